This design comes from an exercise in tuning for small area, a short achievable clock period and few clock cycles per item on the open sky130 flow, not from production work. At most, simulation tests tie the RTL to the original design; equivalence was not proved. Order is by start time. A run may have started before the one above it ended, and the first run may already hold edits. Not every run is shown, and edits may drop behaviour that the tests do not exercise. For runs 3 to 9, 11, 16 and 21, only the layout was checked, not whether the RTL still works.

File: flow/design.v
module iterative_karatsuba_32_16(clk, rst, enable, A, B, C, done);
    input clk;
    input rst;
    input enable;
    input [31:0] A;
    input [31:0] B;
    output [63:0] C;
    output done;
    reg        held;    
    reg [63:0] P_q;     
    wire [63:0] prod = {32'd0, A} * {32'd0, B};
    wire [63:0] C_n  = held ? P_q : prod;
    always @(posedge clk) begin
        if (rst)
            held <= 1'b0;
        else if (enable)
            held <= 1'b1;
        P_q <= C_n;
    end
    assign C    = C_n;
    assign done = held | enable;
endmodule
File: flow/run.sh
#!/bin/bash
# synth_recipe.tcl (not shown) runs the flow's synth.tcl, then flattens the netlist and writes it again
# the make line also repeats each setting of config.mk as NAME=value (left out here)
make -C /OpenROAD-flow-scripts/flow DESIGN_CONFIG=/design/flow/config.mk WORK_HOME=/design/flow/orfs CLKGATE_MAP_FILE= SYNTH_SCRIPT=/design/flow/synth_recipe.tcl finish
File: flow/config.mk
export PLATFORM = sky130hd
export DESIGN_NAME = iterative_karatsuba_32_16
export DESIGN_NICKNAME = iterative_karatsuba_32_16
export VERILOG_FILES = /design/flow/design.v
export SDC_FILE = /design/flow/constraint.sdc
export NUM_CORES = 4
export LEC_CHECK = 0
export CAP_MARGIN = 20
export CORE_MARGIN = 2
export CORE_UTILIZATION = 40
export SLEW_MARGIN = 20
File: flow/constraint.sdc
create_clock -name core_clock -period 42.0 [get_ports {clk}]
set_input_delay 8.4000 -clock core_clock [delete_from_list [all_inputs] [get_ports {clk}]]
set_output_delay 8.4000 -clock core_clock [all_outputs]
set_load 0.01 [all_outputs]
==> impl_metrics.json, run 1 <==
{
  "area_growth_pct": 7.240,
  "synth_seq_area_share_pct": 3.682,
  "post_cts_resized": 0,
  "clock_sinks": 65,
  "synthTopCellsByCount": "fa_1 (896), inv_1 (849), and2_1 (596)",
  "pin_count": 132,
  "design.die.area_um2": 90740,
  "slew_headroom_pct": 39.22,
  "dpl.hpwl_um": 78060,
  "rows": 109,
  "worstReg2RegStart": "held",
  "clkTransAtPathRegs_ps": 60,
  "drv_cap": 0,
  "initial_core_util_pct": 40.17,
  "synth_mux_area_share_pct": 0.2195,
  "num_vias": 25660,
  "htreeDepth": 3,
  "tns_ps": 0,
  "portBuffers": 131,
  "syn_nets": 5134,
  "r2r_cells": 2,
  "crit_arrival_ps": 17560,
  "synthArstFlopShare_pct": 0,
  "clock_latency_ps": 340,
  "avgRoutedWirePerCell_um": 19.83,
  "firstDrtPassIters": 6,
  "cts_tree": "done",
  "hold_path_class": "reg -> reg",
  "grt_usage_pct": 22.88,
  "end_kind": "output pin",
  "cts_made_buffers": 9,
  "critPathLaunch": "A[18]",
  "tightest_slew_ps": 911.8,
  "min_period_ps": 25960,
  "crit_path_end": "C[62]",
  "postCtsSetupBuffers": 0,
  "die_y_um": 301.2,
  "via_per_inst": 5.083,
  "synth-compound-area-share_pct": 4.847,
  "synth-main-ff-cell": "dfxtp_1",
  "die_width_um": 301.2,
  "grt_max_degree": 79,
  "hold_slack_ps": 469.2,
  "worstPathRequired_ps": 33600,
  "yosys.area_share.xor_xnor_pct": 1.363,
  "setup_viol": 0,
  "grt_overflow_total": 0,
  "clock_skew_ps": 8.783,
  "grt_pass1_wl_um": 158500,
  "coreArea_um2": 87970,
  "place_inst": 5028,
  "worst-path-max-fanout": 32,
  "dr.first_iter.drc_count": 1241,
  "synth_edf_count": 0,
  "outcome": "complete, no violations",
  "final_max_slew_viol_count": 0,
  "reg2reg_slack_ps": 40150,
  "drc": 0,
  "synth-seq-cells": 65,
  "yosysTopAreaCellShare_pct": 50.76,
  "syn_area_um2": 35340,
  "r2r-end": "P_q[4]",
  "cts_hold_buffers": 0,
  "crit_path_start_kind": "input port",
  "synthAdderAreaFrac_pct": 60.07,
  "gp_congestion": 0.8682,
  "synth_cells": 3908,
  "synth_most_common_cell": "fa_1",
  "fmax_ghz": 0.03852,
  "fill_cells": 8753,
  "synth_area_leader_cell": "fa_1",
  "instances_no_fill": 5049,
  "synth-simple-area-share_pct": 18.31,
  "synthDistinctLibCells": 62,
  "antenna_found_initial": 5,
  "fin_nets": 5100,
  "layout-drive-gt1-share_pct": 2.784,
  "clockBufferDepth": 2,
  "ys.warnings.count": 1,
  "critical_path_class": "in -> out",
  "avgSynthCellArea_um2": 9.043,
  "hold_violations": 0,
  "ant_nets": 0,
  "synth_top_family_by_area": "adder cells",
  "wirelength_um": 100100,
  "root_buffer": "clkbuf_16",
  "yosys-top-cells-area": "fa_1 (51%), and2_1 (11%), ha_1 (9.3%), inv_1 (9.0%), nand2_1 (5.8%)",
  "min_period_over_period_pct": 61.81,
  "rsz0062_at_grt": "false",
  "grt_pass1_vias": 27840
}
==> how the worst min path moves through the flow <==
| stage | from | to | slack (ps) | depth (start not counted) |
|---|---|---|---|---|
| finish | P_q[37] | P_q[37] | 470 | 2 |
| global route | P_q[52] | P_q[52] | 490 | 2 |
| CTS | P_q[55] | P_q[55] | 470 | 2 |
| detailed placement | P_q[55] | P_q[55] | 460 | 2 |
| global placement | P_q[52] | P_q[52] | 450 | 2 |
| floorplan | P_q[1] | P_q[1] | 490 | 1 |
==> final cells by class <==
class	count	area, µm²	area share (%)
multi-input combinational	2761	29970	79.08
inverter	849	3187	8.409
sequential	65	1305	3.443
clock inverter	7	77.57	0.2047
antenna	5	12.51	0.03301
clock buffer	9	225.2	0.5943
tap	1165	1458	3.846
timing repair buffer	188	1664	4.391
==> sequential cells by signal, summed over array words and instances, names as in the netlist <==
register  count
held          1
P_q          64
==> per-stage QoR <==
| step | worst slack, ps | instance area [µm²] | util (%) |
|---|---|---|---|
| 3_5_place_dp | 15860 | 37590 | 42.74 |
| 3_3_place_gp | 16000 | 37590 | 42.74 |
| 6_report | 16040 | 37900 | 43.08 |
| 5_1_grt | 15690 | 37890 | 43.08 |
| 2_1_floorplan | 18530 | 35340 | - |
| 4_1_cts | 15820 | 37900 | 43.08 |
==> worst max-delay path: stages <==
cell and delay, ps:
clkdlybuf4s50_1 450, buf_4 440, and2_1 230, fa_1 450
fa_1 550, inv_1 60, fa_1 440, fa_1 540
inv_1 60, fa_1 590, fa_1 450, fa_1 510
fa_1 410, ha_1 500, nand2_1 130, o21ai_0 470
o2111ai_1 320, nor3_1 250, o211ai_1 250, a211oi_1 710
o2111ai_1 210, mux2i_1 160, a311oi_1 310, clkdlybuf4s50_1 610
==> cell usage in the layout, fill, tap and decap left out, drive strengths merged, types with 15 or more instances in the layout <==
master	synthesis	routed
a21o	39	39
a21oi	72	72
and2	597	597
buf	6	72
clkdlybuf4s50	0	116
dfxtp	65	65
fa	896	896
ha	263	263
inv	849	851
nand2	547	547
nand3	18	18
nand4	17	17
nor2	37	37
nor3	15	15
o21ai	86	86
xnor2	32	32
xor2	23	23
==> layer usage <==
| layer | global-route usage [%] | vias to the layer above | part of all wire, % |
|---|---|---|---|
| met3 | 2.233 | 184 | 4.4 |
| met1 | 27.19 | 13390 | 38 |
| met2 | 41.61 | 736 | 53 |
| met5 | 0 | - | 0 |
| met4 | 10.44 | 0 | 5.4 |
| li1 | - | 11350 | - |
==> kinds of logic after synthesis <==
kind of cell	Yosys count
buffers and inverters	1082
XOR/XNOR	55
flip-flops	65
adder cells (fa/ha/maj)	1159
AND/OR/NAND/NOR	1267
AO/OA/AOI/OAI	273
multiplexers	7
Testbench counts, summed over its fixed seeds: cycles 3,208, items 3,200.
Power of run 1 is left out: the tool's default activity adds up to more than one toggle a clock period on the data nets, which glitch-free logic cannot reach.
--- run 2: outline of the changes from run 1 ---
flow/design.v: 22 -> 3408 lines; modules unchanged: 0
  iterative_karatsuba_32_16: edited, 22 -> 3408 lines, shown in part
==> module iterative_karatsuba_32_16, changes in run 2, first 107 of 3393 lines <==
@@ -10,4 +10,3390 @@
     reg [63:0] P_q;     
-    wire [63:0] prod = {32'd0, A} * {32'd0, B};
-    wire [63:0] C_n  = held ? P_q : prod;
+    wire bx1_0;
+    wire bx2_0;
+    wire bng_0;
+    wire pp1;
+    wire pp2;
+    wire pp3;
+    wire pp4;
+    wire pp5;
+    wire pp6;
+    wire pp7;
+    wire pp8;
+    wire pp9;
+    wire pp10;
+    wire pp11;
+    wire pp12;
+    wire pp13;
+    wire pp14;
+    wire pp15;
+    wire pp16;
+    wire pp17;
+    wire pp18;
+    wire pp19;
+    wire pp20;
+    wire pp21;
+    wire pp22;
+    wire pp23;
+    wire pp24;
+    wire pp25;
+    wire pp26;
+    wire pp27;
+    wire pp28;
+    wire pp29;
+    wire pp30;
+    wire pp31;
+    wire pp32;
+    wire pp33;
+    wire pn34;
+    wire ps35;
+    wire bx1_1;
+    wire bx2_1;
+    wire bng_1;
+    wire pp36;
+    wire pp37;
+    wire pp38;
+    wire pp39;
+    wire pp40;
+    wire pp41;
+    wire pp42;
+    wire pp43;
+    wire pp44;
+    wire pp45;
+    wire pp46;
+    wire pp47;
+    wire pp48;
+    wire pp49;
+    wire pp50;
+    wire pp51;
+    wire pp52;
+    wire pp53;
+    wire pp54;
+    wire pp55;
+    wire pp56;
+    wire pp57;
+    wire pp58;
+    wire pp59;
+    wire pp60;
+    wire pp61;
+    wire pp62;
+    wire pp63;
+    wire pp64;
+    wire pp65;
+    wire pp66;
+    wire pp67;
+    wire pp68;
+    wire pn69;
+    wire ps70;
+    wire bx1_2;
+    wire bx2_2;
+    wire bng_2;
+    wire pp71;
+    wire pp72;
+    wire pp73;
+    wire pp74;
+    wire pp75;
+    wire pp76;
+    wire pp77;
+    wire pp78;
+    wire pp79;
+    wire pp80;
+    wire pp81;
+    wire pp82;
+    wire pp83;
+    wire pp84;
+    wire pp85;
+    wire pp86;
+    wire pp87;
+    wire pp88;
+    wire pp89;
+    wire pp90;
+    wire pp91;
+    wire pp92;
+    wire pp93;
+    wire pp94;
removed: flow/run.sh
==> flow/flow/run.sh (new file) <==
#!/bin/bash
# Standard layout, except that Yosys's early "abc -fast" inside synth is
# skipped (SYNTH_ARGS=-noabc): the multiplier's full adders then reach
# extract_fa as written, so no inverters land between the adder cells.
# Everything else is standard.sh unchanged.
set -euo pipefail
bash standard.sh SYNTH_ARGS=-noabc synth > synth.log 2>&1
bash standard.sh > layout.log 2>&1
==> flow/standard.sh (new file) <==
#!/bin/bash
# synth_recipe.tcl (not shown) runs the flow's synth.tcl, then flattens the netlist and writes it again
# the make line also repeats each setting of config.mk as NAME=value (left out here)
make -C /OpenROAD-flow-scripts/flow DESIGN_CONFIG=/design/flow/config.mk WORK_HOME=/design/flow/orfs CLKGATE_MAP_FILE= SYNTH_SCRIPT=/design/flow/synth_recipe.tcl "${@:-finish}"
==> run 2 against run 1 <==
Critical path type unchanged. Clock skew shrank 0.65 ps. Non-clock buffer count increased by 22. Still clean on timing, DRC and antenna. Highest routed layer is now met5. Clock-buffer cell count up 2. Critical endpoint is now C[58]. Cell count shrank 29%. Global-route usage increased by 7.8 points. Area after synthesis down 26%.
==> impl_metrics.json, run 2 <==
{
  "outcome": "complete, no violations",
  "yosys-top-cells-area": "fa_1 (36%), xnor2_1 (17%), a22oi_1 (13%), ha_1 (6.3%), dfxtp_1 (5.0%)",
  "clockBufferDepth": 2,
  "grt_max_degree": 106,
  "final_max_slew_viol_count": 0,
  "synth_top_family_by_area": "adder cells",
  "tightest_slew_ps": 1094,
  "rsz0062_at_grt": "false",
  "cp_num_cells": 23,
  "gp_congestion": 0.9368,
  "layout_commonest_cell": "xnor2_1",
  "postCtsSetupBuffers": 0,
  "avgRoutedWirePerCell_um": 29.15,
  "crit_arrival_ps": 16900,
  "multi_input_comb_area_um2": 23480,
  "dpl.hpwl_um": 69860,
  "clock_latency_ps": 340,
  "num_vias": 23380,
  "synth_area_leader_cell": "fa_1",
  "dr.first_iter.drc_count": 3056,
  "clkTransAtPathRegs_ps": 50,
  "yosys.area_share.xor_xnor_pct": 18.56,
  "pin_count": 132,
  "synth-simple-area-share_pct": 6.423,
  "synth_seq_area_share_pct": 4.959,
  "post_cts_resized": 0,
  "critPathMaxStageDelay_ps": 710,
  "ys.warnings.count": 1,
  "synth-compound-area-share_pct": 21.29,
  "fin_nets": 3406,
  "worstHoldPathCells": 2,
  "coreArea_um2": 64700,
  "slew_headroom_pct": 27.04,
  "synth_most_common_cell": "xnor2_1",
  "synth_edf_count": 0,
  "drc": 0,
  "largestRegisters": "P_q x64, held x1",
  "worst-path-max-fanout": 32,
  "hold_slack_ps": 467.0,
  "worstPathRequired_ps": 33600,
  "cpMostUsedCell": "fa_1",
  "die_width_um": 260.1,
  "initial_core_util_pct": 40.55,
  "synth_cells": 2831,
  "cp_slowest_cell": "o311ai_0",
  "portBuffers": 131,
  "register_area_um2": 1305,
  "clock_skew_ps": 8.133,
  "largest_reg_flops": 64,
  "syn_area_um2": 26240,
  "synth-seq-cells": 65,
  "num_antenna_cells": 0,
  "setup_viol": 0,
  "layout-drive-gt1-share_pct": 5.284,
  "htreeDepth": 3,
  "synth-main-ff-cell": "dfxtp_1",
  "grt_pass1_wl_um": 156000,
  "area_growth_pct": 8.255,
  "worst_slack_ps": 16700,
  "crit_buf_inv": 4,
  "synthTopCellsByCount": "xnor2_1 (520), fa_1 (468), a22oi_1 (466)",
  "firstDrtPassIters": 7,
  "r2r_cells": 2,
  "avgSynthCellArea_um2": 9.268,
  "crit_path_start_kind": "input port",
  "fmax_ghz": 0.03953,
  "synthArstFlopShare_pct": 0,
  "critical_path.top_delay_family": "adder cells",
  "hold_violations": 0,
  "wirelength_um": 104900,
  "post-place-ws_ps": 16760,
  "ant_nets": 0,
  "yosysTopAreaCellShare_pct": 35.71,
  "rows": 93,
  "cts_made_buffers": 9,
  "die_y_um": 260.1,
  "syn_nets": 3498,
  "fill_cells": 6264,
  "tns_ps": 0,
  "grt_overflow_total": 0,
  "grt_usage_pct": 30.65,
  "drv_cap": 0,
  "min_period_over_period_pct": 60.23,
  "path_cells": "clkdlybuf4s50_1, ha_1, nand2b_1, clkinv_1, buf_4, xnor2_1, fa_1, fa_1, fa_1, fa_1, fa_1, ha_1, a21oi_1, o21ai_0, o311ai_0, nor2_1, a211oi_1, nor2_1, a21oi_1, o21ai_0, xnor2_1, o21ai_0, clkdlybuf4s50_1",
  "end_kind": "output pin",
  "clock_sinks": 65,
  "root_buffer": "clkbuf_16",
  "hold_path_class": "reg -> reg",
  "critical_path_class": "in -> out",
  "synthAdderAreaFrac_pct": 42.00,
  "grt_pass1_vias": 24580,
  "via_per_inst": 6.497,
  "synthDistinctLibCells": 70,
  "design.die.area_um2": 67660,
  "cts_tree": "done",
  "cts_hold_buffers": 0,
  "synth_mux_area_share_pct": 0.8965,
  "top_register": "P_q",
  "antenna_found_initial": 3,
  "min_period_ps": 25300,
  "layout_common_cells": "xnor2_1 (520), fa_1 (468), a22oi_1 (466)"
}
-- run 2: cells by family after synthesis --
kind of cell | after synthesis
AO/OA/AOI/OAI | 795
XOR/XNOR | 556
adder cells (fa/ha/maj) | 600
buffers and inverters | 408
flip-flops | 65
multiplexers | 23
AND/OR/NAND/NOR | 384
-- run 2: cell type report --
cell class | instances | area share (%)
well taps | 855 | 3.766
flip-flops and latches | 65 | 4.595
multi-input cells | 2358 | 82.67
inverters | 95 | 1.255
clock buffers | 11 | 0.8546
clock inverters | 5 | 0.1938
repair buffers | 210 | 6.669
-- run 2: worst reg2reg max path, stage by stage (launching register included) --
cell     delay (ps)
dfxtp_4         420
buf_4           670
mux2_2          520
-- run 2: stage by stage --
stage / util (%) / cells / area, µm²
finish: 43.90 / 3599 / 28400
detailed placement: 43.44 / 3583 / 28110
global placement: 43.44 / 3583 / 28110
CTS: 43.90 / 3599 / 28400
global route: 43.90 / 3599 / 28400
floorplan: - / 2831 / 26240
-- run 2: worst paths after layout --
path / startpoint / to / slack (ps)
worst max-delay path: B[3] / C[58] / 16700
worst min-delay path: P_q[30] / P_q[30] / 470
worst max register to register: held / P_q[0] / 40270
worst min register to register: P_q[30] / P_q[30] / 470
-- run 2: per-layer routing --
layer  wire [µm]  GRT usage [%]  up-vias
met4        4829          12.83        2
met1       40920          40.62    11680
met5          10              0        -
li1            -              -     9549
met3       13890          9.201      377
met2       45260          46.51     1778
Testbench counts for the RTL of run 2, summed over its fixed seeds: cycles 3,208, items 3,200.
Power of run 2 is left out for the same reason.
==> inputs of run 3 (changes only) <==
--- a/flow/design.v
+++ b/flow/design.v
@@ -1702,2 +1702,386 @@
     wire fc1644;
+    wire pg1645;
+    wire pp_1646;
+    wire pg1647;
+    wire pp_1648;
+    wire pg1649;
+    wire pp_1650;
+    wire pg1651;
+    wire pp_1652;
+    wire pg1653;
+    wire pp_1654;
+    wire pg1655;
+    wire pp_1656;
+    wire pg1657;
+    wire pp_1658;
+    wire pg1659;
+    wire pp_1660;
+    wire pg1661;
+    wire pp_1662;
+    wire pg1663;
+    wire pp_1664;
+    wire pg1665;
+    wire pp_1666;
+    wire pg1667;
+    wire pp_1668;
+    wire pg1669;
+    wire pp_1670;
+    wire pg1671;
+    wire pp_1672;
+    wire pg1673;
+    wire pp_1674;
+    wire pg1675;
+    wire pp_1676;
+    wire pg1677;
+    wire pp_1678;
+    wire pg1679;
+    wire pp_1680;
+    wire pg1681;
+    wire pp_1682;
+    wire pg1683;
+    wire pp_1684;
+    wire pg1685;
+    wire pp_1686;
+    wire pg1687;
+    wire pp_1688;
+    wire pg1689;
+    wire pp_1690;
+    wire pg1691;
+    wire pp_1692;
+    wire pg1693;
+    wire pp_1694;
+    wire pg1695;
+    wire pp_1696;
+    wire pg1697;
+    wire pp_1698;
+    wire pg1699;
+    wire pp_1700;
+    wire pg1701;
+    wire pp_1702;
+    wire pg1703;
+    wire pp_1704;
+    wire pg1705;
+    wire pp_1706;
+    wire pg1707;
+    wire pp_1708;
+    wire pg1709;
+    wire pp_1710;
+    wire pg1711;
+    wire pp_1712;
+    wire pg1713;
+    wire pp_1714;
+    wire pg1715;
+    wire pp_1716;
+    wire pg1717;
+    wire pp_1718;
+    wire pg1719;
+    wire pp_1720;
+    wire pg1721;
+    wire pp_1722;
+    wire pg1723;
+    wire pp_1724;
+    wire pg1725;
+    wire pp_1726;
+    wire pg1727;
+    wire pp_1728;
+    wire pg1729;
+    wire pp_1730;
+    wire pg1731;
+    wire pp_1732;
+    wire pg1733;
+    wire pp_1734;
+    wire pg1735;
+    wire pp_1736;
+    wire pg1737;
+    wire pp_1738;
+    wire pg1739;
+    wire pp_1740;
+    wire pg1741;
+    wire pp_1742;
+    wire pg1743;
+    wire pp_1744;
+    wire pg1745;
+    wire pp_1746;
+    wire pg1747;
+    wire pp_1748;
+    wire pg1749;
+    wire pp_1750;
+    wire pg1751;
+    wire pp_1752;
+    wire pg1753;
+    wire pp_1754;
+    wire pg1755;
+    wire pp_1756;
+    wire pg1757;
+    wire pp_1758;
+    wire pg1759;
+    wire pp_1760;
+    wire pg1761;
+    wire pp_1762;
+    wire pg1763;
+    wire pp_1764;
+    wire pg1765;
+    wire pp_1766;
+    wire pg1767;
+    wire pp_1768;
+    wire pg1769;
+    wire pp_1770;
+    wire pg1771;
+    wire pp_1772;
+    wire pg1773;
+    wire pp_1774;
+    wire pg1775;
+    wire pp_1776;
+    wire pg1777;
+    wire pp_1778;
+    wire pg1779;
+    wire pp_1780;
+    wire pg1781;
+    wire pp_1782;
+    wire pg1783;
+    wire pp_1784;
+    wire pg1785;
+    wire pp_1786;
+    wire pg1787;
+    wire pp_1788;
+    wire pg1789;
+    wire pp_1790;
+    wire pg1791;
+    wire pp_1792;
+    wire pg1793;
+    wire pp_1794;
+    wire pg1795;
+    wire pp_1796;
+    wire pg1797;
+    wire pp_1798;
+    wire pg1799;
+    wire pp_1800;
+    wire pg1801;
+    wire pp_1802;
+    wire pg1803;
+    wire pp_1804;
+    wire pg1805;
+    wire pp_1806;
+    wire pg1807;
+    wire pp_1808;
+    wire pg1809;
+    wire pp_1810;
+    wire pg1811;
+    wire pp_1812;
+    wire pg1813;
+    wire pp_1814;
+    wire pg1815;
+    wire pp_1816;
+    wire pg1817;
+    wire pp_1818;
+    wire pg1819;
+    wire pp_1820;
+    wire pg1821;
+    wire pp_1822;
+    wire pg1823;
+    wire pp_1824;
+    wire pg1825;
+    wire pp_1826;
+    wire pg1827;
+    wire pp_1828;
+    wire pg1829;
+    wire pp_1830;
+    wire pg1831;
+    wire pp_1832;
+    wire pg1833;
+    wire pp_1834;
+    wire pg1835;
+    wire pp_1836;
+    wire pg1837;
+    wire pp_1838;
+    wire pg1839;
+    wire pp_1840;
+    wire pg1841;
+    wire pp_1842;
+    wire pg1843;
+    wire pp_1844;
+    wire pg1845;
+    wire pp_1846;
+    wire pg1847;
+    wire pp_1848;
+    wire pg1849;
+    wire pp_1850;
+    wire pg1851;
+    wire pp_1852;
+    wire pg1853;
+    wire pp_1854;
+    wire pg1855;
+    wire pp_1856;
+    wire pg1857;
+    wire pp_1858;
+    wire pg1859;
+    wire pp_1860;
+    wire pg1861;
+    wire pp_1862;
+    wire pg1863;
+    wire pp_1864;
+    wire pg1865;
+    wire pp_1866;
+    wire pg1867;
+    wire pp_1868;
+    wire pg1869;
+    wire pp_1870;
+    wire pg1871;
+    wire pp_1872;
+    wire pg1873;
+    wire pp_1874;
+    wire pg1875;
+    wire pp_1876;
+    wire pg1877;
+    wire pp_1878;
+    wire pg1879;
+    wire pp_1880;
+    wire pg1881;
+    wire pp_1882;
+    wire pg1883;
+    wire pp_1884;
+    wire pg1885;
+    wire pp_1886;
+    wire pg1887;
+    wire pp_1888;
+    wire pg1889;
+    wire pp_1890;
+    wire pg1891;
+    wire pp_1892;
+    wire pg1893;
+    wire pp_1894;
+    wire pg1895;
+    wire pp_1896;
+    wire pg1897;
+    wire pp_1898;
+    wire pg1899;
+    wire pp_1900;
+    wire pg1901;
+    wire pp_1902;
+    wire pg1903;
+    wire pp_1904;
+    wire pg1905;
+    wire pp_1906;
+    wire pg1907;
+    wire pp_1908;
+    wire pg1909;
+    wire pp_1910;
+    wire pg1911;
+    wire pp_1912;
+    wire pg1913;
+    wire pp_1914;
+    wire pg1915;
+    wire pp_1916;
+    wire pg1917;
+    wire pp_1918;
+    wire pg1919;
+    wire pp_1920;
+    wire pg1921;
+    wire pp_1922;
+    wire pg1923;
+    wire pp_1924;
+    wire pg1925;
+    wire pp_1926;
+    wire pg1927;
+    wire pp_1928;
+    wire pg1929;
+    wire pp_1930;
+    wire pg1931;
+    wire pp_1932;
+    wire pg1933;
+    wire pp_1934;
+    wire pg1935;
+    wire pp_1936;
+    wire pg1937;
+    wire pp_1938;
+    wire pg1939;
+    wire pp_1940;
+    wire pg1941;
+    wire pp_1942;
+    wire pg1943;
+    wire pp_1944;
+    wire pg1945;
+    wire pp_1946;
+    wire pg1947;
+    wire pp_1948;
+    wire pg1949;
+    wire pp_1950;
+    wire pg1951;
+    wire pp_1952;
+    wire pg1953;
+    wire pp_1954;
+    wire pg1955;
+    wire pp_1956;
+    wire pg1957;
+    wire pp_1958;
+    wire pg1959;
+    wire pp_1960;
+    wire pg1961;
+    wire pp_1962;
+    wire pg1963;
+    wire pp_1964;
+    wire pg1965;
+    wire pp_1966;
+    wire pg1967;
+    wire pp_1968;
+    wire pg1969;
+    wire pp_1970;
+    wire pg1971;
+    wire pp_1972;
+    wire pg1973;
+    wire pp_1974;
+    wire pg1975;
+    wire pp_1976;
+    wire pg1977;
+    wire pp_1978;
+    wire pg1979;
+    wire pp_1980;
+    wire pg1981;
+    wire pp_1982;
+    wire pg1983;
+    wire pp_1984;
+    wire pg1985;
+    wire pp_1986;
+    wire pg1987;
+    wire pp_1988;
+    wire pg1989;
+    wire pp_1990;
+    wire pg1991;
+    wire pp_1992;
+    wire pg1993;
+    wire pp_1994;
+    wire pg1995;
+    wire pp_1996;
+    wire pg1997;
+    wire pp_1998;
+    wire pg1999;
+    wire pp_2000;
+    wire pg2001;
+    wire pp_2002;
+    wire pg2003;
+    wire pp_2004;
+    wire pg2005;
+    wire pp_2006;
+    wire pg2007;
+    wire pp_2008;
+    wire pg2009;
+    wire pp_2010;
+    wire pg2011;
+    wire pp_2012;
+    wire pg2013;
+    wire pp_2014;
+    wire pg2015;
+    wire pp_2016;
+    wire pg2017;
+    wire pp_2018;
+    wire pg2019;
+    wire pp_2020;
+    wire pg2021;
+    wire pp_2022;
+    wire pg2023;
+    wire pp_2024;
+    wire pg2025;
+    wire pp_2026;
+    wire pg2027;
+    wire pp_2028;
     assign bx1_0 = B[0] ^ 1'b0;
@@ -3396,3 +3780,391 @@
     wire [63:0] yn = {fs1643, fs1641, fs1639, fs1637, fs1635, fs1633, fs1631, fs1629, fs1627, fs1625, fs1623, fs1621, fs1619, fs1617, fs1615, fs1613, fs1611, fs1609, fs1607, fs1605, fs1603, fs1601, fs1599, fs1597, fs1595, fs1593, fs1591, fs1589, fs1587, fs1585, fs1583, fs1581, fs1579, fs1577, fs1575, fs1573, fs1571, fs1569, fs1567, fs1565, fs1563, fs1561, fs1559, fs1557, fs1555, fs1553, fs1551, fs1549, fs1547, fs1545, fs1543, fs1541, fs1539, fs1537, fs1535, fs1533, fs1531, fs1529, fs1527, fs1525, hs1523, pp36, 1'b0, pp1};
-    wire [63:0] prod = xn + yn;
+    wire [63:0] xa = xn;
+    wire [63:0] ya = yn;
+    wire [63:0] g0 = xa & ya;
+    wire [63:0] p0 = xa ^ ya;
+    assign pg1645 = g0[1] | (p0[1] & g0[0]);
+    assign pp_1646 = p0[1] & p0[0];
+    assign pg1647 = g0[3] | (p0[3] & g0[2]);
+    assign pp_1648 = p0[3] & p0[2];
+    assign pg1649 = g0[5] | (p0[5] & g0[4]);
+    assign pp_1650 = p0[5] & p0[4];
+    assign pg1651 = g0[7] | (p0[7] & g0[6]);
+    assign pp_1652 = p0[7] & p0[6];
+    assign pg1653 = g0[9] | (p0[9] & g0[8]);
+    assign pp_1654 = p0[9] & p0[8];
+    assign pg1655 = g0[11] | (p0[11] & g0[10]);
+    assign pp_1656 = p0[11] & p0[10];
+    assign pg1657 = g0[13] | (p0[13] & g0[12]);
+    assign pp_1658 = p0[13] & p0[12];
+    assign pg1659 = g0[15] | (p0[15] & g0[14]);
+    assign pp_1660 = p0[15] & p0[14];
+    assign pg1661 = g0[17] | (p0[17] & g0[16]);
+    assign pp_1662 = p0[17] & p0[16];
+    assign pg1663 = g0[19] | (p0[19] & g0[18]);
+    assign pp_1664 = p0[19] & p0[18];
+    assign pg1665 = g0[21] | (p0[21] & g0[20]);
+    assign pp_1666 = p0[21] & p0[20];
+    assign pg1667 = g0[23] | (p0[23] & g0[22]);
+    assign pp_1668 = p0[23] & p0[22];
+    assign pg1669 = g0[25] | (p0[25] & g0[24]);
+    assign pp_1670 = p0[25] & p0[24];
+    assign pg1671 = g0[27] | (p0[27] & g0[26]);
+    assign pp_1672 = p0[27] & p0[26];
+    assign pg1673 = g0[29] | (p0[29] & g0[28]);
+    assign pp_1674 = p0[29] & p0[28];
+    assign pg1675 = g0[31] | (p0[31] & g0[30]);
+    assign pp_1676 = p0[31] & p0[30];
+    assign pg1677 = g0[33] | (p0[33] & g0[32]);
+    assign pp_1678 = p0[33] & p0[32];
+    assign pg1679 = g0[35] | (p0[35] & g0[34]);
+    assign pp_1680 = p0[35] & p0[34];
+    assign pg1681 = g0[37] | (p0[37] & g0[36]);
+    assign pp_1682 = p0[37] & p0[36];
+    assign pg1683 = g0[39] | (p0[39] & g0[38]);
+    assign pp_1684 = p0[39] & p0[38];
+    assign pg1685 = g0[41] | (p0[41] & g0[40]);
+    assign pp_1686 = p0[41] & p0[40];
+    assign pg1687 = g0[43] | (p0[43] & g0[42]);
+    assign pp_1688 = p0[43] & p0[42];
+    assign pg1689 = g0[45] | (p0[45] & g0[44]);
+    assign pp_1690 = p0[45] & p0[44];
+    assign pg1691 = g0[47] | (p0[47] & g0[46]);
+    assign pp_1692 = p0[47] & p0[46];
+    assign pg1693 = g0[49] | (p0[49] & g0[48]);
+    assign pp_1694 = p0[49] & p0[48];
+    assign pg1695 = g0[51] | (p0[51] & g0[50]);
+    assign pp_1696 = p0[51] & p0[50];
+    assign pg1697 = g0[53] | (p0[53] & g0[52]);
+    assign pp_1698 = p0[53] & p0[52];
+    assign pg1699 = g0[55] | (p0[55] & g0[54]);
+    assign pp_1700 = p0[55] & p0[54];
+    assign pg1701 = g0[57] | (p0[57] & g0[56]);
+    assign pp_1702 = p0[57] & p0[56];
+    assign pg1703 = g0[59] | (p0[59] & g0[58]);
+    assign pp_1704 = p0[59] & p0[58];
+    assign pg1705 = g0[61] | (p0[61] & g0[60]);
+    assign pp_1706 = p0[61] & p0[60];
+    assign pg1707 = g0[63] | (p0[63] & g0[62]);
+    assign pp_1708 = p0[63] & p0[62];
+    assign pg1709 = g0[2] | (p0[2] & pg1645);
+    assign pp_1710 = p0[2] & pp_1646;
+    assign pg1711 = pg1647 | (pp_1648 & pg1645);
+    assign pp_1712 = pp_1648 & pp_1646;
+    assign pg1713 = g0[6] | (p0[6] & pg1649);
+    assign pp_1714 = p0[6] & pp_1650;
+    assign pg1715 = pg1651 | (pp_1652 & pg1649);
+    assign pp_1716 = pp_1652 & pp_1650;
+    assign pg1717 = g0[10] | (p0[10] & pg1653);
+    assign pp_1718 = p0[10] & pp_1654;
+    assign pg1719 = pg1655 | (pp_1656 & pg1653);
+    assign pp_1720 = pp_1656 & pp_1654;
+    assign pg1721 = g0[14] | (p0[14] & pg1657);
+    assign pp_1722 = p0[14] & pp_1658;
+    assign pg1723 = pg1659 | (pp_1660 & pg1657);
+    assign pp_1724 = pp_1660 & pp_1658;
+    assign pg1725 = g0[18] | (p0[18] & pg1661);
+    assign pp_1726 = p0[18] & pp_1662;
+    assign pg1727 = pg1663 | (pp_1664 & pg1661);
+    assign pp_1728 = pp_1664 & pp_1662;
+    assign pg1729 = g0[22] | (p0[22] & pg1665);
+    assign pp_1730 = p0[22] & pp_1666;
+    assign pg1731 = pg1667 | (pp_1668 & pg1665);
+    assign pp_1732 = pp_1668 & pp_1666;
+    assign pg1733 = g0[26] | (p0[26] & pg1669);
+    assign pp_1734 = p0[26] & pp_1670;
+    assign pg1735 = pg1671 | (pp_1672 & pg1669);
+    assign pp_1736 = pp_1672 & pp_1670;
+    assign pg1737 = g0[30] | (p0[30] & pg1673);
+    assign pp_1738 = p0[30] & pp_1674;
+    assign pg1739 = pg1675 | (pp_1676 & pg1673);
+    assign pp_1740 = pp_1676 & pp_1674;
+    assign pg1741 = g0[34] | (p0[34] & pg1677);
+    assign pp_1742 = p0[34] & pp_1678;
+    assign pg1743 = pg1679 | (pp_1680 & pg1677);
+    assign pp_1744 = pp_1680 & pp_1678;
+    assign pg1745 = g0[38] | (p0[38] & pg1681);
+    assign pp_1746 = p0[38] & pp_1682;
+    assign pg1747 = pg1683 | (pp_1684 & pg1681);
+    assign pp_1748 = pp_1684 & pp_1682;
+    assign pg1749 = g0[42] | (p0[42] & pg1685);
+    assign pp_1750 = p0[42] & pp_1686;
+    assign pg1751 = pg1687 | (pp_1688 & pg1685);
+    assign pp_1752 = pp_1688 & pp_1686;
+    assign pg1753 = g0[46] | (p0[46] & pg1689);
+    assign pp_1754 = p0[46] & pp_1690;
+    assign pg1755 = pg1691 | (pp_1692 & pg1689);
+    assign pp_1756 = pp_1692 & pp_1690;
+    assign pg1757 = g0[50] | (p0[50] & pg1693);
+    assign pp_1758 = p0[50] & pp_1694;
+    assign pg1759 = pg1695 | (pp_1696 & pg1693);
+    assign pp_1760 = pp_1696 & pp_1694;
+    assign pg1761 = g0[54] | (p0[54] & pg1697);
+    assign pp_1762 = p0[54] & pp_1698;
+    assign pg1763 = pg1699 | (pp_1700 & pg1697);
+    assign pp_1764 = pp_1700 & pp_1698;
+    assign pg1765 = g0[58] | (p0[58] & pg1701);
+    assign pp_1766 = p0[58] & pp_1702;
+    assign pg1767 = pg1703 | (pp_1704 & pg1701);
+    assign pp_1768 = pp_1704 & pp_1702;
+    assign pg1769 = g0[62] | (p0[62] & pg1705);
+    assign pp_1770 = p0[62] & pp_1706;
+    assign pg1771 = pg1707 | (pp_1708 & pg1705);
+    assign pp_1772 = pp_1708 & pp_1706;
+    assign pg1773 = g0[4] | (p0[4] & pg1711);
+    assign pp_1774 = p0[4] & pp_1712;
+    assign pg1775 = pg1649 | (pp_1650 & pg1711);
+    assign pp_1776 = pp_1650 & pp_1712;
+    assign pg1777 = pg1713 | (pp_1714 & pg1711);
+    assign pp_1778 = pp_1714 & pp_1712;
+    assign pg1779 = pg1715 | (pp_1716 & pg1711);
+    assign pp_1780 = pp_1716 & pp_1712;
+    assign pg1781 = g0[12] | (p0[12] & pg1719);
+    assign pp_1782 = p0[12] & pp_1720;
+    assign pg1783 = pg1657 | (pp_1658 & pg1719);
+    assign pp_1784 = pp_1658 & pp_1720;
+    assign pg1785 = pg1721 | (pp_1722 & pg1719);
+    assign pp_1786 = pp_1722 & pp_1720;
+    assign pg1787 = pg1723 | (pp_1724 & pg1719);
+    assign pp_1788 = pp_1724 & pp_1720;
+    assign pg1789 = g0[20] | (p0[20] & pg1727);
+    assign pp_1790 = p0[20] & pp_1728;
+    assign pg1791 = pg1665 | (pp_1666 & pg1727);
+    assign pp_1792 = pp_1666 & pp_1728;
+    assign pg1793 = pg1729 | (pp_1730 & pg1727);
+    assign pp_1794 = pp_1730 & pp_1728;
+    assign pg1795 = pg1731 | (pp_1732 & pg1727);
+    assign pp_1796 = pp_1732 & pp_1728;
+    assign pg1797 = g0[28] | (p0[28] & pg1735);
+    assign pp_1798 = p0[28] & pp_1736;
+    assign pg1799 = pg1673 | (pp_1674 & pg1735);
+    assign pp_1800 = pp_1674 & pp_1736;
+    assign pg1801 = pg1737 | (pp_1738 & pg1735);
+    assign pp_1802 = pp_1738 & pp_1736;
+    assign pg1803 = pg1739 | (pp_1740 & pg1735);
+    assign pp_1804 = pp_1740 & pp_1736;
+    assign pg1805 = g0[36] | (p0[36] & pg1743);
+    assign pp_1806 = p0[36] & pp_1744;
+    assign pg1807 = pg1681 | (pp_1682 & pg1743);
+    assign pp_1808 = pp_1682 & pp_1744;
+    assign pg1809 = pg1745 | (pp_1746 & pg1743);
+    assign pp_1810 = pp_1746 & pp_1744;
+    assign pg1811 = pg1747 | (pp_1748 & pg1743);
+    assign pp_1812 = pp_1748 & pp_1744;
+    assign pg1813 = g0[44] | (p0[44] & pg1751);
+    assign pp_1814 = p0[44] & pp_1752;
+    assign pg1815 = pg1689 | (pp_1690 & pg1751);
+    assign pp_1816 = pp_1690 & pp_1752;
+    assign pg1817 = pg1753 | (pp_1754 & pg1751);
+    assign pp_1818 = pp_1754 & pp_1752;
+    assign pg1819 = pg1755 | (pp_1756 & pg1751);
+    assign pp_1820 = pp_1756 & pp_1752;
+    assign pg1821 = g0[52] | (p0[52] & pg1759);
+    assign pp_1822 = p0[52] & pp_1760;
+    assign pg1823 = pg1697 | (pp_1698 & pg1759);
+    assign pp_1824 = pp_1698 & pp_1760;
+    assign pg1825 = pg1761 | (pp_1762 & pg1759);
+    assign pp_1826 = pp_1762 & pp_1760;
+    assign pg1827 = pg1763 | (pp_1764 & pg1759);
+    assign pp_1828 = pp_1764 & pp_1760;
+    assign pg1829 = g0[60] | (p0[60] & pg1767);
+    assign pp_1830 = p0[60] & pp_1768;
+    assign pg1831 = pg1705 | (pp_1706 & pg1767);
+    assign pp_1832 = pp_1706 & pp_1768;
+    assign pg1833 = pg1769 | (pp_1770 & pg1767);
+    assign pp_1834 = pp_1770 & pp_1768;
+    assign pg1835 = pg1771 | (pp_1772 & pg1767);
+    assign pp_1836 = pp_1772 & pp_1768;
+    assign pg1837 = g0[8] | (p0[8] & pg1779);
+    assign pp_1838 = p0[8] & pp_1780;
+    assign pg1839 = pg1653 | (pp_1654 & pg1779);
+    assign pp_1840 = pp_1654 & pp_1780;
+    assign pg1841 = pg1717 | (pp_1718 & pg1779);
+    assign pp_1842 = pp_1718 & pp_1780;
+    assign pg1843 = pg1719 | (pp_1720 & pg1779);
+    assign pp_1844 = pp_1720 & pp_1780;
+    assign pg1845 = pg1781 | (pp_1782 & pg1779);
+    assign pp_1846 = pp_1782 & pp_1780;
+    assign pg1847 = pg1783 | (pp_1784 & pg1779);
+    assign pp_1848 = pp_1784 & pp_1780;
+    assign pg1849 = pg1785 | (pp_1786 & pg1779);
+    assign pp_1850 = pp_1786 & pp_1780;
+    assign pg1851 = pg1787 | (pp_1788 & pg1779);
+    assign pp_1852 = pp_1788 & pp_1780;
+    assign pg1853 = g0[24] | (p0[24] & pg1795);
+    assign pp_1854 = p0[24] & pp_1796;
+    assign pg1855 = pg1669 | (pp_1670 & pg1795);
+    assign pp_1856 = pp_1670 & pp_1796;
+    assign pg1857 = pg1733 | (pp_1734 & pg1795);
+    assign pp_1858 = pp_1734 & pp_1796;
+    assign pg1859 = pg1735 | (pp_1736 & pg1795);
+    assign pp_1860 = pp_1736 & pp_1796;
+    assign pg1861 = pg1797 | (pp_1798 & pg1795);
+    assign pp_1862 = pp_1798 & pp_1796;
+    assign pg1863 = pg1799 | (pp_1800 & pg1795);
+    assign pp_1864 = pp_1800 & pp_1796;
+    assign pg1865 = pg1801 | (pp_1802 & pg1795);
+    assign pp_1866 = pp_1802 & pp_1796;
+    assign pg1867 = pg1803 | (pp_1804 & pg1795);
+    assign pp_1868 = pp_1804 & pp_1796;
+    assign pg1869 = g0[40] | (p0[40] & pg1811);
+    assign pp_1870 = p0[40] & pp_1812;
+    assign pg1871 = pg1685 | (pp_1686 & pg1811);
+    assign pp_1872 = pp_1686 & pp_1812;
+    assign pg1873 = pg1749 | (pp_1750 & pg1811);
+    assign pp_1874 = pp_1750 & pp_1812;
+    assign pg1875 = pg1751 | (pp_1752 & pg1811);
+    assign pp_1876 = pp_1752 & pp_1812;
+    assign pg1877 = pg1813 | (pp_1814 & pg1811);
+    assign pp_1878 = pp_1814 & pp_1812;
+    assign pg1879 = pg1815 | (pp_1816 & pg1811);
+    assign pp_1880 = pp_1816 & pp_1812;
+    assign pg1881 = pg1817 | (pp_1818 & pg1811);
+    assign pp_1882 = pp_1818 & pp_1812;
+    assign pg1883 = pg1819 | (pp_1820 & pg1811);
+    assign pp_1884 = pp_1820 & pp_1812;
+    assign pg1885 = g0[56] | (p0[56] & pg1827);
+    assign pp_1886 = p0[56] & pp_1828;
+    assign pg1887 = pg1701 | (pp_1702 & pg1827);
+    assign pp_1888 = pp_1702 & pp_1828;
+    assign pg1889 = pg1765 | (pp_1766 & pg1827);
+    assign pp_1890 = pp_1766 & pp_1828;
+    assign pg1891 = pg1767 | (pp_1768 & pg1827);
+    assign pp_1892 = pp_1768 & pp_1828;
+    assign pg1893 = pg1829 | (pp_1830 & pg1827);
+    assign pp_1894 = pp_1830 & pp_1828;
+    assign pg1895 = pg1831 | (pp_1832 & pg1827);
+    assign pp_1896 = pp_1832 & pp_1828;
+    assign pg1897 = pg1833 | (pp_1834 & pg1827);
+    assign pp_1898 = pp_1834 & pp_1828;
+    assign pg1899 = pg1835 | (pp_1836 & pg1827);
+    assign pp_1900 = pp_1836 & pp_1828;
+    assign pg1901 = g0[16] | (p0[16] & pg1851);
+    assign pp_1902 = p0[16] & pp_1852;
+    assign pg1903 = pg1661 | (pp_1662 & pg1851);
+    assign pp_1904 = pp_1662 & pp_1852;
+    assign pg1905 = pg1725 | (pp_1726 & pg1851);
+    assign pp_1906 = pp_1726 & pp_1852;
+    assign pg1907 = pg1727 | (pp_1728 & pg1851);
+    assign pp_1908 = pp_1728 & pp_1852;
+    assign pg1909 = pg1789 | (pp_1790 & pg1851);
+    assign pp_1910 = pp_1790 & pp_1852;
+    assign pg1911 = pg1791 | (pp_1792 & pg1851);
+    assign pp_1912 = pp_1792 & pp_1852;
+    assign pg1913 = pg1793 | (pp_1794 & pg1851);
+    assign pp_1914 = pp_1794 & pp_1852;
+    assign pg1915 = pg1795 | (pp_1796 & pg1851);
+    assign pp_1916 = pp_1796 & pp_1852;
+    assign pg1917 = pg1853 | (pp_1854 & pg1851);
+    assign pp_1918 = pp_1854 & pp_1852;
+    assign pg1919 = pg1855 | (pp_1856 & pg1851);
+    assign pp_1920 = pp_1856 & pp_1852;
+    assign pg1921 = pg1857 | (pp_1858 & pg1851);
+    assign pp_1922 = pp_1858 & pp_1852;
+    assign pg1923 = pg1859 | (pp_1860 & pg1851);
+    assign pp_1924 = pp_1860 & pp_1852;
+    assign pg1925 = pg1861 | (pp_1862 & pg1851);
+    assign pp_1926 = pp_1862 & pp_1852;
+    assign pg1927 = pg1863 | (pp_1864 & pg1851);
+    assign pp_1928 = pp_1864 & pp_1852;
+    assign pg1929 = pg1865 | (pp_1866 & pg1851);
+    assign pp_1930 = pp_1866 & pp_1852;
+    assign pg1931 = pg1867 | (pp_1868 & pg1851);
+    assign pp_1932 = pp_1868 & pp_1852;
+    assign pg1933 = g0[48] | (p0[48] & pg1883);
+    assign pp_1934 = p0[48] & pp_1884;
+    assign pg1935 = pg1693 | (pp_1694 & pg1883);
+    assign pp_1936 = pp_1694 & pp_1884;
+    assign pg1937 = pg1757 | (pp_1758 & pg1883);
+    assign pp_1938 = pp_1758 & pp_1884;
+    assign pg1939 = pg1759 | (pp_1760 & pg1883);
+    assign pp_1940 = pp_1760 & pp_1884;
+    assign pg1941 = pg1821 | (pp_1822 & pg1883);
+    assign pp_1942 = pp_1822 & pp_1884;
+    assign pg1943 = pg1823 | (pp_1824 & pg1883);
+    assign pp_1944 = pp_1824 & pp_1884;
+    assign pg1945 = pg1825 | (pp_1826 & pg1883);
+    assign pp_1946 = pp_1826 & pp_1884;
+    assign pg1947 = pg1827 | (pp_1828 & pg1883);
+    assign pp_1948 = pp_1828 & pp_1884;
+    assign pg1949 = pg1885 | (pp_1886 & pg1883);
+    assign pp_1950 = pp_1886 & pp_1884;
+    assign pg1951 = pg1887 | (pp_1888 & pg1883);
+    assign pp_1952 = pp_1888 & pp_1884;
+    assign pg1953 = pg1889 | (pp_1890 & pg1883);
+    assign pp_1954 = pp_1890 & pp_1884;
+    assign pg1955 = pg1891 | (pp_1892 & pg1883);
+    assign pp_1956 = pp_1892 & pp_1884;
+    assign pg1957 = pg1893 | (pp_1894 & pg1883);
+    assign pp_1958 = pp_1894 & pp_1884;
+    assign pg1959 = pg1895 | (pp_1896 & pg1883);
+    assign pp_1960 = pp_1896 & pp_1884;
+    assign pg1961 = pg1897 | (pp_1898 & pg1883);
+    assign pp_1962 = pp_1898 & pp_1884;
+    assign pg1963 = pg1899 | (pp_1900 & pg1883);
+    assign pp_1964 = pp_1900 & pp_1884;
+    assign pg1965 = g0[32] | (p0[32] & pg1931);
+    assign pp_1966 = p0[32] & pp_1932;
+    assign pg1967 = pg1677 | (pp_1678 & pg1931);
+    assign pp_1968 = pp_1678 & pp_1932;
+    assign pg1969 = pg1741 | (pp_1742 & pg1931);
+    assign pp_1970 = pp_1742 & pp_1932;
+    assign pg1971 = pg1743 | (pp_1744 & pg1931);
+    assign pp_1972 = pp_1744 & pp_1932;
+    assign pg1973 = pg1805 | (pp_1806 & pg1931);
+    assign pp_1974 = pp_1806 & pp_1932;
+    assign pg1975 = pg1807 | (pp_1808 & pg1931);
+    assign pp_1976 = pp_1808 & pp_1932;
+    assign pg1977 = pg1809 | (pp_1810 & pg1931);
+    assign pp_1978 = pp_1810 & pp_1932;
+    assign pg1979 = pg1811 | (pp_1812 & pg1931);
+    assign pp_1980 = pp_1812 & pp_1932;
+    assign pg1981 = pg1869 | (pp_1870 & pg1931);
+    assign pp_1982 = pp_1870 & pp_1932;
+    assign pg1983 = pg1871 | (pp_1872 & pg1931);
+    assign pp_1984 = pp_1872 & pp_1932;
+    assign pg1985 = pg1873 | (pp_1874 & pg1931);
+    assign pp_1986 = pp_1874 & pp_1932;
+    assign pg1987 = pg1875 | (pp_1876 & pg1931);
+    assign pp_1988 = pp_1876 & pp_1932;
+    assign pg1989 = pg1877 | (pp_1878 & pg1931);
+    assign pp_1990 = pp_1878 & pp_1932;
+    assign pg1991 = pg1879 | (pp_1880 & pg1931);
+    assign pp_1992 = pp_1880 & pp_1932;
+    assign pg1993 = pg1881 | (pp_1882 & pg1931);
+    assign pp_1994 = pp_1882 & pp_1932;
+    assign pg1995 = pg1883 | (pp_1884 & pg1931);
+    assign pp_1996 = pp_1884 & pp_1932;
+    assign pg1997 = pg1933 | (pp_1934 & pg1931);
+    assign pp_1998 = pp_1934 & pp_1932;
+    assign pg1999 = pg1935 | (pp_1936 & pg1931);
+    assign pp_2000 = pp_1936 & pp_1932;
+    assign pg2001 = pg1937 | (pp_1938 & pg1931);
+    assign pp_2002 = pp_1938 & pp_1932;
+    assign pg2003 = pg1939 | (pp_1940 & pg1931);
+    assign pp_2004 = pp_1940 & pp_1932;
+    assign pg2005 = pg1941 | (pp_1942 & pg1931);
+    assign pp_2006 = pp_1942 & pp_1932;
+    assign pg2007 = pg1943 | (pp_1944 & pg1931);
+    assign pp_2008 = pp_1944 & pp_1932;
+    assign pg2009 = pg1945 | (pp_1946 & pg1931);
+    assign pp_2010 = pp_1946 & pp_1932;
+    assign pg2011 = pg1947 | (pp_1948 & pg1931);
+    assign pp_2012 = pp_1948 & pp_1932;
+    assign pg2013 = pg1949 | (pp_1950 & pg1931);
+    assign pp_2014 = pp_1950 & pp_1932;
+    assign pg2015 = pg1951 | (pp_1952 & pg1931);
+    assign pp_2016 = pp_1952 & pp_1932;
+    assign pg2017 = pg1953 | (pp_1954 & pg1931);
+    assign pp_2018 = pp_1954 & pp_1932;
+    assign pg2019 = pg1955 | (pp_1956 & pg1931);
+    assign pp_2020 = pp_1956 & pp_1932;
+    assign pg2021 = pg1957 | (pp_1958 & pg1931);
+    assign pp_2022 = pp_1958 & pp_1932;
+    assign pg2023 = pg1959 | (pp_1960 & pg1931);
+    assign pp_2024 = pp_1960 & pp_1932;
+    assign pg2025 = pg1961 | (pp_1962 & pg1931);
+    assign pp_2026 = pp_1962 & pp_1932;
+    assign pg2027 = pg1963 | (pp_1964 & pg1931);
+    assign pp_2028 = pp_1964 & pp_1932;
+    wire [63:0] prod = {p0[63] ^ pg2025, p0[62] ^ pg2023, p0[61] ^ pg2021, p0[60] ^ pg2019, p0[59] ^ pg2017, p0[58] ^ pg2015, p0[57] ^ pg2013, p0[56] ^ pg2011, p0[55] ^ pg2009, p0[54] ^ pg2007, p0[53] ^ pg2005, p0[52] ^ pg2003, p0[51] ^ pg2001, p0[50] ^ pg1999, p0[49] ^ pg1997, p0[48] ^ pg1995, p0[47] ^ pg1993, p0[46] ^ pg1991, p0[45] ^ pg1989, p0[44] ^ pg1987, p0[43] ^ pg1985, p0[42] ^ pg1983, p0[41] ^ pg1981, p0[40] ^ pg1979, p0[39] ^ pg1977, p0[38] ^ pg1975, p0[37] ^ pg1973, p0[36] ^ pg1971, p0[35] ^ pg1969, p0[34] ^ pg1967, p0[33] ^ pg1965, p0[32] ^ pg1931, p0[31] ^ pg1929, p0[30] ^ pg1927, p0[29] ^ pg1925, p0[28] ^ pg1923, p0[27] ^ pg1921, p0[26] ^ pg1919, p0[25] ^ pg1917, p0[24] ^ pg1915, p0[23] ^ pg1913, p0[22] ^ pg1911, p0[21] ^ pg1909, p0[20] ^ pg1907, p0[19] ^ pg1905, p0[18] ^ pg1903, p0[17] ^ pg1901, p0[16] ^ pg1851, p0[15] ^ pg1849, p0[14] ^ pg1847, p0[13] ^ pg1845, p0[12] ^ pg1843, p0[11] ^ pg1841, p0[10] ^ pg1839, p0[9] ^ pg1837, p0[8] ^ pg1779, p0[7] ^ pg1777, p0[6] ^ pg1775, p0[5] ^ pg1773, p0[4] ^ pg1711, p0[3] ^ pg1709, p0[2] ^ pg1645, p0[1] ^ g0[0], p0[0]};
     wire [63:0] C_n = held ? P_q : prod;
==> flow/flow/run.sh (replaced) <==
#!/bin/bash
# The standard layout with two changes:
#  - synthesis skips Yosys's early "abc -fast" (SYNTH_ARGS=-noabc), so the
#    multiplier's full adders reach extract_fa as written and no inverters
#    land between the adder cells;
#  - every port still gets its buffer, but a plain buf_2 rather than the
#    delay cell buffer_ports picks by default.
set -euo pipefail
export BUFFER_PORTS_ARGS="-buffer_cell sky130_fd_sc_hd__buf_2"
bash standard.sh SYNTH_ARGS=-noabc synth > synth.log 2>&1
bash standard.sh > layout.log 2>&1
--- a/flow/config.mk
+++ b/flow/config.mk
@@ -9,3 +9,4 @@
 export CORE_MARGIN = 2
-export CORE_UTILIZATION = 40
+export CORE_UTILIZATION = 65
+export PLACE_DENSITY = 0.75
 export SLEW_MARGIN = 20
==> run 3 against run 2 <==
Cell count fell by 16%. Still clean on timing, DRC and antenna. First-iteration DRC count rose by 13%. Area after synthesis fell by 4.3%. Routed wire length fell by 16%. Clock-buffer cell count fell by 1. Design area fell by 7.9%. Critical path depth rose by 2. Core utilization rose by 25 points. Largest cell class unchanged.
==> impl_metrics.json, run 3 <==
{
  "avgRoutedWirePerCell_um": 29.06,
  "wirelength_um": 87630,
  "grt_pass1_wl_um": 134600,
  "fmax_ghz": 0.03958,
  "min_period_ps": 25270,
  "synth_most_common_cell": "xnor2_1",
  "layout_common_cells": "xnor2_1 (518), fa_1 (473), a22oi_1 (467)",
  "hold_violations": 0,
  "tns_ps": 0,
  "min_to": "P_q[29]",
  "cts_tree": "done",
  "ant_nets": 0,
  "root_buffer": "clkbuf_16",
  "hold_path_class": "reg -> reg",
  "synthArstFlopShare_pct": 0,
  "grt_max_degree": 76,
  "worstPathRequired_ps": 33600,
  "die_width_um": 200.5,
  "htreeDepth": 3,
  "synth_edf_count": 0,
  "dr.first_iter.drc_count": 3440,
  "reg2reg_slack_ps": 39700,
  "layout-drive-gt1-share_pct": 10.14,
  "design.die.area_um2": 40210,
  "synth_cells": 2594,
  "firstDrtPassIters": 7,
  "worstHoldPathCells": 2,
  "postCtsSetupBuffers": 0,
  "yosysTopAreaCellShare_pct": 37.72,
  "r2r_cells": 5,
  "syn_area_um2": 25100,
  "r2r-end": "P_q[35]",
  "synthDistinctLibCells": 61,
  "cts_made_buffers": 9,
  "initial_core_util_pct": 66.34,
  "num_antenna_cells": 0,
  "rsz0062_at_grt": "false",
  "num_vias": 21750,
  "clock_skew_ps": 6.549,
  "fin_nets": 3171,
  "die_y_um": 200.5,
  "drv_cap": 0,
  "dpl.hpwl_um": 58210,
  "portBuffers": 131,
  "critical_path_class": "in -> out",
  "setup_viol": 0,
  "synth_area_leader_cell": "fa_1",
  "layout_commonest_cell": "xnor2_1",
  "top_register": "P_q",
  "antenna_found_initial": 0,
  "coreArea_um2": 37840,
  "clkTransAtPathRegs_ps": 50,
  "final_util_pct": 69.15,
  "post-place-ws_ps": 16790,
  "final_max_slew_viol_count": 0,
  "tightest_slew_ps": 1167,
  "worstReg2RegStart": "held",
  "clock_sinks": 65,
  "clock_latency_ps": 370,
  "worst_slack_ps": 16730,
  "area_growth_pct": 4.246,
  "yosys-top-cells-area": "fa_1 (38%), xnor2_1 (18%), a22oi_1 (14%), ha_1 (6.6%), dfxtp_1 (5.2%)",
  "pin_count": 132,
  "end_kind": "output pin",
  "ys.warnings.count": 1,
  "grt_pass1_vias": 22930,
  "avgSynthCellArea_um2": 9.678,
  "grt_usage_pct": 43.76,
  "gp_congestion": 0.9831,
  "rows": 71,
  "clockBufferDepth": 2,
  "largest_reg_flops": 64,
  "synthTopCellsByCount": "xnor2_1 (518), fa_1 (473), a22oi_1 (467)",
  "outcome": "complete, no violations",
  "slew_headroom_pct": 22.13,
  "min_period_over_period_pct": 60.16,
  "crit_path_start_kind": "input port",
  "hold_slack_ps": 455.7,
  "worst-path-max-fanout": 38,
  "largestRegisters": "P_q x64, held x1",
  "synth_seq_area_share_pct": 5.183,
  "synth-seq-cells": 65,
  "via_per_inst": 7.213,
  "cts_hold_buffers": 0,
  "drc": 0,
  "post_cts_resized": 0,
  "syn_nets": 3266,
  "grt_overflow_total": 0,
  "crit_arrival_ps": 16870,
  "synth-main-ff-cell": "dfxtp_1",
  "hold_start": "P_q[29]"
}
run 3: kinds of logic after synthesis:
| family | synth area share, % |
|---|---|
| xor+xnor | 19.61 |
| simple gates | 4.949 |
| fa+ha+maj | 44.30 |
| flops | 5.183 |
| mux | 0.4037 |
| buf+inv | 5.732 |
| compound gates | 19.83 |
run 3: per-stage QoR:
| stage | instance area [µm²] | instances |
|---|---|---|
| after floorplan | 25100 | 2594 |
| after global placement | 25820 | 2999 |
| after detailed placement | 25820 | 2999 |
| after CTS | 26170 | 3015 |
| after global routing | 26170 | 3015 |
| final | 26170 | 3015 |
run 3: worst max-delay path by stage:
stage          start    end  slack (ps)  cells past startpoint
6_report        B[1]  C[62]       16730                     25
5_1_grt         B[1]  C[62]       16140                     25
4_1_cts         B[1]  C[62]       16770                     25
2_1_floorplan  B[29]  C[62]       18770                     23
3_3_place_gp    B[1]  C[62]       17080                     25
3_5_place_dp    B[1]  C[62]       16790                     25
run 3: worst max-delay path: stages:
cell and delay (ps):
buf_2 410, inv_1 730, nand2_1 140, o21ai_2 590, buf_4 350, a22oi_1 110
xnor2_1 190, fa_1 530, fa_1 530, fa_1 420, fa_1 460, fa_1 530
fa_1 410, ha_1 370, a21oi_1 160, o21ai_0 160, a221oi_1 600, or3_1 200
o211ai_1 100, nor3_1 290, a211oi_2 160, o31a_1 330, o21a_1 180, o31ai_1 280
buf_2 190
run 3: cell type report:
| cell class | count | area, µm² |
|---|---|---|
| multi-input cells | 2146 | 22450 |
| fillers | 2979 | 11670 |
| flip-flops and latches | 65 | 1305 |
| repair buffers | 189 | 1091 |
| well taps | 511 | 639.4 |
| inverters | 88 | 330.3 |
| clock buffers | 10 | 239.0 |
| clock inverters | 6 | 115.1 |
run 3: layer usage:
layer	up-vias	wire [µm]	track usage (%)
met2	1943	36470	62.66
li1	8694	-	-
met5	-	0	0
met4	0	4935	21.96
met3	450	15120	19.87
met1	10660	31100	56.01
Power of run 3 is left out for the same reason.
==> inputs of run 4 (changes only) <==
--- a/flow/config.mk
+++ b/flow/config.mk
@@ -9,4 +9,3 @@
 export CORE_MARGIN = 2
-export CORE_UTILIZATION = 65
-export PLACE_DENSITY = 0.75
+export CORE_UTILIZATION = 40
 export SLEW_MARGIN = 20
==> run 4 against run 3 <==
Still clean. Sequential share of layout area is 0.074 points lower. Clock-buffer cell count is 1 lower. First-iteration DRC count is 22% lower. Worst setup slack better by 21 ps. Via count is 2.4% lower. Design area is 1.5% higher. Critical path type unchanged. Highest routed layer is now met5.
==> impl_metrics.json, run 4 <==
{
  "outcome": "complete, no violations",
  "postCtsSetupBuffers": 0,
  "cts_hold_buffers": 0,
  "coreArea_um2": 61830,
  "syn_nets": 3266,
  "synthTopCellsByCount": "xnor2_1 (518), fa_1 (473), a22oi_1 (467)",
  "reg2reg_slack_ps": 39810,
  "hold_path_class": "reg -> reg",
  "grt_pass1_wl_um": 140000,
  "pin_count": 132,
  "antenna_found_initial": 3,
  "design.die.area_um2": 64780,
  "avgSynthCellArea_um2": 9.678,
  "clock_sinks": 65,
  "layout_common_cells": "xnor2_1 (518), fa_1 (473), a22oi_1 (467)",
  "synth_area_leader_cell": "fa_1",
  "cts_made_buffers": 9,
  "via_per_inst": 6.334,
  "grt_usage_pct": 28.97,
  "tightest_slew_ps": 1091,
  "gp_congestion": 0.9028,
  "synth_edf_count": 0,
  "critical_path_class": "in -> out",
  "synth_seq_area_share_pct": 5.183,
  "synth_cells": 2594,
  "htreeDepth": 3,
  "top_register": "P_q",
  "syn_area_um2": 25100,
  "synth-seq-cells": 65,
  "hold_violations": 0,
  "num_vias": 21220,
  "rsz0062_at_grt": "false",
  "layout_commonest_cell": "xnor2_1",
  "clockBufferDepth": 2,
  "wirelength_um": 92750,
  "die_y_um": 254.5,
  "synthArstFlopShare_pct": 0,
  "worstPathRequired_ps": 33600,
  "largest_reg_flops": 64,
  "yosys-top-cells-area": "fa_1 (38%), xnor2_1 (18%), a22oi_1 (14%), ha_1 (6.6%), dfxtp_1 (5.2%)",
  "post_cts_resized": 0,
  "tns_ps": 0,
  "worst-path-max-fanout": 38,
  "synthDistinctLibCells": 61,
  "ys.warnings.count": 1,
  "grt_overflow_total": 0,
  "clock_skew_ps": 10.94,
  "firstDrtPassIters": 7,
  "layout-drive-gt1-share_pct": 10.55,
  "largestRegisters": "P_q x64, held x1",
  "root_buffer": "clkbuf_16",
  "initial_core_util_pct": 40.60,
  "crit_path_start_kind": "input port",
  "slew_headroom_pct": 27.29,
  "die_width_um": 254.5,
  "yosysTopAreaCellShare_pct": 37.72,
  "clkTransAtPathRegs_ps": 60,
  "end_kind": "output pin",
  "portBuffers": 131,
  "final_max_slew_viol_count": 0,
  "avgRoutedWirePerCell_um": 27.69,
  "area_growth_pct": 5.826,
  "rows": 91,
  "min_period_over_period_pct": 60.11,
  "drv_cap": 0,
  "synth-main-ff-cell": "dfxtp_1",
  "ant_nets": 0,
  "cts_tree": "done",
  "setup_viol": 0,
  "crit_arrival_ps": 16850,
  "grt_max_degree": 71,
  "dpl.hpwl_um": 60810,
  "min_period_ps": 25250,
  "fin_nets": 3180,
  "drc": 0,
  "fmax_ghz": 0.03961,
  "synth_most_common_cell": "xnor2_1",
  "grt_pass1_vias": 22700,
  "clock_latency_ps": 390,
  "dr.first_iter.drc_count": 2689
}
==> run 4: kinds of logic (layout without fill, tap and decap cells) <==
kind of cell,Yosys count,in the layout,share of synthesized area [%]
flip-flops,65,65,5.183
AO/OA/AOI/OAI,686,686,19.83
AND/OR/NAND/NOR,284,284,4.949
XOR/XNOR,562,562,19.61
buffers and inverters,383,301,5.732
adder cells (fa/ha/maj),605,605,44.30
other,0,1,0
multiplexers,9,9,0.4037
==> run 4: critical path, cell delays in order <==
cell and delay, ps:
buf_2 90, buf_4 290, ha_1 290, nand2b_1 200, inv_2 770, xnor2_1 210
fa_1 540, fa_1 580, fa_1 430, fa_1 410, fa_1 540, fa_1 410
ha_1 350, a21oi_1 170, o21ai_0 230, a221oi_1 830, or3_1 220, o211ai_1 260
nor3_1 430, a211oi_2 170, o31a_1 360, o21a_1 180, o31ai_1 240, buf_2 190
==> run 4: metal layers <==
metal / vias to the layer above / GRT usage, % / part of all wire [%]
li1: 8702 / - / -
met1: 10720 / 37.17 / 38
met2: 1500 / 46.40 / 46
met3: 288 / 6.603 / 11
met4: 4 / 13.53 / 4.7
met5: - / 0 / 0.029
==> run 4: worst paths after layout <==
path | endpoint | cells past startpoint | start
worst max-delay path | C[62] | 24 | B[1]
worst min register to register | P_q[61] | 2 | P_q[61]
worst min-delay path | P_q[61] | 2 | P_q[61]
worst max register to register | P_q[35] | 3 | held
==> run 4: metrics by stage <==
step / cells / setup WS (ps) / hold slack, ps / area, µm² / utilization [%]
2_1_floorplan: 2594 / 18770 / 487.5 / 25100 / -
4_1_cts: 3349 / 16870 / 456.0 / 26560 / 42.97
3_5_place_dp: 3334 / 16880 / 442.9 / 26280 / 42.50
5_1_grt: 3349 / 16320 / 482.8 / 26560 / 42.97
6_report: 3350 / 16750 / 454.8 / 26570 / 42.97
3_3_place_gp: 3334 / 16980 / 435.5 / 26280 / 42.50
==> run 4: area by class of cell <==
class                   instances  area, µm²
inverters                      88      330.3
clock inverters                 6      60.06
fillers                      5963      35260
clock buffers                   9      225.2
multi-input cells            2146      22440
repair buffers                198       1159
well taps                     837       1047
diodes                          1      2.502
flip-flops and latches         65       1305
Power of run 4 is left out for the same reason.
==> inputs of run 5 (changes only) <==
--- a/flow/flow/run.sh
+++ b/flow/flow/run.sh
@@ -9,2 +9,3 @@
 export BUFFER_PORTS_ARGS="-buffer_cell sky130_fd_sc_hd__buf_2"
+export SETUP_SLACK_MARGIN=18
 bash standard.sh SYNTH_ARGS=-noabc synth > synth.log 2>&1
==> run 5 against run 4 <==
Flip-flop and latch count is the same. Die area did not move. Synthesized cell count unchanged. Sequential share of layout area decreased by 0.12 points. Critical endpoint is now C[39]. Highest routed layer unchanged.
==> impl_metrics.json, run 5 <==
{
  "place_inst": 3334,
  "ys.warnings.count": 1,
  "coreArea_um2": 61830,
  "crit_buf_inv": 4,
  "rows": 91,
  "num_antenna_cells": 0,
  "synthTopCellsByCount": "xnor2_1 (518), fa_1 (473), a22oi_1 (467)",
  "synth_most_common_cell": "xnor2_1",
  "synthDistinctLibCells": 61,
  "antenna_found_initial": 2,
  "num_vias": 21480,
  "gp_congestion": 0.9028,
  "wirelength_um": 93940,
  "layout_common_cells": "xnor2_1 (514), fa_1 (473), a22oi_1 (467)",
  "cts_tree": "done",
  "final_util_pct": 44.04,
  "synth_seq_area_share_pct": 5.183,
  "largest_reg_flops": 64,
  "clkTransAtPathRegs_ps": 60,
  "syn_area_um2": 25100,
  "min_period_over_period_pct": 56.72,
  "via_per_inst": 6.376,
  "tightest_slew_ps": 1104,
  "critical_path.top_delay_family": "adder cells",
  "tns_ps": 0,
  "fin_nets": 3200,
  "synthArstFlopShare_pct": 0,
  "dpl.hpwl_um": 60810,
  "path_cells": "buf_2, buf_12, ha_4, buf_6, a22oi_1, xnor2_1, fa_1, fa_1, fa_1, fa_1, fa_1, ha_1, a21oi_1, o21bai_1, a221o_2, o2111a_2, o31a_1, o21a_1, or2_4, a2111o_1, o221a_2, buf_2",
  "grt_pass1_vias": 22800,
  "synth_area_leader_cell": "fa_1",
  "area_growth_pct": 8.468,
  "cpMostUsedCell": "fa_1",
  "cp_slowest_cell": "fa_1",
  "worstReg2RegStart": "held",
  "clock_sinks": 65,
  "synth_edf_count": 0,
  "min_period_ps": 23820,
  "clockBufferDepth": 2,
  "reg2reg_slack_ps": 39810,
  "dr_wl_met3_um": 10760,
  "syn_nets": 3266,
  "rsz0062_at_grt": "true",
  "grt_usage_pct": 29.09,
  "grt_pass1_wl_um": 140600,
  "grt_max_degree": 71,
  "portBuffers": 131,
  "design.die.area_um2": 64780,
  "grt_overflow_total": 0,
  "hold_violations": 0,
  "route.met2.wl_um": 43340,
  "critical_path_class": "in -> out",
  "layout-drive-gt1-share_pct": 12.56,
  "layout_commonest_cell": "xnor2_1",
  "r2r-end": "P_q[35]",
  "critPathLaunch": "B[1]",
  "hold_path_class": "reg -> reg",
  "crit_arrival_ps": 15420,
  "crit_path_start_kind": "input port",
  "die_width_um": 254.5,
  "largestRegisters": "P_q x64, held x1",
  "instances_no_fill": 3369,
  "critPathMaxStageDelay_ps": 520,
  "yosys-top-cells-area": "fa_1 (38%), xnor2_1 (18%), a22oi_1 (14%), ha_1 (6.6%), dfxtp_1 (5.2%)",
  "avgSynthCellArea_um2": 9.678,
  "synth-main-ff-cell": "dfxtp_1",
  "cts_made_buffers": 9,
  "crit_path_end": "C[39]",
  "root_buffer": "clkbuf_16",
  "cts_hold_buffers": 0,
  "end_kind": "output pin",
  "htreeDepth": 3,
  "setup_viol": 0,
  "synth_cells": 2594,
  "slew_headroom_pct": 26.41,
  "synth-seq-cells": 65,
  "dr.first_iter.drc_count": 2757,
  "clock_latency_ps": 400,
  "r2r_cells": 3,
  "firstDrtPassIters": 7,
  "ant_nets": 0,
  "drv_cap": 0,
  "worst-path-max-fanout": 38,
  "clock_skew_ps": 9.553,
  "outcome": "complete, no violations",
  "cp_num_cells": 22,
  "pin_count": 132,
  "met1_length_um": 35360,
  "die_y_um": 254.5,
  "routed.top_layer": "met5",
  "worstPathRequired_ps": 33600,
  "yosysTopAreaCellShare_pct": 37.72,
  "initial_core_util_pct": 40.60,
  "top_register": "P_q",
  "fmax_ghz": 0.04197,
  "avgRoutedWirePerCell_um": 27.88,
  "drc": 0,
  "final_max_slew_viol_count": 0
}
[run 5: metal layers]
layer | up-vias | global-route usage [%]
li1 | 8750 | -
met1 | 10890 | 37.50
met2 | 1512 | 46.77
met3 | 327 | 6.246
met4 | 4 | 13.41
met5 | - | 0
[run 5: metrics by stage]
stage               hold WS (ps)  area, µm²  setup WS (ps)
global route               482.8      27230          17880
CTS                        456.0      26810          18010
floorplan                  487.5      25100          18770
finish                     454.8      27230          18180
global placement           435.5      26280          16980
detailed placement         442.9      26280          16880
[run 5: worst min path at each step]
stage | start | endpoint | slack [ps] | cells after the start
after floorplan | P_q[60] | P_q[60] | 490 | 2
after global placement | P_q[54] | P_q[54] | 440 | 2
after detailed placement | P_q[61] | P_q[61] | 440 | 2
after CTS | P_q[61] | P_q[61] | 460 | 2
after global routing | P_q[4] | P_q[4] | 480 | 1
final | P_q[61] | P_q[61] | 450 | 2
[run 5: cell type report]
cell class,instances,area [µm²]
Clock buffer,9,225.2
Clock inverter,6,60.06
Fill cell,5930,34600
Inverter,88,389.1
Multi-Input combinational cell,2146,22620
Sequential cell,65,1305
Tap cell,837,1047
Timing Repair Buffer,218,1587
[run 5: logic make-up (layout without fill, tap and decap cells)]
| kind of cell | count (synthesis) | after routing | share of synthesized area [%] |
|---|---|---|---|
| multiplexers | 9 | 9 | 0.4037 |
| buffers and inverters | 383 | 321 | 5.732 |
| XOR/XNOR | 562 | 562 | 19.61 |
| adder cells (fa/ha/maj) | 605 | 605 | 44.30 |
| AO/OA/AOI/OAI | 686 | 686 | 19.83 |
| AND/OR/NAND/NOR | 284 | 284 | 4.949 |
| flip-flops | 65 | 65 | 5.183 |
[run 5: what timing repair did]
item                                    in CTS  in global routing
setup buffers                                7                  8
gates resized for setup                     46                 58
endpoints found under the setup margin      29                 22
pin swaps                                    2                  6
gates cloned                                 0                  5
[run 5: tightest hold or removal path: cells and delay by family, from the launching register on]
kind             cells  cell delay, ps
AND/OR/NAND/NOR      1              50
AO/OA/AOI/OAI        1              70
flip-flops           1             300
Power of run 5 is left out for the same reason.
==> inputs of run 6 (changes only) <==
--- a/flow/flow/run.sh
+++ b/flow/flow/run.sh
@@ -9,3 +9,2 @@
 export BUFFER_PORTS_ARGS="-buffer_cell sky130_fd_sc_hd__buf_2"
-export SETUP_SLACK_MARGIN=18
 bash standard.sh SYNTH_ARGS=-noabc synth > synth.log 2>&1
--- a/flow/config.mk
+++ b/flow/config.mk
@@ -7,5 +7,5 @@
 export LEC_CHECK = 0
-export CAP_MARGIN = 20
+export CAP_MARGIN = 50
 export CORE_MARGIN = 2
 export CORE_UTILIZATION = 40
-export SLEW_MARGIN = 20
+export SLEW_MARGIN = 70
==> run 6 against run 5 <==
Flip-flop and latch count stayed put. Cell count down 0.24%. Synthesized cell count stayed put. Routed wire length down 1.2%. Worst setup slack got worse by 600 ps. Non-clock buffer count down 8. Sequential share of layout area about the same. Critical path depth grew 3. Critical endpoint is now C[63]. Global-route usage is 0.089 points lower. Clock-buffer cell count stayed put.
==> impl_metrics.json, run 6 <==
{
  "synthTopCellsByCount": "xnor2_1 (518), fa_1 (473), a22oi_1 (467)",
  "syn_nets": 3266,
  "synth_edf_count": 0,
  "largest_reg_flops": 64,
  "slew_headroom_pct": 68.77,
  "hold_path_class": "reg -> reg",
  "use_met2_pct": 46.31,
  "clock_sinks": 65,
  "avgRoutedWirePerCell_um": 27.61,
  "synth_area_leader_cell": "fa_1",
  "area_growth_pct": 9.171,
  "end_kind": "output pin",
  "grt_busiest_layer": "met2",
  "drc": 0,
  "setup_viol": 0,
  "cts_made_buffers": 9,
  "die_y_um": 254.5,
  "pin_count": 132,
  "wirelength_um": 92810,
  "critical_path_class": "in -> out",
  "clock_skew_ps": 13.11,
  "layout-drive-gt1-share_pct": 12.44,
  "synthArstFlopShare_pct": 0,
  "grt_util_met3_pct": 7.206,
  "clock_latency_ps": 390,
  "synthDistinctLibCells": 61,
  "final_max_slew_viol_count": 0,
  "synth_most_common_cell": "xnor2_1",
  "syn_area_um2": 25100,
  "grt_max_degree": 71,
  "portBuffers": 131,
  "min_period_ps": 24420,
  "fin_nets": 3192,
  "dr.first_iter.drc_count": 2608,
  "hold_start": "P_q[54]",
  "gp_congestion": 0.9028,
  "r2r_cells": 5,
  "synth-main-ff-cell": "dfxtp_1",
  "grt_use_met1_pct": 36.70,
  "rsz0062_at_grt": "false",
  "initial_core_util_pct": 40.60,
  "synth-seq-cells": 65,
  "tns_ps": 0,
  "worst-path-max-fanout": 18,
  "drv_cap": 0,
  "htreeDepth": 3,
  "ys.warnings.count": 1,
  "worstPathRequired_ps": 33600,
  "layout_commonest_cell": "xnor2_1",
  "grt_usage_pct": 29.01,
  "min_period_over_period_pct": 58.15,
  "root_buffer": "clkbuf_16",
  "layout_common_cells": "xnor2_1 (514), fa_1 (473), a22oi_1 (467)",
  "synth_seq_area_share_pct": 5.183,
  "num_vias": 21430,
  "cts_hold_buffers": 0,
  "design.die.area_um2": 64780,
  "worstReg2RegStart": "held",
  "die_width_um": 254.5,
  "yosysTopAreaCellShare_pct": 37.72,
  "grt_pass1_wl_um": 140500,
  "cts_tree": "done",
  "via_per_inst": 6.377,
  "yosys-top-cells-area": "fa_1 (38%), xnor2_1 (18%), a22oi_1 (14%), ha_1 (6.6%), dfxtp_1 (5.2%)",
  "outcome": "complete, no violations",
  "firstDrtPassIters": 7,
  "crit_arrival_ps": 16020,
  "fmax_ghz": 0.04095,
  "postCtsSetupBuffers": 0,
  "grt_pass1_vias": 22900,
  "antenna_found_initial": 0,
  "critPathLaunch": "B[15]",
  "dpl.hpwl_um": 61760,
  "avgSynthCellArea_um2": 9.678,
  "num_antenna_cells": 0,
  "synth_cells": 2594,
  "top_register": "P_q",
  "rows": 91,
  "hold_violations": 0,
  "crit_path_start_kind": "input port",
  "grt_overflow_total": 0,
  "largestRegisters": "P_q x64, held x1",
  "ant_nets": 0,
  "post_cts_resized": 0,
  "clkTransAtPathRegs_ps": 60,
  "tightest_slew_ps": 468.5,
  "coreArea_um2": 61830,
  "worstHoldPathCells": 2,
  "clockBufferDepth": 2
}
[run 6: routing by layer]
layer  up-vias  part of all wire, %
met1     10790                   37
met5         -                    0
li1       8733                    -
met4         0                  5.4
met2      1568                   46
met3       344                   12
[run 6: worst paths after layout]
check,slack [ps],endpoint
max,17580,C[63]
max reg2reg,40270,P_q[35]
min reg2reg,460,P_q[54]
min,460,P_q[54]
[run 6: layout make-up]
type | instances | area (µm²)
Timing Repair Buffer | 210 | 1745
Inverter | 88 | 342.8
Fill cell | 5888 | 34420
Tap cell | 837 | 1047
Clock inverter | 6 | 60.06
Clock buffer | 9 | 225.2
Sequential cell | 65 | 1305
Multi-Input combinational cell | 2146 | 22680
[run 6: cells by family after synthesis]
family	after synthesis	synth area share (%)
xor+xnor	562	19.61
flops	65	5.183
fa+ha+maj	605	44.30
buf+inv	383	5.732
mux	9	0.4037
simple gates	284	4.949
compound gates	686	19.83
[run 6: metrics by stage]
stage | worst slack [ps] | hold WS, ps | instance area, µm² | cells | utilization (%)
floorplan | 18770 | 487.5 | 25100 | 2594 | -
global placement | 16980 | 435.5 | 26280 | 3334 | 42.50
detailed placement | 17520 | 439.0 | 26960 | 3342 | 43.61
CTS | 17510 | 460.5 | 27250 | 3357 | 44.07
global route | 17210 | 480.3 | 27410 | 3361 | 44.33
finish | 17580 | 455.2 | 27410 | 3361 | 44.33
[run 6: critical path, stage by stage]
cell	delay, ps
buf_2	240
ha_2	210
nand2b_1	250
clkinv_2	400
buf_4	400
xnor2_1	250
fa_1	460
fa_1	400
fa_1	460
fa_1	450
fa_1	530
fa_1	430
ha_1	410
nand3_1	120
a21oi_1	260
a221oi_4	160
or3_1	390
o211ai_1	160
clkdlybuf4s15_2	310
nor3_2	70
a211oi_2	370
nor3_1	130
o21a_1	200
o31ai_1	320
buf_2	200
Power of run 6 is left out for the same reason.
==> inputs of run 7 (changes only) <==
--- a/flow/flow/run.sh
+++ b/flow/flow/run.sh
@@ -9,2 +9,3 @@
 export BUFFER_PORTS_ARGS="-buffer_cell sky130_fd_sc_hd__buf_2"
+export SETUP_SLACK_MARGIN=21
 bash standard.sh SYNTH_ARGS=-noabc synth > synth.log 2>&1
--- a/flow/config.mk
+++ b/flow/config.mk
@@ -7,5 +7,5 @@
 export LEC_CHECK = 0
-export CAP_MARGIN = 50
+export CAP_MARGIN = 20
 export CORE_MARGIN = 2
 export CORE_UTILIZATION = 40
-export SLEW_MARGIN = 70
+export SLEW_MARGIN = 20
==> run 7 against run 6 <==
Die area did not move. First-iteration DRC count is 17% higher. Critical path depth is 1 lower. Worst hold slack got worse by 9.9 ps. Critical path type unchanged. Highest routed layer is now met5.
==> impl_metrics.json, run 7 <==
{
  "wirelength_um": 103600,
  "slew_headroom_pct": 42.27,
  "path_cells": "buf_4, ha_4, buf_6, buf_4, buf_4, buf_8, a22oi_1, xnor2_1, ha_1, fa_2, fa_2, fa_1, fa_1, ha_1, inv_2, o21bai_1, a221o_2, o2111a_2, o31a_1, o21a_1, or2_4, a2111o_1, o221a_4, buf_6",
  "avgSynthCellArea_um2": 9.678,
  "gp_congestion": 0.8801,
  "design.die.area_um2": 64780,
  "synth_seq_area_share_pct": 5.183,
  "top_register": "P_q",
  "fin_nets": 3417,
  "synth-main-ff-cell": "dfxtp_1",
  "dpl.hpwl_um": 60540,
  "cp_slowest_cell": "fa_1",
  "layout_commonest_cell": "xnor2_1",
  "critPathMaxStageDelay_ps": 600,
  "clock_latency_ps": 410,
  "synth-seq-cells": 65,
  "worst-path-max-fanout": 16,
  "die_width_um": 254.5,
  "clockBufferDepth": 2,
  "die_y_um": 254.5,
  "root_buffer": "clkbuf_16",
  "outcome": "complete, no violations",
  "clock_skew_ps": 9.273,
  "largestRegisters": "P_q x64, held x1",
  "syn_nets": 3266,
  "setup_viol": 0,
  "synth_area_leader_cell": "fa_1",
  "grt_max_degree": 62,
  "avgRoutedWirePerCell_um": 28.85,
  "portBuffers": 131,
  "synthTopCellsByCount": "xnor2_1 (518), fa_1 (473), a22oi_1 (467)",
  "firstDrtPassIters": 8,
  "clock_sinks": 65,
  "via_per_inst": 6.415,
  "crit_arrival_ps": 14890,
  "critPathLaunch": "B[10]",
  "initial_core_util_pct": 40.60,
  "crit_path_start_kind": "input port",
  "htreeDepth": 3,
  "reg2reg_slack_ps": 40270,
  "grt_pass1_wl_um": 154400,
  "layout-drive-gt1-share_pct": 31.78,
  "ant_nets": 0,
  "ys.warnings.count": 1,
  "final_max_slew_viol_count": 0,
  "hold_path_class": "reg -> reg",
  "syn_area_um2": 25100,
  "rows": 91,
  "coreArea_um2": 61830,
  "cts_tree": "done",
  "synthArstFlopShare_pct": 0,
  "rsz0062_at_grt": "true",
  "grt_usage_pct": 32.13,
  "synthDistinctLibCells": 61,
  "fmax_ghz": 0.04293,
  "critical_path_class": "in -> out",
  "pin_count": 132,
  "min_period_ps": 23290,
  "r2r_cells": 4,
  "grt_pass1_vias": 24970,
  "end_kind": "output pin",
  "fill_cells": 5391,
  "largest_reg_flops": 64,
  "area_growth_pct": 29.11,
  "drv_cap": 0,
  "worstReg2RegStart": "held",
  "antenna_found_initial": 2,
  "tightest_slew_ps": 865.9,
  "num_vias": 23030,
  "min_period_over_period_pct": 55.46,
  "yosys-top-cells-area": "fa_1 (38%), xnor2_1 (18%), a22oi_1 (14%), ha_1 (6.6%), dfxtp_1 (5.2%)",
  "dr.first_iter.drc_count": 3042,
  "hold_violations": 0,
  "cts_hold_buffers": 0,
  "worstPathRequired_ps": 33600,
  "layout_common_cells": "xnor2_1 (477), a22oi_1 (411), fa_1 (392)",
  "r2r-end": "P_q[43]",
  "tns_ps": 0,
  "clkTransAtPathRegs_ps": 60,
  "synth_most_common_cell": "xnor2_1",
  "drc": 0,
  "yosysTopAreaCellShare_pct": 37.72,
  "synth_cells": 2594,
  "crit_path_end": "C[39]",
  "cts_made_buffers": 9,
  "grt_overflow_total": 0,
  "synth_edf_count": 0,
  "cpMostUsedCell": "buf_4"
}
[run 7: final cells by class]
| class | instances | area, µm² | share of cell area, % |
|---|---|---|---|
| tap | 837 | 1047 | 3.231 |
| inverter | 88 | 470.5 | 1.451 |
| timing repair buffer | 434 | 4523 | 13.95 |
| clock inverter | 5 | 85.08 | 0.2625 |
| antenna | 3 | 7.507 | 0.02316 |
| timing repair inverter | 1 | 8.758 | 0.02702 |
| multi-input combinational | 2146 | 24710 | 76.24 |
| clock buffer | 11 | 254.0 | 0.7836 |
| sequential | 65 | 1305 | 4.026 |
[run 7: logic make-up after synthesis]
group,synth area share (%)
AOI/OAI and AO/OA,19.83
adders and majority gates,44.30
xor gates and xnor gates,19.61
buffers and inverters,5.732
and+or+nand+nor,4.949
DFF,5.183
muxes,0.4037
[run 7: worst max-delay path, delay by kind of cell]
| family | cells | cell delay, ps |
|---|---|---|
| buf+inv | 7 | 910 |
| compound gates | 8 | 2210 |
| fa+ha+maj | 7 | 2900 |
| simple gates | 1 | 260 |
| xor+xnor | 1 | 190 |
[run 7: how the worst min path moves through the flow]
| stage | start | endpoint | cells past startpoint |
|---|---|---|---|
| after global routing | P_q[51] | P_q[51] | 2 |
| after floorplan | P_q[60] | P_q[60] | 2 |
| final | P_q[38] | P_q[38] | 2 |
| after detailed placement | P_q[51] | P_q[51] | 2 |
| after CTS | P_q[51] | P_q[51] | 2 |
| after global placement | P_q[44] | P_q[44] | 2 |
[run 7: timing repair]
item                                   CTS  global route
pin swaps                              184            81
setup endpoints to repair               57            55
endpoints found under the hold margin    0             0
cloned                                  23             3
buffers inserted                       188            33
gates resized for setup                429           126
[run 7: through the flow]
stage               hold slack [ps]  utilization, %  instances  worst slack [ps]  cell area (µm²)
detailed placement            430.8           43.59       3324             17380            26950
floorplan                     450.0               -       2594             19450            26260
global placement              428.1           43.59       3324             17410            26950
CTS                           447.2           50.88       3551             18770            31460
finish                        445.3           52.43       3590             18710            32410
global route                  453.7           52.41       3587             18560            32400
[run 7: metal layers]
layer	vias to the layer above	share of wire [%]	global-route usage (%)
li1	9220	-	-
met2	1737	45	50.14
met4	2	6.9	20.03
met3	499	12	11.07
met5	-	0.0087	0
met1	11570	35	37.98
Power of run 7 is left out for the same reason.
==> inputs of run 8 (changes only) <==
--- a/flow/flow/run.sh
+++ b/flow/flow/run.sh
@@ -9,3 +9,3 @@
 export BUFFER_PORTS_ARGS="-buffer_cell sky130_fd_sc_hd__buf_2"
-export SETUP_SLACK_MARGIN=21
+export SETUP_SLACK_MARGIN=19.5
 bash standard.sh SYNTH_ARGS=-noabc synth > synth.log 2>&1
==> run 8 against run 7 <==
Still clean. Non-clock buffer count increased by 17. Core utilization increased by 0.28 points. Design area increased by 0.53%. Clock skew increased by 15 ps. Register-to-register slack got worse by 390 ps. First-iteration DRC count increased by 5.8%. Global-route usage increased by 1.4 points. Synthesized cell count unchanged. Clock-buffer cell count decreased by 2. Worst setup slack got worse by 89 ps. Area after synthesis unchanged. Critical path depth decreased by 2. Critical endpoint is now C[62].
==> impl_metrics.json, run 8 <==
{
  "ys.warnings.count": 1,
  "worst-path-max-fanout": 33,
  "clockBufferDepth": 2,
  "synth_seq_area_share_pct": 5.183,
  "min_period_over_period_pct": 55.67,
  "synth_cells": 2594,
  "ant_nets": 0,
  "htreeDepth": 3,
  "tns_ps": 0,
  "area_growth_pct": 29.79,
  "final_util_pct": 52.70,
  "syn_nets": 3266,
  "die_y_um": 254.5,
  "synth-seq-cells": 65,
  "grt_usage_pct": 33.57,
  "grt_busiest_layer": "met2",
  "gp_congestion": 0.8850,
  "rows": 91,
  "end_kind": "output pin",
  "top_register": "P_q",
  "min_period_ps": 23380,
  "initial_core_util_pct": 40.60,
  "wirelength_um": 109800,
  "hold_path_class": "reg -> reg",
  "dpl.hpwl_um": 60620,
  "fmax_ghz": 0.04277,
  "hold_violations": 0,
  "synthTopCellsByCount": "xnor2_1 (518), fa_1 (473), a22oi_1 (467)",
  "grt_pass1_vias": 25170,
  "path_cells": "buf_2, buf_4, a22oi_1, xnor2_1, fa_2, fa_2, fa_2, fa_2, fa_1, fa_2, ha_4, a21oi_2, o21ai_2, or4_4, a31oi_4, o211ai_1, nor3_2, a211oi_2, o31a_1, o21a_1, o31ai_4, buf_2",
  "portBuffers": 131,
  "largest_reg_flops": 64,
  "slew_headroom_pct": 37.32,
  "synth_most_common_cell": "xnor2_1",
  "design.die.area_um2": 64780,
  "crit_arrival_ps": 14980,
  "cp_slowest_cell": "fa_1",
  "grt_use_met1_pct": 39.74,
  "rsz0062_at_grt": "true",
  "layout_common_cells": "xnor2_1 (475), a22oi_1 (424), fa_1 (389)",
  "worstPathRequired_ps": 33600,
  "die_width_um": 254.5,
  "grt_max_degree": 67,
  "fin_nets": 3436,
  "syn_area_um2": 25100,
  "crit_buf_inv": 3,
  "synth_edf_count": 0,
  "drc": 0,
  "layout_commonest_cell": "xnor2_1",
  "via_per_inst": 6.600,
  "avgSynthCellArea_um2": 9.678,
  "clock_skew_ps": 24.11,
  "synth-main-ff-cell": "dfxtp_1",
  "outcome": "complete, no violations",
  "critical_path.top_delay_family": "adder cells",
  "synth_area_leader_cell": "fa_1",
  "dr.first_iter.drc_count": 3219,
  "synthArstFlopShare_pct": 0,
  "use_met2_pct": 51.19,
  "cpMostUsedCell": "fa_2",
  "cts_made_buffers": 9,
  "tightest_slew_ps": 940.2,
  "layout-drive-gt1-share_pct": 30.66,
  "antenna_found_initial": 0,
  "critical_path_class": "in -> out",
  "coreArea_um2": 61830,
  "synthDistinctLibCells": 61,
  "critPathMaxStageDelay_ps": 530,
  "yosysTopAreaCellShare_pct": 37.72,
  "clock_latency_ps": 410,
  "grt_util_met3_pct": 12.17,
  "clkTransAtPathRegs_ps": 80,
  "grt_pass1_wl_um": 159600,
  "pin_count": 132,
  "clock_sinks": 65,
  "root_buffer": "clkbuf_16",
  "final_max_slew_viol_count": 0,
  "num_vias": 23810,
  "largestRegisters": "P_q x64, held x1",
  "grt_overflow_total": 0,
  "drv_cap": 0,
  "firstDrtPassIters": 7,
  "avgRoutedWirePerCell_um": 30.44,
  "crit_path_start_kind": "input port",
  "yosys-top-cells-area": "fa_1 (38%), xnor2_1 (18%), a22oi_1 (14%), ha_1 (6.6%), dfxtp_1 (5.2%)",
  "cts_tree": "done",
  "setup_viol": 0
}
## run 8: final timing paths
check,start,end,slack (ps),cells after the start
max,A[28],C[62],18620,22
min,P_q[58],P_q[58],450,2
max reg2reg,held,P_q[16],39880,2
min reg2reg,P_q[58],P_q[58],450,2
## run 8: final cells by class
type	instances	area, µm²
clock buffers	9	225.2
well taps	837	1047
clock inverters	7	102.6
diodes	2	5.005
repair inverters	2	17.52
fillers	5295	29240
repair buffers	451	5016
flip-flops and latches	65	1305
inverters	88	454.2
multi-input cells	2147	24410
## run 8: kinds of logic (layout without fill, tap and decap cells)
| kind of cell | count (synthesis) | count (layout) | synth area share [%] |
|---|---|---|---|
| AO/OA/AOI/OAI | 686 | 687 | 19.83 |
| adder cells (fa/ha/maj) | 605 | 605 | 44.30 |
| XOR/XNOR | 562 | 562 | 19.61 |
| buffers and inverters | 383 | 557 | 5.732 |
| AND/OR/NAND/NOR | 284 | 284 | 4.949 |
| flip-flops | 65 | 65 | 5.183 |
| multiplexers | 9 | 9 | 0.4037 |
| other | 0 | 2 | 0 |
## run 8: worst reg2reg max path, cell delays in order (launching register included)
cell     delay (ps)
dfxtp_4         800
buf_4           660
mux2_2          530
## run 8: per-layer routing
| layer | vias up | part of all wire, % | routed length [µm] |
|---|---|---|---|
| met2 | 2017 | 44 | 48330 |
| met3 | 646 | 13 | 14670 |
| li1 | 9249 | - | - |
| met1 | 11900 | 35 | 38070 |
| met4 | 0 | 8.0 | 8752 |
| met5 | - | 0 | 0 |
## run 8: repair_timing
action / CTS / global route
endpoints found under the hold margin: 0 / 0
hold buffers: 0 / 0
pin swaps: 145 / 145
cloned: 32 / 1
gates resized for setup: 444 / 163
setup endpoints to repair: 48 / 42
setup buffers: 169 / 62
## run 8: through the flow
| stage | area, µm² | cells | hold slack [ps] | worst slack [ps] |
|---|---|---|---|---|
| 2_1_floorplan | 25780 | 2594 | 450.0 | 19450 |
| 3_3_place_gp | 26600 | 3326 | 432.2 | 17410 |
| 3_5_place_dp | 26600 | 3326 | 441.6 | 17310 |
| 4_1_cts | 31360 | 3543 | 462.5 | 18760 |
| 5_1_grt | 32580 | 3606 | 482.2 | 18560 |
| 6_report | 32580 | 3608 | 453.5 | 18620 |
Power of run 8 is left out for the same reason.
==> inputs of run 9 (changes only) <==
--- a/flow/flow/run.sh
+++ b/flow/flow/run.sh
@@ -9,3 +9,3 @@
 export BUFFER_PORTS_ARGS="-buffer_cell sky130_fd_sc_hd__buf_2"
-export SETUP_SLACK_MARGIN=19.5
+export SETUP_SLACK_MARGIN=18
 bash standard.sh SYNTH_ARGS=-noabc synth > synth.log 2>&1
--- a/flow/config.mk
+++ b/flow/config.mk
@@ -7,2 +7,3 @@
 export LEC_CHECK = 0
+export ABC_AREA = 1
 export CAP_MARGIN = 20
==> run 9 against run 8 <==
Worst hold slack got worse by 8.9 ps. Design area decreased by 16%. Routed wire length decreased by 15%. Via count decreased by 4.4%. Critical path type unchanged. Critical endpoint is now C[33]. Largest cell class unchanged.
==> impl_metrics.json, run 9 <==
{
  "grt_overflow_total": 0,
  "synth_edf_count": 0,
  "synth-main-ff-cell": "dfxtp_1",
  "portBuffers": 131,
  "num_antenna_cells": 0,
  "final_max_slew_viol_count": 0,
  "pin_count": 132,
  "synthTopCellsByCount": "xor2_1 (507), o22ai_1 (496), fa_1 (473)",
  "crit_path_start_kind": "input port",
  "use_met2_pct": 42.05,
  "clkTransAtPathRegs_ps": 60,
  "fmax_ghz": 0.04284,
  "initial_core_util_pct": 40.27,
  "synth_seq_area_share_pct": 5.039,
  "hold_slack_ps": 444.5,
  "synth_most_common_cell": "xor2_1",
  "synthArstFlopShare_pct": 0,
  "reg2reg_slack_ps": 39810,
  "worstPathRequired_ps": 33600,
  "dpl.hpwl_um": 63390,
  "worst-path-max-fanout": 38,
  "rsz0062_at_grt": "false",
  "fin_nets": 3662,
  "top_register": "P_q",
  "slew_headroom_pct": 38.25,
  "cpMostUsedCell": "fa_1",
  "die_width_um": 258.1,
  "synth_cells": 3029,
  "yosysTopAreaCellShare_pct": 36.67,
  "drc": 0,
  "end_kind": "output pin",
  "tightest_slew_ps": 925.2,
  "cts_tree": "done",
  "area_growth_pct": 6.347,
  "critPathMaxStageDelay_ps": 540,
  "grt_max_degree": 77,
  "synthDistinctLibCells": 42,
  "hold_path_class": "reg -> reg",
  "outcome": "complete, no violations",
  "dr.first_iter.drc_count": 2416,
  "syn_nets": 3701,
  "ant_nets": 0,
  "avgSynthCellArea_um2": 8.525,
  "largestRegisters": "P_q x64, held x1",
  "yosys-top-cells-area": "fa_1 (37%), xor2_1 (17%), o22ai_1 (12%), nand2_1 (6.7%), ha_1 (6.4%)",
  "clock_sinks": 65,
  "num_vias": 22760,
  "layout_common_cells": "xor2_1 (507), o22ai_1 (496), fa_1 (473)",
  "tns_ps": 0,
  "syn_area_um2": 25820,
  "hold_violations": 0,
  "grt_util_met3_pct": 9.158,
  "design.die.area_um2": 66610,
  "layout-drive-gt1-share_pct": 9.583,
  "via_per_inst": 5.912,
  "synth-seq-cells": 65,
  "rows": 93,
  "min_period_ps": 23340,
  "cp_slowest_cell": "fa_1",
  "clockBufferDepth": 2,
  "htreeDepth": 3,
  "grt_use_met1_pct": 37.14,
  "drv_cap": 0,
  "ys.warnings.count": 1,
  "path_cells": "buf_2, buf_6, ha_1, inv_1, buf_4, o22ai_1, xor2_1, fa_1, fa_1, fa_1, fa_1, fa_1, ha_1, nand2_1, nand2_1, a21oi_2, nand2_2, a21oi_2, nand2_4, fa_1, xnor2_1, o21ai_0, buf_2",
  "firstDrtPassIters": 6,
  "synth_area_leader_cell": "fa_1",
  "grt_pass1_wl_um": 142400,
  "clock_latency_ps": 380,
  "grt_pass1_vias": 23180,
  "layout_commonest_cell": "xor2_1",
  "setup_viol": 0,
  "wirelength_um": 93180,
  "critical_path_class": "in -> out",
  "largest_reg_flops": 64,
  "grt_usage_pct": 28.04,
  "grt_busiest_layer": "met2",
  "min_period_over_period_pct": 55.57,
  "gp_congestion": 0.9569,
  "antenna_found_initial": 7,
  "clock_skew_ps": 7.124,
  "die_y_um": 258.1,
  "avgRoutedWirePerCell_um": 24.20,
  "root_buffer": "clkbuf_16",
  "cts_made_buffers": 9,
  "crit_arrival_ps": 14940,
  "coreArea_um2": 64120
}
run 9: cell count changes after synthesis, sizes merged, moves of 49 or more:
cell | before | now
a22oi | 467 | 0
xnor2 | 518 | 29
buf | 13 | 62
clkbuf | 282 | 201
inv | 79 | 263
xor2 | 44 | 507
nor2 | 30 | 99
nand2 | 179 | 480
o22ai | 11 | 496
nand3 | 10 | 104
run 9: kinds of logic (layout without fill, tap and decap cells):
group | after synthesis | after routing | share of synthesized area [%]
DFF | 65 | 65 | 5.039
adders and majority gates | 605 | 605 | 43.07
buffers and inverters | 528 | 494 | 8.106
and+or+nand+nor | 701 | 701 | 11.35
xor gates and xnor gates | 536 | 536 | 18.18
AOI/OAI and AO/OA | 594 | 594 | 14.26
run 9: per-stage QoR:
stage / instance area (µm²) / utilization, % / std cells / setup WS (ps)
2_1_floorplan: 25820 / - / 3029 / 19540
3_3_place_gp: 27180 / 42.39 / 3834 / 18360
3_5_place_dp: 27180 / 42.39 / 3834 / 18290
4_1_cts: 27450 / 42.82 / 3850 / 18280
5_1_grt: 27460 / 42.83 / 3850 / 18240
6_report: 27460 / 42.83 / 3850 / 18660
run 9: area by class of cell:
type | count | area, µm²
Tap cell | 855 | 1070
Fill cell | 6294 | 36650
Timing Repair Buffer | 213 | 1275
Clock buffer | 11 | 242.7
Inverter | 265 | 999.7
Multi-Input combinational cell | 2436 | 22540
Clock inverter | 5 | 31.28
Sequential cell | 65 | 1305
run 9: worst max-delay path: cells and delay by family:
| family | cells | cell delay (ps) |
|---|---|---|
| xor gates and xnor gates | 2 | 330 |
| adders and majority gates | 8 | 3540 |
| buffers and inverters | 5 | 1020 |
| and+or+nand+nor | 4 | 670 |
| AOI/OAI and AO/OA | 4 | 930 |
run 9: path summary, 6_finish.rpt:
kind,endpoint,cells after the start,start
min reg2reg,P_q[45],2,P_q[45]
max,C[33],23,B[1]
min,P_q[45],2,P_q[45]
max reg2reg,P_q[13],4,held
run 9: metal layers:
layer | share of wire [%] | vias to the layer above
li1 | - | 9911
met1 | 39 | 11050
met2 | 43 | 1491
met3 | 13 | 297
met4 | 4.3 | 14
met5 | 0.079 | -
run 9: timing repair:
item                       in CTS  in global routing
setup endpoints to repair       0                  2
buffers inserted                0                  0
gates resized for setup         0                  2
hold buffers                    0                  0
Power of run 9 is left out for the same reason.
==> inputs of run 10 (changes only) <==
--- a/flow/design.v
+++ b/flow/design.v
@@ -1942,146 +1942,2 @@
     wire pp_1884;
-    wire pg1885;
-    wire pp_1886;
-    wire pg1887;
-    wire pp_1888;
-    wire pg1889;
-    wire pp_1890;
-    wire pg1891;
-    wire pp_1892;
-    wire pg1893;
-    wire pp_1894;
-    wire pg1895;
-    wire pp_1896;
-    wire pg1897;
-    wire pp_1898;
-    wire pg1899;
-    wire pp_1900;
-    wire pg1901;
-    wire pp_1902;
-    wire pg1903;
-    wire pp_1904;
-    wire pg1905;
-    wire pp_1906;
-    wire pg1907;
-    wire pp_1908;
-    wire pg1909;
-    wire pp_1910;
-    wire pg1911;
-    wire pp_1912;
-    wire pg1913;
-    wire pp_1914;
-    wire pg1915;
-    wire pp_1916;
-    wire pg1917;
-    wire pp_1918;
-    wire pg1919;
-    wire pp_1920;
-    wire pg1921;
-    wire pp_1922;
-    wire pg1923;
-    wire pp_1924;
-    wire pg1925;
-    wire pp_1926;
-    wire pg1927;
-    wire pp_1928;
-    wire pg1929;
-    wire pp_1930;
-    wire pg1931;
-    wire pp_1932;
-    wire pg1933;
-    wire pp_1934;
-    wire pg1935;
-    wire pp_1936;
-    wire pg1937;
-    wire pp_1938;
-    wire pg1939;
-    wire pp_1940;
-    wire pg1941;
-    wire pp_1942;
-    wire pg1943;
-    wire pp_1944;
-    wire pg1945;
-    wire pp_1946;
-    wire pg1947;
-    wire pp_1948;
-    wire pg1949;
-    wire pp_1950;
-    wire pg1951;
-    wire pp_1952;
-    wire pg1953;
-    wire pp_1954;
-    wire pg1955;
-    wire pp_1956;
-    wire pg1957;
-    wire pp_1958;
-    wire pg1959;
-    wire pp_1960;
-    wire pg1961;
-    wire pp_1962;
-    wire pg1963;
-    wire pp_1964;
-    wire pg1965;
-    wire pp_1966;
-    wire pg1967;
-    wire pp_1968;
-    wire pg1969;
-    wire pp_1970;
-    wire pg1971;
-    wire pp_1972;
-    wire pg1973;
-    wire pp_1974;
-    wire pg1975;
-    wire pp_1976;
-    wire pg1977;
-    wire pp_1978;
-    wire pg1979;
-    wire pp_1980;
-    wire pg1981;
-    wire pp_1982;
-    wire pg1983;
-    wire pp_1984;
-    wire pg1985;
-    wire pp_1986;
-    wire pg1987;
-    wire pp_1988;
-    wire pg1989;
-    wire pp_1990;
-    wire pg1991;
-    wire pp_1992;
-    wire pg1993;
-    wire pp_1994;
-    wire pg1995;
-    wire pp_1996;
-    wire pg1997;
-    wire pp_1998;
-    wire pg1999;
-    wire pp_2000;
-    wire pg2001;
-    wire pp_2002;
-    wire pg2003;
-    wire pp_2004;
-    wire pg2005;
-    wire pp_2006;
-    wire pg2007;
-    wire pp_2008;
-    wire pg2009;
-    wire pp_2010;
-    wire pg2011;
-    wire pp_2012;
-    wire pg2013;
-    wire pp_2014;
-    wire pg2015;
-    wire pp_2016;
-    wire pg2017;
-    wire pp_2018;
-    wire pg2019;
-    wire pp_2020;
-    wire pg2021;
-    wire pp_2022;
-    wire pg2023;
-    wire pp_2024;
-    wire pg2025;
-    wire pp_2026;
-    wire pg2027;
-    wire pp_2028;
     assign bx1_0 = B[0] ^ 1'b0;
@@ -3848,323 +3704,179 @@
     assign pp_1708 = p0[63] & p0[62];
-    assign pg1709 = g0[2] | (p0[2] & pg1645);
-    assign pp_1710 = p0[2] & pp_1646;
-    assign pg1711 = pg1647 | (pp_1648 & pg1645);
-    assign pp_1712 = pp_1648 & pp_1646;
-    assign pg1713 = g0[6] | (p0[6] & pg1649);
-    assign pp_1714 = p0[6] & pp_1650;
-    assign pg1715 = pg1651 | (pp_1652 & pg1649);
-    assign pp_1716 = pp_1652 & pp_1650;
-    assign pg1717 = g0[10] | (p0[10] & pg1653);
-    assign pp_1718 = p0[10] & pp_1654;
-    assign pg1719 = pg1655 | (pp_1656 & pg1653);
-    assign pp_1720 = pp_1656 & pp_1654;
-    assign pg1721 = g0[14] | (p0[14] & pg1657);
-    assign pp_1722 = p0[14] & pp_1658;
-    assign pg1723 = pg1659 | (pp_1660 & pg1657);
-    assign pp_1724 = pp_1660 & pp_1658;
-    assign pg1725 = g0[18] | (p0[18] & pg1661);
-    assign pp_1726 = p0[18] & pp_1662;
-    assign pg1727 = pg1663 | (pp_1664 & pg1661);
-    assign pp_1728 = pp_1664 & pp_1662;
-    assign pg1729 = g0[22] | (p0[22] & pg1665);
-    assign pp_1730 = p0[22] & pp_1666;
-    assign pg1731 = pg1667 | (pp_1668 & pg1665);
-    assign pp_1732 = pp_1668 & pp_1666;
-    assign pg1733 = g0[26] | (p0[26] & pg1669);
-    assign pp_1734 = p0[26] & pp_1670;
-    assign pg1735 = pg1671 | (pp_1672 & pg1669);
-    assign pp_1736 = pp_1672 & pp_1670;
-    assign pg1737 = g0[30] | (p0[30] & pg1673);
-    assign pp_1738 = p0[30] & pp_1674;
-    assign pg1739 = pg1675 | (pp_1676 & pg1673);
-    assign pp_1740 = pp_1676 & pp_1674;
-    assign pg1741 = g0[34] | (p0[34] & pg1677);
-    assign pp_1742 = p0[34] & pp_1678;
-    assign pg1743 = pg1679 | (pp_1680 & pg1677);
-    assign pp_1744 = pp_1680 & pp_1678;
-    assign pg1745 = g0[38] | (p0[38] & pg1681);
-    assign pp_1746 = p0[38] & pp_1682;
-    assign pg1747 = pg1683 | (pp_1684 & pg1681);
-    assign pp_1748 = pp_1684 & pp_1682;
-    assign pg1749 = g0[42] | (p0[42] & pg1685);
-    assign pp_1750 = p0[42] & pp_1686;
-    assign pg1751 = pg1687 | (pp_1688 & pg1685);
-    assign pp_1752 = pp_1688 & pp_1686;
-    assign pg1753 = g0[46] | (p0[46] & pg1689);
-    assign pp_1754 = p0[46] & pp_1690;
-    assign pg1755 = pg1691 | (pp_1692 & pg1689);
-    assign pp_1756 = pp_1692 & pp_1690;
-    assign pg1757 = g0[50] | (p0[50] & pg1693);
-    assign pp_1758 = p0[50] & pp_1694;
-    assign pg1759 = pg1695 | (pp_1696 & pg1693);
-    assign pp_1760 = pp_1696 & pp_1694;
-    assign pg1761 = g0[54] | (p0[54] & pg1697);
-    assign pp_1762 = p0[54] & pp_1698;
-    assign pg1763 = pg1699 | (pp_1700 & pg1697);
-    assign pp_1764 = pp_1700 & pp_1698;
-    assign pg1765 = g0[58] | (p0[58] & pg1701);
-    assign pp_1766 = p0[58] & pp_1702;
-    assign pg1767 = pg1703 | (pp_1704 & pg1701);
-    assign pp_1768 = pp_1704 & pp_1702;
-    assign pg1769 = g0[62] | (p0[62] & pg1705);
-    assign pp_1770 = p0[62] & pp_1706;
-    assign pg1771 = pg1707 | (pp_1708 & pg1705);
-    assign pp_1772 = pp_1708 & pp_1706;
-    assign pg1773 = g0[4] | (p0[4] & pg1711);
-    assign pp_1774 = p0[4] & pp_1712;
-    assign pg1775 = pg1649 | (pp_1650 & pg1711);
-    assign pp_1776 = pp_1650 & pp_1712;
-    assign pg1777 = pg1713 | (pp_1714 & pg1711);
-    assign pp_1778 = pp_1714 & pp_1712;
-    assign pg1779 = pg1715 | (pp_1716 & pg1711);
-    assign pp_1780 = pp_1716 & pp_1712;
-    assign pg1781 = g0[12] | (p0[12] & pg1719);
-    assign pp_1782 = p0[12] & pp_1720;
-    assign pg1783 = pg1657 | (pp_1658 & pg1719);
-    assign pp_1784 = pp_1658 & pp_1720;
-    assign pg1785 = pg1721 | (pp_1722 & pg1719);
-    assign pp_1786 = pp_1722 & pp_1720;
-    assign pg1787 = pg1723 | (pp_1724 & pg1719);
-    assign pp_1788 = pp_1724 & pp_1720;
-    assign pg1789 = g0[20] | (p0[20] & pg1727);
-    assign pp_1790 = p0[20] & pp_1728;
-    assign pg1791 = pg1665 | (pp_1666 & pg1727);
-    assign pp_1792 = pp_1666 & pp_1728;
-    assign pg1793 = pg1729 | (pp_1730 & pg1727);
-    assign pp_1794 = pp_1730 & pp_1728;
-    assign pg1795 = pg1731 | (pp_1732 & pg1727);
-    assign pp_1796 = pp_1732 & pp_1728;
-    assign pg1797 = g0[28] | (p0[28] & pg1735);
-    assign pp_1798 = p0[28] & pp_1736;
-    assign pg1799 = pg1673 | (pp_1674 & pg1735);
-    assign pp_1800 = pp_1674 & pp_1736;
-    assign pg1801 = pg1737 | (pp_1738 & pg1735);
-    assign pp_1802 = pp_1738 & pp_1736;
-    assign pg1803 = pg1739 | (pp_1740 & pg1735);
-    assign pp_1804 = pp_1740 & pp_1736;
-    assign pg1805 = g0[36] | (p0[36] & pg1743);
-    assign pp_1806 = p0[36] & pp_1744;
-    assign pg1807 = pg1681 | (pp_1682 & pg1743);
-    assign pp_1808 = pp_1682 & pp_1744;
-    assign pg1809 = pg1745 | (pp_1746 & pg1743);
-    assign pp_1810 = pp_1746 & pp_1744;
-    assign pg1811 = pg1747 | (pp_1748 & pg1743);
-    assign pp_1812 = pp_1748 & pp_1744;
-    assign pg1813 = g0[44] | (p0[44] & pg1751);
-    assign pp_1814 = p0[44] & pp_1752;
-    assign pg1815 = pg1689 | (pp_1690 & pg1751);
-    assign pp_1816 = pp_1690 & pp_1752;
-    assign pg1817 = pg1753 | (pp_1754 & pg1751);
-    assign pp_1818 = pp_1754 & pp_1752;
-    assign pg1819 = pg1755 | (pp_1756 & pg1751);
-    assign pp_1820 = pp_1756 & pp_1752;
-    assign pg1821 = g0[52] | (p0[52] & pg1759);
-    assign pp_1822 = p0[52] & pp_1760;
-    assign pg1823 = pg1697 | (pp_1698 & pg1759);
-    assign pp_1824 = pp_1698 & pp_1760;
-    assign pg1825 = pg1761 | (pp_1762 & pg1759);
-    assign pp_1826 = pp_1762 & pp_1760;
-    assign pg1827 = pg1763 | (pp_1764 & pg1759);
-    assign pp_1828 = pp_1764 & pp_1760;
-    assign pg1829 = g0[60] | (p0[60] & pg1767);
-    assign pp_1830 = p0[60] & pp_1768;
-    assign pg1831 = pg1705 | (pp_1706 & pg1767);
-    assign pp_1832 = pp_1706 & pp_1768;
-    assign pg1833 = pg1769 | (pp_1770 & pg1767);
-    assign pp_1834 = pp_1770 & pp_1768;
-    assign pg1835 = pg1771 | (pp_1772 & pg1767);
-    assign pp_1836 = pp_1772 & pp_1768;
-    assign pg1837 = g0[8] | (p0[8] & pg1779);
-    assign pp_1838 = p0[8] & pp_1780;
-    assign pg1839 = pg1653 | (pp_1654 & pg1779);
-    assign pp_1840 = pp_1654 & pp_1780;
-    assign pg1841 = pg1717 | (pp_1718 & pg1779);
-    assign pp_1842 = pp_1718 & pp_1780;
-    assign pg1843 = pg1719 | (pp_1720 & pg1779);
-    assign pp_1844 = pp_1720 & pp_1780;
-    assign pg1845 = pg1781 | (pp_1782 & pg1779);
-    assign pp_1846 = pp_1782 & pp_1780;
-    assign pg1847 = pg1783 | (pp_1784 & pg1779);
-    assign pp_1848 = pp_1784 & pp_1780;
-    assign pg1849 = pg1785 | (pp_1786 & pg1779);
-    assign pp_1850 = pp_1786 & pp_1780;
-    assign pg1851 = pg1787 | (pp_1788 & pg1779);
-    assign pp_1852 = pp_1788 & pp_1780;
-    assign pg1853 = g0[24] | (p0[24] & pg1795);
-    assign pp_1854 = p0[24] & pp_1796;
-    assign pg1855 = pg1669 | (pp_1670 & pg1795);
-    assign pp_1856 = pp_1670 & pp_1796;
-    assign pg1857 = pg1733 | (pp_1734 & pg1795);
-    assign pp_1858 = pp_1734 & pp_1796;
-    assign pg1859 = pg1735 | (pp_1736 & pg1795);
-    assign pp_1860 = pp_1736 & pp_1796;
-    assign pg1861 = pg1797 | (pp_1798 & pg1795);
-    assign pp_1862 = pp_1798 & pp_1796;
-    assign pg1863 = pg1799 | (pp_1800 & pg1795);
-    assign pp_1864 = pp_1800 & pp_1796;
-    assign pg1865 = pg1801 | (pp_1802 & pg1795);
-    assign pp_1866 = pp_1802 & pp_1796;
-    assign pg1867 = pg1803 | (pp_1804 & pg1795);
-    assign pp_1868 = pp_1804 & pp_1796;
-    assign pg1869 = g0[40] | (p0[40] & pg1811);
-    assign pp_1870 = p0[40] & pp_1812;
-    assign pg1871 = pg1685 | (pp_1686 & pg1811);
-    assign pp_1872 = pp_1686 & pp_1812;
-    assign pg1873 = pg1749 | (pp_1750 & pg1811);
-    assign pp_1874 = pp_1750 & pp_1812;
-    assign pg1875 = pg1751 | (pp_1752 & pg1811);
-    assign pp_1876 = pp_1752 & pp_1812;
-    assign pg1877 = pg1813 | (pp_1814 & pg1811);
-    assign pp_1878 = pp_1814 & pp_1812;
-    assign pg1879 = pg1815 | (pp_1816 & pg1811);
-    assign pp_1880 = pp_1816 & pp_1812;
-    assign pg1881 = pg1817 | (pp_1818 & pg1811);
-    assign pp_1882 = pp_1818 & pp_1812;
-    assign pg1883 = pg1819 | (pp_1820 & pg1811);
-    assign pp_1884 = pp_1820 & pp_1812;
-    assign pg1885 = g0[56] | (p0[56] & pg1827);
-    assign pp_1886 = p0[56] & pp_1828;
-    assign pg1887 = pg1701 | (pp_1702 & pg1827);
-    assign pp_1888 = pp_1702 & pp_1828;
-    assign pg1889 = pg1765 | (pp_1766 & pg1827);
-    assign pp_1890 = pp_1766 & pp_1828;
-    assign pg1891 = pg1767 | (pp_1768 & pg1827);
-    assign pp_1892 = pp_1768 & pp_1828;
-    assign pg1893 = pg1829 | (pp_1830 & pg1827);
-    assign pp_1894 = pp_1830 & pp_1828;
-    assign pg1895 = pg1831 | (pp_1832 & pg1827);
-    assign pp_1896 = pp_1832 & pp_1828;
-    assign pg1897 = pg1833 | (pp_1834 & pg1827);
-    assign pp_1898 = pp_1834 & pp_1828;
-    assign pg1899 = pg1835 | (pp_1836 & pg1827);
-    assign pp_1900 = pp_1836 & pp_1828;
-    assign pg1901 = g0[16] | (p0[16] & pg1851);
-    assign pp_1902 = p0[16] & pp_1852;
-    assign pg1903 = pg1661 | (pp_1662 & pg1851);
-    assign pp_1904 = pp_1662 & pp_1852;
-    assign pg1905 = pg1725 | (pp_1726 & pg1851);
-    assign pp_1906 = pp_1726 & pp_1852;
-    assign pg1907 = pg1727 | (pp_1728 & pg1851);
-    assign pp_1908 = pp_1728 & pp_1852;
-    assign pg1909 = pg1789 | (pp_1790 & pg1851);
-    assign pp_1910 = pp_1790 & pp_1852;
-    assign pg1911 = pg1791 | (pp_1792 & pg1851);
-    assign pp_1912 = pp_1792 & pp_1852;
-    assign pg1913 = pg1793 | (pp_1794 & pg1851);
-    assign pp_1914 = pp_1794 & pp_1852;
-    assign pg1915 = pg1795 | (pp_1796 & pg1851);
-    assign pp_1916 = pp_1796 & pp_1852;
-    assign pg1917 = pg1853 | (pp_1854 & pg1851);
-    assign pp_1918 = pp_1854 & pp_1852;
-    assign pg1919 = pg1855 | (pp_1856 & pg1851);
-    assign pp_1920 = pp_1856 & pp_1852;
-    assign pg1921 = pg1857 | (pp_1858 & pg1851);
-    assign pp_1922 = pp_1858 & pp_1852;
-    assign pg1923 = pg1859 | (pp_1860 & pg1851);
-    assign pp_1924 = pp_1860 & pp_1852;
-    assign pg1925 = pg1861 | (pp_1862 & pg1851);
-    assign pp_1926 = pp_1862 & pp_1852;
-    assign pg1927 = pg1863 | (pp_1864 & pg1851);
-    assign pp_1928 = pp_1864 & pp_1852;
-    assign pg1929 = pg1865 | (pp_1866 & pg1851);
-    assign pp_1930 = pp_1866 & pp_1852;
-    assign pg1931 = pg1867 | (pp_1868 & pg1851);
-    assign pp_1932 = pp_1868 & pp_1852;
-    assign pg1933 = g0[48] | (p0[48] & pg1883);
-    assign pp_1934 = p0[48] & pp_1884;
-    assign pg1935 = pg1693 | (pp_1694 & pg1883);
-    assign pp_1936 = pp_1694 & pp_1884;
-    assign pg1937 = pg1757 | (pp_1758 & pg1883);
-    assign pp_1938 = pp_1758 & pp_1884;
-    assign pg1939 = pg1759 | (pp_1760 & pg1883);
-    assign pp_1940 = pp_1760 & pp_1884;
-    assign pg1941 = pg1821 | (pp_1822 & pg1883);
-    assign pp_1942 = pp_1822 & pp_1884;
-    assign pg1943 = pg1823 | (pp_1824 & pg1883);
-    assign pp_1944 = pp_1824 & pp_1884;
-    assign pg1945 = pg1825 | (pp_1826 & pg1883);
-    assign pp_1946 = pp_1826 & pp_1884;
-    assign pg1947 = pg1827 | (pp_1828 & pg1883);
-    assign pp_1948 = pp_1828 & pp_1884;
-    assign pg1949 = pg1885 | (pp_1886 & pg1883);
-    assign pp_1950 = pp_1886 & pp_1884;
-    assign pg1951 = pg1887 | (pp_1888 & pg1883);
-    assign pp_1952 = pp_1888 & pp_1884;
-    assign pg1953 = pg1889 | (pp_1890 & pg1883);
-    assign pp_1954 = pp_1890 & pp_1884;
-    assign pg1955 = pg1891 | (pp_1892 & pg1883);
-    assign pp_1956 = pp_1892 & pp_1884;
-    assign pg1957 = pg1893 | (pp_1894 & pg1883);
-    assign pp_1958 = pp_1894 & pp_1884;
-    assign pg1959 = pg1895 | (pp_1896 & pg1883);
-    assign pp_1960 = pp_1896 & pp_1884;
-    assign pg1961 = pg1897 | (pp_1898 & pg1883);
-    assign pp_1962 = pp_1898 & pp_1884;
-    assign pg1963 = pg1899 | (pp_1900 & pg1883);
-    assign pp_1964 = pp_1900 & pp_1884;
-    assign pg1965 = g0[32] | (p0[32] & pg1931);
-    assign pp_1966 = p0[32] & pp_1932;
-    assign pg1967 = pg1677 | (pp_1678 & pg1931);
-    assign pp_1968 = pp_1678 & pp_1932;
-    assign pg1969 = pg1741 | (pp_1742 & pg1931);
-    assign pp_1970 = pp_1742 & pp_1932;
-    assign pg1971 = pg1743 | (pp_1744 & pg1931);
-    assign pp_1972 = pp_1744 & pp_1932;
-    assign pg1973 = pg1805 | (pp_1806 & pg1931);
-    assign pp_1974 = pp_1806 & pp_1932;
-    assign pg1975 = pg1807 | (pp_1808 & pg1931);
-    assign pp_1976 = pp_1808 & pp_1932;
-    assign pg1977 = pg1809 | (pp_1810 & pg1931);
-    assign pp_1978 = pp_1810 & pp_1932;
-    assign pg1979 = pg1811 | (pp_1812 & pg1931);
-    assign pp_1980 = pp_1812 & pp_1932;
-    assign pg1981 = pg1869 | (pp_1870 & pg1931);
-    assign pp_1982 = pp_1870 & pp_1932;
-    assign pg1983 = pg1871 | (pp_1872 & pg1931);
-    assign pp_1984 = pp_1872 & pp_1932;
-    assign pg1985 = pg1873 | (pp_1874 & pg1931);
-    assign pp_1986 = pp_1874 & pp_1932;
-    assign pg1987 = pg1875 | (pp_1876 & pg1931);
-    assign pp_1988 = pp_1876 & pp_1932;
-    assign pg1989 = pg1877 | (pp_1878 & pg1931);
-    assign pp_1990 = pp_1878 & pp_1932;
-    assign pg1991 = pg1879 | (pp_1880 & pg1931);
-    assign pp_1992 = pp_1880 & pp_1932;
-    assign pg1993 = pg1881 | (pp_1882 & pg1931);
-    assign pp_1994 = pp_1882 & pp_1932;
-    assign pg1995 = pg1883 | (pp_1884 & pg1931);
-    assign pp_1996 = pp_1884 & pp_1932;
-    assign pg1997 = pg1933 | (pp_1934 & pg1931);
-    assign pp_1998 = pp_1934 & pp_1932;
-    assign pg1999 = pg1935 | (pp_1936 & pg1931);
-    assign pp_2000 = pp_1936 & pp_1932;
-    assign pg2001 = pg1937 | (pp_1938 & pg1931);
-    assign pp_2002 = pp_1938 & pp_1932;
-    assign pg2003 = pg1939 | (pp_1940 & pg1931);
-    assign pp_2004 = pp_1940 & pp_1932;
-    assign pg2005 = pg1941 | (pp_1942 & pg1931);
-    assign pp_2006 = pp_1942 & pp_1932;
-    assign pg2007 = pg1943 | (pp_1944 & pg1931);
-    assign pp_2008 = pp_1944 & pp_1932;
-    assign pg2009 = pg1945 | (pp_1946 & pg1931);
-    assign pp_2010 = pp_1946 & pp_1932;
-    assign pg2011 = pg1947 | (pp_1948 & pg1931);
-    assign pp_2012 = pp_1948 & pp_1932;
-    assign pg2013 = pg1949 | (pp_1950 & pg1931);
-    assign pp_2014 = pp_1950 & pp_1932;
-    assign pg2015 = pg1951 | (pp_1952 & pg1931);
-    assign pp_2016 = pp_1952 & pp_1932;
-    assign pg2017 = pg1953 | (pp_1954 & pg1931);
-    assign pp_2018 = pp_1954 & pp_1932;
-    assign pg2019 = pg1955 | (pp_1956 & pg1931);
-    assign pp_2020 = pp_1956 & pp_1932;
-    assign pg2021 = pg1957 | (pp_1958 & pg1931);
-    assign pp_2022 = pp_1958 & pp_1932;
-    assign pg2023 = pg1959 | (pp_1960 & pg1931);
-    assign pp_2024 = pp_1960 & pp_1932;
-    assign pg2025 = pg1961 | (pp_1962 & pg1931);
-    assign pp_2026 = pp_1962 & pp_1932;
-    assign pg2027 = pg1963 | (pp_1964 & pg1931);
-    assign pp_2028 = pp_1964 & pp_1932;
-    wire [63:0] prod = {p0[63] ^ pg2025, p0[62] ^ pg2023, p0[61] ^ pg2021, p0[60] ^ pg2019, p0[59] ^ pg2017, p0[58] ^ pg2015, p0[57] ^ pg2013, p0[56] ^ pg2011, p0[55] ^ pg2009, p0[54] ^ pg2007, p0[53] ^ pg2005, p0[52] ^ pg2003, p0[51] ^ pg2001, p0[50] ^ pg1999, p0[49] ^ pg1997, p0[48] ^ pg1995, p0[47] ^ pg1993, p0[46] ^ pg1991, p0[45] ^ pg1989, p0[44] ^ pg1987, p0[43] ^ pg1985, p0[42] ^ pg1983, p0[41] ^ pg1981, p0[40] ^ pg1979, p0[39] ^ pg1977, p0[38] ^ pg1975, p0[37] ^ pg1973, p0[36] ^ pg1971, p0[35] ^ pg1969, p0[34] ^ pg1967, p0[33] ^ pg1965, p0[32] ^ pg1931, p0[31] ^ pg1929, p0[30] ^ pg1927, p0[29] ^ pg1925, p0[28] ^ pg1923, p0[27] ^ pg1921, p0[26] ^ pg1919, p0[25] ^ pg1917, p0[24] ^ pg1915, p0[23] ^ pg1913, p0[22] ^ pg1911, p0[21] ^ pg1909, p0[20] ^ pg1907, p0[19] ^ pg1905, p0[18] ^ pg1903, p0[17] ^ pg1901, p0[16] ^ pg1851, p0[15] ^ pg1849, p0[14] ^ pg1847, p0[13] ^ pg1845, p0[12] ^ pg1843, p0[11] ^ pg1841, p0[10] ^ pg1839, p0[9] ^ pg1837, p0[8] ^ pg1779, p0[7] ^ pg1777, p0[6] ^ pg1775, p0[5] ^ pg1773, p0[4] ^ pg1711, p0[3] ^ pg1709, p0[2] ^ pg1645, p0[1] ^ g0[0], p0[0]};
+    assign pg1709 = pg1647 | (pp_1648 & pg1645);
+    assign pp_1710 = pp_1648 & pp_1646;
+    assign pg1711 = pg1651 | (pp_1652 & pg1649);
+    assign pp_1712 = pp_1652 & pp_1650;
+    assign pg1713 = pg1655 | (pp_1656 & pg1653);
+    assign pp_1714 = pp_1656 & pp_1654;
+    assign pg1715 = pg1659 | (pp_1660 & pg1657);
+    assign pp_1716 = pp_1660 & pp_1658;
+    assign pg1717 = pg1663 | (pp_1664 & pg1661);
+    assign pp_1718 = pp_1664 & pp_1662;
+    assign pg1719 = pg1667 | (pp_1668 & pg1665);
+    assign pp_1720 = pp_1668 & pp_1666;
+    assign pg1721 = pg1671 | (pp_1672 & pg1669);
+    assign pp_1722 = pp_1672 & pp_1670;
+    assign pg1723 = pg1675 | (pp_1676 & pg1673);
+    assign pp_1724 = pp_1676 & pp_1674;
+    assign pg1725 = pg1679 | (pp_1680 & pg1677);
+    assign pp_1726 = pp_1680 & pp_1678;
+    assign pg1727 = pg1683 | (pp_1684 & pg1681);
+    assign pp_1728 = pp_1684 & pp_1682;
+    assign pg1729 = pg1687 | (pp_1688 & pg1685);
+    assign pp_1730 = pp_1688 & pp_1686;
+    assign pg1731 = pg1691 | (pp_1692 & pg1689);
+    assign pp_1732 = pp_1692 & pp_1690;
+    assign pg1733 = pg1695 | (pp_1696 & pg1693);
+    assign pp_1734 = pp_1696 & pp_1694;
+    assign pg1735 = pg1699 | (pp_1700 & pg1697);
+    assign pp_1736 = pp_1700 & pp_1698;
+    assign pg1737 = pg1703 | (pp_1704 & pg1701);
+    assign pp_1738 = pp_1704 & pp_1702;
+    assign pg1739 = pg1707 | (pp_1708 & pg1705);
+    assign pp_1740 = pp_1708 & pp_1706;
+    assign pg1741 = pg1711 | (pp_1712 & pg1709);
+    assign pp_1742 = pp_1712 & pp_1710;
+    assign pg1743 = pg1715 | (pp_1716 & pg1713);
+    assign pp_1744 = pp_1716 & pp_1714;
+    assign pg1745 = pg1719 | (pp_1720 & pg1717);
+    assign pp_1746 = pp_1720 & pp_1718;
+    assign pg1747 = pg1723 | (pp_1724 & pg1721);
+    assign pp_1748 = pp_1724 & pp_1722;
+    assign pg1749 = pg1727 | (pp_1728 & pg1725);
+    assign pp_1750 = pp_1728 & pp_1726;
+    assign pg1751 = pg1731 | (pp_1732 & pg1729);
+    assign pp_1752 = pp_1732 & pp_1730;
+    assign pg1753 = pg1735 | (pp_1736 & pg1733);
+    assign pp_1754 = pp_1736 & pp_1734;
+    assign pg1755 = pg1739 | (pp_1740 & pg1737);
+    assign pp_1756 = pp_1740 & pp_1738;
+    assign pg1757 = pg1743 | (pp_1744 & pg1741);
+    assign pp_1758 = pp_1744 & pp_1742;
+    assign pg1759 = pg1747 | (pp_1748 & pg1745);
+    assign pp_1760 = pp_1748 & pp_1746;
+    assign pg1761 = pg1751 | (pp_1752 & pg1749);
+    assign pp_1762 = pp_1752 & pp_1750;
+    assign pg1763 = pg1755 | (pp_1756 & pg1753);
+    assign pp_1764 = pp_1756 & pp_1754;
+    assign pg1765 = pg1759 | (pp_1760 & pg1757);
+    assign pp_1766 = pp_1760 & pp_1758;
+    assign pg1767 = pg1763 | (pp_1764 & pg1761);
+    assign pp_1768 = pp_1764 & pp_1762;
+    assign pg1769 = pg1767 | (pp_1768 & pg1765);
+    assign pp_1770 = pp_1768 & pp_1766;
+    assign pg1771 = pg1761 | (pp_1762 & pg1765);
+    assign pp_1772 = pp_1762 & pp_1766;
+    assign pg1773 = pg1745 | (pp_1746 & pg1757);
+    assign pp_1774 = pp_1746 & pp_1758;
+    assign pg1775 = pg1749 | (pp_1750 & pg1765);
+    assign pp_1776 = pp_1750 & pp_1766;
+    assign pg1777 = pg1753 | (pp_1754 & pg1771);
+    assign pp_1778 = pp_1754 & pp_1772;
+    assign pg1779 = pg1713 | (pp_1714 & pg1741);
+    assign pp_1780 = pp_1714 & pp_1742;
+    assign pg1781 = pg1717 | (pp_1718 & pg1757);
+    assign pp_1782 = pp_1718 & pp_1758;
+    assign pg1783 = pg1721 | (pp_1722 & pg1773);
+    assign pp_1784 = pp_1722 & pp_1774;
+    assign pg1785 = pg1725 | (pp_1726 & pg1765);
+    assign pp_1786 = pp_1726 & pp_1766;
+    assign pg1787 = pg1729 | (pp_1730 & pg1775);
+    assign pp_1788 = pp_1730 & pp_1776;
+    assign pg1789 = pg1733 | (pp_1734 & pg1771);
+    assign pp_1790 = pp_1734 & pp_1772;
+    assign pg1791 = pg1737 | (pp_1738 & pg1777);
+    assign pp_1792 = pp_1738 & pp_1778;
+    assign pg1793 = pg1649 | (pp_1650 & pg1709);
+    assign pp_1794 = pp_1650 & pp_1710;
+    assign pg1795 = pg1653 | (pp_1654 & pg1741);
+    assign pp_1796 = pp_1654 & pp_1742;
+    assign pg1797 = pg1657 | (pp_1658 & pg1779);
+    assign pp_1798 = pp_1658 & pp_1780;
+    assign pg1799 = pg1661 | (pp_1662 & pg1757);
+    assign pp_1800 = pp_1662 & pp_1758;
+    assign pg1801 = pg1665 | (pp_1666 & pg1781);
+    assign pp_1802 = pp_1666 & pp_1782;
+    assign pg1803 = pg1669 | (pp_1670 & pg1773);
+    assign pp_1804 = pp_1670 & pp_1774;
+    assign pg1805 = pg1673 | (pp_1674 & pg1783);
+    assign pp_1806 = pp_1674 & pp_1784;
+    assign pg1807 = pg1677 | (pp_1678 & pg1765);
+    assign pp_1808 = pp_1678 & pp_1766;
+    assign pg1809 = pg1681 | (pp_1682 & pg1785);
+    assign pp_1810 = pp_1682 & pp_1786;
+    assign pg1811 = pg1685 | (pp_1686 & pg1775);
+    assign pp_1812 = pp_1686 & pp_1776;
+    assign pg1813 = pg1689 | (pp_1690 & pg1787);
+    assign pp_1814 = pp_1690 & pp_1788;
+    assign pg1815 = pg1693 | (pp_1694 & pg1771);
+    assign pp_1816 = pp_1694 & pp_1772;
+    assign pg1817 = pg1697 | (pp_1698 & pg1789);
+    assign pp_1818 = pp_1698 & pp_1790;
+    assign pg1819 = pg1701 | (pp_1702 & pg1777);
+    assign pp_1820 = pp_1702 & pp_1778;
+    assign pg1821 = pg1705 | (pp_1706 & pg1791);
+    assign pp_1822 = pp_1706 & pp_1792;
+    assign pg1823 = g0[2] | (p0[2] & pg1645);
+    assign pp_1824 = p0[2] & pp_1646;
+    assign pg1825 = g0[4] | (p0[4] & pg1709);
+    assign pp_1826 = p0[4] & pp_1710;
+    assign pg1827 = g0[6] | (p0[6] & pg1793);
+    assign pp_1828 = p0[6] & pp_1794;
+    assign pg1829 = g0[8] | (p0[8] & pg1741);
+    assign pp_1830 = p0[8] & pp_1742;
+    assign pg1831 = g0[10] | (p0[10] & pg1795);
+    assign pp_1832 = p0[10] & pp_1796;
+    assign pg1833 = g0[12] | (p0[12] & pg1779);
+    assign pp_1834 = p0[12] & pp_1780;
+    assign pg1835 = g0[14] | (p0[14] & pg1797);
+    assign pp_1836 = p0[14] & pp_1798;
+    assign pg1837 = g0[16] | (p0[16] & pg1757);
+    assign pp_1838 = p0[16] & pp_1758;
+    assign pg1839 = g0[18] | (p0[18] & pg1799);
+    assign pp_1840 = p0[18] & pp_1800;
+    assign pg1841 = g0[20] | (p0[20] & pg1781);
+    assign pp_1842 = p0[20] & pp_1782;
+    assign pg1843 = g0[22] | (p0[22] & pg1801);
+    assign pp_1844 = p0[22] & pp_1802;
+    assign pg1845 = g0[24] | (p0[24] & pg1773);
+    assign pp_1846 = p0[24] & pp_1774;
+    assign pg1847 = g0[26] | (p0[26] & pg1803);
+    assign pp_1848 = p0[26] & pp_1804;
+    assign pg1849 = g0[28] | (p0[28] & pg1783);
+    assign pp_1850 = p0[28] & pp_1784;
+    assign pg1851 = g0[30] | (p0[30] & pg1805);
+    assign pp_1852 = p0[30] & pp_1806;
+    assign pg1853 = g0[32] | (p0[32] & pg1765);
+    assign pp_1854 = p0[32] & pp_1766;
+    assign pg1855 = g0[34] | (p0[34] & pg1807);
+    assign pp_1856 = p0[34] & pp_1808;
+    assign pg1857 = g0[36] | (p0[36] & pg1785);
+    assign pp_1858 = p0[36] & pp_1786;
+    assign pg1859 = g0[38] | (p0[38] & pg1809);
+    assign pp_1860 = p0[38] & pp_1810;
+    assign pg1861 = g0[40] | (p0[40] & pg1775);
+    assign pp_1862 = p0[40] & pp_1776;
+    assign pg1863 = g0[42] | (p0[42] & pg1811);
+    assign pp_1864 = p0[42] & pp_1812;
+    assign pg1865 = g0[44] | (p0[44] & pg1787);
+    assign pp_1866 = p0[44] & pp_1788;
+    assign pg1867 = g0[46] | (p0[46] & pg1813);
+    assign pp_1868 = p0[46] & pp_1814;
+    assign pg1869 = g0[48] | (p0[48] & pg1771);
+    assign pp_1870 = p0[48] & pp_1772;
+    assign pg1871 = g0[50] | (p0[50] & pg1815);
+    assign pp_1872 = p0[50] & pp_1816;
+    assign pg1873 = g0[52] | (p0[52] & pg1789);
+    assign pp_1874 = p0[52] & pp_1790;
+    assign pg1875 = g0[54] | (p0[54] & pg1817);
+    assign pp_1876 = p0[54] & pp_1818;
+    assign pg1877 = g0[56] | (p0[56] & pg1777);
+    assign pp_1878 = p0[56] & pp_1778;
+    assign pg1879 = g0[58] | (p0[58] & pg1819);
+    assign pp_1880 = p0[58] & pp_1820;
+    assign pg1881 = g0[60] | (p0[60] & pg1791);
+    assign pp_1882 = p0[60] & pp_1792;
+    assign pg1883 = g0[62] | (p0[62] & pg1821);
+    assign pp_1884 = p0[62] & pp_1822;
+    wire [63:0] prod = {p0[63] ^ pg1883, p0[62] ^ pg1821, p0[61] ^ pg1881, p0[60] ^ pg1791, p0[59] ^ pg1879, p0[58] ^ pg1819, p0[57] ^ pg1877, p0[56] ^ pg1777, p0[55] ^ pg1875, p0[54] ^ pg1817, p0[53] ^ pg1873, p0[52] ^ pg1789, p0[51] ^ pg1871, p0[50] ^ pg1815, p0[49] ^ pg1869, p0[48] ^ pg1771, p0[47] ^ pg1867, p0[46] ^ pg1813, p0[45] ^ pg1865, p0[44] ^ pg1787, p0[43] ^ pg1863, p0[42] ^ pg1811, p0[41] ^ pg1861, p0[40] ^ pg1775, p0[39] ^ pg1859, p0[38] ^ pg1809, p0[37] ^ pg1857, p0[36] ^ pg1785, p0[35] ^ pg1855, p0[34] ^ pg1807, p0[33] ^ pg1853, p0[32] ^ pg1765, p0[31] ^ pg1851, p0[30] ^ pg1805, p0[29] ^ pg1849, p0[28] ^ pg1783, p0[27] ^ pg1847, p0[26] ^ pg1803, p0[25] ^ pg1845, p0[24] ^ pg1773, p0[23] ^ pg1843, p0[22] ^ pg1801, p0[21] ^ pg1841, p0[20] ^ pg1781, p0[19] ^ pg1839, p0[18] ^ pg1799, p0[17] ^ pg1837, p0[16] ^ pg1757, p0[15] ^ pg1835, p0[14] ^ pg1797, p0[13] ^ pg1833, p0[12] ^ pg1779, p0[11] ^ pg1831, p0[10] ^ pg1795, p0[9] ^ pg1829, p0[8] ^ pg1741, p0[7] ^ pg1827, p0[6] ^ pg1793, p0[5] ^ pg1825, p0[4] ^ pg1709, p0[3] ^ pg1823, p0[2] ^ pg1645, p0[1] ^ g0[0], p0[0]};
     wire [63:0] C_n = held ? P_q : prod;
==> run 10 against run 9 <==
Still clean on timing, DRC and antenna. Routed wire length down 0.95%. Fmax is 1.6% lower. Worst setup slack got worse by 380 ps. Via count is 5.9% lower. Clock-buffer cell count down 1. Sequential share of layout area rose by 0.14 points. Highest routed layer is now met4.
==> impl_metrics.json, run 10 <==
{
  "grt_overflow_total": 0,
  "synthDistinctLibCells": 29,
  "min_period_over_period_pct": 56.47,
  "design.die.area_um2": 63730,
  "layout-drive-gt1-share_pct": 11.91,
  "worst_slack_ps": 18280,
  "syn_area_um2": 24690,
  "synth_most_common_cell": "xor2_1",
  "dpl.hpwl_um": 60930,
  "synth_cells": 2649,
  "htreeDepth": 3,
  "post-place-ws_ps": 17170,
  "tightest_slew_ps": 848.3,
  "synth-seq-cells": 65,
  "wirelength_um": 92300,
  "avgRoutedWirePerCell_um": 26.93,
  "syn_nets": 3346,
  "synthTopCellsByCount": "xor2_1 (506), fa_1 (499), o22ai_1 (496)",
  "end_kind": "output pin",
  "cp_slowest_cell": "fa_1",
  "outcome": "complete, no violations",
  "clock_latency_ps": 390,
  "cts_tree": "done",
  "grt_max_degree": 54,
  "die_width_um": 252.5,
  "drc": 0,
  "fmax_ghz": 0.04216,
  "synth_seq_area_share_pct": 5.270,
  "final_util_pct": 43.49,
  "root_buffer": "clkbuf_16",
  "setup_viol": 0,
  "yosys-top-cells-area": "fa_1 (40%), xor2_1 (18%), o22ai_1 (13%), ha_1 (6.6%), dfxtp_1 (5.3%)",
  "hold_path_class": "reg -> reg",
  "clock_skew_ps": 8.623,
  "hold_violations": 0,
  "clock_sinks": 65,
  "num_vias": 21410,
  "via_per_inst": 6.248,
  "place_inst": 3393,
  "ys.warnings.count": 1,
  "ant_nets": 0,
  "clockBufferDepth": 2,
  "clkTransAtPathRegs_ps": 70,
  "cts_made_buffers": 9,
  "top_register": "P_q",
  "rsz0062_at_grt": "false",
  "tns_ps": 0,
  "worst-path-max-fanout": 38,
  "largestRegisters": "P_q x64, held x1",
  "area_growth_pct": 8.082,
  "die_y_um": 252.5,
  "crit_path_start_kind": "input port",
  "pin_count": 132,
  "grt_pass1_vias": 23650,
  "grt_pass1_wl_um": 141300,
  "dr.first_iter.drc_count": 2743,
  "min_period_ps": 23720,
  "synth_edf_count": 0,
  "gp_congestion": 0.9083,
  "synth-main-ff-cell": "dfxtp_1",
  "avgSynthCellArea_um2": 9.321,
  "worstPathRequired_ps": 33600,
  "instances_no_fill": 3427,
  "final_max_slew_viol_count": 0,
  "drv_cap": 0,
  "synthArstFlopShare_pct": 0,
  "rows": 91,
  "critPathMaxStageDelay_ps": 530,
  "fin_nets": 3329,
  "layout_commonest_cell": "xor2_1",
  "coreArea_um2": 61370,
  "grt_usage_pct": 29.37,
  "critical_path_class": "in -> out",
  "layout_common_cells": "xor2_1 (506), fa_1 (499), o22ai_1 (495)",
  "largest_reg_flops": 64,
  "antenna_found_initial": 1,
  "crit_arrival_ps": 15320,
  "yosysTopAreaCellShare_pct": 40.46,
  "portBuffers": 131,
  "slew_headroom_pct": 43.04,
  "initial_core_util_pct": 40.23,
  "synth_area_leader_cell": "fa_1",
  "num_antenna_cells": 0,
  "fill_cells": 5923,
  "reg2reg_slack_ps": 40320,
  "cpMostUsedCell": "fa_1",
  "firstDrtPassIters": 8
}
## run 10: worst max-delay path: cells and delay by family
family          cells  cell delay [ps]
fa+ha+maj           8             3530
simple gates       12             1290
compound gates      4              640
buf+inv             5              910
xor+xnor            2              500
## run 10: what timing repair did
| item | 4_1_cts | 5_1_grt |
|---|---|---|
| setup buffers | 11 | 4 |
| cloned | 1 | 2 |
| setup endpoints to repair | 28 | 12 |
| resized for setup | 12 | 52 |
| hold buffers | 0 | 0 |
| pin swaps | 0 | 1 |
## run 10: final cells by class
class	count	area [µm²]	share of cell area (%)
multi-input combinational	2146	21840	81.84
timing repair buffer	229	1549	5.804
sequential	65	1305	4.890
tap	790	988.4	3.704
inverter	179	709.4	2.658
clock buffer	10	239.0	0.8955
clock inverter	6	42.54	0.1594
timing repair inverter	2	12.51	0.04688
## run 10: worst paths after layout
path         startpoint       to  cells after the start
max reg2reg        held  P_q[39]                      2
min reg2reg     P_q[56]  P_q[56]                      2
max                B[1]    C[47]                     31
min             P_q[56]  P_q[56]                      2
## run 10: logic make-up (layout without fill, tap and decap cells)
kind of cell               Yosys count  after routing  synth area share, %
AOI/OAI and AO/OA                  571            571                14.39
xor gates and xnor gates           560            560                19.86
adders and majority gates          630            630                47.10
buffers and inverters              438            426                6.902
DFF                                 65             65                5.270
and+or+nand+nor                    385            385                6.481
## run 10: metrics by stage
step,cell area (µm²),hold WS [ps]
floorplan,24690,483.6
global placement,26030,429.9
detailed placement,26030,433.7
CTS,26440,452.9
global route,26690,459.3
finish,26690,447.2
## run 10: routing by layer
layer | wire length, µm | GRT usage, % | part of all wire, % | vias to the layer above
met3 | 10930 | 8.074 | 12 | 449
li1 | - | - | - | 8797
met2 | 41620 | 46.38 | 45 | 1601
met1 | 33740 | 36.07 | 37 | 10570
met4 | 6003 | 16.96 | 6.5 | 0
met5 | 0 | 0.2317 | 0 | -
Testbench counts for the RTL of run 10, summed over its fixed seeds: cycles 3,208, items 3,200.
Power of run 10 is left out for the same reason.
==> inputs of run 11 (changes only) <==
--- a/flow/design.v
+++ b/flow/design.v
@@ -1943,4 +1943,4 @@
     assign bx1_0 = B[0] ^ 1'b0;
-    assign bx2_0 = (B[1] & ~B[0] & ~1'b0) | (~B[1] & B[0] & 1'b0);
-    assign bng_0 = B[1] & ~(B[0] & 1'b0);
+    assign bx2_0 = (B[1] ^ B[0]) & ~(B[0] ^ 1'b0);
+    assign bng_0 = B[1];
     assign pp1 = ((A[0] & bx1_0) | (1'b0 & bx2_0)) ^ bng_0;
@@ -1981,4 +1981,4 @@
     assign bx1_1 = B[2] ^ B[1];
-    assign bx2_1 = (B[3] & ~B[2] & ~B[1]) | (~B[3] & B[2] & B[1]);
-    assign bng_1 = B[3] & ~(B[2] & B[1]);
+    assign bx2_1 = (B[3] ^ B[2]) & ~(B[2] ^ B[1]);
+    assign bng_1 = B[3];
     assign pp36 = ((A[0] & bx1_1) | (1'b0 & bx2_1)) ^ bng_1;
@@ -2019,4 +2019,4 @@
     assign bx1_2 = B[4] ^ B[3];
-    assign bx2_2 = (B[5] & ~B[4] & ~B[3]) | (~B[5] & B[4] & B[3]);
-    assign bng_2 = B[5] & ~(B[4] & B[3]);
+    assign bx2_2 = (B[5] ^ B[4]) & ~(B[4] ^ B[3]);
+    assign bng_2 = B[5];
     assign pp71 = ((A[0] & bx1_2) | (1'b0 & bx2_2)) ^ bng_2;
@@ -2057,4 +2057,4 @@
     assign bx1_3 = B[6] ^ B[5];
-    assign bx2_3 = (B[7] & ~B[6] & ~B[5]) | (~B[7] & B[6] & B[5]);
-    assign bng_3 = B[7] & ~(B[6] & B[5]);
+    assign bx2_3 = (B[7] ^ B[6]) & ~(B[6] ^ B[5]);
+    assign bng_3 = B[7];
     assign pp106 = ((A[0] & bx1_3) | (1'b0 & bx2_3)) ^ bng_3;
@@ -2095,4 +2095,4 @@
     assign bx1_4 = B[8] ^ B[7];
-    assign bx2_4 = (B[9] & ~B[8] & ~B[7]) | (~B[9] & B[8] & B[7]);
-    assign bng_4 = B[9] & ~(B[8] & B[7]);
+    assign bx2_4 = (B[9] ^ B[8]) & ~(B[8] ^ B[7]);
+    assign bng_4 = B[9];
     assign pp141 = ((A[0] & bx1_4) | (1'b0 & bx2_4)) ^ bng_4;
@@ -2133,4 +2133,4 @@
     assign bx1_5 = B[10] ^ B[9];
-    assign bx2_5 = (B[11] & ~B[10] & ~B[9]) | (~B[11] & B[10] & B[9]);
-    assign bng_5 = B[11] & ~(B[10] & B[9]);
+    assign bx2_5 = (B[11] ^ B[10]) & ~(B[10] ^ B[9]);
+    assign bng_5 = B[11];
     assign pp176 = ((A[0] & bx1_5) | (1'b0 & bx2_5)) ^ bng_5;
@@ -2171,4 +2171,4 @@
     assign bx1_6 = B[12] ^ B[11];
-    assign bx2_6 = (B[13] & ~B[12] & ~B[11]) | (~B[13] & B[12] & B[11]);
-    assign bng_6 = B[13] & ~(B[12] & B[11]);
+    assign bx2_6 = (B[13] ^ B[12]) & ~(B[12] ^ B[11]);
+    assign bng_6 = B[13];
     assign pp211 = ((A[0] & bx1_6) | (1'b0 & bx2_6)) ^ bng_6;
@@ -2209,4 +2209,4 @@
     assign bx1_7 = B[14] ^ B[13];
-    assign bx2_7 = (B[15] & ~B[14] & ~B[13]) | (~B[15] & B[14] & B[13]);
-    assign bng_7 = B[15] & ~(B[14] & B[13]);
+    assign bx2_7 = (B[15] ^ B[14]) & ~(B[14] ^ B[13]);
+    assign bng_7 = B[15];
     assign pp246 = ((A[0] & bx1_7) | (1'b0 & bx2_7)) ^ bng_7;
@@ -2247,4 +2247,4 @@
     assign bx1_8 = B[16] ^ B[15];
-    assign bx2_8 = (B[17] & ~B[16] & ~B[15]) | (~B[17] & B[16] & B[15]);
-    assign bng_8 = B[17] & ~(B[16] & B[15]);
+    assign bx2_8 = (B[17] ^ B[16]) & ~(B[16] ^ B[15]);
+    assign bng_8 = B[17];
     assign pp281 = ((A[0] & bx1_8) | (1'b0 & bx2_8)) ^ bng_8;
@@ -2285,4 +2285,4 @@
     assign bx1_9 = B[18] ^ B[17];
-    assign bx2_9 = (B[19] & ~B[18] & ~B[17]) | (~B[19] & B[18] & B[17]);
-    assign bng_9 = B[19] & ~(B[18] & B[17]);
+    assign bx2_9 = (B[19] ^ B[18]) & ~(B[18] ^ B[17]);
+    assign bng_9 = B[19];
     assign pp316 = ((A[0] & bx1_9) | (1'b0 & bx2_9)) ^ bng_9;
@@ -2323,4 +2323,4 @@
     assign bx1_10 = B[20] ^ B[19];
-    assign bx2_10 = (B[21] & ~B[20] & ~B[19]) | (~B[21] & B[20] & B[19]);
-    assign bng_10 = B[21] & ~(B[20] & B[19]);
+    assign bx2_10 = (B[21] ^ B[20]) & ~(B[20] ^ B[19]);
+    assign bng_10 = B[21];
     assign pp351 = ((A[0] & bx1_10) | (1'b0 & bx2_10)) ^ bng_10;
@@ -2361,4 +2361,4 @@
     assign bx1_11 = B[22] ^ B[21];
-    assign bx2_11 = (B[23] & ~B[22] & ~B[21]) | (~B[23] & B[22] & B[21]);
-    assign bng_11 = B[23] & ~(B[22] & B[21]);
+    assign bx2_11 = (B[23] ^ B[22]) & ~(B[22] ^ B[21]);
+    assign bng_11 = B[23];
     assign pp386 = ((A[0] & bx1_11) | (1'b0 & bx2_11)) ^ bng_11;
@@ -2399,4 +2399,4 @@
     assign bx1_12 = B[24] ^ B[23];
-    assign bx2_12 = (B[25] & ~B[24] & ~B[23]) | (~B[25] & B[24] & B[23]);
-    assign bng_12 = B[25] & ~(B[24] & B[23]);
+    assign bx2_12 = (B[25] ^ B[24]) & ~(B[24] ^ B[23]);
+    assign bng_12 = B[25];
     assign pp421 = ((A[0] & bx1_12) | (1'b0 & bx2_12)) ^ bng_12;
@@ -2437,4 +2437,4 @@
     assign bx1_13 = B[26] ^ B[25];
-    assign bx2_13 = (B[27] & ~B[26] & ~B[25]) | (~B[27] & B[26] & B[25]);
-    assign bng_13 = B[27] & ~(B[26] & B[25]);
+    assign bx2_13 = (B[27] ^ B[26]) & ~(B[26] ^ B[25]);
+    assign bng_13 = B[27];
     assign pp456 = ((A[0] & bx1_13) | (1'b0 & bx2_13)) ^ bng_13;
@@ -2475,4 +2475,4 @@
     assign bx1_14 = B[28] ^ B[27];
-    assign bx2_14 = (B[29] & ~B[28] & ~B[27]) | (~B[29] & B[28] & B[27]);
-    assign bng_14 = B[29] & ~(B[28] & B[27]);
+    assign bx2_14 = (B[29] ^ B[28]) & ~(B[28] ^ B[27]);
+    assign bng_14 = B[29];
     assign pp491 = ((A[0] & bx1_14) | (1'b0 & bx2_14)) ^ bng_14;
@@ -2513,4 +2513,4 @@
     assign bx1_15 = B[30] ^ B[29];
-    assign bx2_15 = (B[31] & ~B[30] & ~B[29]) | (~B[31] & B[30] & B[29]);
-    assign bng_15 = B[31] & ~(B[30] & B[29]);
+    assign bx2_15 = (B[31] ^ B[30]) & ~(B[30] ^ B[29]);
+    assign bng_15 = B[31];
     assign pp526 = ((A[0] & bx1_15) | (1'b0 & bx2_15)) ^ bng_15;
==> run 11 against run 10 <==
Still clean on timing, DRC and antenna. Via count rose by 0.15%. Design area rose by 0.40%. Clock skew rose by 4.9 ps. First-iteration DRC count fell by 7.4%. Worst hold slack improved by 3.9 ps. Routed wire length fell by 1.3%. Largest cell class unchanged. Highest routed layer is now met5.
==> impl_metrics.json, run 11 <==
{
  "outcome": "complete, no violations",
  "area_growth_pct": 9.545,
  "clockBufferDepth": 2,
  "crit_path_end": "C[63]",
  "coreArea_um2": 60360,
  "pin_count": 132,
  "crit_arrival_ps": 15380,
  "rsz0062_at_grt": "false",
  "cpMostUsedCell": "fa_1",
  "drc": 0,
  "grt_max_degree": 97,
  "fin_nets": 3290,
  "syn_area_um2": 24460,
  "clock_sinks": 65,
  "critical_path_class": "in -> out",
  "critPathMaxStageDelay_ps": 600,
  "syn_nets": 3312,
  "yosys-top-cells-area": "fa_1 (41%), xor2_1 (18%), o22ai_1 (13%), ha_1 (6.0%), dfxtp_1 (5.3%)",
  "synth_most_common_cell": "xor2_1",
  "end_kind": "output pin",
  "layout-drive-gt1-share_pct": 12.63,
  "avgSynthCellArea_um2": 9.304,
  "cts_made_buffers": 9,
  "dpl.hpwl_um": 58880,
  "num_vias": 21450,
  "cts_tree": "done",
  "hold_path_class": "reg -> reg",
  "antenna_found_initial": 10,
  "min_period_ps": 23780,
  "yosysTopAreaCellShare_pct": 40.84,
  "synth-seq-cells": 65,
  "worstReg2RegStart": "held",
  "synth-main-ff-cell": "dfxtp_1",
  "r2r-end": "P_q[18]",
  "synthDistinctLibCells": 31,
  "die_y_um": 251.3,
  "largestRegisters": "P_q x64, held x1",
  "initial_core_util_pct": 40.52,
  "largest_reg_flops": 64,
  "crit_path_start_kind": "input port",
  "synthArstFlopShare_pct": 0,
  "htreeDepth": 3,
  "fmax_ghz": 0.04206,
  "clkTransAtPathRegs_ps": 60,
  "hold_violations": 0,
  "reg2reg_slack_ps": 40120,
  "via_per_inst": 6.315,
  "layout_commonest_cell": "xor2_1",
  "clock_latency_ps": 400,
  "critPathLaunch": "B[7]",
  "top_register": "P_q",
  "root_buffer": "clkbuf_16",
  "portBuffers": 131,
  "tightest_slew_ps": 961.5,
  "final_max_slew_viol_count": 0,
  "synth_edf_count": 0,
  "synthTopCellsByCount": "xor2_1 (514), fa_1 (499), o22ai_1 (496)",
  "worstPathRequired_ps": 33600,
  "r2r_cells": 4,
  "slew_headroom_pct": 35.90,
  "clock_skew_ps": 13.48,
  "grt_overflow_total": 0,
  "layout_common_cells": "xor2_1 (513), fa_1 (499), o22ai_1 (495)",
  "dr.first_iter.drc_count": 2541,
  "drv_cap": 0,
  "ys.warnings.count": 1,
  "design.die.area_um2": 63140,
  "rows": 90,
  "wirelength_um": 91060,
  "cp_slowest_cell": "fa_1",
  "grt_pass1_wl_um": 136900,
  "tns_ps": 0,
  "worst-path-max-fanout": 32,
  "avgRoutedWirePerCell_um": 26.81,
  "synth_seq_area_share_pct": 5.320,
  "die_width_um": 251.3,
  "gp_congestion": 0.8975,
  "grt_pass1_vias": 22880,
  "ant_nets": 0,
  "min_period_over_period_pct": 56.61,
  "setup_viol": 0,
  "synth_area_leader_cell": "fa_1",
  "firstDrtPassIters": 5,
  "grt_usage_pct": 28.61,
  "synth_cells": 2629
}
[run 11: cell types whose count changed in the layout (fill, tap and decap cells not counted), moves of 13 or more]
cell     delta
o21ai_0    +28
nor2_1     +13
inv_1      -14
xnor2_1    -25
nand2_1    -23
nand3_1    -14
[run 11: worst min-delay path by stage]
stage	from	endpoint	slack, ps	depth (start not counted)
after floorplan	P_q[10]	P_q[10]	480	2
after global placement	P_q[0]	P_q[0]	430	2
after detailed placement	P_q[58]	P_q[58]	440	2
after CTS	P_q[32]	P_q[32]	450	2
after global routing	P_q[32]	P_q[32]	470	2
final	P_q[10]	P_q[10]	450	2
[run 11: per-stage QoR]
step	std cells	instance area [µm²]	utilization (%)	hold WS, ps	setup slack, ps
2_1_floorplan	2629	24460	-	483.6	18910
3_3_place_gp	3348	25690	42.56	430.8	17480
3_5_place_dp	3348	25690	42.56	435.8	17410
4_1_cts	3369	26200	43.40	452.5	18000
5_1_grt	3395	26790	44.39	467.2	17980
6_report	3396	26790	44.39	451.1	18220
[run 11: critical path, delay by kind of cell]
kind / cells / cell delay [ps]
AND/OR/NAND/NOR: 11 / 950
XOR/XNOR: 3 / 550
buffers and inverters: 5 / 940
AO/OA/AOI/OAI: 5 / 810
adder cells (fa/ha/maj): 8 / 3700
[run 11: repair_timing]
action                                  CTS  global route
endpoints found under the setup margin   25            18
setup buffers                             2            20
pin swaps                                 4             6
hold buffers                              0             0
resized for setup                        38            72
cloned                                    3             5
[run 11: final cells by class]
| type | count | area [µm²] |
|---|---|---|
| Clock inverter | 6 | 67.56 |
| Fill cell | 5794 | 33560 |
| Inverter | 158 | 609.3 |
| Clock buffer | 10 | 239.0 |
| Sequential cell | 65 | 1305 |
| Antenna cell | 2 | 5.005 |
| Tap cell | 782 | 978.4 |
| Multi-Input combinational cell | 2136 | 21740 |
| Timing Repair Buffer | 237 | 1853 |
[run 11: layer usage]
metal,vias up,share of wire [%],track usage [%]
li1,8760,-,-
met1,10810,39,36.88
met3,335,12,8.615
met2,1523,45,44.37
met4,18,4.4,12.77
met5,-,0.12,0
[run 11: kinds of logic (layout without fill, tap and decap cells)]
group	Yosys count	count (layout)	synth area share, %
buffers and inverters	431	411	6.926
AOI/OAI and AO/OA	616	619	15.40
other	0	2	0
adders and majority gates	616	616	46.83
xor gates and xnor gates	544	544	19.48
DFF	65	65	5.320
and+or+nand+nor	357	357	6.052
Power of run 11 is left out for the same reason.
==> inputs of run 12 (changes only) <==
==> flow/design.v: back to that of run 10 <==
--- a/flow/flow/run.sh
+++ b/flow/flow/run.sh
@@ -9,3 +9,3 @@
 export BUFFER_PORTS_ARGS="-buffer_cell sky130_fd_sc_hd__buf_2"
-export SETUP_SLACK_MARGIN=18
+export SETUP_SLACK_MARGIN=17.5
 bash standard.sh SYNTH_ARGS=-noabc synth > synth.log 2>&1
==> run 12 against run 11 <==
Flip-flop and latch count unchanged. Fmax is 1.8% lower. Via count increased by 0.33%. Register-to-register slack better by 200 ps. Clock-buffer cell count unchanged. Synthesized cell count is 0.76% higher. Clock skew down 4.8 ps. Die area grew 0.93%. Sequential share of layout area increased by 0.068 points. Highest routed layer is now met4. Global-route usage is 0.77 points higher. Core utilization is 1.3 points lower.
==> impl_metrics.json, run 12 <==
{
  "ant_nets": 0,
  "avgSynthCellArea_um2": 9.321,
  "cpMostUsedCell": "nand2_1",
  "largestRegisters": "P_q x64, held x1",
  "synth-seq-cells": 65,
  "setup_viol": 0,
  "root_buffer": "clkbuf_16",
  "layout_commonest_cell": "xor2_1",
  "hold_path_class": "reg -> reg",
  "initial_core_util_pct": 40.23,
  "place_inst": 3393,
  "rsz0062_at_grt": "false",
  "final_max_slew_viol_count": 0,
  "final_area_um2": 26430,
  "crit_path_start_kind": "input port",
  "clkTransAtPathRegs_ps": 70,
  "pin_count": 132,
  "ys.warnings.count": 1,
  "synth_edf_count": 0,
  "area_growth_pct": 7.028,
  "critPathMaxStageDelay_ps": 560,
  "clock_skew_ps": 8.691,
  "final_util_pct": 43.06,
  "num_vias": 21520,
  "portBuffers": 131,
  "syn_nets": 3346,
  "htreeDepth": 3,
  "design.die.area_um2": 63730,
  "cts_hold_buffers": 0,
  "die_y_um": 252.5,
  "grt_max_degree": 54,
  "gp_congestion": 0.9083,
  "largest_reg_flops": 64,
  "cts_tree": "done",
  "synthDistinctLibCells": 29,
  "hold_start": "P_q[56]",
  "layout-drive-gt1-share_pct": 11.03,
  "die_width_um": 252.5,
  "synthArstFlopShare_pct": 0,
  "clock_sinks": 65,
  "outcome": "complete, no violations",
  "yosysTopAreaCellShare_pct": 40.46,
  "min_period_ps": 24200,
  "tightest_slew_ps": 842.2,
  "critPathLaunch": "B[1]",
  "synth_area_leader_cell": "fa_1",
  "grt_usage_pct": 29.39,
  "rows": 91,
  "top_register": "P_q",
  "grt_pass1_wl_um": 141200,
  "dpl_cell_area_um2": 26030,
  "synthTopCellsByCount": "xor2_1 (506), fa_1 (499), o22ai_1 (496)",
  "antenna_found_initial": 1,
  "wirelength_um": 92290,
  "grt_pass1_vias": 23550,
  "hold_violations": 0,
  "layout_common_cells": "xor2_1 (506), fa_1 (499), o22ai_1 (496)",
  "coreArea_um2": 61370,
  "synth_most_common_cell": "xor2_1",
  "slew_headroom_pct": 43.85,
  "syn_area_um2": 24690,
  "cp_slowest_cell": "fa_1",
  "drc": 0,
  "dpl.hpwl_um": 60930,
  "worstReg2RegStart": "held",
  "yosys-top-cells-area": "fa_1 (40%), xor2_1 (18%), o22ai_1 (13%), ha_1 (6.6%), dfxtp_1 (5.3%)",
  "end_kind": "output pin",
  "synth_cells": 2649,
  "tns_ps": 0,
  "instances_no_fill": 3421,
  "fin_nets": 3322,
  "firstDrtPassIters": 9,
  "synth-main-ff-cell": "dfxtp_1",
  "crit_arrival_ps": 15800,
  "drv_cap": 0,
  "avgRoutedWirePerCell_um": 26.98,
  "dr.first_iter.drc_count": 2852,
  "synth_seq_area_share_pct": 5.270,
  "grt_overflow_total": 0,
  "clockBufferDepth": 2,
  "fmax_ghz": 0.04132,
  "critical_path_class": "in -> out",
  "cts_made_buffers": 9,
  "clock_latency_ps": 390,
  "worstPathRequired_ps": 33600,
  "via_per_inst": 6.289,
  "worst-path-max-fanout": 38,
  "min_period_over_period_pct": 57.63
}
-- run 12: repair_timing --
action | CTS | global route
setup endpoints to repair | 2 | 8
gates cloned | 1 | 0
resized for setup | 2 | 5
pin swaps | 0 | 0
buffers inserted | 0 | 10
-- run 12: through the flow --
step	hold WS, ps	setup slack [ps]
after floorplan	483.6	19060
after global routing	459.3	17530
final	447.3	17800
after detailed placement	433.7	17170
after global placement	429.9	17280
after CTS	452.9	17610
-- run 12: path summary, 6_finish.rpt --
kind	end	slack [ps]	depth (start not counted)
min reg2reg	P_q[56]	450	2
min	P_q[56]	450	2
max	C[47]	17800	30
max reg2reg	P_q[39]	40320	2
-- run 12: metal layers --
metal	share of wire (%)	routed length [µm]	global-route usage, %
met5	0	0	0
met4	6.2	5734	16.38
met3	11	10600	8.043
met2	45	41770	46.62
met1	37	34180	36.19
-- run 12: layout make-up --
type	instances	area, µm²
Fill cell	5954	34940
Multi-Input combinational cell	2146	21810
Timing Repair Buffer	223	1350
Sequential cell	65	1305
Tap cell	790	988.4
Inverter	179	686.9
Clock buffer	10	239.0
Clock inverter	6	42.54
Timing Repair inverter	1	5.005
Antenna cell	1	2.502
-- run 12: critical path: cells and delay by family --
family                   cells  cell delay (ps)
AO/OA/AOI/OAI                4              700
XOR/XNOR                     2              520
buffers and inverters        5             1330
AND/OR/NAND/NOR             12             1500
adder cells (fa/ha/maj)      7             3250
-- run 12: logic make-up (layout without fill, tap and decap cells) --
kind of cell,after synthesis,after routing,synth area share [%]
AOI/OAI and AO/OA,571,571,14.39
and+or+nand+nor,385,385,6.481
adders and majority gates,630,630,47.10
buffers and inverters,438,419,6.902
DFF,65,65,5.270
other,0,1,0
xor gates and xnor gates,560,560,19.86
Testbench counts for the RTL of run 12, summed over its fixed seeds: cycles 3,208, items 3,200.
Power of run 12 is left out for the same reason.
==> inputs of run 13 (changes only) <==
--- a/flow/flow/run.sh
+++ b/flow/flow/run.sh
@@ -9,3 +9,3 @@
 export BUFFER_PORTS_ARGS="-buffer_cell sky130_fd_sc_hd__buf_2"
-export SETUP_SLACK_MARGIN=17.5
+export SETUP_SLACK_MARGIN=18.5
 bash standard.sh SYNTH_ARGS=-noabc synth > synth.log 2>&1
==> run 13 against run 12 <==
Via count up 0.52%. Clock skew hardly changed. Worst setup slack improved by 730 ps. Register-to-register slack barely moved. Routed wire length rose by 1.3%. Global-route usage up 0.29 points. Core utilization rose by 1.4 points. Synthesized cell count stayed put. Area after synthesis stayed put. Clock-buffer cell count did not move. Largest cell class unchanged.
==> impl_metrics.json, run 13 <==
{
  "grt_pass1_wl_um": 142700,
  "htreeDepth": 3,
  "grt_pass1_vias": 23690,
  "multi_input_comb_area_um2": 22110,
  "layout_common_cells": "xor2_1 (505), o22ai_1 (486), fa_1 (480)",
  "clock_latency_ps": 390,
  "design.die.area_um2": 63730,
  "fill_cells": 5864,
  "fmax_ghz": 0.04261,
  "initial_core_util_pct": 40.23,
  "crit_path_start_kind": "input port",
  "worst-path-max-fanout": 5,
  "cts_tree": "done",
  "cts_hold_buffers": 0,
  "routed.top_layer": "met4",
  "min_period_ps": 23470,
  "register_area_um2": 1305,
  "hold_slack_ps": 447.3,
  "synthArstFlopShare_pct": 0,
  "tightest_slew_ps": 797.8,
  "grt_overflow_total": 0,
  "firstDrtPassIters": 8,
  "route.met2.wl_um": 42380,
  "layout_commonest_cell": "xor2_1",
  "syn_nets": 3346,
  "area_growth_pct": 10.62,
  "tns_ps": 0,
  "dr_wl_met3_um": 10710,
  "critical_path_class": "in -> out",
  "avgSynthCellArea_um2": 9.321,
  "synth_edf_count": 0,
  "met1_length_um": 34480,
  "hold_path_class": "reg -> reg",
  "syn_area_um2": 24690,
  "clockBufferDepth": 2,
  "wirelength_um": 93520,
  "min_period_over_period_pct": 55.88,
  "coreArea_um2": 61370,
  "drc": 0,
  "synth_seq_area_share_pct": 5.270,
  "dpl_cell_area_um2": 26030,
  "portBuffers": 131,
  "root_buffer": "clkbuf_16",
  "dpl.hpwl_um": 60930,
  "rows": 91,
  "clock_sinks": 65,
  "cpMostUsedCell": "nand2_1",
  "via_per_inst": 6.270,
  "slew_headroom_pct": 46.43,
  "crit_arrival_ps": 15070,
  "final_area_um2": 27310,
  "synthTopCellsByCount": "xor2_1 (506), fa_1 (499), o22ai_1 (496)",
  "final_util_pct": 44.50,
  "synth-main-ff-cell": "dfxtp_1",
  "largestRegisters": "P_q x64, held x1",
  "num_vias": 21630,
  "worstPathRequired_ps": 33600,
  "synth_area_leader_cell": "fa_1",
  "dr.first_iter.drc_count": 2712,
  "yosysTopAreaCellShare_pct": 40.46,
  "synthDistinctLibCells": 29,
  "ant_nets": 0,
  "synth_cells": 2649,
  "die_width_um": 252.5,
  "die_y_um": 252.5,
  "fin_nets": 3350,
  "final_max_slew_viol_count": 0,
  "hold_violations": 0,
  "avgRoutedWirePerCell_um": 27.11,
  "yosys-top-cells-area": "fa_1 (40%), xor2_1 (18%), o22ai_1 (13%), ha_1 (6.6%), dfxtp_1 (5.3%)",
  "ys.warnings.count": 1,
  "antenna_found_initial": 1,
  "end_kind": "output pin",
  "clkTransAtPathRegs_ps": 70,
  "grt_max_degree": 54,
  "clock_skew_ps": 8.605,
  "rsz0062_at_grt": "true",
  "synth-seq-cells": 65,
  "worstHoldPathCells": 2,
  "r2r_cells": 2,
  "setup_viol": 0,
  "largest_reg_flops": 64,
  "outcome": "complete, no violations",
  "drv_cap": 0,
  "top_register": "P_q",
  "critPathMaxStageDelay_ps": 530,
  "cts_made_buffers": 9,
  "synth_most_common_cell": "xor2_1",
  "gp_congestion": 0.9083,
  "layout-drive-gt1-share_pct": 14.37,
  "cp_slowest_cell": "fa_1",
  "grt_usage_pct": 29.68,
  "pin_count": 132
}
==> run 13: metal layers <==
layer,up-vias,track usage [%]
met5,-,0.2317
li1,8837,-
met1,10730,36.51
met3,418,8.208
met2,1642,46.92
met4,0,16.82
==> run 13: timing repair <==
action	in CTS	in global routing
pin swaps	5	35
buffers inserted	16	15
endpoints found under the hold margin	0	0
setup endpoints to repair	40	30
gates resized for setup	79	51
cloned	7	1
==> run 13: worst paths after layout <==
kind           start       to  slack (ps)
max             B[3]    C[47]       18530
min          P_q[56]  P_q[56]         450
max reg2reg     held  P_q[39]       40320
min reg2reg  P_q[56]  P_q[56]         450
==> run 13: final cells by class <==
type / count / area share [%]
Clock inverter: 6 / 0.1558
Timing Repair inverter: 2 / 0.04581
Clock buffer: 10 / 0.8750
Sequential cell: 65 / 4.778
Timing Repair Buffer: 250 / 6.954
Multi-Input combinational cell: 2146 / 80.97
Antenna cell: 1 / 0.009162
Inverter: 179 / 2.597
Tap cell: 790 / 3.619
==> run 13: cells by family (layout without fill, tap and decap cells) <==
family	after synthesis	count (layout)	synth area share (%)
adders and majority gates	630	630	47.10
DFF	65	65	5.270
AOI/OAI and AO/OA	571	571	14.39
other	0	1	0
buffers and inverters	438	447	6.902
and+or+nand+nor	385	385	6.481
xor gates and xnor gates	560	560	19.86
==> run 13: worst max-delay path: cells and delay by family <==
family | cells | cell delay (ps)
adders and majority gates | 8 | 3460
and+or+nand+nor | 13 | 1340
buffers and inverters | 4 | 680
xor gates and xnor gates | 2 | 510
AOI/OAI and AO/OA | 4 | 660
==> run 13: stage by stage <==
stage / std cells / worst slack (ps)
3_3_place_gp: 3393 / 17280
4_1_cts: 3432 / 18500
6_report: 3449 / 18530
5_1_grt: 3448 / 18240
2_1_floorplan: 2649 / 19060
3_5_place_dp: 3393 / 17170
Power of run 13 is left out for the same reason.
==> inputs of run 14 (changes only) <==
--- a/flow/flow/run.sh
+++ b/flow/flow/run.sh
@@ -9,3 +9,3 @@
 export BUFFER_PORTS_ARGS="-buffer_cell sky130_fd_sc_hd__buf_2"
-export SETUP_SLACK_MARGIN=18.5
+export SETUP_SLACK_MARGIN=18
 bash standard.sh SYNTH_ARGS=-noabc synth > synth.log 2>&1
--- a/flow/config.mk
+++ b/flow/config.mk
@@ -10,3 +10,4 @@
 export CORE_MARGIN = 2
-export CORE_UTILIZATION = 40
+export CORE_UTILIZATION = 60
+export PLACE_DENSITY = 0.7
 export SLEW_MARGIN = 20
==> run 14 against run 13 <==
Routed wire length decreased by 4.3%. Fmax decreased by 1.4%. Die area down 33%. Non-clock buffer count shrank 15. Area after synthesis unchanged. Core utilization increased by 20 points. Clock-buffer cell count is 1 higher. Via count rose by 1.6%. Worst hold slack hardly changed. Worst setup slack lost 340 ps.
==> impl_metrics.json, run 14 <==
{
  "area_growth_pct": 6.750,
  "cts_hold_buffers": 0,
  "r2r-end": "P_q[15]",
  "slew_headroom_pct": 40.86,
  "synth_seq_area_share_pct": 5.270,
  "critical_path_class": "in -> out",
  "end_kind": "output pin",
  "antenna_found_initial": 1,
  "synth_cells": 2649,
  "clockBufferDepth": 2,
  "drc": 0,
  "outcome": "complete, no violations",
  "critical_path.top_delay_family": "adder cells",
  "crit_buf_inv": 4,
  "gp_congestion": 1.015,
  "synth_edf_count": 0,
  "initial_core_util_pct": 60.61,
  "wirelength_um": 89540,
  "synthDistinctLibCells": 29,
  "critPathMaxStageDelay_ps": 530,
  "coreArea_um2": 40740,
  "crit_arrival_ps": 15410,
  "synth-main-ff-cell": "dfxtp_1",
  "crit_path_end": "C[63]",
  "pin_count": 132,
  "dr.first_iter.drc_count": 3492,
  "ant_nets": 0,
  "layout-drive-gt1-share_pct": 11.73,
  "final_util_pct": 64.70,
  "syn_area_um2": 24690,
  "worstPathRequired_ps": 33600,
  "clkTransAtPathRegs_ps": 50,
  "rsz0062_at_grt": "false",
  "min_period_over_period_pct": 56.70,
  "grt_usage_pct": 42.49,
  "grt_max_degree": 62,
  "cpMostUsedCell": "fa_1",
  "hold_path_class": "reg -> reg",
  "r2r_cells": 2,
  "setup_viol": 0,
  "critPathLaunch": "B[19]",
  "dpl.hpwl_um": 59860,
  "grt_pass1_vias": 22890,
  "worst-path-max-fanout": 19,
  "largestRegisters": "P_q x64, held x1",
  "clock_skew_ps": 10.51,
  "tns_ps": 0,
  "synthArstFlopShare_pct": 0,
  "largest_reg_flops": 64,
  "hold_violations": 0,
  "crit_path_start_kind": "input port",
  "synth_most_common_cell": "xor2_1",
  "synth-seq-cells": 65,
  "yosys-top-cells-area": "fa_1 (40%), xor2_1 (18%), o22ai_1 (13%), ha_1 (6.6%), dfxtp_1 (5.3%)",
  "num_antenna_cells": 0,
  "tightest_slew_ps": 886.2,
  "portBuffers": 131,
  "fin_nets": 3334,
  "cts_made_buffers": 9,
  "drv_cap": 0,
  "grt_pass1_wl_um": 134400,
  "layout_common_cells": "xor2_1 (506), fa_1 (499), o22ai_1 (495)",
  "grt_overflow_total": 0,
  "die_y_um": 206.9,
  "die_width_um": 206.9,
  "fill_cells": 3383,
  "avgSynthCellArea_um2": 9.321,
  "fmax_ghz": 0.04199,
  "synth_area_leader_cell": "fa_1",
  "layout_commonest_cell": "xor2_1",
  "firstDrtPassIters": 7,
  "clock_sinks": 65,
  "num_vias": 21960,
  "avgRoutedWirePerCell_um": 28.21,
  "top_register": "P_q",
  "yosysTopAreaCellShare_pct": 40.46,
  "final_max_slew_viol_count": 0,
  "syn_nets": 3346,
  "cts_tree": "done",
  "via_per_inst": 6.920,
  "min_period_ps": 23810,
  "ys.warnings.count": 1,
  "htreeDepth": 3,
  "cp_num_cells": 29,
  "reg2reg_slack_ps": 40330,
  "root_buffer": "clkbuf_16",
  "clock_latency_ps": 380,
  "synthTopCellsByCount": "xor2_1 (506), fa_1 (499), o22ai_1 (496)",
  "worstReg2RegStart": "held",
  "cp_slowest_cell": "fa_1",
  "design.die.area_um2": 42790,
  "rows": 74
}
run 14: cell type report:
type	count	area, µm²	area share, %
repair buffers	235	1529	5.801
flip-flops and latches	65	1305	4.951
clock inverters	5	81.33	0.3086
clock buffers	11	232.7	0.8829
well taps	532	665.6	2.525
inverters	179	698.2	2.649
multi-input cells	2146	21840	82.86
repair inverters	1	5.005	0.01899
run 14: per-stage QoR:
stage | instance area [µm²] | cells | setup WS (ps) | hold WS (ps)
2_1_floorplan | 24690 | 2649 | 19060 | 483.6
3_3_place_gp | 25690 | 3133 | 17690 | 432.0
3_5_place_dp | 25690 | 3133 | 17600 | 436.3
4_1_cts | 26060 | 3154 | 18010 | 451.7
5_1_grt | 26360 | 3174 | 17990 | 472.3
6_report | 26360 | 3174 | 18190 | 447.7
run 14: how the worst min path moves through the flow:
stage | from | end | cells past startpoint
floorplan | P_q[10] | P_q[10] | 2
global placement | P_q[18] | P_q[18] | 2
detailed placement | P_q[34] | P_q[34] | 2
CTS | P_q[28] | P_q[28] | 2
global route | P_q[48] | P_q[48] | 2
finish | P_q[28] | P_q[28] | 2
run 14: routing by layer:
metal	part of all wire, %	global-route usage (%)	vias to the layer above
met4	5.9	22.34	2
met5	0.015	0	-
met1	37	56.04	10650
li1	-	-	8807
met3	17	17.46	478
met2	41	59.76	2031
run 14: timing repair:
| action | in CTS | in global routing |
|---|---|---|
| gates cloned | 0 | 2 |
| pin swaps | 1 | 1 |
| buffers inserted | 5 | 18 |
| resized for setup | 6 | 26 |
| endpoints found under the setup margin | 17 | 12 |
run 14: worst min-delay path: stages (launching register included):
cell     delay [ps]
dfxtp_1         300
nand2_1          50
nand2_1          60
run 14: kinds of logic after synthesis:
logic type,Yosys count,synth area share [%]
adders and majority gates,630,47.10
AOI/OAI and AO/OA,571,14.39
xor gates and xnor gates,560,19.86
buffers and inverters,438,6.902
and+or+nand+nor,385,6.481
DFF,65,5.270
Power of run 14 is left out for the same reason.
==> inputs of run 15 (changes only) <==
--- a/flow/config.mk
+++ b/flow/config.mk
@@ -10,4 +10,5 @@
 export CORE_MARGIN = 2
-export CORE_UTILIZATION = 60
-export PLACE_DENSITY = 0.7
+export CORE_UTILIZATION = 40
+export CTS_BUF_LIST = sky130_fd_sc_hd__clkbuf_4 sky130_fd_sc_hd__clkbuf_8
+export PLACE_DENSITY = 0.8
 export SLEW_MARGIN = 20
==> run 15 against run 14 <==
Sequential share of layout area about the same. Clock-buffer cell count decreased by 1. Core utilization decreased by 22 points. Area after synthesis unchanged. Critical path depth decreased by 1. First-iteration DRC count increased by 8.8%. Synthesized cell count unchanged. Non-clock buffer count decreased by 4. Via count increased by 0.23%. Worst hold slack improved by 5.5 ps. Cell count increased by 8.3%.
==> impl_metrics.json, run 15 <==
{
  "outcome": "complete, no violations",
  "grt_usage_pct": 27.08,
  "worst-path-max-fanout": 19,
  "tns_ps": 0,
  "ant_nets": 0,
  "hold_start": "P_q[12]",
  "dr.first_iter.drc_count": 3798,
  "wirelength_um": 86810,
  "root_buffer": "clkbuf_8",
  "grt_pass1_vias": 22420,
  "die_width_um": 252.5,
  "clock_latency_ps": 450,
  "hold_path_class": "reg -> reg",
  "r2r_cells": 5,
  "largestRegisters": "P_q x64, held x1",
  "reg2reg_slack_ps": 40000,
  "layout-drive-gt1-share_pct": 11.71,
  "die_y_um": 252.5,
  "min_to": "P_q[12]",
  "synth_most_common_cell": "xor2_1",
  "end_kind": "output pin",
  "crit_arrival_ps": 15400,
  "cts_made_buffers": 9,
  "grt_pass1_wl_um": 130800,
  "initial_core_util_pct": 40.23,
  "fin_nets": 3331,
  "clock_skew_ps": 8.589,
  "rows": 91,
  "final_util_pct": 43.19,
  "grt_overflow_total": 0,
  "largest_reg_flops": 64,
  "coreArea_um2": 61370,
  "setup_viol": 0,
  "slew_headroom_pct": 44.59,
  "tightest_slew_ps": 830.3,
  "synth_cells": 2649,
  "htreeDepth": 3,
  "final_max_slew_viol_count": 0,
  "crit_path_start_kind": "input port",
  "synth_seq_area_share_pct": 5.270,
  "synthDistinctLibCells": 29,
  "via_per_inst": 6.405,
  "r2r-end": "P_q[18]",
  "ys.warnings.count": 1,
  "grt_max_degree": 51,
  "synth-seq-cells": 65,
  "fmax_ghz": 0.04202,
  "pin_count": 132,
  "worstReg2RegStart": "held",
  "worstPathRequired_ps": 33600,
  "antenna_found_initial": 22,
  "cts_tree": "done",
  "layout_commonest_cell": "xor2_1",
  "min_period_over_period_pct": 56.66,
  "avgRoutedWirePerCell_um": 25.26,
  "num_vias": 22010,
  "top_register": "P_q",
  "gp_congestion": 0.9815,
  "hold_violations": 0,
  "syn_area_um2": 24690,
  "dpl.hpwl_um": 58870,
  "syn_nets": 3346,
  "firstDrtPassIters": 10,
  "synthArstFlopShare_pct": 0,
  "clock_sinks": 65,
  "synthTopCellsByCount": "xor2_1 (506), fa_1 (499), o22ai_1 (496)",
  "worstHoldPathCells": 2,
  "yosys-top-cells-area": "fa_1 (40%), xor2_1 (18%), o22ai_1 (13%), ha_1 (6.6%), dfxtp_1 (5.3%)",
  "clockBufferDepth": 2,
  "synth-main-ff-cell": "dfxtp_1",
  "rsz0062_at_grt": "false",
  "avgSynthCellArea_um2": 9.321,
  "area_growth_pct": 7.358,
  "drv_cap": 0,
  "synth_area_leader_cell": "fa_1",
  "synth_edf_count": 0,
  "portBuffers": 131,
  "drc": 0,
  "design.die.area_um2": 63730,
  "min_period_ps": 23800,
  "critical_path_class": "in -> out",
  "yosysTopAreaCellShare_pct": 40.46,
  "clkTransAtPathRegs_ps": 80,
  "layout_common_cells": "xor2_1 (506), fa_1 (499), o22ai_1 (496)",
  "cts_hold_buffers": 0
}
==> run 15: logic make-up (layout without fill, tap and decap cells) <==
kind of cell,count (synthesis),after routing,synth area share [%]
adder cells (fa/ha/maj),630,630,47.10
AO/OA/AOI/OAI,571,571,14.39
XOR/XNOR,560,560,19.86
buffers and inverters,438,428,6.902
AND/OR/NAND/NOR,385,385,6.481
flip-flops,65,65,5.270
other,0,8,0
==> run 15: routing by layer <==
metal	up-vias	global-route usage, %	wire (µm)
li1	8800	-	-
met1	10500	32.87	29300
met2	2062	40.01	36900
met3	625	11.77	14100
met4	28	15.50	6342
met5	-	0	172
==> run 15: through the flow <==
step | hold slack (ps) | area (µm²) | setup WS, ps | std cells
2_1_floorplan | 483.6 | 24690 | 19060 | 2649
3_3_place_gp | 429.9 | 25990 | 17730 | 3389
3_5_place_dp | 436.0 | 26020 | 17570 | 3390
4_1_cts | 455.7 | 26270 | 18000 | 3410
5_1_grt | 470.8 | 26510 | 18000 | 3436
6_report | 453.1 | 26510 | 18200 | 3437
==> run 15: critical path, cell delays in order <==
cell and delay [ps]:
buf_2 120, ha_1 390, clkinvlp_4 330, buf_4 350
o22ai_1 220, xor2_1 210, fa_1 490, fa_1 530
fa_1 420, fa_1 560, fa_1 460, ha_1 350
nand2_1 100, inv_1 40, a21oi_1 150, nand2_1 220
a21oi_2 240, nand2_4 140, nand3_1 120, nand2_2 100
nand2_1 80, nand2_1 90, nand3_1 80, nand2_1 60
fa_1 410, xnor2_2 340, o21ai_0 170, buf_2 200
==> run 15: cell type report <==
| cell class | count | area, µm² |
|---|---|---|
| Multi-Input combinational cell | 2146 | 21820 |
| Timing Repair inverter | 2 | 12.51 |
| Timing Repair Buffer | 231 | 1454 |
| Inverter | 179 | 701.9 |
| Fill cell | 5672 | 34860 |
| Clock inverter | 6 | 67.56 |
| Antenna cell | 8 | 20.02 |
| Sequential cell | 65 | 1305 |
| Clock buffer | 10 | 137.6 |
| Tap cell | 790 | 988.4 |
==> run 15: how the worst max path moves through the flow <==
| stage | startpoint | endpoint | slack (ps) | cells after the start |
|---|---|---|---|---|
| after global placement | B[1] | C[63] | 17730 | 33 |
| after floorplan | B[5] | C[63] | 19060 | 28 |
| after global routing | B[1] | C[47] | 18000 | 33 |
| after detailed placement | B[1] | C[47] | 17570 | 30 |
| final | B[7] | C[47] | 18200 | 28 |
| after CTS | B[5] | C[63] | 18000 | 31 |
==> run 15: what timing repair did <==
item	4_1_cts	5_1_grt
gates resized for setup	4	20
buffers inserted	3	18
pin swaps	0	4
cloned	1	1
endpoints found under the setup margin	19	21
Power of run 15 is left out for the same reason.
==> inputs of run 16 (changes only) <==
--- a/flow/design.v
+++ b/flow/design.v
@@ -1942,5 +1942,149 @@
     wire pp_1884;
+    wire pg1885;
+    wire pp_1886;
+    wire pg1887;
+    wire pp_1888;
+    wire pg1889;
+    wire pp_1890;
+    wire pg1891;
+    wire pp_1892;
+    wire pg1893;
+    wire pp_1894;
+    wire pg1895;
+    wire pp_1896;
+    wire pg1897;
+    wire pp_1898;
+    wire pg1899;
+    wire pp_1900;
+    wire pg1901;
+    wire pp_1902;
+    wire pg1903;
+    wire pp_1904;
+    wire pg1905;
+    wire pp_1906;
+    wire pg1907;
+    wire pp_1908;
+    wire pg1909;
+    wire pp_1910;
+    wire pg1911;
+    wire pp_1912;
+    wire pg1913;
+    wire pp_1914;
+    wire pg1915;
+    wire pp_1916;
+    wire pg1917;
+    wire pp_1918;
+    wire pg1919;
+    wire pp_1920;
+    wire pg1921;
+    wire pp_1922;
+    wire pg1923;
+    wire pp_1924;
+    wire pg1925;
+    wire pp_1926;
+    wire pg1927;
+    wire pp_1928;
+    wire pg1929;
+    wire pp_1930;
+    wire pg1931;
+    wire pp_1932;
+    wire pg1933;
+    wire pp_1934;
+    wire pg1935;
+    wire pp_1936;
+    wire pg1937;
+    wire pp_1938;
+    wire pg1939;
+    wire pp_1940;
+    wire pg1941;
+    wire pp_1942;
+    wire pg1943;
+    wire pp_1944;
+    wire pg1945;
+    wire pp_1946;
+    wire pg1947;
+    wire pp_1948;
+    wire pg1949;
+    wire pp_1950;
+    wire pg1951;
+    wire pp_1952;
+    wire pg1953;
+    wire pp_1954;
+    wire pg1955;
+    wire pp_1956;
+    wire pg1957;
+    wire pp_1958;
+    wire pg1959;
+    wire pp_1960;
+    wire pg1961;
+    wire pp_1962;
+    wire pg1963;
+    wire pp_1964;
+    wire pg1965;
+    wire pp_1966;
+    wire pg1967;
+    wire pp_1968;
+    wire pg1969;
+    wire pp_1970;
+    wire pg1971;
+    wire pp_1972;
+    wire pg1973;
+    wire pp_1974;
+    wire pg1975;
+    wire pp_1976;
+    wire pg1977;
+    wire pp_1978;
+    wire pg1979;
+    wire pp_1980;
+    wire pg1981;
+    wire pp_1982;
+    wire pg1983;
+    wire pp_1984;
+    wire pg1985;
+    wire pp_1986;
+    wire pg1987;
+    wire pp_1988;
+    wire pg1989;
+    wire pp_1990;
+    wire pg1991;
+    wire pp_1992;
+    wire pg1993;
+    wire pp_1994;
+    wire pg1995;
+    wire pp_1996;
+    wire pg1997;
+    wire pp_1998;
+    wire pg1999;
+    wire pp_2000;
+    wire pg2001;
+    wire pp_2002;
+    wire pg2003;
+    wire pp_2004;
+    wire pg2005;
+    wire pp_2006;
+    wire pg2007;
+    wire pp_2008;
+    wire pg2009;
+    wire pp_2010;
+    wire pg2011;
+    wire pp_2012;
+    wire pg2013;
+    wire pp_2014;
+    wire pg2015;
+    wire pp_2016;
+    wire pg2017;
+    wire pp_2018;
+    wire pg2019;
+    wire pp_2020;
+    wire pg2021;
+    wire pp_2022;
+    wire pg2023;
+    wire pp_2024;
+    wire pg2025;
+    wire pp_2026;
+    wire pg2027;
+    wire pp_2028;
     assign bx1_0 = B[0] ^ 1'b0;
-    assign bx2_0 = (B[1] & ~B[0] & ~1'b0) | (~B[1] & B[0] & 1'b0);
-    assign bng_0 = B[1] & ~(B[0] & 1'b0);
+    assign bx2_0 = (B[1] ^ B[0]) & ~(B[0] ^ 1'b0);
+    assign bng_0 = B[1];
     assign pp1 = ((A[0] & bx1_0) | (1'b0 & bx2_0)) ^ bng_0;
@@ -1981,4 +2125,4 @@
     assign bx1_1 = B[2] ^ B[1];
-    assign bx2_1 = (B[3] & ~B[2] & ~B[1]) | (~B[3] & B[2] & B[1]);
-    assign bng_1 = B[3] & ~(B[2] & B[1]);
+    assign bx2_1 = (B[3] ^ B[2]) & ~(B[2] ^ B[1]);
+    assign bng_1 = B[3];
     assign pp36 = ((A[0] & bx1_1) | (1'b0 & bx2_1)) ^ bng_1;
@@ -2019,4 +2163,4 @@
     assign bx1_2 = B[4] ^ B[3];
-    assign bx2_2 = (B[5] & ~B[4] & ~B[3]) | (~B[5] & B[4] & B[3]);
-    assign bng_2 = B[5] & ~(B[4] & B[3]);
+    assign bx2_2 = (B[5] ^ B[4]) & ~(B[4] ^ B[3]);
+    assign bng_2 = B[5];
     assign pp71 = ((A[0] & bx1_2) | (1'b0 & bx2_2)) ^ bng_2;
@@ -2057,4 +2201,4 @@
     assign bx1_3 = B[6] ^ B[5];
-    assign bx2_3 = (B[7] & ~B[6] & ~B[5]) | (~B[7] & B[6] & B[5]);
-    assign bng_3 = B[7] & ~(B[6] & B[5]);
+    assign bx2_3 = (B[7] ^ B[6]) & ~(B[6] ^ B[5]);
+    assign bng_3 = B[7];
     assign pp106 = ((A[0] & bx1_3) | (1'b0 & bx2_3)) ^ bng_3;
@@ -2095,4 +2239,4 @@
     assign bx1_4 = B[8] ^ B[7];
-    assign bx2_4 = (B[9] & ~B[8] & ~B[7]) | (~B[9] & B[8] & B[7]);
-    assign bng_4 = B[9] & ~(B[8] & B[7]);
+    assign bx2_4 = (B[9] ^ B[8]) & ~(B[8] ^ B[7]);
+    assign bng_4 = B[9];
     assign pp141 = ((A[0] & bx1_4) | (1'b0 & bx2_4)) ^ bng_4;
@@ -2133,4 +2277,4 @@
     assign bx1_5 = B[10] ^ B[9];
-    assign bx2_5 = (B[11] & ~B[10] & ~B[9]) | (~B[11] & B[10] & B[9]);
-    assign bng_5 = B[11] & ~(B[10] & B[9]);
+    assign bx2_5 = (B[11] ^ B[10]) & ~(B[10] ^ B[9]);
+    assign bng_5 = B[11];
     assign pp176 = ((A[0] & bx1_5) | (1'b0 & bx2_5)) ^ bng_5;
@@ -2171,4 +2315,4 @@
     assign bx1_6 = B[12] ^ B[11];
-    assign bx2_6 = (B[13] & ~B[12] & ~B[11]) | (~B[13] & B[12] & B[11]);
-    assign bng_6 = B[13] & ~(B[12] & B[11]);
+    assign bx2_6 = (B[13] ^ B[12]) & ~(B[12] ^ B[11]);
+    assign bng_6 = B[13];
     assign pp211 = ((A[0] & bx1_6) | (1'b0 & bx2_6)) ^ bng_6;
@@ -2209,4 +2353,4 @@
     assign bx1_7 = B[14] ^ B[13];
-    assign bx2_7 = (B[15] & ~B[14] & ~B[13]) | (~B[15] & B[14] & B[13]);
-    assign bng_7 = B[15] & ~(B[14] & B[13]);
+    assign bx2_7 = (B[15] ^ B[14]) & ~(B[14] ^ B[13]);
+    assign bng_7 = B[15];
     assign pp246 = ((A[0] & bx1_7) | (1'b0 & bx2_7)) ^ bng_7;
@@ -2247,4 +2391,4 @@
     assign bx1_8 = B[16] ^ B[15];
-    assign bx2_8 = (B[17] & ~B[16] & ~B[15]) | (~B[17] & B[16] & B[15]);
-    assign bng_8 = B[17] & ~(B[16] & B[15]);
+    assign bx2_8 = (B[17] ^ B[16]) & ~(B[16] ^ B[15]);
+    assign bng_8 = B[17];
     assign pp281 = ((A[0] & bx1_8) | (1'b0 & bx2_8)) ^ bng_8;
@@ -2285,4 +2429,4 @@
     assign bx1_9 = B[18] ^ B[17];
-    assign bx2_9 = (B[19] & ~B[18] & ~B[17]) | (~B[19] & B[18] & B[17]);
-    assign bng_9 = B[19] & ~(B[18] & B[17]);
+    assign bx2_9 = (B[19] ^ B[18]) & ~(B[18] ^ B[17]);
+    assign bng_9 = B[19];
     assign pp316 = ((A[0] & bx1_9) | (1'b0 & bx2_9)) ^ bng_9;
@@ -2323,4 +2467,4 @@
     assign bx1_10 = B[20] ^ B[19];
-    assign bx2_10 = (B[21] & ~B[20] & ~B[19]) | (~B[21] & B[20] & B[19]);
-    assign bng_10 = B[21] & ~(B[20] & B[19]);
+    assign bx2_10 = (B[21] ^ B[20]) & ~(B[20] ^ B[19]);
+    assign bng_10 = B[21];
     assign pp351 = ((A[0] & bx1_10) | (1'b0 & bx2_10)) ^ bng_10;
@@ -2361,4 +2505,4 @@
     assign bx1_11 = B[22] ^ B[21];
-    assign bx2_11 = (B[23] & ~B[22] & ~B[21]) | (~B[23] & B[22] & B[21]);
-    assign bng_11 = B[23] & ~(B[22] & B[21]);
+    assign bx2_11 = (B[23] ^ B[22]) & ~(B[22] ^ B[21]);
+    assign bng_11 = B[23];
     assign pp386 = ((A[0] & bx1_11) | (1'b0 & bx2_11)) ^ bng_11;
@@ -2399,4 +2543,4 @@
     assign bx1_12 = B[24] ^ B[23];
-    assign bx2_12 = (B[25] & ~B[24] & ~B[23]) | (~B[25] & B[24] & B[23]);
-    assign bng_12 = B[25] & ~(B[24] & B[23]);
+    assign bx2_12 = (B[25] ^ B[24]) & ~(B[24] ^ B[23]);
+    assign bng_12 = B[25];
     assign pp421 = ((A[0] & bx1_12) | (1'b0 & bx2_12)) ^ bng_12;
@@ -2437,4 +2581,4 @@
     assign bx1_13 = B[26] ^ B[25];
-    assign bx2_13 = (B[27] & ~B[26] & ~B[25]) | (~B[27] & B[26] & B[25]);
-    assign bng_13 = B[27] & ~(B[26] & B[25]);
+    assign bx2_13 = (B[27] ^ B[26]) & ~(B[26] ^ B[25]);
+    assign bng_13 = B[27];
     assign pp456 = ((A[0] & bx1_13) | (1'b0 & bx2_13)) ^ bng_13;
@@ -2475,4 +2619,4 @@
     assign bx1_14 = B[28] ^ B[27];
-    assign bx2_14 = (B[29] & ~B[28] & ~B[27]) | (~B[29] & B[28] & B[27]);
-    assign bng_14 = B[29] & ~(B[28] & B[27]);
+    assign bx2_14 = (B[29] ^ B[28]) & ~(B[28] ^ B[27]);
+    assign bng_14 = B[29];
     assign pp491 = ((A[0] & bx1_14) | (1'b0 & bx2_14)) ^ bng_14;
@@ -2513,4 +2657,4 @@
     assign bx1_15 = B[30] ^ B[29];
-    assign bx2_15 = (B[31] & ~B[30] & ~B[29]) | (~B[31] & B[30] & B[29]);
-    assign bng_15 = B[31] & ~(B[30] & B[29]);
+    assign bx2_15 = (B[31] ^ B[30]) & ~(B[30] ^ B[29]);
+    assign bng_15 = B[31];
     assign pp526 = ((A[0] & bx1_15) | (1'b0 & bx2_15)) ^ bng_15;
@@ -3704,179 +3848,323 @@
     assign pp_1708 = p0[63] & p0[62];
-    assign pg1709 = pg1647 | (pp_1648 & pg1645);
-    assign pp_1710 = pp_1648 & pp_1646;
-    assign pg1711 = pg1651 | (pp_1652 & pg1649);
-    assign pp_1712 = pp_1652 & pp_1650;
-    assign pg1713 = pg1655 | (pp_1656 & pg1653);
-    assign pp_1714 = pp_1656 & pp_1654;
-    assign pg1715 = pg1659 | (pp_1660 & pg1657);
-    assign pp_1716 = pp_1660 & pp_1658;
-    assign pg1717 = pg1663 | (pp_1664 & pg1661);
-    assign pp_1718 = pp_1664 & pp_1662;
-    assign pg1719 = pg1667 | (pp_1668 & pg1665);
-    assign pp_1720 = pp_1668 & pp_1666;
-    assign pg1721 = pg1671 | (pp_1672 & pg1669);
-    assign pp_1722 = pp_1672 & pp_1670;
-    assign pg1723 = pg1675 | (pp_1676 & pg1673);
-    assign pp_1724 = pp_1676 & pp_1674;
-    assign pg1725 = pg1679 | (pp_1680 & pg1677);
-    assign pp_1726 = pp_1680 & pp_1678;
-    assign pg1727 = pg1683 | (pp_1684 & pg1681);
-    assign pp_1728 = pp_1684 & pp_1682;
-    assign pg1729 = pg1687 | (pp_1688 & pg1685);
-    assign pp_1730 = pp_1688 & pp_1686;
-    assign pg1731 = pg1691 | (pp_1692 & pg1689);
-    assign pp_1732 = pp_1692 & pp_1690;
-    assign pg1733 = pg1695 | (pp_1696 & pg1693);
-    assign pp_1734 = pp_1696 & pp_1694;
-    assign pg1735 = pg1699 | (pp_1700 & pg1697);
-    assign pp_1736 = pp_1700 & pp_1698;
-    assign pg1737 = pg1703 | (pp_1704 & pg1701);
-    assign pp_1738 = pp_1704 & pp_1702;
-    assign pg1739 = pg1707 | (pp_1708 & pg1705);
-    assign pp_1740 = pp_1708 & pp_1706;
-    assign pg1741 = pg1711 | (pp_1712 & pg1709);
-    assign pp_1742 = pp_1712 & pp_1710;
-    assign pg1743 = pg1715 | (pp_1716 & pg1713);
-    assign pp_1744 = pp_1716 & pp_1714;
-    assign pg1745 = pg1719 | (pp_1720 & pg1717);
-    assign pp_1746 = pp_1720 & pp_1718;
-    assign pg1747 = pg1723 | (pp_1724 & pg1721);
-    assign pp_1748 = pp_1724 & pp_1722;
-    assign pg1749 = pg1727 | (pp_1728 & pg1725);
-    assign pp_1750 = pp_1728 & pp_1726;
-    assign pg1751 = pg1731 | (pp_1732 & pg1729);
-    assign pp_1752 = pp_1732 & pp_1730;
-    assign pg1753 = pg1735 | (pp_1736 & pg1733);
-    assign pp_1754 = pp_1736 & pp_1734;
-    assign pg1755 = pg1739 | (pp_1740 & pg1737);
-    assign pp_1756 = pp_1740 & pp_1738;
-    assign pg1757 = pg1743 | (pp_1744 & pg1741);
-    assign pp_1758 = pp_1744 & pp_1742;
-    assign pg1759 = pg1747 | (pp_1748 & pg1745);
-    assign pp_1760 = pp_1748 & pp_1746;
-    assign pg1761 = pg1751 | (pp_1752 & pg1749);
-    assign pp_1762 = pp_1752 & pp_1750;
-    assign pg1763 = pg1755 | (pp_1756 & pg1753);
-    assign pp_1764 = pp_1756 & pp_1754;
-    assign pg1765 = pg1759 | (pp_1760 & pg1757);
-    assign pp_1766 = pp_1760 & pp_1758;
-    assign pg1767 = pg1763 | (pp_1764 & pg1761);
-    assign pp_1768 = pp_1764 & pp_1762;
-    assign pg1769 = pg1767 | (pp_1768 & pg1765);
-    assign pp_1770 = pp_1768 & pp_1766;
-    assign pg1771 = pg1761 | (pp_1762 & pg1765);
-    assign pp_1772 = pp_1762 & pp_1766;
-    assign pg1773 = pg1745 | (pp_1746 & pg1757);
-    assign pp_1774 = pp_1746 & pp_1758;
-    assign pg1775 = pg1749 | (pp_1750 & pg1765);
-    assign pp_1776 = pp_1750 & pp_1766;
-    assign pg1777 = pg1753 | (pp_1754 & pg1771);
-    assign pp_1778 = pp_1754 & pp_1772;
-    assign pg1779 = pg1713 | (pp_1714 & pg1741);
-    assign pp_1780 = pp_1714 & pp_1742;
-    assign pg1781 = pg1717 | (pp_1718 & pg1757);
-    assign pp_1782 = pp_1718 & pp_1758;
-    assign pg1783 = pg1721 | (pp_1722 & pg1773);
-    assign pp_1784 = pp_1722 & pp_1774;
-    assign pg1785 = pg1725 | (pp_1726 & pg1765);
-    assign pp_1786 = pp_1726 & pp_1766;
-    assign pg1787 = pg1729 | (pp_1730 & pg1775);
-    assign pp_1788 = pp_1730 & pp_1776;
-    assign pg1789 = pg1733 | (pp_1734 & pg1771);
-    assign pp_1790 = pp_1734 & pp_1772;
-    assign pg1791 = pg1737 | (pp_1738 & pg1777);
-    assign pp_1792 = pp_1738 & pp_1778;
-    assign pg1793 = pg1649 | (pp_1650 & pg1709);
-    assign pp_1794 = pp_1650 & pp_1710;
-    assign pg1795 = pg1653 | (pp_1654 & pg1741);
-    assign pp_1796 = pp_1654 & pp_1742;
-    assign pg1797 = pg1657 | (pp_1658 & pg1779);
-    assign pp_1798 = pp_1658 & pp_1780;
-    assign pg1799 = pg1661 | (pp_1662 & pg1757);
-    assign pp_1800 = pp_1662 & pp_1758;
-    assign pg1801 = pg1665 | (pp_1666 & pg1781);
-    assign pp_1802 = pp_1666 & pp_1782;
-    assign pg1803 = pg1669 | (pp_1670 & pg1773);
-    assign pp_1804 = pp_1670 & pp_1774;
-    assign pg1805 = pg1673 | (pp_1674 & pg1783);
-    assign pp_1806 = pp_1674 & pp_1784;
-    assign pg1807 = pg1677 | (pp_1678 & pg1765);
-    assign pp_1808 = pp_1678 & pp_1766;
-    assign pg1809 = pg1681 | (pp_1682 & pg1785);
-    assign pp_1810 = pp_1682 & pp_1786;
-    assign pg1811 = pg1685 | (pp_1686 & pg1775);
-    assign pp_1812 = pp_1686 & pp_1776;
-    assign pg1813 = pg1689 | (pp_1690 & pg1787);
-    assign pp_1814 = pp_1690 & pp_1788;
-    assign pg1815 = pg1693 | (pp_1694 & pg1771);
-    assign pp_1816 = pp_1694 & pp_1772;
-    assign pg1817 = pg1697 | (pp_1698 & pg1789);
-    assign pp_1818 = pp_1698 & pp_1790;
-    assign pg1819 = pg1701 | (pp_1702 & pg1777);
-    assign pp_1820 = pp_1702 & pp_1778;
-    assign pg1821 = pg1705 | (pp_1706 & pg1791);
-    assign pp_1822 = pp_1706 & pp_1792;
-    assign pg1823 = g0[2] | (p0[2] & pg1645);
-    assign pp_1824 = p0[2] & pp_1646;
-    assign pg1825 = g0[4] | (p0[4] & pg1709);
-    assign pp_1826 = p0[4] & pp_1710;
-    assign pg1827 = g0[6] | (p0[6] & pg1793);
-    assign pp_1828 = p0[6] & pp_1794;
-    assign pg1829 = g0[8] | (p0[8] & pg1741);
-    assign pp_1830 = p0[8] & pp_1742;
-    assign pg1831 = g0[10] | (p0[10] & pg1795);
-    assign pp_1832 = p0[10] & pp_1796;
-    assign pg1833 = g0[12] | (p0[12] & pg1779);
-    assign pp_1834 = p0[12] & pp_1780;
-    assign pg1835 = g0[14] | (p0[14] & pg1797);
-    assign pp_1836 = p0[14] & pp_1798;
-    assign pg1837 = g0[16] | (p0[16] & pg1757);
-    assign pp_1838 = p0[16] & pp_1758;
-    assign pg1839 = g0[18] | (p0[18] & pg1799);
-    assign pp_1840 = p0[18] & pp_1800;
-    assign pg1841 = g0[20] | (p0[20] & pg1781);
-    assign pp_1842 = p0[20] & pp_1782;
-    assign pg1843 = g0[22] | (p0[22] & pg1801);
-    assign pp_1844 = p0[22] & pp_1802;
-    assign pg1845 = g0[24] | (p0[24] & pg1773);
-    assign pp_1846 = p0[24] & pp_1774;
-    assign pg1847 = g0[26] | (p0[26] & pg1803);
-    assign pp_1848 = p0[26] & pp_1804;
-    assign pg1849 = g0[28] | (p0[28] & pg1783);
-    assign pp_1850 = p0[28] & pp_1784;
-    assign pg1851 = g0[30] | (p0[30] & pg1805);
-    assign pp_1852 = p0[30] & pp_1806;
-    assign pg1853 = g0[32] | (p0[32] & pg1765);
-    assign pp_1854 = p0[32] & pp_1766;
-    assign pg1855 = g0[34] | (p0[34] & pg1807);
-    assign pp_1856 = p0[34] & pp_1808;
-    assign pg1857 = g0[36] | (p0[36] & pg1785);
-    assign pp_1858 = p0[36] & pp_1786;
-    assign pg1859 = g0[38] | (p0[38] & pg1809);
-    assign pp_1860 = p0[38] & pp_1810;
-    assign pg1861 = g0[40] | (p0[40] & pg1775);
-    assign pp_1862 = p0[40] & pp_1776;
-    assign pg1863 = g0[42] | (p0[42] & pg1811);
-    assign pp_1864 = p0[42] & pp_1812;
-    assign pg1865 = g0[44] | (p0[44] & pg1787);
-    assign pp_1866 = p0[44] & pp_1788;
-    assign pg1867 = g0[46] | (p0[46] & pg1813);
-    assign pp_1868 = p0[46] & pp_1814;
-    assign pg1869 = g0[48] | (p0[48] & pg1771);
-    assign pp_1870 = p0[48] & pp_1772;
-    assign pg1871 = g0[50] | (p0[50] & pg1815);
-    assign pp_1872 = p0[50] & pp_1816;
-    assign pg1873 = g0[52] | (p0[52] & pg1789);
-    assign pp_1874 = p0[52] & pp_1790;
-    assign pg1875 = g0[54] | (p0[54] & pg1817);
-    assign pp_1876 = p0[54] & pp_1818;
-    assign pg1877 = g0[56] | (p0[56] & pg1777);
-    assign pp_1878 = p0[56] & pp_1778;
-    assign pg1879 = g0[58] | (p0[58] & pg1819);
-    assign pp_1880 = p0[58] & pp_1820;
-    assign pg1881 = g0[60] | (p0[60] & pg1791);
-    assign pp_1882 = p0[60] & pp_1792;
-    assign pg1883 = g0[62] | (p0[62] & pg1821);
-    assign pp_1884 = p0[62] & pp_1822;
-    wire [63:0] prod = {p0[63] ^ pg1883, p0[62] ^ pg1821, p0[61] ^ pg1881, p0[60] ^ pg1791, p0[59] ^ pg1879, p0[58] ^ pg1819, p0[57] ^ pg1877, p0[56] ^ pg1777, p0[55] ^ pg1875, p0[54] ^ pg1817, p0[53] ^ pg1873, p0[52] ^ pg1789, p0[51] ^ pg1871, p0[50] ^ pg1815, p0[49] ^ pg1869, p0[48] ^ pg1771, p0[47] ^ pg1867, p0[46] ^ pg1813, p0[45] ^ pg1865, p0[44] ^ pg1787, p0[43] ^ pg1863, p0[42] ^ pg1811, p0[41] ^ pg1861, p0[40] ^ pg1775, p0[39] ^ pg1859, p0[38] ^ pg1809, p0[37] ^ pg1857, p0[36] ^ pg1785, p0[35] ^ pg1855, p0[34] ^ pg1807, p0[33] ^ pg1853, p0[32] ^ pg1765, p0[31] ^ pg1851, p0[30] ^ pg1805, p0[29] ^ pg1849, p0[28] ^ pg1783, p0[27] ^ pg1847, p0[26] ^ pg1803, p0[25] ^ pg1845, p0[24] ^ pg1773, p0[23] ^ pg1843, p0[22] ^ pg1801, p0[21] ^ pg1841, p0[20] ^ pg1781, p0[19] ^ pg1839, p0[18] ^ pg1799, p0[17] ^ pg1837, p0[16] ^ pg1757, p0[15] ^ pg1835, p0[14] ^ pg1797, p0[13] ^ pg1833, p0[12] ^ pg1779, p0[11] ^ pg1831, p0[10] ^ pg1795, p0[9] ^ pg1829, p0[8] ^ pg1741, p0[7] ^ pg1827, p0[6] ^ pg1793, p0[5] ^ pg1825, p0[4] ^ pg1709, p0[3] ^ pg1823, p0[2] ^ pg1645, p0[1] ^ g0[0], p0[0]};
+    assign pg1709 = g0[2] | (p0[2] & pg1645);
+    assign pp_1710 = p0[2] & pp_1646;
+    assign pg1711 = pg1647 | (pp_1648 & pg1645);
+    assign pp_1712 = pp_1648 & pp_1646;
+    assign pg1713 = g0[6] | (p0[6] & pg1649);
+    assign pp_1714 = p0[6] & pp_1650;
+    assign pg1715 = pg1651 | (pp_1652 & pg1649);
+    assign pp_1716 = pp_1652 & pp_1650;
+    assign pg1717 = g0[10] | (p0[10] & pg1653);
+    assign pp_1718 = p0[10] & pp_1654;
+    assign pg1719 = pg1655 | (pp_1656 & pg1653);
+    assign pp_1720 = pp_1656 & pp_1654;
+    assign pg1721 = g0[14] | (p0[14] & pg1657);
+    assign pp_1722 = p0[14] & pp_1658;
+    assign pg1723 = pg1659 | (pp_1660 & pg1657);
+    assign pp_1724 = pp_1660 & pp_1658;
+    assign pg1725 = g0[18] | (p0[18] & pg1661);
+    assign pp_1726 = p0[18] & pp_1662;
+    assign pg1727 = pg1663 | (pp_1664 & pg1661);
+    assign pp_1728 = pp_1664 & pp_1662;
+    assign pg1729 = g0[22] | (p0[22] & pg1665);
+    assign pp_1730 = p0[22] & pp_1666;
+    assign pg1731 = pg1667 | (pp_1668 & pg1665);
+    assign pp_1732 = pp_1668 & pp_1666;
+    assign pg1733 = g0[26] | (p0[26] & pg1669);
+    assign pp_1734 = p0[26] & pp_1670;
+    assign pg1735 = pg1671 | (pp_1672 & pg1669);
+    assign pp_1736 = pp_1672 & pp_1670;
+    assign pg1737 = g0[30] | (p0[30] & pg1673);
+    assign pp_1738 = p0[30] & pp_1674;
+    assign pg1739 = pg1675 | (pp_1676 & pg1673);
+    assign pp_1740 = pp_1676 & pp_1674;
+    assign pg1741 = g0[34] | (p0[34] & pg1677);
+    assign pp_1742 = p0[34] & pp_1678;
+    assign pg1743 = pg1679 | (pp_1680 & pg1677);
+    assign pp_1744 = pp_1680 & pp_1678;
+    assign pg1745 = g0[38] | (p0[38] & pg1681);
+    assign pp_1746 = p0[38] & pp_1682;
+    assign pg1747 = pg1683 | (pp_1684 & pg1681);
+    assign pp_1748 = pp_1684 & pp_1682;
+    assign pg1749 = g0[42] | (p0[42] & pg1685);
+    assign pp_1750 = p0[42] & pp_1686;
+    assign pg1751 = pg1687 | (pp_1688 & pg1685);
+    assign pp_1752 = pp_1688 & pp_1686;
+    assign pg1753 = g0[46] | (p0[46] & pg1689);
+    assign pp_1754 = p0[46] & pp_1690;
+    assign pg1755 = pg1691 | (pp_1692 & pg1689);
+    assign pp_1756 = pp_1692 & pp_1690;
+    assign pg1757 = g0[50] | (p0[50] & pg1693);
+    assign pp_1758 = p0[50] & pp_1694;
+    assign pg1759 = pg1695 | (pp_1696 & pg1693);
+    assign pp_1760 = pp_1696 & pp_1694;
+    assign pg1761 = g0[54] | (p0[54] & pg1697);
+    assign pp_1762 = p0[54] & pp_1698;
+    assign pg1763 = pg1699 | (pp_1700 & pg1697);
+    assign pp_1764 = pp_1700 & pp_1698;
+    assign pg1765 = g0[58] | (p0[58] & pg1701);
+    assign pp_1766 = p0[58] & pp_1702;
+    assign pg1767 = pg1703 | (pp_1704 & pg1701);
+    assign pp_1768 = pp_1704 & pp_1702;
+    assign pg1769 = g0[62] | (p0[62] & pg1705);
+    assign pp_1770 = p0[62] & pp_1706;
+    assign pg1771 = pg1707 | (pp_1708 & pg1705);
+    assign pp_1772 = pp_1708 & pp_1706;
+    assign pg1773 = g0[4] | (p0[4] & pg1711);
+    assign pp_1774 = p0[4] & pp_1712;
+    assign pg1775 = pg1649 | (pp_1650 & pg1711);
+    assign pp_1776 = pp_1650 & pp_1712;
+    assign pg1777 = pg1713 | (pp_1714 & pg1711);
+    assign pp_1778 = pp_1714 & pp_1712;
+    assign pg1779 = pg1715 | (pp_1716 & pg1711);
+    assign pp_1780 = pp_1716 & pp_1712;
+    assign pg1781 = g0[12] | (p0[12] & pg1719);
+    assign pp_1782 = p0[12] & pp_1720;
+    assign pg1783 = pg1657 | (pp_1658 & pg1719);
+    assign pp_1784 = pp_1658 & pp_1720;
+    assign pg1785 = pg1721 | (pp_1722 & pg1719);
+    assign pp_1786 = pp_1722 & pp_1720;
+    assign pg1787 = pg1723 | (pp_1724 & pg1719);
+    assign pp_1788 = pp_1724 & pp_1720;
+    assign pg1789 = g0[20] | (p0[20] & pg1727);
+    assign pp_1790 = p0[20] & pp_1728;
+    assign pg1791 = pg1665 | (pp_1666 & pg1727);
+    assign pp_1792 = pp_1666 & pp_1728;
+    assign pg1793 = pg1729 | (pp_1730 & pg1727);
+    assign pp_1794 = pp_1730 & pp_1728;
+    assign pg1795 = pg1731 | (pp_1732 & pg1727);
+    assign pp_1796 = pp_1732 & pp_1728;
+    assign pg1797 = g0[28] | (p0[28] & pg1735);
+    assign pp_1798 = p0[28] & pp_1736;
+    assign pg1799 = pg1673 | (pp_1674 & pg1735);
+    assign pp_1800 = pp_1674 & pp_1736;
+    assign pg1801 = pg1737 | (pp_1738 & pg1735);
+    assign pp_1802 = pp_1738 & pp_1736;
+    assign pg1803 = pg1739 | (pp_1740 & pg1735);
+    assign pp_1804 = pp_1740 & pp_1736;
+    assign pg1805 = g0[36] | (p0[36] & pg1743);
+    assign pp_1806 = p0[36] & pp_1744;
+    assign pg1807 = pg1681 | (pp_1682 & pg1743);
+    assign pp_1808 = pp_1682 & pp_1744;
+    assign pg1809 = pg1745 | (pp_1746 & pg1743);
+    assign pp_1810 = pp_1746 & pp_1744;
+    assign pg1811 = pg1747 | (pp_1748 & pg1743);
+    assign pp_1812 = pp_1748 & pp_1744;
+    assign pg1813 = g0[44] | (p0[44] & pg1751);
+    assign pp_1814 = p0[44] & pp_1752;
+    assign pg1815 = pg1689 | (pp_1690 & pg1751);
+    assign pp_1816 = pp_1690 & pp_1752;
+    assign pg1817 = pg1753 | (pp_1754 & pg1751);
+    assign pp_1818 = pp_1754 & pp_1752;
+    assign pg1819 = pg1755 | (pp_1756 & pg1751);
+    assign pp_1820 = pp_1756 & pp_1752;
+    assign pg1821 = g0[52] | (p0[52] & pg1759);
+    assign pp_1822 = p0[52] & pp_1760;
+    assign pg1823 = pg1697 | (pp_1698 & pg1759);
+    assign pp_1824 = pp_1698 & pp_1760;
+    assign pg1825 = pg1761 | (pp_1762 & pg1759);
+    assign pp_1826 = pp_1762 & pp_1760;
+    assign pg1827 = pg1763 | (pp_1764 & pg1759);
+    assign pp_1828 = pp_1764 & pp_1760;
+    assign pg1829 = g0[60] | (p0[60] & pg1767);
+    assign pp_1830 = p0[60] & pp_1768;
+    assign pg1831 = pg1705 | (pp_1706 & pg1767);
+    assign pp_1832 = pp_1706 & pp_1768;
+    assign pg1833 = pg1769 | (pp_1770 & pg1767);
+    assign pp_1834 = pp_1770 & pp_1768;
+    assign pg1835 = pg1771 | (pp_1772 & pg1767);
+    assign pp_1836 = pp_1772 & pp_1768;
+    assign pg1837 = g0[8] | (p0[8] & pg1779);
+    assign pp_1838 = p0[8] & pp_1780;
+    assign pg1839 = pg1653 | (pp_1654 & pg1779);
+    assign pp_1840 = pp_1654 & pp_1780;
+    assign pg1841 = pg1717 | (pp_1718 & pg1779);
+    assign pp_1842 = pp_1718 & pp_1780;
+    assign pg1843 = pg1719 | (pp_1720 & pg1779);
+    assign pp_1844 = pp_1720 & pp_1780;
+    assign pg1845 = pg1781 | (pp_1782 & pg1779);
+    assign pp_1846 = pp_1782 & pp_1780;
+    assign pg1847 = pg1783 | (pp_1784 & pg1779);
+    assign pp_1848 = pp_1784 & pp_1780;
+    assign pg1849 = pg1785 | (pp_1786 & pg1779);
+    assign pp_1850 = pp_1786 & pp_1780;
+    assign pg1851 = pg1787 | (pp_1788 & pg1779);
+    assign pp_1852 = pp_1788 & pp_1780;
+    assign pg1853 = g0[24] | (p0[24] & pg1795);
+    assign pp_1854 = p0[24] & pp_1796;
+    assign pg1855 = pg1669 | (pp_1670 & pg1795);
+    assign pp_1856 = pp_1670 & pp_1796;
+    assign pg1857 = pg1733 | (pp_1734 & pg1795);
+    assign pp_1858 = pp_1734 & pp_1796;
+    assign pg1859 = pg1735 | (pp_1736 & pg1795);
+    assign pp_1860 = pp_1736 & pp_1796;
+    assign pg1861 = pg1797 | (pp_1798 & pg1795);
+    assign pp_1862 = pp_1798 & pp_1796;
+    assign pg1863 = pg1799 | (pp_1800 & pg1795);
+    assign pp_1864 = pp_1800 & pp_1796;
+    assign pg1865 = pg1801 | (pp_1802 & pg1795);
+    assign pp_1866 = pp_1802 & pp_1796;
+    assign pg1867 = pg1803 | (pp_1804 & pg1795);
+    assign pp_1868 = pp_1804 & pp_1796;
+    assign pg1869 = g0[40] | (p0[40] & pg1811);
+    assign pp_1870 = p0[40] & pp_1812;
+    assign pg1871 = pg1685 | (pp_1686 & pg1811);
+    assign pp_1872 = pp_1686 & pp_1812;
+    assign pg1873 = pg1749 | (pp_1750 & pg1811);
+    assign pp_1874 = pp_1750 & pp_1812;
+    assign pg1875 = pg1751 | (pp_1752 & pg1811);
+    assign pp_1876 = pp_1752 & pp_1812;
+    assign pg1877 = pg1813 | (pp_1814 & pg1811);
+    assign pp_1878 = pp_1814 & pp_1812;
+    assign pg1879 = pg1815 | (pp_1816 & pg1811);
+    assign pp_1880 = pp_1816 & pp_1812;
+    assign pg1881 = pg1817 | (pp_1818 & pg1811);
+    assign pp_1882 = pp_1818 & pp_1812;
+    assign pg1883 = pg1819 | (pp_1820 & pg1811);
+    assign pp_1884 = pp_1820 & pp_1812;
+    assign pg1885 = g0[56] | (p0[56] & pg1827);
+    assign pp_1886 = p0[56] & pp_1828;
+    assign pg1887 = pg1701 | (pp_1702 & pg1827);
+    assign pp_1888 = pp_1702 & pp_1828;
+    assign pg1889 = pg1765 | (pp_1766 & pg1827);
+    assign pp_1890 = pp_1766 & pp_1828;
+    assign pg1891 = pg1767 | (pp_1768 & pg1827);
+    assign pp_1892 = pp_1768 & pp_1828;
+    assign pg1893 = pg1829 | (pp_1830 & pg1827);
+    assign pp_1894 = pp_1830 & pp_1828;
+    assign pg1895 = pg1831 | (pp_1832 & pg1827);
+    assign pp_1896 = pp_1832 & pp_1828;
+    assign pg1897 = pg1833 | (pp_1834 & pg1827);
+    assign pp_1898 = pp_1834 & pp_1828;
+    assign pg1899 = pg1835 | (pp_1836 & pg1827);
+    assign pp_1900 = pp_1836 & pp_1828;
+    assign pg1901 = g0[16] | (p0[16] & pg1851);
+    assign pp_1902 = p0[16] & pp_1852;
+    assign pg1903 = pg1661 | (pp_1662 & pg1851);
+    assign pp_1904 = pp_1662 & pp_1852;
+    assign pg1905 = pg1725 | (pp_1726 & pg1851);
+    assign pp_1906 = pp_1726 & pp_1852;
+    assign pg1907 = pg1727 | (pp_1728 & pg1851);
+    assign pp_1908 = pp_1728 & pp_1852;
+    assign pg1909 = pg1789 | (pp_1790 & pg1851);
+    assign pp_1910 = pp_1790 & pp_1852;
+    assign pg1911 = pg1791 | (pp_1792 & pg1851);
+    assign pp_1912 = pp_1792 & pp_1852;
+    assign pg1913 = pg1793 | (pp_1794 & pg1851);
+    assign pp_1914 = pp_1794 & pp_1852;
+    assign pg1915 = pg1795 | (pp_1796 & pg1851);
+    assign pp_1916 = pp_1796 & pp_1852;
+    assign pg1917 = pg1853 | (pp_1854 & pg1851);
+    assign pp_1918 = pp_1854 & pp_1852;
+    assign pg1919 = pg1855 | (pp_1856 & pg1851);
+    assign pp_1920 = pp_1856 & pp_1852;
+    assign pg1921 = pg1857 | (pp_1858 & pg1851);
+    assign pp_1922 = pp_1858 & pp_1852;
+    assign pg1923 = pg1859 | (pp_1860 & pg1851);
+    assign pp_1924 = pp_1860 & pp_1852;
+    assign pg1925 = pg1861 | (pp_1862 & pg1851);
+    assign pp_1926 = pp_1862 & pp_1852;
+    assign pg1927 = pg1863 | (pp_1864 & pg1851);
+    assign pp_1928 = pp_1864 & pp_1852;
+    assign pg1929 = pg1865 | (pp_1866 & pg1851);
+    assign pp_1930 = pp_1866 & pp_1852;
+    assign pg1931 = pg1867 | (pp_1868 & pg1851);
+    assign pp_1932 = pp_1868 & pp_1852;
+    assign pg1933 = g0[48] | (p0[48] & pg1883);
+    assign pp_1934 = p0[48] & pp_1884;
+    assign pg1935 = pg1693 | (pp_1694 & pg1883);
+    assign pp_1936 = pp_1694 & pp_1884;
+    assign pg1937 = pg1757 | (pp_1758 & pg1883);
+    assign pp_1938 = pp_1758 & pp_1884;
+    assign pg1939 = pg1759 | (pp_1760 & pg1883);
+    assign pp_1940 = pp_1760 & pp_1884;
+    assign pg1941 = pg1821 | (pp_1822 & pg1883);
+    assign pp_1942 = pp_1822 & pp_1884;
+    assign pg1943 = pg1823 | (pp_1824 & pg1883);
+    assign pp_1944 = pp_1824 & pp_1884;
+    assign pg1945 = pg1825 | (pp_1826 & pg1883);
+    assign pp_1946 = pp_1826 & pp_1884;
+    assign pg1947 = pg1827 | (pp_1828 & pg1883);
+    assign pp_1948 = pp_1828 & pp_1884;
+    assign pg1949 = pg1885 | (pp_1886 & pg1883);
+    assign pp_1950 = pp_1886 & pp_1884;
+    assign pg1951 = pg1887 | (pp_1888 & pg1883);
+    assign pp_1952 = pp_1888 & pp_1884;
+    assign pg1953 = pg1889 | (pp_1890 & pg1883);
+    assign pp_1954 = pp_1890 & pp_1884;
+    assign pg1955 = pg1891 | (pp_1892 & pg1883);
+    assign pp_1956 = pp_1892 & pp_1884;
+    assign pg1957 = pg1893 | (pp_1894 & pg1883);
+    assign pp_1958 = pp_1894 & pp_1884;
+    assign pg1959 = pg1895 | (pp_1896 & pg1883);
+    assign pp_1960 = pp_1896 & pp_1884;
+    assign pg1961 = pg1897 | (pp_1898 & pg1883);
+    assign pp_1962 = pp_1898 & pp_1884;
+    assign pg1963 = pg1899 | (pp_1900 & pg1883);
+    assign pp_1964 = pp_1900 & pp_1884;
+    assign pg1965 = g0[32] | (p0[32] & pg1931);
+    assign pp_1966 = p0[32] & pp_1932;
+    assign pg1967 = pg1677 | (pp_1678 & pg1931);
+    assign pp_1968 = pp_1678 & pp_1932;
+    assign pg1969 = pg1741 | (pp_1742 & pg1931);
+    assign pp_1970 = pp_1742 & pp_1932;
+    assign pg1971 = pg1743 | (pp_1744 & pg1931);
+    assign pp_1972 = pp_1744 & pp_1932;
+    assign pg1973 = pg1805 | (pp_1806 & pg1931);
+    assign pp_1974 = pp_1806 & pp_1932;
+    assign pg1975 = pg1807 | (pp_1808 & pg1931);
+    assign pp_1976 = pp_1808 & pp_1932;
+    assign pg1977 = pg1809 | (pp_1810 & pg1931);
+    assign pp_1978 = pp_1810 & pp_1932;
+    assign pg1979 = pg1811 | (pp_1812 & pg1931);
+    assign pp_1980 = pp_1812 & pp_1932;
+    assign pg1981 = pg1869 | (pp_1870 & pg1931);
+    assign pp_1982 = pp_1870 & pp_1932;
+    assign pg1983 = pg1871 | (pp_1872 & pg1931);
+    assign pp_1984 = pp_1872 & pp_1932;
+    assign pg1985 = pg1873 | (pp_1874 & pg1931);
+    assign pp_1986 = pp_1874 & pp_1932;
+    assign pg1987 = pg1875 | (pp_1876 & pg1931);
+    assign pp_1988 = pp_1876 & pp_1932;
+    assign pg1989 = pg1877 | (pp_1878 & pg1931);
+    assign pp_1990 = pp_1878 & pp_1932;
+    assign pg1991 = pg1879 | (pp_1880 & pg1931);
+    assign pp_1992 = pp_1880 & pp_1932;
+    assign pg1993 = pg1881 | (pp_1882 & pg1931);
+    assign pp_1994 = pp_1882 & pp_1932;
+    assign pg1995 = pg1883 | (pp_1884 & pg1931);
+    assign pp_1996 = pp_1884 & pp_1932;
+    assign pg1997 = pg1933 | (pp_1934 & pg1931);
+    assign pp_1998 = pp_1934 & pp_1932;
+    assign pg1999 = pg1935 | (pp_1936 & pg1931);
+    assign pp_2000 = pp_1936 & pp_1932;
+    assign pg2001 = pg1937 | (pp_1938 & pg1931);
+    assign pp_2002 = pp_1938 & pp_1932;
+    assign pg2003 = pg1939 | (pp_1940 & pg1931);
+    assign pp_2004 = pp_1940 & pp_1932;
+    assign pg2005 = pg1941 | (pp_1942 & pg1931);
+    assign pp_2006 = pp_1942 & pp_1932;
+    assign pg2007 = pg1943 | (pp_1944 & pg1931);
+    assign pp_2008 = pp_1944 & pp_1932;
+    assign pg2009 = pg1945 | (pp_1946 & pg1931);
+    assign pp_2010 = pp_1946 & pp_1932;
+    assign pg2011 = pg1947 | (pp_1948 & pg1931);
+    assign pp_2012 = pp_1948 & pp_1932;
+    assign pg2013 = pg1949 | (pp_1950 & pg1931);
+    assign pp_2014 = pp_1950 & pp_1932;
+    assign pg2015 = pg1951 | (pp_1952 & pg1931);
+    assign pp_2016 = pp_1952 & pp_1932;
+    assign pg2017 = pg1953 | (pp_1954 & pg1931);
+    assign pp_2018 = pp_1954 & pp_1932;
+    assign pg2019 = pg1955 | (pp_1956 & pg1931);
+    assign pp_2020 = pp_1956 & pp_1932;
+    assign pg2021 = pg1957 | (pp_1958 & pg1931);
+    assign pp_2022 = pp_1958 & pp_1932;
+    assign pg2023 = pg1959 | (pp_1960 & pg1931);
+    assign pp_2024 = pp_1960 & pp_1932;
+    assign pg2025 = pg1961 | (pp_1962 & pg1931);
+    assign pp_2026 = pp_1962 & pp_1932;
+    assign pg2027 = pg1963 | (pp_1964 & pg1931);
+    assign pp_2028 = pp_1964 & pp_1932;
+    wire [63:0] prod = {p0[63] ^ pg2025, p0[62] ^ pg2023, p0[61] ^ pg2021, p0[60] ^ pg2019, p0[59] ^ pg2017, p0[58] ^ pg2015, p0[57] ^ pg2013, p0[56] ^ pg2011, p0[55] ^ pg2009, p0[54] ^ pg2007, p0[53] ^ pg2005, p0[52] ^ pg2003, p0[51] ^ pg2001, p0[50] ^ pg1999, p0[49] ^ pg1997, p0[48] ^ pg1995, p0[47] ^ pg1993, p0[46] ^ pg1991, p0[45] ^ pg1989, p0[44] ^ pg1987, p0[43] ^ pg1985, p0[42] ^ pg1983, p0[41] ^ pg1981, p0[40] ^ pg1979, p0[39] ^ pg1977, p0[38] ^ pg1975, p0[37] ^ pg1973, p0[36] ^ pg1971, p0[35] ^ pg1969, p0[34] ^ pg1967, p0[33] ^ pg1965, p0[32] ^ pg1931, p0[31] ^ pg1929, p0[30] ^ pg1927, p0[29] ^ pg1925, p0[28] ^ pg1923, p0[27] ^ pg1921, p0[26] ^ pg1919, p0[25] ^ pg1917, p0[24] ^ pg1915, p0[23] ^ pg1913, p0[22] ^ pg1911, p0[21] ^ pg1909, p0[20] ^ pg1907, p0[19] ^ pg1905, p0[18] ^ pg1903, p0[17] ^ pg1901, p0[16] ^ pg1851, p0[15] ^ pg1849, p0[14] ^ pg1847, p0[13] ^ pg1845, p0[12] ^ pg1843, p0[11] ^ pg1841, p0[10] ^ pg1839, p0[9] ^ pg1837, p0[8] ^ pg1779, p0[7] ^ pg1777, p0[6] ^ pg1775, p0[5] ^ pg1773, p0[4] ^ pg1711, p0[3] ^ pg1709, p0[2] ^ pg1645, p0[1] ^ g0[0], p0[0]};
     wire [63:0] C_n = held ? P_q : prod;
--- a/flow/config.mk
+++ b/flow/config.mk
@@ -11,4 +11,2 @@
 export CORE_UTILIZATION = 40
-export CTS_BUF_LIST = sky130_fd_sc_hd__clkbuf_4 sky130_fd_sc_hd__clkbuf_8
-export PLACE_DENSITY = 0.8
 export SLEW_MARGIN = 20
==> run 16 against run 15 <==
Fmax hardly changed. Register-to-register slack improved by 140 ps. Area after synthesis is 3.6% higher. Via count increased by 3.1%. Still clean. Clock-buffer cell count unchanged. Design area is 3.1% higher. Global-route usage grew 1.4 points. Critical endpoint is now C[33]. Clock skew grew 1.9 ps. Flip-flop and latch count unchanged. Die area is 3.6% higher. Routed wire length up 8.3%.
==> impl_metrics.json, run 16 <==
{
  "cts_tree": "done",
  "largest_reg_flops": 64,
  "clock_sinks": 65,
  "dr.first_iter.drc_count": 2481,
  "syn_nets": 3656,
  "wirelength_um": 93980,
  "min_period_over_period_pct": 56.63,
  "root_buffer": "clkbuf_16",
  "portBuffers": 131,
  "firstDrtPassIters": 6,
  "synth_most_common_cell": "xor2_1",
  "dpl.hpwl_um": 63150,
  "grt_pass1_wl_um": 143400,
  "layout_commonest_cell": "xor2_1",
  "largestRegisters": "P_q x64, held x1",
  "min_period_ps": 23780,
  "synth_seq_area_share_pct": 5.085,
  "fin_nets": 3607,
  "hold_path_class": "reg -> reg",
  "path_cells": "buf_2, buf_12, nor2_1, inv_1, nand2_1, buf_6, o22ai_1, xor2_1, fa_1, fa_1, fa_1, fa_1, fa_1, fa_1, ha_1, a21o_1, nor2_1, nand2_1, a21oi_4, nand2_8, fa_1, xnor2_1, o21ai_0, buf_2",
  "clock_skew_ps": 10.47,
  "crit_path_start_kind": "input port",
  "gp_congestion": 0.9152,
  "die_width_um": 256.9,
  "drv_cap": 0,
  "tns_ps": 0,
  "fill_cells": 6331,
  "initial_core_util_pct": 40.50,
  "pin_count": 132,
  "design.die.area_um2": 66020,
  "critPathMaxStageDelay_ps": 560,
  "grt_usage_pct": 28.43,
  "hold_start": "P_q[7]",
  "layout_common_cells": "xor2_1 (517), o22ai_1 (496), fa_1 (473)",
  "synthTopCellsByCount": "xor2_1 (517), o22ai_1 (496), fa_1 (473)",
  "cp_slowest_cell": "fa_1",
  "rows": 92,
  "clock_latency_ps": 390,
  "avgSynthCellArea_um2": 8.536,
  "fmax_ghz": 0.04205,
  "end_kind": "output pin",
  "critPathLaunch": "B[9]",
  "final_max_slew_viol_count": 0,
  "synthArstFlopShare_pct": 0,
  "synth-main-ff-cell": "dfxtp_1",
  "top_register": "P_q",
  "hold_violations": 0,
  "ant_nets": 0,
  "register_area_um2": 1305,
  "antenna_found_initial": 0,
  "grt_overflow_total": 0,
  "synth-seq-cells": 65,
  "critical_path_class": "in -> out",
  "layout-drive-gt1-share_pct": 11.17,
  "avgRoutedWirePerCell_um": 24.72,
  "synth_cells": 2998,
  "outcome": "complete, no violations",
  "clkTransAtPathRegs_ps": 60,
  "die_y_um": 256.9,
  "synthDistinctLibCells": 39,
  "grt_pass1_vias": 23170,
  "rsz0062_at_grt": "false",
  "via_per_inst": 5.969,
  "cpMostUsedCell": "fa_1",
  "synth_edf_count": 0,
  "slew_headroom_pct": 38.33,
  "final_area_um2": 27320,
  "setup_viol": 0,
  "worst-path-max-fanout": 36,
  "yosysTopAreaCellShare_pct": 37.00,
  "drc": 0,
  "multi_input_comb_area_um2": 22350,
  "worstPathRequired_ps": 33600,
  "coreArea_um2": 63200,
  "area_growth_pct": 6.757,
  "syn_area_um2": 25590,
  "worstReg2RegStart": "held",
  "htreeDepth": 3,
  "clockBufferDepth": 2,
  "dpl_cell_area_um2": 26810,
  "cts_made_buffers": 9,
  "yosys-top-cells-area": "fa_1 (37%), xor2_1 (18%), o22ai_1 (12%), nand2_1 (6.1%), ha_1 (5.8%)",
  "tightest_slew_ps": 924.1,
  "grt_max_degree": 45,
  "crit_arrival_ps": 15380,
  "synth_area_leader_cell": "fa_1",
  "num_vias": 22690,
  "ys.warnings.count": 1
}
[run 16: stage by stage]
stage / util [%] / instances / worst slack (ps) / hold slack (ps)
after floorplan: - / 2998 / 19390 / 483.5
after global placement: 42.42 / 3773 / 17540 / 430.0
after detailed placement: 42.43 / 3773 / 17600 / 432.0
after CTS: 42.93 / 3790 / 17840 / 448.7
after global routing: 43.23 / 3800 / 17980 / 467.5
final: 43.23 / 3801 / 18220 / 446.4
[run 16: logic make-up after synthesis]
| group | after synthesis | synth area share [%] |
|---|---|---|
| XOR/XNOR | 522 | 17.86 |
| AND/OR/NAND/NOR | 653 | 10.84 |
| flip-flops | 65 | 5.085 |
| buffers and inverters | 524 | 8.042 |
| AO/OA/AOI/OAI | 643 | 15.40 |
| adder cells (fa/ha/maj) | 591 | 42.77 |
[run 16: critical path: cells and delay by family]
| kind | cells | cell delay [ps] |
|---|---|---|
| buffers and inverters | 5 | 890 |
| xor gates and xnor gates | 2 | 500 |
| and+or+nand+nor | 5 | 1050 |
| AOI/OAI and AO/OA | 4 | 830 |
| adders and majority gates | 8 | 3650 |
[run 16: routing by layer]
layer | vias to the layer above | global-route usage, % | part of all wire [%]
met1 | 11110 | 36.82 | 39
met5 | - | 0 | 0
met3 | 320 | 6.314 | 10
li1 | 9821 | - | -
met4 | 0 | 15.02 | 5.8
met2 | 1437 | 44.44 | 45
[run 16: cell type report]
cell class,instances,area share [%]
Sequential cell,65,4.777
Clock inverter,6,0.1603
Inverter,244,3.380
Antenna cell,1,0.009159
Tap cell,846,3.874
Timing Repair inverter,2,0.03664
Timing Repair Buffer,218,5.092
Multi-Input combinational cell,2409,81.80
Clock buffer,10,0.8747
[run 16: worst paths after layout]
check / to / slack (ps) / cells past startpoint
setup / recovery: C[33] / 18220 / 24
hold / removal: P_q[7] / 450 / 2
setup reg to reg: P_q[39] / 40140 / 4
hold reg to reg: P_q[7] / 450 / 2
[run 16: timing repair]
action | 4_1_cts | 5_1_grt
endpoints found under the setup margin | 11 | 31
gates resized for setup | 6 | 24
gates cloned | 0 | 2
hold buffers | 0 | 0
setup buffers | 1 | 8
pin swaps | 1 | 2
Power of run 16 is left out for the same reason.
==> inputs of run 17 (changes only) <==
==> flow/design.v: back to that of run 10 <==
--- a/flow/flow/run.sh
+++ b/flow/flow/run.sh
@@ -10,2 +10,3 @@
 export SETUP_SLACK_MARGIN=18
+export RECOVER_POWER=50
 bash standard.sh SYNTH_ARGS=-noabc synth > synth.log 2>&1
==> run 17 against run 16 <==
The layout now fails its checks (max-capacitance violations, max-slew violations). Register-to-register slack better by 180 ps. Clock-buffer cell count unchanged. Routed wire length down 1.5%. First-iteration DRC count up 13%. Design area down 2.6%. Critical endpoint is now C[47]. Critical path type unchanged.
==> impl_metrics.json, run 17 <==
{
  "outcome": "failed layout checks",
  "failed_checks": "max-capacitance violations, max-slew violations",
  "yosysTopAreaCellShare_pct": 40.46,
  "largest_reg_flops": 64,
  "synth-compound-area-share_pct": 14.39,
  "synth_most_common_cell": "xor2_1",
  "hold_path_class": "reg -> reg",
  "min_period_ps": 25280,
  "cp_slowest_cell": "clkbuf_1",
  "critPathMaxStageDelay_ps": 1200,
  "design.die.area_um2": 63730,
  "fill_cells": 5935,
  "num_vias": 21580,
  "synth-simple-area-share_pct": 6.481,
  "cts_made_buffers": 9,
  "synth_top_family_by_area": "adder cells",
  "clock_skew_ps": 8.683,
  "synthDistinctLibCells": 29,
  "wirelength_um": 92600,
  "cts_tree": "done",
  "final_max_slew_viol_count": 19,
  "root_buffer": "clkbuf_16",
  "rsz0062_at_grt": "false",
  "critical_path.top_delay_family": "adder cells",
  "worstPathRequired_ps": 33600,
  "initial_core_util_pct": 40.23,
  "grt_pass1_wl_um": 141300,
  "final_util_pct": 43.38,
  "clock_latency_ps": 390,
  "register_area_um2": 1305,
  "dpl.hpwl_um": 60930,
  "cts_hold_buffers": 0,
  "pin_count": 132,
  "layout_common_cells": "xor2_1 (506), fa_1 (499), o22ai_1 (495)",
  "coreArea_um2": 61370,
  "synth_edf_count": 0,
  "clock_sinks": 65,
  "gp_congestion": 0.9083,
  "fin_nets": 3329,
  "grt_overflow_total": 0,
  "avgRoutedWirePerCell_um": 27.01,
  "grt_pass1_vias": 23650,
  "rows": 91,
  "multi_input_comb_area_um2": 21780,
  "syn_nets": 3346,
  "synthArstFlopShare_pct": 0,
  "tns_ps": 0,
  "grt_usage_pct": 29.37,
  "grt_max_degree": 54,
  "htreeDepth": 3,
  "die_y_um": 252.5,
  "antenna_found_initial": 1,
  "drc": 0,
  "crit_buf_inv": 5,
  "yosys-top-cells-area": "fa_1 (40%), xor2_1 (18%), o22ai_1 (13%), ha_1 (6.6%), dfxtp_1 (5.3%)",
  "slew_headroom_pct": -11.78,
  "portBuffers": 131,
  "top_register": "P_q",
  "ys.warnings.count": 1,
  "yosys.area_share.xor_xnor_pct": 19.86,
  "ant_nets": 0,
  "setup_viol": 0,
  "crit_arrival_ps": 16880,
  "clkTransAtPathRegs_ps": 70,
  "tightest_slew_ps": 1677,
  "layout-drive-gt1-share_pct": 11.41,
  "synth-seq-cells": 65,
  "fmax_ghz": 0.03955,
  "end_kind": "output pin",
  "hold_violations": 0,
  "synth-main-ff-cell": "dfxtp_1",
  "die_width_um": 252.5,
  "synthAdderAreaFrac_pct": 47.10,
  "largestRegisters": "P_q x64, held x1",
  "crit_path_start_kind": "input port",
  "drv_cap": 1,
  "layout_commonest_cell": "xor2_1",
  "min_period_over_period_pct": 60.19,
  "firstDrtPassIters": 11,
  "area_growth_pct": 7.809,
  "clockBufferDepth": 2,
  "synthTopCellsByCount": "xor2_1 (506), fa_1 (499), o22ai_1 (496)",
  "synth_seq_area_share_pct": 5.270,
  "critical_path_class": "in -> out",
  "syn_area_um2": 24690,
  "avgSynthCellArea_um2": 9.321,
  "dr.first_iter.drc_count": 2802,
  "via_per_inst": 6.294,
  "synth_area_leader_cell": "fa_1",
  "synth_cells": 2649,
  "synth_mux_area_share_pct": 0,
  "worst-path-max-fanout": 18
}
[run 17: cell types whose count changed in the layout (fill, tap and decap cells not counted), sizes merged, moves of 6 or more]
cell,change
xnor2,+49
xor2,-11
nand3,-51
a21oi,-48
nor3,-15
nor2,-55
ha,+13
clkinvlp,+8
nand2,-146
inv,-70
fa,+26
a31o,+10
buf,+6
o21ai,-32
[run 17: final cells by class]
type	instances	share of cell area [%]
clock buffer	10	0.8978
timing repair inverter	2	0.04700
antenna	1	0.009401
multi-input combinational	2146	81.81
inverter	179	2.665
tap	790	3.713
clock inverter	6	0.1598
sequential	65	4.902
timing repair buffer	229	5.791
[run 17: what timing repair did]
item	4_1_cts	5_1_grt
endpoints found under the setup margin	28	12
gates cloned	1	2
setup buffers	11	4
resized for setup	12	52
pin swaps	0	1
[run 17: path summary, 6_finish.rpt]
path                start  endpoint  slack, ps  depth (start not counted)
hold reg to reg   P_q[56]   P_q[56]        450                          2
setup reg to reg     held   P_q[39]      40320                          2
hold / removal    P_q[56]   P_q[56]        450                          2
setup / recovery     A[0]     C[47]      16720                         27
[run 17: per-layer routing]
metal	up-vias	wire length, µm	global-route usage, %
met5	-	0	0.2317
met4	0	5982	16.96
met3	428	10780	8.074
met2	1676	41810	46.38
met1	10680	34030	36.07
li1	8790	-	-
[run 17: kinds of logic (layout without fill, tap and decap cells)]
kind of cell | Yosys count | after routing
XOR/XNOR | 560 | 560
AND/OR/NAND/NOR | 385 | 385
other | 0 | 1
flip-flops | 65 | 65
adder cells (fa/ha/maj) | 630 | 630
AO/OA/AOI/OAI | 571 | 571
buffers and inverters | 438 | 426
[run 17: worst register-to-register path, cell delays in order, from the launching register on]
cell and delay, ps:
dfxtp_4 630, buf_4 530, o21ai_0 350
[run 17: per-stage QoR]
stage / hold slack (ps) / instances / instance area [µm²] / setup slack (ps)
detailed placement: 433.7 / 3393 / 26030 / 17170
CTS: 452.9 / 3421 / 26440 / 18000
global placement: 429.9 / 3393 / 26030 / 17280
finish: 447.3 / 3428 / 26620 / 16720
floorplan: 483.6 / 2649 / 24690 / 19060
global route: 459.3 / 3427 / 26620 / 16440
Testbench counts for the RTL of run 17, summed over its fixed seeds: cycles 3,208, items 3,200.
Power of run 17 is left out for the same reason.
==> inputs of run 18 (changes only) <==
==> flow/design.v: back to that of run 2 <==
--- a/flow/flow/run.sh
+++ b/flow/flow/run.sh
@@ -10,3 +10,2 @@
 export SETUP_SLACK_MARGIN=18
-export RECOVER_POWER=50
 bash standard.sh SYNTH_ARGS=-noabc synth > synth.log 2>&1
==> run 18 against run 17 <==
The run now finishes clean. Critical path depth decreased by 3. Synthesized cell count increased by 25%. Cell count increased by 21%. Worst hold slack improved by 1.7 ps. Design area increased by 7.9%.
==> impl_metrics.json, run 18 <==
{
  "avgRoutedWirePerCell_um": 25.53,
  "pin_count": 132,
  "largest_reg_flops": 64,
  "hold_path_class": "reg -> reg",
  "cpMostUsedCell": "fa_1",
  "fill_cells": 6867,
  "min_period_ps": 23670,
  "slew_headroom_pct": 35.97,
  "rows": 95,
  "rsz0062_at_grt": "false",
  "synth-compound-area-share_pct": 15.90,
  "synth_edf_count": 0,
  "die_width_um": 263.7,
  "met1_length_um": 41640,
  "worst-path-max-fanout": 33,
  "synth-seq-cells": 65,
  "fmax_ghz": 0.04225,
  "layout_commonest_cell": "xor2_1",
  "yosys-top-cells-area": "fa_1 (35%), xor2_1 (16%), o22ai_1 (11%), nand2_1 (6.4%), ha_1 (6.1%)",
  "htreeDepth": 3,
  "wirelength_um": 106100,
  "via_per_inst": 5.997,
  "crit_arrival_ps": 15270,
  "critPathMaxStageDelay_ps": 580,
  "area_growth_pct": 6.470,
  "layout-drive-gt1-share_pct": 8.686,
  "postCtsSetupBuffers": 0,
  "dpl.hpwl_um": 74320,
  "design.die.area_um2": 69540,
  "crit_buf_inv": 6,
  "synthAdderAreaFrac_pct": 40.85,
  "route.met2.wl_um": 46370,
  "cp_slowest_cell": "fa_1",
  "antenna_found_initial": 1,
  "layout_common_cells": "xor2_1 (504), o22ai_1 (495), fa_1 (468)",
  "grt_max_degree": 80,
  "synthTopCellsByCount": "xor2_1 (504), o22ai_1 (495), fa_1 (468)",
  "grt_pass1_vias": 25340,
  "post_cts_resized": 0,
  "synth_area_leader_cell": "fa_1",
  "coreArea_um2": 66920,
  "clockBufferDepth": 2,
  "largestRegisters": "P_q x64, held x1",
  "hold_violations": 0,
  "end_kind": "output pin",
  "synth-simple-area-share_pct": 12.66,
  "drc": 0,
  "dr.first_iter.drc_count": 2712,
  "worstPathRequired_ps": 33600,
  "yosys.area_share.xor_xnor_pct": 17.47,
  "synth_mux_area_share_pct": 0,
  "routed.top_layer": "met5",
  "clock_skew_ps": 11.65,
  "outcome": "complete, no violations",
  "dr_wl_met3_um": 12610,
  "final_max_slew_viol_count": 0,
  "synth_cells": 3311,
  "syn_area_um2": 26980,
  "drv_cap": 0,
  "yosysTopAreaCellShare_pct": 34.73,
  "critical_path_class": "in -> out",
  "top_register": "P_q",
  "setup_viol": 0,
  "tightest_slew_ps": 959.1,
  "synthArstFlopShare_pct": 0,
  "grt_usage_pct": 30.01,
  "ys.warnings.count": 1,
  "synth-main-ff-cell": "dfxtp_1",
  "hold_slack_ps": 448.9,
  "reg2reg_slack_ps": 39950,
  "cts_tree": "done",
  "min_period_over_period_pct": 56.35,
  "final_util_pct": 42.92,
  "path_cells": "buf_2, buf_4, inv_1, or2_2, clkinv_1, buf_4, fa_1, fa_1, fa_1, fa_1, fa_1, fa_1, ha_1, a21oi_1, o21ai_0, o21bai_1, a21oi_1, nor2_1, nor2_1, nand2_1, nand2_1, nand3_1, nand2_1, buf_2",
  "clock_sinks": 65,
  "ant_nets": 0,
  "clock_latency_ps": 350,
  "root_buffer": "clkbuf_16",
  "avgSynthCellArea_um2": 8.148,
  "crit_path_start_kind": "input port",
  "grt_pass1_wl_um": 158400,
  "critical_path.top_delay_family": "adder cells",
  "fin_nets": 3943,
  "gp_congestion": 0.9780,
  "synthDistinctLibCells": 42,
  "portBuffers": 131,
  "firstDrtPassIters": 6,
  "die_y_um": 263.7,
  "initial_core_util_pct": 40.31,
  "synth_top_family_by_area": "adder cells",
  "syn_nets": 3978,
  "grt_overflow_total": 0,
  "tns_ps": 0,
  "cts_hold_buffers": 0,
  "clkTransAtPathRegs_ps": 50,
  "synth_seq_area_share_pct": 4.824,
  "synth_most_common_cell": "xor2_1",
  "cts_made_buffers": 9,
  "num_vias": 24920
}
run 18: cell types whose count changed in the layout (fill, tap and decap cells not counted), moves of 13 or more:
cell     delta
nand2_1   +166
inv_1     +135
xnor2_1    -20
buf_6      -13
nor2_1    +156
o21ai_0    +33
nand3_1    +67
nor3_1     +16
a21oi_1    +72
fa_1       -31
run 18: stage by stage:
step / std cells / setup WS (ps) / instance area (µm²)
2_1_floorplan: 3311 / 19930 / 26980
3_3_place_gp: 4138 / 18520 / 28400
3_5_place_dp: 4138 / 18450 / 28400
4_1_cts: 4154 / 18430 / 28720
5_1_grt: 4154 / 18080 / 28720
6_report: 4155 / 18330 / 28720
run 18: layout make-up:
class,instances,area (µm²),area share (%)
Antenna cell,1,2.502,0.008712
Tap cell,873,1092,3.803
Sequential cell,65,1303,4.535
Clock inverter,6,92.59,0.3224
Timing Repair Buffer,214,1279,4.452
Clock buffer,10,229.0,0.7972
Multi-Input combinational cell,2671,23540,81.97
Inverter,315,1182,4.117
run 18: logic make-up after synthesis:
kind of cell	count (synthesis)
adders and majority gates	600
xor gates and xnor gates	538
and+or+nand+nor	826
DFF	65
buffers and inverters	575
AOI/OAI and AO/OA	707
run 18: path summary, 6_finish.rpt:
check,from,to,cells after the start
setup reg to reg,held,P_q[35],5
setup / recovery,B[31],C[58],24
hold reg to reg,P_q[58],P_q[58],2
hold / removal,P_q[58],P_q[58],2
run 18: worst min-delay path: cells and delay by family, from the launching register on:
family / cells / cell delay (ps)
DFF: 1 / 300
and+or+nand+nor: 2 / 120
run 18: per-layer routing:
metal  vias to the layer above  global-route usage [%]
met4                         2                   14.46
met2                      1666                   46.00
met3                       340                   8.473
li1                      10840                       -
met5                         -                       0
met1                     12070                   39.01
Testbench counts for the RTL of run 18, summed over its fixed seeds: cycles 3,208, items 3,200.
Power of run 18 is left out for the same reason.
==> inputs of run 19 (changes only) <==
==> flow/design.v: back to that of run 10 <==
--- a/flow/config.mk
+++ b/flow/config.mk
@@ -11,2 +11,3 @@
 export CORE_UTILIZATION = 40
+export CTS_BUF_LIST = sky130_fd_sc_hd__clkbuf_4 sky130_fd_sc_hd__clkbuf_8
 export SLEW_MARGIN = 20
==> run 19 against run 18 <==
Still clean on timing, DRC and antenna. Design area is 7.4% lower. Register-to-register slack better by 370 ps. Routed wire length down 13%. Critical path depth rose by 7. Cell count is 17% lower. Worst setup slack worse by 41 ps. Die area fell by 8.3%. First-iteration DRC count grew 2.2%. Clock-buffer cell count is the same. Critical path type unchanged. Largest cell class unchanged. Highest routed layer is now met4.
==> impl_metrics.json, run 19 <==
{
  "critPathMaxStageDelay_ps": 530,
  "ant_nets": 0,
  "synth-compound-area-share_pct": 14.39,
  "critical_path_class": "in -> out",
  "rsz0062_at_grt": "false",
  "synth-simple-area-share_pct": 6.481,
  "end_kind": "output pin",
  "synth-seq-cells": 65,
  "syn_nets": 3346,
  "design.die.area_um2": 63730,
  "gp_congestion": 0.9083,
  "synthAdderAreaFrac_pct": 47.10,
  "final_max_slew_viol_count": 0,
  "synth_top_family_by_area": "adder cells",
  "layout_commonest_cell": "xor2_1",
  "cts_made_buffers": 9,
  "avgSynthCellArea_um2": 9.321,
  "synth_area_leader_cell": "fa_1",
  "grt_pass1_wl_um": 141200,
  "dpl.hpwl_um": 60930,
  "drv_cap": 0,
  "min_period_over_period_pct": 56.45,
  "layout_common_cells": "xor2_1 (506), fa_1 (499), o22ai_1 (495)",
  "avgRoutedWirePerCell_um": 26.91,
  "htreeDepth": 3,
  "coreArea_um2": 61370,
  "layout-drive-gt1-share_pct": 11.91,
  "top_register": "P_q",
  "yosys.area_share.xor_xnor_pct": 19.86,
  "antenna_found_initial": 1,
  "largestRegisters": "P_q x64, held x1",
  "drc": 0,
  "ys.warnings.count": 1,
  "cts_hold_buffers": 0,
  "hold_violations": 0,
  "fin_nets": 3329,
  "synth_mux_area_share_pct": 0,
  "synth_cells": 2649,
  "grt_usage_pct": 29.32,
  "pin_count": 132,
  "outcome": "complete, no violations",
  "crit_arrival_ps": 15310,
  "largest_reg_flops": 64,
  "worst-path-max-fanout": 38,
  "grt_pass1_vias": 23640,
  "dr.first_iter.drc_count": 2772,
  "crit_buf_inv": 5,
  "via_per_inst": 6.262,
  "crit_path_start_kind": "input port",
  "synthArstFlopShare_pct": 0,
  "synthDistinctLibCells": 29,
  "root_buffer": "clkbuf_8",
  "grt_overflow_total": 0,
  "cts_tree": "done",
  "clock_latency_ps": 460,
  "yosys-top-cells-area": "fa_1 (40%), xor2_1 (18%), o22ai_1 (13%), ha_1 (6.6%), dfxtp_1 (5.3%)",
  "synth_most_common_cell": "xor2_1",
  "die_y_um": 252.5,
  "tightest_slew_ps": 823.4,
  "min_period_ps": 23710,
  "clock_skew_ps": 15.48,
  "rows": 91,
  "synthTopCellsByCount": "xor2_1 (506), fa_1 (499), o22ai_1 (496)",
  "tns_ps": 0,
  "synth_seq_area_share_pct": 5.270,
  "num_vias": 21470,
  "wirelength_um": 92240,
  "synth_edf_count": 0,
  "area_growth_pct": 7.662,
  "cpMostUsedCell": "fa_1",
  "worstPathRequired_ps": 33600,
  "die_width_um": 252.5,
  "portBuffers": 131,
  "synth-main-ff-cell": "dfxtp_1",
  "yosysTopAreaCellShare_pct": 40.46,
  "syn_area_um2": 24690,
  "clkTransAtPathRegs_ps": 70,
  "clockBufferDepth": 2,
  "slew_headroom_pct": 44.71,
  "reg2reg_slack_ps": 40320,
  "fmax_ghz": 0.04218,
  "clock_sinks": 65,
  "grt_max_degree": 54,
  "hold_path_class": "reg -> reg",
  "critical_path.top_delay_family": "adder cells",
  "firstDrtPassIters": 7,
  "initial_core_util_pct": 40.23,
  "cp_slowest_cell": "fa_1",
  "setup_viol": 0
}
==> run 19: changes by cell type after synthesis, sizes merged, moves of 9 or more <==
| cell | before | now |
|---|---|---|
| nand2 | 479 | 305 |
| nor2 | 196 | 41 |
| inv | 313 | 177 |
| a21oi | 91 | 19 |
| nand3 | 98 | 30 |
| o21ai | 75 | 34 |
| fa | 468 | 499 |
| xnor2 | 34 | 54 |
| nor3 | 17 | 0 |
| nand3b | 12 | 0 |
| or2 | 14 | 2 |
| o21bai | 13 | 2 |
| a31o | 0 | 10 |
| o21a | 9 | 0 |
==> run 19: path summary, 6_finish.rpt <==
path | depth (start not counted) | to | startpoint
min reg2reg | 2 | P_q[1] | P_q[1]
max | 31 | C[47] | B[1]
min | 2 | P_q[1] | P_q[1]
max reg2reg | 2 | P_q[39] | held
==> run 19: cell families (layout without fill, tap and decap cells) <==
| logic type | after synthesis | in the layout |
|---|---|---|
| other | 0 | 1 |
| buffers and inverters | 438 | 426 |
| xor gates and xnor gates | 560 | 560 |
| adders and majority gates | 630 | 630 |
| DFF | 65 | 65 |
| and+or+nand+nor | 385 | 385 |
| AOI/OAI and AO/OA | 571 | 571 |
==> run 19: tightest hold or removal path, delay by kind of cell, from the launching register on <==
| kind | cells | cell delay [ps] |
|---|---|---|
| simple gates | 2 | 120 |
| flops | 1 | 310 |
==> run 19: metal layers <==
| layer | GRT usage, % | up-vias | routed length (µm) |
|---|---|---|---|
| met1 | 35.94 | 10620 | 33850 |
| met4 | 16.45 | 0 | 5723 |
| met5 | 0.2317 | - | 0 |
| met2 | 46.68 | 1614 | 41860 |
| li1 | - | 8788 | - |
| met3 | 7.981 | 440 | 10800 |
==> run 19: area by class of cell <==
class	instances	area (µm²)
fillers	5940	34790
multi-input cells	2146	21840
repair buffers	229	1544
flip-flops and latches	65	1305
well taps	790	988.4
inverters	179	709.4
clock buffers	10	137.6
clock inverters	6	42.54
repair inverters	2	12.51
diodes	1	2.502
==> run 19: timing repair <==
item,4_1_cts,5_1_grt
setup endpoints to repair,28,12
resized for setup,12,51
pin swaps,0,1
setup buffers,11,4
gates cloned,1,2
==> run 19: per-stage QoR <==
stage,utilization (%),setup WS (ps),area [µm²],hold WS [ps],std cells
6_report,43.32,18290,26580,453.3,3428
5_1_grt,43.31,18020,26580,465.6,3427
4_1_cts,42.92,18000,26340,457.7,3421
3_5_place_dp,42.41,17170,26030,433.7,3393
3_3_place_gp,42.41,17280,26030,429.9,3393
2_1_floorplan,-,19060,24690,483.6,2649
Testbench counts for the RTL of run 19, summed over its fixed seeds: cycles 3,208, items 3,200.
Power of run 19 is left out for the same reason.
==> inputs of run 20 (changes only) <==
--- a/flow/flow/run.sh
+++ b/flow/flow/run.sh
@@ -5,6 +5,6 @@
 #    land between the adder cells;
-#  - every port still gets its buffer, but a plain buf_2 rather than the
+#  - every port still gets its buffer, but a plain buf_1 rather than the
 #    delay cell buffer_ports picks by default.
 set -euo pipefail
-export BUFFER_PORTS_ARGS="-buffer_cell sky130_fd_sc_hd__buf_2"
+export BUFFER_PORTS_ARGS="-buffer_cell sky130_fd_sc_hd__buf_1"
 export SETUP_SLACK_MARGIN=18
--- a/flow/config.mk
+++ b/flow/config.mk
@@ -11,3 +11,2 @@
 export CORE_UTILIZATION = 40
-export CTS_BUF_LIST = sky130_fd_sc_hd__clkbuf_4 sky130_fd_sc_hd__clkbuf_8
 export SLEW_MARGIN = 20
==> run 20 against run 19 <==
Clock-buffer cell count shrank 1. Register-to-register slack worse by 660 ps. Critical path depth is the same. Die area is the same. Non-clock buffer count increased by 4. Via count is 0.67% higher. Synthesized cell count unchanged. First-iteration DRC count is 0.94% higher. Fmax decreased by 0.19%. Sequential share of layout area about the same. Global-route usage is 0.50 points higher. Design area shrank 0.19%.
==> impl_metrics.json, run 20 <==
{
  "outcome": "complete, no violations",
  "rsz0062_at_grt": "false",
  "post-place-ws_ps": 17230,
  "setup_viol": 0,
  "cts_made_buffers": 9,
  "synth_area_leader_cell": "fa_1",
  "synthDistinctLibCells": 29,
  "ant_nets": 0,
  "worst_slack_ps": 18250,
  "gp_congestion": 0.9024,
  "avgRoutedWirePerCell_um": 27.26,
  "tns_ps": 0,
  "antenna_found_initial": 2,
  "syn_area_um2": 24690,
  "dpl_cell_area_um2": 25870,
  "drc": 0,
  "rows": 91,
  "dpl.hpwl_um": 61460,
  "grt_overflow_total": 0,
  "design.die.area_um2": 63730,
  "hold_path_class": "reg -> reg",
  "synth-main-ff-cell": "dfxtp_1",
  "crit_arrival_ps": 15350,
  "clock_sinks": 65,
  "synth_seq_area_share_pct": 5.270,
  "firstDrtPassIters": 8,
  "die_y_um": 252.5,
  "critPathMaxStageDelay_ps": 580,
  "via_per_inst": 6.300,
  "initial_core_util_pct": 40.23,
  "area_growth_pct": 7.459,
  "tightest_slew_ps": 950.7,
  "num_antenna_cells": 0,
  "hold_violations": 0,
  "grt_max_degree": 59,
  "clkTransAtPathRegs_ps": 60,
  "synth_cells": 2649,
  "clock_skew_ps": 16.19,
  "final_max_slew_viol_count": 0,
  "clock_latency_ps": 400,
  "slew_headroom_pct": 36.23,
  "grt_pass1_wl_um": 142700,
  "min_period_over_period_pct": 56.55,
  "synth_most_common_cell": "xor2_1",
  "coreArea_um2": 61370,
  "syn_nets": 3346,
  "die_width_um": 252.5,
  "top_register": "P_q",
  "cp_slowest_cell": "fa_1",
  "critical_path_class": "in -> out",
  "num_vias": 21610,
  "synthTopCellsByCount": "xor2_1 (506), fa_1 (499), o22ai_1 (496)",
  "largest_reg_flops": 64,
  "fin_nets": 3332,
  "avgSynthCellArea_um2": 9.321,
  "portBuffers": 131,
  "layout-drive-gt1-share_pct": 7.121,
  "layout_common_cells": "xor2_1 (506), fa_1 (498), o22ai_1 (494)",
  "dr.first_iter.drc_count": 2798,
  "yosys-top-cells-area": "fa_1 (40%), xor2_1 (18%), o22ai_1 (13%), ha_1 (6.6%), dfxtp_1 (5.3%)",
  "layout_commonest_cell": "xor2_1",
  "min_period_ps": 23750,
  "wirelength_um": 93500,
  "synth_edf_count": 0,
  "root_buffer": "clkbuf_16",
  "clockBufferDepth": 2,
  "grt_pass1_vias": 23420,
  "crit_path_start_kind": "input port",
  "largestRegisters": "P_q x64, held x1",
  "yosysTopAreaCellShare_pct": 40.46,
  "end_kind": "output pin",
  "cts_tree": "done",
  "ys.warnings.count": 1,
  "htreeDepth": 3,
  "synthArstFlopShare_pct": 0,
  "worstPathRequired_ps": 33600,
  "final_util_pct": 43.23,
  "grt_usage_pct": 29.82,
  "final_area_um2": 26530,
  "drv_cap": 0,
  "fmax_ghz": 0.04210,
  "worst-path-max-fanout": 19,
  "synth-seq-cells": 65,
  "pin_count": 132
}
==> run 20: cell counts after synthesis <==
No cell type changed its count.
==> run 20: final cells by class <==
cell class,count,area (µm²)
Multi-Input combinational cell,2146,21830
Clock buffer,9,225.2
Fill cell,5878,34840
Timing Repair Buffer,233,1386
Sequential cell,65,1305
Inverter,179,699.4
Timing Repair inverter,1,5.005
Tap cell,790,988.4
Clock inverter,7,93.84
==> run 20: routing by layer <==
metal,global-route usage [%],routed length [µm],vias to the layer above
li1,-,-,8804
met2,46.78,42120,1640
met1,36.38,33800,10690
met5,0,29,-
met4,17.26,6371,2
met3,8.980,11180,471
==> run 20: path summary, 6_finish.rpt <==
kind | from | end | slack (ps) | depth (start not counted)
hold reg to reg | P_q[56] | P_q[56] | 450 | 2
setup reg to reg | held | P_q[28] | 39660 | 4
hold / removal | P_q[56] | P_q[56] | 450 | 2
setup / recovery | B[1] | C[47] | 18250 | 31
==> run 20: cell families (layout without fill, tap and decap cells) <==
| family | after synthesis | after routing | synth area share (%) |
|---|---|---|---|
| simple gates | 385 | 385 | 6.481 |
| flops | 65 | 65 | 5.270 |
| fa+ha+maj | 630 | 630 | 47.10 |
| compound gates | 571 | 571 | 14.39 |
| buf+inv | 438 | 429 | 6.902 |
| xor+xnor | 560 | 560 | 19.86 |
==> run 20: metrics by stage <==
step           std cells  hold slack [ps]
2_1_floorplan       2649            483.6
3_3_place_gp        3394            431.6
3_5_place_dp        3394            435.5
4_1_cts             3414            451.6
5_1_grt             3430            468.5
6_report            3430            447.7
==> run 20: timing repair <==
action | 4_1_cts | 5_1_grt
hold buffers | 0 | 0
buffers inserted | 3 | 15
gates cloned | 1 | 1
endpoints found under the setup margin | 33 | 18
gates resized for setup | 10 | 40
pin swaps | 0 | 1
==> run 20: worst max-delay path, delay by kind of cell <==
| family | cells | cell delay [ps] |
|---|---|---|
| fa+ha+maj | 7 | 3190 |
| simple gates | 12 | 1350 |
| buf+inv | 6 | 1100 |
| compound gates | 4 | 690 |
| xor+xnor | 2 | 560 |
Power of run 20 is left out for the same reason.
==> inputs of run 21 (changes only) <==
==> flow/design.v: back to that of run 11 <==
--- a/flow/flow/run.sh
+++ b/flow/flow/run.sh
@@ -5,6 +5,6 @@
 #    land between the adder cells;
-#  - every port still gets its buffer, but a plain buf_1 rather than the
+#  - every port still gets its buffer, but a plain buf_2 rather than the
 #    delay cell buffer_ports picks by default.
 set -euo pipefail
-export BUFFER_PORTS_ARGS="-buffer_cell sky130_fd_sc_hd__buf_1"
+export BUFFER_PORTS_ARGS="-buffer_cell sky130_fd_sc_hd__buf_2"
 export SETUP_SLACK_MARGIN=18
--- a/flow/config.mk
+++ b/flow/config.mk
@@ -11,2 +11,3 @@
 export CORE_UTILIZATION = 40
+export CTS_BUF_LIST = sky130_fd_sc_hd__clkbuf_4 sky130_fd_sc_hd__clkbuf_8
 export SLEW_MARGIN = 20
==> run 21 against run 20 <==
Sequential share of layout area is essentially flat. Worst setup slack lost 40 ps. Synthesized cell count shrank 0.76%. Core utilization grew 1.1 points. Cell count shrank 0.93%. Register-to-register slack gained 450 ps. Area after synthesis shrank 0.94%. Still clean. Clock-buffer cell count grew 1. Critical path depth shrank 1. Via count shrank 1.0%. Fmax shrank 0.17%.
==> impl_metrics.json, run 21 <==
{
  "cpMostUsedCell": "fa_1",
  "grt_pass1_vias": 22930,
  "grt_max_degree": 97,
  "avgRoutedWirePerCell_um": 26.89,
  "wirelength_um": 91370,
  "clockBufferDepth": 2,
  "synth_seq_area_share_pct": 5.320,
  "syn_nets": 3312,
  "final_max_slew_viol_count": 0,
  "largest_reg_flops": 64,
  "dr_wl_met3_um": 11300,
  "clock_latency_ps": 460,
  "instances_no_fill": 3398,
  "grt_usage_pct": 28.61,
  "route.met2.wl_um": 40900,
  "critical_path_class": "in -> out",
  "coreArea_um2": 60360,
  "synth_edf_count": 0,
  "multi_input_comb_area_um2": 21740,
  "final_area_um2": 26730,
  "die_y_um": 251.3,
  "synth_area_leader_cell": "fa_1",
  "clock_skew_ps": 18.77,
  "synth-main-ff-cell": "dfxtp_1",
  "yosys-top-cells-area": "fa_1 (41%), xor2_1 (18%), o22ai_1 (13%), ha_1 (6.0%), dfxtp_1 (5.3%)",
  "place_inst": 3348,
  "grt_pass1_wl_um": 136900,
  "syn_area_um2": 24460,
  "synthDistinctLibCells": 31,
  "hold_violations": 0,
  "synthArstFlopShare_pct": 0,
  "synthTopCellsByCount": "xor2_1 (514), fa_1 (499), o22ai_1 (496)",
  "initial_core_util_pct": 40.52,
  "dpl_cell_area_um2": 25690,
  "via_per_inst": 6.293,
  "synth_cells": 2629,
  "drc": 0,
  "num_vias": 21380,
  "htreeDepth": 3,
  "portBuffers": 131,
  "routed.top_layer": "met5",
  "rows": 90,
  "layout_common_cells": "xor2_1 (513), fa_1 (499), o22ai_1 (494)",
  "ant_nets": 0,
  "cts_hold_buffers": 0,
  "fmax_ghz": 0.04203,
  "grt_overflow_total": 0,
  "drv_cap": 0,
  "layout-drive-gt1-share_pct": 12.63,
  "cts_made_buffers": 9,
  "firstDrtPassIters": 8,
  "clkTransAtPathRegs_ps": 70,
  "yosysTopAreaCellShare_pct": 40.84,
  "top_register": "P_q",
  "antenna_found_initial": 11,
  "fin_nets": 3290,
  "gp_congestion": 0.8975,
  "area_growth_pct": 9.290,
  "synth_most_common_cell": "xor2_1",
  "cp_slowest_cell": "fa_1",
  "die_width_um": 251.3,
  "pin_count": 132,
  "critPathMaxStageDelay_ps": 600,
  "synth_mux_area_share_pct": 0,
  "cts_tree": "done",
  "end_kind": "output pin",
  "rsz0062_at_grt": "false",
  "setup_viol": 0,
  "crit_path_start_kind": "input port",
  "fill_cells": 5795,
  "synth-compound-area-share_pct": 15.40,
  "avgSynthCellArea_um2": 9.304,
  "synthAdderAreaFrac_pct": 46.83,
  "tightest_slew_ps": 959.2,
  "tns_ps": 0,
  "dr.first_iter.drc_count": 2542,
  "min_period_over_period_pct": 56.65,
  "worstPathRequired_ps": 33600,
  "register_area_um2": 1305,
  "yosys.area_share.xor_xnor_pct": 19.48,
  "largestRegisters": "P_q x64, held x1",
  "hold_path_class": "reg -> reg",
  "slew_headroom_pct": 36.06,
  "clock_sinks": 65,
  "outcome": "complete, no violations",
  "met1_length_um": 34810,
  "dpl.hpwl_um": 58880,
  "synth-seq-cells": 65,
  "design.die.area_um2": 63140,
  "synth-simple-area-share_pct": 6.051,
  "final_util_pct": 44.29,
  "layout_commonest_cell": "xor2_1",
  "worst-path-max-fanout": 19,
  "synth_top_family_by_area": "adder cells",
  "min_period_ps": 23790,
  "crit_arrival_ps": 15390,
  "root_buffer": "clkbuf_8",
  "ys.warnings.count": 1
}
-- run 21: changes by cell type after synthesis, moves of 4 or more --
cell	before	now
a21oi_1	18	22
buf_1	3	20
buf_2	48	61
clkbuf_1	208	192
ha_1	131	117
inv_1	177	155
nand2_1	290	274
nand3_1	30	15
nor2_1	38	43
o21ai_0	34	77
xnor2_1	54	30
xor2_1	506	514
-- run 21: area by class of cell --
cell class                 count  area share [%]
clock buffer                  10          0.5149
clock inverter                 6          0.2527
timing repair buffer         237           7.049
tap                          782           3.660
inverter                     158           2.279
multi-input combinational   2136           81.32
antenna                        4         0.03744
sequential                    65           4.882
-- run 21: per-layer routing --
layer  GRT usage (%)  up-vias
li1                -     8756
met1           36.84    10690
met2           44.09     1590
met3           8.521      332
met4           13.59       18
met5               0        -
-- run 21: critical path: cells and delay by family --
family | cells | cell delay, ps
AO/OA/AOI/OAI | 6 | 1300
XOR/XNOR | 3 | 530
adder cells (fa/ha/maj) | 8 | 3770
buffers and inverters | 3 | 590
AND/OR/NAND/NOR | 10 | 780
-- run 21: logic make-up (layout without fill, tap and decap cells) --
group	Yosys count	after routing
XOR/XNOR	544	544
adder cells (fa/ha/maj)	616	616
AO/OA/AOI/OAI	616	619
flip-flops	65	65
buffers and inverters	431	411
AND/OR/NAND/NOR	357	357
other	0	4
-- run 21: worst paths after layout --
| path | end | startpoint | cells after the start | slack (ps) |
|---|---|---|---|---|
| hold / removal | P_q[32] | P_q[32] | 2 | 450 |
| setup / recovery | C[63] | B[3] | 30 | 18210 |
| setup reg to reg | P_q[18] | held | 4 | 40110 |
| hold reg to reg | P_q[32] | P_q[32] | 2 | 450 |
-- run 21: timing repair --
item	4_1_cts	5_1_grt
pin swaps	4	6
cloned	3	6
buffers inserted	2	19
setup endpoints to repair	25	18
resized for setup	38	71
-- run 21: stage by stage --
| stage | worst slack [ps] | hold slack, ps |
|---|---|---|
| after floorplan | 18910 | 483.6 |
| after global placement | 17480 | 430.8 |
| after detailed placement | 17410 | 435.8 |
| after CTS | 18000 | 457.8 |
| after global routing | 17970 | 472.8 |
| final | 18210 | 454.2 |
Power of run 21 is left out for the same reason.
==> inputs of run 22 (changes only) <==
==> flow/design.v: back to that of run 10 <==
--- a/flow/flow/run.sh
+++ b/flow/flow/run.sh
@@ -5,6 +5,6 @@
 #    land between the adder cells;
-#  - every port still gets its buffer, but a plain buf_2 rather than the
+#  - every port still gets its buffer, but a plain buf_1 rather than the
 #    delay cell buffer_ports picks by default.
 set -euo pipefail
-export BUFFER_PORTS_ARGS="-buffer_cell sky130_fd_sc_hd__buf_2"
+export BUFFER_PORTS_ARGS="-buffer_cell sky130_fd_sc_hd__buf_1"
 export SETUP_SLACK_MARGIN=18
==> run 22 against run 21 <==
Synthesized cell count up 0.76%. Register-to-register slack got worse by 440 ps. Area after synthesis increased by 0.95%. Via count is 0.63% higher. Non-clock buffer count shrank 5. Die area up 0.93%. Design area shrank 1.2%. Clock skew decreased by 0.72 ps. Critical path depth increased by 1. Largest cell class unchanged.
==> impl_metrics.json, run 22 <==
{
  "clkTransAtPathRegs_ps": 80,
  "post-place-ws_ps": 17230,
  "critPathMaxStageDelay_ps": 580,
  "cts_made_buffers": 9,
  "reg2reg_slack_ps": 39670,
  "num_antenna_cells": 0,
  "rsz0062_at_grt": "false",
  "min_period_ps": 23770,
  "instances_no_fill": 3429,
  "wirelength_um": 93300,
  "worst_slack_ps": 18230,
  "worst-path-max-fanout": 19,
  "clock_skew_ps": 18.05,
  "r2r_cells": 4,
  "gp_congestion": 0.9024,
  "firstDrtPassIters": 6,
  "layout-drive-gt1-share_pct": 7.086,
  "layout_commonest_cell": "xor2_1",
  "num_vias": 21520,
  "yosysTopAreaCellShare_pct": 40.46,
  "setup_viol": 0,
  "worstReg2RegStart": "held",
  "grt_pass1_wl_um": 142800,
  "dpl.hpwl_um": 61460,
  "root_buffer": "clkbuf_8",
  "dr.first_iter.drc_count": 2722,
  "r2r-end": "P_q[28]",
  "tightest_slew_ps": 942.3,
  "hold_path_class": "reg -> reg",
  "top_register": "P_q",
  "final_area_um2": 26420,
  "synthArstFlopShare_pct": 0,
  "syn_area_um2": 24690,
  "synth-compound-area-share_pct": 14.39,
  "grt_overflow_total": 0,
  "synth_mux_area_share_pct": 0,
  "cp_slowest_cell": "fa_1",
  "grt_max_degree": 59,
  "hold_start": "P_q[56]",
  "worstHoldPathCells": 2,
  "grt_pass1_vias": 23400,
  "die_width_um": 252.5,
  "area_growth_pct": 7.018,
  "min_to": "P_q[56]",
  "die_y_um": 252.5,
  "largestRegisters": "P_q x64, held x1",
  "synth_seq_area_share_pct": 5.270,
  "fmax_ghz": 0.04207,
  "synth_edf_count": 0,
  "antenna_found_initial": 0,
  "synthDistinctLibCells": 29,
  "outcome": "complete, no violations",
  "synth_top_family_by_area": "adder cells",
  "synth-main-ff-cell": "dfxtp_1",
  "largest_reg_flops": 64,
  "design.die.area_um2": 63730,
  "cts_tree": "done",
  "yosys-top-cells-area": "fa_1 (40%), xor2_1 (18%), o22ai_1 (13%), ha_1 (6.6%), dfxtp_1 (5.3%)",
  "synth-simple-area-share_pct": 6.481,
  "via_per_inst": 6.276,
  "final_max_slew_viol_count": 0,
  "avgSynthCellArea_um2": 9.321,
  "pin_count": 132,
  "hold_violations": 0,
  "coreArea_um2": 61370,
  "avgRoutedWirePerCell_um": 27.21,
  "end_kind": "output pin",
  "grt_usage_pct": 29.83,
  "synth-seq-cells": 65,
  "slew_headroom_pct": 36.79,
  "yosys.area_share.xor_xnor_pct": 19.86,
  "cts_hold_buffers": 0,
  "worstPathRequired_ps": 33600,
  "clock_sinks": 65,
  "syn_nets": 3346,
  "critical_path_class": "in -> out",
  "dpl_cell_area_um2": 25870,
  "synth_cells": 2649,
  "fin_nets": 3331,
  "min_period_over_period_pct": 56.60,
  "synth_most_common_cell": "xor2_1",
  "clock_latency_ps": 460,
  "layout_common_cells": "xor2_1 (506), fa_1 (498), o22ai_1 (494)",
  "initial_core_util_pct": 40.23,
  "drv_cap": 0,
  "portBuffers": 131,
  "crit_path_start_kind": "input port",
  "drc": 0,
  "clockBufferDepth": 2,
  "rows": 91,
  "ys.warnings.count": 1,
  "tns_ps": 0,
  "place_inst": 3394,
  "crit_arrival_ps": 15370,
  "ant_nets": 0,
  "synthAdderAreaFrac_pct": 47.10,
  "synth_area_leader_cell": "fa_1",
  "htreeDepth": 3,
  "synthTopCellsByCount": "xor2_1 (506), fa_1 (499), o22ai_1 (496)"
}
==> run 22: cell types whose count changed in the layout (fill, tap and decap cells not counted), moves of 12 or more <==
cell     before  now
buf_4        63   85
xnor2_1      28   53
buf_12       19    5
nor2_1       38   25
nand3_1      15   30
o21ai_0      61   33
nor2_4        2   14
buf_2       131    1
nand2_1     265  288
ha_1        117  129
inv_1       151  165
buf_1         0  128
==> run 22: timing repair <==
| item | CTS | global route |
|---|---|---|
| endpoints found under the setup margin | 33 | 18 |
| pin swaps | 0 | 1 |
| setup buffers | 3 | 14 |
| resized for setup | 10 | 40 |
| gates cloned | 1 | 1 |
| hold endpoints to repair | 0 | 0 |
==> run 22: layout make-up <==
type                       count  area, µm²
inverter                     179      699.4
timing repair inverter         1      5.005
clock buffer                   9      123.9
sequential                    65       1305
timing repair buffer         232       1379
clock inverter                 7      93.84
fill                        5895      34950
tap                          790      988.4
multi-input combinational   2146      21830
==> run 22: routing by layer <==
layer	track usage (%)	up-vias	routed length, µm
li1	-	8799	-
met3	8.651	454	11010
met5	0.1544	-	0
met2	46.84	1662	42090
met4	16.80	0	6101
met1	36.74	10600	34100
==> run 22: critical path, delay by kind of cell <==
| family | cells | cell delay (ps) |
|---|---|---|
| adders and majority gates | 7 | 3200 |
| and+or+nand+nor | 12 | 1350 |
| buffers and inverters | 6 | 1110 |
| AOI/OAI and AO/OA | 4 | 690 |
| xor gates and xnor gates | 2 | 570 |
==> run 22: cells by family (layout without fill, tap and decap cells) <==
| family | Yosys count | after routing |
|---|---|---|
| and+or+nand+nor | 385 | 385 |
| xor gates and xnor gates | 560 | 560 |
| buffers and inverters | 438 | 428 |
| adders and majority gates | 630 | 630 |
| AOI/OAI and AO/OA | 571 | 571 |
| DFF | 65 | 65 |
==> run 22: how the worst max path moves through the flow <==
| stage | slack, ps | end | cells after the start | start |
|---|---|---|---|---|
| finish | 18230 | C[47] | 31 | B[1] |
| global placement | 17340 | C[47] | 33 | B[1] |
| detailed placement | 17230 | C[47] | 33 | B[1] |
| floorplan | 19060 | C[63] | 28 | B[5] |
| global route | 18000 | C[63] | 36 | B[1] |
| CTS | 18010 | C[63] | 29 | A[31] |
==> run 22: stage by stage <==
| stage | utilization [%] | hold WS [ps] |
|---|---|---|
| finish | 43.06 | 452.8 |
| global route | 43.06 | 474.5 |
| CTS | 42.61 | 457.6 |
| detailed placement | 42.16 | 435.5 |
| global placement | 42.16 | 431.6 |
| floorplan | - | 483.6 |
Testbench counts for the RTL of run 22, summed over its fixed seeds: cycles 3,208, items 3,200.
Power of run 22 is left out for the same reason.
==> inputs of run 23 (changes only) <==
--- a/flow/config.mk
+++ b/flow/config.mk
@@ -12,2 +12,3 @@
 export CTS_BUF_LIST = sky130_fd_sc_hd__clkbuf_4 sky130_fd_sc_hd__clkbuf_8
+export PLACE_DENSITY = 0.8
 export SLEW_MARGIN = 20
==> run 23 against run 22 <==
Still clean. Non-clock buffer count is 11 higher. Worst setup slack worse by 16 ps. Clock skew is 2.4 ps higher. Register-to-register slack better by 740 ps. Clock-buffer cell count stayed put. Die area stayed put. First-iteration DRC count is 47% higher. Critical path depth is 2 lower. Sequential share of layout area hardly changed. Worst hold slack better by 1.2 ps. Critical path type unchanged.
==> impl_metrics.json, run 23 <==
{
  "end_kind": "output pin",
  "pin_count": 132,
  "reg2reg_slack_ps": 40410,
  "cp_slowest_cell": "inv_1",
  "die_y_um": 252.5,
  "r2r-end": "P_q[45]",
  "rsz0062_at_grt": "true",
  "largest_reg_flops": 64,
  "synth_area_leader_cell": "fa_1",
  "avgRoutedWirePerCell_um": 25.35,
  "syn_nets": 3346,
  "num_vias": 22090,
  "firstDrtPassIters": 17,
  "outcome": "complete, no violations",
  "setup_viol": 0,
  "synth-main-ff-cell": "dfxtp_1",
  "wirelength_um": 87370,
  "synth_edf_count": 0,
  "synthArstFlopShare_pct": 0,
  "die_width_um": 252.5,
  "critical_path_class": "in -> out",
  "hold_path_class": "reg -> reg",
  "synthTopCellsByCount": "xor2_1 (506), fa_1 (499), o22ai_1 (496)",
  "largestRegisters": "P_q x64, held x1",
  "final_area_um2": 26500,
  "fin_nets": 3342,
  "initial_core_util_pct": 40.23,
  "min_period_over_period_pct": 56.64,
  "drv_cap": 0,
  "avgSynthCellArea_um2": 9.321,
  "worstPathRequired_ps": 33600,
  "portBuffers": 131,
  "grt_usage_pct": 27.20,
  "dpl.hpwl_um": 58690,
  "worst-path-max-fanout": 18,
  "grt_max_degree": 50,
  "ant_nets": 0,
  "grt_pass1_vias": 22670,
  "cpMostUsedCell": "fa_1",
  "crit_path_end": "C[63]",
  "tns_ps": 0,
  "tightest_slew_ps": 1078,
  "dr.first_iter.drc_count": 3988,
  "coreArea_um2": 61370,
  "dpl_cell_area_um2": 25860,
  "synthAdderAreaFrac_pct": 47.10,
  "synth-simple-area-share_pct": 6.481,
  "gp_congestion": 0.9648,
  "synth-seq-cells": 65,
  "synthDistinctLibCells": 29,
  "synth_seq_area_share_pct": 5.270,
  "min_period_ps": 23790,
  "r2r_cells": 2,
  "crit_arrival_ps": 15390,
  "layout_commonest_cell": "xor2_1",
  "top_register": "P_q",
  "clock_sinks": 65,
  "synth_cells": 2649,
  "cts_made_buffers": 9,
  "layout-drive-gt1-share_pct": 7.170,
  "syn_area_um2": 24690,
  "htreeDepth": 3,
  "grt_pass1_wl_um": 132000,
  "worstReg2RegStart": "held",
  "clkTransAtPathRegs_ps": 70,
  "final_max_slew_viol_count": 0,
  "yosysTopAreaCellShare_pct": 40.46,
  "hold_violations": 0,
  "root_buffer": "clkbuf_8",
  "rows": 91,
  "yosys.area_share.xor_xnor_pct": 19.86,
  "multi_input_comb_area_um2": 21810,
  "synth_top_family_by_area": "adder cells",
  "ys.warnings.count": 1,
  "layout_common_cells": "xor2_1 (506), fa_1 (499), o22ai_1 (496)",
  "critPathLaunch": "A[15]",
  "fmax_ghz": 0.04204,
  "critPathMaxStageDelay_ps": 570,
  "antenna_found_initial": 19,
  "clock_skew_ps": 20.44,
  "clock_latency_ps": 460,
  "via_per_inst": 6.410,
  "clockBufferDepth": 2,
  "yosys-top-cells-area": "fa_1 (40%), xor2_1 (18%), o22ai_1 (13%), ha_1 (6.6%), dfxtp_1 (5.3%)",
  "area_growth_pct": 7.327,
  "synth-compound-area-share_pct": 14.39,
  "design.die.area_um2": 63730,
  "synth_most_common_cell": "xor2_1",
  "synth_mux_area_share_pct": 0,
  "grt_overflow_total": 0,
  "register_area_um2": 1305,
  "crit_path_start_kind": "input port",
  "cts_tree": "done",
  "slew_headroom_pct": 28.08,
  "drc": 0,
  "fill_cells": 5635
}
run 23: how the worst min path moves through the flow:
stage	start	cells past startpoint	end	slack [ps]
floorplan	P_q[10]	2	P_q[10]	480
global placement	P_q[38]	2	P_q[38]	430
detailed placement	P_q[36]	2	P_q[36]	430
CTS	P_q[36]	2	P_q[36]	450
global route	P_q[48]	2	P_q[48]	480
finish	P_q[38]	2	P_q[38]	450
run 23: final cells by class:
type                       instances  area share (%)
antenna                            7         0.06610
clock buffer                       9          0.4674
clock inverter                     7          0.3541
inverter                         179           2.649
multi-input combinational       2146           82.31
sequential                        65           4.924
tap                              790           3.730
timing repair buffer             243           5.467
timing repair inverter             1         0.02833
run 23: logic make-up after synthesis:
group	after synthesis
buf+inv	438
fa+ha+maj	630
flops	65
xor+xnor	560
compound gates	571
simple gates	385
run 23: worst max-delay path: cells and delay by family:
kind / cells / cell delay, ps
xor+xnor: 3 / 500
fa+ha+maj: 8 / 3600
buf+inv: 4 / 1290
simple gates: 10 / 810
compound gates: 4 / 760
run 23: per-layer routing:
metal | GRT usage (%) | up-vias | routed length, µm
met1 | 32.61 | 10500 | 29180
met3 | 12.78 | 654 | 14750
met5 | 0 | - | 134
li1 | - | 8820 | -
met4 | 16.31 | 24 | 6603
met2 | 39.61 | 2100 | 36700
run 23: through the flow:
stage | cells | hold slack (ps) | util (%) | setup slack [ps]
floorplan | 2649 | 483.6 | - | 19060
global placement | 3393 | 434.3 | 42.14 | 17880
detailed placement | 3393 | 434.3 | 42.14 | 17760
CTS | 3410 | 452.8 | 42.53 | 18020
global route | 3445 | 482.2 | 43.17 | 17950
finish | 3447 | 454.0 | 43.18 | 18210
run 23: timing repair:
action                                  in CTS  in global routing
cloned                                       1                  1
pin swaps                                    0                  5
hold buffers                                 0                  0
endpoints found under the setup margin       3                 21
buffers inserted                             0                 29
gates resized for setup                      3                 28
Power of run 23 is left out for the same reason.
==> inputs of run 24 (changes only) <==
--- a/flow/config.mk
+++ b/flow/config.mk
@@ -12,3 +12,3 @@
 export CTS_BUF_LIST = sky130_fd_sc_hd__clkbuf_4 sky130_fd_sc_hd__clkbuf_8
-export PLACE_DENSITY = 0.8
+export GPL_ROUTABILITY_DRIVEN = 0
 export SLEW_MARGIN = 20
==> run 24 against run 23 <==
Largest cell class unchanged. Critical endpoint unchanged. Worst hold slack lost 3.2 ps. Clock-buffer cell count grew 4. Non-clock buffer count down 2. Routed wire length rose by 7.5%. Still clean on timing, DRC and antenna. Core utilization decreased by 0.090 points. Design area is 0.21% lower. Register-to-register slack got worse by 280 ps. Cell count decreased by 0.29%.
==> impl_metrics.json, run 24 <==
{
  "final_max_slew_viol_count": 0,
  "firstDrtPassIters": 6,
  "num_vias": 21630,
  "largest_reg_flops": 64,
  "avgSynthCellArea_um2": 9.321,
  "clockBufferDepth": 2,
  "yosys-top-cells-area": "fa_1 (40%), xor2_1 (18%), o22ai_1 (13%), ha_1 (6.6%), dfxtp_1 (5.3%)",
  "via_per_inst": 6.293,
  "drv_cap": 0,
  "ant_nets": 0,
  "r2r_cells": 4,
  "tns_ps": 0,
  "grt_pass1_vias": 23420,
  "worstPathRequired_ps": 33600,
  "clock_skew_ps": 20.10,
  "synth_seq_area_share_pct": 5.270,
  "grt_usage_pct": 29.75,
  "root_buffer": "clkbuf_8",
  "avgRoutedWirePerCell_um": 27.32,
  "reg2reg_slack_ps": 40130,
  "worstReg2RegStart": "held",
  "synth_cells": 2649,
  "worstHoldPathCells": 2,
  "synthTopCellsByCount": "xor2_1 (506), fa_1 (499), o22ai_1 (496)",
  "grt_pass1_wl_um": 142100,
  "portBuffers": 131,
  "drc": 0,
  "dr.first_iter.drc_count": 2920,
  "layout_common_cells": "xor2_1 (506), fa_1 (499), o22ai_1 (496)",
  "synth-main-ff-cell": "dfxtp_1",
  "min_to": "P_q[24]",
  "r2r-end": "P_q[34]",
  "fin_nets": 3339,
  "slew_headroom_pct": 45.57,
  "syn_nets": 3346,
  "ys.warnings.count": 1,
  "dpl.hpwl_um": 61990,
  "cpMostUsedCell": "fa_1",
  "synthDistinctLibCells": 29,
  "setup_viol": 0,
  "worst-path-max-fanout": 26,
  "pin_count": 132,
  "synth-seq-cells": 65,
  "grt_overflow_total": 0,
  "critical_path_class": "in -> out",
  "cts_hold_buffers": 0,
  "area_growth_pct": 7.105,
  "crit_path_start_kind": "input port",
  "antenna_found_initial": 2,
  "synth_area_leader_cell": "fa_1",
  "tightest_slew_ps": 816.5,
  "critPathMaxStageDelay_ps": 550,
  "wirelength_um": 93910,
  "rsz0062_at_grt": "false",
  "synth_most_common_cell": "xor2_1",
  "min_period_over_period_pct": 56.55,
  "initial_core_util_pct": 40.23,
  "cp_slowest_cell": "fa_1",
  "crit_arrival_ps": 15350,
  "grt_max_degree": 59,
  "end_kind": "output pin",
  "cts_tree": "done",
  "min_period_ps": 23750,
  "largestRegisters": "P_q x64, held x1",
  "clock_latency_ps": 440,
  "rows": 91,
  "htreeDepth": 3,
  "top_register": "P_q",
  "die_width_um": 252.5,
  "clkTransAtPathRegs_ps": 70,
  "layout-drive-gt1-share_pct": 7.067,
  "hold_violations": 0,
  "syn_area_um2": 24690,
  "coreArea_um2": 61370,
  "outcome": "complete, no violations",
  "die_y_um": 252.5,
  "synthArstFlopShare_pct": 0,
  "hold_start": "P_q[24]",
  "clock_sinks": 65,
  "design.die.area_um2": 63730,
  "yosysTopAreaCellShare_pct": 40.46,
  "fmax_ghz": 0.04210,
  "layout_commonest_cell": "xor2_1",
  "cts_made_buffers": 9,
  "hold_path_class": "reg -> reg",
  "synth_edf_count": 0
}
run 24: cell count changes in the layout (fill, tap and decap cells not counted), moves of 3 or more:
cell | previous run | this run
buf_4 | 101 | 95
buf_6 | 3 | 7
clkbuf_8 | 9 | 12
clkinvlp_4 | 9 | 6
diode_2 | 7 | 1
run 24: timing repair:
action | 4_1_cts | 5_1_grt
gates cloned | 0 | 1
resized for setup | 10 | 25
pin swaps | 0 | 4
setup endpoints to repair | 15 | 18
buffers inserted | 5 | 19
run 24: area by class of cell:
type / instances / area, µm²
clock buffer: 13 / 172.7
sequential: 65 / 1305
inverter: 179 / 693.2
fill: 5947 / 34920
antenna: 1 / 2.502
timing repair buffer: 241 / 1460
clock inverter: 2 / 12.51
tap: 790 / 988.4
multi-input combinational: 2146 / 21810
run 24: routing by layer:
layer	vias to the layer above	GRT usage, %	share of wire (%)	wire length (µm)
met5	-	0	0	0
met4	0	18.50	6.7	6293
met3	499	8.342	13	11780
met2	1725	46.51	45	41980
met1	10600	36.34	36	33850
li1	8811	-	-	-
run 24: cell families after synthesis:
family                   synth area share [%]
adder cells (fa/ha/maj)                 47.10
flip-flops                              5.270
XOR/XNOR                                19.86
AO/OA/AOI/OAI                           14.39
AND/OR/NAND/NOR                         6.481
buffers and inverters                   6.902
run 24: worst max-delay path: cells and delay by family:
kind / cells / cell delay [ps]
fa+ha+maj: 9 / 4120
xor+xnor: 3 / 510
buf+inv: 4 / 880
compound gates: 5 / 810
simple gates: 8 / 600
run 24: worst max path at each step:
stage	start	end	slack [ps]
2_1_floorplan	B[5]	C[63]	19060
3_3_place_gp	B[1]	C[47]	17700
3_5_place_dp	B[1]	C[47]	17610
4_1_cts	B[5]	C[63]	18030
5_1_grt	B[5]	C[63]	18010
6_report	B[17]	C[63]	18250
run 24: stage by stage:
step / std cells / util, % / area (µm²) / setup slack, ps / hold WS (ps)
2_1_floorplan: 2649 / - / 24690 / 19060 / 483.6
4_1_cts: 3416 / 42.63 / 26170 / 18030 / 457.9
3_5_place_dp: 3396 / 42.21 / 25910 / 17610 / 437.2
6_report: 3437 / 43.09 / 26450 / 18250 / 450.8
5_1_grt: 3436 / 43.09 / 26440 / 18010 / 476.3
3_3_place_gp: 3395 / 42.17 / 25880 / 17700 / 433.5
Power of run 24 is left out for the same reason.

[re-timing with driven ports]
The flow's constraints put no driver on any port. The routed layouts listed below were extracted and timed again, unchanged, in two steps. Step 1, drivers: a clkbuf_16 drives clk and a buf_2 each remaining input, both assumed. Step 2 moves the port delays by t, midway between the first and last clock arrival at a register: inputs arrive t later, outputs are due t later. That takes back most of the time a late clock gives input paths. a / b / c = ideal ports / drivers / drivers and shift; a / b = the first two.
| run | shift t [ns] | setup WS [ns] | hold slack, ns | worst setup path at the end |
|---|---|---|---|---|
| run 1 | 0.381 | 16.039 / 16.016 / 16.016 | 0.469 / 0.469 / 0.469 | input to output |
| run 2 | 0.389 | 16.702 / 16.680 / 16.680 | 0.467 / 0.467 / 0.467 | input to output |
| run 3 | 0.414 | 16.733 / 16.714 / 16.714 | 0.456 / 0.456 / 0.456 | input to output |
| run 4 | 0.447 | 16.754 / 16.731 / 16.731 | 0.455 / 0.455 / 0.455 | input to output |
| run 5 | 0.452 | 18.176 / 18.153 / 18.153 | 0.455 / 0.455 / 0.455 | input to output |
| run 6 | 0.448 | 17.577 / 17.547 / 17.547 | 0.455 / 0.455 / 0.455 | input to output |
| run 7 | 0.459 | 18.709 / 18.672 / 18.672 | 0.445 / 0.445 / 0.445 | input to output |
| run 8 | 0.462 | 18.620 / 18.599 / 18.599 | 0.453 / 0.453 / 0.453 | input to output |
| run 9 | 0.429 | 18.659 / 18.612 / 18.612 | 0.445 / 0.445 / 0.445 | input to output |
| run 10 | 0.444 | 18.282 / 18.247 / 18.247 | 0.447 / 0.447 / 0.447 | input to output |
| run 11 | 0.448 | 18.223 / 18.202 / 18.202 | 0.451 / 0.451 / 0.451 | input to output |
| run 12 | 0.448 | 17.797 / 17.762 / 17.762 | 0.447 / 0.447 / 0.447 | input to output |
| run 13 | 0.447 | 18.529 / 18.492 / 18.492 | 0.447 / 0.447 / 0.447 | input to output |
| run 14 | 0.440 | 18.186 / 18.153 / 18.153 | 0.448 / 0.448 / 0.448 | input to output |
| run 15 | 0.498 | 18.204 / 18.126 / 18.126 | 0.453 / 0.453 / 0.453 | input to output |
| run 16 | 0.434 | 18.217 / 18.198 / 18.198 | 0.446 / 0.446 / 0.446 | input to output |
| run 17 | 0.446 | 16.718 / 16.686 / 16.686 | 0.447 / 0.447 / 0.447 | input to output |
| run 18 | 0.396 | 18.333 / 18.313 / 18.313 | 0.449 / 0.449 / 0.449 | input to output |
| run 19 | 0.499 | 18.293 / 18.258 / 18.258 | 0.453 / 0.453 / 0.453 | input to output |
| run 20 | 0.449 | 18.248 / 18.226 / 18.226 | 0.448 / 0.448 / 0.448 | input to output |
| run 21 | 0.503 | 18.209 / 18.185 / 18.185 | 0.454 / 0.454 / 0.454 | input to output |
| run 22 | 0.504 | 18.228 / 18.206 / 18.206 | 0.453 / 0.453 / 0.453 | input to output |
| run 23 | 0.505 | 18.213 / 18.133 / 18.133 | 0.454 / 0.454 / 0.454 | input to output |
| run 24 | 0.492 | 18.249 / 18.218 / 18.218 | 0.451 / 0.451 / 0.451 | input to output |
For run 23, which loses most, drivers alone change the setup slack by -0.080 ns; drivers and shift together by -0.080 ns.
